This design comes from an exercise in tuning for small area, a short achievable clock period and few clock cycles per item on the open sky130 flow, not from production work.
At most, simulation tests tie the RTL to the original design; equivalence was not proved.
Runs are listed by start time; runs that overlapped did not see each other's results, and the first one shown may already differ from the original design.
Some runs may be left out. An edit can pass the tests and still lose a function that they never use.
Function not checked in runs 2, 4, 11 to 15, 17, 21, 22, 27 and 28: the RTL went through the layout flow alone.

==> flow/design.v <==
`timescale 1ns / 1ps
module mod_arith #(
  parameter integer DATA_WIDTH = 16,     
  parameter integer MODULUS    = 17,     
  parameter integer EXP_WIDTH  = 8       
)(
  input  wire [DATA_WIDTH-1:0] x,        
  input  wire [DATA_WIDTH-1:0] y,        
  input  wire [EXP_WIDTH-1:0]  exp,      
  output wire [DATA_WIDTH-1:0] add_o,    
  output wire [DATA_WIDTH-1:0] sub_o,    
  output wire [DATA_WIDTH-1:0] mul_o,    
  output wire [DATA_WIDTH-1:0] exp_o     
);
  function [DATA_WIDTH-1:0] f_add;
    input [DATA_WIDTH-1:0] a, b;
    integer sum;
    begin
      sum = a + b;
      f_add = (sum >= MODULUS ? sum - MODULUS : sum);
    end
  endfunction
  function [DATA_WIDTH-1:0] f_sub;
    input [DATA_WIDTH-1:0] a, b;
    integer diff;
    begin
      diff = a - b;
      f_sub = (diff < 0 ? diff + MODULUS : diff);
    end
  endfunction
  function [DATA_WIDTH-1:0] f_mul;
    input [DATA_WIDTH-1:0] a, b;
    integer prod;
    begin
      prod = a * b;
      f_mul = prod % MODULUS;
    end
  endfunction
  function [DATA_WIDTH-1:0] f_exp;
    input [DATA_WIDTH-1:0] base;
    input [EXP_WIDTH-1:0]  e;
    integer k;
    reg [DATA_WIDTH-1:0] acc;
    begin
      acc = 1;
      for (k = 0; k < (1 << EXP_WIDTH); k = k + 1)
        if (k < e)
          acc = f_mul(acc, base);
      f_exp = acc;
    end
  endfunction
  assign add_o = f_add(x, y);
  assign sub_o = f_sub(x, y);
  assign mul_o = f_mul(x, y);
  assign exp_o = f_exp(x, exp);
endmodule
`timescale 1ns / 1ps
module butterfly #(
  parameter integer DATA_WIDTH = 16,   
  parameter integer MODULUS    = 17     
)(
  input  wire [DATA_WIDTH-1:0] u,        
  input  wire [DATA_WIDTH-1:0] v,        
  input  wire [DATA_WIDTH-1:0] twiddle,  
  output wire [DATA_WIDTH-1:0] out_sum,  
  output wire [DATA_WIDTH-1:0] out_diff  
);
  wire [DATA_WIDTH-1:0] v_mul;
  mod_arith #(
    .DATA_WIDTH(DATA_WIDTH),
    .MODULUS   (MODULUS),
    .EXP_WIDTH (1)           
  ) mul_unit (
    .x    (v),
    .y    (twiddle),
    .exp  (1'b0),           
    .add_o(),               
    .sub_o(),               
    .mul_o(v_mul),          
    .exp_o()                
  );
  mod_arith #(
    .DATA_WIDTH(DATA_WIDTH),
    .MODULUS   (MODULUS),
    .EXP_WIDTH (1)
  ) addsub_unit (
    .x    (u),
    .y    (v_mul),
    .exp  (1'b0),
    .add_o(out_sum),
    .sub_o(out_diff),
    .mul_o(),               
    .exp_o()                
  );
endmodule
`timescale 1ns / 1ps
module ntt_stage #(
  parameter integer STAGE      = 1,
  parameter integer N          = 16,
  parameter integer DATA_WIDTH = 16,
  parameter integer MODULUS    = 17,
  parameter integer ROOT       = 3
)(
  input  wire [DATA_WIDTH-1:0] din0,  din1,  din2,  din3,
  input  wire [DATA_WIDTH-1:0] din4,  din5,  din6,  din7,
  input  wire [DATA_WIDTH-1:0] din8,  din9,  din10, din11,
  input  wire [DATA_WIDTH-1:0] din12, din13, din14, din15,
  output wire [DATA_WIDTH-1:0] dout0, dout1, dout2, dout3,
  output wire [DATA_WIDTH-1:0] dout4, dout5, dout6, dout7,
  output wire [DATA_WIDTH-1:0] dout8, dout9, dout10, dout11,
  output wire [DATA_WIDTH-1:0] dout12, dout13, dout14, dout15
);
  localparam integer LEN  = 1 << STAGE;
  localparam integer HALF = LEN >> 1;
  function [DATA_WIDTH-1:0] f_const_exp;
    input integer base, expn;
    integer k;
    reg [DATA_WIDTH-1:0] acc;
    begin
      acc = 1;
      for (k = 0; k < expn; k = k + 1)
        acc = (acc * base) % MODULUS;
      f_const_exp = acc;
    end
  endfunction
  localparam [DATA_WIDTH-1:0] WLEN = f_const_exp(ROOT, N/LEN);
  wire [DATA_WIDTH-1:0] a [0:N-1];
  wire [DATA_WIDTH-1:0] b [0:N-1];
  assign a[0]  = din0;   assign a[1]  = din1;
  assign a[2]  = din2;   assign a[3]  = din3;
  assign a[4]  = din4;   assign a[5]  = din5;
  assign a[6]  = din6;   assign a[7]  = din7;
  assign a[8]  = din8;   assign a[9]  = din9;
  assign a[10] = din10;  assign a[11] = din11;
  assign a[12] = din12;  assign a[13] = din13;
  assign a[14] = din14;  assign a[15] = din15;
  generate
    genvar base_idx, j;
    for (base_idx = 0; base_idx < N; base_idx = base_idx + LEN) begin : BASE
      for (j = 0; j < HALF; j = j + 1) begin : BFY
        localparam integer IDX0 = base_idx + j;
        localparam integer IDX1 = base_idx + j + HALF;
        localparam [DATA_WIDTH-1:0] WJ = f_const_exp(WLEN, j);
        butterfly #(
          .DATA_WIDTH(DATA_WIDTH),
          .MODULUS   (MODULUS)
        ) u_bfly (
          .u        (a[IDX0]),
          .v        (a[IDX1]),
          .twiddle  (WJ),
          .out_sum  (b[IDX0]),
          .out_diff (b[IDX1])
        );
      end
    end
  endgenerate
  assign dout0  = b[0];   assign dout1  = b[1];
  assign dout2  = b[2];   assign dout3  = b[3];
  assign dout4  = b[4];   assign dout5  = b[5];
  assign dout6  = b[6];   assign dout7  = b[7];
  assign dout8  = b[8];   assign dout9  = b[9];
  assign dout10 = b[10];  assign dout11 = b[11];
  assign dout12 = b[12];  assign dout13 = b[13];
  assign dout14 = b[14];  assign dout15 = b[15];
endmodule
`timescale 1ns / 1ps
module bitrev #(
  parameter integer DATA_WIDTH = 16,  
  parameter integer N          = 16    
)(
  input  wire [DATA_WIDTH-1:0] din0,  din1,  din2,  din3,
  input  wire [DATA_WIDTH-1:0] din4,  din5,  din6,  din7,
  input  wire [DATA_WIDTH-1:0] din8,  din9,  din10, din11,
  input  wire [DATA_WIDTH-1:0] din12, din13, din14, din15,
  output wire [DATA_WIDTH-1:0] dout0, dout1, dout2, dout3,
  output wire [DATA_WIDTH-1:0] dout4, dout5, dout6, dout7,
  output wire [DATA_WIDTH-1:0] dout8, dout9, dout10, dout11,
  output wire [DATA_WIDTH-1:0] dout12, dout13, dout14, dout15
);
  function [3:0] f_bitrev;
    input [3:0] idx;
    begin
      f_bitrev = { idx[0], idx[1], idx[2], idx[3] };
    end
  endfunction
  wire [DATA_WIDTH-1:0] A [0:N-1];
  wire [DATA_WIDTH-1:0] B [0:N-1];
  assign A[0]=din0;   assign A[1]=din1;   assign A[2]=din2;   assign A[3]=din3;
  assign A[4]=din4;   assign A[5]=din5;   assign A[6]=din6;   assign A[7]=din7;
  assign A[8]=din8;   assign A[9]=din9;   assign A[10]=din10; assign A[11]=din11;
  assign A[12]=din12; assign A[13]=din13; assign A[14]=din14; assign A[15]=din15;
  generate
    genvar i;
    for (i = 0; i < N; i = i + 1) begin : REV
      localparam [3:0] R = f_bitrev(i[3:0]);
      assign B[R] = A[i];
    end
  endgenerate
  assign dout0  = B[0];   assign dout1  = B[1];
  assign dout2  = B[2];   assign dout3  = B[3];
  assign dout4  = B[4];   assign dout5  = B[5];
  assign dout6  = B[6];   assign dout7  = B[7];
  assign dout8  = B[8];   assign dout9  = B[9];
  assign dout10 = B[10];  assign dout11 = B[11];
  assign dout12 = B[12];  assign dout13 = B[13];
  assign dout14 = B[14];  assign dout15 = B[15];
endmodule
`timescale 1ns / 1ps
module ram16 #(
  parameter integer DATA_WIDTH = 16,
  parameter integer N          = 16
)(
  input  wire                   clk,   
  input  wire                   load,   
  input  wire [DATA_WIDTH-1:0]  din0,  din1,  din2,  din3,
  input  wire [DATA_WIDTH-1:0]  din4,  din5,  din6,  din7,
  input  wire [DATA_WIDTH-1:0]  din8,  din9,  din10, din11,
  input  wire [DATA_WIDTH-1:0]  din12, din13, din14, din15,
  output wire [DATA_WIDTH-1:0]  dout0, dout1, dout2, dout3,
  output wire [DATA_WIDTH-1:0]  dout4, dout5, dout6, dout7,
  output wire [DATA_WIDTH-1:0]  dout8, dout9, dout10, dout11,
  output wire [DATA_WIDTH-1:0]  dout12, dout13, dout14, dout15
);
  reg [DATA_WIDTH-1:0] mem [0:N-1];
  integer i;
  always @(posedge clk) begin
    if (load) begin
      mem[0]  <= din0;  mem[1]  <= din1;
      mem[2]  <= din2;  mem[3]  <= din3;
      mem[4]  <= din4;  mem[5]  <= din5;
      mem[6]  <= din6;  mem[7]  <= din7;
      mem[8]  <= din8;  mem[9]  <= din9;
      mem[10] <= din10; mem[11] <= din11;
      mem[12] <= din12; mem[13] <= din13;
      mem[14] <= din14; mem[15] <= din15;
    end
  end
  assign dout0  = mem[0];   assign dout1  = mem[1];
  assign dout2  = mem[2];   assign dout3  = mem[3];
  assign dout4  = mem[4];   assign dout5  = mem[5];
  assign dout6  = mem[6];   assign dout7  = mem[7];
  assign dout8  = mem[8];   assign dout9  = mem[9];
  assign dout10 = mem[10];  assign dout11 = mem[11];
  assign dout12 = mem[12];  assign dout13 = mem[13];
  assign dout14 = mem[14];  assign dout15 = mem[15];
endmodule
`timescale 1ns / 1ps
module ntt_top #(
  parameter integer DATA_WIDTH = 16,
  parameter integer N          = 16,
  parameter integer MODULUS    = 17,
  parameter integer ROOT       = 3
)(
  input  wire                       clk,
  input  wire                       rst,
  input  wire                       start,
  input  wire [DATA_WIDTH-1:0]      din0,  din1,  din2,  din3,
  input  wire [DATA_WIDTH-1:0]      din4,  din5,  din6,  din7,
  input  wire [DATA_WIDTH-1:0]      din8,  din9,  din10, din11,
  input  wire [DATA_WIDTH-1:0]      din12, din13, din14, din15,
  output wire [DATA_WIDTH-1:0]      dout0,  dout1,  dout2,  dout3,
  output wire [DATA_WIDTH-1:0]      dout4,  dout5,  dout6,  dout7,
  output wire [DATA_WIDTH-1:0]      dout8,  dout9,  dout10, dout11,
  output wire [DATA_WIDTH-1:0]      dout12, dout13, dout14, dout15,
  output wire                       done
);
  localparam [2:0]
    IDLE   = 3'd0,
    LOAD   = 3'd1,
    BITREV = 3'd2,
    STG1   = 3'd3,
    STG2   = 3'd4,
    STG3   = 3'd5,
    STG4   = 3'd6,
    DONE_ST= 3'd7;
  reg [2:0] state, next_state;
  reg       load;
  wire [DATA_WIDTH-1:0] ram_dout0,  ram_dout1,  ram_dout2,  ram_dout3;
  wire [DATA_WIDTH-1:0] ram_dout4,  ram_dout5,  ram_dout6,  ram_dout7;
  wire [DATA_WIDTH-1:0] ram_dout8,  ram_dout9,  ram_dout10, ram_dout11;
  wire [DATA_WIDTH-1:0] ram_dout12, ram_dout13, ram_dout14, ram_dout15;
  reg  [DATA_WIDTH-1:0] ram_din0,   ram_din1,   ram_din2,   ram_din3;
  reg  [DATA_WIDTH-1:0] ram_din4,   ram_din5,   ram_din6,   ram_din7;
  reg  [DATA_WIDTH-1:0] ram_din8,   ram_din9,   ram_din10,  ram_din11;
  reg  [DATA_WIDTH-1:0] ram_din12,  ram_din13,  ram_din14,  ram_din15;
  wire [DATA_WIDTH-1:0] rev0,  rev1,  rev2,  rev3;
  wire [DATA_WIDTH-1:0] rev4,  rev5,  rev6,  rev7;
  wire [DATA_WIDTH-1:0] rev8,  rev9,  rev10, rev11;
  wire [DATA_WIDTH-1:0] rev12, rev13, rev14, rev15;
  wire [DATA_WIDTH-1:0] s10,  s11,  s12,  s13;
  wire [DATA_WIDTH-1:0] s14,  s15,  s16,  s17;
  wire [DATA_WIDTH-1:0] s18,  s19,  s110, s111;
  wire [DATA_WIDTH-1:0] s112, s113, s114, s115;
  wire [DATA_WIDTH-1:0] s20,  s21,  s22,  s23;
  wire [DATA_WIDTH-1:0] s24,  s25,  s26,  s27;
  wire [DATA_WIDTH-1:0] s28,  s29,  s210, s211;
  wire [DATA_WIDTH-1:0] s212, s213, s214, s215;
  wire [DATA_WIDTH-1:0] s30,  s31,  s32,  s33;
  wire [DATA_WIDTH-1:0] s34,  s35,  s36,  s37;
  wire [DATA_WIDTH-1:0] s38,  s39,  s310, s311;
  wire [DATA_WIDTH-1:0] s312, s313, s314, s315;
  wire [DATA_WIDTH-1:0] s40,  s41,  s42,  s43;
  wire [DATA_WIDTH-1:0] s44,  s45,  s46,  s47;
  wire [DATA_WIDTH-1:0] s48,  s49,  s410, s411;
  wire [DATA_WIDTH-1:0] s412, s413, s414, s415;
  always @(posedge clk) begin
    if (rst) state <= IDLE;
    else      state <= next_state;
  end
  always @(*) begin
    next_state = state;
    load       = 1'b0;
    case(state)
      IDLE:    if (start)        next_state = LOAD;
      LOAD:                       begin load = 1'b1; next_state = BITREV; end
      BITREV:                     begin load = 1'b1; next_state = STG1;  end
      STG1:                       begin load = 1'b1; next_state = STG2;  end
      STG2:                       begin load = 1'b1; next_state = STG3;  end
      STG3:                       begin load = 1'b1; next_state = STG4;  end
      STG4:                       begin load = 1'b1; next_state = DONE_ST; end
      DONE_ST:                   next_state = IDLE;
    endcase
  end
  always @(*) begin
    case(state)
      LOAD:   {ram_din0,ram_din1,ram_din2,ram_din3,
               ram_din4,ram_din5,ram_din6,ram_din7,
               ram_din8,ram_din9,ram_din10,ram_din11,
               ram_din12,ram_din13,ram_din14,ram_din15}
              = {din0, din1, din2, din3,
                 din4, din5, din6, din7,
                 din8, din9, din10, din11,
                 din12, din13, din14, din15};
      BITREV: {ram_din0,ram_din1,ram_din2,ram_din3,
               ram_din4,ram_din5,ram_din6,ram_din7,
               ram_din8,ram_din9,ram_din10,ram_din11,
               ram_din12,ram_din13,ram_din14,ram_din15}
              = {rev0, rev1, rev2, rev3,
                 rev4, rev5, rev6, rev7,
                 rev8, rev9, rev10,rev11,
                 rev12,rev13,rev14,rev15};
      STG1:   {ram_din0,ram_din1,ram_din2,ram_din3,
               ram_din4,ram_din5,ram_din6,ram_din7,
               ram_din8,ram_din9,ram_din10,ram_din11,
               ram_din12,ram_din13,ram_din14,ram_din15}
              = {s10, s11, s12, s13,
                 s14, s15, s16, s17,
                 s18, s19, s110,s111,
                 s112,s113,s114,s115};
      STG2:   {ram_din0,ram_din1,ram_din2,ram_din3,
               ram_din4,ram_din5,ram_din6,ram_din7,
               ram_din8,ram_din9,ram_din10,ram_din11,
               ram_din12,ram_din13,ram_din14,ram_din15}
              = {s20, s21, s22, s23,
                 s24, s25, s26, s27,
                 s28, s29, s210,s211,
                 s212,s213,s214,s215};
      STG3:   {ram_din0,ram_din1,ram_din2,ram_din3,
               ram_din4,ram_din5,ram_din6,ram_din7,
               ram_din8,ram_din9,ram_din10,ram_din11,
               ram_din12,ram_din13,ram_din14,ram_din15}
              = {s30, s31, s32, s33,
                 s34, s35, s36, s37,
                 s38, s39, s310,s311,
                 s312,s313,s314,s315};
      STG4:   {ram_din0,ram_din1,ram_din2,ram_din3,
               ram_din4,ram_din5,ram_din6,ram_din7,
               ram_din8,ram_din9,ram_din10,ram_din11,
               ram_din12,ram_din13,ram_din14,ram_din15}
              = {s40, s41, s42, s43,
                 s44, s45, s46, s47,
                 s48, s49, s410,s411,
                 s412,s413,s414,s415};
      default:   
        {ram_din0,ram_din1,ram_din2,ram_din3,
         ram_din4,ram_din5,ram_din6,ram_din7,
         ram_din8,ram_din9,ram_din10,ram_din11,
         ram_din12,ram_din13,ram_din14,ram_din15}
        = {ram_dout0,ram_dout1,ram_dout2,ram_dout3,
           ram_dout4,ram_dout5,ram_dout6,ram_dout7,
           ram_dout8,ram_dout9,ram_dout10,ram_dout11,
           ram_dout12,ram_dout13,ram_dout14,ram_dout15};
    endcase
  end
  ram16 #(.DATA_WIDTH(DATA_WIDTH), .N(N)) ram_u (
    .clk   (clk),    .load  (load),
    .din0  (ram_din0),  .din1 (ram_din1),  .din2 (ram_din2),  .din3 (ram_din3),
    .din4  (ram_din4),  .din5 (ram_din5),  .din6 (ram_din6),  .din7 (ram_din7),
    .din8  (ram_din8),  .din9 (ram_din9),  .din10(ram_din10),.din11(ram_din11),
    .din12 (ram_din12), .din13(ram_din13), .din14(ram_din14), .din15(ram_din15),
    .dout0  (ram_dout0),  .dout1  (ram_dout1),
    .dout2  (ram_dout2),  .dout3  (ram_dout3),
    .dout4  (ram_dout4),  .dout5  (ram_dout5),
    .dout6  (ram_dout6),  .dout7  (ram_dout7),
    .dout8  (ram_dout8),  .dout9  (ram_dout9),
    .dout10 (ram_dout10), .dout11 (ram_dout11),
    .dout12 (ram_dout12), .dout13 (ram_dout13),
    .dout14 (ram_dout14), .dout15 (ram_dout15)
  );
  bitrev #(.DATA_WIDTH(DATA_WIDTH), .N(N)) br_u (
    .din0(ram_dout0),  .din1(ram_dout1),  .din2(ram_dout2),  .din3(ram_dout3),
    .din4(ram_dout4),  .din5(ram_dout5),  .din6(ram_dout6),  .din7(ram_dout7),
    .din8(ram_dout8),  .din9(ram_dout9),  .din10(ram_dout10),.din11(ram_dout11),
    .din12(ram_dout12),.din13(ram_dout13),.din14(ram_dout14),.din15(ram_dout15),
    .dout0(rev0),      .dout1(rev1),      .dout2(rev2),      .dout3(rev3),
    .dout4(rev4),      .dout5(rev5),      .dout6(rev6),      .dout7(rev7),
    .dout8(rev8),      .dout9(rev9),      .dout10(rev10),    .dout11(rev11),
    .dout12(rev12),    .dout13(rev13),    .dout14(rev14),    .dout15(rev15)
  );
  ntt_stage #(.STAGE(1), .DATA_WIDTH(DATA_WIDTH), .MODULUS(MODULUS)) s1_u (
    .din0(ram_dout0),  .din1(ram_dout1),  .din2(ram_dout2),  .din3(ram_dout3),
    .din4(ram_dout4),  .din5(ram_dout5),  .din6(ram_dout6),  .din7(ram_dout7),
    .din8(ram_dout8),  .din9(ram_dout9),  .din10(ram_dout10),.din11(ram_dout11),
    .din12(ram_dout12),.din13(ram_dout13),.din14(ram_dout14),.din15(ram_dout15),
    .dout0(s10),       .dout1(s11),       .dout2(s12),       .dout3(s13),
    .dout4(s14),       .dout5(s15),       .dout6(s16),       .dout7(s17),
    .dout8(s18),       .dout9(s19),       .dout10(s110),     .dout11(s111),
    .dout12(s112),     .dout13(s113),     .dout14(s114),     .dout15(s115)
  );
  ntt_stage #(.STAGE(2), .DATA_WIDTH(DATA_WIDTH), .MODULUS(MODULUS)) s2_u (
    .din0(ram_dout0),  .din1(ram_dout1),  .din2(ram_dout2),  .din3(ram_dout3),
    .din4(ram_dout4),  .din5(ram_dout5),  .din6(ram_dout6),  .din7(ram_dout7),
    .din8(ram_dout8),  .din9(ram_dout9),  .din10(ram_dout10),.din11(ram_dout11),
    .din12(ram_dout12),.din13(ram_dout13),.din14(ram_dout14),.din15(ram_dout15),
    .dout0(s20),       .dout1(s21),       .dout2(s22),       .dout3(s23),
    .dout4(s24),       .dout5(s25),       .dout6(s26),       .dout7(s27),
    .dout8(s28),       .dout9(s29),       .dout10(s210),     .dout11(s211),
    .dout12(s212),     .dout13(s213),     .dout14(s214),     .dout15(s215)
  );
  ntt_stage #(.STAGE(3), .DATA_WIDTH(DATA_WIDTH), .MODULUS(MODULUS)) s3_u (
    .din0(ram_dout0),  .din1(ram_dout1),  .din2(ram_dout2),  .din3(ram_dout3),
    .din4(ram_dout4),  .din5(ram_dout5),  .din6(ram_dout6),  .din7(ram_dout7),
    .din8(ram_dout8),  .din9(ram_dout9),  .din10(ram_dout10),.din11(ram_dout11),
    .din12(ram_dout12),.din13(ram_dout13),.din14(ram_dout14),.din15(ram_dout15),
    .dout0(s30),       .dout1(s31),       .dout2(s32),       .dout3(s33),
    .dout4(s34),       .dout5(s35),       .dout6(s36),       .dout7(s37),
    .dout8(s38),       .dout9(s39),       .dout10(s310),     .dout11(s311),
    .dout12(s312),     .dout13(s313),     .dout14(s314),     .dout15(s315)
  );
  ntt_stage #(.STAGE(4), .DATA_WIDTH(DATA_WIDTH), .MODULUS(MODULUS)) s4_u (
    .din0(ram_dout0),  .din1(ram_dout1),  .din2(ram_dout2),  .din3(ram_dout3),
    .din4(ram_dout4),  .din5(ram_dout5),  .din6(ram_dout6),  .din7(ram_dout7),
    .din8(ram_dout8),  .din9(ram_dout9),  .din10(ram_dout10),.din11(ram_dout11),
    .din12(ram_dout12),.din13(ram_dout13),.din14(ram_dout14),.din15(ram_dout15),
    .dout0(s40),       .dout1(s41),       .dout2(s42),       .dout3(s43),
    .dout4(s44),       .dout5(s45),       .dout6(s46),       .dout7(s47),
    .dout8(s48),       .dout9(s49),       .dout10(s410),     .dout11(s411),
    .dout12(s412),     .dout13(s413),     .dout14(s414),     .dout15(s415)
  );
  assign dout0  = ram_dout0;   assign dout1  = ram_dout1;
  assign dout2  = ram_dout2;   assign dout3  = ram_dout3;
  assign dout4  = ram_dout4;   assign dout5  = ram_dout5;
  assign dout6  = ram_dout6;   assign dout7  = ram_dout7;
  assign dout8  = ram_dout8;   assign dout9  = ram_dout9;
  assign dout10 = ram_dout10;  assign dout11 = ram_dout11;
  assign dout12 = ram_dout12;  assign dout13 = ram_dout13;
  assign dout14 = ram_dout14;  assign dout15 = ram_dout15;
  assign done = (state == DONE_ST);
endmodule
==> flow/run.sh <==
#!/bin/bash
# synth_recipe.tcl (not shown) runs the flow's synth.tcl, then flattens the netlist and writes it again
# the make line also repeats each setting of config.mk as NAME=value (left out here)
make -C /OpenROAD-flow-scripts/flow DESIGN_CONFIG=/design/flow/config.mk WORK_HOME=/design/flow/orfs CLKGATE_MAP_FILE= SYNTH_SCRIPT=/design/flow/synth_recipe.tcl finish
==> flow/config.mk <==
export PLATFORM = sky130hd
export DESIGN_NAME = ntt_top
export DESIGN_NICKNAME = ntt_top
export VERILOG_FILES = /design/flow/design.v
export SDC_FILE = /design/flow/constraint.sdc
export NUM_CORES = 8
export LEC_CHECK = 0
export CAP_MARGIN = 20
export CORE_MARGIN = 2
export CORE_UTILIZATION = 30
export SETUP_SLACK_MARGIN = 2.0
export SLEW_MARGIN = 20
==> flow/constraint.sdc <==
create_clock -name core_clock -period 22.0 [get_ports {clk}]
set_input_delay 4.4000 -clock core_clock [delete_from_list [all_inputs] [get_ports {clk}]]
set_output_delay 4.4000 -clock core_clock [all_outputs]
set_load 0.01 [all_outputs]
==> results of run 1 <==
[critical path: cells and delay by family (launching register included)]
kind | cells | cell delay (ns)
flip-flops | 1 | 0.40
multiplexers | 2 | 0.73
AND/OR/NAND/NOR | 28 | 7.99
XOR/XNOR | 4 | 0.77
adder cells (fa/ha/maj) | 4 | 1.04
buffers and inverters | 8 | 1.74
AO/OA/AOI/OAI | 29 | 6.94
[worst paths after layout]
| kind | startpoint | depth (start not counted) | end | slack (ns) |
|---|---|---|---|---|
| worst max register to register | ram_u.mem[3][2] | 75 | ram_u.mem[3][11] | 2.07 |
| worst min-delay path | state[0] | 1 | state[0] | 0.84 |
| worst max-delay path | ram_u.mem[3][2] | 75 | ram_u.mem[3][11] | 2.07 |
| worst min register to register | state[0] | 1 | state[0] | 0.84 |
[kinds of logic after synthesis]
kind of cell | count (synthesis)
xor gates and xnor gates | 3919
adders and majority gates | 2267
muxes | 619
buffers and inverters | 2850
AOI/OAI and AO/OA | 10800
and+or+nand+nor | 12400
DFF | 259
[state kept, by name (all words and copies together) (netlist names)]
| name | count |
|---|---|
| ram_u.mem | 256 |
| state | 3 |
[per-layer routing]
| metal | wire length (um) | vias to the layer above | track usage (%) |
|---|---|---|---|
| met4 | 82600 | 56 | 16.2 |
| li1 | - | 125000 | - |
| met5 | 442 | - | 0.0246 |
| met1 | 473000 | 130000 | 35.8 |
| met2 | 475000 | 12600 | 41.8 |
| met3 | 109000 | 2343 | 5.81 |
[layout make-up]
type | instances | area, um^2 | share of cell area, %
antenna | 71 | 178 | 0.0681
clock buffer | 53 | 1160 | 0.443
clock inverter | 30 | 367 | 0.141
inverter | 1621 | 6190 | 2.37
multi-input combinational | 30000 | 217000 | 83.2
sequential | 259 | 7760 | 2.98
tap | 10200 | 12700 | 4.88
timing repair buffer | 1852 | 15500 | 5.95
[layout by cell type (no fill, tap or decap), types with 202 or more instances in the layout]
cell                n
nor2_1           3709
xnor2_1          2636
nand2_1          2582
a21oi_1          2204
ha_1             1935
o21ai_0          1588
inv_1            1553
buf_4            1299
xor2_1           1112
nand3_1          1027
nor3_1            933
o21bai_1          673
clkdlybuf4s50_1   515
a21o_1            461
a31oi_1           448
o211ai_1          446
nand2b_1          420
or2_2             420
and2_1            414
or3_1             405
a211oi_1          373
and3_1            373
nand4_1           361
mux2i_1           343
o21a_1            321
o22ai_1           318
o31ai_1           280
fa_1              261
nor4_1            256
edfxtp_1          256
mux2_2            207
nor2b_1           202
[timing repair]
action | in CTS | in global routing
hold buffers | 0 | 0
pin swaps | 53 | 144
endpoints found under the setup margin | 256 | 256
setup buffers | 118 | 218
gates cloned | 1 | 5
resized for setup | 489 | 903
[metrics by stage]
step / utilization [%] / TNS (ns)
floorplan: - / 0
detailed placement: 32.7 / 0
CTS: 33.3 / 0
finish: 34.2 / 0
global placement: 32.7 / -0.0591
global route: 34.2 / 0
==> results.toml, run 1 <==
[logic_synthesis]
synth.distinct_cells = 220
synthMuxAreaShare_pct = 2.84
synthSimpleGateAreaFrac_pct = 27.1
synth_top_area_share_pct = 10.6
synth_top_family_by_area = "compound AO/OA/AOI/OAI gates"
synth_area_um2 = 229000
ys_ff_latch = 259
synthTopCellsByArea = "ha_1, xnor2_1, nor2_1"
synth_compound_area_share_pct = 33.3
yosysMostFrequentCell = "nor2_1"
synth-edff-count = 256
synthAdderAreaFrac_pct = 13.2
syn_inst = 33200
ys_seq_area_share_pct = 3.38
synthArstFlopShare_pct = 0
syn_nets = 35600
syn_avg_cell_area_um2 = 6.91
synth_flop_cell = "edfxtp_1"
synth_top_cells_by_count = "nor2_1, xnor2_1, nand2_1"
yosysWarnings = 9
synth-xor-area-share_pct = 15.1
synth_top_area_cell = "ha_1"

[setup_path]
crit_slowest_cell = "nor4_1"
critPathCaptureType = "flop"
cpPeakStageDelay_ns = 0.69
cp-start-kind = "flop"
crit_fanout = 11
crit_arrival_ns = 20.46
crit_required_ns = 22.53
critPathKind = "flop to flop"

[hold_path]
min_path_type = "flop to flop"

[grt]
antenna_found_initial = 129
first_global_vias = 246000
grt_overflow = 0
grt_max_degree = 70
grt_pass1_wl_um = 1630000
grt_usage_pct = 27.5

[die]
die_height_um = 878
ios = 516
num_rows = 321
start_util_pct = 30.0
dieWidth_um = 878
dieArea_um2 = 771000
core_um2 = 763000

[place]
numPortBuffers = 515
dp_hpwl_um = 926000
place_area_um2 = 249000
dp.cells = 43600
place_congestion = 1.06
post-place-ws_ns = 0.0946

[sta]
hold_viol = 0
fin_skew_ns = 0.0473
setup_viol = 0
fmax_ghz = 0.0502
rsz0062_at_grt = "yes"
min_period_ns = 19.93
drv_slew = 0
post-route-period-util_pct = 90.6
relSlewSlack_pct = 12.5
worst_pin_slew_ns = 1.31
hold_slack_ns = 0.838
fin_ws_ns = 2.07

[detailed_routing]
first_pass_iters = 14
vias = 270000
ant_nets = 0
first_iter_violations = 29100
viasPerCell = 6.11
routed_wl_um = 1140000
drc = 0
wl_per_cell_um = 25.8

[clock_tree]
htree_levels = 2
cts_buffers = 45
cts_tree = "yes"
path_clk_slew_ns = 0.06
numClockSinks = 259
clock_latency_ns = 0.78
ctsLongestPathBuffers = 3
cts-root-buf = "clkbuf_16"

[finish]
area_delta_synth_final_pct = 13.8
drive_above_1_share_pct = 12.0
nets = 36300
fill_cells = 81800
finalNonFillerCells = 44100
fin_area_um2 = 261000

[job]
drv_cap = 0

[status]
status = "complete, no violations"
Testbench counts, summed over its fixed seeds: cycles 19,200, items 2,400.
Power of run 1 is not shown: default switching activity piles up to over one toggle a cycle in this logic, so the estimate is an artifact.
==> run 2: changes to the inputs <==
==> flow/design.v (replaced) <==
`timescale 1ns / 1ps
module ntt_top (
  input  wire        clk, rst, start,
  input  wire [15:0] din0, din1, din2, din3, din4, din5, din6, din7, din8, din9, din10, din11, din12, din13, din14, din15,
  output wire [15:0] dout0, dout1, dout2, dout3, dout4, dout5, dout6, dout7, dout8, dout9, dout10, dout11, dout12, dout13, dout14, dout15,
  output wire        done
);
  wire [4:0] x [0:15];
  assign x[0] = din0[4:0];
  assign x[1] = din1[4:0];
  assign x[2] = din2[4:0];
  assign x[3] = din3[4:0];
  assign x[4] = din4[4:0];
  assign x[5] = din5[4:0];
  assign x[6] = din6[4:0];
  assign x[7] = din7[4:0];
  assign x[8] = din8[4:0];
  assign x[9] = din9[4:0];
  assign x[10] = din10[4:0];
  assign x[11] = din11[4:0];
  assign x[12] = din12[4:0];
  assign x[13] = din13[4:0];
  assign x[14] = din14[4:0];
  assign x[15] = din15[4:0];
  reg  [4:0] res [0:15];
  wire [4:0] y [0:15];
  integer k;
  always @(posedge clk) for (k = 0; k < 16; k = k + 1) res[k] <= y[k];
  wire s1, c2;
  ntt_fa u_s1 (.a(x[0][0]), .b(~x[0][4]), .c(x[8][0]), .s(s1), .co(c2));
  wire s3, c4;
  ntt_fa u_s3 (.a(x[0][1]), .b(x[8][1]), .c(c2), .s(s3), .co(c4));
  wire s5, c6;
  ntt_fa u_s5 (.a(x[0][2]), .b(x[8][2]), .c(c4), .s(s5), .co(c6));
  wire s7, c8;
  ntt_fa u_s7 (.a(x[0][3]), .b(x[8][3]), .c(c6), .s(s7), .co(c8));
  wire s9, c10;
  ntt_fa u_s9 (.a(x[8][4]), .b(~s1), .c(c8), .s(s9), .co(c10));
  wire s11, c12;
  ntt_fa u_s11 (.a(~x[0][0]), .b(x[0][4]), .c(x[8][0]), .s(s11), .co(c12));
  wire s13, c14;
  ntt_fa u_s13 (.a(~x[0][1]), .b(x[8][1]), .c(c12), .s(s13), .co(c14));
  wire s15, c16;
  ntt_fa u_s15 (.a(~x[0][2]), .b(x[8][2]), .c(c14), .s(s15), .co(c16));
  wire s17, c18;
  ntt_fa u_s17 (.a(~x[0][3]), .b(x[8][3]), .c(c16), .s(s17), .co(c18));
  wire s19, c20;
  ntt_fa u_s19 (.a(x[8][4]), .b(~s11), .c(c18), .s(s19), .co(c20));
  wire s21, c22;
  ntt_fa u_s21 (.a(x[4][0]), .b(~x[4][4]), .c(x[12][0]), .s(s21), .co(c22));
  wire s23, c24;
  ntt_fa u_s23 (.a(x[4][1]), .b(x[12][1]), .c(c22), .s(s23), .co(c24));
  wire s25, c26;
  ntt_fa u_s25 (.a(x[4][2]), .b(x[12][2]), .c(c24), .s(s25), .co(c26));
  wire s27, c28;
  ntt_fa u_s27 (.a(x[4][3]), .b(x[12][3]), .c(c26), .s(s27), .co(c28));
  wire s29, c30;
  ntt_fa u_s29 (.a(x[12][4]), .b(~s21), .c(c28), .s(s29), .co(c30));
  wire s31, c32;
  ntt_fa u_s31 (.a(~x[4][0]), .b(x[4][4]), .c(x[12][0]), .s(s31), .co(c32));
  wire s33, c34;
  ntt_fa u_s33 (.a(~x[4][1]), .b(x[12][1]), .c(c32), .s(s33), .co(c34));
  wire s35, c36;
  ntt_fa u_s35 (.a(~x[4][2]), .b(x[12][2]), .c(c34), .s(s35), .co(c36));
  wire s37, c38;
  ntt_fa u_s37 (.a(~x[4][3]), .b(x[12][3]), .c(c36), .s(s37), .co(c38));
  wire s39, c40;
  ntt_fa u_s39 (.a(x[12][4]), .b(~s31), .c(c38), .s(s39), .co(c40));
  wire s41, c42;
  ntt_fa u_s41 (.a(x[2][0]), .b(~x[2][4]), .c(x[10][0]), .s(s41), .co(c42));
  wire s43, c44;
  ntt_fa u_s43 (.a(x[2][1]), .b(x[10][1]), .c(c42), .s(s43), .co(c44));
  wire s45, c46;
  ntt_fa u_s45 (.a(x[2][2]), .b(x[10][2]), .c(c44), .s(s45), .co(c46));
  wire s47, c48;
  ntt_fa u_s47 (.a(x[2][3]), .b(x[10][3]), .c(c46), .s(s47), .co(c48));
  wire s49, c50;
  ntt_fa u_s49 (.a(x[10][4]), .b(~s41), .c(c48), .s(s49), .co(c50));
  wire s51, c52;
  ntt_fa u_s51 (.a(~x[2][0]), .b(x[2][4]), .c(x[10][0]), .s(s51), .co(c52));
  wire s53, c54;
  ntt_fa u_s53 (.a(~x[2][1]), .b(x[10][1]), .c(c52), .s(s53), .co(c54));
  wire s55, c56;
  ntt_fa u_s55 (.a(~x[2][2]), .b(x[10][2]), .c(c54), .s(s55), .co(c56));
  wire s57, c58;
  ntt_fa u_s57 (.a(~x[2][3]), .b(x[10][3]), .c(c56), .s(s57), .co(c58));
  wire s59, c60;
  ntt_fa u_s59 (.a(x[10][4]), .b(~s51), .c(c58), .s(s59), .co(c60));
  wire s61, c62;
  ntt_fa u_s61 (.a(x[6][0]), .b(~x[6][4]), .c(x[14][0]), .s(s61), .co(c62));
  wire s63, c64;
  ntt_fa u_s63 (.a(x[6][1]), .b(x[14][1]), .c(c62), .s(s63), .co(c64));
  wire s65, c66;
  ntt_fa u_s65 (.a(x[6][2]), .b(x[14][2]), .c(c64), .s(s65), .co(c66));
  wire s67, c68;
  ntt_fa u_s67 (.a(x[6][3]), .b(x[14][3]), .c(c66), .s(s67), .co(c68));
  wire s69, c70;
  ntt_fa u_s69 (.a(x[14][4]), .b(~s61), .c(c68), .s(s69), .co(c70));
  wire s71, c72;
  ntt_fa u_s71 (.a(~x[6][0]), .b(x[6][4]), .c(x[14][0]), .s(s71), .co(c72));
  wire s73, c74;
  ntt_fa u_s73 (.a(~x[6][1]), .b(x[14][1]), .c(c72), .s(s73), .co(c74));
  wire s75, c76;
  ntt_fa u_s75 (.a(~x[6][2]), .b(x[14][2]), .c(c74), .s(s75), .co(c76));
  wire s77, c78;
  ntt_fa u_s77 (.a(~x[6][3]), .b(x[14][3]), .c(c76), .s(s77), .co(c78));
  wire s79, c80;
  ntt_fa u_s79 (.a(x[14][4]), .b(~s71), .c(c78), .s(s79), .co(c80));
  wire s81, c82;
  ntt_fa u_s81 (.a(x[1][0]), .b(~x[1][4]), .c(x[9][0]), .s(s81), .co(c82));
  wire s83, c84;
  ntt_fa u_s83 (.a(x[1][1]), .b(x[9][1]), .c(c82), .s(s83), .co(c84));
  wire s85, c86;
  ntt_fa u_s85 (.a(x[1][2]), .b(x[9][2]), .c(c84), .s(s85), .co(c86));
  wire s87, c88;
  ntt_fa u_s87 (.a(x[1][3]), .b(x[9][3]), .c(c86), .s(s87), .co(c88));
  wire s89, c90;
  ntt_fa u_s89 (.a(x[9][4]), .b(~s81), .c(c88), .s(s89), .co(c90));
  wire s91, c92;
  ntt_fa u_s91 (.a(~x[1][0]), .b(x[1][4]), .c(x[9][0]), .s(s91), .co(c92));
  wire s93, c94;
  ntt_fa u_s93 (.a(~x[1][1]), .b(x[9][1]), .c(c92), .s(s93), .co(c94));
  wire s95, c96;
  ntt_fa u_s95 (.a(~x[1][2]), .b(x[9][2]), .c(c94), .s(s95), .co(c96));
  wire s97, c98;
  ntt_fa u_s97 (.a(~x[1][3]), .b(x[9][3]), .c(c96), .s(s97), .co(c98));
  wire s99, c100;
  ntt_fa u_s99 (.a(x[9][4]), .b(~s91), .c(c98), .s(s99), .co(c100));
  wire s101, c102;
  ntt_fa u_s101 (.a(x[5][0]), .b(~x[5][4]), .c(x[13][0]), .s(s101), .co(c102));
  wire s103, c104;
  ntt_fa u_s103 (.a(x[5][1]), .b(x[13][1]), .c(c102), .s(s103), .co(c104));
  wire s105, c106;
  ntt_fa u_s105 (.a(x[5][2]), .b(x[13][2]), .c(c104), .s(s105), .co(c106));
  wire s107, c108;
  ntt_fa u_s107 (.a(x[5][3]), .b(x[13][3]), .c(c106), .s(s107), .co(c108));
  wire s109, c110;
  ntt_fa u_s109 (.a(x[13][4]), .b(~s101), .c(c108), .s(s109), .co(c110));
  wire s111, c112;
  ntt_fa u_s111 (.a(~x[5][0]), .b(x[5][4]), .c(x[13][0]), .s(s111), .co(c112));
  wire s113, c114;
  ntt_fa u_s113 (.a(~x[5][1]), .b(x[13][1]), .c(c112), .s(s113), .co(c114));
  wire s115, c116;
  ntt_fa u_s115 (.a(~x[5][2]), .b(x[13][2]), .c(c114), .s(s115), .co(c116));
  wire s117, c118;
  ntt_fa u_s117 (.a(~x[5][3]), .b(x[13][3]), .c(c116), .s(s117), .co(c118));
  wire s119, c120;
  ntt_fa u_s119 (.a(x[13][4]), .b(~s111), .c(c118), .s(s119), .co(c120));
  wire s121, c122;
  ntt_fa u_s121 (.a(x[3][0]), .b(~x[3][4]), .c(x[11][0]), .s(s121), .co(c122));
  wire s123, c124;
  ntt_fa u_s123 (.a(x[3][1]), .b(x[11][1]), .c(c122), .s(s123), .co(c124));
  wire s125, c126;
  ntt_fa u_s125 (.a(x[3][2]), .b(x[11][2]), .c(c124), .s(s125), .co(c126));
  wire s127, c128;
  ntt_fa u_s127 (.a(x[3][3]), .b(x[11][3]), .c(c126), .s(s127), .co(c128));
  wire s129, c130;
  ntt_fa u_s129 (.a(x[11][4]), .b(~s121), .c(c128), .s(s129), .co(c130));
  wire s131, c132;
  ntt_fa u_s131 (.a(~x[3][0]), .b(x[3][4]), .c(x[11][0]), .s(s131), .co(c132));
  wire s133, c134;
  ntt_fa u_s133 (.a(~x[3][1]), .b(x[11][1]), .c(c132), .s(s133), .co(c134));
  wire s135, c136;
  ntt_fa u_s135 (.a(~x[3][2]), .b(x[11][2]), .c(c134), .s(s135), .co(c136));
  wire s137, c138;
  ntt_fa u_s137 (.a(~x[3][3]), .b(x[11][3]), .c(c136), .s(s137), .co(c138));
  wire s139, c140;
  ntt_fa u_s139 (.a(x[11][4]), .b(~s131), .c(c138), .s(s139), .co(c140));
  wire s141, c142;
  ntt_fa u_s141 (.a(x[7][0]), .b(~x[7][4]), .c(x[15][0]), .s(s141), .co(c142));
  wire s143, c144;
  ntt_fa u_s143 (.a(x[7][1]), .b(x[15][1]), .c(c142), .s(s143), .co(c144));
  wire s145, c146;
  ntt_fa u_s145 (.a(x[7][2]), .b(x[15][2]), .c(c144), .s(s145), .co(c146));
  wire s147, c148;
  ntt_fa u_s147 (.a(x[7][3]), .b(x[15][3]), .c(c146), .s(s147), .co(c148));
  wire s149, c150;
  ntt_fa u_s149 (.a(x[15][4]), .b(~s141), .c(c148), .s(s149), .co(c150));
  wire s151, c152;
  ntt_fa u_s151 (.a(~x[7][0]), .b(x[7][4]), .c(x[15][0]), .s(s151), .co(c152));
  wire s153, c154;
  ntt_fa u_s153 (.a(~x[7][1]), .b(x[15][1]), .c(c152), .s(s153), .co(c154));
  wire s155, c156;
  ntt_fa u_s155 (.a(~x[7][2]), .b(x[15][2]), .c(c154), .s(s155), .co(c156));
  wire s157, c158;
  ntt_fa u_s157 (.a(~x[7][3]), .b(x[15][3]), .c(c156), .s(s157), .co(c158));
  wire s159, c160;
  ntt_fa u_s159 (.a(x[15][4]), .b(~s151), .c(c158), .s(s159), .co(c160));
  wire s161, c162;
  ntt_fa u_s161 (.a(s3), .b(s23), .c(~c10), .s(s161), .co(c162));
  wire s163, c164;
  ntt_fa u_s163 (.a(s5), .b(s25), .c(c162), .s(s163), .co(c164));
  wire s165, c166;
  ntt_fa u_s165 (.a(s7), .b(s27), .c(c164), .s(s165), .co(c166));
  wire s167, c168;
  ntt_fa u_s167 (.a(s9), .b(s29), .c(c166), .s(s167), .co(c168));
  wire s169, c170;
  ntt_fa u_s169 (.a(c30), .b(~s161), .c(c168), .s(s169), .co(c170));
  wire s171, c172;
  ntt_fa u_s171 (.a(~s3), .b(s23), .c(c10), .s(s171), .co(c172));
  wire s173, c174;
  ntt_fa u_s173 (.a(~s5), .b(s25), .c(c172), .s(s173), .co(c174));
  wire s175, c176;
  ntt_fa u_s175 (.a(~s7), .b(s27), .c(c174), .s(s175), .co(c176));
  wire s177, c178;
  ntt_fa u_s177 (.a(~s9), .b(s29), .c(c176), .s(s177), .co(c178));
  wire s179, c180;
  ntt_fa u_s179 (.a(c30), .b(~s171), .c(c178), .s(s179), .co(c180));
  wire s181, c182;
  ntt_fa u_s181 (.a(s13), .b(s37), .c(~c20), .s(s181), .co(c182));
  wire s183, c184;
  ntt_fa u_s183 (.a(~s33), .b(s17), .c(c40), .s(s183), .co(c184));
  wire s185, c186;
  ntt_fa u_s185 (.a(s15), .b(s39), .c(c182), .s(s185), .co(c186));
  wire s187, c188;
  ntt_fa u_s187 (.a(~s35), .b(s19), .c(c184), .s(s187), .co(c188));
  wire s189, c190;
  ntt_ha u_s189 (.a(~s181), .b(c188), .s(s189), .co(c190));
  wire s191, c192;
  ntt_ha u_s191 (.a(~s185), .b(c190), .s(s191), .co(c192));
  wire s193, c194;
  ntt_fa u_s193 (.a(s183), .b(c186), .c(~c192), .s(s193), .co(c194));
  wire s195, c196;
  ntt_fa u_s195 (.a(~s13), .b(s37), .c(c20), .s(s195), .co(c196));
  wire s197, c198;
  ntt_fa u_s197 (.a(s33), .b(s17), .c(~c40), .s(s197), .co(c198));
  wire s199, c200;
  ntt_fa u_s199 (.a(s35), .b(s19), .c(c198), .s(s199), .co(c200));
  wire s201, c202;
  ntt_fa u_s201 (.a(~s15), .b(s39), .c(c196), .s(s201), .co(c202));
  wire s203, c204;
  ntt_ha u_s203 (.a(s195), .b(c200), .s(s203), .co(c204));
  wire s205, c206;
  ntt_ha u_s205 (.a(s201), .b(c204), .s(s205), .co(c206));
  wire s207, c208;
  ntt_fa u_s207 (.a(~s197), .b(c202), .c(c206), .s(s207), .co(c208));
  wire s209, c210;
  ntt_fa u_s209 (.a(s43), .b(s63), .c(~c50), .s(s209), .co(c210));
  wire s211, c212;
  ntt_fa u_s211 (.a(s45), .b(s65), .c(c210), .s(s211), .co(c212));
  wire s213, c214;
  ntt_fa u_s213 (.a(s47), .b(s67), .c(c212), .s(s213), .co(c214));
  wire s215, c216;
  ntt_fa u_s215 (.a(s49), .b(s69), .c(c214), .s(s215), .co(c216));
  wire s217, c218;
  ntt_fa u_s217 (.a(c70), .b(~s209), .c(c216), .s(s217), .co(c218));
  wire s219, c220;
  ntt_fa u_s219 (.a(~s43), .b(s63), .c(c50), .s(s219), .co(c220));
  wire s221, c222;
  ntt_fa u_s221 (.a(~s45), .b(s65), .c(c220), .s(s221), .co(c222));
  wire s223, c224;
  ntt_fa u_s223 (.a(~s47), .b(s67), .c(c222), .s(s223), .co(c224));
  wire s225, c226;
  ntt_fa u_s225 (.a(~s49), .b(s69), .c(c224), .s(s225), .co(c226));
  wire s227, c228;
  ntt_fa u_s227 (.a(c70), .b(~s219), .c(c226), .s(s227), .co(c228));
  wire s229, c230;
  ntt_fa u_s229 (.a(s53), .b(s77), .c(~c60), .s(s229), .co(c230));
  wire s231, c232;
  ntt_fa u_s231 (.a(~s73), .b(s57), .c(c80), .s(s231), .co(c232));
  wire s233, c234;
  ntt_fa u_s233 (.a(s55), .b(s79), .c(c230), .s(s233), .co(c234));
  wire s235, c236;
  ntt_fa u_s235 (.a(~s75), .b(s59), .c(c232), .s(s235), .co(c236));
  wire s237, c238;
  ntt_ha u_s237 (.a(~s229), .b(c236), .s(s237), .co(c238));
  wire s239, c240;
  ntt_ha u_s239 (.a(~s233), .b(c238), .s(s239), .co(c240));
  wire s241, c242;
  ntt_fa u_s241 (.a(s231), .b(c234), .c(~c240), .s(s241), .co(c242));
  wire s243, c244;
  ntt_fa u_s243 (.a(~s53), .b(s77), .c(c60), .s(s243), .co(c244));
  wire s245, c246;
  ntt_fa u_s245 (.a(s73), .b(s57), .c(~c80), .s(s245), .co(c246));
  wire s247, c248;
  ntt_fa u_s247 (.a(s75), .b(s59), .c(c246), .s(s247), .co(c248));
  wire s249, c250;
  ntt_fa u_s249 (.a(~s55), .b(s79), .c(c244), .s(s249), .co(c250));
  wire s251, c252;
  ntt_ha u_s251 (.a(s243), .b(c248), .s(s251), .co(c252));
  wire s253, c254;
  ntt_ha u_s253 (.a(s249), .b(c252), .s(s253), .co(c254));
  wire s255, c256;
  ntt_fa u_s255 (.a(~s245), .b(c250), .c(c254), .s(s255), .co(c256));
  wire s257, c258;
  ntt_fa u_s257 (.a(s83), .b(s103), .c(~c90), .s(s257), .co(c258));
  wire s259, c260;
  ntt_fa u_s259 (.a(s85), .b(s105), .c(c258), .s(s259), .co(c260));
  wire s261, c262;
  ntt_fa u_s261 (.a(s87), .b(s107), .c(c260), .s(s261), .co(c262));
  wire s263, c264;
  ntt_fa u_s263 (.a(s89), .b(s109), .c(c262), .s(s263), .co(c264));
  wire s265, c266;
  ntt_fa u_s265 (.a(c110), .b(~s257), .c(c264), .s(s265), .co(c266));
  wire s267, c268;
  ntt_fa u_s267 (.a(~s83), .b(s103), .c(c90), .s(s267), .co(c268));
  wire s269, c270;
  ntt_fa u_s269 (.a(~s85), .b(s105), .c(c268), .s(s269), .co(c270));
  wire s271, c272;
  ntt_fa u_s271 (.a(~s87), .b(s107), .c(c270), .s(s271), .co(c272));
  wire s273, c274;
  ntt_fa u_s273 (.a(~s89), .b(s109), .c(c272), .s(s273), .co(c274));
  wire s275, c276;
  ntt_fa u_s275 (.a(c110), .b(~s267), .c(c274), .s(s275), .co(c276));
  wire s277, c278;
  ntt_fa u_s277 (.a(s93), .b(s117), .c(~c100), .s(s277), .co(c278));
  wire s279, c280;
  ntt_fa u_s279 (.a(~s113), .b(s97), .c(c120), .s(s279), .co(c280));
  wire s281, c282;
  ntt_fa u_s281 (.a(s95), .b(s119), .c(c278), .s(s281), .co(c282));
  wire s283, c284;
  ntt_fa u_s283 (.a(~s115), .b(s99), .c(c280), .s(s283), .co(c284));
  wire s285, c286;
  ntt_ha u_s285 (.a(~s277), .b(c284), .s(s285), .co(c286));
  wire s287, c288;
  ntt_ha u_s287 (.a(~s281), .b(c286), .s(s287), .co(c288));
  wire s289, c290;
  ntt_fa u_s289 (.a(s279), .b(c282), .c(~c288), .s(s289), .co(c290));
  wire s291, c292;
  ntt_fa u_s291 (.a(~s93), .b(s117), .c(c100), .s(s291), .co(c292));
  wire s293, c294;
  ntt_fa u_s293 (.a(s113), .b(s97), .c(~c120), .s(s293), .co(c294));
  wire s295, c296;
  ntt_fa u_s295 (.a(s115), .b(s99), .c(c294), .s(s295), .co(c296));
  wire s297, c298;
  ntt_fa u_s297 (.a(~s95), .b(s119), .c(c292), .s(s297), .co(c298));
  wire s299, c300;
  ntt_ha u_s299 (.a(s291), .b(c296), .s(s299), .co(c300));
  wire s301, c302;
  ntt_ha u_s301 (.a(s297), .b(c300), .s(s301), .co(c302));
  wire s303, c304;
  ntt_fa u_s303 (.a(~s293), .b(c298), .c(c302), .s(s303), .co(c304));
  wire s305, c306;
  ntt_fa u_s305 (.a(s123), .b(s143), .c(~c130), .s(s305), .co(c306));
  wire s307, c308;
  ntt_fa u_s307 (.a(s125), .b(s145), .c(c306), .s(s307), .co(c308));
  wire s309, c310;
  ntt_fa u_s309 (.a(s127), .b(s147), .c(c308), .s(s309), .co(c310));
  wire s311, c312;
  ntt_fa u_s311 (.a(s129), .b(s149), .c(c310), .s(s311), .co(c312));
  wire s313, c314;
  ntt_fa u_s313 (.a(c150), .b(~s305), .c(c312), .s(s313), .co(c314));
  wire s315, c316;
  ntt_fa u_s315 (.a(~s123), .b(s143), .c(c130), .s(s315), .co(c316));
  wire s317, c318;
  ntt_fa u_s317 (.a(~s125), .b(s145), .c(c316), .s(s317), .co(c318));
  wire s319, c320;
  ntt_fa u_s319 (.a(~s127), .b(s147), .c(c318), .s(s319), .co(c320));
  wire s321, c322;
  ntt_fa u_s321 (.a(~s129), .b(s149), .c(c320), .s(s321), .co(c322));
  wire s323, c324;
  ntt_fa u_s323 (.a(c150), .b(~s315), .c(c322), .s(s323), .co(c324));
  wire s325, c326;
  ntt_fa u_s325 (.a(s133), .b(s157), .c(~c140), .s(s325), .co(c326));
  wire s327, c328;
  ntt_fa u_s327 (.a(~s153), .b(s137), .c(c160), .s(s327), .co(c328));
  wire s329, c330;
  ntt_fa u_s329 (.a(s135), .b(s159), .c(c326), .s(s329), .co(c330));
  wire s331, c332;
  ntt_fa u_s331 (.a(~s155), .b(s139), .c(c328), .s(s331), .co(c332));
  wire s333, c334;
  ntt_ha u_s333 (.a(~s325), .b(c332), .s(s333), .co(c334));
  wire s335, c336;
  ntt_ha u_s335 (.a(~s329), .b(c334), .s(s335), .co(c336));
  wire s337, c338;
  ntt_fa u_s337 (.a(s327), .b(c330), .c(~c336), .s(s337), .co(c338));
  wire s339, c340;
  ntt_fa u_s339 (.a(~s133), .b(s157), .c(c140), .s(s339), .co(c340));
  wire s341, c342;
  ntt_fa u_s341 (.a(s153), .b(s137), .c(~c160), .s(s341), .co(c342));
  wire s343, c344;
  ntt_fa u_s343 (.a(s155), .b(s139), .c(c342), .s(s343), .co(c344));
  wire s345, c346;
  ntt_fa u_s345 (.a(~s135), .b(s159), .c(c340), .s(s345), .co(c346));
  wire s347, c348;
  ntt_ha u_s347 (.a(s339), .b(c344), .s(s347), .co(c348));
  wire s349, c350;
  ntt_ha u_s349 (.a(s345), .b(c348), .s(s349), .co(c350));
  wire s351, c352;
  ntt_fa u_s351 (.a(~s341), .b(c346), .c(c350), .s(s351), .co(c352));
  wire s353, c354;
  ntt_fa u_s353 (.a(s163), .b(s211), .c(~c170), .s(s353), .co(c354));
  wire s355, c356;
  ntt_fa u_s355 (.a(s165), .b(s213), .c(c354), .s(s355), .co(c356));
  wire s357, c358;
  ntt_fa u_s357 (.a(s167), .b(s215), .c(c356), .s(s357), .co(c358));
  wire s359, c360;
  ntt_fa u_s359 (.a(s169), .b(s217), .c(c358), .s(s359), .co(c360));
  wire s361, c362;
  ntt_fa u_s361 (.a(c218), .b(~s353), .c(c360), .s(s361), .co(c362));
  wire s363, c364;
  ntt_fa u_s363 (.a(~s163), .b(s211), .c(c170), .s(s363), .co(c364));
  wire s365, c366;
  ntt_fa u_s365 (.a(~s165), .b(s213), .c(c364), .s(s365), .co(c366));
  wire s367, c368;
  ntt_fa u_s367 (.a(~s167), .b(s215), .c(c366), .s(s367), .co(c368));
  wire s369, c370;
  ntt_fa u_s369 (.a(~s169), .b(s217), .c(c368), .s(s369), .co(c370));
  wire s371, c372;
  ntt_fa u_s371 (.a(c218), .b(~s363), .c(c370), .s(s371), .co(c372));
  wire s373, c374;
  ntt_fa u_s373 (.a(s187), .b(s237), .c(c194), .s(s373), .co(c374));
  wire s375, c376;
  ntt_fa u_s375 (.a(s235), .b(s193), .c(c242), .s(s375), .co(c376));
  wire s377, c378;
  ntt_fa u_s377 (.a(s189), .b(s239), .c(c374), .s(s377), .co(c378));
  wire s379, c380;
  ntt_fa u_s379 (.a(s191), .b(~s241), .c(c378), .s(s379), .co(c380));
  wire s381, c382;
  ntt_ha u_s381 (.a(~s375), .b(c380), .s(s381), .co(c382));
  wire s383, c384;
  ntt_fa u_s383 (.a(s373), .b(c376), .c(~c382), .s(s383), .co(c384));
  wire s385, c386;
  ntt_fa u_s385 (.a(s187), .b(~s237), .c(c194), .s(s385), .co(c386));
  wire s387, c388;
  ntt_fa u_s387 (.a(s235), .b(~s193), .c(c242), .s(s387), .co(c388));
  wire s389, c390;
  ntt_fa u_s389 (.a(s189), .b(~s239), .c(c386), .s(s389), .co(c390));
  wire s391, c392;
  ntt_fa u_s391 (.a(s191), .b(s241), .c(c390), .s(s391), .co(c392));
  wire s393, c394;
  ntt_ha u_s393 (.a(s387), .b(c392), .s(s393), .co(c394));
  wire s395, c396;
  ntt_fa u_s395 (.a(~s385), .b(c388), .c(c394), .s(s395), .co(c396));
  wire s397, c398;
  ntt_fa u_s397 (.a(~s221), .b(s177), .c(c228), .s(s397), .co(c398));
  wire s399, c400;
  ntt_fa u_s399 (.a(s173), .b(s225), .c(~c180), .s(s399), .co(c400));
  wire s401, c402;
  ntt_fa u_s401 (.a(s175), .b(s227), .c(c400), .s(s401), .co(c402));
  wire s403, c404;
  ntt_fa u_s403 (.a(~s223), .b(s179), .c(c398), .s(s403), .co(c404));
  wire s405, c406;
  ntt_ha u_s405 (.a(s397), .b(c402), .s(s405), .co(c406));
  wire s407, c408;
  ntt_ha u_s407 (.a(s403), .b(c406), .s(s407), .co(c408));
  wire s409, c410;
  ntt_fa u_s409 (.a(~s399), .b(c404), .c(c408), .s(s409), .co(c410));
  wire s411, c412;
  ntt_fa u_s411 (.a(s221), .b(s177), .c(~c228), .s(s411), .co(c412));
  wire s413, c414;
  ntt_fa u_s413 (.a(~s173), .b(s225), .c(c180), .s(s413), .co(c414));
  wire s415, c416;
  ntt_fa u_s415 (.a(s223), .b(s179), .c(c412), .s(s415), .co(c416));
  wire s417, c418;
  ntt_fa u_s417 (.a(~s175), .b(s227), .c(c414), .s(s417), .co(c418));
  wire s419, c420;
  ntt_ha u_s419 (.a(s411), .b(~c418), .s(s419), .co(c420));
  wire s421, c422;
  ntt_ha u_s421 (.a(s415), .b(c420), .s(s421), .co(c422));
  wire s423, c424;
  ntt_fa u_s423 (.a(s413), .b(c416), .c(c422), .s(s423), .co(c424));
  wire s425, c426;
  ntt_fa u_s425 (.a(s199), .b(~c208), .c(s255), .s(s425), .co(c426));
  wire s427, c428;
  ntt_fa u_s427 (.a(~s247), .b(s203), .c(c256), .s(s427), .co(c428));
  wire s429, c430;
  ntt_fa u_s429 (.a(~s251), .b(s205), .c(c428), .s(s429), .co(c430));
  wire s431, c432;
  ntt_fa u_s431 (.a(~s253), .b(s207), .c(c430), .s(s431), .co(c432));
  wire s433, c434;
  ntt_ha u_s433 (.a(s425), .b(~c432), .s(s433), .co(c434));
  wire s435, c436;
  ntt_fa u_s435 (.a(c426), .b(s427), .c(c434), .s(s435), .co(c436));
  wire s437, c438;
  ntt_fa u_s437 (.a(~s199), .b(c208), .c(s255), .s(s437), .co(c438));
  wire s439, c440;
  ntt_fa u_s439 (.a(s247), .b(s203), .c(~c256), .s(s439), .co(c440));
  wire s441, c442;
  ntt_fa u_s441 (.a(s251), .b(s205), .c(c440), .s(s441), .co(c442));
  wire s443, c444;
  ntt_fa u_s443 (.a(s253), .b(s207), .c(c442), .s(s443), .co(c444));
  wire s445, c446;
  assign s445 = s437 ^ c444;
  assign c446 = s437 | c444;
  wire s447, c448;
  ntt_fa u_s447 (.a(c438), .b(~s439), .c(c446), .s(s447), .co(c448));
  wire s449, c450;
  ntt_fa u_s449 (.a(s259), .b(s307), .c(~c266), .s(s449), .co(c450));
  wire s451, c452;
  ntt_fa u_s451 (.a(s261), .b(s309), .c(c450), .s(s451), .co(c452));
  wire s453, c454;
  ntt_fa u_s453 (.a(s263), .b(s311), .c(c452), .s(s453), .co(c454));
  wire s455, c456;
  ntt_fa u_s455 (.a(s265), .b(s313), .c(c454), .s(s455), .co(c456));
  wire s457, c458;
  ntt_fa u_s457 (.a(c314), .b(~s449), .c(c456), .s(s457), .co(c458));
  wire s459, c460;
  ntt_fa u_s459 (.a(~s259), .b(s307), .c(c266), .s(s459), .co(c460));
  wire s461, c462;
  ntt_fa u_s461 (.a(~s261), .b(s309), .c(c460), .s(s461), .co(c462));
  wire s463, c464;
  ntt_fa u_s463 (.a(~s263), .b(s311), .c(c462), .s(s463), .co(c464));
  wire s465, c466;
  ntt_fa u_s465 (.a(~s265), .b(s313), .c(c464), .s(s465), .co(c466));
  wire s467, c468;
  ntt_fa u_s467 (.a(c314), .b(~s459), .c(c466), .s(s467), .co(c468));
  wire s469, c470;
  ntt_fa u_s469 (.a(s283), .b(s333), .c(c290), .s(s469), .co(c470));
  wire s471, c472;
  ntt_fa u_s471 (.a(s331), .b(s289), .c(c338), .s(s471), .co(c472));
  wire s473, c474;
  ntt_fa u_s473 (.a(s285), .b(s335), .c(c470), .s(s473), .co(c474));
  wire s475, c476;
  ntt_fa u_s475 (.a(s287), .b(~s337), .c(c474), .s(s475), .co(c476));
  wire s477, c478;
  ntt_ha u_s477 (.a(~s471), .b(c476), .s(s477), .co(c478));
  wire s479, c480;
  ntt_fa u_s479 (.a(s469), .b(c472), .c(~c478), .s(s479), .co(c480));
  wire s481, c482;
  ntt_fa u_s481 (.a(s283), .b(~s333), .c(c290), .s(s481), .co(c482));
  wire s483, c484;
  ntt_fa u_s483 (.a(s331), .b(~s289), .c(c338), .s(s483), .co(c484));
  wire s485, c486;
  ntt_fa u_s485 (.a(s285), .b(~s335), .c(c482), .s(s485), .co(c486));
  wire s487, c488;
  ntt_fa u_s487 (.a(s287), .b(s337), .c(c486), .s(s487), .co(c488));
  wire s489, c490;
  ntt_ha u_s489 (.a(s483), .b(c488), .s(s489), .co(c490));
  wire s491, c492;
  ntt_fa u_s491 (.a(~s481), .b(c484), .c(c490), .s(s491), .co(c492));
  wire s493, c494;
  ntt_fa u_s493 (.a(~s317), .b(s273), .c(c324), .s(s493), .co(c494));
  wire s495, c496;
  ntt_fa u_s495 (.a(s269), .b(s321), .c(~c276), .s(s495), .co(c496));
  wire s497, c498;
  ntt_fa u_s497 (.a(s271), .b(s323), .c(c496), .s(s497), .co(c498));
  wire s499, c500;
  ntt_fa u_s499 (.a(~s319), .b(s275), .c(c494), .s(s499), .co(c500));
  wire s501, c502;
  ntt_ha u_s501 (.a(s493), .b(c498), .s(s501), .co(c502));
  wire s503, c504;
  ntt_ha u_s503 (.a(s499), .b(c502), .s(s503), .co(c504));
  wire s505, c506;
  ntt_fa u_s505 (.a(~s495), .b(c500), .c(c504), .s(s505), .co(c506));
  wire s507, c508;
  ntt_fa u_s507 (.a(s317), .b(s273), .c(~c324), .s(s507), .co(c508));
  wire s509, c510;
  ntt_fa u_s509 (.a(~s269), .b(s321), .c(c276), .s(s509), .co(c510));
  wire s511, c512;
  ntt_fa u_s511 (.a(s319), .b(s275), .c(c508), .s(s511), .co(c512));
  wire s513, c514;
  ntt_fa u_s513 (.a(~s271), .b(s323), .c(c510), .s(s513), .co(c514));
  wire s515, c516;
  ntt_ha u_s515 (.a(s507), .b(~c514), .s(s515), .co(c516));
  wire s517, c518;
  ntt_ha u_s517 (.a(s511), .b(c516), .s(s517), .co(c518));
  wire s519, c520;
  ntt_fa u_s519 (.a(s509), .b(c512), .c(c518), .s(s519), .co(c520));
  wire s521, c522;
  ntt_fa u_s521 (.a(s295), .b(~c304), .c(s351), .s(s521), .co(c522));
  wire s523, c524;
  ntt_fa u_s523 (.a(~s343), .b(s299), .c(c352), .s(s523), .co(c524));
  wire s525, c526;
  ntt_fa u_s525 (.a(~s347), .b(s301), .c(c524), .s(s525), .co(c526));
  wire s527, c528;
  ntt_fa u_s527 (.a(~s349), .b(s303), .c(c526), .s(s527), .co(c528));
  wire s529, c530;
  ntt_ha u_s529 (.a(s521), .b(~c528), .s(s529), .co(c530));
  wire s531, c532;
  ntt_fa u_s531 (.a(c522), .b(s523), .c(c530), .s(s531), .co(c532));
  wire s533, c534;
  ntt_fa u_s533 (.a(~s295), .b(c304), .c(s351), .s(s533), .co(c534));
  wire s535, c536;
  ntt_fa u_s535 (.a(s343), .b(s299), .c(~c352), .s(s535), .co(c536));
  wire s537, c538;
  ntt_fa u_s537 (.a(s347), .b(s301), .c(c536), .s(s537), .co(c538));
  wire s539, c540;
  ntt_fa u_s539 (.a(s349), .b(s303), .c(c538), .s(s539), .co(c540));
  wire s541, c542;
  assign s541 = s533 ^ c540;
  assign c542 = s533 | c540;
  wire s543, c544;
  ntt_fa u_s543 (.a(c534), .b(~s535), .c(c542), .s(s543), .co(c544));
  wire s545, c546;
  ntt_fa u_s545 (.a(s355), .b(s451), .c(~c362), .s(s545), .co(c546));
  wire s547, c548;
  ntt_fa u_s547 (.a(s357), .b(s453), .c(c546), .s(s547), .co(c548));
  wire s549, c550;
  ntt_fa u_s549 (.a(s359), .b(s455), .c(c548), .s(s549), .co(c550));
  wire s551, c552;
  ntt_fa u_s551 (.a(s361), .b(s457), .c(c550), .s(s551), .co(c552));
  wire s553, c554;
  ntt_fa u_s553 (.a(c458), .b(~s545), .c(c552), .s(s553), .co(c554));
  wire s555, c556;
  ntt_fa u_s555 (.a(~s355), .b(s451), .c(c362), .s(s555), .co(c556));
  wire s557, c558;
  ntt_fa u_s557 (.a(~s357), .b(s453), .c(c556), .s(s557), .co(c558));
  wire s559, c560;
  ntt_fa u_s559 (.a(~s359), .b(s455), .c(c558), .s(s559), .co(c560));
  wire s561, c562;
  ntt_fa u_s561 (.a(~s361), .b(s457), .c(c560), .s(s561), .co(c562));
  wire s563, c564;
  ntt_fa u_s563 (.a(c458), .b(~s555), .c(c562), .s(s563), .co(c564));
  wire s565, c566;
  ntt_fa u_s565 (.a(s473), .b(c480), .c(s479), .s(s565), .co(c566));
  wire s567, c568;
  ntt_fa u_s567 (.a(s473), .b(s475), .c(c480), .s(s567), .co(c568));
  wire s569, c570;
  ntt_fa u_s569 (.a(s475), .b(s477), .c(c568), .s(s569), .co(c570));
  wire s571, c572;
  ntt_fa u_s571 (.a(s477), .b(~s479), .c(c570), .s(s571), .co(c572));
  wire s573, c574;
  ntt_ha u_s573 (.a(s565), .b(~c572), .s(s573), .co(c574));
  wire s575, c576;
  ntt_fa u_s575 (.a(c566), .b(s567), .c(c574), .s(s575), .co(c576));
  wire s577, c578;
  ntt_fa u_s577 (.a(s377), .b(c384), .c(s573), .s(s577), .co(c578));
  wire s579, c580;
  ntt_fa u_s579 (.a(s379), .b(s575), .c(c578), .s(s579), .co(c580));
  wire s581, c582;
  ntt_fa u_s581 (.a(s381), .b(s569), .c(c576), .s(s581), .co(c582));
  wire s583, c584;
  ntt_fa u_s583 (.a(~s383), .b(s571), .c(c582), .s(s583), .co(c584));
  wire s585, c586;
  ntt_ha u_s585 (.a(c580), .b(s581), .s(s585), .co(c586));
  wire s587, c588;
  assign s587 = s583 ^ c586;
  assign c588 = s583 | c586;
  wire s589, c590;
  ntt_fa u_s589 (.a(~s577), .b(c584), .c(c588), .s(s589), .co(c590));
  wire s591, c592;
  ntt_fa u_s591 (.a(s377), .b(c384), .c(~s573), .s(s591), .co(c592));
  wire s593, c594;
  ntt_fa u_s593 (.a(s379), .b(~s575), .c(c592), .s(s593), .co(c594));
  wire s595, c596;
  ntt_fa u_s595 (.a(~s381), .b(s569), .c(c576), .s(s595), .co(c596));
  wire s597, c598;
  ntt_fa u_s597 (.a(s383), .b(s571), .c(c596), .s(s597), .co(c598));
  wire s599, c600;
  ntt_ha u_s599 (.a(c594), .b(~s595), .s(s599), .co(c600));
  wire s601, c602;
  ntt_ha u_s601 (.a(s597), .b(~c600), .s(s601), .co(c602));
  wire s603, c604;
  ntt_fa u_s603 (.a(s591), .b(c598), .c(c602), .s(s603), .co(c604));
  wire s605, c606;
  ntt_fa u_s605 (.a(~s497), .b(s409), .c(c506), .s(s605), .co(c606));
  wire s607, c608;
  ntt_fa u_s607 (.a(s401), .b(s501), .c(~c410), .s(s607), .co(c608));
  wire s609, c610;
  ntt_fa u_s609 (.a(s405), .b(s503), .c(c608), .s(s609), .co(c610));
  wire s611, c612;
  ntt_fa u_s611 (.a(s407), .b(s505), .c(c610), .s(s611), .co(c612));
  wire s613, c614;
  ntt_ha u_s613 (.a(s605), .b(c612), .s(s613), .co(c614));
  wire s615, c616;
  ntt_fa u_s615 (.a(c606), .b(~s607), .c(c614), .s(s615), .co(c616));
  wire s617, c618;
  ntt_fa u_s617 (.a(s497), .b(s409), .c(~c506), .s(s617), .co(c618));
  wire s619, c620;
  ntt_fa u_s619 (.a(~s401), .b(s501), .c(c410), .s(s619), .co(c620));
  wire s621, c622;
  ntt_fa u_s621 (.a(~s405), .b(s503), .c(c620), .s(s621), .co(c622));
  wire s623, c624;
  ntt_fa u_s623 (.a(~s407), .b(s505), .c(c622), .s(s623), .co(c624));
  wire s625, c626;
  ntt_ha u_s625 (.a(s617), .b(~c624), .s(s625), .co(c626));
  wire s627, c628;
  ntt_fa u_s627 (.a(c618), .b(s619), .c(c626), .s(s627), .co(c628));
  wire s629, c630;
  ntt_fa u_s629 (.a(s525), .b(c532), .c(s531), .s(s629), .co(c630));
  wire s631, c632;
  ntt_fa u_s631 (.a(s525), .b(s527), .c(c532), .s(s631), .co(c632));
  wire s633, c634;
  ntt_fa u_s633 (.a(s527), .b(~s529), .c(c632), .s(s633), .co(c634));
  wire s635, c636;
  ntt_fa u_s635 (.a(s529), .b(s531), .c(~c634), .s(s635), .co(c636));
  wire s637, c638;
  ntt_ha u_s637 (.a(s629), .b(c636), .s(s637), .co(c638));
  wire s639, c640;
  ntt_fa u_s639 (.a(c630), .b(s631), .c(c638), .s(s639), .co(c640));
  wire s641, c642;
  ntt_fa u_s641 (.a(s429), .b(c436), .c(s639), .s(s641), .co(c642));
  wire s643, c644;
  ntt_fa u_s643 (.a(s431), .b(s633), .c(c640), .s(s643), .co(c644));
  wire s645, c646;
  ntt_fa u_s645 (.a(s433), .b(s635), .c(~c644), .s(s645), .co(c646));
  wire s647, c648;
  ntt_fa u_s647 (.a(s435), .b(s637), .c(c646), .s(s647), .co(c648));
  wire s649, c650;
  ntt_ha u_s649 (.a(s641), .b(c648), .s(s649), .co(c650));
  wire s651, c652;
  ntt_fa u_s651 (.a(c642), .b(s643), .c(c650), .s(s651), .co(c652));
  wire s653, c654;
  ntt_fa u_s653 (.a(s429), .b(c436), .c(~s639), .s(s653), .co(c654));
  wire s655, c656;
  ntt_fa u_s655 (.a(~s431), .b(s633), .c(c640), .s(s655), .co(c656));
  wire s657, c658;
  ntt_fa u_s657 (.a(s433), .b(~s635), .c(c656), .s(s657), .co(c658));
  wire s659, c660;
  ntt_fa u_s659 (.a(s435), .b(~s637), .c(c658), .s(s659), .co(c660));
  wire s661, c662;
  ntt_ha u_s661 (.a(s653), .b(c660), .s(s661), .co(c662));
  wire s663, c664;
  ntt_fa u_s663 (.a(c654), .b(~s655), .c(c662), .s(s663), .co(c664));
  wire s665, c666;
  ntt_fa u_s665 (.a(~s461), .b(s369), .c(c468), .s(s665), .co(c666));
  wire s667, c668;
  ntt_fa u_s667 (.a(s365), .b(s465), .c(~c372), .s(s667), .co(c668));
  wire s669, c670;
  ntt_fa u_s669 (.a(s367), .b(s467), .c(c668), .s(s669), .co(c670));
  wire s671, c672;
  ntt_fa u_s671 (.a(~s463), .b(s371), .c(c666), .s(s671), .co(c672));
  wire s673, c674;
  ntt_ha u_s673 (.a(s665), .b(c670), .s(s673), .co(c674));
  wire s675, c676;
  ntt_ha u_s675 (.a(s671), .b(c674), .s(s675), .co(c676));
  wire s677, c678;
  ntt_fa u_s677 (.a(~s667), .b(c672), .c(c676), .s(s677), .co(c678));
  wire s679, c680;
  ntt_fa u_s679 (.a(s461), .b(s369), .c(~c468), .s(s679), .co(c680));
  wire s681, c682;
  ntt_fa u_s681 (.a(~s365), .b(s465), .c(c372), .s(s681), .co(c682));
  wire s683, c684;
  ntt_fa u_s683 (.a(s463), .b(s371), .c(c680), .s(s683), .co(c684));
  wire s685, c686;
  ntt_fa u_s685 (.a(~s367), .b(s467), .c(c682), .s(s685), .co(c686));
  wire s687, c688;
  ntt_ha u_s687 (.a(s679), .b(~c686), .s(s687), .co(c688));
  wire s689, c690;
  ntt_ha u_s689 (.a(s683), .b(c688), .s(s689), .co(c690));
  wire s691, c692;
  ntt_fa u_s691 (.a(s681), .b(c684), .c(c690), .s(s691), .co(c692));
  wire s693, c694;
  ntt_fa u_s693 (.a(s485), .b(s487), .c(~c492), .s(s693), .co(c694));
  wire s695, c696;
  ntt_fa u_s695 (.a(~s485), .b(c492), .c(s491), .s(s695), .co(c696));
  wire s697, c698;
  ntt_fa u_s697 (.a(s487), .b(s489), .c(c694), .s(s697), .co(c698));
  wire s699, c700;
  ntt_fa u_s699 (.a(s489), .b(s491), .c(c698), .s(s699), .co(c700));
  wire s701, c702;
  ntt_ha u_s701 (.a(s695), .b(c700), .s(s701), .co(c702));
  wire s703, c704;
  ntt_fa u_s703 (.a(~s693), .b(c696), .c(c702), .s(s703), .co(c704));
  wire s705, c706;
  ntt_fa u_s705 (.a(s389), .b(~c396), .c(s697), .s(s705), .co(c706));
  wire s707, c708;
  ntt_fa u_s707 (.a(s391), .b(s699), .c(c706), .s(s707), .co(c708));
  wire s709, c710;
  ntt_fa u_s709 (.a(s393), .b(s701), .c(c708), .s(s709), .co(c710));
  wire s711, c712;
  ntt_fa u_s711 (.a(s395), .b(s703), .c(c710), .s(s711), .co(c712));
  wire s713, c714;
  ntt_fa u_s713 (.a(~s705), .b(c704), .c(c712), .s(s713), .co(c714));
  wire s715, c716;
  ntt_fa u_s715 (.a(~s389), .b(c396), .c(s697), .s(s715), .co(c716));
  wire s717, c718;
  ntt_fa u_s717 (.a(~s391), .b(s699), .c(c716), .s(s717), .co(c718));
  wire s719, c720;
  ntt_fa u_s719 (.a(~s393), .b(s701), .c(c718), .s(s719), .co(c720));
  wire s721, c722;
  ntt_fa u_s721 (.a(~s395), .b(s703), .c(c720), .s(s721), .co(c722));
  wire s723, c724;
  ntt_fa u_s723 (.a(~s715), .b(c704), .c(c722), .s(s723), .co(c724));
  wire s725, c726;
  ntt_fa u_s725 (.a(s513), .b(s419), .c(c520), .s(s725), .co(c726));
  wire s727, c728;
  ntt_fa u_s727 (.a(s417), .b(c424), .c(~s519), .s(s727), .co(c728));
  wire s729, c730;
  ntt_fa u_s729 (.a(~s515), .b(s421), .c(c726), .s(s729), .co(c730));
  wire s731, c732;
  ntt_fa u_s731 (.a(~s517), .b(s423), .c(c730), .s(s731), .co(c732));
  wire s733, c734;
  ntt_ha u_s733 (.a(s727), .b(c732), .s(s733), .co(c734));
  wire s735, c736;
  ntt_fa u_s735 (.a(~s725), .b(c728), .c(c734), .s(s735), .co(c736));
  wire s737, c738;
  ntt_fa u_s737 (.a(s417), .b(c424), .c(s519), .s(s737), .co(c738));
  wire s739, c740;
  ntt_fa u_s739 (.a(s513), .b(~s419), .c(c520), .s(s739), .co(c740));
  wire s741, c742;
  ntt_fa u_s741 (.a(s515), .b(s421), .c(~c740), .s(s741), .co(c742));
  wire s743, c744;
  ntt_fa u_s743 (.a(s517), .b(s423), .c(c742), .s(s743), .co(c744));
  wire s745, c746;
  ntt_ha u_s745 (.a(s737), .b(c744), .s(s745), .co(c746));
  wire s747, c748;
  ntt_fa u_s747 (.a(c738), .b(s739), .c(c746), .s(s747), .co(c748));
  wire s749, c750;
  ntt_fa u_s749 (.a(s537), .b(s539), .c(~c544), .s(s749), .co(c750));
  wire s751, c752;
  ntt_fa u_s751 (.a(~s537), .b(c544), .c(s543), .s(s751), .co(c752));
  wire s753, c754;
  ntt_fa u_s753 (.a(s539), .b(~s541), .c(c750), .s(s753), .co(c754));
  wire s755, c756;
  ntt_fa u_s755 (.a(~s541), .b(s543), .c(c754), .s(s755), .co(c756));
  wire s757, c758;
  ntt_ha u_s757 (.a(s751), .b(c756), .s(s757), .co(c758));
  wire s759, c760;
  ntt_fa u_s759 (.a(~s749), .b(c752), .c(c758), .s(s759), .co(c760));
  wire s761, c762;
  ntt_fa u_s761 (.a(s441), .b(~c448), .c(s755), .s(s761), .co(c762));
  wire s763, c764;
  ntt_fa u_s763 (.a(s443), .b(s757), .c(c762), .s(s763), .co(c764));
  wire s765, c766;
  ntt_fa u_s765 (.a(~s445), .b(s759), .c(c764), .s(s765), .co(c766));
  wire s767, c768;
  ntt_fa u_s767 (.a(s447), .b(~s753), .c(c760), .s(s767), .co(c768));
  wire s769, c770;
  assign s769 = c766 ^ s767;
  assign c770 = c766 | s767;
  wire s771, c772;
  ntt_fa u_s771 (.a(~s761), .b(c768), .c(c770), .s(s771), .co(c772));
  wire s773, c774;
  ntt_fa u_s773 (.a(~s441), .b(c448), .c(s755), .s(s773), .co(c774));
  wire s775, c776;
  ntt_fa u_s775 (.a(~s443), .b(s757), .c(c774), .s(s775), .co(c776));
  wire s777, c778;
  ntt_fa u_s777 (.a(s445), .b(s759), .c(c776), .s(s777), .co(c778));
  wire s779, c780;
  ntt_fa u_s779 (.a(s447), .b(s753), .c(~c760), .s(s779), .co(c780));
  wire s781, c782;
  ntt_ha u_s781 (.a(c778), .b(~s779), .s(s781), .co(c782));
  wire s783, c784;
  ntt_fa u_s783 (.a(s773), .b(c780), .c(~c782), .s(s783), .co(c784));
  reg [4:0] r0;
  always @(*) case ({~s553, ~s551, ~s549, c554, ~s547})
    5'd0: r0 = 5'd2;
    5'd1: r0 = 5'd3;
    5'd2: r0 = 5'd3;
    5'd3: r0 = 5'd4;
    5'd4: r0 = 5'd4;
    5'd5: r0 = 5'd5;
    5'd6: r0 = 5'd5;
    5'd7: r0 = 5'd6;
    5'd8: r0 = 5'd6;
    5'd9: r0 = 5'd7;
    5'd10: r0 = 5'd7;
    5'd11: r0 = 5'd8;
    5'd12: r0 = 5'd8;
    5'd13: r0 = 5'd9;
    5'd14: r0 = 5'd9;
    5'd15: r0 = 5'd10;
    5'd16: r0 = 5'd10;
    5'd17: r0 = 5'd11;
    5'd18: r0 = 5'd11;
    5'd19: r0 = 5'd12;
    5'd20: r0 = 5'd12;
    5'd21: r0 = 5'd13;
    5'd22: r0 = 5'd13;
    5'd23: r0 = 5'd14;
    5'd24: r0 = 5'd14;
    5'd25: r0 = 5'd15;
    5'd26: r0 = 5'd15;
    5'd27: r0 = 5'd16;
    5'd28: r0 = 5'd16;
    5'd29: r0 = 5'd0;
    5'd30: r0 = 5'd0;
    5'd31: r0 = 5'd1;
    default: r0 = 5'd0;
  endcase
  assign y[0] = start ? r0 : res[0];
  assign dout0 = {11'd0, y[0]};
  reg [4:0] r1;
  always @(*) case ({s585, ~c590, s579, ~s589, s587})
    5'd0: r1 = 5'd13;
    5'd1: r1 = 5'd14;
    5'd2: r1 = 5'd15;
    5'd3: r1 = 5'd16;
    5'd4: r1 = 5'd0;
    5'd5: r1 = 5'd1;
    5'd6: r1 = 5'd2;
    5'd7: r1 = 5'd3;
    5'd8: r1 = 5'd0;
    5'd9: r1 = 5'd1;
    5'd10: r1 = 5'd2;
    5'd11: r1 = 5'd3;
    5'd12: r1 = 5'd4;
    5'd13: r1 = 5'd5;
    5'd14: r1 = 5'd6;
    5'd15: r1 = 5'd7;
    5'd16: r1 = 5'd4;
    5'd17: r1 = 5'd5;
    5'd18: r1 = 5'd6;
    5'd19: r1 = 5'd7;
    5'd20: r1 = 5'd8;
    5'd21: r1 = 5'd9;
    5'd22: r1 = 5'd10;
    5'd23: r1 = 5'd11;
    5'd24: r1 = 5'd8;
    5'd25: r1 = 5'd9;
    5'd26: r1 = 5'd10;
    5'd27: r1 = 5'd11;
    5'd28: r1 = 5'd12;
    5'd29: r1 = 5'd13;
    5'd30: r1 = 5'd14;
    5'd31: r1 = 5'd15;
    default: r1 = 5'd0;
  endcase
  assign y[1] = start ? r1 : res[1];
  assign dout1 = {11'd0, y[1]};
  reg [4:0] r2;
  always @(*) case ({s615, s613, s611, ~c616, s609})
    5'd0: r2 = 5'd9;
    5'd1: r2 = 5'd10;
    5'd2: r2 = 5'd10;
    5'd3: r2 = 5'd11;
    5'd4: r2 = 5'd11;
    5'd5: r2 = 5'd12;
    5'd6: r2 = 5'd12;
    5'd7: r2 = 5'd13;
    5'd8: r2 = 5'd13;
    5'd9: r2 = 5'd14;
    5'd10: r2 = 5'd14;
    5'd11: r2 = 5'd15;
    5'd12: r2 = 5'd15;
    5'd13: r2 = 5'd16;
    5'd14: r2 = 5'd16;
    5'd15: r2 = 5'd0;
    5'd16: r2 = 5'd0;
    5'd17: r2 = 5'd1;
    5'd18: r2 = 5'd1;
    5'd19: r2 = 5'd2;
    5'd20: r2 = 5'd2;
    5'd21: r2 = 5'd3;
    5'd22: r2 = 5'd3;
    5'd23: r2 = 5'd4;
    5'd24: r2 = 5'd4;
    5'd25: r2 = 5'd5;
    5'd26: r2 = 5'd5;
    5'd27: r2 = 5'd6;
    5'd28: r2 = 5'd6;
    5'd29: r2 = 5'd7;
    5'd30: r2 = 5'd7;
    5'd31: r2 = 5'd8;
    default: r2 = 5'd0;
  endcase
  assign y[2] = start ? r2 : res[2];
  assign dout2 = {11'd0, y[2]};
  reg [4:0] r3;
  always @(*) case ({s651, s649, s647, ~c652, s645})
    5'd0: r3 = 5'd10;
    5'd1: r3 = 5'd11;
    5'd2: r3 = 5'd11;
    5'd3: r3 = 5'd12;
    5'd4: r3 = 5'd12;
    5'd5: r3 = 5'd13;
    5'd6: r3 = 5'd13;
    5'd7: r3 = 5'd14;
    5'd8: r3 = 5'd14;
    5'd9: r3 = 5'd15;
    5'd10: r3 = 5'd15;
    5'd11: r3 = 5'd16;
    5'd12: r3 = 5'd16;
    5'd13: r3 = 5'd0;
    5'd14: r3 = 5'd0;
    5'd15: r3 = 5'd1;
    5'd16: r3 = 5'd1;
    5'd17: r3 = 5'd2;
    5'd18: r3 = 5'd2;
    5'd19: r3 = 5'd3;
    5'd20: r3 = 5'd3;
    5'd21: r3 = 5'd4;
    5'd22: r3 = 5'd4;
    5'd23: r3 = 5'd5;
    5'd24: r3 = 5'd5;
    5'd25: r3 = 5'd6;
    5'd26: r3 = 5'd6;
    5'd27: r3 = 5'd7;
    5'd28: r3 = 5'd7;
    5'd29: r3 = 5'd8;
    5'd30: r3 = 5'd8;
    5'd31: r3 = 5'd9;
    default: r3 = 5'd0;
  endcase
  assign y[3] = start ? r3 : res[3];
  assign dout3 = {11'd0, y[3]};
  reg [4:0] r4;
  always @(*) case ({s677, s675, s673, ~c678, s669})
    5'd0: r4 = 5'd12;
    5'd1: r4 = 5'd13;
    5'd2: r4 = 5'd13;
    5'd3: r4 = 5'd14;
    5'd4: r4 = 5'd14;
    5'd5: r4 = 5'd15;
    5'd6: r4 = 5'd15;
    5'd7: r4 = 5'd16;
    5'd8: r4 = 5'd16;
    5'd9: r4 = 5'd0;
    5'd10: r4 = 5'd0;
    5'd11: r4 = 5'd1;
    5'd12: r4 = 5'd1;
    5'd13: r4 = 5'd2;
    5'd14: r4 = 5'd2;
    5'd15: r4 = 5'd3;
    5'd16: r4 = 5'd3;
    5'd17: r4 = 5'd4;
    5'd18: r4 = 5'd4;
    5'd19: r4 = 5'd5;
    5'd20: r4 = 5'd5;
    5'd21: r4 = 5'd6;
    5'd22: r4 = 5'd6;
    5'd23: r4 = 5'd7;
    5'd24: r4 = 5'd7;
    5'd25: r4 = 5'd8;
    5'd26: r4 = 5'd8;
    5'd27: r4 = 5'd9;
    5'd28: r4 = 5'd9;
    5'd29: r4 = 5'd10;
    5'd30: r4 = 5'd10;
    5'd31: r4 = 5'd11;
    default: r4 = 5'd0;
  endcase
  assign y[4] = start ? r4 : res[4];
  assign dout4 = {11'd0, y[4]};
  reg [4:0] r5;
  always @(*) case ({s709, ~c714, s707, ~s713, ~s711})
    5'd0: r5 = 5'd2;
    5'd1: r5 = 5'd3;
    5'd2: r5 = 5'd4;
    5'd3: r5 = 5'd5;
    5'd4: r5 = 5'd6;
    5'd5: r5 = 5'd7;
    5'd6: r5 = 5'd8;
    5'd7: r5 = 5'd9;
    5'd8: r5 = 5'd6;
    5'd9: r5 = 5'd7;
    5'd10: r5 = 5'd8;
    5'd11: r5 = 5'd9;
    5'd12: r5 = 5'd10;
    5'd13: r5 = 5'd11;
    5'd14: r5 = 5'd12;
    5'd15: r5 = 5'd13;
    5'd16: r5 = 5'd10;
    5'd17: r5 = 5'd11;
    5'd18: r5 = 5'd12;
    5'd19: r5 = 5'd13;
    5'd20: r5 = 5'd14;
    5'd21: r5 = 5'd15;
    5'd22: r5 = 5'd16;
    5'd23: r5 = 5'd0;
    5'd24: r5 = 5'd14;
    5'd25: r5 = 5'd15;
    5'd26: r5 = 5'd16;
    5'd27: r5 = 5'd0;
    5'd28: r5 = 5'd1;
    5'd29: r5 = 5'd2;
    5'd30: r5 = 5'd3;
    5'd31: r5 = 5'd4;
    default: r5 = 5'd0;
  endcase
  assign y[5] = start ? r5 : res[5];
  assign dout5 = {11'd0, y[5]};
  reg [4:0] r6;
  always @(*) case ({s733, s731, ~c736, s729, ~s735})
    5'd0: r6 = 5'd11;
    5'd1: r6 = 5'd12;
    5'd2: r6 = 5'd13;
    5'd3: r6 = 5'd14;
    5'd4: r6 = 5'd13;
    5'd5: r6 = 5'd14;
    5'd6: r6 = 5'd15;
    5'd7: r6 = 5'd16;
    5'd8: r6 = 5'd15;
    5'd9: r6 = 5'd16;
    5'd10: r6 = 5'd0;
    5'd11: r6 = 5'd1;
    5'd12: r6 = 5'd0;
    5'd13: r6 = 5'd1;
    5'd14: r6 = 5'd2;
    5'd15: r6 = 5'd3;
    5'd16: r6 = 5'd2;
    5'd17: r6 = 5'd3;
    5'd18: r6 = 5'd4;
    5'd19: r6 = 5'd5;
    5'd20: r6 = 5'd4;
    5'd21: r6 = 5'd5;
    5'd22: r6 = 5'd6;
    5'd23: r6 = 5'd7;
    5'd24: r6 = 5'd6;
    5'd25: r6 = 5'd7;
    5'd26: r6 = 5'd8;
    5'd27: r6 = 5'd9;
    5'd28: r6 = 5'd8;
    5'd29: r6 = 5'd9;
    5'd30: r6 = 5'd10;
    5'd31: r6 = 5'd11;
    default: r6 = 5'd0;
  endcase
  assign y[6] = start ? r6 : res[6];
  assign dout6 = {11'd0, y[6]};
  reg [4:0] r7;
  always @(*) case ({~c772, s763, ~s771, s769, ~s765})
    5'd0: r7 = 5'd14;
    5'd1: r7 = 5'd15;
    5'd2: r7 = 5'd16;
    5'd3: r7 = 5'd0;
    5'd4: r7 = 5'd1;
    5'd5: r7 = 5'd2;
    5'd6: r7 = 5'd3;
    5'd7: r7 = 5'd4;
    5'd8: r7 = 5'd5;
    5'd9: r7 = 5'd6;
    5'd10: r7 = 5'd7;
    5'd11: r7 = 5'd8;
    5'd12: r7 = 5'd9;
    5'd13: r7 = 5'd10;
    5'd14: r7 = 5'd11;
    5'd15: r7 = 5'd12;
    5'd16: r7 = 5'd5;
    5'd17: r7 = 5'd6;
    5'd18: r7 = 5'd7;
    5'd19: r7 = 5'd8;
    5'd20: r7 = 5'd9;
    5'd21: r7 = 5'd10;
    5'd22: r7 = 5'd11;
    5'd23: r7 = 5'd12;
    5'd24: r7 = 5'd13;
    5'd25: r7 = 5'd14;
    5'd26: r7 = 5'd15;
    5'd27: r7 = 5'd16;
    5'd28: r7 = 5'd0;
    5'd29: r7 = 5'd1;
    5'd30: r7 = 5'd2;
    5'd31: r7 = 5'd3;
    default: r7 = 5'd0;
  endcase
  assign y[7] = start ? r7 : res[7];
  assign dout7 = {11'd0, y[7]};
  reg [4:0] r8;
  always @(*) case ({s563, s561, s559, ~c564, s557})
    5'd0: r8 = 5'd9;
    5'd1: r8 = 5'd10;
    5'd2: r8 = 5'd10;
    5'd3: r8 = 5'd11;
    5'd4: r8 = 5'd11;
    5'd5: r8 = 5'd12;
    5'd6: r8 = 5'd12;
    5'd7: r8 = 5'd13;
    5'd8: r8 = 5'd13;
    5'd9: r8 = 5'd14;
    5'd10: r8 = 5'd14;
    5'd11: r8 = 5'd15;
    5'd12: r8 = 5'd15;
    5'd13: r8 = 5'd16;
    5'd14: r8 = 5'd16;
    5'd15: r8 = 5'd0;
    5'd16: r8 = 5'd0;
    5'd17: r8 = 5'd1;
    5'd18: r8 = 5'd1;
    5'd19: r8 = 5'd2;
    5'd20: r8 = 5'd2;
    5'd21: r8 = 5'd3;
    5'd22: r8 = 5'd3;
    5'd23: r8 = 5'd4;
    5'd24: r8 = 5'd4;
    5'd25: r8 = 5'd5;
    5'd26: r8 = 5'd5;
    5'd27: r8 = 5'd6;
    5'd28: r8 = 5'd6;
    5'd29: r8 = 5'd7;
    5'd30: r8 = 5'd7;
    5'd31: r8 = 5'd8;
    default: r8 = 5'd0;
  endcase
  assign y[8] = start ? r8 : res[8];
  assign dout8 = {11'd0, y[8]};
  reg [4:0] r9;
  always @(*) case ({s599, c604, s593, s603, s601})
    5'd0: r9 = 5'd11;
    5'd1: r9 = 5'd12;
    5'd2: r9 = 5'd13;
    5'd3: r9 = 5'd14;
    5'd4: r9 = 5'd15;
    5'd5: r9 = 5'd16;
    5'd6: r9 = 5'd0;
    5'd7: r9 = 5'd1;
    5'd8: r9 = 5'd15;
    5'd9: r9 = 5'd16;
    5'd10: r9 = 5'd0;
    5'd11: r9 = 5'd1;
    5'd12: r9 = 5'd2;
    5'd13: r9 = 5'd3;
    5'd14: r9 = 5'd4;
    5'd15: r9 = 5'd5;
    5'd16: r9 = 5'd2;
    5'd17: r9 = 5'd3;
    5'd18: r9 = 5'd4;
    5'd19: r9 = 5'd5;
    5'd20: r9 = 5'd6;
    5'd21: r9 = 5'd7;
    5'd22: r9 = 5'd8;
    5'd23: r9 = 5'd9;
    5'd24: r9 = 5'd6;
    5'd25: r9 = 5'd7;
    5'd26: r9 = 5'd8;
    5'd27: r9 = 5'd9;
    5'd28: r9 = 5'd10;
    5'd29: r9 = 5'd11;
    5'd30: r9 = 5'd12;
    5'd31: r9 = 5'd13;
    default: r9 = 5'd0;
  endcase
  assign y[9] = start ? r9 : res[9];
  assign dout9 = {11'd0, y[9]};
  reg [4:0] r10;
  always @(*) case ({s627, s625, ~s623, ~c628, ~s621})
    5'd0: r10 = 5'd16;
    5'd1: r10 = 5'd0;
    5'd2: r10 = 5'd0;
    5'd3: r10 = 5'd1;
    5'd4: r10 = 5'd1;
    5'd5: r10 = 5'd2;
    5'd6: r10 = 5'd2;
    5'd7: r10 = 5'd3;
    5'd8: r10 = 5'd3;
    5'd9: r10 = 5'd4;
    5'd10: r10 = 5'd4;
    5'd11: r10 = 5'd5;
    5'd12: r10 = 5'd5;
    5'd13: r10 = 5'd6;
    5'd14: r10 = 5'd6;
    5'd15: r10 = 5'd7;
    5'd16: r10 = 5'd7;
    5'd17: r10 = 5'd8;
    5'd18: r10 = 5'd8;
    5'd19: r10 = 5'd9;
    5'd20: r10 = 5'd9;
    5'd21: r10 = 5'd10;
    5'd22: r10 = 5'd10;
    5'd23: r10 = 5'd11;
    5'd24: r10 = 5'd11;
    5'd25: r10 = 5'd12;
    5'd26: r10 = 5'd12;
    5'd27: r10 = 5'd13;
    5'd28: r10 = 5'd13;
    5'd29: r10 = 5'd14;
    5'd30: r10 = 5'd14;
    5'd31: r10 = 5'd15;
    default: r10 = 5'd0;
  endcase
  assign y[10] = start ? r10 : res[10];
  assign dout10 = {11'd0, y[10]};
  reg [4:0] r11;
  always @(*) case ({s663, s661, s659, ~c664, s657})
    5'd0: r11 = 5'd7;
    5'd1: r11 = 5'd8;
    5'd2: r11 = 5'd8;
    5'd3: r11 = 5'd9;
    5'd4: r11 = 5'd9;
    5'd5: r11 = 5'd10;
    5'd6: r11 = 5'd10;
    5'd7: r11 = 5'd11;
    5'd8: r11 = 5'd11;
    5'd9: r11 = 5'd12;
    5'd10: r11 = 5'd12;
    5'd11: r11 = 5'd13;
    5'd12: r11 = 5'd13;
    5'd13: r11 = 5'd14;
    5'd14: r11 = 5'd14;
    5'd15: r11 = 5'd15;
    5'd16: r11 = 5'd15;
    5'd17: r11 = 5'd16;
    5'd18: r11 = 5'd16;
    5'd19: r11 = 5'd0;
    5'd20: r11 = 5'd0;
    5'd21: r11 = 5'd1;
    5'd22: r11 = 5'd1;
    5'd23: r11 = 5'd2;
    5'd24: r11 = 5'd2;
    5'd25: r11 = 5'd3;
    5'd26: r11 = 5'd3;
    5'd27: r11 = 5'd4;
    5'd28: r11 = 5'd4;
    5'd29: r11 = 5'd5;
    5'd30: r11 = 5'd5;
    5'd31: r11 = 5'd6;
    default: r11 = 5'd0;
  endcase
  assign y[11] = start ? r11 : res[11];
  assign dout11 = {11'd0, y[11]};
  reg [4:0] r12;
  always @(*) case ({s691, s689, s687, ~c692, ~s685})
    5'd0: r12 = 5'd12;
    5'd1: r12 = 5'd13;
    5'd2: r12 = 5'd13;
    5'd3: r12 = 5'd14;
    5'd4: r12 = 5'd14;
    5'd5: r12 = 5'd15;
    5'd6: r12 = 5'd15;
    5'd7: r12 = 5'd16;
    5'd8: r12 = 5'd16;
    5'd9: r12 = 5'd0;
    5'd10: r12 = 5'd0;
    5'd11: r12 = 5'd1;
    5'd12: r12 = 5'd1;
    5'd13: r12 = 5'd2;
    5'd14: r12 = 5'd2;
    5'd15: r12 = 5'd3;
    5'd16: r12 = 5'd3;
    5'd17: r12 = 5'd4;
    5'd18: r12 = 5'd4;
    5'd19: r12 = 5'd5;
    5'd20: r12 = 5'd5;
    5'd21: r12 = 5'd6;
    5'd22: r12 = 5'd6;
    5'd23: r12 = 5'd7;
    5'd24: r12 = 5'd7;
    5'd25: r12 = 5'd8;
    5'd26: r12 = 5'd8;
    5'd27: r12 = 5'd9;
    5'd28: r12 = 5'd9;
    5'd29: r12 = 5'd10;
    5'd30: r12 = 5'd10;
    5'd31: r12 = 5'd11;
    default: r12 = 5'd0;
  endcase
  assign y[12] = start ? r12 : res[12];
  assign dout12 = {11'd0, y[12]};
  reg [4:0] r13;
  always @(*) case ({~s719, c724, ~s717, s723, s721})
    5'd0: r13 = 5'd7;
    5'd1: r13 = 5'd8;
    5'd2: r13 = 5'd9;
    5'd3: r13 = 5'd10;
    5'd4: r13 = 5'd11;
    5'd5: r13 = 5'd12;
    5'd6: r13 = 5'd13;
    5'd7: r13 = 5'd14;
    5'd8: r13 = 5'd11;
    5'd9: r13 = 5'd12;
    5'd10: r13 = 5'd13;
    5'd11: r13 = 5'd14;
    5'd12: r13 = 5'd15;
    5'd13: r13 = 5'd16;
    5'd14: r13 = 5'd0;
    5'd15: r13 = 5'd1;
    5'd16: r13 = 5'd15;
    5'd17: r13 = 5'd16;
    5'd18: r13 = 5'd0;
    5'd19: r13 = 5'd1;
    5'd20: r13 = 5'd2;
    5'd21: r13 = 5'd3;
    5'd22: r13 = 5'd4;
    5'd23: r13 = 5'd5;
    5'd24: r13 = 5'd2;
    5'd25: r13 = 5'd3;
    5'd26: r13 = 5'd4;
    5'd27: r13 = 5'd5;
    5'd28: r13 = 5'd6;
    5'd29: r13 = 5'd7;
    5'd30: r13 = 5'd8;
    5'd31: r13 = 5'd9;
    default: r13 = 5'd0;
  endcase
  assign y[13] = start ? r13 : res[13];
  assign dout13 = {11'd0, y[13]};
  reg [4:0] r14;
  always @(*) case ({s745, s743, ~c748, s741, ~s747})
    5'd0: r14 = 5'd0;
    5'd1: r14 = 5'd1;
    5'd2: r14 = 5'd2;
    5'd3: r14 = 5'd3;
    5'd4: r14 = 5'd2;
    5'd5: r14 = 5'd3;
    5'd6: r14 = 5'd4;
    5'd7: r14 = 5'd5;
    5'd8: r14 = 5'd4;
    5'd9: r14 = 5'd5;
    5'd10: r14 = 5'd6;
    5'd11: r14 = 5'd7;
    5'd12: r14 = 5'd6;
    5'd13: r14 = 5'd7;
    5'd14: r14 = 5'd8;
    5'd15: r14 = 5'd9;
    5'd16: r14 = 5'd8;
    5'd17: r14 = 5'd9;
    5'd18: r14 = 5'd10;
    5'd19: r14 = 5'd11;
    5'd20: r14 = 5'd10;
    5'd21: r14 = 5'd11;
    5'd22: r14 = 5'd12;
    5'd23: r14 = 5'd13;
    5'd24: r14 = 5'd12;
    5'd25: r14 = 5'd13;
    5'd26: r14 = 5'd14;
    5'd27: r14 = 5'd15;
    5'd28: r14 = 5'd14;
    5'd29: r14 = 5'd15;
    5'd30: r14 = 5'd16;
    5'd31: r14 = 5'd0;
    default: r14 = 5'd0;
  endcase
  assign y[14] = start ? r14 : res[14];
  assign dout14 = {11'd0, y[14]};
  reg [4:0] r15;
  always @(*) case ({~c784, ~s775, ~s783, s781, s777})
    5'd0: r15 = 5'd1;
    5'd1: r15 = 5'd2;
    5'd2: r15 = 5'd3;
    5'd3: r15 = 5'd4;
    5'd4: r15 = 5'd5;
    5'd5: r15 = 5'd6;
    5'd6: r15 = 5'd7;
    5'd7: r15 = 5'd8;
    5'd8: r15 = 5'd9;
    5'd9: r15 = 5'd10;
    5'd10: r15 = 5'd11;
    5'd11: r15 = 5'd12;
    5'd12: r15 = 5'd13;
    5'd13: r15 = 5'd14;
    5'd14: r15 = 5'd15;
    5'd15: r15 = 5'd16;
    5'd16: r15 = 5'd9;
    5'd17: r15 = 5'd10;
    5'd18: r15 = 5'd11;
    5'd19: r15 = 5'd12;
    5'd20: r15 = 5'd13;
    5'd21: r15 = 5'd14;
    5'd22: r15 = 5'd15;
    5'd23: r15 = 5'd16;
    5'd24: r15 = 5'd0;
    5'd25: r15 = 5'd1;
    5'd26: r15 = 5'd2;
    5'd27: r15 = 5'd3;
    5'd28: r15 = 5'd4;
    5'd29: r15 = 5'd5;
    5'd30: r15 = 5'd6;
    5'd31: r15 = 5'd7;
    default: r15 = 5'd0;
  endcase
  assign y[15] = start ? r15 : res[15];
  assign dout15 = {11'd0, y[15]};
  assign done = start & ~rst;
endmodule
module ntt_fa (input wire a, b, c, output wire s, co);
  assign s  = a ^ b ^ c;
  assign co = (a & b) | (a & c) | (b & c);
endmodule
module ntt_ha (input wire a, b, output wire s, co);
  assign s  = a ^ b;
  assign co = a & b;
endmodule
==> flow/flow/run.sh (new file) <==
#!/bin/bash
# The standard layout (standard.sh: the standard flow's synthesis and ORFS flow), with two
# placement options changed:
#  - port buffers are sky130_fd_sc_hd__buf_1 instead of the default pick;
#  - the constant-0 outputs share tie cells instead of one tie cell per port.
set -euo pipefail
bash standard.sh \
  "BUFFER_PORTS_ARGS=-buffer_cell sky130_fd_sc_hd__buf_1" \
  SKIP_REPAIR_TIE_FANOUT=1 \
  finish > standard_flow.log 2>&1
==> flow/standard.sh (new file) <==
#!/bin/bash
# synth_recipe.tcl (not shown) runs the flow's synth.tcl, then flattens the netlist and writes it again
# the make line also repeats each setting of config.mk as NAME=value (left out here)
make -C /OpenROAD-flow-scripts/flow DESIGN_CONFIG=/design/flow/config.mk WORK_HOME=/design/flow/orfs CLKGATE_MAP_FILE= SYNTH_SCRIPT=/design/flow/synth_recipe.tcl "${@:-finish}"
--- a/flow/config.mk
+++ b/flow/config.mk
@@ -10,3 +10,5 @@
 export CORE_UTILIZATION = 30
 export SETUP_SLACK_MARGIN = 2.0
 export SLEW_MARGIN = 20
+export SYNTH_HIERARCHICAL = 1
+export SYNTH_MINIMUM_KEEP_SIZE = 0
removed: flow/run.sh
==> run 2 against run 1 <==
Net effect:
- area after synthesis down 93%
- first-iteration DRC count down 99%
- maximum frequency up 7.2%
- utilization down 3.5 points
- count of clock-buffer cells in the layout down 43
- critical path type is now primary input to output pin
==> results.toml, run 2 <==
[die]
die_height_um = 228
dieWidth_um = 228
core_um2 = 49800
ios = 516
dieArea_um2 = 51900
num_rows = 82
start_util_pct = 30.2

[logic_synthesis]
yosysMostFrequentCell = "inv_1"
yosysWarnings = 9
synth_top_area_share_pct = 45.3
syn_avg_cell_area_um2 = 10.0
synthTopCellsByArea = "fa_1, dfxtp_1, ha_1"
synth-edff-count = 0
synthArstFlopShare_pct = 0
ys_ff_latch = 80
syn_nets = 2210
synth_top_cells_by_count = "inv_1, fa_1, buf_4"
syn_inst = 1496
synth_flop_cell = "dfxtp_1"
synth_area_um2 = 15000
synth_top_area_cell = "fa_1"
ys_seq_area_share_pct = 10.7
synth.distinct_cells = 56

[sta]
setup_viol = 0
drv_slew = 0
fin_ws_ns = 3.40
fin_skew_ns = 0
tns_ns = 0
relSlewSlack_pct = 48.7
rsz0062_at_grt = "no"
min_period_ns = 18.60
post-route-period-util_pct = 84.6
hold_viol = 0
worst_pin_slew_ns = 0.769
fmax_ghz = 0.0538

[detailed_routing]
first_pass_iters = 4
viasPerCell = 4.29
ant_nets = 0
wl_per_cell_um = 16.1
routed_wl_um = 34300
first_iter_violations = 379
drc = 0
vias = 9140

[clock_tree]
path_clk_slew_ns = 0.06
cts_setup_buffers = 0
cts_tree = "yes"
ctsHoldBuffers = 0
ctsLongestPathBuffers = 2
clock_latency_ns = 0.36
cts_buffers = 9
cts-root-buf = "clkbuf_16"
cts_resized = 0
htree_levels = 3
numClockSinks = 80

[setup_path]
crit_arrival_ns = 14.20
cpPeakStageDelay_ns = 0.65
crit_top_cell = "fa_1"
critPathCaptureType = "output pin"
critPathKind = "primary input to output pin"
cp-start-kind = "primary input"
crit_fanout = 9
crit_required_ns = 17.60
crit_slowest_cell = "fa_1"

[status]
status = "complete, no violations"

[grt]
grt_usage_pct = 13.5
grt_pass1_wl_um = 54400
grt_overflow = 0
antenna_found_initial = 5
grt_max_degree = 177
first_global_vias = 10100

[finish]
final_common_cell = "inv_1"
top_regs = "res: 80 flops"
nets = 2169
area_delta_synth_final_pct = 1.77
diodes = 0
drive_above_1_share_pct = 2.61
layout_common_cells = "inv_1, fa_1, buf_1"
regMostFlops = "res"
largest_reg_flops = 80

[place]
dp_hpwl_um = 31200
place_congestion = 0.911
post-place-ws_ns = 3.44
numPortBuffers = 163

[job]
drv_cap = 0

[hold_path]
min_path_type = "flop to flop"
[run 2: cell types whose count changed after synthesis, sizes merged, moves of 1157 or more]
cell / delta
a21oi: -2255
ha: -1824
inv: -1241
nand2: -2571
nor2: -3753
o21ai: -1816
xnor2: -2740
xor2: -1157
[run 2: cell families (layout without fill, tap and decap cells)]
logic type | count (synthesis) | after routing | share of synthesized area, %
other | 1 | 1 | 0.0250
AND/OR/NAND/NOR | 168 | 168 | 5.30
buffers and inverters | 566 | 528 | 18.8
adder cells (fa/ha/maj) | 456 | 456 | 54.9
flip-flops | 80 | 80 | 10.7
multiplexers | 27 | 27 | 2.10
XOR/XNOR | 11 | 11 | 0.641
AO/OA/AOI/OAI | 187 | 187 | 7.58
[run 2: per-stage QoR]
stage / instance area (um^2) / std cells / hold slack, ns / util, %
2_1_floorplan: 15000 / 1496 / 0.490 / -
3_3_place_gp: 15000 / 2116 / 0.436 / 30.1
3_5_place_dp: 15000 / 2116 / 0.445 / 30.1
4_1_cts: 15300 / 2130 / 0.460 / 30.7
5_1_grt: 15300 / 2130 / 0.471 / 30.7
6_report: 15300 / 2130 / 0.456 / 30.7
[run 2: per-module statistics from Yosys, one instance, submodules excluded]
module	cells inside	flip-flops and latches	cell area [um^2]
ntt_ha	1	0	12.5
ntt_top	1108	80	7620
ntt_fa	1	0	20.0
[run 2: final timing paths]
check | start | end | slack [ns] | cells after the start
setup / recovery | din3[0] | dout11[2] | 3.40 | 33
hold / removal | res[7][1] | res[7][1] | 0.46 | 1
setup reg to reg | res[4][0] | res[4][0] | 21.25 | 2
hold reg to reg | res[7][1] | res[7][1] | 0.46 | 1
[run 2: critical path, delay by kind of cell]
family	cells	cell delay [ns]
AND/OR/NAND/NOR	1	0.07
adder cells (fa/ha/maj)	24	8.54
AO/OA/AOI/OAI	2	0.45
multiplexers	1	0.27
buffers and inverters	5	0.46
[run 2: cell type report]
type	count	area [um^2]
Fill cell	5146	34500
Multi-Input combinational cell	850	10600
Sequential cell	80	1600
Inverter	350	1310
Tap cell	672	841
Timing Repair Buffer	164	623
Clock buffer	10	239
Clock inverter	4	70.1
[run 2: layer usage]
metal  vias up  track usage, %  wire length [um]
met1      4607            17.9             15700
met3        24            3.26              2370
met5         -               0                74
met4        10            2.88               348
li1       4289               -                 -
met2       210            22.5             15800
Power of run 2 is left out for the same reason.
==> run 3: changes to the inputs <==
==> flow/design.v (replaced) <==
`timescale 1ns / 1ps
module ntt_top (
  input  wire        clk, rst, start,
  input  wire [15:0] din0, din1, din2, din3, din4, din5, din6, din7, din8, din9, din10, din11, din12, din13, din14, din15,
  output wire [15:0] dout0, dout1, dout2, dout3, dout4, dout5, dout6, dout7, dout8, dout9, dout10, dout11, dout12, dout13, dout14, dout15,
  output wire        done
);
  wire [4:0] x0 = din0[4:0];
  wire [4:0] x1 = din1[4:0];
  wire [4:0] x2 = din2[4:0];
  wire [4:0] x3 = din3[4:0];
  wire [4:0] x4 = din4[4:0];
  wire [4:0] x5 = din5[4:0];
  wire [4:0] x6 = din6[4:0];
  wire [4:0] x7 = din7[4:0];
  wire [4:0] x8 = din8[4:0];
  wire [4:0] x9 = din9[4:0];
  wire [4:0] x10 = din10[4:0];
  wire [4:0] x11 = din11[4:0];
  wire [4:0] x12 = din12[4:0];
  wire [4:0] x13 = din13[4:0];
  wire [4:0] x14 = din14[4:0];
  wire [4:0] x15 = din15[4:0];
  wire s1, c2;
  ntt_fa u_s1 (.a(x0[0]), .b(~x0[4]), .c(x8[0]), .s(s1), .co(c2));
  wire s3, c4;
  ntt_fa u_s3 (.a(x0[1]), .b(x8[1]), .c(c2), .s(s3), .co(c4));
  wire s5, c6;
  ntt_fa u_s5 (.a(x0[2]), .b(x8[2]), .c(c4), .s(s5), .co(c6));
  wire s7, c8;
  ntt_fa u_s7 (.a(x0[3]), .b(x8[3]), .c(c6), .s(s7), .co(c8));
  wire s9, c10;
  ntt_fa u_s9 (.a(x8[4]), .b(~s1), .c(c8), .s(s9), .co(c10));
  wire s11, c12;
  ntt_fa u_s11 (.a(~x0[0]), .b(x0[4]), .c(x8[0]), .s(s11), .co(c12));
  wire s13, c14;
  ntt_fa u_s13 (.a(~x0[1]), .b(x8[1]), .c(c12), .s(s13), .co(c14));
  wire s15, c16;
  ntt_fa u_s15 (.a(~x0[2]), .b(x8[2]), .c(c14), .s(s15), .co(c16));
  wire s17, c18;
  ntt_fa u_s17 (.a(~x0[3]), .b(x8[3]), .c(c16), .s(s17), .co(c18));
  wire s19, c20;
  ntt_fa u_s19 (.a(x8[4]), .b(~s11), .c(c18), .s(s19), .co(c20));
  wire s21, c22;
  ntt_fa u_s21 (.a(x4[0]), .b(~x4[4]), .c(x12[0]), .s(s21), .co(c22));
  wire s23, c24;
  ntt_fa u_s23 (.a(x4[1]), .b(x12[1]), .c(c22), .s(s23), .co(c24));
  wire s25, c26;
  ntt_fa u_s25 (.a(x4[2]), .b(x12[2]), .c(c24), .s(s25), .co(c26));
  wire s27, c28;
  ntt_fa u_s27 (.a(x4[3]), .b(x12[3]), .c(c26), .s(s27), .co(c28));
  wire s29, c30;
  ntt_fa u_s29 (.a(x12[4]), .b(~s21), .c(c28), .s(s29), .co(c30));
  wire s31, c32;
  ntt_fa u_s31 (.a(~x4[0]), .b(x4[4]), .c(x12[0]), .s(s31), .co(c32));
  wire s33, c34;
  ntt_fa u_s33 (.a(~x4[1]), .b(x12[1]), .c(c32), .s(s33), .co(c34));
  wire s35, c36;
  ntt_fa u_s35 (.a(~x4[2]), .b(x12[2]), .c(c34), .s(s35), .co(c36));
  wire s37, c38;
  ntt_fa u_s37 (.a(~x4[3]), .b(x12[3]), .c(c36), .s(s37), .co(c38));
  wire s39, c40;
  ntt_fa u_s39 (.a(x12[4]), .b(~s31), .c(c38), .s(s39), .co(c40));
  wire s41, c42;
  ntt_fa u_s41 (.a(x2[0]), .b(~x2[4]), .c(x10[0]), .s(s41), .co(c42));
  wire s43, c44;
  ntt_fa u_s43 (.a(x2[1]), .b(x10[1]), .c(c42), .s(s43), .co(c44));
  wire s45, c46;
  ntt_fa u_s45 (.a(x2[2]), .b(x10[2]), .c(c44), .s(s45), .co(c46));
  wire s47, c48;
  ntt_fa u_s47 (.a(x2[3]), .b(x10[3]), .c(c46), .s(s47), .co(c48));
  wire s49, c50;
  ntt_fa u_s49 (.a(x10[4]), .b(~s41), .c(c48), .s(s49), .co(c50));
  wire s51, c52;
  ntt_fa u_s51 (.a(~x2[0]), .b(x2[4]), .c(x10[0]), .s(s51), .co(c52));
  wire s53, c54;
  ntt_fa u_s53 (.a(~x2[1]), .b(x10[1]), .c(c52), .s(s53), .co(c54));
  wire s55, c56;
  ntt_fa u_s55 (.a(~x2[2]), .b(x10[2]), .c(c54), .s(s55), .co(c56));
  wire s57, c58;
  ntt_fa u_s57 (.a(~x2[3]), .b(x10[3]), .c(c56), .s(s57), .co(c58));
  wire s59, c60;
  ntt_fa u_s59 (.a(x10[4]), .b(~s51), .c(c58), .s(s59), .co(c60));
  wire s61, c62;
  ntt_fa u_s61 (.a(x6[0]), .b(~x6[4]), .c(x14[0]), .s(s61), .co(c62));
  wire s63, c64;
  ntt_fa u_s63 (.a(x6[1]), .b(x14[1]), .c(c62), .s(s63), .co(c64));
  wire s65, c66;
  ntt_fa u_s65 (.a(x6[2]), .b(x14[2]), .c(c64), .s(s65), .co(c66));
  wire s67, c68;
  ntt_fa u_s67 (.a(x6[3]), .b(x14[3]), .c(c66), .s(s67), .co(c68));
  wire s69, c70;
  ntt_fa u_s69 (.a(x14[4]), .b(~s61), .c(c68), .s(s69), .co(c70));
  wire s71, c72;
  ntt_fa u_s71 (.a(~x6[0]), .b(x6[4]), .c(x14[0]), .s(s71), .co(c72));
  wire s73, c74;
  ntt_fa u_s73 (.a(~x6[1]), .b(x14[1]), .c(c72), .s(s73), .co(c74));
  wire s75, c76;
  ntt_fa u_s75 (.a(~x6[2]), .b(x14[2]), .c(c74), .s(s75), .co(c76));
  wire s77, c78;
  ntt_fa u_s77 (.a(~x6[3]), .b(x14[3]), .c(c76), .s(s77), .co(c78));
  wire s79, c80;
  ntt_fa u_s79 (.a(x14[4]), .b(~s71), .c(c78), .s(s79), .co(c80));
  wire s81, c82;
  ntt_fa u_s81 (.a(x1[0]), .b(~x1[4]), .c(x9[0]), .s(s81), .co(c82));
  wire s83, c84;
  ntt_fa u_s83 (.a(x1[1]), .b(x9[1]), .c(c82), .s(s83), .co(c84));
  wire s85, c86;
  ntt_fa u_s85 (.a(x1[2]), .b(x9[2]), .c(c84), .s(s85), .co(c86));
  wire s87, c88;
  ntt_fa u_s87 (.a(x1[3]), .b(x9[3]), .c(c86), .s(s87), .co(c88));
  wire s89, c90;
  ntt_fa u_s89 (.a(x9[4]), .b(~s81), .c(c88), .s(s89), .co(c90));
  wire s91, c92;
  ntt_fa u_s91 (.a(~x1[0]), .b(x1[4]), .c(x9[0]), .s(s91), .co(c92));
  wire s93, c94;
  ntt_fa u_s93 (.a(~x1[1]), .b(x9[1]), .c(c92), .s(s93), .co(c94));
  wire s95, c96;
  ntt_fa u_s95 (.a(~x1[2]), .b(x9[2]), .c(c94), .s(s95), .co(c96));
  wire s97, c98;
  ntt_fa u_s97 (.a(~x1[3]), .b(x9[3]), .c(c96), .s(s97), .co(c98));
  wire s99, c100;
  ntt_fa u_s99 (.a(x9[4]), .b(~s91), .c(c98), .s(s99), .co(c100));
  wire s101, c102;
  ntt_fa u_s101 (.a(x5[0]), .b(~x5[4]), .c(x13[0]), .s(s101), .co(c102));
  wire s103, c104;
  ntt_fa u_s103 (.a(x5[1]), .b(x13[1]), .c(c102), .s(s103), .co(c104));
  wire s105, c106;
  ntt_fa u_s105 (.a(x5[2]), .b(x13[2]), .c(c104), .s(s105), .co(c106));
  wire s107, c108;
  ntt_fa u_s107 (.a(x5[3]), .b(x13[3]), .c(c106), .s(s107), .co(c108));
  wire s109, c110;
  ntt_fa u_s109 (.a(x13[4]), .b(~s101), .c(c108), .s(s109), .co(c110));
  wire s111, c112;
  ntt_fa u_s111 (.a(~x5[0]), .b(x5[4]), .c(x13[0]), .s(s111), .co(c112));
  wire s113, c114;
  ntt_fa u_s113 (.a(~x5[1]), .b(x13[1]), .c(c112), .s(s113), .co(c114));
  wire s115, c116;
  ntt_fa u_s115 (.a(~x5[2]), .b(x13[2]), .c(c114), .s(s115), .co(c116));
  wire s117, c118;
  ntt_fa u_s117 (.a(~x5[3]), .b(x13[3]), .c(c116), .s(s117), .co(c118));
  wire s119, c120;
  ntt_fa u_s119 (.a(x13[4]), .b(~s111), .c(c118), .s(s119), .co(c120));
  wire s121, c122;
  ntt_fa u_s121 (.a(x3[0]), .b(~x3[4]), .c(x11[0]), .s(s121), .co(c122));
  wire s123, c124;
  ntt_fa u_s123 (.a(x3[1]), .b(x11[1]), .c(c122), .s(s123), .co(c124));
  wire s125, c126;
  ntt_fa u_s125 (.a(x3[2]), .b(x11[2]), .c(c124), .s(s125), .co(c126));
  wire s127, c128;
  ntt_fa u_s127 (.a(x3[3]), .b(x11[3]), .c(c126), .s(s127), .co(c128));
  wire s129, c130;
  ntt_fa u_s129 (.a(x11[4]), .b(~s121), .c(c128), .s(s129), .co(c130));
  wire s131, c132;
  ntt_fa u_s131 (.a(~x3[0]), .b(x3[4]), .c(x11[0]), .s(s131), .co(c132));
  wire s133, c134;
  ntt_fa u_s133 (.a(~x3[1]), .b(x11[1]), .c(c132), .s(s133), .co(c134));
  wire s135, c136;
  ntt_fa u_s135 (.a(~x3[2]), .b(x11[2]), .c(c134), .s(s135), .co(c136));
  wire s137, c138;
  ntt_fa u_s137 (.a(~x3[3]), .b(x11[3]), .c(c136), .s(s137), .co(c138));
  wire s139, c140;
  ntt_fa u_s139 (.a(x11[4]), .b(~s131), .c(c138), .s(s139), .co(c140));
  wire s141, c142;
  ntt_fa u_s141 (.a(x7[0]), .b(~x7[4]), .c(x15[0]), .s(s141), .co(c142));
  wire s143, c144;
  ntt_fa u_s143 (.a(x7[1]), .b(x15[1]), .c(c142), .s(s143), .co(c144));
  wire s145, c146;
  ntt_fa u_s145 (.a(x7[2]), .b(x15[2]), .c(c144), .s(s145), .co(c146));
  wire s147, c148;
  ntt_fa u_s147 (.a(x7[3]), .b(x15[3]), .c(c146), .s(s147), .co(c148));
  wire s149, c150;
  ntt_fa u_s149 (.a(x15[4]), .b(~s141), .c(c148), .s(s149), .co(c150));
  wire s151, c152;
  ntt_fa u_s151 (.a(~x7[0]), .b(x7[4]), .c(x15[0]), .s(s151), .co(c152));
  wire s153, c154;
  ntt_fa u_s153 (.a(~x7[1]), .b(x15[1]), .c(c152), .s(s153), .co(c154));
  wire s155, c156;
  ntt_fa u_s155 (.a(~x7[2]), .b(x15[2]), .c(c154), .s(s155), .co(c156));
  wire s157, c158;
  ntt_fa u_s157 (.a(~x7[3]), .b(x15[3]), .c(c156), .s(s157), .co(c158));
  wire s159, c160;
  ntt_fa u_s159 (.a(x15[4]), .b(~s151), .c(c158), .s(s159), .co(c160));
  wire s161, c162;
  ntt_fa u_s161 (.a(s3), .b(~c10), .c(s23), .s(s161), .co(c162));
  wire s163, c164;
  ntt_fa u_s163 (.a(s5), .b(s25), .c(c162), .s(s163), .co(c164));
  wire s165, c166;
  ntt_fa u_s165 (.a(s7), .b(s27), .c(c164), .s(s165), .co(c166));
  wire s167, c168;
  ntt_fa u_s167 (.a(s9), .b(s29), .c(c166), .s(s167), .co(c168));
  wire s169, c170;
  ntt_fa u_s169 (.a(c30), .b(~s161), .c(c168), .s(s169), .co(c170));
  wire s171, c172;
  ntt_fa u_s171 (.a(~s3), .b(c10), .c(s23), .s(s171), .co(c172));
  wire s173, c174;
  ntt_fa u_s173 (.a(~s5), .b(s25), .c(c172), .s(s173), .co(c174));
  wire s175, c176;
  ntt_fa u_s175 (.a(~s7), .b(s27), .c(c174), .s(s175), .co(c176));
  wire s177, c178;
  ntt_fa u_s177 (.a(~s9), .b(s29), .c(c176), .s(s177), .co(c178));
  wire s179, c180;
  ntt_fa u_s179 (.a(c30), .b(~s171), .c(c178), .s(s179), .co(c180));
  wire s181, c182;
  ntt_fa u_s181 (.a(s13), .b(~c20), .c(s37), .s(s181), .co(c182));
  wire s183, c184;
  ntt_fa u_s183 (.a(s17), .b(~s33), .c(c40), .s(s183), .co(c184));
  wire s185, c186;
  ntt_fa u_s185 (.a(s15), .b(s39), .c(c182), .s(s185), .co(c186));
  wire s187, c188;
  ntt_fa u_s187 (.a(s19), .b(~s35), .c(c184), .s(s187), .co(c188));
  wire s189, c190;
  ntt_ha u_s189 (.a(~s181), .b(c188), .s(s189), .co(c190));
  wire s191, c192;
  ntt_ha u_s191 (.a(~s185), .b(c190), .s(s191), .co(c192));
  wire s193, c194;
  ntt_fa u_s193 (.a(s183), .b(c186), .c(~c192), .s(s193), .co(c194));
  wire s195, c196;
  ntt_fa u_s195 (.a(~s13), .b(c20), .c(s37), .s(s195), .co(c196));
  wire s197, c198;
  ntt_fa u_s197 (.a(s17), .b(s33), .c(~c40), .s(s197), .co(c198));
  wire s199, c200;
  ntt_fa u_s199 (.a(s19), .b(s35), .c(c198), .s(s199), .co(c200));
  wire s201, c202;
  ntt_fa u_s201 (.a(~s15), .b(s39), .c(c196), .s(s201), .co(c202));
  wire s203, c204;
  ntt_ha u_s203 (.a(~s197), .b(c202), .s(s203), .co(c204));
  wire s205, c206;
  ntt_ha u_s205 (.a(s199), .b(~c204), .s(s205), .co(c206));
  wire s207, c208;
  ntt_fa u_s207 (.a(s195), .b(c200), .c(c206), .s(s207), .co(c208));
  wire s209, c210;
  ntt_fa u_s209 (.a(s43), .b(~c50), .c(s63), .s(s209), .co(c210));
  wire s211, c212;
  ntt_fa u_s211 (.a(s45), .b(s65), .c(c210), .s(s211), .co(c212));
  wire s213, c214;
  ntt_fa u_s213 (.a(s47), .b(s67), .c(c212), .s(s213), .co(c214));
  wire s215, c216;
  ntt_fa u_s215 (.a(s49), .b(s69), .c(c214), .s(s215), .co(c216));
  wire s217, c218;
  ntt_fa u_s217 (.a(c70), .b(~s209), .c(c216), .s(s217), .co(c218));
  wire s219, c220;
  ntt_fa u_s219 (.a(~s43), .b(c50), .c(s63), .s(s219), .co(c220));
  wire s221, c222;
  ntt_fa u_s221 (.a(~s45), .b(s65), .c(c220), .s(s221), .co(c222));
  wire s223, c224;
  ntt_fa u_s223 (.a(~s47), .b(s67), .c(c222), .s(s223), .co(c224));
  wire s225, c226;
  ntt_fa u_s225 (.a(~s49), .b(s69), .c(c224), .s(s225), .co(c226));
  wire s227, c228;
  ntt_fa u_s227 (.a(c70), .b(~s219), .c(c226), .s(s227), .co(c228));
  wire s229, c230;
  ntt_fa u_s229 (.a(s53), .b(~c60), .c(s77), .s(s229), .co(c230));
  wire s231, c232;
  ntt_fa u_s231 (.a(s57), .b(~s73), .c(c80), .s(s231), .co(c232));
  wire s233, c234;
  ntt_fa u_s233 (.a(s55), .b(s79), .c(c230), .s(s233), .co(c234));
  wire s235, c236;
  ntt_fa u_s235 (.a(s59), .b(~s75), .c(c232), .s(s235), .co(c236));
  wire s237, c238;
  ntt_ha u_s237 (.a(~s229), .b(c236), .s(s237), .co(c238));
  wire s239, c240;
  ntt_ha u_s239 (.a(~s233), .b(c238), .s(s239), .co(c240));
  wire s241, c242;
  ntt_fa u_s241 (.a(s231), .b(c234), .c(~c240), .s(s241), .co(c242));
  wire s243, c244;
  ntt_fa u_s243 (.a(~s53), .b(c60), .c(s77), .s(s243), .co(c244));
  wire s245, c246;
  ntt_fa u_s245 (.a(s57), .b(s73), .c(~c80), .s(s245), .co(c246));
  wire s247, c248;
  ntt_fa u_s247 (.a(s59), .b(s75), .c(c246), .s(s247), .co(c248));
  wire s249, c250;
  ntt_fa u_s249 (.a(~s55), .b(s79), .c(c244), .s(s249), .co(c250));
  wire s251, c252;
  ntt_ha u_s251 (.a(~s245), .b(c250), .s(s251), .co(c252));
  wire s253, c254;
  ntt_ha u_s253 (.a(s247), .b(~c252), .s(s253), .co(c254));
  wire s255, c256;
  ntt_fa u_s255 (.a(s243), .b(c248), .c(c254), .s(s255), .co(c256));
  wire s257, c258;
  ntt_fa u_s257 (.a(s83), .b(~c90), .c(s103), .s(s257), .co(c258));
  wire s259, c260;
  ntt_fa u_s259 (.a(s85), .b(s105), .c(c258), .s(s259), .co(c260));
  wire s261, c262;
  ntt_fa u_s261 (.a(s87), .b(s107), .c(c260), .s(s261), .co(c262));
  wire s263, c264;
  ntt_fa u_s263 (.a(s89), .b(s109), .c(c262), .s(s263), .co(c264));
  wire s265, c266;
  ntt_fa u_s265 (.a(c110), .b(~s257), .c(c264), .s(s265), .co(c266));
  wire s267, c268;
  ntt_fa u_s267 (.a(~s83), .b(c90), .c(s103), .s(s267), .co(c268));
  wire s269, c270;
  ntt_fa u_s269 (.a(~s85), .b(s105), .c(c268), .s(s269), .co(c270));
  wire s271, c272;
  ntt_fa u_s271 (.a(~s87), .b(s107), .c(c270), .s(s271), .co(c272));
  wire s273, c274;
  ntt_fa u_s273 (.a(~s89), .b(s109), .c(c272), .s(s273), .co(c274));
  wire s275, c276;
  ntt_fa u_s275 (.a(c110), .b(~s267), .c(c274), .s(s275), .co(c276));
  wire s277, c278;
  ntt_fa u_s277 (.a(s93), .b(~c100), .c(s117), .s(s277), .co(c278));
  wire s279, c280;
  ntt_fa u_s279 (.a(s97), .b(~s113), .c(c120), .s(s279), .co(c280));
  wire s281, c282;
  ntt_fa u_s281 (.a(s95), .b(s119), .c(c278), .s(s281), .co(c282));
  wire s283, c284;
  ntt_fa u_s283 (.a(s99), .b(~s115), .c(c280), .s(s283), .co(c284));
  wire s285, c286;
  ntt_ha u_s285 (.a(~s277), .b(c284), .s(s285), .co(c286));
  wire s287, c288;
  ntt_ha u_s287 (.a(~s281), .b(c286), .s(s287), .co(c288));
  wire s289, c290;
  ntt_fa u_s289 (.a(s279), .b(c282), .c(~c288), .s(s289), .co(c290));
  wire s291, c292;
  ntt_fa u_s291 (.a(~s93), .b(c100), .c(s117), .s(s291), .co(c292));
  wire s293, c294;
  ntt_fa u_s293 (.a(s97), .b(s113), .c(~c120), .s(s293), .co(c294));
  wire s295, c296;
  ntt_fa u_s295 (.a(s99), .b(s115), .c(c294), .s(s295), .co(c296));
  wire s297, c298;
  ntt_fa u_s297 (.a(~s95), .b(s119), .c(c292), .s(s297), .co(c298));
  wire s299, c300;
  ntt_ha u_s299 (.a(~s293), .b(c298), .s(s299), .co(c300));
  wire s301, c302;
  ntt_ha u_s301 (.a(s295), .b(~c300), .s(s301), .co(c302));
  wire s303, c304;
  ntt_fa u_s303 (.a(s291), .b(c296), .c(c302), .s(s303), .co(c304));
  wire s305, c306;
  ntt_fa u_s305 (.a(s123), .b(~c130), .c(s143), .s(s305), .co(c306));
  wire s307, c308;
  ntt_fa u_s307 (.a(s125), .b(s145), .c(c306), .s(s307), .co(c308));
  wire s309, c310;
  ntt_fa u_s309 (.a(s127), .b(s147), .c(c308), .s(s309), .co(c310));
  wire s311, c312;
  ntt_fa u_s311 (.a(s129), .b(s149), .c(c310), .s(s311), .co(c312));
  wire s313, c314;
  ntt_fa u_s313 (.a(c150), .b(~s305), .c(c312), .s(s313), .co(c314));
  wire s315, c316;
  ntt_fa u_s315 (.a(~s123), .b(c130), .c(s143), .s(s315), .co(c316));
  wire s317, c318;
  ntt_fa u_s317 (.a(~s125), .b(s145), .c(c316), .s(s317), .co(c318));
  wire s319, c320;
  ntt_fa u_s319 (.a(~s127), .b(s147), .c(c318), .s(s319), .co(c320));
  wire s321, c322;
  ntt_fa u_s321 (.a(~s129), .b(s149), .c(c320), .s(s321), .co(c322));
  wire s323, c324;
  ntt_fa u_s323 (.a(c150), .b(~s315), .c(c322), .s(s323), .co(c324));
  wire s325, c326;
  ntt_fa u_s325 (.a(s133), .b(~c140), .c(s157), .s(s325), .co(c326));
  wire s327, c328;
  ntt_fa u_s327 (.a(s137), .b(~s153), .c(c160), .s(s327), .co(c328));
  wire s329, c330;
  ntt_fa u_s329 (.a(s135), .b(s159), .c(c326), .s(s329), .co(c330));
  wire s331, c332;
  ntt_fa u_s331 (.a(s139), .b(~s155), .c(c328), .s(s331), .co(c332));
  wire s333, c334;
  ntt_ha u_s333 (.a(~s325), .b(c332), .s(s333), .co(c334));
  wire s335, c336;
  ntt_ha u_s335 (.a(~s329), .b(c334), .s(s335), .co(c336));
  wire s337, c338;
  ntt_fa u_s337 (.a(s327), .b(c330), .c(~c336), .s(s337), .co(c338));
  wire s339, c340;
  ntt_fa u_s339 (.a(~s133), .b(c140), .c(s157), .s(s339), .co(c340));
  wire s341, c342;
  ntt_fa u_s341 (.a(s137), .b(s153), .c(~c160), .s(s341), .co(c342));
  wire s343, c344;
  ntt_fa u_s343 (.a(s139), .b(s155), .c(c342), .s(s343), .co(c344));
  wire s345, c346;
  ntt_fa u_s345 (.a(~s135), .b(s159), .c(c340), .s(s345), .co(c346));
  wire s347, c348;
  ntt_ha u_s347 (.a(~s341), .b(c346), .s(s347), .co(c348));
  wire s349, c350;
  ntt_ha u_s349 (.a(s343), .b(~c348), .s(s349), .co(c350));
  wire s351, c352;
  ntt_fa u_s351 (.a(s339), .b(c344), .c(c350), .s(s351), .co(c352));
  wire s353, c354;
  ntt_fa u_s353 (.a(s163), .b(~c170), .c(s211), .s(s353), .co(c354));
  wire s355, c356;
  ntt_fa u_s355 (.a(s165), .b(s213), .c(c354), .s(s355), .co(c356));
  wire s357, c358;
  ntt_fa u_s357 (.a(s167), .b(s215), .c(c356), .s(s357), .co(c358));
  wire s359, c360;
  ntt_fa u_s359 (.a(s169), .b(s217), .c(c358), .s(s359), .co(c360));
  wire s361, c362;
  ntt_fa u_s361 (.a(c218), .b(~s353), .c(c360), .s(s361), .co(c362));
  wire s363, c364;
  ntt_fa u_s363 (.a(~s163), .b(c170), .c(s211), .s(s363), .co(c364));
  wire s365, c366;
  ntt_fa u_s365 (.a(~s165), .b(s213), .c(c364), .s(s365), .co(c366));
  wire s367, c368;
  ntt_fa u_s367 (.a(~s167), .b(s215), .c(c366), .s(s367), .co(c368));
  wire s369, c370;
  ntt_fa u_s369 (.a(~s169), .b(s217), .c(c368), .s(s369), .co(c370));
  wire s371, c372;
  ntt_fa u_s371 (.a(c218), .b(~s363), .c(c370), .s(s371), .co(c372));
  wire s373, c374;
  ntt_fa u_s373 (.a(s187), .b(c194), .c(s237), .s(s373), .co(c374));
  wire s375, c376;
  ntt_fa u_s375 (.a(s193), .b(s235), .c(c242), .s(s375), .co(c376));
  wire s377, c378;
  ntt_fa u_s377 (.a(s189), .b(s239), .c(c374), .s(s377), .co(c378));
  wire s379, c380;
  ntt_fa u_s379 (.a(s191), .b(~s241), .c(c378), .s(s379), .co(c380));
  wire s381, c382;
  ntt_ha u_s381 (.a(~s375), .b(c380), .s(s381), .co(c382));
  wire s383, c384;
  ntt_fa u_s383 (.a(s373), .b(c376), .c(~c382), .s(s383), .co(c384));
  wire s385, c386;
  ntt_fa u_s385 (.a(s187), .b(c194), .c(~s237), .s(s385), .co(c386));
  wire s387, c388;
  ntt_fa u_s387 (.a(~s193), .b(s235), .c(c242), .s(s387), .co(c388));
  wire s389, c390;
  ntt_fa u_s389 (.a(s189), .b(~s239), .c(c386), .s(s389), .co(c390));
  wire s391, c392;
  ntt_fa u_s391 (.a(s191), .b(s241), .c(c390), .s(s391), .co(c392));
  wire s393, c394;
  ntt_ha u_s393 (.a(s387), .b(c392), .s(s393), .co(c394));
  wire s395, c396;
  ntt_fa u_s395 (.a(~s385), .b(c388), .c(c394), .s(s395), .co(c396));
  wire s397, c398;
  ntt_fa u_s397 (.a(s177), .b(~s221), .c(c228), .s(s397), .co(c398));
  wire s399, c400;
  ntt_fa u_s399 (.a(s173), .b(~c180), .c(s225), .s(s399), .co(c400));
  wire s401, c402;
  ntt_fa u_s401 (.a(s175), .b(s227), .c(c400), .s(s401), .co(c402));
  wire s403, c404;
  ntt_fa u_s403 (.a(s179), .b(~s223), .c(c398), .s(s403), .co(c404));
  wire s405, c406;
  ntt_ha u_s405 (.a(~s399), .b(c404), .s(s405), .co(c406));
  wire s407, c408;
  ntt_ha u_s407 (.a(~s401), .b(c406), .s(s407), .co(c408));
  wire s409, c410;
  ntt_fa u_s409 (.a(s397), .b(c402), .c(~c408), .s(s409), .co(c410));
  wire s411, c412;
  ntt_fa u_s411 (.a(s177), .b(s221), .c(~c228), .s(s411), .co(c412));
  wire s413, c414;
  ntt_fa u_s413 (.a(~s173), .b(c180), .c(s225), .s(s413), .co(c414));
  wire s415, c416;
  ntt_fa u_s415 (.a(s179), .b(s223), .c(c412), .s(s415), .co(c416));
  wire s417, c418;
  ntt_fa u_s417 (.a(~s175), .b(s227), .c(c414), .s(s417), .co(c418));
  wire s419, c420;
  ntt_ha u_s419 (.a(s411), .b(~c418), .s(s419), .co(c420));
  wire s421, c422;
  ntt_ha u_s421 (.a(s415), .b(c420), .s(s421), .co(c422));
  wire s423, c424;
  ntt_fa u_s423 (.a(s413), .b(c416), .c(c422), .s(s423), .co(c424));
  wire s425, c426;
  ntt_fa u_s425 (.a(s201), .b(c208), .c(~s255), .s(s425), .co(c426));
  wire s427, c428;
  ntt_fa u_s427 (.a(~s203), .b(s249), .c(c256), .s(s427), .co(c428));
  wire s429, c430;
  ntt_fa u_s429 (.a(s205), .b(s251), .c(c428), .s(s429), .co(c430));
  wire s431, c432;
  ntt_fa u_s431 (.a(s207), .b(~s253), .c(c430), .s(s431), .co(c432));
  wire s433, c434;
  ntt_ha u_s433 (.a(s425), .b(c432), .s(s433), .co(c434));
  wire s435, c436;
  ntt_fa u_s435 (.a(c426), .b(~s427), .c(c434), .s(s435), .co(c436));
  wire s437, c438;
  ntt_fa u_s437 (.a(s201), .b(c208), .c(s255), .s(s437), .co(c438));
  wire s439, c440;
  ntt_fa u_s439 (.a(s203), .b(s249), .c(c256), .s(s439), .co(c440));
  wire s441, c442;
  ntt_fa u_s441 (.a(~s205), .b(s251), .c(c440), .s(s441), .co(c442));
  wire s443, c444;
  ntt_fa u_s443 (.a(s207), .b(s253), .c(~c442), .s(s443), .co(c444));
  wire s445, c446;
  ntt_ha u_s445 (.a(s437), .b(c444), .s(s445), .co(c446));
  wire s447, c448;
  ntt_fa u_s447 (.a(c438), .b(s439), .c(c446), .s(s447), .co(c448));
  wire s449, c450;
  ntt_fa u_s449 (.a(s259), .b(~c266), .c(s307), .s(s449), .co(c450));
  wire s451, c452;
  ntt_fa u_s451 (.a(s261), .b(s309), .c(c450), .s(s451), .co(c452));
  wire s453, c454;
  ntt_fa u_s453 (.a(s263), .b(s311), .c(c452), .s(s453), .co(c454));
  wire s455, c456;
  ntt_fa u_s455 (.a(s265), .b(s313), .c(c454), .s(s455), .co(c456));
  wire s457, c458;
  ntt_fa u_s457 (.a(c314), .b(~s449), .c(c456), .s(s457), .co(c458));
  wire s459, c460;
  ntt_fa u_s459 (.a(~s259), .b(c266), .c(s307), .s(s459), .co(c460));
  wire s461, c462;
  ntt_fa u_s461 (.a(~s261), .b(s309), .c(c460), .s(s461), .co(c462));
  wire s463, c464;
  ntt_fa u_s463 (.a(~s263), .b(s311), .c(c462), .s(s463), .co(c464));
  wire s465, c466;
  ntt_fa u_s465 (.a(~s265), .b(s313), .c(c464), .s(s465), .co(c466));
  wire s467, c468;
  ntt_fa u_s467 (.a(c314), .b(~s459), .c(c466), .s(s467), .co(c468));
  wire s469, c470;
  ntt_fa u_s469 (.a(s283), .b(c290), .c(s333), .s(s469), .co(c470));
  wire s471, c472;
  ntt_fa u_s471 (.a(s289), .b(s331), .c(c338), .s(s471), .co(c472));
  wire s473, c474;
  ntt_fa u_s473 (.a(s285), .b(s335), .c(c470), .s(s473), .co(c474));
  wire s475, c476;
  ntt_fa u_s475 (.a(s287), .b(~s337), .c(c474), .s(s475), .co(c476));
  wire s477, c478;
  ntt_ha u_s477 (.a(~s471), .b(c476), .s(s477), .co(c478));
  wire s479, c480;
  ntt_fa u_s479 (.a(s469), .b(c472), .c(~c478), .s(s479), .co(c480));
  wire s481, c482;
  ntt_fa u_s481 (.a(s283), .b(c290), .c(~s333), .s(s481), .co(c482));
  wire s483, c484;
  ntt_fa u_s483 (.a(~s289), .b(s331), .c(c338), .s(s483), .co(c484));
  wire s485, c486;
  ntt_fa u_s485 (.a(s285), .b(~s335), .c(c482), .s(s485), .co(c486));
  wire s487, c488;
  ntt_fa u_s487 (.a(s287), .b(s337), .c(c486), .s(s487), .co(c488));
  wire s489, c490;
  ntt_ha u_s489 (.a(s483), .b(c488), .s(s489), .co(c490));
  wire s491, c492;
  ntt_fa u_s491 (.a(~s481), .b(c484), .c(c490), .s(s491), .co(c492));
  wire s493, c494;
  ntt_fa u_s493 (.a(s273), .b(~s317), .c(c324), .s(s493), .co(c494));
  wire s495, c496;
  ntt_fa u_s495 (.a(s269), .b(~c276), .c(s321), .s(s495), .co(c496));
  wire s497, c498;
  ntt_fa u_s497 (.a(s271), .b(s323), .c(c496), .s(s497), .co(c498));
  wire s499, c500;
  ntt_fa u_s499 (.a(s275), .b(~s319), .c(c494), .s(s499), .co(c500));
  wire s501, c502;
  ntt_ha u_s501 (.a(~s495), .b(c500), .s(s501), .co(c502));
  wire s503, c504;
  ntt_ha u_s503 (.a(~s497), .b(c502), .s(s503), .co(c504));
  wire s505, c506;
  ntt_fa u_s505 (.a(s493), .b(c498), .c(~c504), .s(s505), .co(c506));
  wire s507, c508;
  ntt_fa u_s507 (.a(s273), .b(s317), .c(~c324), .s(s507), .co(c508));
  wire s509, c510;
  ntt_fa u_s509 (.a(~s269), .b(c276), .c(s321), .s(s509), .co(c510));
  wire s511, c512;
  ntt_fa u_s511 (.a(s275), .b(s319), .c(c508), .s(s511), .co(c512));
  wire s513, c514;
  ntt_fa u_s513 (.a(~s271), .b(s323), .c(c510), .s(s513), .co(c514));
  wire s515, c516;
  ntt_ha u_s515 (.a(s507), .b(~c514), .s(s515), .co(c516));
  wire s517, c518;
  ntt_ha u_s517 (.a(s511), .b(c516), .s(s517), .co(c518));
  wire s519, c520;
  ntt_fa u_s519 (.a(s509), .b(c512), .c(c518), .s(s519), .co(c520));
  wire s521, c522;
  ntt_fa u_s521 (.a(s297), .b(c304), .c(~s351), .s(s521), .co(c522));
  wire s523, c524;
  ntt_fa u_s523 (.a(~s299), .b(s345), .c(c352), .s(s523), .co(c524));
  wire s525, c526;
  ntt_fa u_s525 (.a(s301), .b(s347), .c(c524), .s(s525), .co(c526));
  wire s527, c528;
  ntt_fa u_s527 (.a(s303), .b(~s349), .c(c526), .s(s527), .co(c528));
  wire s529, c530;
  ntt_ha u_s529 (.a(s521), .b(c528), .s(s529), .co(c530));
  wire s531, c532;
  ntt_fa u_s531 (.a(c522), .b(~s523), .c(c530), .s(s531), .co(c532));
  wire s533, c534;
  ntt_fa u_s533 (.a(s297), .b(c304), .c(s351), .s(s533), .co(c534));
  wire s535, c536;
  ntt_fa u_s535 (.a(s299), .b(s345), .c(c352), .s(s535), .co(c536));
  wire s537, c538;
  ntt_fa u_s537 (.a(~s301), .b(s347), .c(c536), .s(s537), .co(c538));
  wire s539, c540;
  ntt_fa u_s539 (.a(s303), .b(s349), .c(~c538), .s(s539), .co(c540));
  wire s541, c542;
  ntt_ha u_s541 (.a(s533), .b(c540), .s(s541), .co(c542));
  wire s543, c544;
  ntt_fa u_s543 (.a(c534), .b(s535), .c(c542), .s(s543), .co(c544));
  wire s545, c546;
  ntt_fa u_s545 (.a(s473), .b(c480), .c(s479), .s(s545), .co(c546));
  wire s547, c548;
  ntt_fa u_s547 (.a(s475), .b(s473), .c(c480), .s(s547), .co(c548));
  wire s549, c550;
  ntt_fa u_s549 (.a(s477), .b(s475), .c(c548), .s(s549), .co(c550));
  wire s551, c552;
  ntt_fa u_s551 (.a(~s479), .b(s477), .c(c550), .s(s551), .co(c552));
  wire s553, c554;
  ntt_ha u_s553 (.a(s545), .b(~c552), .s(s553), .co(c554));
  wire s555, c556;
  ntt_fa u_s555 (.a(c546), .b(s547), .c(c554), .s(s555), .co(c556));
  wire s557, c558;
  ntt_fa u_s557 (.a(s527), .b(s525), .c(~c532), .s(s557), .co(c558));
  wire s559, c560;
  ntt_fa u_s559 (.a(~s525), .b(c532), .c(s531), .s(s559), .co(c560));
  wire s561, c562;
  ntt_fa u_s561 (.a(s529), .b(s527), .c(c558), .s(s561), .co(c562));
  wire s563, c564;
  ntt_fa u_s563 (.a(s531), .b(s529), .c(c562), .s(s563), .co(c564));
  wire s565, c566;
  ntt_ha u_s565 (.a(s559), .b(c564), .s(s565), .co(c566));
  wire s567, c568;
  ntt_fa u_s567 (.a(~s557), .b(c560), .c(c566), .s(s567), .co(c568));
  wire s569, c570;
  ntt_fa u_s569 (.a(s487), .b(s485), .c(~c492), .s(s569), .co(c570));
  wire s571, c572;
  ntt_fa u_s571 (.a(~s485), .b(c492), .c(s491), .s(s571), .co(c572));
  wire s573, c574;
  ntt_fa u_s573 (.a(s489), .b(s487), .c(c570), .s(s573), .co(c574));
  wire s575, c576;
  ntt_fa u_s575 (.a(s491), .b(s489), .c(c574), .s(s575), .co(c576));
  wire s577, c578;
  ntt_ha u_s577 (.a(s571), .b(c576), .s(s577), .co(c578));
  wire s579, c580;
  ntt_fa u_s579 (.a(~s569), .b(c572), .c(c578), .s(s579), .co(c580));
  wire s581, c582;
  ntt_fa u_s581 (.a(s537), .b(c544), .c(s543), .s(s581), .co(c582));
  wire s583, c584;
  ntt_fa u_s583 (.a(~s539), .b(s537), .c(c544), .s(s583), .co(c584));
  wire s585, c586;
  ntt_fa u_s585 (.a(s541), .b(s539), .c(~c584), .s(s585), .co(c586));
  wire s587, c588;
  ntt_fa u_s587 (.a(s543), .b(s541), .c(c586), .s(s587), .co(c588));
  wire s589, c590;
  ntt_ha u_s589 (.a(s581), .b(c588), .s(s589), .co(c590));
  wire s591, c592;
  ntt_fa u_s591 (.a(c582), .b(s583), .c(c590), .s(s591), .co(c592));
  wire s697 = ~s357 ^ ~s453;
  wire c698 = ~s357 | ~s453;
  wire s699, c700;
  ntt_fa u_s699 (.a(s359), .b(s455), .c(~c698), .s(s699), .co(c700));
  wire s701, c702;
  ntt_fa u_s701 (.a(s361), .b(s457), .c(c700), .s(s701), .co(c702));
  wire s703, c704;
  ntt_fa u_s703 (.a(s355), .b(~c362), .c(s451), .s(s703), .co(c704));
  wire s705, c706;
  ntt_fa u_s705 (.a(c458), .b(c702), .c(~s703), .s(s705), .co(c706));
  wire s707, c708;
  ntt_fa u_s707 (.a(s697), .b(c704), .c(~c706), .s(s707), .co(c708));
  wire s709, c710;
  assign s709 = s699 ^ c708;
  assign c710 = s699 | c708;
  wire s711, c712;
  assign s711 = s701 ^ c710;
  assign c712 = s701 | c710;
  wire s713, c714;
  assign s713 = s705 ^ c712;
  assign c714 = s705 | c712;
  wire s9409 = s377 ^ c384;
  wire c9410 = s377 | c384;
  wire s9411 = s381 ^ s549;
  wire c9412 = s381 | s549;
  wire s9413 = s383 ^ ~c9412;
  wire c9414 = s383 | ~c9412;
  wire s9415, c9416;
  ntt_fa u_s9415 (.a(s553), .b(~s9409), .c(c9414), .s(s9415), .co(c9416));
  wire s9417, c9418;
  ntt_fa u_s9417 (.a(s379), .b(s555), .c(c9410), .s(s9417), .co(c9418));
  wire s9419, c9420;
  ntt_fa u_s9419 (.a(c556), .b(~s9411), .c(c9418), .s(s9419), .co(c9420));
  wire s9421, c9422;
  ntt_fa u_s9421 (.a(s551), .b(s9413), .c(c9420), .s(s9421), .co(c9422));
  wire s9423, c9424;
  ntt_ha u_s9423 (.a(s9415), .b(~c9422), .s(s9423), .co(c9424));
  wire s9425, c9426;
  ntt_fa u_s9425 (.a(c9416), .b(s9417), .c(c9424), .s(s9425), .co(c9426));
  wire s9427, c9428;
  ntt_ha u_s9427 (.a(s9419), .b(c9426), .s(s9427), .co(c9428));
  wire s9429, c9430;
  assign s9429 = s9421 ^ c9428;
  assign c9430 = s9421 | c9428;
  wire s9431, c9432;
  ntt_ha u_s9431 (.a(s9423), .b(~c9430), .s(s9431), .co(c9432));
  wire s9433, c9434;
  ntt_ha u_s9433 (.a(s9425), .b(c9432), .s(s9433), .co(c9434));
  wire s9435, c9436;
  ntt_ha u_s9435 (.a(s9427), .b(c9434), .s(s9435), .co(c9436));
  wire s17551 = s403 ^ s501;
  wire c17552 = s403 | s501;
  wire s17553 = s405 ^ c17552;
  wire c17554 = s405 | c17552;
  wire s17555 = s407 ^ c17554;
  wire c17556 = s407 | c17554;
  wire s17557, c17558;
  ntt_fa u_s17557 (.a(s409), .b(s499), .c(c506), .s(s17557), .co(c17558));
  wire s17559 = ~c17556 ^ s17557;
  wire c17560 = ~c17556 | s17557;
  wire s17561, c17562;
  ntt_fa u_s17561 (.a(c410), .b(~s17551), .c(c17558), .s(s17561), .co(c17562));
  wire s17563, c17564;
  ntt_fa u_s17563 (.a(s503), .b(~s17553), .c(c17562), .s(s17563), .co(c17564));
  wire s17565, c17566;
  ntt_fa u_s17565 (.a(s505), .b(s17555), .c(~c17564), .s(s17565), .co(c17566));
  wire s17567, c17568;
  ntt_ha u_s17567 (.a(~s17559), .b(c17566), .s(s17567), .co(c17568));
  wire s17569, c17570;
  ntt_fa u_s17569 (.a(c17560), .b(s17561), .c(c17568), .s(s17569), .co(c17570));
  wire s17571, c17572;
  ntt_ha u_s17571 (.a(s17563), .b(c17570), .s(s17571), .co(c17572));
  wire s17573, c17574;
  ntt_ha u_s17573 (.a(~s17565), .b(c17572), .s(s17573), .co(c17574));
  wire s20291 = s429 ^ ~c436;
  wire c20292 = s429 | ~c436;
  wire s20293, c20294;
  ntt_fa u_s20293 (.a(s431), .b(s561), .c(c20292), .s(s20293), .co(c20294));
  wire s20295, c20296;
  ntt_fa u_s20295 (.a(s433), .b(s563), .c(c20294), .s(s20295), .co(c20296));
  wire s20297 = s435 ^ s565;
  wire c20298 = s435 | s565;
  wire s20299, c20300;
  ntt_fa u_s20299 (.a(s567), .b(s20291), .c(c20298), .s(s20299), .co(c20300));
  wire s20301, c20302;
  ntt_fa u_s20301 (.a(c568), .b(~s20293), .c(c20300), .s(s20301), .co(c20302));
  wire s20303, c20304;
  ntt_ha u_s20303 (.a(s20295), .b(~c20302), .s(s20303), .co(c20304));
  wire s20305, c20306;
  ntt_fa u_s20305 (.a(c20296), .b(~s20297), .c(c20304), .s(s20305), .co(c20306));
  wire s26683 = s369 ^ ~s461;
  wire c26684 = s369 | ~s461;
  wire s26685 = ~s365 ^ ~s465;
  wire c26686 = ~s365 | ~s465;
  wire s26687 = s367 ^ ~c26686;
  wire c26688 = s367 | ~c26686;
  wire s26689, c26690;
  ntt_fa u_s26689 (.a(s371), .b(~s463), .c(c26684), .s(s26689), .co(c26690));
  wire s26691, c26692;
  ntt_fa u_s26691 (.a(c468), .b(~s26683), .c(c26688), .s(s26691), .co(c26692));
  wire s26693, c26694;
  ntt_fa u_s26693 (.a(c372), .b(~s26685), .c(c26690), .s(s26693), .co(c26694));
  wire s26695, c26696;
  ntt_fa u_s26695 (.a(~s467), .b(s26687), .c(c26694), .s(s26695), .co(c26696));
  wire s26697, c26698;
  ntt_ha u_s26697 (.a(s26691), .b(~c26696), .s(s26697), .co(c26698));
  wire s26699, c26700;
  ntt_fa u_s26699 (.a(s26689), .b(c26692), .c(c26698), .s(s26699), .co(c26700));
  wire s26701, c26702;
  ntt_ha u_s26701 (.a(s26693), .b(c26700), .s(s26701), .co(c26702));
  wire s29477, c29478;
  ntt_fa u_s29477 (.a(s389), .b(~c396), .c(s573), .s(s29477), .co(c29478));
  wire s29479, c29480;
  ntt_fa u_s29479 (.a(s391), .b(s575), .c(c29478), .s(s29479), .co(c29480));
  wire s29481, c29482;
  ntt_fa u_s29481 (.a(s393), .b(s577), .c(c29480), .s(s29481), .co(c29482));
  wire s29483 = ~s395 ^ ~s579;
  wire c29484 = ~s395 | ~s579;
  wire s29485, c29486;
  ntt_fa u_s29485 (.a(~c580), .b(s29477), .c(c29484), .s(s29485), .co(c29486));
  wire s29487, c29488;
  assign s29487 = c29482 ^ s29483;
  assign c29488 = c29482 | s29483;
  wire s29489, c29490;
  ntt_ha u_s29489 (.a(~c29488), .b(s29485), .s(s29489), .co(c29490));
  wire s29491, c29492;
  ntt_fa u_s29491 (.a(s29479), .b(c29486), .c(c29490), .s(s29491), .co(c29492));
  wire s29493, c29494;
  ntt_ha u_s29493 (.a(s29481), .b(c29492), .s(s29493), .co(c29494));
  wire s37407 = s421 ^ ~s515;
  wire c37408 = s421 | ~s515;
  wire s37409, c37410;
  ntt_fa u_s37409 (.a(s419), .b(s513), .c(c520), .s(s37409), .co(c37410));
  wire s37411 = c424 ^ ~s519;
  wire c37412 = c424 | ~s519;
  wire s37413, c37414;
  ntt_fa u_s37413 (.a(s423), .b(~s517), .c(c37408), .s(s37413), .co(c37414));
  wire s37415, c37416;
  ntt_fa u_s37415 (.a(s417), .b(~s37411), .c(c37414), .s(s37415), .co(c37416));
  wire s37417, c37418;
  ntt_fa u_s37417 (.a(~s37409), .b(c37412), .c(c37416), .s(s37417), .co(c37418));
  wire s37419, c37420;
  ntt_fa u_s37419 (.a(s37407), .b(~c37410), .c(c37418), .s(s37419), .co(c37420));
  wire s37421, c37422;
  ntt_ha u_s37421 (.a(s37413), .b(~c37420), .s(s37421), .co(c37422));
  wire s37423, c37424;
  ntt_ha u_s37423 (.a(s37415), .b(c37422), .s(s37423), .co(c37424));
  wire s40931 = ~s441 ^ ~c448;
  wire c40932 = ~s441 | ~c448;
  wire s40933 = s443 ^ c40932;
  wire c40934 = s443 | c40932;
  wire s40935, c40936;
  ntt_fa u_s40935 (.a(s445), .b(s591), .c(c40934), .s(s40935), .co(c40936));
  wire s40937, c40938;
  ntt_fa u_s40937 (.a(s447), .b(~s585), .c(c592), .s(s40937), .co(c40938));
  wire s40939, c40940;
  ntt_fa u_s40939 (.a(~s587), .b(s40931), .c(c40938), .s(s40939), .co(c40940));
  wire s40941, c40942;
  ntt_fa u_s40941 (.a(~s589), .b(s40933), .c(c40940), .s(s40941), .co(c40942));
  wire s40943, c40944;
  ntt_ha u_s40943 (.a(s40935), .b(~c40942), .s(s40943), .co(c40944));
  wire s40945, c40946;
  ntt_fa u_s40945 (.a(c40936), .b(s40937), .c(c40944), .s(s40945), .co(c40946));
  wire s40947, c40948;
  assign s40947 = s40939 ^ c40946;
  assign c40948 = s40939 | c40946;
  wire s40949, c40950;
  assign s40949 = s40941 ^ c40948;
  assign c40950 = s40941 | c40948;
  wire s40951, c40952;
  ntt_ha u_s40951 (.a(s40943), .b(~c40950), .s(s40951), .co(c40952));
  wire s40953, c40954;
  ntt_ha u_s40953 (.a(s40945), .b(c40952), .s(s40953), .co(c40954));
  wire s47855 = ~s357 ^ s453;
  wire c47856 = ~s357 | s453;
  wire s47857 = ~s359 ^ c47856;
  wire c47858 = ~s359 | c47856;
  wire s47859 = ~s361 ^ c47858;
  wire c47860 = ~s361 | c47858;
  wire s47861, c47862;
  ntt_fa u_s47861 (.a(s355), .b(~c362), .c(c458), .s(s47861), .co(c47862));
  wire s47863, c47864;
  ntt_fa u_s47863 (.a(~s451), .b(c47860), .c(s47861), .s(s47863), .co(c47864));
  wire s47865, c47866;
  ntt_fa u_s47865 (.a(s47855), .b(c47862), .c(c47864), .s(s47865), .co(c47866));
  wire s47867, c47868;
  ntt_fa u_s47867 (.a(~s455), .b(s47857), .c(c47866), .s(s47867), .co(c47868));
  wire s47869, c47870;
  ntt_fa u_s47869 (.a(~s457), .b(s47859), .c(c47868), .s(s47869), .co(c47870));
  wire s47871, c47872;
  ntt_ha u_s47871 (.a(s47863), .b(~c47870), .s(s47871), .co(c47872));
  wire s47873, c47874;
  assign s47873 = s47865 ^ c47872;
  assign c47874 = s47865 | c47872;
  wire s47875, c47876;
  assign s47875 = s47867 ^ c47874;
  assign c47876 = s47867 | c47874;
  wire s47877, c47878;
  assign s47877 = s47869 ^ c47876;
  assign c47878 = s47869 | c47876;
  wire s47879, c47880;
  ntt_ha u_s47879 (.a(s47871), .b(~c47878), .s(s47879), .co(c47880));
  wire s54685 = s381 ^ ~s549;
  wire c54686 = s381 | ~s549;
  wire s54687 = s383 ^ ~c54686;
  wire c54688 = s383 | ~c54686;
  wire s54689, c54690;
  ntt_fa u_s54689 (.a(s377), .b(c384), .c(c54688), .s(s54689), .co(c54690));
  wire s54691, c54692;
  ntt_fa u_s54691 (.a(s379), .b(~s555), .c(c54690), .s(s54691), .co(c54692));
  wire s54693, c54694;
  ntt_fa u_s54693 (.a(c556), .b(s54685), .c(~c54692), .s(s54693), .co(c54694));
  wire s54695, c54696;
  ntt_fa u_s54695 (.a(s551), .b(~s54687), .c(c54694), .s(s54695), .co(c54696));
  wire s54697, c54698;
  ntt_fa u_s54697 (.a(~s553), .b(s54689), .c(c54696), .s(s54697), .co(c54698));
  wire s54699, c54700;
  ntt_ha u_s54699 (.a(s54691), .b(c54698), .s(s54699), .co(c54700));
  wire s54701, c54702;
  ntt_ha u_s54701 (.a(~s54693), .b(c54700), .s(s54701), .co(c54702));
  wire s54703, c54704;
  ntt_ha u_s54703 (.a(s54695), .b(~c54702), .s(s54703), .co(c54704));
  wire s54705, c54706;
  ntt_ha u_s54705 (.a(s54697), .b(c54704), .s(s54705), .co(c54706));
  wire s54707, c54708;
  ntt_ha u_s54707 (.a(s54699), .b(c54706), .s(s54707), .co(c54708));
  wire s54709, c54710;
  ntt_ha u_s54709 (.a(s54701), .b(c54708), .s(s54709), .co(c54710));
  wire s60747 = s409 ^ ~s499;
  wire c60748 = s409 | ~s499;
  wire s60749 = s407 ^ s505;
  wire c60750 = s407 | s505;
  wire s60751, c60752;
  ntt_fa u_s60751 (.a(c506), .b(s60747), .c(c60750), .s(s60751), .co(c60752));
  wire s60753, c60754;
  ntt_fa u_s60753 (.a(s403), .b(c410), .c(~s501), .s(s60753), .co(c60754));
  wire s60755, c60756;
  ntt_fa u_s60755 (.a(s405), .b(~s503), .c(c60754), .s(s60755), .co(c60756));
  wire s60757, c60758;
  ntt_fa u_s60757 (.a(c60748), .b(~c60752), .c(s60753), .s(s60757), .co(c60758));
  wire s60759, c60760;
  ntt_ha u_s60759 (.a(s60755), .b(c60758), .s(s60759), .co(c60760));
  wire s60761, c60762;
  ntt_fa u_s60761 (.a(~s60749), .b(c60756), .c(c60760), .s(s60761), .co(c60762));
  wire s60763, c60764;
  assign s60763 = s60751 ^ c60762;
  assign c60764 = s60751 | c60762;
  wire s60765, c60766;
  ntt_ha u_s60765 (.a(s60757), .b(~c60764), .s(s60765), .co(c60766));
  wire s60767, c60768;
  ntt_ha u_s60767 (.a(s60759), .b(c60766), .s(s60767), .co(c60768));
  wire s60769, c60770;
  ntt_ha u_s60769 (.a(s60761), .b(c60768), .s(s60769), .co(c60770));
  wire s64377, c64378;
  ntt_fa u_s64377 (.a(s429), .b(~c436), .c(s567), .s(s64377), .co(c64378));
  wire s64379, c64380;
  ntt_fa u_s64379 (.a(s431), .b(~s561), .c(c568), .s(s64379), .co(c64380));
  wire s64381, c64382;
  ntt_fa u_s64381 (.a(s433), .b(~s563), .c(c64380), .s(s64381), .co(c64382));
  wire s64383, c64384;
  ntt_fa u_s64383 (.a(s435), .b(~s565), .c(c64382), .s(s64383), .co(c64384));
  wire s64385, c64386;
  ntt_ha u_s64385 (.a(s64377), .b(~c64384), .s(s64385), .co(c64386));
  wire s64387, c64388;
  ntt_fa u_s64387 (.a(c64378), .b(s64379), .c(c64386), .s(s64387), .co(c64388));
  wire s64389, c64390;
  ntt_ha u_s64389 (.a(s64381), .b(c64388), .s(s64389), .co(c64390));
  wire s64391, c64392;
  ntt_ha u_s64391 (.a(s64383), .b(c64390), .s(s64391), .co(c64392));
  wire s72811 = s369 ^ s461;
  wire c72812 = s369 | s461;
  wire s72813 = ~s365 ^ s465;
  wire c72814 = ~s365 | s465;
  wire s72815 = s367 ^ ~c72814;
  wire c72816 = s367 | ~c72814;
  wire s72817, c72818;
  ntt_fa u_s72817 (.a(s371), .b(s463), .c(c72812), .s(s72817), .co(c72818));
  wire s72819, c72820;
  ntt_fa u_s72819 (.a(c468), .b(s72811), .c(~c72816), .s(s72819), .co(c72820));
  wire s72821, c72822;
  ntt_fa u_s72821 (.a(c372), .b(~s72813), .c(c72818), .s(s72821), .co(c72822));
  wire s72823, c72824;
  ntt_fa u_s72823 (.a(s467), .b(s72815), .c(c72822), .s(s72823), .co(c72824));
  wire s72825, c72826;
  assign s72825 = s72819 ^ c72824;
  assign c72826 = s72819 | c72824;
  wire s72827, c72828;
  ntt_fa u_s72827 (.a(~s72817), .b(c72820), .c(c72826), .s(s72827), .co(c72828));
  wire s72829, c72830;
  ntt_ha u_s72829 (.a(s72821), .b(~c72828), .s(s72829), .co(c72830));
  wire s76555 = s389 ^ ~c396;
  wire c76556 = s389 | ~c396;
  wire s76557 = s391 ^ c76556;
  wire c76558 = s391 | c76556;
  wire s76559, c76560;
  ntt_fa u_s76559 (.a(s393), .b(~s577), .c(c76558), .s(s76559), .co(c76560));
  wire s76561, c76562;
  ntt_fa u_s76561 (.a(s573), .b(~c580), .c(s76555), .s(s76561), .co(c76562));
  wire s76563, c76564;
  ntt_fa u_s76563 (.a(s395), .b(~s579), .c(c76560), .s(s76563), .co(c76564));
  wire s76565, c76566;
  ntt_fa u_s76565 (.a(s575), .b(s76557), .c(c76562), .s(s76565), .co(c76566));
  wire s76567, c76568;
  assign s76567 = s76561 ^ c76564;
  assign c76568 = s76561 | c76564;
  wire s76569, c76570;
  assign s76569 = c76568 ^ s76565;
  assign c76570 = c76568 | s76565;
  wire s76571, c76572;
  ntt_fa u_s76571 (.a(~s76559), .b(c76566), .c(c76570), .s(s76571), .co(c76572));
  wire s86519 = s419 ^ ~s513;
  wire c86520 = s419 | ~s513;
  wire s86521 = s421 ^ s515;
  wire c86522 = s421 | s515;
  wire s86523 = s517 ^ c86522;
  wire c86524 = s517 | c86522;
  wire s86525 = ~c520 ^ ~s86519;
  wire c86526 = ~c520 | ~s86519;
  wire s86527, c86528;
  ntt_fa u_s86527 (.a(s417), .b(c424), .c(s519), .s(s86527), .co(c86528));
  wire s86529 = c86524 ^ s86527;
  wire c86530 = c86524 | s86527;
  wire s86531, c86532;
  ntt_fa u_s86531 (.a(c86520), .b(~s86521), .c(c86526), .s(s86531), .co(c86532));
  wire s86533, c86534;
  ntt_fa u_s86533 (.a(s86525), .b(c86528), .c(c86530), .s(s86533), .co(c86534));
  wire s86535, c86536;
  ntt_fa u_s86535 (.a(s423), .b(~s86523), .c(c86532), .s(s86535), .co(c86536));
  wire s86537, c86538;
  ntt_ha u_s86537 (.a(s86531), .b(~c86534), .s(s86537), .co(c86538));
  wire s86539, c86540;
  ntt_ha u_s86539 (.a(s86535), .b(c86538), .s(s86539), .co(c86540));
  wire s86541, c86542;
  ntt_fa u_s86541 (.a(~s86529), .b(c86536), .c(c86540), .s(s86541), .co(c86542));
  wire s87011, c87012;
  ntt_fa u_s87011 (.a(s441), .b(c448), .c(s587), .s(s87011), .co(c87012));
  wire s87013, c87014;
  ntt_fa u_s87013 (.a(~s443), .b(s589), .c(c87012), .s(s87013), .co(c87014));
  wire s87015, c87016;
  ntt_fa u_s87015 (.a(s447), .b(s585), .c(~c592), .s(s87015), .co(c87016));
  wire s87017, c87018;
  ntt_fa u_s87017 (.a(~s445), .b(s591), .c(c87014), .s(s87017), .co(c87018));
  wire s87019, c87020;
  ntt_ha u_s87019 (.a(s87015), .b(~c87018), .s(s87019), .co(c87020));
  wire s87021, c87022;
  ntt_fa u_s87021 (.a(s87011), .b(c87016), .c(c87020), .s(s87021), .co(c87022));
  wire s87023, c87024;
  assign s87023 = s87013 ^ c87022;
  assign c87024 = s87013 | c87022;
  wire s87025, c87026;
  assign s87025 = s87017 ^ c87024;
  assign c87026 = s87017 | c87024;
  wire s87027, c87028;
  ntt_ha u_s87027 (.a(s87019), .b(~c87026), .s(s87027), .co(c87028));
  reg  [4:0] res [0:15];
  wire [4:0] y [0:15];
  wire [4:0] r0;
  wire [3:0] q0 = {s713, s711, s709, ~s707};
  wire e0 = c714;
  assign r0[0] = q0[0] ^ e0;
  assign r0[1] = q0[1] ^ (q0[0] & e0);
  assign r0[2] = q0[2] ^ (q0[1] & q0[0] & e0);
  assign r0[3] = q0[3] ^ (q0[2] & q0[1] & q0[0] & e0);
  assign r0[4] = &{q0, e0};
  assign y[0] = start ? r0 : res[0];
  assign dout0 = {11'd0, y[0]};
  wire [4:0] r1;
  wire [3:0] q1 = {s9435, s9433, s9431, s9429};
  wire e1 = ~c9436;
  assign r1[0] = q1[0] ^ e1;
  assign r1[1] = q1[1] ^ (q1[0] & e1);
  assign r1[2] = q1[2] ^ (q1[1] & q1[0] & e1);
  assign r1[3] = q1[3] ^ (q1[2] & q1[1] & q1[0] & e1);
  assign r1[4] = &{q1, e1};
  assign y[1] = start ? r1 : res[1];
  assign dout1 = {11'd0, y[1]};
  wire [4:0] r2;
  wire [3:0] q2 = {s17573, s17571, s17569, s17567};
  wire e2 = ~c17574;
  assign r2[0] = q2[0] ^ e2;
  assign r2[1] = q2[1] ^ (q2[0] & e2);
  assign r2[2] = q2[2] ^ (q2[1] & q2[0] & e2);
  assign r2[3] = q2[3] ^ (q2[2] & q2[1] & q2[0] & e2);
  assign r2[4] = &{q2, e2};
  assign y[2] = start ? r2 : res[2];
  assign dout2 = {11'd0, y[2]};
  wire [4:0] r3;
  wire [3:0] q3 = {s20305, s20303, ~s20301, ~s20299};
  wire e3 = ~c20306;
  assign r3[0] = q3[0] ^ e3;
  assign r3[1] = q3[1] ^ (q3[0] & e3);
  assign r3[2] = q3[2] ^ (q3[1] & q3[0] & e3);
  assign r3[3] = q3[3] ^ (q3[2] & q3[1] & q3[0] & e3);
  assign r3[4] = &{q3, e3};
  assign y[3] = start ? r3 : res[3];
  assign dout3 = {11'd0, y[3]};
  wire [4:0] r4;
  wire [3:0] q4 = {s26701, s26699, s26697, ~s26695};
  wire e4 = ~c26702;
  assign r4[0] = q4[0] ^ e4;
  assign r4[1] = q4[1] ^ (q4[0] & e4);
  assign r4[2] = q4[2] ^ (q4[1] & q4[0] & e4);
  assign r4[3] = q4[3] ^ (q4[2] & q4[1] & q4[0] & e4);
  assign r4[4] = &{q4, e4};
  assign y[4] = start ? r4 : res[4];
  assign dout4 = {11'd0, y[4]};
  wire [4:0] r5;
  wire [3:0] q5 = {s29493, s29491, s29489, s29487};
  wire e5 = ~c29494;
  assign r5[0] = q5[0] ^ e5;
  assign r5[1] = q5[1] ^ (q5[0] & e5);
  assign r5[2] = q5[2] ^ (q5[1] & q5[0] & e5);
  assign r5[3] = q5[3] ^ (q5[2] & q5[1] & q5[0] & e5);
  assign r5[4] = &{q5, e5};
  assign y[5] = start ? r5 : res[5];
  assign dout5 = {11'd0, y[5]};
  wire [4:0] r6;
  wire [3:0] q6 = {s37423, s37421, ~s37419, ~s37417};
  wire e6 = ~c37424;
  assign r6[0] = q6[0] ^ e6;
  assign r6[1] = q6[1] ^ (q6[0] & e6);
  assign r6[2] = q6[2] ^ (q6[1] & q6[0] & e6);
  assign r6[3] = q6[3] ^ (q6[2] & q6[1] & q6[0] & e6);
  assign r6[4] = &{q6, e6};
  assign y[6] = start ? r6 : res[6];
  assign dout6 = {11'd0, y[6]};
  wire [4:0] r7;
  wire [3:0] q7 = {s40953, s40951, s40949, s40947};
  wire e7 = ~c40954;
  assign r7[0] = q7[0] ^ e7;
  assign r7[1] = q7[1] ^ (q7[0] & e7);
  assign r7[2] = q7[2] ^ (q7[1] & q7[0] & e7);
  assign r7[3] = q7[3] ^ (q7[2] & q7[1] & q7[0] & e7);
  assign r7[4] = &{q7, e7};
  assign y[7] = start ? r7 : res[7];
  assign dout7 = {11'd0, y[7]};
  wire [4:0] r8;
  wire [3:0] q8 = {s47879, s47877, s47875, s47873};
  wire e8 = ~c47880;
  assign r8[0] = q8[0] ^ e8;
  assign r8[1] = q8[1] ^ (q8[0] & e8);
  assign r8[2] = q8[2] ^ (q8[1] & q8[0] & e8);
  assign r8[3] = q8[3] ^ (q8[2] & q8[1] & q8[0] & e8);
  assign r8[4] = &{q8, e8};
  assign y[8] = start ? r8 : res[8];
  assign dout8 = {11'd0, y[8]};
  wire [4:0] r9;
  wire [3:0] q9 = {s54709, s54707, s54705, s54703};
  wire e9 = ~c54710;
  assign r9[0] = q9[0] ^ e9;
  assign r9[1] = q9[1] ^ (q9[0] & e9);
  assign r9[2] = q9[2] ^ (q9[1] & q9[0] & e9);
  assign r9[3] = q9[3] ^ (q9[2] & q9[1] & q9[0] & e9);
  assign r9[4] = &{q9, e9};
  assign y[9] = start ? r9 : res[9];
  assign dout9 = {11'd0, y[9]};
  wire [4:0] r10;
  wire [3:0] q10 = {s60769, s60767, s60765, s60763};
  wire e10 = ~c60770;
  assign r10[0] = q10[0] ^ e10;
  assign r10[1] = q10[1] ^ (q10[0] & e10);
  assign r10[2] = q10[2] ^ (q10[1] & q10[0] & e10);
  assign r10[3] = q10[3] ^ (q10[2] & q10[1] & q10[0] & e10);
  assign r10[4] = &{q10, e10};
  assign y[10] = start ? r10 : res[10];
  assign dout10 = {11'd0, y[10]};
  wire [4:0] r11;
  wire [3:0] q11 = {s64391, s64389, s64387, s64385};
  wire e11 = ~c64392;
  assign r11[0] = q11[0] ^ e11;
  assign r11[1] = q11[1] ^ (q11[0] & e11);
  assign r11[2] = q11[2] ^ (q11[1] & q11[0] & e11);
  assign r11[3] = q11[3] ^ (q11[2] & q11[1] & q11[0] & e11);
  assign r11[4] = &{q11, e11};
  assign y[11] = start ? r11 : res[11];
  assign dout11 = {11'd0, y[11]};
  wire [4:0] r12;
  wire [3:0] q12 = {s72829, ~s72827, s72825, ~s72823};
  wire e12 = ~c72830;
  assign r12[0] = q12[0] ^ e12;
  assign r12[1] = q12[1] ^ (q12[0] & e12);
  assign r12[2] = q12[2] ^ (q12[1] & q12[0] & e12);
  assign r12[3] = q12[3] ^ (q12[2] & q12[1] & q12[0] & e12);
  assign r12[4] = &{q12, e12};
  assign y[12] = start ? r12 : res[12];
  assign dout12 = {11'd0, y[12]};
  wire [4:0] r13;
  wire [3:0] q13 = {~s76571, s76569, s76567, ~s76563};
  wire e13 = c76572;
  assign r13[0] = q13[0] ^ e13;
  assign r13[1] = q13[1] ^ (q13[0] & e13);
  assign r13[2] = q13[2] ^ (q13[1] & q13[0] & e13);
  assign r13[3] = q13[3] ^ (q13[2] & q13[1] & q13[0] & e13);
  assign r13[4] = &{q13, e13};
  assign y[13] = start ? r13 : res[13];
  assign dout13 = {11'd0, y[13]};
  wire [4:0] r14;
  wire [3:0] q14 = {s86541, s86539, s86537, ~s86533};
  wire e14 = ~c86542;
  assign r14[0] = q14[0] ^ e14;
  assign r14[1] = q14[1] ^ (q14[0] & e14);
  assign r14[2] = q14[2] ^ (q14[1] & q14[0] & e14);
  assign r14[3] = q14[3] ^ (q14[2] & q14[1] & q14[0] & e14);
  assign r14[4] = &{q14, e14};
  assign y[14] = start ? r14 : res[14];
  assign dout14 = {11'd0, y[14]};
  wire [4:0] r15;
  wire [3:0] q15 = {s87027, s87025, s87023, ~s87021};
  wire e15 = ~c87028;
  assign r15[0] = q15[0] ^ e15;
  assign r15[1] = q15[1] ^ (q15[0] & e15);
  assign r15[2] = q15[2] ^ (q15[1] & q15[0] & e15);
  assign r15[3] = q15[3] ^ (q15[2] & q15[1] & q15[0] & e15);
  assign r15[4] = &{q15, e15};
  assign y[15] = start ? r15 : res[15];
  assign dout15 = {11'd0, y[15]};
  integer k;
  always @(posedge clk) for (k = 0; k < 16; k = k + 1) res[k] <= y[k];
  assign done = start & ~rst;
endmodule
module ntt_fa (input wire a, b, c, output wire s, co);
  assign s  = a ^ b ^ c;
  assign co = (a & b) | (a & c) | (b & c);
endmodule
module ntt_ha (input wire a, b, output wire s, co);
  assign s  = a ^ b;
  assign co = a & b;
endmodule
==> run 3 against run 2 <==
Net effect:
- sequential share of layout area up 0.37 points
- critical path depth rose by 8
- utilization rose by 0.27 points
- area after synthesis shrank 3.7%
==> results.toml, run 3 <==
[sta]
drv_slew = 0
fmax_ghz = 0.0527
setup_viol = 0
rsz0062_at_grt = "no"
hold_slack_ns = 0.448
fin_skew_ns = 0
relSlewSlack_pct = 37.2
post-route-period-util_pct = 86.3
min_period_ns = 18.99
tns_ns = 0
worst_pin_slew_ns = 0.942
hold_viol = 0

[finish]
regMostFlops = "res"
drive_above_1_share_pct = 1.57
layout_common_cells = "inv_1, fa_1, buf_1"
top_regs = "res: 80 flops"
largest_reg_flops = 80
fin_util_pct = 31.0
nets = 2076
fin_area_um2 = 14800
area_delta_synth_final_pct = 2.12
final_common_cell = "inv_1"

[logic_synthesis]
synth_flop_cell = "dfxtp_1"
syn_inst = 1353
synth_top_cells_by_count = "inv_1, fa_1, buf_4"
synth_top_area_share_pct = 47.1
ys_ff_latch = 80
ys_seq_area_share_pct = 11.1
synth.distinct_cells = 31
synth_area_um2 = 14500
synth_top_area_cell = "fa_1"
synthTopCellsByArea = "fa_1, ha_1, dfxtp_1"
synthArstFlopShare_pct = 0
synth-edff-count = 0
syn_nets = 2093
yosysMostFrequentCell = "inv_1"
syn_avg_cell_area_um2 = 10.7
yosysWarnings = 8

[setup_path]
crit_arrival_ns = 14.59
r2r-start = "res[15][0]"
crit_top_cell = "fa_1"
regToRegSetupSlack_ns = 21.26
crit_slowest_cell = "fa_1"
reg2reg_depth = 1
cpPeakStageDelay_ns = 0.48
critPathCaptureType = "output pin"
crit_fanout = 3
critPathKind = "primary input to output pin"
r2r-end = "res[15][0]"
crit_required_ns = 17.60
cp-start-kind = "primary input"

[die]
core_um2 = 47600
ios = 516
num_rows = 80
dieWidth_um = 224
dieArea_um2 = 50000
die_height_um = 224
start_util_pct = 30.4

[detailed_routing]
routed_wl_um = 32100
wl_met2_um = 14800
wl_met3_um = 2660
wl_met1_um = 14100
drc = 0
first_iter_violations = 277
highest_layer = "met5"
first_pass_iters = 6
ant_nets = 0
viasPerCell = 4.18
wl_per_cell_um = 16.4
vias = 8194

[place]
place_area_um2 = 14500
place_congestion = 0.904
numPortBuffers = 163
dp_hpwl_um = 30000

[clock_tree]
path_clk_slew_ns = 0.06
cts_buffers = 9
cts_resized = 0
htree_levels = 3
numClockSinks = 80
ctsLongestPathBuffers = 2
cts_tree = "yes"
cts-root-buf = "clkbuf_16"
clock_latency_ns = 0.35
ctsHoldBuffers = 0
cts_setup_buffers = 0

[job]
drv_cap = 0

[hold_path]
hold_end = "res[4][4]"
min_path_type = "flop to flop"
worst_hold_startpoint = "res[4][4]"
hold_depth = 2

[grt]
grt_usage_pct = 13.2
grt_max_degree = 177
grt_overflow = 0
grt_pass1_wl_um = 50000
first_global_vias = 9175
antenna_found_initial = 21

[status]
status = "complete, no violations"
==> run 3: cell families (layout without fill, tap and decap cells) <==
group,after synthesis,after routing,share of synthesized area (%)
AOI/OAI and AO/OA,62,62,2.27
xor gates and xnor gates,47,47,2.85
adders and majority gates,481,481,59.2
buffers and inverters,570,557,19.4
DFF,80,80,11.1
muxes,19,19,1.48
other,1,8,0.0259
and+or+nand+nor,93,93,3.63
==> run 3: worst max-delay path by stage <==
stage | start | endpoint | slack, ns | cells after the start
6_report | din5[0] | dout9[3] | 3.01 | 41
5_1_grt | din5[0] | dout9[3] | 2.46 | 41
4_1_cts | din5[0] | dout9[0] | 2.97 | 41
3_5_place_dp | din5[0] | dout1[3] | 2.95 | 40
3_3_place_gp | din5[0] | dout1[3] | 3.15 | 40
2_1_floorplan | din5[0] | dout1[3] | 3.76 | 38
==> run 3: final cells by class <==
cell class	instances	area, um^2
fill	4948	32900
clock inverter	4	55.1
clock buffer	11	233
multi-input combinational	703	10100
timing repair buffer	164	623
sequential	80	1600
inverter	378	1420
tap	615	769
antenna	7	17.5
==> run 3: critical path, delay by kind of cell <==
| family | cells | cell delay (ns) |
|---|---|---|
| adders and majority gates | 28 | 8.77 |
| buffers and inverters | 10 | 0.86 |
| and+or+nand+nor | 1 | 0.26 |
| AOI/OAI and AO/OA | 1 | 0.20 |
| xor gates and xnor gates | 1 | 0.12 |
==> run 3: routing by layer <==
layer | vias up | GRT usage (%)
li1 | 3764 | -
met1 | 4178 | 16.9
met2 | 185 | 21.9
met3 | 39 | 4.13
met4 | 28 | 3.05
met5 | - | 0
==> run 3: per-module statistics from Yosys (local to each module, per instance) <==
module | copies in the design | cells | area, um^2 | flip-flops and latches
ntt_ha | 74 | 1 | 12.5 | 0
ntt_top | 1 | 939 | 6730 | 80
ntt_fa | 340 | 1 | 20.0 | 0
==> run 3: metrics by stage <==
step / setup slack (ns) / std cells
2_1_floorplan: 3.76 / 1353
3_3_place_gp: 3.15 / 1940
3_5_place_dp: 2.95 / 1940
4_1_cts: 2.97 / 1955
5_1_grt: 2.46 / 1957
6_report: 3.01 / 1962
Testbench counts for the RTL of run 3, summed over its fixed seeds: cycles 2,400, items 2,400.
Power of run 3 is left out for the same reason.
==> run 4: too many edits to list; what changed since run 3 <==
flow/design.v: 1143 -> 1897 lines; modules unchanged: 2
  ntt_top: edited, 1134 -> 1816 lines, not shown
  ntt_a21o_1: new, 3 lines
  ntt_a221o_1: new, 3 lines, not shown
  ntt_a22o_1: new, 3 lines
  ntt_a31oi_1: new, 3 lines, not shown
  ntt_a32o_1: new, 3 lines
  ntt_a32oi_1: new, 3 lines, not shown
  ntt_and2_1: new, 3 lines
  ntt_and3_1: new, 3 lines
  ntt_inv_1: new, 3 lines
  ntt_nand2_1: new, 3 lines
  ntt_nand2b_1: new, 3 lines
  ntt_nand3_1: new, 3 lines
  ntt_nand3b_1: new, 3 lines
  ntt_nand4_1: new, 3 lines
  ntt_nor2_1: new, 3 lines
  ntt_o211a_1: new, 3 lines, not shown
  ntt_o21a_1: new, 3 lines
  ntt_o21ai_0: new, 3 lines
  ntt_o221a_1: new, 3 lines, not shown
  ntt_o22ai_1: new, 3 lines
  ntt_or2_1: new, 3 lines
  ntt_or3_1: new, 3 lines
  ntt_xnor2_1: new, 3 lines
  ntt_xor2_1: new, 3 lines
==> module ntt_a21o_1 as of run 4 <==
module ntt_a21o_1 (input wire A1, A2, B1, output wire X);
  assign X = (A1&A2) | (B1);
endmodule
==> module ntt_a22o_1 as of run 4 <==
module ntt_a22o_1 (input wire A1, A2, B1, B2, output wire X);
  assign X = (B1&B2) | (A1&A2);
endmodule
==> module ntt_a32o_1 as of run 4 <==
module ntt_a32o_1 (input wire A1, A2, A3, B1, B2, output wire X);
  assign X = (A1&A2&A3) | (B1&B2);
endmodule
==> module ntt_and2_1 as of run 4 <==
module ntt_and2_1 (input wire A, B, output wire X);
  assign X = (A&B);
endmodule
==> module ntt_and3_1 as of run 4 <==
module ntt_and3_1 (input wire A, B, C, output wire X);
  assign X = (A&B&C);
endmodule
==> module ntt_inv_1 as of run 4 <==
module ntt_inv_1 (input wire A, output wire Y);
  assign Y = (~A);
endmodule
==> module ntt_nand2_1 as of run 4 <==
module ntt_nand2_1 (input wire A, B, output wire Y);
  assign Y = (~A) | (~B);
endmodule
==> module ntt_nand2b_1 as of run 4 <==
module ntt_nand2b_1 (input wire A_N, B, output wire Y);
  assign Y = (A_N) | (~B);
endmodule
==> module ntt_nand3_1 as of run 4 <==
module ntt_nand3_1 (input wire A, B, C, output wire Y);
  assign Y = (~A) | (~B) | (~C);
endmodule
==> module ntt_nand3b_1 as of run 4 <==
module ntt_nand3b_1 (input wire A_N, B, C, output wire Y);
  assign Y = (A_N) | (~B) | (~C);
endmodule
==> module ntt_nand4_1 as of run 4 <==
module ntt_nand4_1 (input wire A, B, C, D, output wire Y);
  assign Y = (~A) | (~B) | (~C) | (~D);
endmodule
==> module ntt_nor2_1 as of run 4 <==
module ntt_nor2_1 (input wire A, B, output wire Y);
  assign Y = (~A&~B);
endmodule
==> module ntt_o21a_1 as of run 4 <==
module ntt_o21a_1 (input wire A1, A2, B1, output wire X);
  assign X = (A1&B1) | (A2&B1);
endmodule
==> module ntt_o21ai_0 as of run 4 <==
module ntt_o21ai_0 (input wire A1, A2, B1, output wire Y);
  assign Y = (~A1&~A2) | (~B1);
endmodule
==> module ntt_o22ai_1 as of run 4 <==
module ntt_o22ai_1 (input wire A1, A2, B1, B2, output wire Y);
  assign Y = (~B1&~B2) | (~A1&~A2);
endmodule
==> module ntt_or2_1 as of run 4 <==
module ntt_or2_1 (input wire A, B, output wire X);
  assign X = (A) | (B);
endmodule
==> module ntt_or3_1 as of run 4 <==
module ntt_or3_1 (input wire A, B, C, output wire X);
  assign X = (A) | (B) | (C);
endmodule
==> module ntt_xnor2_1 as of run 4 <==
module ntt_xnor2_1 (input wire A, B, output wire Y);
  assign Y = (~A&~B) | (A&B);
endmodule
==> module ntt_xor2_1 as of run 4 <==
module ntt_xor2_1 (input wire A, B, output wire X);
  assign X = (A&~B) | (~A&B);
endmodule
==> run 4 against run 3 <==
Net effect:
- cell count up 16%
- sequential share of layout area down 1.6 points
- clock skew stayed put
- register-to-register slack hardly changed
- area after synthesis grew 16%
- first-iteration DRC count grew 47%
- global-route usage up 2.7 points
- critical endpoint is now dout5[0]
- hold slack worse by 0.010 ns
- critical path type unchanged
- non-clock buffer count increased by 2
- routed wire length rose by 32%
- still clean
==> results.toml, run 4 <==
[status]
status = "complete, no violations"

[detailed_routing]
first_pass_iters = 5
vias = 9710
drc = 0
ant_nets = 0
routed_wl_um = 42400
viasPerCell = 4.27
first_iter_violations = 407
wl_per_cell_um = 18.6

[logic_synthesis]
yosysMostFrequentCell = "fa_1"
syn_nets = 2313
synth_top_area_share_pct = 63.1
synth_top_cells_by_count = "fa_1, inv_1, buf_4"
ys_ff_latch = 80
synth_flop_cell = "dfxtp_1"
syn_avg_cell_area_um2 = 11.1
yosysWarnings = 9
synth_area_um2 = 16800
synthArstFlopShare_pct = 0
synth-edff-count = 0
synth_top_area_cell = "fa_1"
synth.distinct_cells = 30
syn_inst = 1510
ys_seq_area_share_pct = 9.56
synthTopCellsByArea = "fa_1, dfxtp_1, inv_1"

[die]
die_height_um = 240
core_um2 = 55200
dieArea_um2 = 57700
start_util_pct = 30.3
num_rows = 86
dieWidth_um = 240
ios = 516

[place]
numPortBuffers = 163
place_congestion = 0.915
dp_hpwl_um = 39600

[setup_path]
crit_fanout = 4
crit_required_ns = 17.60
critPathCaptureType = "output pin"
critPathKind = "primary input to output pin"
cp-start-kind = "primary input"
crit_arrival_ns = 11.87

[sta]
drv_slew = 0
relSlewSlack_pct = 50.2
worst_pin_slew_ns = 0.747
rsz0062_at_grt = "no"
min_period_ns = 16.27
hold_viol = 0
tns_ns = 0
fin_skew_ns = 0
setup_viol = 0
fmax_ghz = 0.0615
post-route-period-util_pct = 74.0

[hold_path]
min_path_type = "flop to flop"

[grt]
grt_usage_pct = 15.9
grt_max_degree = 177
antenna_found_initial = 29
grt_overflow = 0
grt_pass1_wl_um = 66200
first_global_vias = 11400

[clock_tree]
path_clk_slew_ns = 0.07
cts_tree = "yes"
cts_resized = 0
cts_setup_buffers = 0
ctsLongestPathBuffers = 2
htree_levels = 3
cts_buffers = 9
numClockSinks = 80
ctsHoldBuffers = 0
clock_latency_ns = 0.39
cts-root-buf = "clkbuf_16"

[finish]
fill_cells = 5663
final_common_cell = "fa_1"
regMostFlops = "res"
top_regs = "res: 80 flops"
largest_reg_flops = 80
area_delta_synth_final_pct = 3.44
layout_common_cells = "fa_1, inv_1, buf_1"
nets = 2314
drive_above_1_share_pct = 1.45

[job]
drv_cap = 0
-- run 4: cell count changes after synthesis, sizes merged, moves of 10 or more --
cell	change
xor2	-16
a22o	+10
inv	-16
fa	+188
o21ai	+51
xnor2	-27
a31oi	+12
buf	-12
mux2	-19
nor2	+39
ha	-125
a21oi	-44
nand2	+104
-- run 4: kinds of logic (layout without fill, tap and decap cells) --
kind of cell | after synthesis | in the layout | synth area share [%]
flops | 80 | 80 | 9.56
compound gates | 101 | 101 | 3.83
fa+ha+maj | 544 | 544 | 64.3
other cells | 1 | 10 | 0.0224
simple gates | 242 | 242 | 6.09
buf+inv | 538 | 544 | 16.0
xor+xnor | 4 | 4 | 0.209
-- run 4: per-module statistics from Yosys, one instance, submodules excluded, excerpt --
module	cell area, um^2	times used	cells inside
ntt_fa	20.0	528	1
ntt_nand2b_1	6.26	9	1
ntt_a22o_1	8.76	10	1
ntt_or3_1	6.26	7	1
ntt_or2_1	6.26	1	1
ntt_a21o_1	7.51	1	1
ntt_top	4320	1	610
ntt_o21ai_0	5.00	57	1
ntt_a31oi_1	6.26	13	1
ntt_inv_1	3.75	17	1
ntt_o211a_1	10.0	2	1
ntt_nand4_1	6.26	4	1
ntt_nand2_1	3.75	114	1
ntt_a221o_1	10.0	1	1
ntt_a32oi_1	8.76	3	1
ntt_o22ai_1	6.26	2	1
-- run 4: cell type report --
class / instances / area (um^2) / share of cell area, %
timing repair buffer: 166 / 636 / 3.67
sequential: 80 / 1600 / 9.24
multi-input combinational: 892 / 12500 / 72.0
antenna: 9 / 22.5 / 0.130
inverter: 362 / 1360 / 7.84
clock buffer: 9 / 225 / 1.30
clock inverter: 7 / 78.8 / 0.455
tap: 748 / 936 / 5.40
-- run 4: path summary, 6_finish.rpt --
check | cells past startpoint | end | startpoint | slack (ns)
setup reg to reg | 2 | res[2][2] | res[2][2] | 21.27
hold reg to reg | 2 | res[6][3] | res[6][3] | 0.44
setup / recovery | 28 | dout5[0] | din4[4] | 5.73
hold / removal | 2 | res[6][3] | res[6][3] | 0.44
-- run 4: metal layers --
layer / global-route usage (%) / wire length, um / vias up
met5: 0 / 220 / -
met4: 3.84 / 734 / 36
met3: 6.85 / 4180 / 78
met2: 25.9 / 20200 / 254
met1: 19.4 / 17000 / 5122
li1: - / - / 4220
-- run 4: worst max-delay path: stages --
cell	delay [ns]
buf_1	0.20
inv_1	0.13
fa_1	0.42
fa_1	0.44
fa_1	0.43
fa_1	0.55
fa_1	0.57
inv_1	0.05
fa_1	0.57
fa_1	0.49
fa_1	0.56
fa_1	0.42
inv_1	0.07
ha_1	0.13
inv_1	0.05
fa_1	0.37
fa_1	0.36
inv_1	0.08
fa_1	0.44
and2_1	0.17
nor2_1	0.09
inv_1	0.05
nor2_1	0.09
inv_1	0.08
nor2_1	0.17
nand2_1	0.09
a31oi_1	0.22
buf_1	0.18
-- run 4: metrics by stage --
stage	utilization, %	hold WS (ns)	setup WS, ns	instances	cell area [um^2]
2_1_floorplan	-	0.474	6.46	1510	16800
4_1_cts	31.4	0.446	5.65	2264	17300
3_3_place_gp	30.8	0.423	5.70	2248	17000
5_1_grt	31.4	0.461	5.21	2267	17300
3_5_place_dp	30.8	0.429	5.66	2248	17000
6_report	31.4	0.438	5.73	2273	17300
Power of run 4 is left out for the same reason.
==> run 5: too many edits to list; what changed since run 4 <==
flow/design.v: 1897 -> 1637 lines; modules unchanged: 24
  ntt_top: edited, 1816 -> 1547 lines, shown in part
  ntt_a211o_1: new, 3 lines
  ntt_a311oi_1: new, 3 lines
  ntt_o22a_1: new, 3 lines
  ntt_o311ai_0: new, 3 lines
  ntt_o32a_1: new, 3 lines
  removed: ntt_and3_1, ntt_or2_1
==> module ntt_top, changes in run 5, first 35 of 2683 lines <==
@@ -25,1790 +25,1521 @@
   wire s3, c4;
   ntt_fa u_s3 (.a(x0[1]), .b(x8[1]), .c(c2), .s(s3), .co(c4));
   wire s5, c6;
-  ntt_fa u_s5 (.a(x0[0]), .b(~x0[4]), .c(x8[4]), .s(s5), .co(c6));
+  ntt_fa u_s5 (.a(x0[2]), .b(x8[2]), .c(c4), .s(s5), .co(c6));
   wire s7, c8;
-  ntt_fa u_s7 (.a(x0[1]), .b(~x8[1]), .c(c6), .s(s7), .co(c8));
+  ntt_fa u_s7 (.a(x0[3]), .b(x8[3]), .c(c6), .s(s7), .co(c8));
   wire s9, c10;
-  ntt_fa u_s9 (.a(x4[0]), .b(~x4[4]), .c(x12[0]), .s(s9), .co(c10));
+  ntt_fa u_s9 (.a(x8[4]), .b(~s1), .c(c8), .s(s9), .co(c10));
   wire s11, c12;
-  ntt_fa u_s11 (.a(x4[1]), .b(x12[1]), .c(c10), .s(s11), .co(c12));
+  ntt_fa u_s11 (.a(x0[0]), .b(~x0[4]), .c(x8[4]), .s(s11), .co(c12));
   wire s13, c14;
-  ntt_fa u_s13 (.a(x4[0]), .b(~x4[4]), .c(x12[4]), .s(s13), .co(c14));
+  ntt_fa u_s13 (.a(x0[1]), .b(~x8[1]), .c(c12), .s(s13), .co(c14));
   wire s15, c16;
-  ntt_fa u_s15 (.a(x4[1]), .b(~x12[1]), .c(c14), .s(s15), .co(c16));
+  ntt_fa u_s15 (.a(x0[2]), .b(~x8[2]), .c(c14), .s(s15), .co(c16));
   wire s17, c18;
-  ntt_fa u_s17 (.a(x2[0]), .b(~x2[4]), .c(x10[0]), .s(s17), .co(c18));
+  ntt_fa u_s17 (.a(x0[3]), .b(~x8[3]), .c(c16), .s(s17), .co(c18));
   wire s19, c20;
-  ntt_fa u_s19 (.a(x2[1]), .b(x10[1]), .c(c18), .s(s19), .co(c20));
+  ntt_fa u_s19 (.a(x8[0]), .b(~s11), .c(c18), .s(s19), .co(c20));
   wire s21, c22;
-  ntt_fa u_s21 (.a(x2[0]), .b(~x2[4]), .c(x10[4]), .s(s21), .co(c22));
+  ntt_fa u_s21 (.a(x4[0]), .b(~x4[4]), .c(x12[0]), .s(s21), .co(c22));
   wire s23, c24;
-  ntt_fa u_s23 (.a(x2[1]), .b(~x10[1]), .c(c22), .s(s23), .co(c24));
+  ntt_fa u_s23 (.a(x4[1]), .b(x12[1]), .c(c22), .s(s23), .co(c24));
   wire s25, c26;
-  ntt_fa u_s25 (.a(x6[0]), .b(~x6[4]), .c(x14[0]), .s(s25), .co(c26));
==> module ntt_a211o_1 as of run 5 <==
module ntt_a211o_1 (input wire A1, A2, B1, C1, output wire X);
  assign X = (A1&A2) | (B1) | (C1);
endmodule
==> module ntt_a311oi_1 as of run 5 <==
module ntt_a311oi_1 (input wire A1, A2, A3, B1, C1, output wire Y);
  assign Y = (~A1&~B1&~C1) | (~A2&~B1&~C1) | (~A3&~B1&~C1);
endmodule
==> module ntt_o22a_1 as of run 5 <==
module ntt_o22a_1 (input wire A1, A2, B1, B2, output wire X);
  assign X = (A1&B1) | (A2&B1) | (A1&B2) | (A2&B2);
endmodule
==> module ntt_o311ai_0 as of run 5 <==
module ntt_o311ai_0 (input wire A1, A2, A3, B1, C1, output wire Y);
  assign Y = (~A1&~A2&~A3) | (~B1) | (~C1);
endmodule
==> module ntt_o32a_1 as of run 5 <==
module ntt_o32a_1 (input wire A1, A2, A3, B1, B2, output wire X);
  assign X = (A1&B1) | (A1&B2) | (A2&B1) | (A3&B1) | (A2&B2) | (A3&B2);
endmodule
==> run 5 against run 4 <==
Net effect:
- die area down 20%
- count of clock-buffer cells in the layout unchanged
- sequential cell count unchanged
- global-route usage down 1.5 points
- via count down 17%
- routed wire length down 26%
- cell count down 14%
- maximum frequency down 13%
- synthesized cell count down 11%
- clock skew unchanged
- first-iteration DRC count down 24%
- non-clock buffer count down 1
- largest cell class unchanged
==> results.toml, run 5 <==
[detailed_routing]
ant_nets = 0
wl_per_cell_um = 16.2
first_pass_iters = 5
vias = 8072
first_iter_violations = 310
drc = 0
routed_wl_um = 31500
viasPerCell = 4.15

[setup_path]
crit_fanout = 4
critPathKind = "primary input to output pin"
crit_top_cell = "fa_1"
critPathCaptureType = "output pin"
r2r-start = "res[6][3]"
regToRegSetupSlack_ns = 21.15
cp-start-kind = "primary input"
r2r-end = "res[6][3]"
reg2reg_depth = 2
crit_required_ns = 17.60
crit_arrival_ns = 14.22
crit_slowest_cell = "fa_1"
cpPeakStageDelay_ns = 0.48

[logic_synthesis]
synth-edff-count = 0
ys_ff_latch = 80
syn_inst = 1347
synth_top_area_cell = "fa_1"
synth_flop_cell = "dfxtp_1"
synth_area_um2 = 13400
syn_nets = 1998
yosysWarnings = 9
synth_top_cells_by_count = "inv_1, fa_1, buf_4"
syn_avg_cell_area_um2 = 9.95
synthArstFlopShare_pct = 0
yosysMostFrequentCell = "inv_1"
synth_top_area_share_pct = 50.8
synthTopCellsByArea = "fa_1, dfxtp_1, inv_1"
ys_seq_area_share_pct = 11.9
synth.distinct_cells = 33

[clock_tree]
path_clk_slew_ns = 0.07
cts_resized = 0
clock_latency_ns = 0.35
htree_levels = 3
ctsLongestPathBuffers = 2
cts_tree = "yes"
cts_setup_buffers = 0
cts_buffers = 9
ctsHoldBuffers = 0
numClockSinks = 80
cts-root-buf = "clkbuf_16"

[sta]
relSlewSlack_pct = 57.8
hold_slack_ns = 0.438
setup_viol = 0
hold_viol = 0
post-route-period-util_pct = 84.7
min_period_ns = 18.62
fmax_ghz = 0.0537
fin_skew_ns = 0
rsz0062_at_grt = "no"
drv_slew = 0
worst_pin_slew_ns = 0.628
tns_ns = 0

[place]
numPortBuffers = 163
place_congestion = 0.840
place_area_um2 = 13500
dp_hpwl_um = 28800

[finish]
nets = 1998
area_delta_synth_final_pct = 2.57
drive_above_1_share_pct = 1.48
layout_common_cells = "inv_1, fa_1, buf_1"
final_common_cell = "inv_1"
fin_area_um2 = 13700
largest_reg_flops = 80
top_regs = "res: 80 flops"
regMostFlops = "res"

[die]
core_um2 = 44100
ios = 516
dieArea_um2 = 46400
start_util_pct = 30.4
num_rows = 77
dieWidth_um = 215
die_height_um = 215

[grt]
first_global_vias = 9157
antenna_found_initial = 8
grt_max_degree = 177
grt_pass1_wl_um = 50500
grt_overflow = 0
grt_usage_pct = 14.4

[job]
drv_cap = 0

[hold_path]
hold_end = "res[12][4]"
worst_hold_startpoint = "res[12][4]"
hold_depth = 2
min_path_type = "flop to flop"

[status]
status = "complete, no violations"
[run 5: changes by cell type after synthesis, moves of 5 or more]
cell	change
fa_1	-188
a22o_1	-5
and3_1	-5
o22ai_1	+5
nor2_1	-7
o22a_1	+5
ha_1	+36
o21ai_1	-6
or3_1	-5
nand3_1	+6
[run 5: routing by layer]
layer / vias up / share of wire (%) / global-route usage [%]
met3: 28 / 5.9 / 2.83
met5: - / 0.22 / 0
met1: 4094 / 43 / 18.4
met4: 10 / 2.2 / 3.86
li1: 3756 / - / -
met2: 184 / 49 / 24.9
[run 5: cell type report]
| type | instances | area, um^2 |
|---|---|---|
| Inverter | 358 | 1340 |
| Fill cell | 4636 | 30400 |
| Tap cell | 592 | 741 |
| Clock buffer | 9 | 225 |
| Multi-Input combinational cell | 733 | 9140 |
| Antenna cell | 3 | 7.51 |
| Timing Repair Buffer | 165 | 631 |
| Sequential cell | 80 | 1600 |
| Clock inverter | 7 | 61.3 |
[run 5: per-module statistics from Yosys (local to each module, per instance), a selection]
| module | cell area (um^2) | flops+latches |
|---|---|---|
| ntt_nand3_1 | 5.00 | 0 |
| ntt_top | 4350 | 80 |
| ntt_and2_1 | 6.26 | 0 |
| ntt_ha | 12.5 | 0 |
| ntt_o21a_1 | 7.51 | 0 |
| ntt_a31oi_1 | 6.26 | 0 |
| ntt_o311ai_0 | 8.76 | 0 |
| ntt_o22ai_1 | 6.26 | 0 |
[run 5: kinds of logic (layout without fill, tap and decap cells)]
kind of cell	after synthesis	count (layout)	synth area share (%)
compound gates	101	101	4.88
fa+ha+maj	392	392	55.6
xor+xnor	6	6	0.392
flops	80	80	11.9
buf+inv	534	539	19.9
other cells	1	4	0.0280
simple gates	233	233	7.24
[run 5: per-stage QoR]
| stage | setup slack [ns] | instances | util [%] |
|---|---|---|---|
| after global routing | 2.90 | 1944 | 31.1 |
| after detailed placement | 3.37 | 1928 | 30.5 |
| after global placement | 3.53 | 1928 | 30.5 |
| after floorplan | 4.31 | 1347 | - |
| after CTS | 3.35 | 1944 | 31.1 |
| final | 3.38 | 1947 | 31.2 |
[run 5: how the worst max path moves through the flow]
stage / cells after the start / end / slack (ns) / startpoint
finish: 36 / dout13[4] / 3.38 / din1[0]
global route: 43 / dout9[4] / 2.90 / din1[4]
CTS: 36 / dout13[4] / 3.35 / din1[0]
detailed placement: 36 / dout13[4] / 3.37 / din1[0]
global placement: 36 / dout13[4] / 3.53 / din1[0]
floorplan: 35 / dout13[3] / 4.31 / din1[4]
[run 5: critical path: cells and delay by family]
kind,cells,cell delay (ns)
simple gates,4,0.53
fa+ha+maj,21,7.92
compound gates,4,0.60
buf+inv,7,0.78
Testbench counts for the RTL of run 5, summed over its fixed seeds: cycles 2,400, items 2,400.
Power of run 5 is left out for the same reason.
--- run 6: outline of the changes from run 5 ---
flow/design.v: 1637 -> 1602 lines; modules unchanged: 27
  ntt_top: edited, 1547 -> 1512 lines, shown in part
  ntt_and3_1: new, 3 lines
  ntt_mux2i_1: new, 3 lines
  removed: ntt_a211o_1, ntt_o311ai_0
==> module ntt_top, changes in run 6, first 36 of 2016 lines <==
@@ -209,633 +209,611 @@
   wire s187, c188;
   ntt_fa u_s187 (.a(s19), .b(~s35), .c(c184), .s(s187), .co(c188));
   wire s189, c190;
-  ntt_ha u_s189 (.a(s181), .b(~c188), .s(s189), .co(c190));
+  ntt_fa u_s189 (.a(~s13), .b(c20), .c(s37), .s(s189), .co(c190));
   wire s191, c192;
-  ntt_ha u_s191 (.a(s185), .b(c190), .s(s191), .co(c192));
+  ntt_fa u_s191 (.a(s17), .b(s33), .c(~c40), .s(s191), .co(c192));
   wire s193, c194;
-  ntt_fa u_s193 (.a(s183), .b(c186), .c(c192), .s(s193), .co(c194));
+  ntt_fa u_s193 (.a(s19), .b(s35), .c(c192), .s(s193), .co(c194));
   wire s195, c196;
-  ntt_fa u_s195 (.a(~s13), .b(c20), .c(s37), .s(s195), .co(c196));
+  ntt_fa u_s195 (.a(~s15), .b(s39), .c(c190), .s(s195), .co(c196));
   wire s197, c198;
-  ntt_fa u_s197 (.a(s17), .b(s33), .c(~c40), .s(s197), .co(c198));
+  ntt_fa u_s197 (.a(s43), .b(~c50), .c(s63), .s(s197), .co(c198));
   wire s199, c200;
-  ntt_fa u_s199 (.a(s19), .b(s35), .c(c198), .s(s199), .co(c200));
+  ntt_fa u_s199 (.a(s45), .b(s65), .c(c198), .s(s199), .co(c200));
   wire s201, c202;
-  ntt_fa u_s201 (.a(~s15), .b(s39), .c(c196), .s(s201), .co(c202));
+  ntt_fa u_s201 (.a(s47), .b(s67), .c(c200), .s(s201), .co(c202));
   wire s203, c204;
-  ntt_ha u_s203 (.a(s197), .b(~c202), .s(s203), .co(c204));
+  ntt_fa u_s203 (.a(s49), .b(s69), .c(c202), .s(s203), .co(c204));
   wire s205, c206;
-  assign s205 = s199 ^ c204;
-  assign c206 = s199 | c204;
+  ntt_fa u_s205 (.a(c70), .b(~s197), .c(c204), .s(s205), .co(c206));
   wire s207, c208;
-  ntt_fa u_s207 (.a(s195), .b(c200), .c(c206), .s(s207), .co(c208));
+  ntt_fa u_s207 (.a(s43), .b(~c50), .c(c70), .s(s207), .co(c208));
   wire s209, c210;
-  ntt_fa u_s209 (.a(s43), .b(~c50), .c(s63), .s(s209), .co(c210));
==> module ntt_and3_1 as of run 6 <==
module ntt_and3_1 (input wire A, B, C, output wire X);
  assign X = (A&B&C);
endmodule
==> module ntt_mux2i_1 as of run 6 <==
module ntt_mux2i_1 (input wire A0, A1, S, output wire Y);
  assign Y = (~A0&~S) | (~A1&S);
endmodule
==> run 6 against run 5 <==
Net effect:
- still clean
- synthesized cell count down 1.7%
- cell area down 0.69%
- sequential cell count unchanged
- global-route usage up 0.21 points
- clock skew unchanged
- area after synthesis down 1.1%
- critical path depth down 1
- routed wire length down 0.41%
- critical endpoint is now dout5[2]
==> results.toml, run 6 <==
[die]
start_util_pct = 30.2
dieWidth_um = 214
core_um2 = 43900
num_rows = 77
dieArea_um2 = 45900
ios = 516
die_height_um = 214

[logic_synthesis]
synth.distinct_cells = 33
synth-edff-count = 0
synth_compound_area_share_pct = 4.33
synthTopCellsByArea = "fa_1, dfxtp_1, buf_4"
synthMuxAreaShare_pct = 0.0755
synth_area_um2 = 13300
synth_top_cells_by_count = "fa_1, inv_1, buf_4"
synth_top_family_by_area = "adder cells"
synth_top_area_share_pct = 53.1
yosysWarnings = 9
synthArstFlopShare_pct = 0
synth-xor-area-share_pct = 0.330
yosysMostFrequentCell = "fa_1"
synthAdderAreaFrac_pct = 55.8
ys_ff_latch = 80
synthSimpleGateAreaFrac_pct = 7.59
synth_flop_cell = "dfxtp_1"
syn_nets = 1963
syn_avg_cell_area_um2 = 10.0
synth_top_area_cell = "fa_1"
syn_inst = 1324
ys_seq_area_share_pct = 12.1

[place]
place_congestion = 0.865
numPortBuffers = 163
dp.cells = 1906
dp_hpwl_um = 28600

[clock_tree]
cts_setup_buffers = 0
ctsLongestPathBuffers = 2
numClockSinks = 80
cts_buffers = 9
htree_levels = 3
cts_resized = 0
cts-root-buf = "clkbuf_16"
path_clk_slew_ns = 0.07
ctsHoldBuffers = 0
clock_latency_ns = 0.35
cts_tree = "yes"

[detailed_routing]
wl_per_cell_um = 16.3
first_pass_iters = 4
first_iter_violations = 380
ant_nets = 0
vias = 7899
drc = 0
viasPerCell = 4.11
routed_wl_um = 31400

[grt]
grt_overflow = 0
grt_max_degree = 177
antenna_found_initial = 5
grt_usage_pct = 14.6
grt_pass1_wl_um = 50800
first_global_vias = 9182

[sta]
post-route-period-util_pct = 81.5
fin_skew_ns = 0
relSlewSlack_pct = 64.2
hold_viol = 0
worst_pin_slew_ns = 0.537
rsz0062_at_grt = "no"
drv_slew = 0
setup_viol = 0
min_period_ns = 17.94
tns_ns = 0
fmax_ghz = 0.0558

[finish]
largest_reg_flops = 80
nets = 1964
layout_common_cells = "fa_1, inv_1, buf_1"
top_regs = "res: 80 flops"
regMostFlops = "res"
fill_cells = 4603
area_delta_synth_final_pct = 2.97
drive_above_1_share_pct = 1.65
finalNonFillerCells = 1923
final_common_cell = "fa_1"

[setup_path]
regToRegSetupSlack_ns = 21.21
cp-start-kind = "primary input"
crit_required_ns = 17.60
cpPeakStageDelay_ns = 0.57
crit_top_cell = "fa_1"
critPathCaptureType = "output pin"
crit_arrival_ns = 13.54
crit_fanout = 3
crit_slowest_cell = "fa_1"
critPathKind = "primary input to output pin"

[job]
drv_cap = 0

[status]
status = "complete, no violations"

[hold_path]
min_path_type = "flop to flop"
-- run 6: cell families after synthesis --
| family | Yosys count |
|---|---|
| flip-flops | 80 |
| AND/OR/NAND/NOR | 246 |
| AO/OA/AOI/OAI | 88 |
| other | 1 |
| multiplexers | 1 |
| XOR/XNOR | 5 |
| buffers and inverters | 523 |
| adder cells (fa/ha/maj) | 380 |
-- run 6: worst max-delay path: cells and delay by family --
family	cells	cell delay, ns
buffers and inverters	9	0.91
AOI/OAI and AO/OA	1	0.09
and+or+nand+nor	6	0.81
adders and majority gates	19	7.33
-- run 6: modules after synthesis (local to each module, per instance), excerpt --
module        cells inside  copies in the design  flops+latches
ntt_a31oi_1              1                    11              0
ntt_a311oi_1             1                     1              0
ntt_nand3b_1             1                     4              0
ntt_fa                   1                   352              0
ntt_a21o_1               1                     1              0
ntt_ha                   1                    11              0
ntt_a22o_1               1                     8              0
ntt_nand2_1              1                   118              0
ntt_xnor2_1              1                     2              0
ntt_nand3_1              1                    16              0
ntt_or3_1                1                     3              0
ntt_a32oi_1              1                     1              0
ntt_o32a_1               1                     1              0
ntt_o21ai_0              1                    42              0
-- run 6: final timing paths --
check / startpoint / end / cells past startpoint
worst max-delay path: din7[0] / dout5[2] / 35
worst min-delay path: res[10][4] / res[10][4] / 2
worst max register to register: res[7][3] / res[7][3] / 2
worst min register to register: res[10][4] / res[10][4] / 2
-- run 6: layer usage --
| layer | part of all wire (%) | global-route usage, % |
|---|---|---|
| met1 | 41 | 17.7 |
| met5 | 0.16 | 0 |
| met4 | 2.6 | 4.44 |
| met3 | 6.2 | 3.15 |
| met2 | 50 | 26.0 |
-- run 6: final cells by class --
cell class              count  area (um^2)  share of cell area (%)
inverters                 347         1300                    9.54
repair buffers            166          636                    4.66
clock buffers               9          225                    1.65
multi-input cells         721         9030                    66.2
clock inverters             7          111                   0.816
well taps                 592          741                    5.42
diodes                      1         2.50                  0.0183
flip-flops and latches     80         1600                    11.7
-- run 6: metrics by stage --
| step | hold slack (ns) | cell area, um^2 | setup slack, ns | util (%) |
|---|---|---|---|---|
| 6_report | 0.439 | 13700 | 4.06 | 31.1 |
| 5_1_grt | 0.472 | 13700 | 3.55 | 31.1 |
| 4_1_cts | 0.444 | 13700 | 4.04 | 31.1 |
| 3_5_place_dp | 0.427 | 13300 | 4.04 | 30.3 |
| 3_3_place_gp | 0.421 | 13300 | 4.13 | 30.3 |
| 2_1_floorplan | 0.474 | 13300 | 4.84 | - |
Testbench counts for the RTL of run 6, summed over its fixed seeds: cycles 2,400, items 2,400.
Power of run 6 is left out for the same reason.
==> run 7: changes to the inputs <==
==> flow/design.v: back to that of run 5 <==
--- a/flow/config.mk
+++ b/flow/config.mk
@@ -8,6 +8,7 @@
 export CAP_MARGIN = 20
 export CORE_MARGIN = 2
 export CORE_UTILIZATION = 30
+export CTS_BUF_LIST = sky130_fd_sc_hd__clkbuf_8
 export SETUP_SLACK_MARGIN = 2.0
 export SLEW_MARGIN = 20
 export SYNTH_HIERARCHICAL = 1
==> run 7 against run 6 <==
Net effect:
- routed wire length grew 0.63%
- clock skew is the same
- die area grew 1.1%
- critical path depth grew 1
- sequential share of layout area is essentially flat
- global-route usage shrank 0.22 points
- utilization shrank 0.15 points
- via count grew 2.0%
- synthesized cell count grew 1.7%
- register-to-register slack lost 0.06 ns
- highest routed layer unchanged
==> results.toml, run 7 <==
[status]
status = "complete, no violations"

[grt]
grt_usage_pct = 14.4
grt_max_degree = 177
antenna_found_initial = 8
first_global_vias = 9147
grt_overflow = 0
grt_pass1_wl_um = 50600

[logic_synthesis]
synth-edff-count = 0
synth_flop_cell = "dfxtp_1"
ys_seq_area_share_pct = 11.9
yosysWarnings = 9
synth_top_area_share_pct = 50.8
ys_ff_latch = 80
synth.distinct_cells = 33
synthTopCellsByArea = "fa_1, dfxtp_1, inv_1"
synthSimpleGateAreaFrac_pct = 7.24
synthAdderAreaFrac_pct = 55.6
syn_nets = 1998
synthMuxAreaShare_pct = 0
synth_top_family_by_area = "adder cells"
synthArstFlopShare_pct = 0
yosysMostFrequentCell = "inv_1"
synth_top_cells_by_count = "inv_1, fa_1, buf_4"
syn_avg_cell_area_um2 = 9.95
synth_compound_area_share_pct = 4.88
synth_area_um2 = 13400
syn_inst = 1347
synth-xor-area-share_pct = 0.392
synth_top_area_cell = "fa_1"

[die]
num_rows = 77
die_height_um = 215
ios = 516
start_util_pct = 30.4
dieWidth_um = 215
dieArea_um2 = 46400
core_um2 = 44100

[detailed_routing]
ant_nets = 0
first_iter_violations = 308
first_pass_iters = 4
routed_wl_um = 31600
wl_per_cell_um = 16.2
viasPerCell = 4.14
drc = 0
vias = 8060

[clock_tree]
cts_setup_buffers = 0
cts_tree = "yes"
ctsHoldBuffers = 0
cts_resized = 0
cts-root-buf = "clkbuf_8"
htree_levels = 3
cts_buffers = 9
clock_latency_ns = 0.39
ctsLongestPathBuffers = 2
path_clk_slew_ns = 0.08
numClockSinks = 80

[sta]
worst_pin_slew_ns = 0.622
fmax_ghz = 0.0537
relSlewSlack_pct = 58.3
fin_skew_ns = 0
hold_viol = 0
setup_viol = 0
tns_ns = 0
rsz0062_at_grt = "no"
post-route-period-util_pct = 84.7
min_period_ns = 18.63
drv_slew = 0

[finish]
nets = 1998
drive_above_1_share_pct = 1.48
fin_util_pct = 30.9
regMostFlops = "res"
final_common_cell = "inv_1"
area_delta_synth_final_pct = 1.81
top_regs = "res: 80 flops"
layout_common_cells = "inv_1, fa_1, buf_1"
fill_cells = 4650
largest_reg_flops = 80

[setup_path]
critPathKind = "primary input to output pin"
cp-start-kind = "primary input"
cpPeakStageDelay_ns = 0.48
crit_arrival_ns = 14.23
critPathCaptureType = "output pin"
crit_slowest_cell = "fa_1"
crit_top_cell = "fa_1"
crit_required_ns = 17.60
crit_fanout = 4

[place]
numPortBuffers = 163
place_congestion = 0.840
dp_hpwl_um = 28800

[hold_path]
min_path_type = "flop to flop"

[job]
drv_cap = 0
[run 7: worst paths after layout]
kind                    from         end  slack [ns]  depth (start not counted)
setup / recovery     din1[0]   dout13[4]        3.37                         36
hold reg to reg   res[12][2]  res[12][2]        0.44                          2
setup reg to reg   res[6][3]   res[6][3]       21.15                          2
hold / removal    res[12][2]  res[12][2]        0.44                          2
[run 7: per-stage QoR]
stage               instances  cell area (um^2)  hold WS (ns)  setup slack, ns
floorplan                1347             13400         0.474             4.31
global placement         1928             13500         0.423             3.53
detailed placement       1928             13500         0.427             3.37
CTS                      1944             13600         0.446             3.35
global route             1944             13600         0.464             2.90
finish                   1947             13600         0.444             3.37
[run 7: area by class of cell]
| class | count | area, um^2 | share of cell area, % |
|---|---|---|---|
| inverters | 358 | 1340 | 9.85 |
| clock inverters | 7 | 61.3 | 0.449 |
| well taps | 592 | 741 | 5.43 |
| diodes | 3 | 7.51 | 0.0550 |
| multi-input cells | 733 | 9140 | 67.0 |
| flip-flops and latches | 80 | 1600 | 11.7 |
| clock buffers | 9 | 124 | 0.908 |
| repair buffers | 165 | 631 | 4.62 |
[run 7: per-module statistics from Yosys (local to each module, per instance), a selection]
module	area, um^2	flops+latches	times used
ntt_fa	20.0	0	340
ntt_or3_1	6.26	0	2
ntt_a32o_1	10.0	0	2
ntt_nand3b_1	7.51	0	5
ntt_o22ai_1	6.26	0	7
ntt_o211a_1	10.0	0	2
ntt_a21o_1	7.51	0	2
[run 7: worst max-delay path: cells and delay by family]
kind | cells | cell delay [ns]
AOI/OAI and AO/OA | 4 | 0.59
adders and majority gates | 21 | 7.93
buffers and inverters | 7 | 0.78
and+or+nand+nor | 4 | 0.53
[run 7: logic make-up after synthesis]
group	count (synthesis)
buf+inv	534
fa+ha+maj	392
simple gates	233
compound gates	101
flops	80
xor+xnor	6
other cells	1
[run 7: routing by layer]
metal,wire [um],vias up,track usage [%]
li1,-,3754,-
met1,13900,4097,18.5
met2,15300,168,24.9
met3,1610,31,2.79
met4,682,10,3.72
met5,70,-,0
Testbench counts for the RTL of run 7, summed over its fixed seeds: cycles 2,400, items 2,400.
Power of run 7 is left out for the same reason.
==> run 8: changes to the inputs <==
==> flow/design.v: back to that of run 6 <==
==> run 8 against run 7 <==
Net effect:
- sequential cell count did not move
- die area fell by 1.1%
- critical path depth rose by 3
- synthesized cell count fell by 1.7%
- critical endpoint is now dout11[2]
- largest cell class unchanged
==> results.toml, run 8 <==
[detailed_routing]
drc = 0
wl_per_cell_um = 16.3
vias = 7902
routed_wl_um = 31300
viasPerCell = 4.11
ant_nets = 0
first_pass_iters = 4
first_iter_violations = 357

[setup_path]
crit_top_cell = "fa_1"
crit_family = "adder cells"
crit_fanout = 3
critPathCaptureType = "output pin"
cp-start-kind = "primary input"
path_buf_inv = 10
r2r-end = "res[7][3]"
crit_required_ns = 17.60
critPathLaunch = "din3[0]"
crit_cells = 39
r2r-start = "res[7][3]"
crit_arrival_ns = 13.53
critPathKind = "primary input to output pin"
crit_end = "dout11[2]"
reg2reg_depth = 2
regToRegSetupSlack_ns = 21.21
crit_slowest_cell = "fa_1"
cpPeakStageDelay_ns = 0.50

[finish]
area_delta_synth_final_pct = 2.21
fill_cells = 4610
nets = 1964
regMostFlops = "res"
layout_common_cells = "fa_1, inv_1, buf_1"
multiInputGateArea_um2 = 9030
seqCellArea_um2 = 1600
fin_util_pct = 30.8
final_common_cell = "fa_1"
largest_reg_flops = 80
drive_above_1_share_pct = 1.65
top_regs = "res: 80 flops"

[logic_synthesis]
synthArstFlopShare_pct = 0
yosysWarnings = 9
ys_seq_area_share_pct = 12.1
syn_avg_cell_area_um2 = 10.0
synthTopCellsByArea = "fa_1, dfxtp_1, buf_4"
synth_area_um2 = 13300
synth_flop_cell = "dfxtp_1"
synth_top_area_cell = "fa_1"
synth_top_cells_by_count = "fa_1, inv_1, buf_4"
synth_top_area_share_pct = 53.1
syn_inst = 1324
synth.distinct_cells = 33
yosysMostFrequentCell = "fa_1"
synth-edff-count = 0
ys_ff_latch = 80
syn_nets = 1963

[die]
dieArea_um2 = 45900
start_util_pct = 30.2
dieWidth_um = 214
core_um2 = 43900
die_height_um = 214
ios = 516
num_rows = 77

[sta]
fmax_ghz = 0.0558
min_period_ns = 17.93
relSlewSlack_pct = 64.6
tns_ns = 0
rsz0062_at_grt = "no"
hold_slack_ns = 0.444
setup_viol = 0
fin_skew_ns = 0
hold_viol = 0
fin_ws_ns = 4.07
post-route-period-util_pct = 81.5
worst_pin_slew_ns = 0.531
drv_slew = 0

[place]
place_congestion = 0.865
post-place-ws_ns = 4.04
numPortBuffers = 163
dp_hpwl_um = 28600

[clock_tree]
cts_tree = "yes"
ctsHoldBuffers = 0
clock_latency_ns = 0.37
cts_buffers = 9
cts_resized = 0
ctsLongestPathBuffers = 2
numClockSinks = 80
path_clk_slew_ns = 0.09
cts_setup_buffers = 0
htree_levels = 3
cts-root-buf = "clkbuf_8"

[grt]
grt_max_degree = 177
grt_overflow = 0
grt_usage_pct = 14.6
antenna_found_initial = 5
grt_pass1_wl_um = 50800
first_global_vias = 9168

[hold_path]
min_path_type = "flop to flop"

[status]
status = "complete, no violations"

[job]
drv_cap = 0
-- run 8: changes by cell type in the layout (fill, tap and decap cells not counted), moves of 3 or more --
cell and change:
inv_1 -12, nand2b_1 -8, nor2_1 +16, ha_1 -24
fa_1 +12, a22o_1 +3, o21ai_1 -9
-- run 8: stage by stage --
step / cell area [um^2] / std cells
after floorplan: 13300 / 1324
after global placement: 13300 / 1906
after detailed placement: 13300 / 1906
after CTS: 13600 / 1922
after global routing: 13600 / 1922
final: 13600 / 1923
-- run 8: cell type report --
cell class                 instances  share of cell area [%]
antenna                            1                  0.0185
clock buffer                       9                   0.914
clock inverter                     7                   0.822
inverter                         347                    9.61
multi-input combinational        721                    66.7
sequential                        80                    11.8
tap                              592                    5.47
timing repair buffer             166                    4.69
-- run 8: worst reg2reg max path, cell delays in order (launching register included) --
cell and delay, ns:
dfxtp_1 0.32, nor2_1 0.04, a311oi_1 0.33
-- run 8: cells by family after synthesis --
kind of cell    Yosys count  share of synthesized area (%)
compound gates           88                           4.33
xor+xnor                  5                          0.330
other cells               1                         0.0283
mux                       1                         0.0755
fa+ha+maj               380                           55.8
buf+inv                 523                           19.8
flops                    80                           12.1
simple gates            246                           7.59
-- run 8: per-layer routing --
metal	share of wire, %	GRT usage (%)
met5	0.16	0
met4	2.7	4.33
met3	6.6	3.29
met2	49	25.9
met1	41	17.7
-- run 8: modules after synthesis (local to each module, per instance), excerpt --
| module | cell area (um^2) | cells inside | flops+latches |
|---|---|---|---|
| ntt_a22o_1 | 8.76 | 1 | 0 |
| ntt_a221o_1 | 10.0 | 1 | 0 |
| ntt_o21a_1 | 7.51 | 1 | 0 |
| ntt_a311oi_1 | 8.76 | 1 | 0 |
| ntt_a32oi_1 | 8.76 | 1 | 0 |
| ntt_o211a_1 | 10.0 | 1 | 0 |
| ntt_top | 4350 | 594 | 80 |
| ntt_and3_1 | 6.26 | 1 | 0 |
| ntt_xnor2_1 | 8.76 | 1 | 0 |
| ntt_ha | 12.5 | 1 | 0 |
| ntt_fa | 20.0 | 1 | 0 |
| ntt_nand4_1 | 6.26 | 1 | 0 |
| ntt_or3_1 | 6.26 | 1 | 0 |
| ntt_a32o_1 | 10.0 | 1 | 0 |
| ntt_nand3b_1 | 7.51 | 1 | 0 |
| ntt_nand2b_1 | 6.26 | 1 | 0 |
-- run 8: worst min-delay path by stage --
stage	startpoint	endpoint	slack (ns)	depth (start not counted)
final	res[10][4]	res[10][4]	0.44	2
after global routing	res[9][3]	res[9][3]	0.48	2
after CTS	res[7][0]	res[7][0]	0.45	2
after detailed placement	res[7][0]	res[7][0]	0.43	2
after global placement	res[7][0]	res[7][0]	0.42	2
after floorplan	res[0][2]	res[0][2]	0.47	2
Testbench counts for the RTL of run 8, summed over its fixed seeds: cycles 2,400, items 2,400.
Power of run 8 is left out for the same reason.
==> run 9: changes to the inputs <==
--- a/flow/config.mk
+++ b/flow/config.mk
@@ -7,8 +7,9 @@
 export LEC_CHECK = 0
 export CAP_MARGIN = 20
 export CORE_MARGIN = 2
-export CORE_UTILIZATION = 30
+export CORE_UTILIZATION = 50
 export CTS_BUF_LIST = sky130_fd_sc_hd__clkbuf_8
+export PLACE_DENSITY = 0.8
 export SETUP_SLACK_MARGIN = 2.0
 export SLEW_MARGIN = 20
 export SYNTH_HIERARCHICAL = 1
==> run 9 against run 8 <==
Net effect:
- non-clock buffer count fell by 1
- synthesized cell count did not move
- critical endpoint unchanged
- highest routed layer unchanged
- cell count fell by 13%
- global-route usage rose by 7.4 points
==> results.toml, run 9 <==
[logic_synthesis]
synth_area_um2 = 13300
syn_nets = 1963
syn_inst = 1324
yosysMostFrequentCell = "fa_1"
synth_top_cells_by_count = "fa_1, inv_1, buf_4"
synthTopCellsByArea = "fa_1, dfxtp_1, buf_4"
synthArstFlopShare_pct = 0
synth_top_area_share_pct = 53.1
ys_ff_latch = 80
synth-edff-count = 0
synth_flop_cell = "dfxtp_1"
yosysWarnings = 9
synth.distinct_cells = 33
synth_top_area_cell = "fa_1"
ys_seq_area_share_pct = 12.1
syn_avg_cell_area_um2 = 10.0

[clock_tree]
cts-root-buf = "clkbuf_8"
cts_setup_buffers = 0
htree_levels = 3
cts_tree = "yes"
ctsLongestPathBuffers = 2
cts_resized = 0
ctsHoldBuffers = 0
path_clk_slew_ns = 0.09
cts_buffers = 9
numClockSinks = 80
clock_latency_ns = 0.39

[detailed_routing]
viasPerCell = 4.97
wl_per_cell_um = 17.3
routed_wl_um = 28900
first_iter_violations = 379
first_pass_iters = 5
ant_nets = 0
drc = 0
vias = 8269

[grt]
grt_overflow = 0
first_global_vias = 9549
grt_pass1_wl_um = 47200
grt_usage_pct = 22.0
grt_max_degree = 177
antenna_found_initial = 4

[hold_path]
worst_hold_startpoint = "res[0][2]"
hold_end = "res[0][2]"
min_path_type = "flop to flop"
hold_depth = 2

[finish]
fill_cells = 2242
final_common_cell = "fa_1"
area_delta_synth_final_pct = -0.274
largest_reg_flops = 80
nets = 1963
drive_above_1_share_pct = 1.50
regMostFlops = "res"
top_regs = "res: 80 flops"
layout_common_cells = "fa_1, inv_1, buf_1"

[sta]
drv_slew = 0
tns_ns = 0
fmax_ghz = 0.0554
min_period_ns = 18.04
relSlewSlack_pct = 56.3
worst_pin_slew_ns = 0.656
fin_skew_ns = 0
post-route-period-util_pct = 82.0
setup_viol = 0
rsz0062_at_grt = "no"
hold_viol = 0

[setup_path]
regToRegSetupSlack_ns = 21.20
crit_top_cell = "fa_1"
crit_arrival_ns = 13.64
critPathKind = "primary input to output pin"
r2r-start = "res[7][3]"
cp-start-kind = "primary input"
crit_required_ns = 17.60
r2r-end = "res[7][3]"
critPathLaunch = "din3[0]"
reg2reg_depth = 2
crit_slowest_cell = "fa_1"
cpPeakStageDelay_ns = 0.51
critPathCaptureType = "output pin"
crit_fanout = 3

[place]
numPortBuffers = 163
place_congestion = 0.907
dp_hpwl_um = 26100

[die]
start_util_pct = 50.9
core_um2 = 26100
ios = 516
num_rows = 59
dieArea_um2 = 27800
dieWidth_um = 167
die_height_um = 167

[job]
drv_cap = 0

[status]
status = "complete, no violations"
## run 9: changes by cell type in the layout (fill, tap and decap cells not counted)
cell      delta
buf_2        -1
inv_6        +2
inv_8        -2
clkinv_1     +1
clkinv_4     -1
clkbuf_2     +1
inv_2        -1
buf_4        -1
clkbuf_8     +1
## run 9: cell type report
class                   instances  area, um^2  area share (%)
diodes                          1        2.50          0.0189
inverters                     347        1300            9.85
clock buffers                  10         138            1.04
repair buffers                165         628            4.75
well taps                     335         419            3.17
clock inverters                 6        97.6           0.738
multi-input cells             721        9030            68.3
flip-flops and latches         80        1600            12.1
## run 9: worst max path at each step
stage / to / slack [ns] / cells after the start
floorplan: dout11[2] / 4.84 / 38
global placement: dout9[2] / 4.13 / 39
detailed placement: dout9[2] / 4.00 / 39
CTS: dout11[2] / 3.97 / 39
global route: dout9[2] / 3.47 / 40
finish: dout11[2] / 3.96 / 39
## run 9: stage by stage
| stage | std cells | util, % | hold WS [ns] | worst slack, ns | area [um^2] |
|---|---|---|---|---|---|
| after CTS | 1664 | 50.7 | 0.445 | 3.97 | 13200 |
| final | 1665 | 50.7 | 0.446 | 3.96 | 13200 |
| after detailed placement | 1648 | 49.8 | 0.425 | 4.00 | 13000 |
| after floorplan | 1324 | - | 0.474 | 4.84 | 13300 |
| after global routing | 1664 | 50.7 | 0.465 | 3.47 | 13200 |
| after global placement | 1648 | 49.8 | 0.417 | 4.13 | 13000 |
## run 9: kinds of logic (layout without fill, tap and decap cells)
logic type	Yosys count	in the layout	share of synthesized area [%]
buffers and inverters	523	528	19.8
AND/OR/NAND/NOR	246	246	7.59
flip-flops	80	80	12.1
other	1	2	0.0283
AO/OA/AOI/OAI	88	88	4.33
multiplexers	1	1	0.0755
XOR/XNOR	5	5	0.330
adder cells (fa/ha/maj)	380	380	55.8
## run 9: metal layers
layer,vias up,track usage [%],share of wire [%]
met4,6,8.66,3.8
met2,265,39.2,52
met3,66,4.02,5.3
li1,3662,-,-
met1,4270,26.4,39
met5,-,0,0.14
## run 9: critical path: cells and delay by family
family | cells | cell delay, ns
simple gates | 5 | 0.57
fa+ha+maj | 20 | 7.40
buf+inv | 10 | 0.82
compound gates | 4 | 0.44
## run 9: modules after synthesis (local to each module, per instance), excerpt
| module | cell area (um^2) | flip-flops and latches |
|---|---|---|
| ntt_o21a_1 | 7.51 | 0 |
| ntt_o221a_1 | 11.3 | 0 |
| ntt_a32oi_1 | 8.76 | 0 |
| ntt_and2_1 | 6.26 | 0 |
| ntt_nand2_1 | 3.75 | 0 |
| ntt_a21o_1 | 7.51 | 0 |
| ntt_or3_1 | 6.26 | 0 |
| ntt_ha | 12.5 | 0 |
| ntt_a31oi_1 | 6.26 | 0 |
| ntt_mux2i_1 | 10.0 | 0 |
| ntt_o22ai_1 | 6.26 | 0 |
| ntt_xnor2_1 | 8.76 | 0 |
| ntt_o211a_1 | 10.0 | 0 |
Power of run 9 is left out for the same reason.
==> run 10: changes to the inputs <==
--- a/flow/config.mk
+++ b/flow/config.mk
@@ -7,7 +7,7 @@
 export LEC_CHECK = 0
 export CAP_MARGIN = 20
 export CORE_MARGIN = 2
-export CORE_UTILIZATION = 50
+export CORE_UTILIZATION = 30
 export CTS_BUF_LIST = sky130_fd_sc_hd__clkbuf_8
 export PLACE_DENSITY = 0.8
 export SETUP_SLACK_MARGIN = 2.0
==> run 10 against run 9 <==
Net effect:
- sequential share of layout area fell by 0.29 points
- still clean
- cell area is 2.5% higher
- critical path type unchanged
- die area up 65%
- area after synthesis unchanged
==> results.toml, run 10 <==
[status]
status = "complete, no violations"

[sta]
rsz0062_at_grt = "no"
setup_viol = 0
fin_skew_ns = 0
hold_viol = 0
min_period_ns = 18.03
worst_pin_slew_ns = 0.617
relSlewSlack_pct = 58.9
tns_ns = 0
drv_slew = 0
post-route-period-util_pct = 81.9
fmax_ghz = 0.0555

[grt]
grt_usage_pct = 14.9
grt_pass1_wl_um = 52000
grt_overflow = 0
antenna_found_initial = 7
first_global_vias = 9357
grt_max_degree = 177

[detailed_routing]
drc = 0
first_pass_iters = 4
wl_per_cell_um = 16.8
vias = 8078
viasPerCell = 4.20
ant_nets = 0
first_iter_violations = 323
routed_wl_um = 32300

[die]
start_util_pct = 30.2
dieArea_um2 = 45900
core_um2 = 43900
num_rows = 77
die_height_um = 214
dieWidth_um = 214
ios = 516

[logic_synthesis]
synth_top_area_share_pct = 53.1
synthAdderAreaFrac_pct = 55.8
synthMuxAreaShare_pct = 0.0755
synth_top_cells_by_count = "fa_1, inv_1, buf_4"
synthArstFlopShare_pct = 0
synth_compound_area_share_pct = 4.33
synth-edff-count = 0
synth_area_um2 = 13300
yosysMostFrequentCell = "fa_1"
ys_seq_area_share_pct = 12.1
synth.distinct_cells = 33
synth_top_family_by_area = "adder cells"
syn_nets = 1963
synthTopCellsByArea = "fa_1, dfxtp_1, buf_4"
syn_inst = 1324
yosysWarnings = 9
syn_avg_cell_area_um2 = 10.0
ys_ff_latch = 80
synth_flop_cell = "dfxtp_1"
synthSimpleGateAreaFrac_pct = 7.59
synth-xor-area-share_pct = 0.330
synth_top_area_cell = "fa_1"

[setup_path]
crit_arrival_ns = 13.63
crit_fanout = 3
crit_slowest_cell = "fa_1"
cp-start-kind = "primary input"
crit_required_ns = 17.60
critPathKind = "primary input to output pin"
critPathCaptureType = "output pin"
cpPeakStageDelay_ns = 0.52
r2r-end = "res[7][3]"
regToRegSetupSlack_ns = 21.19
reg2reg_depth = 2
r2r-start = "res[7][3]"
crit_top_cell = "fa_1"

[clock_tree]
ctsLongestPathBuffers = 2
cts_resized = 0
numClockSinks = 80
path_clk_slew_ns = 0.09
cts_tree = "yes"
clock_latency_ns = 0.38
ctsHoldBuffers = 0
htree_levels = 3
cts_buffers = 9
cts_setup_buffers = 0
cts-root-buf = "clkbuf_8"

[finish]
fin_util_pct = 30.8
drive_above_1_share_pct = 1.50
final_common_cell = "fa_1"
area_delta_synth_final_pct = 2.20
regMostFlops = "res"
layout_common_cells = "fa_1, inv_1, buf_1"
largest_reg_flops = 80
top_regs = "res: 80 flops"
nets = 1963

[hold_path]
min_path_type = "flop to flop"
hold_depth = 2
worst_hold_startpoint = "res[9][3]"
hold_end = "res[9][3]"

[job]
drv_cap = 0

[place]
dp_hpwl_um = 29700
place_congestion = 0.883
numPortBuffers = 163
run 10: cell counts after synthesis:
Identical to the previous run, type by type.
run 10: layer usage:
| metal | routed length [um] | GRT usage [%] |
|---|---|---|
| met5 | 36 | 0 |
| met4 | 869 | 4.35 |
| met3 | 1810 | 2.82 |
| met1 | 13100 | 18.0 |
| met2 | 16500 | 27.0 |
run 10: logic make-up (layout without fill, tap and decap cells):
group | after synthesis | after routing
simple gates | 246 | 246
compound gates | 88 | 88
buf+inv | 523 | 528
other cells | 1 | 5
mux | 1 | 1
xor+xnor | 5 | 5
flops | 80 | 80
fa+ha+maj | 380 | 380
run 10: how the worst max path moves through the flow:
stage | startpoint | endpoint | slack [ns]
detailed placement | din3[0] | dout11[2] | 3.94
global route | din3[0] | dout11[2] | 3.39
floorplan | din3[4] | dout11[2] | 4.84
finish | din3[0] | dout11[2] | 3.97
CTS | din3[0] | dout11[2] | 3.91
global placement | din3[0] | dout11[2] | 4.17
run 10: layout make-up:
cell class	count	area, um^2
Clock buffer	9	124
Antenna cell	4	10.0
Clock inverter	7	110
Multi-Input combinational cell	721	9030
Timing Repair Buffer	165	628
Fill cell	4602	30400
Tap cell	592	741
Sequential cell	80	1600
Inverter	347	1300
run 10: Yosys stat by module, one instance, submodules excluded, a selection:
| module | cells inside | flip-flops and latches |
|---|---|---|
| ntt_o221a_1 | 1 | 0 |
| ntt_o211a_1 | 1 | 0 |
| ntt_xor2_1 | 1 | 0 |
| ntt_a32oi_1 | 1 | 0 |
| ntt_o21a_1 | 1 | 0 |
| ntt_and3_1 | 1 | 0 |
| ntt_nand4_1 | 1 | 0 |
| ntt_nand3_1 | 1 | 0 |
run 10: through the flow:
step | cells | worst slack [ns] | hold WS (ns) | area (um^2)
global route | 1922 | 3.39 | 0.465 | 13500
finish | 1925 | 3.97 | 0.445 | 13600
CTS | 1921 | 3.91 | 0.450 | 13500
global placement | 1905 | 4.17 | 0.422 | 13300
floorplan | 1324 | 4.84 | 0.474 | 13300
detailed placement | 1905 | 3.94 | 0.429 | 13300
run 10: critical path: cells and delay by family:
family	cells	cell delay, ns
buf+inv	10	0.88
fa+ha+maj	20	7.38
compound gates	4	0.43
simple gates	5	0.55
Power of run 10 is left out for the same reason.
--- run 11: outline of the changes from run 10 ---
flow/design.v: 1602 -> 1560 lines; modules unchanged: 27
  ntt_top: edited, 1512 -> 1458 lines, shown in part
  ntt_and2_0: new, 3 lines
  ntt_o21bai_1: new, 3 lines
  ntt_o311ai_0: new, 3 lines
  ntt_or2_0: new, 3 lines
  ntt_or2_1: new, 3 lines
  ntt_or4_1: new, 3 lines
  removed: ntt_mux2i_1, ntt_o32a_1
==> module ntt_top, changes in run 11, first 40 of 1066 lines <==
@@ -799,54 +799,52 @@
   ntt_fa u_s759 (.a(s749), .b(c754), .c(c758), .s(s759), .co(c760));
   reg  [4:0] res [0:15];
   wire [4:0] y [0:15];
-  wire cmp0 = ~c562;
-  wire b0_new_n18;
-  ntt_nor2_1 u_b0_1 (.A(s555), .B(cmp0), .Y(b0_new_n18));
-  wire b0_new_n19;
-  ntt_inv_1 u_b0_2 (.A(b0_new_n18), .Y(b0_new_n19));
+  wire cmp0 = ~res[0][0];
+  wire cmp1 = ~s559;
+  wire cmp2 = ~s561;
   wire b0_new_n20;
-  ntt_and2_1 u_b0_3 (.A(b0_new_n19), .B(s557), .X(b0_new_n20));
-  wire b0_new_n21;
-  ntt_nor2_1 u_b0_4 (.A(s559), .B(b0_new_n20), .Y(b0_new_n21));
+  ntt_nand2_1 u_b0_3 (.A(cmp1), .B(cmp2), .Y(b0_new_n20));
+  wire cmp3 = ~c562;
   wire b0_new_n22;
-  ntt_inv_1 u_b0_5 (.A(b0_new_n21), .Y(b0_new_n22));
+  ntt_nor2_1 u_b0_5 (.A(s555), .B(cmp3), .Y(b0_new_n22));
   wire b0_new_n23;
-  ntt_nor2_1 u_b0_6 (.A(s561), .B(b0_new_n22), .Y(b0_new_n23));
+  ntt_and2_1 u_b0_6 (.A(cmp3), .B(s555), .X(b0_new_n23));
   wire b0_new_n24;
-  ntt_nand2_1 u_b0_7 (.A(cmp0), .B(s555), .Y(b0_new_n24));
+  ntt_o21a_1 u_b0_7 (.A1(s557), .A2(b0_new_n20), .B1(b0_new_n22), .X(b0_new_n24));
   wire b0_new_n25;
-  ntt_nand2_1 u_b0_8 (.A(b0_new_n19), .B(b0_new_n24), .Y(b0_new_n25));
+  ntt_nor2_1 u_b0_8 (.A(b0_new_n23), .B(b0_new_n24), .Y(b0_new_n25));
   wire b0_new_n26;
-  ntt_nor2_1 u_b0_9 (.A(b0_new_n25), .B(b0_new_n23), .Y(b0_new_n26));
-  wire cmp1 = ~start;
+  ntt_o311ai_0 u_b0_9 (.A1(s557), .A2(b0_new_n20), .A3(b0_new_n22), .B1(start), .C1(b0_new_n25), .Y(b0_new_n26));
+  ntt_o21ai_0 u_b0_10 (.A1(start), .A2(cmp0), .B1(b0_new_n26), .Y(y[0][0]));
   wire b0_new_n28;
-  ntt_nor2_1 u_b0_11 (.A(cmp1), .B(b0_new_n23), .Y(b0_new_n28));
-  wire b0_new_n29;
-  ntt_nor2_1 u_b0_12 (.A(s557), .B(b0_new_n19), .Y(b0_new_n29));
+  ntt_nor2_1 u_b0_11 (.A(start), .B(res[0][1]), .Y(b0_new_n28));
==> module ntt_and2_0 as of run 11 <==
module ntt_and2_0 (input wire A, B, output wire X);
  assign X = (A&B);
endmodule
==> module ntt_o21bai_1 as of run 11 <==
module ntt_o21bai_1 (input wire A1, A2, B1_N, output wire Y);
  assign Y = (~A1&~A2) | (B1_N);
endmodule
==> module ntt_o311ai_0 as of run 11 <==
module ntt_o311ai_0 (input wire A1, A2, A3, B1, C1, output wire Y);
  assign Y = (~A1&~A2&~A3) | (~B1) | (~C1);
endmodule
==> module ntt_or2_0 as of run 11 <==
module ntt_or2_0 (input wire A, B, output wire X);
  assign X = (A) | (B);
endmodule
==> module ntt_or2_1 as of run 11 <==
module ntt_or2_1 (input wire A, B, output wire X);
  assign X = (A) | (B);
endmodule
==> module ntt_or4_1 as of run 11 <==
module ntt_or4_1 (input wire A, B, C, D, output wire X);
  assign X = (A) | (B) | (C) | (D);
endmodule
--- a/flow/config.mk
+++ b/flow/config.mk
@@ -9,7 +9,6 @@
 export CORE_MARGIN = 2
 export CORE_UTILIZATION = 30
 export CTS_BUF_LIST = sky130_fd_sc_hd__clkbuf_8
-export PLACE_DENSITY = 0.8
 export SETUP_SLACK_MARGIN = 2.0
 export SLEW_MARGIN = 20
 export SYNTH_HIERARCHICAL = 1
==> run 11 against run 10 <==
Net effect:
- synthesized cell count shrank 1.8%
- global-route usage shrank 0.66 points
- maximum frequency shrank 0.45%
- count of clock-buffer cells in the layout is the same
- sequential cell count is the same
- die area is essentially flat
- register-to-register slack lost 0.05 ns
- non-clock buffer count is the same
- critical endpoint is now dout9[2]
- highest routed layer unchanged
==> results.toml, run 11 <==
[place]
dp.cells = 1881
place_congestion = 0.895
place_area_um2 = 13300
dp_hpwl_um = 28400
numPortBuffers = 163

[detailed_routing]
ant_nets = 0
first_pass_iters = 5
drc = 0
routed_wl_um = 31100
first_iter_violations = 407
wl_per_cell_um = 16.4
vias = 7983
viasPerCell = 4.21

[finish]
diodes = 0
layout_common_cells = "fa_1, inv_1, buf_1"
final_common_cell = "fa_1"
nets = 1939
regMostFlops = "res"
drive_above_1_share_pct = 1.53
finalNonFillerCells = 1897
largest_reg_flops = 80
top_regs = "res: 80 flops"
seqCellArea_um2 = 1600
fill_cells = 4638
fin_area_um2 = 13600
multiInputGateArea_um2 = 9060
area_delta_synth_final_pct = 2.14

[die]
dieArea_um2 = 45900
ios = 516
core_um2 = 43900
start_util_pct = 30.2
num_rows = 77
die_height_um = 214
dieWidth_um = 214

[sta]
tns_ns = 0
setup_viol = 0
fmax_ghz = 0.0552
min_period_ns = 18.11
fin_skew_ns = 0
hold_slack_ns = 0.446
worst_pin_slew_ns = 0.788
post-route-period-util_pct = 82.3
drv_slew = 0
rsz0062_at_grt = "no"
hold_viol = 0
relSlewSlack_pct = 47.4

[setup_path]
crit_fanout = 3
cpPeakStageDelay_ns = 0.56
critPathCaptureType = "output pin"
cp-start-kind = "primary input"
crit_slowest_cell = "or4_1"
critPathKind = "primary input to output pin"
crit_required_ns = 17.60
crit_arrival_ns = 13.71
crit_top_cell = "fa_1"

[grt]
grt_usage_pct = 14.3
grt_overflow = 0
grt_pass1_wl_um = 49800
antenna_found_initial = 2
first_global_vias = 9123
grt_max_degree = 177

[job]
drv_cap = 0

[status]
status = "complete, no violations"

[hold_path]
min_path_type = "flop to flop"

[clock_tree]
cts_setup_buffers = 0
path_clk_slew_ns = 0.09
numClockSinks = 80
clock_latency_ns = 0.38
cts-root-buf = "clkbuf_8"
htree_levels = 3
cts_resized = 0
cts_tree = "yes"
ctsLongestPathBuffers = 2
cts_buffers = 9
ctsHoldBuffers = 0

[logic_synthesis]
synth_flop_cell = "dfxtp_1"
yosysMostFrequentCell = "fa_1"
synth.distinct_cells = 35
syn_avg_cell_area_um2 = 10.2
synthArstFlopShare_pct = 0
ys_seq_area_share_pct = 12.1
synth_top_cells_by_count = "fa_1, inv_1, buf_4"
ys_ff_latch = 80
yosysWarnings = 9
syn_inst = 1300
synth_top_area_cell = "fa_1"
synth_top_area_share_pct = 53.1
syn_nets = 1939
synth_area_um2 = 13300
synthTopCellsByArea = "fa_1, dfxtp_1, buf_4"
synth-edff-count = 0
run 11: changes by cell type after synthesis, sizes merged, moves of 3 or more:
cell and change:
or2 +5, a22o -3, a31oi +5, nor2 -27
nand2 -18, inv -5, nand4 +5, nand3b -3
o221a +3, a21o +3, a32o +9, o22ai +3
run 11: path summary, 6_finish.rpt:
path	from	endpoint	slack (ns)	cells past startpoint
worst max-delay path	din5[0]	dout9[2]	3.89	33
worst min-delay path	res[10][4]	res[10][4]	0.45	2
worst max register to register	res[14][0]	res[14][0]	21.14	2
worst min register to register	res[10][4]	res[10][4]	0.45	2
run 11: kinds of logic after synthesis:
logic type                 count (synthesis)  synth area share, %
xor gates and xnor gates                   5                0.330
other                                      1               0.0283
AOI/OAI and AO/OA                        106                 5.52
DFF                                       80                 12.1
adders and majority gates                380                 55.7
and+or+nand+nor                          210                 6.69
buffers and inverters                    518                 19.6
run 11: stage by stage:
step	setup WS (ns)	util (%)
floorplan	4.73	-
global placement	4.07	30.3
detailed placement	3.92	30.3
CTS	3.93	30.9
global route	3.54	30.9
finish	3.89	30.9
run 11: per-module statistics from Yosys, one instance, submodules excluded, excerpt:
module	area (um^2)	cells inside
ntt_a221o_1	10.0	1
ntt_a311oi_1	8.76	1
ntt_a32oi_1	8.76	1
ntt_and3_1	6.26	1
ntt_nand3_1	5.00	1
ntt_o211a_1	10.0	1
ntt_o21bai_1	7.51	1
ntt_or2_0	6.26	1
run 11: area by class of cell:
class / instances / area share (%)
clock inverter: 7 / 0.812
inverter: 342 / 9.47
sequential: 80 / 11.8
timing repair buffer: 165 / 4.65
tap: 592 / 5.46
clock buffer: 9 / 0.914
multi-input combinational: 702 / 66.9
run 11: routing by layer:
layer | vias up | GRT usage (%) | share of wire, %
met5 | - | 0 | 0.087
met4 | 4 | 3.73 | 2.0
li1 | 3656 | - | -
met2 | 210 | 25.5 | 50
met3 | 25 | 2.92 | 5.9
met1 | 4088 | 17.5 | 42
run 11: worst max-delay path: cells and delay by family:
family	cells	cell delay [ns]
and+or+nand+nor	2	0.70
AOI/OAI and AO/OA	1	0.38
adders and majority gates	21	7.51
buffers and inverters	9	0.72
Power of run 11 is left out for the same reason.
==> run 12: changes to the inputs <==
--- a/flow/config.mk
+++ b/flow/config.mk
@@ -9,7 +9,7 @@
 export CORE_MARGIN = 2
 export CORE_UTILIZATION = 30
 export CTS_BUF_LIST = sky130_fd_sc_hd__clkbuf_8
-export SETUP_SLACK_MARGIN = 2.0
+export SETUP_SLACK_MARGIN = 5.0
 export SLEW_MARGIN = 20
 export SYNTH_HIERARCHICAL = 1
 export SYNTH_MINIMUM_KEEP_SIZE = 0
==> run 12 against run 11 <==
Net effect:
- hold slack is essentially flat
- count of clock-buffer cells in the layout is the same
- utilization grew 2.9 points
- area after synthesis is the same
- global-route usage grew 0.24 points
- via count grew 3.4%
- synthesized cell count is the same
- critical path depth grew 3
- non-clock buffer count grew 50
- maximum frequency grew 5.1%
- sequential cell count is the same
- still clean on timing, DRC and antenna
==> results.toml, run 12 <==
[status]
status = "complete, no violations"

[grt]
antenna_found_initial = 3
grt_max_degree = 177
gr-usage-met3_pct = 2.24
grt_pass1_wl_um = 51100
grt_usage_pct = 14.5
top_usage_layer = "met2"
use_met1_pct = 18.3
met2_usage_pct = 26.0
first_global_vias = 9402
grt_overflow = 0

[logic_synthesis]
synth_area_um2 = 13300
yosysMostFrequentCell = "fa_1"
yosysWarnings = 9
syn_nets = 1939
synth_top_cells_by_count = "fa_1, inv_1, buf_4"
ys_ff_latch = 80
synth_top_area_cell = "fa_1"
synth-edff-count = 0
synth_top_area_share_pct = 53.1
syn_inst = 1300
synth.distinct_cells = 35
syn_avg_cell_area_um2 = 10.2
synthTopCellsByArea = "fa_1, dfxtp_1, buf_4"
synthArstFlopShare_pct = 0
synth_flop_cell = "dfxtp_1"
ys_seq_area_share_pct = 12.1

[finish]
drive_above_1_share_pct = 27.2
seqCellArea_um2 = 1600
diodes = 0
area_delta_synth_final_pct = 11.9
largest_reg_flops = 80
layout_common_cells = "inv_1, fa_1, fa_2"
fin_util_pct = 33.8
fill_cells = 4463
final_common_cell = "inv_1"
top_regs = "res: 80 flops"
fin_area_um2 = 14900
regMostFlops = "res"
multiInputGateArea_um2 = 9880
nets = 1989

[sta]
min_period_ns = 17.23
setup_viol = 0
fmax_ghz = 0.0580
drv_slew = 0
tns_ns = 0
hold_viol = 0
worst_pin_slew_ns = 0.724
fin_skew_ns = 0
relSlewSlack_pct = 51.7
rsz0062_at_grt = "yes"
post-route-period-util_pct = 78.3

[detailed_routing]
first_iter_violations = 408
wl_per_cell_um = 16.6
viasPerCell = 4.24
first_pass_iters = 4
routed_wl_um = 32200
ant_nets = 0
vias = 8257
drc = 0

[clock_tree]
ctsLongestPathBuffers = 2
cts_tree = "yes"
cts_buffers = 9
path_clk_slew_ns = 0.09
numClockSinks = 80
clock_latency_ns = 0.39
ctsHoldBuffers = 0
htree_levels = 3
cts-root-buf = "clkbuf_8"

[place]
place_congestion = 0.900
place_area_um2 = 13300
dp_hpwl_um = 28100
numPortBuffers = 163

[setup_path]
cpPeakStageDelay_ns = 0.54
cp-start-kind = "primary input"
crit_fanout = 3
crit_top_cell = "fa_2"
crit_slowest_cell = "fa_1"
crit_required_ns = 17.60
critPathKind = "primary input to output pin"
critPathCaptureType = "output pin"
crit_arrival_ns = 12.83

[die]
core_um2 = 43900
dieWidth_um = 214
num_rows = 77
ios = 516
die_height_um = 214
start_util_pct = 30.2
dieArea_um2 = 45900

[hold_path]
min_path_type = "flop to flop"

[job]
drv_cap = 0
[run 12: cell counts after synthesis]
No cell type changed its count.
[run 12: per-module statistics from Yosys, one instance, submodules excluded, a selection]
module	times used	flip-flops and latches
ntt_top	1	80
ntt_nand3b_1	1	0
ntt_xor2_1	4	0
ntt_o311ai_0	2	0
ntt_a32oi_1	1	0
ntt_o22a_1	1	0
ntt_or3_1	2	0
ntt_fa	352	0
ntt_nand4_1	7	0
ntt_ha	11	0
ntt_and2_1	4	0
ntt_o21ai_0	41	0
ntt_o221a_1	5	0
ntt_inv_1	17	0
ntt_a32o_1	12	0
ntt_o21bai_1	1	0
[run 12: cells by family after synthesis]
group	share of synthesized area (%)
AOI/OAI and AO/OA	5.52
xor gates and xnor gates	0.330
adders and majority gates	55.7
buffers and inverters	19.6
DFF	12.1
other	0.0283
and+or+nand+nor	6.69
[run 12: worst max-delay path: cells and delay by family]
kind | cells | cell delay (ns)
buf+inv | 12 | 0.78
compound gates | 1 | 0.31
simple gates | 2 | 0.54
fa+ha+maj | 21 | 6.81
[run 12: final timing paths]
check	startpoint	endpoint	slack, ns	cells after the start
setup reg to reg	res[14][0]	res[14][0]	21.08	2
hold reg to reg	res[11][4]	res[11][4]	0.45	2
hold / removal	res[11][4]	res[11][4]	0.45	2
setup / recovery	din5[4]	dout9[3]	4.77	36
[run 12: repair_timing]
item	in CTS	in global routing
gates resized for setup	187	154
endpoints found under the setup margin	51	65
pin swaps	60	62
buffers inserted	36	14
[run 12: stage by stage]
stage	std cells	worst slack, ns	hold slack (ns)
final	1947	4.77	0.446
after global routing	1947	4.50	0.473
after CTS	1933	4.71	0.451
after detailed placement	1881	4.28	0.427
after global placement	1881	4.41	0.424
after floorplan	1300	5.01	0.474
[run 12: routing by layer]
metal / share of wire, % / wire length, um
met1: 42 / 13600
met2: 51 / 16400
met3: 5.1 / 1650
met4: 1.7 / 537
met5: 0.099 / 32
[run 12: final cells by class]
type | instances | area share (%)
clock buffer | 9 | 0.834
tap | 592 | 4.99
timing repair buffer | 215 | 7.64
inverter | 342 | 8.68
multi-input combinational | 702 | 66.5
clock inverter | 7 | 0.564
sequential | 80 | 10.8
Power of run 12 is left out for the same reason.
--- run 13: outline of the changes from run 12 ---
flow/design.v: 1560 -> 1512 lines; modules unchanged: 28
  ntt_top: edited, 1458 -> 1419 lines, shown in part
  ntt_a222oi_1: new, 3 lines
  ntt_a311o_1: new, 3 lines
  removed: ntt_and3_1, ntt_o21bai_1, ntt_o22a_1, ntt_o311ai_0, ntt_or4_1
==> module ntt_top as of run 13, first 45 of 1419 lines <==
module ntt_top (
  input  wire        clk, rst, start,
  input  wire [15:0] din0, din1, din2, din3, din4, din5, din6, din7, din8, din9, din10, din11, din12, din13, din14, din15,
  output wire [15:0] dout0, dout1, dout2, dout3, dout4, dout5, dout6, dout7, dout8, dout9, dout10, dout11, dout12, dout13, dout14, dout15,
  output wire        done
);
  wire [4:0] x0 = din0[4:0];
  wire [4:0] x1 = din1[4:0];
  wire [4:0] x2 = din2[4:0];
  wire [4:0] x3 = din3[4:0];
  wire [4:0] x4 = din4[4:0];
  wire [4:0] x5 = din5[4:0];
  wire [4:0] x6 = din6[4:0];
  wire [4:0] x7 = din7[4:0];
  wire [4:0] x8 = din8[4:0];
  wire [4:0] x9 = din9[4:0];
  wire [4:0] x10 = din10[4:0];
  wire [4:0] x11 = din11[4:0];
  wire [4:0] x12 = din12[4:0];
  wire [4:0] x13 = din13[4:0];
  wire [4:0] x14 = din14[4:0];
  wire [4:0] x15 = din15[4:0];
  wire s1, c2;
  ntt_fa u_s1 (.a(x0[0]), .b(~x0[4]), .c(x8[0]), .s(s1), .co(c2));
  wire s3, c4;
  ntt_fa u_s3 (.a(x0[1]), .b(x8[1]), .c(c2), .s(s3), .co(c4));
  wire s5, c6;
  ntt_fa u_s5 (.a(x0[2]), .b(x8[2]), .c(c4), .s(s5), .co(c6));
  wire s7, c8;
  ntt_fa u_s7 (.a(x0[3]), .b(x8[3]), .c(c6), .s(s7), .co(c8));
  wire s9, c10;
  ntt_fa u_s9 (.a(x8[4]), .b(~s1), .c(c8), .s(s9), .co(c10));
  wire s11, c12;
  ntt_fa u_s11 (.a(x0[0]), .b(~x0[4]), .c(x8[4]), .s(s11), .co(c12));
  wire s13, c14;
  ntt_fa u_s13 (.a(x0[1]), .b(~x8[1]), .c(c12), .s(s13), .co(c14));
  wire s15, c16;
  ntt_fa u_s15 (.a(x0[2]), .b(~x8[2]), .c(c14), .s(s15), .co(c16));
  wire s17, c18;
  ntt_fa u_s17 (.a(x0[3]), .b(~x8[3]), .c(c16), .s(s17), .co(c18));
  wire s19, c20;
  ntt_fa u_s19 (.a(x8[0]), .b(~s11), .c(c18), .s(s19), .co(c20));
  wire s21, c22;
  ntt_fa u_s21 (.a(x4[0]), .b(~x4[4]), .c(x12[0]), .s(s21), .co(c22));
  wire s23, c24;
==> module ntt_a222oi_1 as of run 13 <==
module ntt_a222oi_1 (input wire A1, A2, B1, B2, C1, C2, output wire Y);
  assign Y = (~A1&~B1&~C1) | (~A1&~B1&~C2) | (~A1&~B2&~C1) | (~A2&~B1&~C1) | (~A1&~B2&~C2) | (~A2&~B1&~C2) | (~A2&~B2&~C1) | (~A2&~B2&~C2);
endmodule
==> module ntt_a311o_1 as of run 13 <==
module ntt_a311o_1 (input wire A1, A2, A3, B1, C1, output wire X);
  assign X = (A1&A2&A3) | (B1) | (C1);
endmodule
--- a/flow/config.mk
+++ b/flow/config.mk
@@ -9,7 +9,7 @@
 export CORE_MARGIN = 2
 export CORE_UTILIZATION = 30
 export CTS_BUF_LIST = sky130_fd_sc_hd__clkbuf_8
-export SETUP_SLACK_MARGIN = 5.0
+export SETUP_SLACK_MARGIN = 2.0
 export SLEW_MARGIN = 20
 export SYNTH_HIERARCHICAL = 1
 export SYNTH_MINIMUM_KEEP_SIZE = 0
==> run 13 against run 12 <==
Net effect:
- routed wire length down 1.0%
- count of clock-buffer cells in the layout unchanged
- area after synthesis is 0.46% lower
- critical path type unchanged
==> results.toml, run 13 <==
[finish]
top_regs = "res: 80 flops"
fill_cells = 4511
final_common_cell = "fa_1"
area_delta_synth_final_pct = 1.89
fin_util_pct = 31.1
layout_common_cells = "fa_1, inv_1, buf_1"
nets = 1922
regMostFlops = "res"
diodes = 0
largest_reg_flops = 80
drive_above_1_share_pct = 1.55

[place]
post-place-ws_ns = 4.11
numPortBuffers = 163
place_congestion = 0.897
dp_hpwl_um = 29300

[logic_synthesis]
synthArstFlopShare_pct = 0
ys_ff_latch = 80
synthTopCellsByArea = "fa_1, dfxtp_1, buf_4"
synth_area_um2 = 13200
synth_top_area_cell = "fa_1"
synth_flop_cell = "dfxtp_1"
syn_inst = 1283
syn_nets = 1922
synth-edff-count = 0
synth_top_cells_by_count = "fa_1, inv_1, buf_4"
yosysWarnings = 9
syn_avg_cell_area_um2 = 10.3
yosysMostFrequentCell = "fa_1"
ys_seq_area_share_pct = 12.1
synth_top_area_share_pct = 53.3
synth.distinct_cells = 32

[sta]
hold_viol = 0
fin_ws_ns = 4.07
worst_pin_slew_ns = 0.674
setup_viol = 0
rsz0062_at_grt = "no"
fmax_ghz = 0.0558
drv_slew = 0
tns_ns = 0
hold_slack_ns = 0.454
post-route-period-util_pct = 81.5
min_period_ns = 17.93
relSlewSlack_pct = 55.1
fin_skew_ns = 0

[detailed_routing]
vias = 7799
first_pass_iters = 4
routed_wl_um = 31900
viasPerCell = 4.16
drc = 0
wl_per_cell_um = 17.0
ant_nets = 0
first_iter_violations = 317

[job]
drv_cap = 0

[setup_path]
crit_fanout = 3
crit_top_cell = "fa_1"
crit_required_ns = 17.60
cpPeakStageDelay_ns = 0.52
crit_arrival_ns = 13.53
critPathCaptureType = "output pin"
crit_slowest_cell = "fa_1"
critPathKind = "primary input to output pin"
cp-start-kind = "primary input"

[grt]
grt_usage_pct = 14.8
grt_overflow = 0
first_global_vias = 8783
grt_max_degree = 177
antenna_found_initial = 3
grt_pass1_wl_um = 49200

[clock_tree]
cts_tree = "yes"
ctsHoldBuffers = 0
cts_buffers = 9
numClockSinks = 80
cts_setup_buffers = 0
cts_resized = 0
clock_latency_ns = 0.40
path_clk_slew_ns = 0.09
ctsLongestPathBuffers = 2
cts-root-buf = "clkbuf_8"
htree_levels = 3

[die]
die_height_um = 214
dieWidth_um = 214
core_um2 = 43300
dieArea_um2 = 45700
num_rows = 76
start_util_pct = 30.5
ios = 516

[hold_path]
min_path_type = "flop to flop"

[status]
status = "complete, no violations"
-- run 13: cell count changes in the layout (fill, tap and decap cells not counted), sizes merged, moves of 3 or more --
cell / previous run / this run
nor2: 65 / 73
nand2b: 3 / 6
nand3: 18 / 7
buf: 209 / 164
a22o: 5 / 9
nand2: 100 / 87
and2: 6 / 3
o21ai: 41 / 36
clkbuf: 15 / 10
-- run 13: cell families (layout without fill, tap and decap cells) --
kind of cell               after synthesis  in the layout  synth area share, %
other                                    1              1               0.0284
DFF                                     80             80                 12.1
and+or+nand+nor                        195            195                 6.20
AOI/OAI and AO/OA                      103            103                 5.49
adders and majority gates              380            380                 56.0
buffers and inverters                  517            522                 19.7
xor gates and xnor gates                 7              7                0.464
-- run 13: worst max-delay path, delay by kind of cell --
kind / cells / cell delay, ns
fa+ha+maj: 19 / 7.53
simple gates: 6 / 0.82
buf+inv: 6 / 0.66
compound gates: 1 / 0.11
-- run 13: per-module statistics from Yosys, one instance, submodules excluded, excerpt --
module | cell area, um^2 | flip-flops and latches | copies in the design | cells inside
ntt_a311oi_1 | 8.76 | 0 | 1 | 1
ntt_a31oi_1 | 6.26 | 0 | 15 | 1
ntt_a32o_1 | 10.0 | 0 | 13 | 1
ntt_a32oi_1 | 8.76 | 0 | 2 | 1
ntt_and2_1 | 6.26 | 0 | 2 | 1
ntt_fa | 20.0 | 0 | 352 | 1
ntt_inv_1 | 3.75 | 0 | 15 | 1
ntt_nand2b_1 | 6.26 | 0 | 6 | 1
ntt_nor2_1 | 3.75 | 0 | 73 | 1
ntt_o211a_1 | 10.0 | 0 | 1 | 1
ntt_o21a_1 | 7.51 | 0 | 2 | 1
ntt_o22ai_1 | 6.26 | 0 | 12 | 1
ntt_or3_1 | 6.26 | 0 | 4 | 1
-- run 13: final cells by class --
class / instances / area, um^2 / area share [%]
timing repair buffer: 165 / 631 / 4.69
sequential: 80 / 1600 / 11.9
tap: 585 / 732 / 5.44
clock buffer: 9 / 124 / 0.920
clock inverter: 7 / 83.8 / 0.623
inverter: 341 / 1280 / 9.51
multi-input combinational: 686 / 9010 / 66.9
-- run 13: path summary, 6_finish.rpt --
check,from,endpoint,slack (ns),cells past startpoint
worst min register to register,res[1][2],res[1][2],0.45,2
worst max register to register,res[10][0],res[10][0],21.17,2
worst min-delay path,res[1][2],res[1][2],0.45,2
worst max-delay path,din5[0],dout5[2],4.07,32
-- run 13: stage by stage --
stage          cells  area [um^2]
2_1_floorplan   1283        13200
3_3_place_gp    1857        13300
3_5_place_dp    1857        13300
4_1_cts         1873        13500
5_1_grt         1873        13500
6_report        1873        13500
-- run 13: per-layer routing --
layer  wire length [um]  vias to the layer above  GRT usage [%]  share of wire, %
li1                   -                     3593              -                 -
met1              13600                     3972           18.6                43
met2              15300                      194           25.3                48
met3               2250                       34           3.54               7.0
met4                732                        6           4.29               2.3
met5                 36                        -              0              0.11
Power of run 13 is left out for the same reason.
--- run 14: outline of the changes from run 13 ---
flow/design.v: 1512 -> 1520 lines; modules unchanged: 25
  ntt_top: edited, 1419 -> 1433 lines, shown in part
  ntt_and3_1: new, 3 lines
  ntt_o21bai_1: new, 3 lines
  ntt_o311ai_0: new, 3 lines
  removed: ntt_a221o_1, ntt_a222oi_1, ntt_a311o_1, ntt_a311oi_1, ntt_and2_0
==> module ntt_top, changes in run 14, first 44 of 1856 lines <==
@@ -21,7 +21,7 @@
   wire [4:0] x14 = din14[4:0];
   wire [4:0] x15 = din15[4:0];
   wire s1, c2;
-  ntt_fa u_s1 (.a(x0[0]), .b(~x0[4]), .c(x8[0]), .s(s1), .co(c2));
+  ntt_fa u_s1 (.a(x0[0]), .b(x8[0]), .c(~x0[4]), .s(s1), .co(c2));
   wire s3, c4;
   ntt_fa u_s3 (.a(x0[1]), .b(x8[1]), .c(c2), .s(s3), .co(c4));
   wire s5, c6;
@@ -31,7 +31,7 @@
   wire s9, c10;
   ntt_fa u_s9 (.a(x8[4]), .b(~s1), .c(c8), .s(s9), .co(c10));
   wire s11, c12;
-  ntt_fa u_s11 (.a(x0[0]), .b(~x0[4]), .c(x8[4]), .s(s11), .co(c12));
+  ntt_fa u_s11 (.a(x0[0]), .b(x8[4]), .c(~x0[4]), .s(s11), .co(c12));
   wire s13, c14;
   ntt_fa u_s13 (.a(x0[1]), .b(~x8[1]), .c(c12), .s(s13), .co(c14));
   wire s15, c16;
@@ -41,7 +41,7 @@
   wire s19, c20;
   ntt_fa u_s19 (.a(x8[0]), .b(~s11), .c(c18), .s(s19), .co(c20));
   wire s21, c22;
-  ntt_fa u_s21 (.a(x4[0]), .b(~x4[4]), .c(x12[0]), .s(s21), .co(c22));
+  ntt_fa u_s21 (.a(x4[0]), .b(x12[0]), .c(~x4[4]), .s(s21), .co(c22));
   wire s23, c24;
   ntt_fa u_s23 (.a(x4[1]), .b(x12[1]), .c(c22), .s(s23), .co(c24));
   wire s25, c26;
@@ -51,7 +51,7 @@
   wire s29, c30;
   ntt_fa u_s29 (.a(x12[4]), .b(~s21), .c(c28), .s(s29), .co(c30));
   wire s31, c32;
-  ntt_fa u_s31 (.a(x4[0]), .b(~x4[4]), .c(x12[4]), .s(s31), .co(c32));
+  ntt_fa u_s31 (.a(x4[0]), .b(x12[4]), .c(~x4[4]), .s(s31), .co(c32));
   wire s33, c34;
   ntt_fa u_s33 (.a(x4[1]), .b(~x12[1]), .c(c32), .s(s33), .co(c34));
   wire s35, c36;
@@ -61,7 +61,7 @@
   wire s39, c40;
   ntt_fa u_s39 (.a(x12[0]), .b(~s31), .c(c38), .s(s39), .co(c40));
   wire s41, c42;
-  ntt_fa u_s41 (.a(x2[0]), .b(~x2[4]), .c(x10[0]), .s(s41), .co(c42));
+  ntt_fa u_s41 (.a(x2[0]), .b(x10[0]), .c(~x2[4]), .s(s41), .co(c42));
   wire s43, c44;
   ntt_fa u_s43 (.a(x2[1]), .b(x10[1]), .c(c42), .s(s43), .co(c44));
==> module ntt_and3_1 as of run 14 <==
module ntt_and3_1 (input wire A, B, C, output wire X);
  assign X = (A&B&C);
endmodule
==> module ntt_o21bai_1 as of run 14 <==
module ntt_o21bai_1 (input wire A1, A2, B1_N, output wire Y);
  assign Y = (~A1&~A2) | (B1_N);
endmodule
==> module ntt_o311ai_0 as of run 14 <==
module ntt_o311ai_0 (input wire A1, A2, A3, B1, C1, output wire Y);
  assign Y = (~A1&~A2&~A3) | (~B1) | (~C1);
endmodule
==> run 14 against run 13 <==
Net effect:
- cell count increased by 0.32%
- sequential share of layout area about the same
- worst setup slack better by 0.13 ns
- maximum frequency up 0.75%
- critical path depth shrank 3
- still clean on timing, DRC and antenna
- die area hardly changed
- highest routed layer unchanged
- via count increased by 1.5%
- non-clock buffer count down 1
- global-route usage shrank 0.20 points
==> results.toml, run 14 <==
[status]
status = "complete, no violations"

[grt]
grt_usage_pct = 14.6
grt_pass1_wl_um = 49500
first_global_vias = 9063
grt_overflow = 0
grt_max_degree = 177
antenna_found_initial = 3

[clock_tree]
path_clk_slew_ns = 0.10
htree_levels = 3
numClockSinks = 80
cts_buffers = 9
cts-root-buf = "clkbuf_8"
clock_latency_ns = 0.39
cts_tree = "yes"
ctsHoldBuffers = 0
cts_resized = 0
ctsLongestPathBuffers = 2
cts_setup_buffers = 0

[finish]
nets = 1927
area_delta_synth_final_pct = 2.03
regMostFlops = "res"
seqCellArea_um2 = 1600
final_common_cell = "fa_1"
multiInputGateArea_um2 = 9020
drive_above_1_share_pct = 1.55
largest_reg_flops = 80
fill_cells = 4542
layout_common_cells = "fa_1, inv_1, buf_1"
top_regs = "res: 80 flops"

[logic_synthesis]
synth_top_cells_by_count = "fa_1, inv_1, buf_4"
yosysWarnings = 9
synth.distinct_cells = 31
ys_ff_latch = 80
synth_area_um2 = 13200
synth_flop_cell = "dfxtp_1"
synth_top_area_share_pct = 53.3
ys_seq_area_share_pct = 12.1
syn_inst = 1289
synthTopCellsByArea = "fa_1, dfxtp_1, buf_4"
syn_avg_cell_area_um2 = 10.3
syn_nets = 1928
synth-edff-count = 0
yosysMostFrequentCell = "fa_1"
synthArstFlopShare_pct = 0
synth_top_area_cell = "fa_1"

[detailed_routing]
drc = 0
wl_per_cell_um = 16.6
viasPerCell = 4.21
routed_wl_um = 31200
ant_nets = 0
vias = 7916
first_pass_iters = 5
first_iter_violations = 288

[hold_path]
worst_hold_startpoint = "res[3][0]"
hold_end = "res[3][0]"
hold_depth = 2
min_path_type = "flop to flop"

[setup_path]
crit_required_ns = 17.60
cpPeakStageDelay_ns = 0.50
reg2reg_depth = 2
crit_arrival_ns = 13.40
path_buf_inv = 5
crit_top_cell = "fa_1"
cp-start-kind = "primary input"
crit_fanout = 6
critPathKind = "primary input to output pin"
crit_family = "adder cells"
r2r-end = "res[7][2]"
critPathCaptureType = "output pin"
crit_cells = 29
crit_slowest_cell = "fa_1"
r2r-start = "res[7][2]"
regToRegSetupSlack_ns = 21.26

[die]
ios = 516
num_rows = 76
dieWidth_um = 214
dieArea_um2 = 45700
start_util_pct = 30.5
die_height_um = 214
core_um2 = 43300

[sta]
min_period_ns = 17.80
rsz0062_at_grt = "no"
drv_slew = 0
relSlewSlack_pct = 30.7
post-route-period-util_pct = 80.9
fmax_ghz = 0.0562
hold_viol = 0
fin_ws_ns = 4.20
worst_pin_slew_ns = 1.04
fin_skew_ns = 0
tns_ns = 0
hold_slack_ns = 0.451
setup_viol = 0

[job]
drv_cap = 0

[place]
dp_hpwl_um = 28600
numPortBuffers = 163
post-place-ws_ns = 4.19
place_congestion = 0.914
==> run 14: changes by cell type in the layout (fill, tap and decap cells not counted), sizes merged, moves of 3 or more <==
cell	before	now
nand2	87	107
nor2	73	58
o22ai	12	16
a31oi	15	18
nand3	7	10
nand4	7	10
o21ai	36	33
o21bai	0	3
o221a	5	2
==> run 14: final cells by class <==
type | instances | share of cell area [%]
multi-input combinational | 695 | 66.9
sequential | 80 | 11.9
inverter | 338 | 9.41
tap | 585 | 5.43
timing repair buffer | 164 | 4.62
clock buffer | 9 | 0.919
clock inverter | 7 | 0.798
antenna | 1 | 0.0186
==> run 14: kinds of logic after synthesis <==
| logic type | after synthesis | share of synthesized area (%) |
|---|---|---|
| buffers and inverters | 514 | 19.6 |
| adder cells (fa/ha/maj) | 380 | 56.0 |
| AND/OR/NAND/NOR | 204 | 6.50 |
| AO/OA/AOI/OAI | 105 | 5.45 |
| flip-flops | 80 | 12.1 |
| XOR/XNOR | 5 | 0.331 |
| other | 1 | 0.0284 |
==> run 14: stage by stage <==
| stage | instances | utilization, % | instance area [um^2] |
|---|---|---|---|
| floorplan | 1289 | - | 13200 |
| global placement | 1862 | 30.6 | 13300 |
| detailed placement | 1862 | 30.6 | 13300 |
| CTS | 1878 | 31.2 | 13500 |
| global route | 1878 | 31.2 | 13500 |
| finish | 1879 | 31.2 | 13500 |
==> run 14: how the worst max path moves through the flow <==
stage / start / end / slack [ns]
after floorplan: din3[0] / dout3[2] / 5.03
after global placement: din3[0] / dout3[4] / 4.28
after detailed placement: din3[0] / dout3[4] / 4.19
after CTS: din3[0] / dout3[4] / 4.19
after global routing: din3[0] / dout3[4] / 3.74
final: din3[0] / dout3[4] / 4.20
==> run 14: routing by layer <==
layer	global-route usage [%]	wire length, um	vias up
li1	-	-	3618
met1	17.7	13100	4056
met2	24.9	14900	202
met3	3.98	2130	36
met4	5.17	990	4
met5	0	16	-
==> run 14: Yosys stat by module, one instance, submodules excluded, excerpt <==
module	flip-flops and latches	cells inside	cell area, um^2	copies in the design
ntt_o221a_1	0	1	11.3	2
ntt_o21bai_1	0	1	7.51	3
ntt_inv_1	0	1	3.75	15
ntt_o311ai_0	0	1	8.76	2
ntt_ha	0	1	12.5	10
ntt_o211a_1	0	1	10.0	2
==> run 14: tightest hold or removal path: cells and delay by family, from the launching register on <==
family | cells | cell delay, ns
flip-flops | 1 | 0.31
AND/OR/NAND/NOR | 2 | 0.09
Power of run 14 is left out for the same reason.
==> run 15: changes to the inputs <==
--- a/flow/config.mk
+++ b/flow/config.mk
@@ -9,6 +9,7 @@
 export CORE_MARGIN = 2
 export CORE_UTILIZATION = 30
 export CTS_BUF_LIST = sky130_fd_sc_hd__clkbuf_8
+export CTS_CLUSTER_SIZE = 40
 export SETUP_SLACK_MARGIN = 2.0
 export SLEW_MARGIN = 20
 export SYNTH_HIERARCHICAL = 1
==> run 15 against run 14 <==
Net effect:
- still clean
- non-clock buffer count did not move
- via count did not move
- global-route usage unchanged
- routed wire length unchanged
- utilization is the same
- clock skew unchanged
- cell area is the same
- first-iteration DRC count is the same
- die area stayed put
==> results.toml, run 15 <==
[finish]
regMostFlops = "res"
area_delta_synth_final_pct = 2.03
layout_common_cells = "fa_1, inv_1, buf_1"
largest_reg_flops = 80
top_regs = "res: 80 flops"
nets = 1927
fill_cells = 4542
final_common_cell = "fa_1"
drive_above_1_share_pct = 1.55

[clock_tree]
cts_setup_buffers = 0
cts_resized = 0
clock_latency_ns = 0.39
cts_buffers = 9
ctsLongestPathBuffers = 2
path_clk_slew_ns = 0.10
cts-root-buf = "clkbuf_8"
numClockSinks = 80
ctsHoldBuffers = 0
cts_tree = "yes"
htree_levels = 3

[grt]
first_global_vias = 9063
antenna_found_initial = 3
grt_pass1_wl_um = 49500
grt_overflow = 0
grt_max_degree = 177
grt_usage_pct = 14.6

[sta]
post-route-period-util_pct = 80.9
min_period_ns = 17.80
fin_skew_ns = 0
hold_viol = 0
drv_slew = 0
relSlewSlack_pct = 30.7
rsz0062_at_grt = "no"
tns_ns = 0
worst_pin_slew_ns = 1.04
setup_viol = 0
fmax_ghz = 0.0562

[setup_path]
crit_family = "adder cells"
cp-start-kind = "primary input"
crit_required_ns = 17.60
critPathKind = "primary input to output pin"
cpPeakStageDelay_ns = 0.50
crit_arrival_ns = 13.40
crit_fanout = 6
critPathCaptureType = "output pin"
crit_slowest_cell = "fa_1"
crit_top_cell = "fa_1"
path_buf_inv = 5

[place]
dp_hpwl_um = 28600
place_congestion = 0.914
numPortBuffers = 163

[die]
die_height_um = 214
num_rows = 76
dieWidth_um = 214
dieArea_um2 = 45700
ios = 516
core_um2 = 43300
start_util_pct = 30.5

[detailed_routing]
first_iter_violations = 288
wl_per_cell_um = 16.6
first_pass_iters = 5
viasPerCell = 4.21
routed_wl_um = 31200
vias = 7916
ant_nets = 0
drc = 0

[logic_synthesis]
syn_nets = 1928
syn_inst = 1289
yosysMostFrequentCell = "fa_1"
synthArstFlopShare_pct = 0
yosysWarnings = 9
synthTopCellsByArea = "fa_1, dfxtp_1, buf_4"
ys_ff_latch = 80
synth-edff-count = 0
synth_top_area_share_pct = 53.3
syn_avg_cell_area_um2 = 10.3
synth_area_um2 = 13200
synth_flop_cell = "dfxtp_1"
synth.distinct_cells = 31
ys_seq_area_share_pct = 12.1
synth_top_cells_by_count = "fa_1, inv_1, buf_4"
synth_top_area_cell = "fa_1"

[hold_path]
min_path_type = "flop to flop"

[status]
status = "complete, no violations"

[job]
drv_cap = 0
## run 15: cell counts after synthesis
Identical to the previous run, type by type.
## run 15: stage by stage
step | hold slack [ns] | instances | util [%] | cell area, um^2 | setup slack, ns
floorplan | 0.474 | 1289 | - | 13200 | 5.03
global placement | 0.431 | 1862 | 30.6 | 13300 | 4.28
detailed placement | 0.441 | 1862 | 30.6 | 13300 | 4.19
CTS | 0.463 | 1878 | 31.2 | 13500 | 4.19
global route | 0.480 | 1878 | 31.2 | 13500 | 3.74
finish | 0.451 | 1879 | 31.2 | 13500 | 4.20
## run 15: worst paths after layout
path / from / to / slack (ns) / cells past startpoint
max reg2reg: res[7][2] / res[7][2] / 21.26 / 2
min: res[3][0] / res[3][0] / 0.45 / 2
min reg2reg: res[3][0] / res[3][0] / 0.45 / 2
max: din3[0] / dout3[4] / 4.20 / 29
## run 15: cells by family (layout without fill, tap and decap cells)
logic type | count (synthesis) | in the layout | share of synthesized area, %
buf+inv | 514 | 518 | 19.6
simple gates | 204 | 204 | 6.50
other cells | 1 | 2 | 0.0284
flops | 80 | 80 | 12.1
xor+xnor | 5 | 5 | 0.331
compound gates | 105 | 105 | 5.45
fa+ha+maj | 380 | 380 | 56.0
## run 15: worst register-to-register path: stages, from the launching register on
cell,delay [ns]
dfxtp_1,0.32
inv_1,0.04
o22ai_1,0.27
## run 15: area by class of cell
class,count,area (um^2),share of cell area (%)
Timing Repair Buffer,164,623,4.62
Inverter,338,1270,9.41
Clock buffer,9,124,0.919
Tap cell,585,732,5.43
Clock inverter,7,108,0.798
Antenna cell,1,2.50,0.0186
Multi-Input combinational cell,695,9020,66.9
Sequential cell,80,1600,11.9
## run 15: routing by layer
| layer | part of all wire [%] | GRT usage (%) | vias to the layer above | routed length, um |
|---|---|---|---|---|
| li1 | - | - | 3618 | - |
| met1 | 42 | 17.7 | 4056 | 13100 |
| met2 | 48 | 24.9 | 202 | 14900 |
| met3 | 6.8 | 3.98 | 36 | 2130 |
| met4 | 3.2 | 5.17 | 4 | 990 |
| met5 | 0.051 | 0 | - | 16 |
## run 15: Yosys stat by module, one instance, submodules excluded, excerpt
module        flip-flops and latches  times used
ntt_top                           80           1
ntt_a22o_1                         0           9
ntt_nand3b_1                       0           1
ntt_nand4_1                        0          10
ntt_or3_1                          0           3
ntt_inv_1                          0          15
Power of run 15 is left out for the same reason.
--- run 16: outline of the changes from run 15 ---
flow/design.v: 1520 -> 1512 lines; modules unchanged: 25
  ntt_top: edited, 1433 -> 1428 lines, shown in part
  ntt_a221o_1: new, 3 lines
  ntt_o22a_1: new, 3 lines
  removed: ntt_and3_1, ntt_nand3b_1, ntt_or3_1
==> module ntt_top, changes in run 16, first 39 of 2197 lines <==
@@ -21,7 +21,7 @@
   wire [4:0] x14 = din14[4:0];
   wire [4:0] x15 = din15[4:0];
   wire s1, c2;
-  ntt_fa u_s1 (.a(x0[0]), .b(x8[0]), .c(~x0[4]), .s(s1), .co(c2));
+  ntt_fa u_s1 (.a(x0[0]), .b(x8[0]), .c(~x8[4]), .s(s1), .co(c2));
   wire s3, c4;
   ntt_fa u_s3 (.a(x0[1]), .b(x8[1]), .c(c2), .s(s3), .co(c4));
   wire s5, c6;
@@ -29,29 +29,29 @@
   wire s7, c8;
   ntt_fa u_s7 (.a(x0[3]), .b(x8[3]), .c(c6), .s(s7), .co(c8));
   wire s9, c10;
-  ntt_fa u_s9 (.a(x8[4]), .b(~s1), .c(c8), .s(s9), .co(c10));
+  ntt_fa u_s9 (.a(x0[4]), .b(~s1), .c(c8), .s(s9), .co(c10));
   wire s11, c12;
-  ntt_fa u_s11 (.a(x0[0]), .b(x8[4]), .c(~x0[4]), .s(s11), .co(c12));
+  ntt_fa u_s11 (.a(x0[4]), .b(x8[0]), .c(~x8[4]), .s(s11), .co(c12));
   wire s13, c14;
-  ntt_fa u_s13 (.a(x0[1]), .b(~x8[1]), .c(c12), .s(s13), .co(c14));
+  ntt_fa u_s13 (.a(x8[1]), .b(~x0[1]), .c(c12), .s(s13), .co(c14));
   wire s15, c16;
-  ntt_fa u_s15 (.a(x0[2]), .b(~x8[2]), .c(c14), .s(s15), .co(c16));
+  ntt_fa u_s15 (.a(x8[2]), .b(~x0[2]), .c(c14), .s(s15), .co(c16));
   wire s17, c18;
-  ntt_fa u_s17 (.a(x0[3]), .b(~x8[3]), .c(c16), .s(s17), .co(c18));
+  ntt_fa u_s17 (.a(x8[3]), .b(~x0[3]), .c(c16), .s(s17), .co(c18));
   wire s19, c20;
-  ntt_fa u_s19 (.a(x8[0]), .b(~s11), .c(c18), .s(s19), .co(c20));
+  ntt_fa u_s19 (.a(x0[0]), .b(~s11), .c(c18), .s(s19), .co(c20));
   wire s21, c22;
-  ntt_fa u_s21 (.a(x4[0]), .b(x12[0]), .c(~x4[4]), .s(s21), .co(c22));
+  ntt_fa u_s21 (.a(x4[4]), .b(x12[4]), .c(~x12[0]), .s(s21), .co(c22));
   wire s23, c24;
-  ntt_fa u_s23 (.a(x4[1]), .b(x12[1]), .c(c22), .s(s23), .co(c24));
+  ntt_fa u_s23 (.a(x4[1]), .b(x12[1]), .c(~c22), .s(s23), .co(c24));
   wire s25, c26;
   ntt_fa u_s25 (.a(x4[2]), .b(x12[2]), .c(c24), .s(s25), .co(c26));
   wire s27, c28;
==> module ntt_a221o_1 as of run 16 <==
module ntt_a221o_1 (input wire A1, A2, B1, B2, C1, output wire X);
  assign X = (B1&B2) | (A1&A2) | (C1);
endmodule
==> module ntt_o22a_1 as of run 16 <==
module ntt_o22a_1 (input wire A1, A2, B1, B2, output wire X);
  assign X = (A1&B1) | (A2&B1) | (A1&B2) | (A2&B2);
endmodule
--- a/flow/config.mk
+++ b/flow/config.mk
@@ -9,7 +9,6 @@
 export CORE_MARGIN = 2
 export CORE_UTILIZATION = 30
 export CTS_BUF_LIST = sky130_fd_sc_hd__clkbuf_8
-export CTS_CLUSTER_SIZE = 40
 export SETUP_SLACK_MARGIN = 2.0
 export SLEW_MARGIN = 20
 export SYNTH_HIERARCHICAL = 1
==> run 16 against run 15 <==
Net effect:
- clock skew unchanged
- hold slack worse by 0.0070 ns
- synthesized cell count down 2.5%
- cell area down 1.4%
- routed wire length down 0.73%
- non-clock buffer count up 1
- utilization down 0.22 points
- count of clock-buffer cells in the layout unchanged
- maximum frequency down 1.1%
- register-to-register slack worse by 0.02 ns
- sequential share of layout area up 0.16 points
- die area down 1.4%
- critical endpoint is now dout11[1]
==> results.toml, run 16 <==
[grt]
grt_overflow = 0
first_global_vias = 8642
met2_usage_pct = 25.6
gr-usage-met3_pct = 3.49
top_usage_layer = "met2"
grt_max_degree = 177
use_met1_pct = 17.9
grt_pass1_wl_um = 48400
antenna_found_initial = 10
grt_usage_pct = 14.7

[sta]
fmax_ghz = 0.0556
min_period_ns = 18.00
rsz0062_at_grt = "no"
fin_skew_ns = 0
hold_viol = 0
relSlewSlack_pct = 52.1
tns_ns = 0
drv_slew = 0
worst_pin_slew_ns = 0.718
post-route-period-util_pct = 81.8
setup_viol = 0

[finish]
layout_common_cells = "fa_1, inv_1, buf_1"
final_common_cell = "fa_1"
regMostFlops = "res"
top_regs = "res: 80 flops"
drive_above_1_share_pct = 1.58
largest_reg_flops = 80
fin_util_pct = 30.9
nets = 1888
multiInputGateArea_um2 = 8950
seqCellArea_um2 = 1600
fill_cells = 4489
area_delta_synth_final_pct = 2.13
finalNonFillerCells = 1849

[place]
place_congestion = 0.927
dp_hpwl_um = 28400
dp.cells = 1831
numPortBuffers = 163

[setup_path]
critPathCaptureType = "output pin"
critPathKind = "primary input to output pin"
crit_slowest_cell = "fa_1"
crit_arrival_ns = 13.60
crit_top_cell = "fa_1"
crit_required_ns = 17.60
crit_fanout = 4
cpPeakStageDelay_ns = 0.55
cp-start-kind = "primary input"

[die]
ios = 516
num_rows = 76
die_height_um = 212
core_um2 = 43000
start_util_pct = 30.3
dieArea_um2 = 45100
dieWidth_um = 212

[status]
status = "complete, no violations"

[logic_synthesis]
synthArstFlopShare_pct = 0
syn_nets = 1888
synth_flop_cell = "dfxtp_1"
yosysWarnings = 9
ys_ff_latch = 80
synth_top_area_cell = "fa_1"
synth.distinct_cells = 30
ys_seq_area_share_pct = 12.3
synth-edff-count = 0
syn_inst = 1257
synthTopCellsByArea = "fa_1, dfxtp_1, buf_4"
yosysMostFrequentCell = "fa_1"
synth_top_area_share_pct = 54.1
syn_avg_cell_area_um2 = 10.4
synth_area_um2 = 13000
synth_top_cells_by_count = "fa_1, inv_1, buf_4"

[detailed_routing]
wl_per_cell_um = 16.7
first_pass_iters = 4
vias = 7765
ant_nets = 0
drc = 0
routed_wl_um = 30900
viasPerCell = 4.20
first_iter_violations = 310

[clock_tree]
clock_latency_ns = 0.41
cts_resized = 0
ctsLongestPathBuffers = 2
htree_levels = 3
cts_setup_buffers = 0
path_clk_slew_ns = 0.08
cts_tree = "yes"
numClockSinks = 80
ctsHoldBuffers = 0
cts-root-buf = "clkbuf_8"
cts_buffers = 9

[hold_path]
min_path_type = "flop to flop"

[job]
drv_cap = 0
run 16: changes by cell type in the layout (fill, tap and decap cells not counted), moves of 6 or more:
cell      change
a32o_1        -9
inv_1        -31
nand3_1       +7
o22ai_1       -6
ha_1          -8
nor2_1        -7
nand2_1       +6
o21ai_1       +7
nand2b_1      +6
run 16: metal layers:
metal  share of wire, %  vias up  wire length [um]
li1                   -     3541                 -
met1                 41     3978             12600
met3                6.6       42              2050
met2                 50      188             15300
met5               0.37        -               114
met4                2.6       16               802
run 16: Yosys stat by module (local to each module, per instance), excerpt:
module,cells,cell area [um^2]
ntt_top,555,4110
ntt_fa,1,20.0
ntt_a32o_1,1,10.0
ntt_ha,1,12.5
ntt_o311ai_0,1,8.76
ntt_nand4_1,1,6.26
ntt_a32oi_1,1,8.76
ntt_a221o_1,1,10.0
ntt_o21bai_1,1,7.51
ntt_nand2b_1,1,6.26
ntt_o21a_1,1,7.51
ntt_o22ai_1,1,6.26
ntt_o221a_1,1,11.3
ntt_nand2_1,1,3.75
run 16: final timing paths:
| path | start | end | slack (ns) | cells past startpoint |
|---|---|---|---|---|
| setup / recovery | din5[0] | dout11[1] | 4.00 | 30 |
| hold / removal | res[5][4] | res[5][4] | 0.44 | 2 |
| setup reg to reg | res[2][0] | res[2][0] | 21.24 | 2 |
| hold reg to reg | res[5][4] | res[5][4] | 0.44 | 2 |
run 16: cell type report:
type                    instances  area share (%)
multi-input cells             695            67.3
flip-flops and latches         80            12.0
inverters                     306            8.64
well taps                     585            5.50
repair buffers                165            4.74
clock buffers                   9           0.931
clock inverters                 7           0.809
diodes                          2          0.0376
run 16: cells by family (layout without fill, tap and decap cells):
family                     after synthesis  in the layout  share of synthesized area, %
buffers and inverters                  482            487                          19.0
adders and majority gates              372            372                          56.0
and+or+nand+nor                        212            212                          6.93
AOI/OAI and AO/OA                      103            103                          5.27
DFF                                     80             80                          12.3
xor gates and xnor gates                 7              7                         0.471
other                                    1              3                        0.0288
run 16: critical path: cells and delay by family:
family / cells / cell delay, ns
fa+ha+maj: 19 / 7.72
buf+inv: 5 / 0.52
simple gates: 5 / 0.72
compound gates: 1 / 0.21
run 16: per-stage QoR:
step	worst slack (ns)	cell area [um^2]	hold WS, ns
after floorplan	4.87	13000	0.474
after global placement	4.19	13100	0.422
after detailed placement	4.02	13100	0.430
after CTS	4.02	13300	0.449
after global routing	3.56	13300	0.476
final	4.00	13300	0.444
Testbench counts for the RTL of run 16, summed over its fixed seeds: cycles 2,400, items 2,400.
Power of run 16 is left out for the same reason.
==> run 17: too many edits to list; what changed since run 16 <==
flow/design.v: 1512 -> 1519 lines; modules unchanged: 25
  ntt_top: edited, 1428 -> 1426 lines, shown in part
  ntt_a222oi_1: new, 3 lines
  ntt_and3_1: new, 3 lines
  ntt_and4b_1: new, 3 lines
  ntt_nand3b_1: new, 3 lines
  ntt_or3_1: new, 3 lines
  removed: ntt_a221o_1, ntt_o21bai_1
==> module ntt_top, changes in run 17, first 36 of 2151 lines <==
@@ -29,29 +29,29 @@
   wire s7, c8;
   ntt_fa u_s7 (.a(x0[3]), .b(x8[3]), .c(c6), .s(s7), .co(c8));
   wire s9, c10;
-  ntt_fa u_s9 (.a(x0[4]), .b(~s1), .c(c8), .s(s9), .co(c10));
+  ntt_fa u_s9 (.a(~x0[4]), .b(s1), .c(~c8), .s(s9), .co(c10));
   wire s11, c12;
-  ntt_fa u_s11 (.a(x0[4]), .b(x8[0]), .c(~x8[4]), .s(s11), .co(c12));
+  ntt_fa u_s11 (.a(~x0[4]), .b(~x8[0]), .c(x8[4]), .s(s11), .co(c12));
   wire s13, c14;
-  ntt_fa u_s13 (.a(x8[1]), .b(~x0[1]), .c(c12), .s(s13), .co(c14));
+  ntt_fa u_s13 (.a(~x8[1]), .b(x0[1]), .c(c12), .s(s13), .co(c14));
   wire s15, c16;
-  ntt_fa u_s15 (.a(x8[2]), .b(~x0[2]), .c(c14), .s(s15), .co(c16));
+  ntt_fa u_s15 (.a(~x8[2]), .b(x0[2]), .c(c14), .s(s15), .co(c16));
   wire s17, c18;
-  ntt_fa u_s17 (.a(x8[3]), .b(~x0[3]), .c(c16), .s(s17), .co(c18));
+  ntt_fa u_s17 (.a(x8[3]), .b(~x0[3]), .c(~c16), .s(s17), .co(c18));
   wire s19, c20;
-  ntt_fa u_s19 (.a(x0[0]), .b(~s11), .c(c18), .s(s19), .co(c20));
+  ntt_fa u_s19 (.a(x0[0]), .b(s11), .c(c18), .s(s19), .co(c20));
   wire s21, c22;
-  ntt_fa u_s21 (.a(x4[4]), .b(x12[4]), .c(~x12[0]), .s(s21), .co(c22));
+  ntt_fa u_s21 (.a(x4[0]), .b(x12[0]), .c(~x4[4]), .s(s21), .co(c22));
   wire s23, c24;
-  ntt_fa u_s23 (.a(x4[1]), .b(x12[1]), .c(~c22), .s(s23), .co(c24));
+  ntt_fa u_s23 (.a(x4[1]), .b(x12[1]), .c(c22), .s(s23), .co(c24));
   wire s25, c26;
   ntt_fa u_s25 (.a(x4[2]), .b(x12[2]), .c(c24), .s(s25), .co(c26));
   wire s27, c28;
   ntt_fa u_s27 (.a(x4[3]), .b(x12[3]), .c(c26), .s(s27), .co(c28));
   wire s29, c30;
-  ntt_fa u_s29 (.a(~x4[0]), .b(s21), .c(c28), .s(s29), .co(c30));
+  ntt_fa u_s29 (.a(x12[4]), .b(~s21), .c(c28), .s(s29), .co(c30));
   wire s31, c32;
-  ntt_fa u_s31 (.a(x4[0]), .b(x12[4]), .c(~x12[0]), .s(s31), .co(c32));
==> module ntt_a222oi_1 as of run 17 <==
module ntt_a222oi_1 (input wire A1, A2, B1, B2, C1, C2, output wire Y);
  assign Y = (~A1&~B1&~C1) | (~A1&~B1&~C2) | (~A1&~B2&~C1) | (~A2&~B1&~C1) | (~A1&~B2&~C2) | (~A2&~B1&~C2) | (~A2&~B2&~C1) | (~A2&~B2&~C2);
endmodule
==> module ntt_and3_1 as of run 17 <==
module ntt_and3_1 (input wire A, B, C, output wire X);
  assign X = (A&B&C);
endmodule
==> module ntt_and4b_1 as of run 17 <==
module ntt_and4b_1 (input wire A_N, B, C, D, output wire X);
  assign X = (~A_N&B&C&D);
endmodule
==> module ntt_nand3b_1 as of run 17 <==
module ntt_nand3b_1 (input wire A_N, B, C, output wire Y);
  assign Y = (A_N) | (~B) | (~C);
endmodule
==> module ntt_or3_1 as of run 17 <==
module ntt_or3_1 (input wire A, B, C, output wire X);
  assign X = (A) | (B) | (C);
endmodule
==> run 17 against run 16 <==
Net effect:
- routed wire length increased by 3.4%
- first-iteration DRC count shrank 0.32%
- cell count is 0.81% lower
- synthesized cell count decreased by 1.0%
- non-clock buffer count unchanged
- via count up 0.19%
- global-route usage grew 0.45 points
==> results.toml, run 17 <==
[grt]
grt_usage_pct = 15.1
grt_max_degree = 177
grt_pass1_wl_um = 49600
antenna_found_initial = 0
gr-usage-met3_pct = 3.09
top_usage_layer = "met2"
met2_usage_pct = 25.6
use_met1_pct = 20.0
first_global_vias = 8752
grt_overflow = 0

[die]
core_um2 = 42900
dieArea_um2 = 45000
die_height_um = 212
dieWidth_um = 212
start_util_pct = 30.3
ios = 516
num_rows = 76

[finish]
fill_cells = 4483
layout_common_cells = "fa_1, inv_1, buf_1"
largest_reg_flops = 80
top_regs = "res: 80 flops"
area_delta_synth_final_pct = 2.06
regMostFlops = "res"
drive_above_1_share_pct = 1.68
final_common_cell = "fa_1"
diodes = 0
nets = 1881

[logic_synthesis]
syn_nets = 1881
yosysMostFrequentCell = "fa_1"
yosysWarnings = 9
synth_area_um2 = 13000
syn_inst = 1244
synthArstFlopShare_pct = 0
ys_seq_area_share_pct = 12.3
synth_top_cells_by_count = "fa_1, inv_1, buf_4"
synthTopCellsByArea = "fa_1, dfxtp_1, buf_4"
synth-edff-count = 0
synth.distinct_cells = 33
synth_top_area_cell = "fa_1"
synth_flop_cell = "dfxtp_1"
ys_ff_latch = 80
syn_avg_cell_area_um2 = 10.4
synth_top_area_share_pct = 54.2

[setup_path]
crit_fanout = 4
crit_required_ns = 17.60
critPathKind = "primary input to output pin"
crit_arrival_ns = 13.75
cp-start-kind = "primary input"
crit_slowest_cell = "o311ai_1"
crit_top_cell = "fa_1"
cpPeakStageDelay_ns = 0.63
critPathCaptureType = "output pin"

[detailed_routing]
ant_nets = 0
vias = 7780
first_iter_violations = 309
wl_per_cell_um = 17.4
routed_wl_um = 32000
drc = 0
viasPerCell = 4.24
first_pass_iters = 6

[clock_tree]
ctsHoldBuffers = 0
htree_levels = 3
cts_setup_buffers = 0
clock_latency_ns = 0.41
ctsLongestPathBuffers = 2
path_clk_slew_ns = 0.09
numClockSinks = 80
cts_tree = "yes"
cts_buffers = 9
cts_resized = 0
cts-root-buf = "clkbuf_8"

[place]
numPortBuffers = 163
place_congestion = 0.882
dp_hpwl_um = 29400

[sta]
setup_viol = 0
post-route-period-util_pct = 82.5
hold_viol = 0
rsz0062_at_grt = "no"
tns_ns = 0
min_period_ns = 18.15
fin_skew_ns = 0
drv_slew = 0
worst_pin_slew_ns = 0.741
relSlewSlack_pct = 49.8
fmax_ghz = 0.0551

[hold_path]
min_path_type = "flop to flop"

[status]
status = "complete, no violations"

[job]
drv_cap = 0
[run 17: cells by family (layout without fill, tap and decap cells)]
kind of cell / after synthesis / in the layout / share of synthesized area (%)
buffers and inverters: 469 / 474 / 18.6
adders and majority gates: 378 / 378 / 56.8
and+or+nand+nor: 211 / 211 / 6.88
AOI/OAI and AO/OA: 100 / 100 / 5.04
DFF: 80 / 80 / 12.3
xor gates and xnor gates: 5 / 5 / 0.337
other: 1 / 1 / 0.0289
[run 17: through the flow]
stage / setup WS [ns] / instances / util (%) / cell area [um^2] / hold WS (ns)
floorplan: 4.93 / 1244 / - / 13000 / 0.474
global placement: 3.89 / 1818 / 30.4 / 13000 / 0.426
detailed placement: 3.70 / 1818 / 30.4 / 13000 / 0.430
CTS: 3.70 / 1834 / 30.9 / 13300 / 0.451
global route: 3.31 / 1834 / 30.9 / 13300 / 0.480
finish: 3.85 / 1834 / 30.9 / 13300 / 0.447
[run 17: per-module statistics from Yosys, one instance, submodules excluded, a selection]
module | flops+latches | times used | cells inside
ntt_or2_0 | 0 | 2 | 1
ntt_nand3b_1 | 0 | 1 | 1
ntt_o22ai_1 | 0 | 7 | 1
ntt_nand3_1 | 0 | 9 | 1
ntt_a32oi_1 | 0 | 1 | 1
ntt_a22o_1 | 0 | 7 | 1
ntt_o221a_1 | 0 | 4 | 1
ntt_fa | 0 | 352 | 1
ntt_nor2_1 | 0 | 55 | 1
ntt_a32o_1 | 0 | 6 | 1
ntt_a31oi_1 | 0 | 17 | 1
ntt_nand4_1 | 0 | 10 | 1
ntt_and2_1 | 0 | 5 | 1
[run 17: path summary, 6_finish.rpt]
check	from	end	slack, ns	cells past startpoint
min reg2reg	res[10][2]	res[10][2]	0.45	2
max reg2reg	res[11][0]	res[11][0]	21.15	2
min	res[10][2]	res[10][2]	0.45	2
max	din5[0]	dout15[0]	3.85	31
[run 17: layer usage]
layer  part of all wire, %  vias up
met5                     0        -
met4                   1.3        0
met3                   6.1       15
met2                    49      213
met1                    44     4042
li1                      -     3510
[run 17: worst max-delay path: cells and delay by family]
kind / cells / cell delay (ns)
AOI/OAI and AO/OA: 4 / 1.10
xor gates and xnor gates: 1 / 0.25
and+or+nand+nor: 2 / 0.24
buffers and inverters: 5 / 0.51
adders and majority gates: 19 / 7.24
[run 17: area by class of cell]
class / count / area [um^2] / area share (%)
well taps: 585 / 732 / 5.52
clock inverters: 7 / 103 / 0.774
inverters: 293 / 1100 / 8.30
repair buffers: 165 / 631 / 4.76
clock buffers: 9 / 124 / 0.934
flip-flops and latches: 80 / 1600 / 12.1
multi-input cells: 695 / 8970 / 67.6
Power of run 17 is left out for the same reason.
## Run 18: large edit since run 17, in outline
flow/design.v: 1519 -> 1528 lines; modules unchanged: 24
  ntt_top: edited, 1426 -> 1447 lines, shown in part
  ntt_a221o_1: new, 3 lines
  ntt_a311oi_1: new, 3 lines
  removed: ntt_a21o_1, ntt_and3_1, ntt_and4b_1, ntt_or2_0, ntt_or2_1, ntt_xor2_1
==> module ntt_top, changes in run 18, first 37 of 2300 lines <==
@@ -21,793 +21,781 @@
   wire [4:0] x14 = din14[4:0];
   wire [4:0] x15 = din15[4:0];
   wire s1, c2;
-  ntt_fa u_s1 (.a(x0[0]), .b(x8[0]), .c(~x8[4]), .s(s1), .co(c2));
+  ntt_fa u_s1 (.a(x0[4]), .b(x8[4]), .c(~x0[0]), .s(s1), .co(c2));
   wire s3, c4;
-  ntt_fa u_s3 (.a(x0[1]), .b(x8[1]), .c(c2), .s(s3), .co(c4));
+  ntt_fa u_s3 (.a(x0[1]), .b(x8[1]), .c(~c2), .s(s3), .co(c4));
   wire s5, c6;
   ntt_fa u_s5 (.a(x0[2]), .b(x8[2]), .c(c4), .s(s5), .co(c6));
   wire s7, c8;
   ntt_fa u_s7 (.a(x0[3]), .b(x8[3]), .c(c6), .s(s7), .co(c8));
   wire s9, c10;
-  ntt_fa u_s9 (.a(~x0[4]), .b(s1), .c(~c8), .s(s9), .co(c10));
+  ntt_fa u_s9 (.a(x8[0]), .b(~s1), .c(~c8), .s(s9), .co(c10));
   wire s11, c12;
-  ntt_fa u_s11 (.a(~x0[4]), .b(~x8[0]), .c(x8[4]), .s(s11), .co(c12));
+  ntt_fa u_s11 (.a(x0[4]), .b(x8[0]), .c(~x0[0]), .s(s11), .co(c12));
   wire s13, c14;
-  ntt_fa u_s13 (.a(~x8[1]), .b(x0[1]), .c(c12), .s(s13), .co(c14));
+  ntt_fa u_s13 (.a(x8[1]), .b(~x0[1]), .c(c12), .s(s13), .co(c14));
   wire s15, c16;
-  ntt_fa u_s15 (.a(~x8[2]), .b(x0[2]), .c(c14), .s(s15), .co(c16));
+  ntt_fa u_s15 (.a(x8[2]), .b(~x0[2]), .c(c14), .s(s15), .co(c16));
   wire s17, c18;
-  ntt_fa u_s17 (.a(x8[3]), .b(~x0[3]), .c(~c16), .s(s17), .co(c18));
+  ntt_fa u_s17 (.a(x8[3]), .b(~x0[3]), .c(c16), .s(s17), .co(c18));
   wire s19, c20;
-  ntt_fa u_s19 (.a(x0[0]), .b(s11), .c(c18), .s(s19), .co(c20));
+  ntt_fa u_s19 (.a(x8[4]), .b(~s11), .c(c18), .s(s19), .co(c20));
   wire s21, c22;
-  ntt_fa u_s21 (.a(x4[0]), .b(x12[0]), .c(~x4[4]), .s(s21), .co(c22));
+  ntt_fa u_s21 (.a(x1[4]), .b(x9[4]), .c(~x1[0]), .s(s21), .co(c22));
   wire s23, c24;
-  ntt_fa u_s23 (.a(x4[1]), .b(x12[1]), .c(c22), .s(s23), .co(c24));
+  ntt_fa u_s23 (.a(x1[1]), .b(x9[1]), .c(~c22), .s(s23), .co(c24));
==> module ntt_a221o_1 as of run 18 <==
module ntt_a221o_1 (input wire A1, A2, B1, B2, C1, output wire X);
  assign X = (B1&B2) | (A1&A2) | (C1);
endmodule
==> module ntt_a311oi_1 as of run 18 <==
module ntt_a311oi_1 (input wire A1, A2, A3, B1, C1, output wire Y);
  assign Y = (~A1&~B1&~C1) | (~A2&~B1&~C1) | (~A3&~B1&~C1);
endmodule
--- a/flow/config.mk
+++ b/flow/config.mk
@@ -8,7 +8,9 @@
 export CAP_MARGIN = 20
 export CORE_MARGIN = 2
 export CORE_UTILIZATION = 30
-export CTS_BUF_LIST = sky130_fd_sc_hd__clkbuf_8
+export CTS_BUF_LIST = sky130_fd_sc_hd__clkbuf_16
+export CTS_CLUSTER_DIAMETER = 500
+export CTS_CLUSTER_SIZE = 80
 export SETUP_SLACK_MARGIN = 2.0
 export SLEW_MARGIN = 20
 export SYNTH_HIERARCHICAL = 1
==> run 18 against run 17 <==
Net effect:
- via count is 1.1% lower
- count of clock-buffer cells in the layout unchanged
- highest routed layer is now met5
- utilization increased by 0.14 points
- cell area increased by 0.69%
- still clean
- global-route usage down 0.63 points
- sequential cell count unchanged
==> results.toml, run 18 <==
[clock_tree]
clock_latency_ns = 0.36
ctsLongestPathBuffers = 2
cts_setup_buffers = 0
numClockSinks = 80
cts-root-buf = "clkbuf_16"
cts_resized = 0
cts_tree = "yes"
cts_buffers = 9
ctsHoldBuffers = 0
htree_levels = 3
path_clk_slew_ns = 0.06

[logic_synthesis]
synth_top_cells_by_count = "fa_1, inv_1, buf_4"
synth.distinct_cells = 30
synthArstFlopShare_pct = 0
syn_inst = 1257
synth_area_um2 = 13000
yosysMostFrequentCell = "fa_1"
yosysWarnings = 9
synth_top_area_share_pct = 54.4
ys_seq_area_share_pct = 12.3
syn_nets = 1890
synth_top_area_cell = "fa_1"
syn_avg_cell_area_um2 = 10.4
synth_flop_cell = "dfxtp_1"
ys_ff_latch = 80
synth-edff-count = 0
synthTopCellsByArea = "fa_1, dfxtp_1, buf_4"

[hold_path]
min_path_type = "flop to flop"
hold_depth = 2

[die]
start_util_pct = 30.3
dieArea_um2 = 45100
ios = 516
num_rows = 76
die_height_um = 212
dieWidth_um = 212
core_um2 = 43000

[sta]
post-route-period-util_pct = 79.9
fin_skew_ns = 0
worst_pin_slew_ns = 0.806
tns_ns = 0
hold_viol = 0
min_period_ns = 17.58
setup_viol = 0
rsz0062_at_grt = "no"
fmax_ghz = 0.0569
drv_slew = 0
relSlewSlack_pct = 46.2
hold_slack_ns = 0.438

[detailed_routing]
wl_per_cell_um = 16.5
first_iter_violations = 237
ant_nets = 0
drc = 0
vias = 7693
viasPerCell = 4.17
routed_wl_um = 30400
first_pass_iters = 5

[setup_path]
crit_slowest_cell = "a222oi_1"
cp-start-kind = "primary input"
critPathKind = "primary input to output pin"
crit_arrival_ns = 13.18
crit_end = "dout9[4]"
r2r-start = "res[4][3]"
reg2reg_depth = 2
crit_fanout = 5
critPathCaptureType = "output pin"
critPathLaunch = "din7[0]"
crit_top_cell = "fa_1"
regToRegSetupSlack_ns = 21.13
r2r-end = "res[4][3]"
cpPeakStageDelay_ns = 0.52
crit_required_ns = 17.60

[place]
numPortBuffers = 163
dp_hpwl_um = 27900
place_congestion = 0.897
dp.cells = 1831

[finish]
layout_common_cells = "fa_1, inv_1, buf_1"
nets = 1890
fin_util_pct = 31.1
area_delta_synth_final_pct = 2.53
largest_reg_flops = 80
drive_above_1_share_pct = 1.51
fill_cells = 4507
finalNonFillerCells = 1847
top_regs = "res: 80 flops"
regMostFlops = "res"
final_common_cell = "fa_1"

[grt]
grt_usage_pct = 14.5
grt_pass1_wl_um = 48100
grt_overflow = 0
first_global_vias = 8731
antenna_found_initial = 3
grt_max_degree = 177

[job]
drv_cap = 0

[status]
status = "complete, no violations"
==> run 18: cell count changes after synthesis, sizes merged, moves of 3 or more <==
cell and change:
ha -6, nor2 +8, inv +3, or2 -3, a32o -4, xnor2 +3
nand2b +3, nand3 +6
==> run 18: cells by family (layout without fill, tap and decap cells) <==
kind of cell             count (synthesis)  after routing  share of synthesized area, %
buffers and inverters                  472            476                          18.7
adder cells (fa/ha/maj)                374            374                          56.4
AND/OR/NAND/NOR                        226            226                          7.31
AO/OA/AOI/OAI                           98             98                          4.92
flip-flops                              80             80                          12.3
XOR/XNOR                                 6              6                         0.404
other                                    1              2                        0.0288
==> run 18: worst min-delay path by stage <==
stage                     from    endpoint
finish               res[4][0]   res[4][0]
global route         res[4][0]   res[4][0]
global placement    res[13][3]  res[13][3]
CTS                  res[4][0]   res[4][0]
detailed placement   res[4][0]   res[4][0]
floorplan           res[10][2]  res[10][2]
==> run 18: per-stage QoR <==
step	instance area, um^2	setup WS (ns)
final	13300	4.42
after global placement	13100	4.54
after detailed placement	13100	4.44
after CTS	13300	4.43
after global routing	13300	3.99
after floorplan	13000	5.16
==> run 18: cell type report <==
cell class	instances	area (um^2)	area share [%]
diodes	1	2.50	0.0187
clock buffers	9	225	1.69
clock inverters	6	62.6	0.469
inverters	296	1110	8.32
multi-input cells	705	8990	67.3
flip-flops and latches	80	1600	12.0
well taps	585	732	5.48
repair buffers	165	628	4.71
==> run 18: Yosys stat by module (local to each module, per instance), excerpt <==
module | cells inside | flops+latches | times used
ntt_top | 546 | 80 | 1
ntt_inv_1 | 1 | 0 | 14
ntt_nand2b_1 | 1 | 0 | 11
ntt_ha | 1 | 0 | 14
ntt_nor2_1 | 1 | 0 | 63
ntt_a22o_1 | 1 | 0 | 7
ntt_xnor2_1 | 1 | 0 | 6
ntt_nand3b_1 | 1 | 0 | 2
ntt_o311ai_0 | 1 | 0 | 3
==> run 18: worst max-delay path, delay by kind of cell <==
kind | cells | cell delay (ns)
AOI/OAI and AO/OA | 1 | 0.52
adders and majority gates | 20 | 6.85
buffers and inverters | 8 | 0.80
and+or+nand+nor | 4 | 0.60
==> run 18: metal layers <==
| metal | up-vias | share of wire, % | track usage [%] |
|---|---|---|---|
| met3 | 19 | 6.0 | 3.91 |
| met4 | 4 | 0.85 | 2.15 |
| met1 | 3982 | 43 | 18.2 |
| li1 | 3534 | - | - |
| met5 | - | 0.076 | 0 |
| met2 | 154 | 50 | 25.5 |
Testbench counts for the RTL of run 18, summed over its fixed seeds: cycles 2,400, items 2,400.
Power of run 18 is left out for the same reason.
==> run 19: changes to the inputs <==
--- a/flow/config.mk
+++ b/flow/config.mk
@@ -8,9 +8,9 @@
 export CAP_MARGIN = 20
 export CORE_MARGIN = 2
 export CORE_UTILIZATION = 30
-export CTS_BUF_LIST = sky130_fd_sc_hd__clkbuf_16
-export CTS_CLUSTER_DIAMETER = 500
-export CTS_CLUSTER_SIZE = 80
+export CTS_BUF_LIST = sky130_fd_sc_hd__clkbuf_8
+export CTS_CLUSTER_DIAMETER = 200
+export CTS_CLUSTER_SIZE = 30
 export SETUP_SLACK_MARGIN = 2.0
 export SLEW_MARGIN = 20
 export SYNTH_HIERARCHICAL = 1
==> run 19 against run 18 <==
Net effect:
- critical path type unchanged
- register-to-register slack is essentially flat
- cell count is essentially flat
- via count is essentially flat
==> results.toml, run 19 <==
[grt]
first_global_vias = 8714
antenna_found_initial = 3
grt_pass1_wl_um = 48000
grt_overflow = 0
grt_usage_pct = 14.5
grt_max_degree = 177

[finish]
final_common_cell = "fa_1"
nets = 1890
top_regs = "res: 80 flops"
layout_common_cells = "fa_1, inv_1, buf_1"
drive_above_1_share_pct = 1.51
seqCellArea_um2 = 1600
largest_reg_flops = 80
diodes = 0
fin_util_pct = 30.8
regMostFlops = "res"
area_delta_synth_final_pct = 1.73
multiInputGateArea_um2 = 8990
fill_cells = 4517

[die]
num_rows = 76
dieArea_um2 = 45100
start_util_pct = 30.3
ios = 516
dieWidth_um = 212
die_height_um = 212
core_um2 = 43000

[clock_tree]
ctsLongestPathBuffers = 2
ctsHoldBuffers = 0
cts-root-buf = "clkbuf_8"
cts_setup_buffers = 0
htree_levels = 3
clock_latency_ns = 0.40
cts_resized = 0
numClockSinks = 80
path_clk_slew_ns = 0.08
cts_buffers = 9
cts_tree = "yes"

[detailed_routing]
first_pass_iters = 5
wl_per_cell_um = 16.5
first_iter_violations = 240
viasPerCell = 4.17
drc = 0
vias = 7699
ant_nets = 0
routed_wl_um = 30400

[logic_synthesis]
synthArstFlopShare_pct = 0
syn_avg_cell_area_um2 = 10.4
synth_area_um2 = 13000
ys_ff_latch = 80
synth_top_cells_by_count = "fa_1, inv_1, buf_4"
synth_top_area_share_pct = 54.4
ys_seq_area_share_pct = 12.3
yosysWarnings = 9
synth.distinct_cells = 30
synth-edff-count = 0
synthTopCellsByArea = "fa_1, dfxtp_1, buf_4"
syn_nets = 1890
synth_top_area_cell = "fa_1"
synth_flop_cell = "dfxtp_1"
syn_inst = 1257
yosysMostFrequentCell = "fa_1"

[setup_path]
cpPeakStageDelay_ns = 0.51
crit_fanout = 5
crit_required_ns = 17.60
crit_slowest_cell = "a222oi_1"
critPathKind = "primary input to output pin"
cp-start-kind = "primary input"
crit_arrival_ns = 13.16
crit_top_cell = "fa_1"
critPathCaptureType = "output pin"

[sta]
fin_skew_ns = 0
hold_viol = 0
relSlewSlack_pct = 46.2
tns_ns = 0
post-route-period-util_pct = 79.8
fmax_ghz = 0.0569
setup_viol = 0
rsz0062_at_grt = "no"
drv_slew = 0
worst_pin_slew_ns = 0.807
min_period_ns = 17.56

[place]
numPortBuffers = 163
place_congestion = 0.897
dp_hpwl_um = 27900

[job]
drv_cap = 0

[hold_path]
min_path_type = "flop to flop"

[status]
status = "complete, no violations"
==> run 19: per-stage QoR <==
stage	cells	cell area [um^2]	hold slack, ns	setup slack (ns)
final	1846	13200	0.443	4.44
after global routing	1846	13200	0.470	3.99
after CTS	1846	13200	0.452	4.43
after detailed placement	1831	13100	0.432	4.44
after global placement	1831	13100	0.419	4.54
after floorplan	1257	13000	0.474	5.16
==> run 19: area by class of cell <==
cell class	instances	area share, %
Multi-Input combinational cell	705	67.8
Sequential cell	80	12.1
Clock inverter	6	0.472
Timing Repair Buffer	165	4.74
Clock buffer	9	0.935
Tap cell	585	5.53
Inverter	296	8.39
==> run 19: worst max-delay path, delay by kind of cell <==
family | cells | cell delay (ns)
AND/OR/NAND/NOR | 4 | 0.60
adder cells (fa/ha/maj) | 20 | 6.85
buffers and inverters | 8 | 0.80
AO/OA/AOI/OAI | 1 | 0.51
==> run 19: cells by family (layout without fill, tap and decap cells) <==
logic type / count (synthesis) / count (layout) / synth area share, %
buf+inv: 472 / 476 / 18.7
other cells: 1 / 1 / 0.0288
compound gates: 98 / 98 / 4.92
flops: 80 / 80 / 12.3
simple gates: 226 / 226 / 7.31
xor+xnor: 6 / 6 / 0.404
fa+ha+maj: 374 / 374 / 56.4
==> run 19: final timing paths <==
path / cells past startpoint / to / start / slack, ns
worst max register to register: 2 / res[4][3] / res[4][3] / 21.13
worst min register to register: 2 / res[4][0] / res[4][0] / 0.44
worst min-delay path: 2 / res[4][0] / res[4][0] / 0.44
worst max-delay path: 33 / dout9[4] / din7[0] / 4.44
==> run 19: per-module statistics from Yosys (local to each module, per instance), a selection <==
module / cells / flip-flops and latches / cell area [um^2] / times used
ntt_o22ai_1: 1 / 0 / 6.26 / 7
ntt_nand3_1: 1 / 0 / 5.00 / 15
ntt_o311ai_0: 1 / 0 / 8.76 / 3
ntt_and2_1: 1 / 0 / 6.26 / 5
ntt_nand2_1: 1 / 0 / 3.75 / 118
ntt_or3_1: 1 / 0 / 6.26 / 2
ntt_a32oi_1: 1 / 0 / 8.76 / 1
ntt_o211a_1: 1 / 0 / 10.0 / 4
ntt_a222oi_1: 1 / 0 / 10.0 / 1
ntt_o22a_1: 1 / 0 / 8.76 / 2
ntt_inv_1: 1 / 0 / 3.75 / 14
ntt_o21ai_0: 1 / 0 / 5.00 / 47
==> run 19: per-layer routing <==
metal  vias up  global-route usage [%]  share of wire (%)
met5         -                       0              0.076
met4         4                    2.29               0.91
met3        19                    3.91                5.9
met2       151                    25.4                 50
met1      3993                    18.2                 43
li1       3532                       -                  -
Power of run 19 is left out for the same reason.
==> run 20: changes to the inputs <==
--- a/flow/config.mk
+++ b/flow/config.mk
@@ -9,8 +9,6 @@
 export CORE_MARGIN = 2
 export CORE_UTILIZATION = 30
 export CTS_BUF_LIST = sky130_fd_sc_hd__clkbuf_8
-export CTS_CLUSTER_DIAMETER = 200
-export CTS_CLUSTER_SIZE = 30
 export SETUP_SLACK_MARGIN = 2.0
 export SLEW_MARGIN = 20
 export SYNTH_HIERARCHICAL = 1
==> run 20 against run 19 <==
Net effect:
- synthesized cell count unchanged
- area after synthesis stayed put
- sequential share of layout area stayed put
- hold slack did not move
- still clean on timing, DRC and antenna
- largest cell class unchanged
- first-iteration DRC count stayed put
==> results.toml, run 20 <==
[status]
status = "complete, no violations"

[logic_synthesis]
ys_ff_latch = 80
synthMuxAreaShare_pct = 0
synthSimpleGateAreaFrac_pct = 7.31
synth_top_family_by_area = "adder cells"
synth_area_um2 = 13000
synth_flop_cell = "dfxtp_1"
yosysWarnings = 9
synth.distinct_cells = 30
yosysMostFrequentCell = "fa_1"
synth-xor-area-share_pct = 0.404
synth_top_area_share_pct = 54.4
syn_avg_cell_area_um2 = 10.4
synth_top_cells_by_count = "fa_1, inv_1, buf_4"
synthTopCellsByArea = "fa_1, dfxtp_1, buf_4"
synthArstFlopShare_pct = 0
syn_nets = 1890
ys_seq_area_share_pct = 12.3
synth_compound_area_share_pct = 4.92
synth-edff-count = 0
syn_inst = 1257
synthAdderAreaFrac_pct = 56.4
synth_top_area_cell = "fa_1"

[clock_tree]
clock_latency_ns = 0.40
cts_setup_buffers = 0
cts_tree = "yes"
cts_resized = 0
numClockSinks = 80
cts_buffers = 9
path_clk_slew_ns = 0.08
ctsLongestPathBuffers = 2
cts-root-buf = "clkbuf_8"
ctsHoldBuffers = 0
htree_levels = 3

[setup_path]
crit_slowest_cell = "a222oi_1"
crit_arrival_ns = 13.16
cpPeakStageDelay_ns = 0.51
cp-start-kind = "primary input"
critPathCaptureType = "output pin"
crit_top_cell = "fa_1"
critPathKind = "primary input to output pin"
crit_required_ns = 17.60
crit_fanout = 5

[place]
place_congestion = 0.897
dp_hpwl_um = 27900
numPortBuffers = 163

[grt]
grt_max_degree = 177
grt_usage_pct = 14.5
first_global_vias = 8714
grt_overflow = 0
grt_pass1_wl_um = 48000
antenna_found_initial = 3

[finish]
fill_cells = 4517
diodes = 0
regMostFlops = "res"
area_delta_synth_final_pct = 1.73
nets = 1890
final_common_cell = "fa_1"
largest_reg_flops = 80
layout_common_cells = "fa_1, inv_1, buf_1"
drive_above_1_share_pct = 1.51
top_regs = "res: 80 flops"

[sta]
min_period_ns = 17.56
setup_viol = 0
relSlewSlack_pct = 46.2
worst_pin_slew_ns = 0.807
drv_slew = 0
hold_viol = 0
tns_ns = 0
fmax_ghz = 0.0569
post-route-period-util_pct = 79.8
fin_skew_ns = 0
rsz0062_at_grt = "no"

[detailed_routing]
ant_nets = 0
vias = 7699
viasPerCell = 4.17
wl_per_cell_um = 16.5
drc = 0
routed_wl_um = 30400
first_iter_violations = 240
first_pass_iters = 5

[die]
dieWidth_um = 212
num_rows = 76
core_um2 = 43000
ios = 516
die_height_um = 212
dieArea_um2 = 45100
start_util_pct = 30.3

[job]
drv_cap = 0

[hold_path]
min_path_type = "flop to flop"
run 20: cell counts after synthesis:
Identical to the previous run, type by type.
run 20: final timing paths:
kind | start | to | slack (ns) | cells past startpoint
setup / recovery | din7[0] | dout9[4] | 4.44 | 33
hold / removal | res[4][0] | res[4][0] | 0.44 | 2
setup reg to reg | res[4][3] | res[4][3] | 21.13 | 2
hold reg to reg | res[4][0] | res[4][0] | 0.44 | 2
run 20: kinds of logic after synthesis:
logic type | after synthesis
DFF | 80
and+or+nand+nor | 226
buffers and inverters | 472
other | 1
adders and majority gates | 374
xor gates and xnor gates | 6
AOI/OAI and AO/OA | 98
run 20: worst max-delay path: cells and delay by family:
kind / cells / cell delay [ns]
and+or+nand+nor: 4 / 0.60
adders and majority gates: 20 / 6.85
AOI/OAI and AO/OA: 1 / 0.51
buffers and inverters: 8 / 0.80
run 20: per-stage QoR:
| stage | cell area, um^2 | utilization (%) | std cells | hold WS [ns] | setup slack (ns) |
|---|---|---|---|---|---|
| floorplan | 13000 | - | 1257 | 0.474 | 5.16 |
| global placement | 13100 | 30.4 | 1831 | 0.419 | 4.54 |
| detailed placement | 13100 | 30.4 | 1831 | 0.432 | 4.44 |
| CTS | 13200 | 30.8 | 1846 | 0.452 | 4.43 |
| global route | 13200 | 30.8 | 1846 | 0.470 | 3.99 |
| finish | 13200 | 30.8 | 1846 | 0.443 | 4.44 |
run 20: cell type report:
class	instances	area, um^2	share of cell area [%]
Clock buffer	9	124	0.935
Multi-Input combinational cell	705	8990	67.8
Inverter	296	1110	8.39
Tap cell	585	732	5.53
Timing Repair Buffer	165	628	4.74
Clock inverter	6	62.6	0.472
Sequential cell	80	1600	12.1
run 20: per-layer routing:
| layer | wire [um] | vias up | global-route usage [%] | share of wire, % |
|---|---|---|---|---|
| li1 | - | 3532 | - | - |
| met3 | 1780 | 19 | 3.91 | 5.9 |
| met1 | 13200 | 3993 | 18.2 | 43 |
| met5 | 23 | - | 0 | 0.076 |
| met2 | 15200 | 151 | 25.4 | 50 |
| met4 | 277 | 4 | 2.29 | 0.91 |
run 20: per-module statistics from Yosys, one instance, submodules excluded, a selection:
module	flops+latches	cells
ntt_ha	0	1
ntt_a221o_1	0	1
ntt_o211a_1	0	1
ntt_o311ai_0	0	1
ntt_o21a_1	0	1
ntt_nor2_1	0	1
Power of run 20 is left out for the same reason.
## Run 21: large edit since run 20, in outline
flow/design.v: 1528 -> 1489 lines; modules unchanged: 25
  ntt_top: edited, 1447 -> 1402 lines, shown in part
  ntt_and3b_1: new, 3 lines
  ntt_or2_0: new, 3 lines
  ntt_or2_1: new, 3 lines
  removed: ntt_a222oi_1
==> module ntt_top, changes in run 21, first 39 of 2208 lines <==
@@ -21,7 +21,7 @@
   wire [4:0] x14 = din14[4:0];
   wire [4:0] x15 = din15[4:0];
   wire s1, c2;
-  ntt_fa u_s1 (.a(x0[4]), .b(x8[4]), .c(~x0[0]), .s(s1), .co(c2));
+  ntt_fa u_s1 (.a(~x0[0]), .b(~x8[0]), .c(x0[4]), .s(s1), .co(c2));
   wire s3, c4;
   ntt_fa u_s3 (.a(x0[1]), .b(x8[1]), .c(~c2), .s(s3), .co(c4));
   wire s5, c6;
@@ -29,29 +29,29 @@
   wire s7, c8;
   ntt_fa u_s7 (.a(x0[3]), .b(x8[3]), .c(c6), .s(s7), .co(c8));
   wire s9, c10;
-  ntt_fa u_s9 (.a(x8[0]), .b(~s1), .c(~c8), .s(s9), .co(c10));
+  ntt_fa u_s9 (.a(x8[4]), .b(s1), .c(c8), .s(s9), .co(c10));
   wire s11, c12;
-  ntt_fa u_s11 (.a(x0[4]), .b(x8[0]), .c(~x0[0]), .s(s11), .co(c12));
+  ntt_fa u_s11 (.a(~x0[0]), .b(~x8[4]), .c(x0[4]), .s(s11), .co(c12));
   wire s13, c14;
-  ntt_fa u_s13 (.a(x8[1]), .b(~x0[1]), .c(c12), .s(s13), .co(c14));
+  ntt_fa u_s13 (.a(~x0[1]), .b(x8[1]), .c(c12), .s(s13), .co(c14));
   wire s15, c16;
-  ntt_fa u_s15 (.a(x8[2]), .b(~x0[2]), .c(c14), .s(s15), .co(c16));
+  ntt_fa u_s15 (.a(~x0[2]), .b(x8[2]), .c(c14), .s(s15), .co(c16));
   wire s17, c18;
-  ntt_fa u_s17 (.a(x8[3]), .b(~x0[3]), .c(c16), .s(s17), .co(c18));
+  ntt_fa u_s17 (.a(~x0[3]), .b(x8[3]), .c(c16), .s(s17), .co(c18));
   wire s19, c20;
-  ntt_fa u_s19 (.a(x8[4]), .b(~s11), .c(c18), .s(s19), .co(c20));
+  ntt_fa u_s19 (.a(x8[0]), .b(s11), .c(~c18), .s(s19), .co(c20));
   wire s21, c22;
-  ntt_fa u_s21 (.a(x1[4]), .b(x9[4]), .c(~x1[0]), .s(s21), .co(c22));
+  ntt_fa u_s21 (.a(x1[0]), .b(x9[0]), .c(~x1[4]), .s(s21), .co(c22));
   wire s23, c24;
-  ntt_fa u_s23 (.a(x1[1]), .b(x9[1]), .c(~c22), .s(s23), .co(c24));
+  ntt_fa u_s23 (.a(x1[1]), .b(x9[1]), .c(c22), .s(s23), .co(c24));
   wire s25, c26;
   ntt_fa u_s25 (.a(x1[2]), .b(x9[2]), .c(c24), .s(s25), .co(c26));
   wire s27, c28;
==> module ntt_and3b_1 as of run 21 <==
module ntt_and3b_1 (input wire A_N, B, C, output wire X);
  assign X = (~A_N&B&C);
endmodule
==> module ntt_or2_0 as of run 21 <==
module ntt_or2_0 (input wire A, B, output wire X);
  assign X = (A) | (B);
endmodule
==> module ntt_or2_1 as of run 21 <==
module ntt_or2_1 (input wire A, B, output wire X);
  assign X = (A) | (B);
endmodule
==> run 21 against run 20 <==
Net effect:
- still clean on timing, DRC and antenna
- clock skew did not move
- area after synthesis fell by 0.23%
- routed wire length rose by 3.7%
- cell area barely moved
- via count fell by 1.0%
- first-iteration DRC count rose by 46%
- sequential cell count did not move
- non-clock buffer count did not move
- hold slack improved by 0.013 ns
- critical path type unchanged
- highest routed layer unchanged
==> results.toml, run 21 <==
[logic_synthesis]
ys_seq_area_share_pct = 12.3
synth-edff-count = 0
syn_inst = 1237
syn_nets = 1873
syn_avg_cell_area_um2 = 10.5
synth_top_cells_by_count = "fa_1, inv_1, buf_4"
synth_top_area_cell = "fa_1"
synth_top_area_share_pct = 54.6
ys_ff_latch = 80
yosysMostFrequentCell = "fa_1"
synth_area_um2 = 13000
synth.distinct_cells = 31
synthTopCellsByArea = "fa_1, dfxtp_1, buf_4"
synth_flop_cell = "dfxtp_1"
yosysWarnings = 9
synthArstFlopShare_pct = 0

[finish]
layout_common_cells = "fa_1, inv_1, buf_1"
finalNonFillerCells = 1832
final_common_cell = "fa_1"
seqCellArea_um2 = 1600
drive_above_1_share_pct = 1.69
nets = 1873
top_regs = "res: 80 flops"
fill_cells = 4437
multiInputGateArea_um2 = 8950
largest_reg_flops = 80
area_delta_synth_final_pct = 2.03
regMostFlops = "res"

[sta]
fin_ws_ns = 3.76
setup_viol = 0
drv_slew = 0
rsz0062_at_grt = "no"
relSlewSlack_pct = 52.9
min_period_ns = 18.24
tns_ns = 0
post-route-period-util_pct = 82.9
fin_skew_ns = 0
fmax_ghz = 0.0548
hold_viol = 0
worst_pin_slew_ns = 0.707

[die]
dieArea_um2 = 45000
start_util_pct = 30.3
dieWidth_um = 212
ios = 516
core_um2 = 42900
die_height_um = 212
num_rows = 76

[grt]
grt_max_degree = 177
grt_pass1_wl_um = 50700
antenna_found_initial = 7
grt_usage_pct = 15.3
grt_overflow = 0
first_global_vias = 8928

[detailed_routing]
first_iter_violations = 351
drc = 0
first_pass_iters = 4
ant_nets = 0
routed_wl_um = 31600
vias = 7620
viasPerCell = 4.16
wl_per_cell_um = 17.2

[clock_tree]
cts_buffers = 9
ctsLongestPathBuffers = 2
clock_latency_ns = 0.39
htree_levels = 3
cts_setup_buffers = 0
cts_resized = 0
ctsHoldBuffers = 0
path_clk_slew_ns = 0.10
cts_tree = "yes"
numClockSinks = 80
cts-root-buf = "clkbuf_8"

[setup_path]
critPathLaunch = "din11[0]"
critPathKind = "primary input to output pin"
crit_slowest_cell = "fa_1"
r2r-start = "res[4][3]"
crit_fanout = 3
critPathCaptureType = "output pin"
crit_required_ns = 17.60
cp-start-kind = "primary input"
cpPeakStageDelay_ns = 0.52
crit_arrival_ns = 13.84
crit_top_cell = "fa_1"
path_buf_inv = 9
crit_family = "adder cells"

[place]
dp_hpwl_um = 29100
dp.cells = 1811
post-place-ws_ns = 3.72
place_congestion = 0.886
numPortBuffers = 163

[hold_path]
worst_hold_startpoint = "res[11][3]"
min_path_type = "flop to flop"

[job]
drv_cap = 0

[status]
status = "complete, no violations"
## run 21: cell count changes after synthesis, moves of 5 or more
| cell | before | now |
|---|---|---|
| xnor2_1 | 6 | 1 |
| a31oi_1 | 16 | 10 |
| nand2_1 | 118 | 101 |
| o21ai_1 | 47 | 42 |
| nand4_1 | 9 | 2 |
| a32o_1 | 2 | 14 |
| or2_1 | 0 | 7 |
## run 21: layer usage
layer	track usage, %	vias up	part of all wire (%)
met3	3.12	23	5.7
met4	3.93	4	1.9
met1	20.0	3940	44
met5	0	-	0.076
li1	-	3483	-
met2	25.9	170	48
## run 21: logic make-up after synthesis
family	after synthesis	share of synthesized area (%)
AO/OA/AOI/OAI	99	5.30
adder cells (fa/ha/maj)	377	56.8
flip-flops	80	12.3
AND/OR/NAND/NOR	205	6.72
other	1	0.0289
buffers and inverters	474	18.8
XOR/XNOR	1	0.0674
## run 21: final cells by class
class / instances / area share, %
clock buffer: 9 / 0.935
timing repair buffer: 165 / 4.76
tap: 585 / 5.52
inverter: 298 / 8.44
multi-input combinational: 683 / 67.5
antenna: 5 / 0.0944
clock inverter: 7 / 0.651
sequential: 80 / 12.1
## run 21: worst reg2reg max path, cell delays in order (launching register included)
cell and delay (ns):
dfxtp_1 0.32, o22ai_1 0.07, a311oi_1 0.33
## run 21: path summary, 6_finish.rpt
path | endpoint | slack, ns | cells past startpoint
max | dout9[4] | 3.76 | 36
min | res[11][3] | 0.46 | 2
min reg2reg | res[11][3] | 0.46 | 2
max reg2reg | res[4][3] | 21.18 | 2
## run 21: stage by stage
stage                     utilization (%)  cell area [um^2]  hold WS, ns
after floorplan                         -             13000        0.474
after global placement               30.4             13000        0.428
after detailed placement             30.4             13000        0.440
after CTS                            30.9             13200        0.461
after global routing                 30.9             13200        0.481
final                                30.9             13300        0.456
## run 21: modules after synthesis (local to each module, per instance), a selection
module,times used,flip-flops and latches,area (um^2)
ntt_or2_0,5,0,6.26
ntt_a32oi_1,1,0,8.76
ntt_a221o_1,2,0,10.0
ntt_o311ai_0,1,0,8.76
ntt_nand4_1,2,0,6.26
ntt_o22ai_1,9,0,6.26
ntt_xnor2_1,1,0,8.76
ntt_inv_1,15,0,3.75
Power of run 21 is left out for the same reason.
## Run 22: large edit since run 21, in outline
flow/design.v: 1489 -> 1560 lines; modules unchanged: 27
  ntt_top: edited, 1402 -> 1461 lines, shown in part
  ntt_a211o_1: new, 3 lines
  ntt_a21o_1: new, 3 lines
  ntt_a31o_1: new, 3 lines
  ntt_o31a_1: new, 3 lines
  ntt_xor2_1: new, 3 lines
  removed: ntt_or2_1
==> module ntt_top, changes in run 22, first 39 of 2250 lines <==
@@ -21,27 +21,27 @@
   wire [4:0] x14 = din14[4:0];
   wire [4:0] x15 = din15[4:0];
   wire s1, c2;
-  ntt_fa u_s1 (.a(~x0[0]), .b(~x8[0]), .c(x0[4]), .s(s1), .co(c2));
+  ntt_fa u_s1 (.a(x0[0]), .b(x8[0]), .c(~x0[4]), .s(s1), .co(c2));
   wire s3, c4;
-  ntt_fa u_s3 (.a(x0[1]), .b(x8[1]), .c(~c2), .s(s3), .co(c4));
+  ntt_fa u_s3 (.a(x0[1]), .b(x8[1]), .c(c2), .s(s3), .co(c4));
   wire s5, c6;
   ntt_fa u_s5 (.a(x0[2]), .b(x8[2]), .c(c4), .s(s5), .co(c6));
   wire s7, c8;
   ntt_fa u_s7 (.a(x0[3]), .b(x8[3]), .c(c6), .s(s7), .co(c8));
   wire s9, c10;
-  ntt_fa u_s9 (.a(x8[4]), .b(s1), .c(c8), .s(s9), .co(c10));
+  ntt_fa u_s9 (.a(x8[4]), .b(~s1), .c(c8), .s(s9), .co(c10));
   wire s11, c12;
-  ntt_fa u_s11 (.a(~x0[0]), .b(~x8[4]), .c(x0[4]), .s(s11), .co(c12));
+  ntt_fa u_s11 (.a(x0[0]), .b(x8[4]), .c(~x0[4]), .s(s11), .co(c12));
   wire s13, c14;
-  ntt_fa u_s13 (.a(~x0[1]), .b(x8[1]), .c(c12), .s(s13), .co(c14));
+  ntt_fa u_s13 (.a(x0[1]), .b(~x8[1]), .c(c12), .s(s13), .co(c14));
   wire s15, c16;
-  ntt_fa u_s15 (.a(~x0[2]), .b(x8[2]), .c(c14), .s(s15), .co(c16));
+  ntt_fa u_s15 (.a(x0[2]), .b(~x8[2]), .c(c14), .s(s15), .co(c16));
   wire s17, c18;
-  ntt_fa u_s17 (.a(~x0[3]), .b(x8[3]), .c(c16), .s(s17), .co(c18));
+  ntt_fa u_s17 (.a(~x0[3]), .b(x8[3]), .c(~c16), .s(s17), .co(c18));
   wire s19, c20;
-  ntt_fa u_s19 (.a(x8[0]), .b(s11), .c(~c18), .s(s19), .co(c20));
+  ntt_fa u_s19 (.a(~x8[0]), .b(s11), .c(c18), .s(s19), .co(c20));
   wire s21, c22;
-  ntt_fa u_s21 (.a(x1[0]), .b(x9[0]), .c(~x1[4]), .s(s21), .co(c22));
+  ntt_fa u_s21 (.a(~x1[4]), .b(~x9[4]), .c(x1[0]), .s(s21), .co(c22));
   wire s23, c24;
   ntt_fa u_s23 (.a(x1[1]), .b(x9[1]), .c(c22), .s(s23), .co(c24));
   wire s25, c26;
@@ -49,763 +49,752 @@
   wire s27, c28;
==> module ntt_a211o_1 as of run 22 <==
module ntt_a211o_1 (input wire A1, A2, B1, C1, output wire X);
  assign X = (A1&A2) | (B1) | (C1);
endmodule
==> module ntt_a21o_1 as of run 22 <==
module ntt_a21o_1 (input wire A1, A2, B1, output wire X);
  assign X = (A1&A2) | (B1);
endmodule
==> module ntt_a31o_1 as of run 22 <==
module ntt_a31o_1 (input wire A1, A2, A3, B1, output wire X);
  assign X = (A1&A2&A3) | (B1);
endmodule
==> module ntt_o31a_1 as of run 22 <==
module ntt_o31a_1 (input wire A1, A2, A3, B1, output wire X);
  assign X = (A1&B1) | (A2&B1) | (A3&B1);
endmodule
==> module ntt_xor2_1 as of run 22 <==
module ntt_xor2_1 (input wire A, B, output wire X);
  assign X = (A&~B) | (~A&B);
endmodule
==> run 22 against run 21 <==
Net effect:
- non-clock buffer count did not move
- via count rose by 4.1%
- global-route usage fell by 0.41 points
- worst setup slack improved by 0.58 ns
- routed wire length fell by 0.22%
- critical path depth fell by 10
==> results.toml, run 22 <==
[clock_tree]
ctsHoldBuffers = 0
cts-root-buf = "clkbuf_8"
cts_setup_buffers = 0
cts_resized = 0
cts_buffers = 9
cts_tree = "yes"
ctsLongestPathBuffers = 2
htree_levels = 3
clock_latency_ns = 0.39
numClockSinks = 80
path_clk_slew_ns = 0.09

[setup_path]
crit_fanout = 4
crit_arrival_ns = 13.26
crit_slowest_cell = "fa_1"
critPathKind = "primary input to output pin"
crit_required_ns = 17.60
crit_family = "adder cells"
path_buf_inv = 3
crit_top_cell = "fa_1"
cpPeakStageDelay_ns = 0.57
critPathCaptureType = "output pin"
cp-start-kind = "primary input"

[sta]
hold_viol = 0
drv_slew = 0
fmax_ghz = 0.0566
setup_viol = 0
post-route-period-util_pct = 80.3
min_period_ns = 17.66
rsz0062_at_grt = "no"
tns_ns = 0
relSlewSlack_pct = 63.6
worst_pin_slew_ns = 0.547
fin_skew_ns = 0

[die]
dieWidth_um = 213
num_rows = 76
dieArea_um2 = 45200
start_util_pct = 30.3
die_height_um = 213
ios = 516
core_um2 = 43100

[finish]
area_delta_synth_final_pct = 1.81
regMostFlops = "res"
drive_above_1_share_pct = 1.66
final_common_cell = "fa_1"
largest_reg_flops = 80
top_regs = "res: 80 flops"
nets = 1895
layout_common_cells = "fa_1, inv_1, buf_1"

[logic_synthesis]
synth_top_area_share_pct = 53.9
synth-edff-count = 0
ys_seq_area_share_pct = 12.3
synthTopCellsByArea = "fa_1, dfxtp_1, buf_4"
yosysWarnings = 9
synth_flop_cell = "dfxtp_1"
yosysMostFrequentCell = "fa_1"
synth_top_cells_by_count = "fa_1, inv_1, buf_4"
syn_inst = 1262
synthArstFlopShare_pct = 0
ys_ff_latch = 80
synth.distinct_cells = 36
syn_nets = 1895
synth_area_um2 = 13100
syn_avg_cell_area_um2 = 10.4
synth_top_area_cell = "fa_1"

[hold_path]
min_path_type = "flop to flop"

[grt]
grt_max_degree = 177
antenna_found_initial = 5
grt_pass1_wl_um = 49600
first_global_vias = 8787
grt_usage_pct = 14.9
grt_overflow = 0

[detailed_routing]
first_iter_violations = 372
first_pass_iters = 5
drc = 0
ant_nets = 0
wl_per_cell_um = 17.0
routed_wl_um = 31500
vias = 7929
viasPerCell = 4.27

[place]
place_congestion = 0.926
dp_hpwl_um = 28800
numPortBuffers = 163

[status]
status = "complete, no violations"

[job]
drv_cap = 0
## run 22: cell count changes after synthesis, sizes merged, moves of 3 or more
cell	before	now
o21ai	42	59
or3	5	2
nor2	62	58
xnor2	1	4
a22o	10	6
nand2	101	109
nand2b	7	11
a32o	14	4
nand4	2	6
nand3	11	21
inv	298	295
or2	7	1
## run 22: final cells by class
cell class	instances	area, um^2
Fill cell	4499	29800
Multi-Input combinational cell	711	9030
Sequential cell	80	1600
Inverter	295	1110
Tap cell	585	732
Timing Repair Buffer	165	631
Clock buffer	10	138
Clock inverter	6	50.0
Antenna cell	3	7.51
## run 22: metrics by stage
step                area [um^2]  hold slack (ns)  worst slack, ns  instances  utilization, %
CTS                       13300            0.454             4.33       1852            30.9
detailed placement        13100            0.429             4.33       1836            30.4
finish                    13300            0.448             4.34       1855            30.9
global placement          13100            0.423             4.52       1836            30.4
global route              13300            0.468             3.92       1853            30.9
floorplan                 13100            0.474             5.17       1262               -
## run 22: worst paths after layout
check | endpoint | slack [ns] | cells after the start | from
worst max-delay path | dout3[4] | 4.34 | 26 | din7[0]
worst min-delay path | res[14][2] | 0.45 | 2 | res[14][2]
worst max register to register | res[13][0] | 21.10 | 2 | res[13][0]
worst min register to register | res[14][2] | 0.45 | 2 | res[14][2]
## run 22: per-module statistics from Yosys (local to each module, per instance), excerpt
module        times used  cells inside  flops+latches  cell area (um^2)
ntt_top                1           546             80              4090
ntt_a22o_1             6             1              0              8.76
ntt_nand3b_1           3             1              0              7.51
ntt_o311ai_0           3             1              0              8.76
ntt_a31o_1             1             1              0              8.76
ntt_and3b_1            1             1              0              8.76
ntt_nand3_1           21             1              0              5.00
## run 22: per-layer routing
layer | GRT usage [%] | part of all wire, % | vias up
li1 | - | - | 3592
met4 | 2.75 | 0.95 | 4
met1 | 20.7 | 47 | 4099
met5 | 0 | 0.076 | -
met3 | 3.31 | 5.9 | 18
met2 | 24.0 | 46 | 216
## run 22: kinds of logic (layout without fill, tap and decap cells)
family                     after synthesis  after routing  share of synthesized area (%)
adders and majority gates              374            374                           56.0
and+or+nand+nor                        217            217                           7.10
AOI/OAI and AO/OA                      114            114                           5.65
xor gates and xnor gates                 5              5                          0.335
other                                    1              4                         0.0287
buffers and inverters                  471            476                           18.6
DFF                                     80             80                           12.3
## run 22: worst min-delay path, stage by stage, from the launching register on
cell and delay (ns):
dfxtp_1 0.31, nand2_1 0.04, nand2_1 0.05
Power of run 22 is left out for the same reason.
==> run 23: changes to the inputs <==
==> flow/design.v: back to that of run 18 <==
--- a/flow/config.mk
+++ b/flow/config.mk
@@ -9,7 +9,7 @@
 export CORE_MARGIN = 2
 export CORE_UTILIZATION = 30
 export CTS_BUF_LIST = sky130_fd_sc_hd__clkbuf_8
-export SETUP_SLACK_MARGIN = 2.0
+export SETUP_SLACK_MARGIN = 5.0
 export SLEW_MARGIN = 20
 export SYNTH_HIERARCHICAL = 1
 export SYNTH_MINIMUM_KEEP_SIZE = 0
==> run 23 against run 22 <==
Net effect:
- sequential share of layout area decreased by 0.48 points
- sequential cell count stayed put
- highest routed layer unchanged
- cell count grew 1.1%
- critical endpoint is now dout9[4]
- non-clock buffer count up 30
- synthesized cell count decreased by 0.40%
- worst setup slack improved by 0.83 ns
- global-route usage shrank 0.16 points
- die area decreased by 0.34%
==> results.toml, run 23 <==
[status]
status = "complete, no violations"

[finish]
multiInputGateArea_um2 = 9340
regMostFlops = "res"
area_delta_synth_final_pct = 6.43
final_common_cell = "inv_1"
drive_above_1_share_pct = 16.3
largest_reg_flops = 80
fin_util_pct = 32.2
seqCellArea_um2 = 1600
nets = 1920
fill_cells = 4474
layout_common_cells = "inv_1, fa_1, buf_1"
diodes = 0
top_regs = "res: 80 flops"

[sta]
relSlewSlack_pct = 43.0
setup_viol = 0
hold_viol = 0
worst_pin_slew_ns = 0.855
fmax_ghz = 0.0594
hold_slack_ns = 0.443
tns_ns = 0
drv_slew = 0
min_period_ns = 16.83
post-route-period-util_pct = 76.5
fin_skew_ns = 0
rsz0062_at_grt = "yes"

[detailed_routing]
routed_wl_um = 31100
drc = 0
ant_nets = 0
wl_per_cell_um = 16.6
first_pass_iters = 4
vias = 7902
first_iter_violations = 245
viasPerCell = 4.21

[hold_path]
min_path_type = "flop to flop"
worst_hold_startpoint = "res[4][0]"
hold_depth = 2
hold_end = "res[4][0]"

[job]
drv_cap = 0

[logic_synthesis]
ys_ff_latch = 80
synth_top_area_share_pct = 54.4
yosysWarnings = 9
ys_seq_area_share_pct = 12.3
syn_inst = 1257
synth_flop_cell = "dfxtp_1"
syn_avg_cell_area_um2 = 10.4
synthArstFlopShare_pct = 0
yosysMostFrequentCell = "fa_1"
synth-edff-count = 0
synth.distinct_cells = 30
synthTopCellsByArea = "fa_1, dfxtp_1, buf_4"
synth_area_um2 = 13000
synth_top_cells_by_count = "fa_1, inv_1, buf_4"
synth_top_area_cell = "fa_1"
syn_nets = 1890

[setup_path]
r2r-start = "res[4][3]"
regToRegSetupSlack_ns = 21.12
crit_fanout = 4
crit_top_cell = "fa_2"
r2r-end = "res[4][3]"
crit_required_ns = 17.60
critPathKind = "primary input to output pin"
crit_arrival_ns = 12.43
crit_slowest_cell = "fa_1"
reg2reg_depth = 2
critPathCaptureType = "output pin"
cp-start-kind = "primary input"
cpPeakStageDelay_ns = 0.49

[die]
ios = 516
die_height_um = 212
core_um2 = 43000
start_util_pct = 30.3
dieArea_um2 = 45100
num_rows = 76
dieWidth_um = 212

[clock_tree]
cts_buffers = 9
clock_latency_ns = 0.40
ctsLongestPathBuffers = 2
path_clk_slew_ns = 0.08
cts-root-buf = "clkbuf_8"
numClockSinks = 80
htree_levels = 3
cts_tree = "yes"

[place]
dp_hpwl_um = 27900
place_congestion = 0.897
numPortBuffers = 163

[grt]
grt_pass1_wl_um = 48700
grt_overflow = 0
grt_usage_pct = 14.7
grt_max_degree = 177
antenna_found_initial = 3
first_global_vias = 8863
==> run 23: stage by stage <==
stage / instance area, um^2 / std cells / setup WS, ns
global placement: 13100 / 1831 / 4.54
global route: 13900 / 1876 / 4.92
finish: 13900 / 1876 / 5.17
detailed placement: 13100 / 1831 / 4.44
CTS: 13500 / 1857 / 4.97
floorplan: 13000 / 1257 / 5.16
==> run 23: worst max-delay path by stage <==
stage / start / to / slack, ns / depth (start not counted)
6_report: din11[4] / dout9[4] / 5.17 / 30
5_1_grt: din7[0] / dout9[4] / 4.92 / 35
4_1_cts: din11[4] / dout9[4] / 4.97 / 32
3_5_place_dp: din7[0] / dout9[4] / 4.44 / 33
3_3_place_gp: din7[0] / dout9[4] / 4.54 / 33
2_1_floorplan: din3[0] / dout9[4] / 5.16 / 30
==> run 23: metal layers <==
layer	vias to the layer above	track usage, %	part of all wire, %
met5	-	0	0.074
met4	4	2.29	0.90
met3	23	3.62	6.1
met2	172	26.0	51
met1	4112	18.5	42
li1	3591	-	-
==> run 23: timing repair <==
item | CTS | global route
endpoints found under the setup margin | 37 | 53
setup buffers | 11 | 19
hold buffers | 0 | 0
gates resized for setup | 66 | 103
pin swaps | 20 | 54
==> run 23: layout make-up <==
| class | instances | share of cell area, % |
|---|---|---|
| multi-input cells | 705 | 67.4 |
| flip-flops and latches | 80 | 11.6 |
| inverters | 296 | 8.02 |
| repair buffers | 195 | 6.39 |
| well taps | 585 | 5.28 |
| clock buffers | 9 | 0.894 |
| clock inverters | 6 | 0.451 |
==> run 23: worst max-delay path: cells and delay by family <==
kind | cells | cell delay [ns]
fa+ha+maj | 19 | 6.51
buf+inv | 6 | 0.56
compound gates | 1 | 0.49
simple gates | 4 | 0.43
==> run 23: cells by family after synthesis <==
| logic type | Yosys count | synth area share [%] |
|---|---|---|
| AOI/OAI and AO/OA | 98 | 4.92 |
| xor gates and xnor gates | 6 | 0.404 |
| adders and majority gates | 374 | 56.4 |
| buffers and inverters | 472 | 18.7 |
| DFF | 80 | 12.3 |
| other | 1 | 0.0288 |
| and+or+nand+nor | 226 | 7.31 |
==> run 23: modules after synthesis, one instance, submodules excluded, a selection <==
module,times used,flops+latches
ntt_top,1,80
ntt_ha,14,0
ntt_o211a_1,4,0
ntt_a222oi_1,1,0
ntt_a32oi_1,1,0
ntt_a22o_1,7,0
ntt_nand3b_1,2,0
ntt_or3_1,2,0
ntt_a31oi_1,16,0
ntt_o22ai_1,7,0
ntt_nor2_1,63,0
ntt_nand2_1,118,0
Testbench counts for the RTL of run 23, summed over its fixed seeds: cycles 2,400, items 2,400.
Power of run 23 is left out for the same reason.
==> run 24: changes to the inputs <==
--- a/flow/config.mk
+++ b/flow/config.mk
@@ -9,7 +9,7 @@
 export CORE_MARGIN = 2
 export CORE_UTILIZATION = 30
 export CTS_BUF_LIST = sky130_fd_sc_hd__clkbuf_8
-export SETUP_SLACK_MARGIN = 5.0
+export SETUP_SLACK_MARGIN = 4.6
 export SLEW_MARGIN = 20
 export SYNTH_HIERARCHICAL = 1
 export SYNTH_MINIMUM_KEEP_SIZE = 0
==> run 24 against run 23 <==
Net effect:
- still clean on timing, DRC and antenna
- routed wire length decreased by 1.5%
- count of clock-buffer cells in the layout unchanged
- global-route usage decreased by 0.18 points
- die area unchanged
- utilization decreased by 0.86 points
- critical path type unchanged
==> results.toml, run 24 <==
[status]
status = "complete, no violations"

[logic_synthesis]
synth_flop_cell = "dfxtp_1"
yosysMostFrequentCell = "fa_1"
synthSimpleGateAreaFrac_pct = 7.31
synth_top_family_by_area = "adder cells"
synth-edff-count = 0
synth-xor-area-share_pct = 0.404
syn_nets = 1890
synth_top_area_cell = "fa_1"
synth.distinct_cells = 30
synthArstFlopShare_pct = 0
synthAdderAreaFrac_pct = 56.4
synth_area_um2 = 13000
synth_top_cells_by_count = "fa_1, inv_1, buf_4"
syn_inst = 1257
ys_seq_area_share_pct = 12.3
synth_top_area_share_pct = 54.4
ys_ff_latch = 80
yosysWarnings = 9
synthMuxAreaShare_pct = 0
syn_avg_cell_area_um2 = 10.4
synth_compound_area_share_pct = 4.92
synthTopCellsByArea = "fa_1, dfxtp_1, buf_4"

[detailed_routing]
routed_wl_um = 30600
first_pass_iters = 4
viasPerCell = 4.18
drc = 0
wl_per_cell_um = 16.5
first_iter_violations = 219
vias = 7770
ant_nets = 0

[hold_path]
hold_end = "res[4][0]"
min_path_type = "flop to flop"
worst_hold_startpoint = "res[4][0]"
hold_depth = 2

[sta]
relSlewSlack_pct = 43.3
fin_skew_ns = 0
min_period_ns = 17.15
setup_viol = 0
tns_ns = 0
worst_pin_slew_ns = 0.851
fmax_ghz = 0.0583
hold_viol = 0
rsz0062_at_grt = "yes"
post-route-period-util_pct = 78.0
drv_slew = 0

[grt]
grt_pass1_wl_um = 48000
grt_max_degree = 177
first_global_vias = 8730
grt_usage_pct = 14.5
grt_overflow = 0
antenna_found_initial = 3

[setup_path]
r2r-start = "res[4][3]"
critPathCaptureType = "output pin"
crit_required_ns = 17.60
crit_top_cell = "fa_2"
crit_arrival_ns = 12.75
crit_slowest_cell = "a222oi_1"
r2r-end = "res[4][3]"
reg2reg_depth = 2
critPathKind = "primary input to output pin"
crit_fanout = 4
cpPeakStageDelay_ns = 0.49
regToRegSetupSlack_ns = 21.13
cp-start-kind = "primary input"

[finish]
finalNonFillerCells = 1857
area_delta_synth_final_pct = 3.60
top_regs = "res: 80 flops"
nets = 1901
final_common_cell = "fa_1"
largest_reg_flops = 80
diodes = 0
drive_above_1_share_pct = 7.08
seqCellArea_um2 = 1600
multiInputGateArea_um2 = 9130
layout_common_cells = "fa_1, inv_1, buf_1"
regMostFlops = "res"
fill_cells = 4497

[die]
start_util_pct = 30.3
die_height_um = 212
ios = 516
core_um2 = 43000
dieWidth_um = 212
num_rows = 76
dieArea_um2 = 45100

[job]
drv_cap = 0

[clock_tree]
htree_levels = 3
clock_latency_ns = 0.40
cts_tree = "yes"
cts_buffers = 9
ctsHoldBuffers = 0
numClockSinks = 80
cts-root-buf = "clkbuf_8"
path_clk_slew_ns = 0.08
ctsLongestPathBuffers = 2

[place]
numPortBuffers = 163
place_congestion = 0.897
dp_hpwl_um = 27900
dp.cells = 1831
[run 24: per-module statistics from Yosys (local to each module, per instance), excerpt]
module        area (um^2)  flops+latches  cells inside
ntt_nand4_1          6.26              0             1
ntt_top              4070             80           546
ntt_a311oi_1         8.76              0             1
ntt_a32o_1           10.0              0             1
ntt_xnor2_1          8.76              0             1
ntt_inv_1            3.75              0             1
ntt_o22ai_1          6.26              0             1
ntt_or3_1            6.26              0             1
ntt_a222oi_1         10.0              0             1
ntt_a31oi_1          6.26              0             1
[run 24: per-stage QoR]
stage | worst slack [ns] | hold slack, ns | area (um^2) | util (%)
finish | 4.85 | 0.443 | 13500 | 31.4
floorplan | 5.16 | 0.474 | 13000 | -
global route | 4.54 | 0.470 | 13500 | 31.4
detailed placement | 4.44 | 0.432 | 13100 | 30.4
CTS | 4.55 | 0.452 | 13300 | 30.9
global placement | 4.54 | 0.419 | 13100 | 30.4
[run 24: repair_timing]
item / in CTS / in global routing
setup buffers: 2 / 9
resized for setup: 6 / 60
setup endpoints to repair: 8 / 30
endpoints found under the hold margin: 0 / 0
pin swaps: 2 / 19
[run 24: cells by family after synthesis]
| kind of cell | Yosys count |
|---|---|
| adder cells (fa/ha/maj) | 374 |
| AO/OA/AOI/OAI | 98 |
| flip-flops | 80 |
| other | 1 |
| XOR/XNOR | 6 |
| buffers and inverters | 472 |
| AND/OR/NAND/NOR | 226 |
[run 24: layout make-up]
type / instances / share of cell area, %
flip-flops and latches: 80 / 11.9
clock buffers: 9 / 0.918
multi-input cells: 705 / 67.7
repair buffers: 176 / 5.37
inverters: 296 / 8.24
well taps: 585 / 5.43
clock inverters: 6 / 0.464
[run 24: worst max-delay path by stage]
stage | from | endpoint | slack (ns) | depth (start not counted)
2_1_floorplan | din3[0] | dout9[4] | 5.16 | 30
3_3_place_gp | din7[0] | dout9[4] | 4.54 | 33
3_5_place_dp | din7[0] | dout9[4] | 4.44 | 33
4_1_cts | din3[0] | dout9[4] | 4.55 | 32
5_1_grt | din7[0] | dout9[4] | 4.54 | 35
6_report | din11[4] | dout9[4] | 4.85 | 32
[run 24: routing by layer]
metal / track usage, % / vias up / share of wire, % / wire (um)
met5: 0 / - / 0.075 / 23
met4: 2.29 / 4 / 0.92 / 282
met3: 3.91 / 20 / 6.0 / 1830
met2: 25.5 / 164 / 50 / 15300
met1: 18.2 / 4027 / 43 / 13200
li1: - / 3555 / - / -
[run 24: critical path, delay by kind of cell]
| kind | cells | cell delay (ns) |
|---|---|---|
| AOI/OAI and AO/OA | 1 | 0.49 |
| and+or+nand+nor | 4 | 0.45 |
| adders and majority gates | 19 | 6.64 |
| buffers and inverters | 8 | 0.75 |
Power of run 24 is left out for the same reason.
## Run 25: large edit since run 24, in outline
flow/design.v: 1528 -> 1540 lines; modules unchanged: 24
  ntt_top: edited, 1447 -> 1447 lines, shown in part
  ntt_a211o_1: new, 3 lines
  ntt_a21o_1: new, 3 lines
  ntt_and2_0: new, 3 lines
  ntt_and3_1: new, 3 lines
  ntt_or2_0: new, 3 lines
  ntt_xor2_1: new, 3 lines
  removed: ntt_a222oi_1, ntt_nand3b_1
==> module ntt_top, changes in run 25, first 37 of 2326 lines <==
@@ -21,37 +21,37 @@
   wire [4:0] x14 = din14[4:0];
   wire [4:0] x15 = din15[4:0];
   wire s1, c2;
-  ntt_fa u_s1 (.a(x0[4]), .b(x8[4]), .c(~x0[0]), .s(s1), .co(c2));
+  ntt_fa u_s1 (.a(~x0[4]), .b(~x8[4]), .c(x0[0]), .s(s1), .co(c2));
   wire s3, c4;
-  ntt_fa u_s3 (.a(x0[1]), .b(x8[1]), .c(~c2), .s(s3), .co(c4));
+  ntt_fa u_s3 (.a(x0[1]), .b(x8[1]), .c(c2), .s(s3), .co(c4));
   wire s5, c6;
   ntt_fa u_s5 (.a(x0[2]), .b(x8[2]), .c(c4), .s(s5), .co(c6));
   wire s7, c8;
   ntt_fa u_s7 (.a(x0[3]), .b(x8[3]), .c(c6), .s(s7), .co(c8));
   wire s9, c10;
-  ntt_fa u_s9 (.a(x8[0]), .b(~s1), .c(~c8), .s(s9), .co(c10));
+  ntt_fa u_s9 (.a(x8[0]), .b(s1), .c(~c8), .s(s9), .co(c10));
   wire s11, c12;
-  ntt_fa u_s11 (.a(x0[4]), .b(x8[0]), .c(~x0[0]), .s(s11), .co(c12));
+  ntt_fa u_s11 (.a(x0[0]), .b(x8[4]), .c(~x8[0]), .s(s11), .co(c12));
   wire s13, c14;
-  ntt_fa u_s13 (.a(x8[1]), .b(~x0[1]), .c(c12), .s(s13), .co(c14));
+  ntt_fa u_s13 (.a(~x0[1]), .b(x8[1]), .c(~c12), .s(s13), .co(c14));
   wire s15, c16;
-  ntt_fa u_s15 (.a(x8[2]), .b(~x0[2]), .c(c14), .s(s15), .co(c16));
+  ntt_fa u_s15 (.a(~x0[2]), .b(x8[2]), .c(c14), .s(s15), .co(c16));
   wire s17, c18;
-  ntt_fa u_s17 (.a(x8[3]), .b(~x0[3]), .c(c16), .s(s17), .co(c18));
+  ntt_fa u_s17 (.a(~x0[3]), .b(x8[3]), .c(c16), .s(s17), .co(c18));
   wire s19, c20;
-  ntt_fa u_s19 (.a(x8[4]), .b(~s11), .c(c18), .s(s19), .co(c20));
+  ntt_fa u_s19 (.a(~x0[4]), .b(s11), .c(c18), .s(s19), .co(c20));
   wire s21, c22;
-  ntt_fa u_s21 (.a(x1[4]), .b(x9[4]), .c(~x1[0]), .s(s21), .co(c22));
+  ntt_fa u_s21 (.a(x1[0]), .b(x9[0]), .c(~x1[4]), .s(s21), .co(c22));
   wire s23, c24;
-  ntt_fa u_s23 (.a(x1[1]), .b(x9[1]), .c(~c22), .s(s23), .co(c24));
+  ntt_fa u_s23 (.a(x1[1]), .b(x9[1]), .c(c22), .s(s23), .co(c24));
==> module ntt_a211o_1 as of run 25 <==
module ntt_a211o_1 (input wire A1, A2, B1, C1, output wire X);
  assign X = (A1&A2) | (B1) | (C1);
endmodule
==> module ntt_a21o_1 as of run 25 <==
module ntt_a21o_1 (input wire A1, A2, B1, output wire X);
  assign X = (A1&A2) | (B1);
endmodule
==> module ntt_and2_0 as of run 25 <==
module ntt_and2_0 (input wire A, B, output wire X);
  assign X = (A&B);
endmodule
==> module ntt_and3_1 as of run 25 <==
module ntt_and3_1 (input wire A, B, C, output wire X);
  assign X = (A&B&C);
endmodule
==> module ntt_or2_0 as of run 25 <==
module ntt_or2_0 (input wire A, B, output wire X);
  assign X = (A) | (B);
endmodule
==> module ntt_xor2_1 as of run 25 <==
module ntt_xor2_1 (input wire A, B, output wire X);
  assign X = (A&~B) | (~A&B);
endmodule
--- a/flow/config.mk
+++ b/flow/config.mk
@@ -9,7 +9,7 @@
 export CORE_MARGIN = 2
 export CORE_UTILIZATION = 30
 export CTS_BUF_LIST = sky130_fd_sc_hd__clkbuf_8
-export SETUP_SLACK_MARGIN = 4.6
+export SETUP_SLACK_MARGIN = 2.0
 export SLEW_MARGIN = 20
 export SYNTH_HIERARCHICAL = 1
 export SYNTH_MINIMUM_KEEP_SIZE = 0
==> run 25 against run 24 <==
Net effect:
- still clean on timing, DRC and antenna
- sequential cell count unchanged
- clock skew is the same
- utilization is 0.50 points lower
- maximum frequency down 0.72%
- cell count down 0.65%
- global-route usage grew 0.72 points
- synthesized cell count down 0.24%
- sequential share of layout area increased by 0.19 points
- critical path depth up 1
==> results.toml, run 25 <==
[clock_tree]
numClockSinks = 80
cts_tree = "yes"
cts_buffers = 9
clock_latency_ns = 0.41
ctsHoldBuffers = 0
path_clk_slew_ns = 0.10
cts_setup_buffers = 0
htree_levels = 3
cts_resized = 0
ctsLongestPathBuffers = 2
cts-root-buf = "clkbuf_8"

[hold_path]
min_path_type = "flop to flop"
hold_end = "res[6][2]"
worst_hold_startpoint = "res[6][2]"
hold_depth = 2

[die]
dieArea_um2 = 45100
die_height_um = 212
ios = 516
dieWidth_um = 212
num_rows = 76
start_util_pct = 30.3
core_um2 = 43000

[logic_synthesis]
ys_ff_latch = 80
synth_area_um2 = 13000
yosysMostFrequentCell = "fa_1"
synth_compound_area_share_pct = 5.43
synth-edff-count = 0
syn_avg_cell_area_um2 = 10.4
synth.distinct_cells = 33
synthAdderAreaFrac_pct = 56.0
synth_top_area_share_pct = 54.1
syn_inst = 1254
synthSimpleGateAreaFrac_pct = 7.22
synth-xor-area-share_pct = 0.336
yosysWarnings = 9
synthMuxAreaShare_pct = 0
synth_top_area_cell = "fa_1"
ys_seq_area_share_pct = 12.3
synth_top_family_by_area = "adder cells"
syn_nets = 1885
synth_top_cells_by_count = "fa_1, inv_1, buf_4"
synthArstFlopShare_pct = 0
synth_flop_cell = "dfxtp_1"
synthTopCellsByArea = "fa_1, dfxtp_1, buf_4"

[setup_path]
path_buf_inv = 10
crit_top_cell = "fa_1"
cp-start-kind = "primary input"
crit_arrival_ns = 12.88
reg2reg_depth = 2
critPathCaptureType = "output pin"
critPathKind = "primary input to output pin"
crit_fanout = 4
cpPeakStageDelay_ns = 0.50
regToRegSetupSlack_ns = 21.17
crit_slowest_cell = "fa_1"
crit_required_ns = 17.60
crit_family = "adder cells"
r2r-start = "res[12][3]"
r2r-end = "res[12][3]"

[detailed_routing]
drc = 0
first_pass_iters = 7
vias = 7844
viasPerCell = 4.25
first_iter_violations = 312
wl_per_cell_um = 17.3
ant_nets = 0
routed_wl_um = 32000

[sta]
worst_pin_slew_ns = 0.690
min_period_ns = 17.28
fin_ws_ns = 4.72
drv_slew = 0
fmax_ghz = 0.0579
tns_ns = 0
rsz0062_at_grt = "no"
setup_viol = 0
post-route-period-util_pct = 78.5
relSlewSlack_pct = 54.0
fin_skew_ns = 0
hold_viol = 0

[finish]
drive_above_1_share_pct = 1.67
area_delta_synth_final_pct = 1.94
regMostFlops = "res"
top_regs = "res: 80 flops"
layout_common_cells = "fa_1, inv_1, buf_1"
fill_cells = 4514
nets = 1885
final_common_cell = "fa_1"
largest_reg_flops = 80

[place]
place_congestion = 0.910
numPortBuffers = 163
post-place-ws_ns = 4.72
dp_hpwl_um = 29100

[grt]
grt_max_degree = 177
antenna_found_initial = 7
grt_usage_pct = 15.2
grt_pass1_wl_um = 50600
grt_overflow = 0
first_global_vias = 9028

[status]
status = "complete, no violations"

[job]
drv_cap = 0
run 25: per-module statistics from Yosys (local to each module, per instance), excerpt:
module	cells	copies in the design	cell area (um^2)	flip-flops and latches
ntt_a21o_1	1	1	7.51	0
ntt_a31oi_1	1	14	6.26	0
ntt_a32oi_1	1	3	8.76	0
ntt_and2_0	1	1	6.26	0
ntt_and3_1	1	2	6.26	0
ntt_fa	1	352	20.0	0
ntt_nand2b_1	1	9	6.26	0
ntt_nand4_1	1	9	6.26	0
ntt_o21a_1	1	2	7.51	0
ntt_o21ai_0	1	46	5.00	0
ntt_o22a_1	1	2	8.76	0
ntt_o22ai_1	1	8	6.26	0
ntt_o311ai_0	1	2	8.76	0
ntt_or2_0	1	4	6.26	0
ntt_xnor2_1	1	3	8.76	0
run 25: worst max-delay path by stage:
stage | from | end | slack (ns) | cells after the start
2_1_floorplan | din1[0] | dout15[1] | 5.59 | 22
3_3_place_gp | din3[0] | dout13[3] | 4.87 | 33
3_5_place_dp | din3[0] | dout13[3] | 4.72 | 33
4_1_cts | din3[0] | dout13[3] | 4.72 | 33
5_1_grt | din3[0] | dout13[3] | 4.31 | 33
6_report | din3[0] | dout13[3] | 4.72 | 33
run 25: per-stage QoR:
step	instance area, um^2	hold slack, ns	util, %	std cells
CTS	13300	0.455	30.9	1844
global placement	13100	0.427	30.4	1828
detailed placement	13100	0.434	30.4	1828
global route	13300	0.486	30.9	1845
floorplan	13000	0.474	-	1254
finish	13300	0.456	30.9	1845
run 25: area by class of cell:
class	count	area, um^2	area share [%]
diodes	1	2.50	0.0189
flip-flops and latches	80	1600	12.1
repair buffers	165	631	4.75
well taps	585	732	5.51
multi-input cells	703	8990	67.7
inverters	295	1110	8.34
clock buffers	9	124	0.933
clock inverters	7	85.1	0.641
run 25: layer usage:
layer	routed length [um]	global-route usage, %
met5	74	0
met4	835	5.09
met3	1820	3.19
met2	15900	26.7
met1	13400	18.7
run 25: kinds of logic after synthesis:
family	Yosys count
other	1
buffers and inverters	471
AND/OR/NAND/NOR	221
AO/OA/AOI/OAI	104
XOR/XNOR	5
adder cells (fa/ha/maj)	372
flip-flops	80
run 25: worst register-to-register path, delay by kind of cell (launching register included):
kind,cells,cell delay (ns)
DFF,1,0.32
AOI/OAI and AO/OA,2,0.41
Testbench counts for the RTL of run 25, summed over its fixed seeds: cycles 2,400, items 2,400.
Power of run 25 is left out for the same reason.
==> run 26: changes to the inputs <==
--- a/flow/config.mk
+++ b/flow/config.mk
@@ -9,7 +9,7 @@
 export CORE_MARGIN = 2
 export CORE_UTILIZATION = 30
 export CTS_BUF_LIST = sky130_fd_sc_hd__clkbuf_8
-export SETUP_SLACK_MARGIN = 2.0
+export SETUP_SLACK_MARGIN = 4.9
 export SLEW_MARGIN = 20
 export SYNTH_HIERARCHICAL = 1
 export SYNTH_MINIMUM_KEEP_SIZE = 0
==> run 26 against run 25 <==
Net effect:
- still clean
- count of clock-buffer cells in the layout stayed put
- register-to-register slack hardly changed
- sequential cell count stayed put
- synthesized cell count stayed put
- critical path depth is 8 lower
- via count is 0.66% higher
- cell area is 2.1% higher
- sequential share of layout area is 0.25 points lower
- critical path type unchanged
==> results.toml, run 26 <==
[status]
status = "complete, no violations"

[setup_path]
crit_slowest_cell = "fa_1"
crit_top_cell = "fa_1"
critPathCaptureType = "output pin"
crit_fanout = 3
cp-start-kind = "primary input"
cpPeakStageDelay_ns = 0.57
critPathKind = "primary input to output pin"
crit_required_ns = 17.60
crit_arrival_ns = 12.42

[sta]
min_period_ns = 16.82
post-route-period-util_pct = 76.4
relSlewSlack_pct = 53.1
rsz0062_at_grt = "yes"
fin_ws_ns = 5.18
setup_viol = 0
fin_skew_ns = 0
drv_slew = 0
worst_pin_slew_ns = 0.703
fmax_ghz = 0.0595
tns_ns = 0
hold_viol = 0
hold_slack_ns = 0.456

[logic_synthesis]
synthArstFlopShare_pct = 0
synth_top_cells_by_count = "fa_1, inv_1, buf_4"
yosysMostFrequentCell = "fa_1"
ys_seq_area_share_pct = 12.3
syn_inst = 1254
synth_top_area_cell = "fa_1"
synth-edff-count = 0
ys_ff_latch = 80
syn_avg_cell_area_um2 = 10.4
synthTopCellsByArea = "fa_1, dfxtp_1, buf_4"
synth_flop_cell = "dfxtp_1"
synth.distinct_cells = 33
synth_area_um2 = 13000
syn_nets = 1885
yosysWarnings = 9
synth_top_area_share_pct = 54.1

[hold_path]
min_path_type = "flop to flop"

[clock_tree]
path_clk_slew_ns = 0.10
clock_latency_ns = 0.41
ctsLongestPathBuffers = 2
htree_levels = 3
cts_buffers = 9
cts_tree = "yes"
cts-root-buf = "clkbuf_8"
ctsHoldBuffers = 0
numClockSinks = 80

[die]
core_um2 = 43000
start_util_pct = 30.3
dieWidth_um = 212
die_height_um = 212
dieArea_um2 = 45100
num_rows = 76
ios = 516

[detailed_routing]
viasPerCell = 4.27
vias = 7896
first_pass_iters = 7
first_iter_violations = 332
routed_wl_um = 32100
ant_nets = 0
wl_per_cell_um = 17.3
drc = 0

[place]
place_congestion = 0.910
dp_hpwl_um = 29100
numPortBuffers = 163
post-place-ws_ns = 4.72

[finish]
area_delta_synth_final_pct = 4.05
layout_common_cells = "fa_1, inv_1, buf_1"
fill_cells = 4497
seqCellArea_um2 = 1600
nets = 1891
multiInputGateArea_um2 = 9200
largest_reg_flops = 80
regMostFlops = "res"
drive_above_1_share_pct = 8.30
final_common_cell = "fa_1"
top_regs = "res: 80 flops"

[grt]
grt_pass1_wl_um = 50700
first_global_vias = 9045
grt_usage_pct = 15.3
antenna_found_initial = 7
grt_overflow = 0
grt_max_degree = 177

[job]
drv_cap = 0
## run 26: cell counts after synthesis
No cell type changed its count.
## run 26: final timing paths
| check | start | to | slack (ns) | cells after the start |
|---|---|---|---|---|
| worst max-delay path | din7[4] | dout3[0] | 5.18 | 25 |
| worst min register to register | res[6][2] | res[6][2] | 0.46 | 2 |
| worst min-delay path | res[6][2] | res[6][2] | 0.46 | 2 |
| worst max register to register | res[5][1] | res[5][1] | 21.16 | 2 |
## run 26: modules after synthesis, one instance, submodules excluded, a selection
module | cell area (um^2) | copies in the design | flops+latches
ntt_xor2_1 | 8.76 | 2 | 0
ntt_a31oi_1 | 6.26 | 14 | 0
ntt_a311oi_1 | 8.76 | 1 | 0
ntt_a221o_1 | 10.0 | 1 | 0
ntt_and2_0 | 6.26 | 1 | 0
ntt_a32oi_1 | 8.76 | 3 | 0
ntt_a21o_1 | 7.51 | 1 | 0
ntt_nand2_1 | 3.75 | 109 | 0
ntt_o22a_1 | 8.76 | 2 | 0
ntt_nand4_1 | 6.26 | 9 | 0
ntt_nand3_1 | 5.00 | 20 | 0
ntt_a32o_1 | 10.0 | 10 | 0
ntt_o311ai_0 | 8.76 | 2 | 0
## run 26: layer usage
layer	vias up	wire, um	global-route usage, %
li1	3559	-	-
met2	181	15900	26.6
met3	48	1800	3.19
met1	4096	13400	18.7
met5	-	74	0
met4	12	969	5.45
## run 26: cell type report
cell class	instances	share of cell area [%]
Multi-Input combinational cell	703	67.9
Clock buffer	9	0.914
Clock inverter	7	0.628
Inverter	295	8.17
Antenna cell	1	0.0185
Timing Repair Buffer	171	5.13
Tap cell	585	5.40
Sequential cell	80	11.8
## run 26: per-stage QoR
step	utilization (%)	cell area, um^2	cells
3_5_place_dp	30.4	13100	1828
2_1_floorplan	-	13000	1254
3_3_place_gp	30.4	13100	1828
5_1_grt	31.5	13500	1851
4_1_cts	31.0	13300	1846
6_report	31.5	13500	1851
## run 26: cell families after synthesis
family / after synthesis / share of synthesized area [%]
DFF: 80 / 12.3
and+or+nand+nor: 221 / 7.22
adders and majority gates: 372 / 56.0
other: 1 / 0.0288
xor gates and xnor gates: 5 / 0.336
buffers and inverters: 471 / 18.7
AOI/OAI and AO/OA: 104 / 5.43
## run 26: critical path, delay by kind of cell
kind                       cells  cell delay (ns)
adders and majority gates     17             6.92
and+or+nand+nor                2             0.21
buffers and inverters          4             0.44
AOI/OAI and AO/OA              2             0.44
## run 26: timing repair
item,CTS,global route
setup endpoints to repair,5,46
setup buffers,2,4
resized for setup,10,70
pin swaps,2,16
Power of run 26 is left out for the same reason.
==> run 27: too many edits to list; what changed since run 26 <==
flow/design.v: 1540 -> 1541 lines; modules unchanged: 26
  ntt_top: edited, 1447 -> 1448 lines, shown in part
  ntt_a41o_1: new, 3 lines
  ntt_nand3b_1: new, 3 lines
  ntt_or2_1: new, 3 lines
  ntt_or4_1: new, 3 lines
  removed: ntt_a211o_1, ntt_a311oi_1, ntt_and2_0, ntt_and3_1
==> module ntt_top, changes in run 27, first 40 of 2315 lines <==
@@ -21,7 +21,7 @@
   wire [4:0] x14 = din14[4:0];
   wire [4:0] x15 = din15[4:0];
   wire s1, c2;
-  ntt_fa u_s1 (.a(~x0[4]), .b(~x8[4]), .c(x0[0]), .s(s1), .co(c2));
+  ntt_fa u_s1 (.a(x0[0]), .b(x8[0]), .c(~x0[4]), .s(s1), .co(c2));
   wire s3, c4;
   ntt_fa u_s3 (.a(x0[1]), .b(x8[1]), .c(c2), .s(s3), .co(c4));
   wire s5, c6;
@@ -29,17 +29,17 @@
   wire s7, c8;
   ntt_fa u_s7 (.a(x0[3]), .b(x8[3]), .c(c6), .s(s7), .co(c8));
   wire s9, c10;
-  ntt_fa u_s9 (.a(x8[0]), .b(s1), .c(~c8), .s(s9), .co(c10));
+  ntt_fa u_s9 (.a(x8[4]), .b(~s1), .c(c8), .s(s9), .co(c10));
   wire s11, c12;
-  ntt_fa u_s11 (.a(x0[0]), .b(x8[4]), .c(~x8[0]), .s(s11), .co(c12));
+  ntt_fa u_s11 (.a(x0[0]), .b(x8[4]), .c(~x0[4]), .s(s11), .co(c12));
   wire s13, c14;
-  ntt_fa u_s13 (.a(~x0[1]), .b(x8[1]), .c(~c12), .s(s13), .co(c14));
+  ntt_fa u_s13 (.a(x0[1]), .b(~x8[1]), .c(c12), .s(s13), .co(c14));
   wire s15, c16;
-  ntt_fa u_s15 (.a(~x0[2]), .b(x8[2]), .c(c14), .s(s15), .co(c16));
+  ntt_fa u_s15 (.a(x0[2]), .b(~x8[2]), .c(c14), .s(s15), .co(c16));
   wire s17, c18;
-  ntt_fa u_s17 (.a(~x0[3]), .b(x8[3]), .c(c16), .s(s17), .co(c18));
+  ntt_fa u_s17 (.a(~x0[3]), .b(x8[3]), .c(~c16), .s(s17), .co(c18));
   wire s19, c20;
-  ntt_fa u_s19 (.a(~x0[4]), .b(s11), .c(c18), .s(s19), .co(c20));
+  ntt_fa u_s19 (.a(~x8[0]), .b(s11), .c(c18), .s(s19), .co(c20));
   wire s21, c22;
   ntt_fa u_s21 (.a(x1[0]), .b(x9[0]), .c(~x1[4]), .s(s21), .co(c22));
   wire s23, c24;
@@ -49,914 +49,938 @@
   wire s27, c28;
   ntt_fa u_s27 (.a(x1[3]), .b(x9[3]), .c(c26), .s(s27), .co(c28));
   wire s29, c30;
-  ntt_fa u_s29 (.a(x9[4]), .b(~s21), .c(c28), .s(s29), .co(c30));
+  ntt_fa u_s29 (.a(~x9[4]), .b(s21), .c(~c28), .s(s29), .co(c30));
   wire s31, c32;
==> module ntt_a41o_1 as of run 27 <==
module ntt_a41o_1 (input wire A1, A2, A3, A4, B1, output wire X);
  assign X = (A1&A2&A3&A4) | (B1);
endmodule
==> module ntt_nand3b_1 as of run 27 <==
module ntt_nand3b_1 (input wire A_N, B, C, output wire Y);
  assign Y = (A_N) | (~B) | (~C);
endmodule
==> module ntt_or2_1 as of run 27 <==
module ntt_or2_1 (input wire A, B, output wire X);
  assign X = (A) | (B);
endmodule
==> module ntt_or4_1 as of run 27 <==
module ntt_or4_1 (input wire A, B, C, D, output wire X);
  assign X = (A) | (B) | (C) | (D);
endmodule
--- a/flow/config.mk
+++ b/flow/config.mk
@@ -9,7 +9,7 @@
 export CORE_MARGIN = 2
 export CORE_UTILIZATION = 30
 export CTS_BUF_LIST = sky130_fd_sc_hd__clkbuf_8
-export SETUP_SLACK_MARGIN = 4.9
+export SETUP_SLACK_MARGIN = 2.0
 export SLEW_MARGIN = 20
 export SYNTH_HIERARCHICAL = 1
 export SYNTH_MINIMUM_KEEP_SIZE = 0
==> run 27 against run 26 <==
Net effect:
- routed wire length shrank 0.64%
- non-clock buffer count shrank 6
- global-route usage is essentially flat
- cell area shrank 1.6%
- count of clock-buffer cells in the layout is the same
- worst setup slack lost 0.93 ns
- sequential cell count is the same
- sequential share of layout area grew 0.20 points
- first-iteration DRC count grew 6.3%
- register-to-register slack gained 0.10 ns
==> results.toml, run 27 <==
[logic_synthesis]
yosysMostFrequentCell = "fa_1"
syn_inst = 1258
synthTopCellsByArea = "fa_1, dfxtp_1, buf_4"
synth-edff-count = 0
synthArstFlopShare_pct = 0
syn_avg_cell_area_um2 = 10.4
synth_top_area_share_pct = 54.5
synth.distinct_cells = 33
synth_flop_cell = "dfxtp_1"
ys_ff_latch = 80
syn_nets = 1893
synth_top_area_cell = "fa_1"
yosysWarnings = 9
synth_area_um2 = 13100
ys_seq_area_share_pct = 12.2
synth_top_cells_by_count = "fa_1, inv_1, buf_4"

[place]
dp_hpwl_um = 29400
numPortBuffers = 163
place_congestion = 0.936
dp.cells = 1832

[die]
core_um2 = 43100
dieArea_um2 = 45300
ios = 516
num_rows = 76
die_height_um = 213
start_util_pct = 30.4
dieWidth_um = 213

[setup_path]
path_buf_inv = 7
crit_fanout = 3
crit_arrival_ns = 13.34
crit_end = "dout8[4]"
critPathLaunch = "din5[0]"
crit_family = "adder cells"
critPathKind = "primary input to output pin"
critPathCaptureType = "output pin"
cp-start-kind = "primary input"
r2r-start = "res[12][3]"
crit_cells = 34
cpPeakStageDelay_ns = 0.46
regToRegSetupSlack_ns = 21.26
crit_top_cell = "fa_1"
r2r-end = "res[12][3]"
crit_slowest_cell = "fa_1"
crit_required_ns = 17.60
reg2reg_depth = 2

[grt]
grt_pass1_wl_um = 50100
grt_overflow = 0
first_global_vias = 8826
antenna_found_initial = 7
grt_max_degree = 177
grt_usage_pct = 15.2

[detailed_routing]
first_iter_violations = 353
ant_nets = 0
first_pass_iters = 4
viasPerCell = 4.25
vias = 7865
drc = 0
wl_per_cell_um = 17.2
routed_wl_um = 31900

[finish]
finalNonFillerCells = 1851
layout_common_cells = "fa_1, inv_1, buf_1"
drive_above_1_share_pct = 1.50
area_delta_synth_final_pct = 1.87
final_common_cell = "fa_1"
fill_cells = 4433
top_regs = "res: 80 flops"
largest_reg_flops = 80
regMostFlops = "res"
nets = 1893

[sta]
fin_skew_ns = 0
rsz0062_at_grt = "no"
setup_viol = 0
drv_slew = 0
min_period_ns = 17.74
tns_ns = 0
fmax_ghz = 0.0564
worst_pin_slew_ns = 0.986
post-route-period-util_pct = 80.7
hold_viol = 0
hold_slack_ns = 0.446
relSlewSlack_pct = 33.8

[clock_tree]
cts_resized = 0
path_clk_slew_ns = 0.08
ctsHoldBuffers = 0
cts_tree = "yes"
numClockSinks = 80
ctsLongestPathBuffers = 2
cts_buffers = 9
clock_latency_ns = 0.44
cts_setup_buffers = 0
cts-root-buf = "clkbuf_8"
htree_levels = 3

[job]
drv_cap = 0

[hold_path]
min_path_type = "flop to flop"

[status]
status = "complete, no violations"
==> run 27: cell types whose count changed after synthesis, moves of 2 or more <==
cell / change
a31oi_1: +7
inv_1: +7
nand4_1: +6
nor2_1: -6
a22o_1: -4
a32o_1: -4
fa_1: +4
a21o_1: +3
o21ai_1: -3
a32oi_1: -2
and3_1: -2
nand3_1: -2
or2_1: -2
==> run 27: cell families (layout without fill, tap and decap cells) <==
family / Yosys count / in the layout / synth area share, %
buffers and inverters: 478 / 483 / 18.8
adders and majority gates: 376 / 376 / 56.4
and+or+nand+nor: 217 / 217 / 7.16
AOI/OAI and AO/OA: 102 / 102 / 5.15
DFF: 80 / 80 / 12.2
xor gates and xnor gates: 4 / 4 / 0.268
other: 1 / 4 / 0.0287
==> run 27: layer usage <==
metal  vias up  global-route usage (%)  share of wire, %
met5         -                       0              0.16
met1      4087                    19.9                44
met3        22                    4.81               7.4
li1       3563                       -                 -
met2       185                    24.8                47
met4         8                    3.28              0.92
==> run 27: worst register-to-register path, cell delays in order (launching register included) <==
cell	delay, ns
dfxtp_1	0.32
nor2_1	0.04
a31oi_1	0.27
==> run 27: layout make-up <==
type | instances | area (um^2) | share of cell area, %
clock inverter | 7 | 72.6 | 0.544
tap | 585 | 732 | 5.49
timing repair buffer | 165 | 631 | 4.73
inverter | 302 | 1130 | 8.51
sequential | 80 | 1600 | 12.0
clock buffer | 9 | 124 | 0.929
antenna | 3 | 7.51 | 0.0563
multi-input combinational | 700 | 9030 | 67.7
==> run 27: modules after synthesis, one instance, submodules excluded, excerpt <==
module	flip-flops and latches	cells
ntt_a31oi_1	0	1
ntt_a32o_1	0	1
ntt_and2_1	0	1
ntt_inv_1	0	1
ntt_nand3_1	0	1
ntt_nand4_1	0	1
ntt_nor2_1	0	1
ntt_o21a_1	0	1
ntt_o21ai_0	0	1
ntt_o221a_1	0	1
ntt_o22ai_1	0	1
ntt_or2_0	0	1
ntt_or3_1	0	1
ntt_xor2_1	0	1
==> run 27: worst min-delay path by stage <==
stage	from	end	cells after the start
finish	res[5][4]	res[5][4]	2
global route	res[5][4]	res[5][4]	2
CTS	res[5][4]	res[5][4]	2
detailed placement	res[6][2]	res[6][2]	2
global placement	res[14][2]	res[14][2]	2
floorplan	res[14][2]	res[14][2]	2
==> run 27: metrics by stage <==
| step | setup WS [ns] | cell area, um^2 | utilization [%] |
|---|---|---|---|
| floorplan | 5.08 | 13100 | - |
| global placement | 4.43 | 13100 | 30.5 |
| detailed placement | 4.31 | 13100 | 30.5 |
| CTS | 4.28 | 13300 | 30.9 |
| global route | 3.83 | 13300 | 30.9 |
| finish | 4.26 | 13300 | 30.9 |
Power of run 27 is left out for the same reason.
==> run 28: too many edits to list; what changed since run 27 <==
flow/design.v: 1541 -> 1515 lines; modules unchanged: 25
  ntt_top: edited, 1448 -> 1425 lines, shown in part
  ntt_a222oi_1: new, 3 lines
  ntt_and2_0: new, 3 lines
  ntt_and3_1: new, 3 lines
  ntt_and4b_1: new, 3 lines
  removed: ntt_a221o_1, ntt_a41o_1, ntt_nand3b_1, ntt_or4_1, ntt_xnor2_1
==> module ntt_top, changes in run 28, first 39 of 2238 lines <==
@@ -21,25 +21,25 @@
   wire [4:0] x14 = din14[4:0];
   wire [4:0] x15 = din15[4:0];
   wire s1, c2;
-  ntt_fa u_s1 (.a(x0[0]), .b(x8[0]), .c(~x0[4]), .s(s1), .co(c2));
+  ntt_fa u_s1 (.a(x0[4]), .b(x8[4]), .c(~x8[0]), .s(s1), .co(c2));
   wire s3, c4;
-  ntt_fa u_s3 (.a(x0[1]), .b(x8[1]), .c(c2), .s(s3), .co(c4));
+  ntt_fa u_s3 (.a(x0[1]), .b(x8[1]), .c(~c2), .s(s3), .co(c4));
   wire s5, c6;
   ntt_fa u_s5 (.a(x0[2]), .b(x8[2]), .c(c4), .s(s5), .co(c6));
   wire s7, c8;
   ntt_fa u_s7 (.a(x0[3]), .b(x8[3]), .c(c6), .s(s7), .co(c8));
   wire s9, c10;
-  ntt_fa u_s9 (.a(x8[4]), .b(~s1), .c(c8), .s(s9), .co(c10));
+  ntt_fa u_s9 (.a(~x0[0]), .b(s1), .c(c8), .s(s9), .co(c10));
   wire s11, c12;
-  ntt_fa u_s11 (.a(x0[0]), .b(x8[4]), .c(~x0[4]), .s(s11), .co(c12));
+  ntt_fa u_s11 (.a(~x0[4]), .b(~x8[0]), .c(x0[0]), .s(s11), .co(c12));
   wire s13, c14;
-  ntt_fa u_s13 (.a(x0[1]), .b(~x8[1]), .c(c12), .s(s13), .co(c14));
+  ntt_fa u_s13 (.a(~x8[1]), .b(x0[1]), .c(c12), .s(s13), .co(c14));
   wire s15, c16;
-  ntt_fa u_s15 (.a(x0[2]), .b(~x8[2]), .c(c14), .s(s15), .co(c16));
+  ntt_fa u_s15 (.a(~x8[2]), .b(x0[2]), .c(c14), .s(s15), .co(c16));
   wire s17, c18;
-  ntt_fa u_s17 (.a(~x0[3]), .b(x8[3]), .c(~c16), .s(s17), .co(c18));
+  ntt_fa u_s17 (.a(~x8[3]), .b(x0[3]), .c(c16), .s(s17), .co(c18));
   wire s19, c20;
-  ntt_fa u_s19 (.a(~x8[0]), .b(s11), .c(c18), .s(s19), .co(c20));
+  ntt_fa u_s19 (.a(x8[4]), .b(s11), .c(~c18), .s(s19), .co(c20));
   wire s21, c22;
   ntt_fa u_s21 (.a(x1[0]), .b(x9[0]), .c(~x1[4]), .s(s21), .co(c22));
   wire s23, c24;
@@ -57,39 +57,39 @@
   wire s35, c36;
   ntt_fa u_s35 (.a(~x1[2]), .b(x9[2]), .c(c34), .s(s35), .co(c36));
   wire s37, c38;
-  ntt_fa u_s37 (.a(~x1[3]), .b(x9[3]), .c(c36), .s(s37), .co(c38));
==> module ntt_a222oi_1 as of run 28 <==
module ntt_a222oi_1 (input wire A1, A2, B1, B2, C1, C2, output wire Y);
  assign Y = (~A1&~B1&~C1) | (~A1&~B1&~C2) | (~A1&~B2&~C1) | (~A2&~B1&~C1) | (~A1&~B2&~C2) | (~A2&~B1&~C2) | (~A2&~B2&~C1) | (~A2&~B2&~C2);
endmodule
==> module ntt_and2_0 as of run 28 <==
module ntt_and2_0 (input wire A, B, output wire X);
  assign X = (A&B);
endmodule
==> module ntt_and3_1 as of run 28 <==
module ntt_and3_1 (input wire A, B, C, output wire X);
  assign X = (A&B&C);
endmodule
==> module ntt_and4b_1 as of run 28 <==
module ntt_and4b_1 (input wire A_N, B, C, D, output wire X);
  assign X = (~A_N&B&C&D);
endmodule
==> run 28 against run 27 <==
Net effect:
- synthesized cell count is 0.72% lower
- register-to-register slack worse by 0.16 ns
- non-clock buffer count unchanged
- first-iteration DRC count fell by 5.1%
- sequential share of layout area barely moved
- critical path type unchanged
==> results.toml, run 28 <==
[grt]
grt_pass1_wl_um = 50000
grt_overflow = 0
first_global_vias = 8749
grt_max_degree = 177
antenna_found_initial = 5
grt_usage_pct = 15.2

[finish]
drive_above_1_share_pct = 1.67
top_regs = "res: 80 flops"
final_common_cell = "fa_1"
largest_reg_flops = 80
regMostFlops = "res"
layout_common_cells = "fa_1, inv_1, buf_1"
area_delta_synth_final_pct = 1.91
nets = 1892

[sta]
relSlewSlack_pct = 58.6
hold_viol = 0
drv_slew = 0
setup_viol = 0
fin_skew_ns = 0
min_period_ns = 17.62
worst_pin_slew_ns = 0.622
hold_slack_ns = 0.449
rsz0062_at_grt = "no"
tns_ns = 0
fmax_ghz = 0.0568
post-route-period-util_pct = 80.1

[setup_path]
cpPeakStageDelay_ns = 0.56
crit_slowest_cell = "a222oi_1"
crit_fanout = 5
regToRegSetupSlack_ns = 21.10
crit_family = "adder cells"
critPathKind = "primary input to output pin"
crit_top_cell = "fa_1"
crit_arrival_ns = 13.22
crit_required_ns = 17.60
cp-start-kind = "primary input"
critPathCaptureType = "output pin"
path_buf_inv = 6

[logic_synthesis]
ys_ff_latch = 80
synth_flop_cell = "dfxtp_1"
synth_top_area_cell = "fa_1"
synth.distinct_cells = 31
synth_top_cells_by_count = "fa_1, inv_1, buf_4"
synthArstFlopShare_pct = 0
syn_avg_cell_area_um2 = 10.5
synth-edff-count = 0
synth_area_um2 = 13100
synth_top_area_share_pct = 54.3
yosysMostFrequentCell = "fa_1"
syn_inst = 1249
synthTopCellsByArea = "fa_1, dfxtp_1, buf_4"
syn_nets = 1892
ys_seq_area_share_pct = 12.2
yosysWarnings = 9

[detailed_routing]
viasPerCell = 4.23
wl_per_cell_um = 17.4
vias = 7792
first_pass_iters = 7
routed_wl_um = 32000
ant_nets = 0
drc = 0
first_iter_violations = 335

[clock_tree]
ctsLongestPathBuffers = 2
htree_levels = 3
clock_latency_ns = 0.42
cts-root-buf = "clkbuf_8"
cts_setup_buffers = 0
cts_resized = 0
path_clk_slew_ns = 0.10
cts_tree = "yes"
ctsHoldBuffers = 0
cts_buffers = 9
numClockSinks = 80

[place]
dp_hpwl_um = 29600
numPortBuffers = 163
place_congestion = 0.902

[die]
die_height_um = 213
dieArea_um2 = 45400
core_um2 = 43100
ios = 516
num_rows = 76
start_util_pct = 30.5
dieWidth_um = 213

[hold_path]
min_path_type = "flop to flop"

[status]
status = "complete, no violations"

[job]
drv_cap = 0
==> run 28: cell count changes in the layout (fill, tap and decap cells not counted), moves of 4 or more <==
cell and change:
a22o_1 +5, inv_1 -4, ha_1 +8, nand3_1 -4, nand2_1 -15, nor2_1 +4
nand4_1 -6
==> run 28: logic make-up after synthesis <==
family          share of synthesized area, %
compound gates                          5.44
xor+xnor                               0.134
fa+ha+maj                               57.0
buf+inv                                 18.6
flops                                   12.2
other cells                           0.0286
simple gates                            6.59
==> run 28: Yosys stat by module, one instance, submodules excluded, a selection <==
| module | copies in the design | flops+latches | area (um^2) |
|---|---|---|---|
| ntt_fa | 356 | 0 | 20.0 |
| ntt_o221a_1 | 5 | 0 | 11.3 |
| ntt_a32o_1 | 8 | 0 | 10.0 |
| ntt_and4b_1 | 1 | 0 | 10.0 |
| ntt_xor2_1 | 2 | 0 | 8.76 |
| ntt_o21a_1 | 2 | 0 | 7.51 |
| ntt_a21o_1 | 3 | 0 | 7.51 |
| ntt_or2_1 | 1 | 0 | 6.26 |
| ntt_o22ai_1 | 11 | 0 | 6.26 |
| ntt_and3_1 | 1 | 0 | 6.26 |
| ntt_and2_1 | 4 | 0 | 6.26 |
| ntt_nand2b_1 | 8 | 0 | 6.26 |
| ntt_nand4_1 | 9 | 0 | 6.26 |
| ntt_o21ai_0 | 45 | 0 | 5.00 |
| ntt_inv_1 | 15 | 0 | 3.75 |
| ntt_nand2_1 | 93 | 0 | 3.75 |
==> run 28: worst register-to-register path, cell delays in order (launching register included) <==
cell and delay (ns):
dfxtp_1 0.32, inv_1 0.03, a222oi_1 0.40
==> run 28: area by class of cell <==
cell class	instances	area [um^2]
Tap cell	585	732
Fill cell	4480	29700
Clock buffer	9	124
Multi-Input combinational cell	694	9080
Clock inverter	7	80.1
Antenna cell	2	5.00
Sequential cell	80	1600
Timing Repair Buffer	165	631
Inverter	299	1120
==> run 28: per-layer routing <==
layer  vias to the layer above  share of wire, %  global-route usage (%)
li1                       3540                 -                       -
met1                      4050                45                    20.1
met2                       179                48                    25.5
met3                        19               6.2                    3.50
met4                         4               1.2                    3.62
met5                         -             0.087                       0
==> run 28: path summary, 6_finish.rpt <==
check             from        end  cells past startpoint
max           din10[0]   dout8[4]                     31
min          res[1][4]  res[1][4]                      2
max reg2reg  res[8][4]  res[8][4]                      2
min reg2reg  res[1][4]  res[1][4]                      2
==> run 28: metrics by stage <==
step	cell area, um^2	utilization (%)	setup slack [ns]	std cells
after floorplan	13100	-	5.10	1249
after global placement	13200	30.6	4.51	1823
after detailed placement	13200	30.6	4.33	1823
after CTS	13400	31.0	4.32	1839
after global routing	13400	31.0	3.90	1839
final	13400	31.0	4.38	1841
Power of run 28 is left out for the same reason.
==> run 29: changes to the inputs <==
==> flow/design.v: back to that of run 25 <==
--- a/flow/config.mk
+++ b/flow/config.mk
@@ -9,7 +9,7 @@
 export CORE_MARGIN = 2
 export CORE_UTILIZATION = 30
 export CTS_BUF_LIST = sky130_fd_sc_hd__clkbuf_8
-export SETUP_SLACK_MARGIN = 2.0
+export SETUP_SLACK_MARGIN = 5.0
 export SLEW_MARGIN = 20
 export SYNTH_HIERARCHICAL = 1
 export SYNTH_MINIMUM_KEEP_SIZE = 0
==> run 29 against run 28 <==
Net effect:
- still clean
- die area decreased by 0.75%
- count of clock-buffer cells in the layout unchanged
- non-clock buffer count increased by 9
- global-route usage about the same
- highest routed layer unchanged
==> results.toml, run 29 <==
[status]
status = "complete, no violations"

[logic_synthesis]
synth.distinct_cells = 33
synth_top_family_by_area = "adder cells"
synthTopCellsByArea = "fa_1, dfxtp_1, buf_4"
synthAdderAreaFrac_pct = 56.0
synth-xor-area-share_pct = 0.336
synth_top_cells_by_count = "fa_1, inv_1, buf_4"
yosysWarnings = 9
synth-edff-count = 0
synth_top_area_cell = "fa_1"
syn_avg_cell_area_um2 = 10.4
synthArstFlopShare_pct = 0
yosysMostFrequentCell = "fa_1"
synth_top_area_share_pct = 54.1
synthSimpleGateAreaFrac_pct = 7.22
syn_nets = 1885
synth_flop_cell = "dfxtp_1"
synth_compound_area_share_pct = 5.43
synthMuxAreaShare_pct = 0
syn_inst = 1254
synth_area_um2 = 13000
ys_ff_latch = 80
ys_seq_area_share_pct = 12.3

[grt]
antenna_found_initial = 7
first_global_vias = 9051
use_met1_pct = 18.7
grt_overflow = 0
met2_usage_pct = 26.6
top_usage_layer = "met2"
gr-usage-met3_pct = 3.19
grt_pass1_wl_um = 50600
grt_max_degree = 177
grt_usage_pct = 15.3

[clock_tree]
numClockSinks = 80
htree_levels = 3
ctsLongestPathBuffers = 2
ctsHoldBuffers = 0
path_clk_slew_ns = 0.09
clock_latency_ns = 0.41
cts-root-buf = "clkbuf_8"
cts_buffers = 9
cts_tree = "yes"

[die]
die_height_um = 212
start_util_pct = 30.3
num_rows = 76
dieArea_um2 = 45100
ios = 516
dieWidth_um = 212
core_um2 = 43000

[setup_path]
crit_required_ns = 17.60
crit_chain = "buf_1 -> fa_1 -> fa_1 -> fa_1 -> fa_1 -> fa_1 -> fa_1 -> fa_1 -> fa_1 -> fa_1 -> fa_1 -> fa_2 -> fa_1 -> fa_1 -> fa_1 -> fa_1 -> fa_1 -> nor2_1 -> nor2_1 -> a211o_1 -> o22ai_2 -> clkbuf_2"
crit_fanout = 3
crit_arrival_ns = 12.31
critPathKind = "primary input to output pin"
cpPeakStageDelay_ns = 0.58
cp-start-kind = "primary input"
crit_slowest_cell = "fa_1"
critPathCaptureType = "output pin"
crit_top_cell = "fa_1"

[detailed_routing]
drc = 0
viasPerCell = 4.25
ant_nets = 0
routed_wl_um = 32200
first_pass_iters = 7
vias = 7886
first_iter_violations = 291
wl_per_cell_um = 17.4

[sta]
hold_slack_ns = 0.457
fin_ws_ns = 5.29
post-route-period-util_pct = 76.0
setup_viol = 0
hold_viol = 0
fin_skew_ns = 0
rsz0062_at_grt = "yes"
tns_ns = 0
min_period_ns = 16.71
relSlewSlack_pct = 52.7
fmax_ghz = 0.0598
worst_pin_slew_ns = 0.710
drv_slew = 0

[finish]
area_delta_synth_final_pct = 4.86
fill_cells = 4492
largest_reg_flops = 80
layout_common_cells = "fa_1, inv_1, buf_1"
final_common_cell = "fa_1"
regMostFlops = "res"
top_regs = "res: 80 flops"
drive_above_1_share_pct = 11.1
nets = 1894

[place]
numPortBuffers = 163
dp_hpwl_um = 29100
place_congestion = 0.910
post-place-ws_ns = 4.72

[job]
drv_cap = 0

[hold_path]
min_path_type = "flop to flop"
## run 29: logic make-up after synthesis
family	count (synthesis)
simple gates	221
other cells	1
fa+ha+maj	372
buf+inv	471
compound gates	104
flops	80
xor+xnor	5
## run 29: final timing paths
check,cells past startpoint,end,slack [ns],start
max,22,dout3[0],5.29,din4[0]
min reg2reg,2,res[12][0],0.46,res[12][0]
min,2,res[12][0],0.46,res[12][0]
max reg2reg,2,res[12][3],21.17,res[12][3]
## run 29: Yosys stat by module (local to each module, per instance), excerpt
module	copies in the design	flops+latches
ntt_nor2_1	61	0
ntt_a32oi_1	3	0
ntt_or2_0	4	0
ntt_and3_1	2	0
ntt_or3_1	3	0
ntt_a22o_1	6	0
ntt_xor2_1	2	0
ntt_top	1	80
ntt_xnor2_1	3	0
ntt_o21ai_0	46	0
ntt_o221a_1	4	0
ntt_nand2_1	109	0
ntt_inv_1	13	0
ntt_and2_1	2	0
## run 29: area by class of cell
cell class / instances / area (um^2) / share of cell area, %
multi-input cells: 703 / 9280 / 67.9
flip-flops and latches: 80 / 1600 / 11.7
inverters: 295 / 1110 / 8.11
well taps: 585 / 732 / 5.36
repair buffers: 174 / 726 / 5.31
clock buffers: 9 / 124 / 0.907
clock inverters: 7 / 85.1 / 0.623
diodes: 1 / 2.50 / 0.0183
## run 29: through the flow
stage,util (%),instances,area (um^2)
after floorplan,-,1254,13000
after global placement,30.4,1828,13100
after detailed placement,30.4,1828,13100
after CTS,31.1,1848,13400
after global routing,31.8,1854,13700
final,31.8,1854,13700
## run 29: what timing repair did
| item | CTS | global route |
|---|---|---|
| setup endpoints to repair | 14 | 60 |
| hold endpoints to repair | 0 | 0 |
| pin swaps | 7 | 27 |
| setup buffers | 4 | 5 |
| resized for setup | 20 | 93 |
## run 29: critical path: cells and delay by family
| family | cells | cell delay, ns |
|---|---|---|
| adders and majority gates | 16 | 6.95 |
| and+or+nand+nor | 2 | 0.21 |
| AOI/OAI and AO/OA | 2 | 0.44 |
| buffers and inverters | 2 | 0.29 |
## run 29: per-layer routing
| metal | routed length, um | share of wire, % |
|---|---|---|
| met5 | 74 | 0.23 |
| met4 | 970 | 3.0 |
| met3 | 1760 | 5.5 |
| met2 | 16000 | 50 |
| met1 | 13400 | 42 |
Testbench counts for the RTL of run 29, summed over its fixed seeds: cycles 2,400, items 2,400.
Power of run 29 is left out for the same reason.

-- port drivers added, routing unchanged --
Ports are ideal in the flow. The routed layouts listed here were re-timed in OpenROAD.
Step 1 (the two cells are an assumption about what drives the block):
set clk [get_ports {clk}]
set_driving_cell -lib_cell sky130_fd_sc_hd__clkbuf_16 $clk
set_driving_cell -lib_cell sky130_fd_sc_hd__buf_2 [delete_from_list [all_inputs] $clk]
Step 2 times the ports against the registers' clock, not the clock port: input delays grow and output delays shrink by t, the midpoint of the rising clock arrivals with the driver on.
Slacks: ideal / step 1 / step 2; pairs: ideal / step 1.
run	shift t [ns]	setup WS [ns]	hold slack, ns	worst setup path at the end	worst data-port slew with drivers (ns)
run 1	0.897	2.069 / 2.069 / 2.069	0.838 / 0.838 / 0.838	register to register	0.51
run 2	0.407	3.399 / 3.375 / 3.375	0.456 / 0.456 / 0.456	input to output	0.10
run 3	0.402	3.007 / 2.983 / 2.983	0.448 / 0.448 / 0.448	input to output	0.13
run 4	0.438	5.729 / 5.702 / 5.702	0.438 / 0.438 / 0.438	input to output	0.17
run 5	0.399	3.375 / 3.355 / 3.355	0.438 / 0.438 / 0.438	input to output	0.10
run 6	0.404	4.064 / 4.041 / 4.041	0.439 / 0.439 / 0.439	input to output	0.09
run 7	0.429	3.370 / 3.350 / 3.350	0.444 / 0.444 / 0.444	input to output	0.10
run 8	0.431	4.074 / 4.052 / 4.052	0.444 / 0.444 / 0.444	input to output	0.09
run 9	0.430	3.960 / 3.939 / 3.939	0.446 / 0.446 / 0.446	input to output	0.09
run 10	0.427	3.972 / 3.951 / 3.951	0.445 / 0.445 / 0.445	input to output	0.09
run 11	0.430	3.890 / 3.861 / 3.861	0.446 / 0.446 / 0.446	input to output	0.08
run 12	0.438	4.767 / 4.743 / 4.743	0.446 / 0.446 / 0.446	input to output	0.10
run 13	0.438	4.069 / 4.043 / 4.043	0.454 / 0.454 / 0.454	input to output	0.12
run 14	0.430	4.203 / 4.181 / 4.181	0.451 / 0.451 / 0.451	input to output	0.10
run 15	0.430	4.203 / 4.181 / 4.181	0.451 / 0.451 / 0.451	input to output	0.10
run 16	0.454	4.000 / 3.977 / 3.977	0.444 / 0.444 / 0.444	input to output	0.10
run 17	0.459	3.851 / 3.795 / 3.795	0.447 / 0.447 / 0.447	input to output	0.08
run 18	0.411	4.425 / 4.402 / 4.402	0.438 / 0.438 / 0.438	input to output	0.11
run 19	0.452	4.437 / 4.414 / 4.414	0.443 / 0.443 / 0.443	input to output	0.12
run 20	0.452	4.437 / 4.414 / 4.414	0.443 / 0.443 / 0.443	input to output	0.12
run 21	0.425	3.764 / 3.740 / 3.740	0.456 / 0.456 / 0.456	input to output	0.10
run 22	0.442	4.342 / 4.319 / 4.319	0.448 / 0.448 / 0.448	input to output	0.10
run 23	0.450	5.173 / 5.145 / 5.145	0.443 / 0.443 / 0.443	input to output	0.12
run 24	0.451	4.847 / 4.827 / 4.827	0.443 / 0.443 / 0.443	input to output	0.10
run 25	0.456	4.723 / 4.687 / 4.687	0.456 / 0.456 / 0.456	input to output	0.09
run 26	0.456	5.181 / 5.136 / 5.136	0.456 / 0.456 / 0.456	input to output	0.09
run 27	0.469	4.256 / 4.234 / 4.234	0.446 / 0.446 / 0.446	input to output	0.10
run 28	0.474	4.383 / 4.361 / 4.361	0.449 / 0.449 / 0.449	input to output	0.16
run 29	0.458	5.286 / 5.250 / 5.250	0.457 / 0.457 / 0.457	input to output	0.10
After both steps setup and hold are still met in every run listed. For run 17, which loses most, drivers alone change the setup slack by -0.056 ns; drivers and shift together by -0.056 ns.
